What follows belongs to an exercise in optimizing a design on an open flow for small area, a short achievable clock period and few clock cycles; a production flow would make more cautious choices. Only simulation tests tie the RTL to the original design; equivalence was not proved. The runs stand in the order in which they began. Some may have run side by side, so a run need not build on the results above it, and the first need not be the original design. The series may have gaps, and a smaller design here may also do less where the tests do not look.

### flow/run.sh
#!/bin/bash
# synth_recipe.tcl (not shown) runs the flow's synth.tcl, then flattens the netlist and writes it again
# the make line also repeats each setting of config.mk as NAME=value (left out here)
make -C /OpenROAD-flow-scripts/flow DESIGN_CONFIG=/design/flow/config.mk WORK_HOME=/design/flow/orfs CLKGATE_MAP_FILE= SYNTH_SCRIPT=/design/flow/synth_recipe.tcl finish
### flow/config.mk
export PLATFORM = sky130hd
export DESIGN_NAME = Top
export DESIGN_NICKNAME = Top
export VERILOG_FILES = /design/flow/design.v
export SDC_FILE = /design/flow/constraint.sdc
export NUM_CORES = 4
export LEC_CHECK = 0
export CAP_MARGIN = 20
export CORE_MARGIN = 2
export CORE_UTILIZATION = 40
export SLEW_MARGIN = 20
### flow/constraint.sdc
create_clock -name core_clock -period 8.0 [get_ports {clock}]
set_input_delay 1.6000 -clock core_clock [delete_from_list [all_inputs] [get_ports {clock}]]
set_output_delay 1.6000 -clock core_clock [all_outputs]
set_load 0.01 [all_outputs]
### flow/design.v
module DW01_add #(parameter width = 8) (
  input  wire [width-1:0] A,
  input  wire [width-1:0] B,
  input  wire             CI,
  output wire [width-1:0] SUM,
  output wire             CO
  );
  assign {CO, SUM} = A + B + CI;
endmodule
module divider_pipe_stage(
  input wire clock,
  input wire reset_n,
  input wire start,
  input wire [27:0] divided,
  input wire [19:0] divisor,
  input wire [7:0] q_in,
  output reg start_out,
  output reg [19:0] divisor_out,
  output reg [27:0] result,
  output reg [7:0] q_out
  );
  wire [20:0] stage_result;
  wire [27:0] stage_divided;
  wire q;
  wire [7:0] q_inner;
  assign stage_divided = {divided, 1'd0};
  DW01_add #(20)
    stage_add(.A(stage_divided[27:8]), .B(divisor), .CI(1'd1), .SUM(stage_result[19:0]), .CO(stage_result[20]));
  assign q = stage_result[20] ^ divided[27];
  assign q_inner = {q_in,q};
  always@(posedge clock or negedge reset_n)
    begin
      if(!reset_n)
        begin
          divisor_out <= 20'd0;
          result <= 28'd0;
          q_out <= 8'd0;
          start_out <= 1'd0;
        end
      else
        begin
          if(start)
            begin
              divisor_out <= divisor;
              result <= q ? {stage_result, stage_divided[7:0]} : stage_divided;
              q_out <= q_inner;
              start_out <= 1'd1;
            end
          else
            begin
              divisor_out <= 20'd0;
              result <= 28'd0;
              q_out <= 8'd0;
              start_out <= 1'd0;
            end
        end
    end
endmodule
module end_pipe_stage(
  input wire clock,
  input wire reset_n,
  input wire start,
  input wire [27:0] divided,
  input wire [19:0] divisor,
  input wire [7:0] q_in,
  output reg start_out,
  output reg [7:0] q_out
  );
  reg [27:0] result;
  wire [20:0] stage_result;
  wire [27:0] stage_divided;
  wire q;
  wire [7:0] q_inner;
  wire [19:0] divided_input;
  assign stage_divided = {divided, 1'd0};
  assign divided_input = stage_divided[27:8];
  DW01_add #(20)
    stage_add(.A(divided_input), .B(divisor), .CI(1'd1), .SUM(stage_result[19:0]), .CO(stage_result[20]));
  assign q = stage_result[20] ^ divided[27];
  assign q_inner = {q_in,q};
  always@(posedge clock or negedge reset_n)
    begin
      if(!reset_n)
        begin
          result <= 28'd0;
          q_out <= 8'd0;
          start_out <= 1'd0;
        end
      else
        begin
          if(start)
            begin
              result <= stage_result;
              q_out <= q_inner;
              start_out <= 1'd1;
            end
          else
            begin
              result <= 28'd0;
              q_out <= 8'd0;
              start_out <= 1'd0;
            end
        end
    end
endmodule
module pipeline_divider(
  input wire clock,
  input wire reset_n,
  input wire start,
  input wire [27:0] divided,
  input wire [19:0] divisor,
  output wire [7:0] q,
  output wire StartOut
  );
  wire start1, start2, start3, start4, start5, start6, start7;
  wire [19:0] divisor1, divisor2, divisor3, divisor4, divisor5, divisor6, divisor7, divisor_in;
  wire [27:0] result1, result2, result3, result4, result5, result6, result7;
  wire [7:0] q0, q1, q2, q3, q4, q5, q6;
  wire [9:0] input_init;
  assign divisor_in = ~divisor;
  divider_pipe_stage stage0(
  .clock(clock),
  .reset_n(reset_n),
  .start(start),
  .divided(divided),
  .divisor(divisor_in),
  .q_in(8'd0),
  .start_out(start1),
  .divisor_out(divisor1),
  .result(result1),
  .q_out(q0)
  );
  divider_pipe_stage stage1(
  .clock(clock),
  .reset_n(reset_n),
  .start(start1),
  .divided(result1),
  .divisor(divisor1),
  .q_in(q0),
  .start_out(start2),
  .divisor_out(divisor2),
  .result(result2),
  .q_out(q1)
  );
  divider_pipe_stage stage2(
  .clock(clock),
  .reset_n(reset_n),
  .start(start2),
  .divided(result2),
  .divisor(divisor2),
  .q_in(q1),
  .start_out(start3),
  .divisor_out(divisor3),
  .result(result3),
  .q_out(q2)
  );
  divider_pipe_stage stage3(
  .clock(clock),
  .reset_n(reset_n),
  .start(start3),
  .divided(result3),
  .divisor(divisor3),
  .q_in(q2),
  .start_out(start4),
  .divisor_out(divisor4),
  .result(result4),
  .q_out(q3)
  );
  divider_pipe_stage stage4(
  .clock(clock),
  .reset_n(reset_n),
  .start(start4),
  .divided(result4),
  .divisor(divisor4),
  .q_in(q3),
  .start_out(start5),
  .divisor_out(divisor5),
  .result(result5),
  .q_out(q4)
  );
  divider_pipe_stage stage5(
  .clock(clock),
  .reset_n(reset_n),
  .start(start5),
  .divided(result5),
  .divisor(divisor5),
  .q_in(q4),
  .start_out(start6),
  .divisor_out(divisor6),
  .result(result6),
  .q_out(q5)
  );
  divider_pipe_stage stage6(
  .clock(clock),
  .reset_n(reset_n),
  .start(start6),
  .divided(result6),
  .divisor(divisor6),
  .q_in(q5),
  .start_out(start7),
  .divisor_out(divisor7),
  .result(result7),
  .q_out(q6)
  );
  end_pipe_stage stage7(
  .clock(clock),
  .reset_n(reset_n),
  .start(start7),
  .divided(result7),
  .divisor(divisor7),
  .q_in(q6),
  .start_out(StartOut),
  .q_out(q)
  );
endmodule
module Output_Fetch_MEM(
  input wire          clock,
  input wire          reset_n,
  input wire          start,
  input wire [127:0]  ReadBus,
  output reg [15:0]   ReadAddress,
  output reg [15:0]   DataOut,
  output reg          StartOut,
  input wire output_base_offset,
  output reg done
  );
  reg [3:0]           short_count;
  reg [127:0]           data_in;
  reg done0, done1, done2, done3, done4, done5, done6, done7, done8, done9, done10, done11;
  reg base_offset;
  reg StartOut1,  StartOut0;
  always@(posedge clock or negedge reset_n)
    begin
      if(!reset_n)
        begin
          done1 <= 1'd0;
          done2 <= 1'd0;
          done3 <= 1'd0;
          done4 <= 1'd0;
          done5 <= 1'd0;
          done6 <= 1'd0;
          done7 <= 1'd0;
          done8 <= 1'd0;
          done9 <= 1'd0;
          done10 <= 1'd0;
          done11 <= 1'd0;
          done <= 1'd0;
        end
      else if(start)
        begin
          done1 <= done0;
          done2 <= done1;
          done3 <= done2;
          done4 <= done3;
          done5 <= done4;
          done6 <= done5;
          done7 <= done6;
          done8 <= done7;
          done9 <= done8;
          done10 <= done9;
          done11 <= done10;
          done <= done11;
        end
      else
         begin
          done1 <= 1'd0;
          done2 <= 1'd0;
          done3 <= 1'd0;
          done4 <= 1'd0;
          done5 <= 1'd0;
          done6 <= 1'd0;
          done7 <= 1'd0;
          done8 <= 1'd0;
          done9 <= 1'd0;
          done10 <= 1'd0;
          done11 <= 1'd0;
          done <= 1'd0;
        end
    end
  always@(posedge clock or negedge reset_n)
    begin
      if(!reset_n)
        begin
          ReadAddress <= 16'b0;
          StartOut <= 1'b0;
          data_in <= 8'd0;
          short_count <= 4'd0;
          done0 <= 1'b0;
        end
      else
        begin
          if(start & (ReadAddress[14:0]) == 15'd19200)
            begin
              StartOut <= 1'd0;
              ReadAddress <= ReadAddress;
              data_in <= 8'd0;
              short_count <= 4'd0;
              done0 <= 1'b1;
            end
          else if(start & (short_count != 4'hf))
            begin
              ReadAddress <= ReadAddress;
              StartOut <= 1'b1;
              data_in <= ReadBus;
              short_count <= short_count + 1'b1;
              done0 <= 1'b0;
            end
          else if(start & (short_count == 4'hf))
            begin
              StartOut <= 1'd1;
              ReadAddress <= ReadAddress + 1'd1;
              short_count <= 4'd0;
              done0 <= 1'b0;
              data_in <= ReadBus;
            end
          else
            begin
              ReadAddress <= {output_base_offset, 15'b0};
              StartOut <= 1'b0;
              data_in <= 8'd0;
              short_count <= 1'b0;
              done0 <= 1'd0;
            end
        end
    end
  always@(posedge clock)
    base_offset <= output_base_offset;
  always@(*)
    begin
      case(short_count)
        16'hf: DataOut <= {base_offset,7'd0, data_in[15:8]};
        16'he: DataOut <= {base_offset,7'd0, data_in[23:16]};
        16'hd: DataOut <= {base_offset,7'd0, data_in[31:24]};
        16'hc: DataOut <= {base_offset,7'd0, data_in[39:32]};
        16'hb: DataOut <= {base_offset,7'd0, data_in[47:40]};
        16'ha: DataOut <= {base_offset,7'd0, data_in[55:48]};
        16'h9: DataOut <= {base_offset,7'd0, data_in[63:56]};
        16'h8: DataOut <= {base_offset,7'd0, data_in[71:64]};
        16'h7: DataOut <= {base_offset,7'd0, data_in[79:72]};
        16'h6: DataOut <= {base_offset,7'd0, data_in[87:80]};
        16'h5: DataOut <= {base_offset,7'd0, data_in[95:88]};
        16'h4: DataOut <= {base_offset,7'd0, data_in[103:96]};
        16'h3: DataOut <= {base_offset,7'd0, data_in[111:104]};
        16'h2: DataOut <= {base_offset,7'd0, data_in[119:112]};
        16'h1: DataOut <= {base_offset,7'd0, data_in[127:120]};
        16'h0: DataOut <= {base_offset,7'd0, data_in[7:0]};
      endcase
    end
endmodule
module Output_Fetch_Cdf(
  input wire          clock,
  input wire          reset_n,
  input wire [19:0]  ReadBus,
  output reg [19:0]   DataOut,
  input wire          StartIn,
  output reg          StartOut
  );
  always@(posedge clock or negedge reset_n)
    begin
      if(!reset_n)
        begin
          StartOut <= 1'b0;
          DataOut <= 20'd0;
        end
      else
        begin
          if(StartIn)
            begin
              StartOut <= 1'b1;
              DataOut <= ReadBus[19:0];
            end
          else
            begin
              StartOut <= 1'b0;
              DataOut <= 20'd0;
            end
        end
    end
endmodule
module Output_TopExpression(
  input wire clock,
  input wire reset_n,
  input wire [19:0] DataIn,
  input wire [19:0] CdfMin,
  input wire StartIn,
  output reg StartOut,
  output reg [27:0] DataOut
  );
  reg [19:0] Data;
  wire [19:0] dataResult;
  reg [19:0] dataTop;
  reg dataCout;
  wire [13:0] result, data_Result;
  reg [13:0] dataBottom;
  wire cout, bottom_cout, data_cout;
  reg  Start0, Start1;
  wire [27:0] B;
  DW01_add #(20)
    first_add(.A(DataIn), .B(~CdfMin), .CI(1'd1), .SUM(dataResult), .CO(data_cout));
  always@(posedge clock or negedge reset_n)
    if(!reset_n)
      begin
        Data <= 20'd0;
        Start0 <= 1'd0;
      end
    else
      begin
        if(StartIn)
          begin
            Data <= dataResult;
            Start0 <= 1'd1;
          end
        else
          begin
            Data <= 20'b0;
            Start0 <= 1'd0;
          end
      end
  DW01_add #(14)
    bottom_add(.A({Data[5:0],8'd0}), .B(~Data[13:0]), .CI(1'd1), .SUM(data_Result), .CO(bottom_cout));
  always@(posedge clock or negedge reset_n)
    begin
      if(!reset_n)
        begin
          dataTop <= 20'd0;
          dataBottom <= 14'd0;
          dataCout <= 1'd0;
          Start1 <= 1'd0;
        end
      else
        begin
          if(Start0)
            begin
              dataTop <= Data;
              dataBottom <= data_Result;
              dataCout <= bottom_cout;
              Start1 <= 1'd1;
            end
          else
            begin
              dataTop <= 20'd0;
              dataBottom <= 14'd0;
              dataCout <= 1'd0;
              Start1 <= 1'd0;
            end
        end
    end
  DW01_add #(14)
    top_add(.A(dataTop[19:6]), .B(~{8'd0,dataTop[19:14]}), .CI(dataCout), .SUM(result), .CO(cout));
  always@(posedge clock or negedge reset_n)
    begin
      if(!reset_n)
        begin
          DataOut <= 28'b0;
          StartOut <= 1'd0;
        end
      else
        begin
          if(Start1)
            begin
                DataOut <= {result, dataBottom};
                StartOut <= 1'd1;
            end
          else
            begin
              DataOut <= 28'b0;
              StartOut <= 1'd0;
            end
        end
    end
endmodule
module Output_Result(
  input wire clock,
  input wire reset_n,
  input wire [27:0] DataIn,
  input wire StartIn,
  input wire [19:0] Divisor,
  output wire StartOut,
  output wire [7:0] DataOut
  );
  pipeline_divider divider(
    .clock(clock),
    .reset_n(reset_n),
    .start(StartIn),
    .divided(DataIn),
    .divisor(Divisor),
    .q(DataOut),
    .StartOut(StartOut)
  );
endmodule
module Output_Store(
  input wire clock,
  input wire reset_n,
  input wire StartIn,
  input wire [7:0] ResultIn,
  output reg [127:0] WriteBus,
  output reg [15:0] WriteAddress,
  output reg WriteEnable,
  input wire output_base_offset
  );
  reg [4:0] short_count;
  reg [15:0] next_WriteAddress;
  reg [127:0] data;
  reg [127:0] offset;
  always@(posedge clock)
    begin
      WriteAddress <= next_WriteAddress;
    end
  always@(posedge clock or negedge reset_n)
    begin
      if(!reset_n)
        begin
          WriteBus <= 127'b0;
          next_WriteAddress <= 16'b0;
          WriteEnable <= 1'b0;
          short_count <= 4'd15;
        end
      else
        begin
          if(StartIn)
            begin
              case(short_count)
                4'h0: WriteBus <= {WriteBus[127:8], ResultIn};
                4'h1: WriteBus <= {WriteBus[127:16], ResultIn, WriteBus[7:0]};
                4'h2: WriteBus <= {WriteBus[127:24], ResultIn, WriteBus[15:0]};
                4'h3: WriteBus <= {WriteBus[127:32], ResultIn, WriteBus[23:0]};
                4'h4: WriteBus <= {WriteBus[127:40], ResultIn, WriteBus[31:0]};
                4'h5: WriteBus <= {WriteBus[127:48], ResultIn, WriteBus[39:0]};
                4'h6: WriteBus <= {WriteBus[127:56], ResultIn, WriteBus[47:0]};
                4'h7: WriteBus <= {WriteBus[127:64], ResultIn, WriteBus[55:0]};
                4'h8: WriteBus <= {WriteBus[127:72], ResultIn, WriteBus[63:0]};
                4'h9: WriteBus <= {WriteBus[127:80], ResultIn, WriteBus[71:0]};
                4'ha: WriteBus <= {WriteBus[127:88], ResultIn, WriteBus[79:0]};
                4'hb: WriteBus <= {WriteBus[127:96], ResultIn, WriteBus[87:0]};
                4'hc: WriteBus <= {WriteBus[127:104], ResultIn, WriteBus[95:0]};
                4'hd: WriteBus <= {WriteBus[127:112], ResultIn, WriteBus[103:0]};
                4'he: WriteBus <= {WriteBus[127:120], ResultIn, WriteBus[111:0]};
                4'hf: WriteBus <= {ResultIn, WriteBus[119:0]};
              endcase
              if(short_count == 4'h0)
                begin
                  next_WriteAddress <= next_WriteAddress + 1'd1;
                  WriteEnable <= 1'b1;
                  short_count <= 4'd15;
                end
              else
                begin
                  next_WriteAddress <= next_WriteAddress;
                  WriteEnable <= 1'b0;
                  short_count <= short_count - 1'b1;
                end
            end
          else
            begin
              WriteBus <= 127'b0;
              next_WriteAddress <= 16'b0;
              WriteEnable <= 1'b0;
              short_count <= 4'd15;
            end
        end
    end
  endmodule
module Output_top(
  input wire          clock,
  input wire          reset_n,
  input wire          start,
  input wire [19:0]   CdfMin,
  input wire [19:0]   divisor,
  input wire [19:0]  M2SP_ReadBus,
  output wire [15:0]  M2SP_ReadAddress,
  input wire [127:0]  M3SP_ReadBus,
  output wire [15:0]  M3SP_ReadAddress,
  output wire         WriteEnable,
  output wire [127:0] Output_MEMBus,
  output wire [15:0]  Output_MEMAddress,
  output wire done,
  input wire output_base_offset
  );
  wire                start_to_stage_two;
  wire [19:0]         DataToStageThree;
  wire                start_to_stage_three;
  wire [27:0]         DataToStageFour;
  wire                start_to_stage_four;
  wire [7:0]          result;
  wire                start_to_stage_five;
  Output_Fetch_MEM stage1(
    .clock(clock),
    .reset_n(reset_n),
    .start(start),
    .ReadBus(M3SP_ReadBus),
    .ReadAddress(M3SP_ReadAddress),
    .DataOut(M2SP_ReadAddress),
    .StartOut(start_to_stage_two),
    .output_base_offset(output_base_offset),
    .done(done)
    );
  Output_Fetch_Cdf stage2(
    .clock(clock),
    .reset_n(reset_n),
    .ReadBus(M2SP_ReadBus),
    .DataOut(DataToStageThree),
    .StartIn(start_to_stage_two),
    .StartOut(start_to_stage_three)
    );
  Output_TopExpression stage3(
    .clock(clock),
    .reset_n(reset_n),
    .DataIn(DataToStageThree),
    .CdfMin(CdfMin),
    .StartIn(start_to_stage_three),
    .StartOut(start_to_stage_four),
    .DataOut(DataToStageFour)
  );
  Output_Result stage4(
    .clock(clock),
    .reset_n(reset_n),
    .DataIn(DataToStageFour),
    .StartIn(start_to_stage_four),
    .StartOut(start_to_stage_five),
    .Divisor(divisor),
    .DataOut(result)
  );
  Output_Store stage5(
    .clock(clock),
    .reset_n(reset_n),
    .StartIn(start_to_stage_five),
    .ResultIn(result),
    .WriteBus(Output_MEMBus),
    .WriteAddress(Output_MEMAddress),
    .WriteEnable(WriteEnable),
    .output_base_offset(output_base_offset)
  );
endmodule
module Cdf_Fetch(
  input wire          clock,
  input wire          reset_n,
  input wire         start,
  input wire [35:0]  ReadBus,
  output wire [15:0]   ReadAddr,
  output reg [19:0]   AccumlateOut,
  output reg          StartOut,
  output reg [15:0]   StoreAddress,
  input wire input_base_offset,
  output reg done
  );
  reg [8:0]           count;
  reg [19:0]         DataIn;
  reg [15:0]          ReadAddress;
  reg done0, done1;
  assign ReadAddr =  ReadAddress;
  always@(*)
    begin
      if(ReadBus[35:20] == 16'haaaa)
        DataIn <= ReadBus[19:0];
      else
        DataIn <= 20'd0;
    end
  always@(posedge clock or negedge reset_n)
    begin
      if(!reset_n)
        begin
          StoreAddress <= 16'b0;
          done1 <= 1'd0;
          done <= 1'd0;
        end
      else if(start)
        begin
          StoreAddress <= ReadAddress;
          done1 <= done0;
          done <= done1;
        end
      else
        begin
          StoreAddress <= 16'b0;
          done1 <= 1'd0;
          done <= 1'd0;
        end
    end
  always@(posedge clock or negedge reset_n)
    begin
      if(!reset_n)
        begin
          ReadAddress <= 16'b0;
          AccumlateOut <= 20'b0;
          StartOut <= 1'b0;
          count <= 0;
          done0 <= 1'd0;
        end
      else
        begin
          if(start & (count < 9'd256))
            begin
              ReadAddress <= ReadAddress + 1'b1;
              AccumlateOut <= DataIn;
              StartOut <= 1'b1;
              count <= count + 1'b1;
              done0 <= 1'd0;
            end
          else if(start & (count >9'd255))
            begin
              ReadAddress <= 16'd0;
              AccumlateOut <= DataIn;
              StartOut <= 1'b0;
              count <= count;
              done0 <= 1'd1;
            end
          else
            begin
              ReadAddress <= {input_base_offset,15'b0};
              AccumlateOut <= 20'b0;
              StartOut <= 1'b0;
              count <= 1'b0;
              done0 <= 1'd0;
            end
        end
    end
endmodule
module Cdf_Accumlate(
  input wire clock,
  input wire reset_n,
  input wire [19:0] AccumlateIn,
  input wire StartIn,
  input wire [15:0] StoreAddressIn,
  output reg [19:0] AccumlateResult,
  output reg [15:0] StoreAddressOut,
  output reg StartOut,
  output reg [19:0] CdfMin,
  output reg CdfValid
  );
  wire [19:0] AccumlateOut;
  wire Cout;
  always@(posedge clock or negedge reset_n)
    if(!reset_n)
      begin
        StartOut <= 1'b0;
      end
    else
      begin
        if(StartIn)
          begin
            StartOut <= 1'b1;
          end
        else
          begin
            StartOut <= 1'b0;
          end
      end
  always@(posedge clock)
    begin
      StoreAddressOut <= StoreAddressIn;
    end
  always@(posedge clock or negedge reset_n)
    begin
      if(!reset_n)
        begin
          AccumlateResult <= 1'b0;
          CdfMin <= 20'd0;
          CdfValid <= 1'd0;
        end
      else
        begin
          if(StartIn)
            begin
              AccumlateResult <= AccumlateOut;
              if(CdfMin == 20'd0)
                begin
                  if(AccumlateOut > 20'd0)
                    begin
                      CdfMin <= AccumlateOut;
                      CdfValid <= 1'd1;
                    end
                  else
                    begin
                      CdfMin <= CdfMin;
                      CdfValid <= 1'd0;
                    end
                end
              else
                begin
                  CdfMin <= CdfMin;
                  CdfValid <= 1'd0;
                end
            end
          else
            begin
              AccumlateResult <= 1'b0;
              CdfMin <= 20'd0;
              CdfValid <= 1'd0;
            end
        end
    end
  DW01_add #(20)
    add(.A(AccumlateResult), .B(AccumlateIn), .CI(1'd0), .SUM(AccumlateOut), .CO(Cout));
endmodule
module Cdf_Store(
  input wire clock,
  input wire reset_n,
  input wire StartIn,
  input wire [19:0] ResultIn,
  input wire [15:0] StoreAddressIn,
  output reg [127:0] WriteBus,
  output reg [15:0] WriteAddress,
  output reg WriteEnable
  );
  always@(posedge clock or negedge reset_n)
    begin
      if(!reset_n)
        begin
          WriteBus <= 16'b0;
          WriteAddress <= 16'b0;
          WriteEnable <= 1'b0;
        end
      else
        begin
          if(StartIn)
            begin    
              WriteBus <= ResultIn;
              WriteAddress <= StoreAddressIn;
              WriteEnable <= 1'b1;
            end
          else
            begin
              WriteBus <= 16'b0;
              WriteAddress <= 16'b0;
              WriteEnable <= 1'b0;
            end
        end
    end
  endmodule
module Cdf_top(
  input wire          clock,
  input wire          reset_n,
  input wire          start,
  input wire [35:0]  SP_ReadBus,
  output wire [15:0]  SP_ReadAddress,
  output wire         WriteEnable,
  output wire [127:0] Output_MEMBus,
  output wire [15:0]  Output_MEMAddress,
  output wire [19:0] Cdf_Min,
  output wire done,
  input wire input_base_offset,
  output wire cdf_valid
  );
  wire [19:0]         Accumlate;
  wire [19:0]         AccumlateResult;
  wire [15:0]         store_address;
  wire [15:0]         store_address_to_store;
  wire                start_to_accumlate;
  wire                start_to_store;
  Cdf_Fetch stage1 (
    .clock(clock),
    .reset_n(reset_n),
    .start(start),
    .ReadBus(SP_ReadBus),
    .ReadAddr(SP_ReadAddress),
    .AccumlateOut(Accumlate),
    .StartOut(start_to_accumlate),
    .StoreAddress(store_address),
    .input_base_offset(input_base_offset),
    .done(done)
    );
  Cdf_Accumlate stage2(
    .clock(clock),
    .reset_n(reset_n),
    .AccumlateIn(Accumlate),
    .StartIn(start_to_accumlate),
    .StoreAddressIn(store_address),
    .AccumlateResult(AccumlateResult),
    .StoreAddressOut(store_address_to_store),
    .StartOut(start_to_store),
    .CdfMin(Cdf_Min),
    .CdfValid(cdf_valid)
    );
  Cdf_Store stage3(
    .clock(clock),
    .reset_n(reset_n),
    .StartIn(start_to_store),
    .ResultIn(AccumlateResult),
    .StoreAddressIn(store_address_to_store),
    .WriteBus(Output_MEMBus),
    .WriteAddress(Output_MEMAddress),
    .WriteEnable(WriteEnable)
  );
endmodule
module input_pipeline(
  input start, clock, rst_n,
  input [127:0] m1ReadBus,
  input [35:0] m2ReadBus,
  input inputBaseOffset,
  output reg [15:0] m1ReadAddr, 
  output reg [15:0] m2ReadAddr, 
  output reg [15:0] m2WriteAddr, m3WriteAddr, 
  output reg [127:0] m2WriteBus, m3WriteBus,
  output reg m2WE, m3WE,
  output reg input_done
);
parameter ADDRESS_OF_LAST = 15'd19199;
parameter [2:0]
  RESET = 3'b000,
  GET_VALUES = 3'b001,
  LOAD_NEXT = 3'b010,
  GET_LAST_VAL = 3'b011,
  FINAL_LOAD1 = 3'b100,
  FINAL_LOAD2 = 3'b101, 
  DONE = 3'b110;
reg write_enable, m2WE_FI, m2WE_FS, m2WE_Accum;
reg [14:0] readInitial_FI, readInitial_FS, readInitial_Accum;
reg [35:0] scratchVal_FS, scratchVal_Accum;
reg done_FI, done_FS, done_Accum, done_enable;
reg [6:0] pipelineCounter;
reg [15:0] memoryCounter;
reg [15:0] m1ReadBus_Reg;
reg [35:0] m2ReadBus_Reg;
always@(*) begin
  m1ReadBus_Reg <= m1ReadBus[pipelineCounter+:8'd8];
  m1ReadAddr <= memoryCounter;
  m2ReadAddr <= {inputBaseOffset,readInitial_FI};
  if(!input_done && m2WE && (readInitial_FI == m2WriteAddr[14:0])) begin
    m2ReadBus_Reg <= m2WriteBus[35:0];
  end else begin 
    m2ReadBus_Reg <= m2ReadBus[35:0];
  end
end
always@(posedge clock) begin
  m2WE <= m2WE_Accum;
  m2WriteAddr <= {inputBaseOffset,readInitial_Accum};
  m2WriteBus <= scratchVal_Accum;
  m3WE <= m2WE_FI;
  m3WriteAddr <= {inputBaseOffset,m1ReadAddr[14:0]};
  m3WriteBus <= m1ReadBus;
  input_done <= done_Accum;
end
always@(posedge clock or negedge rst_n) begin
  if(!rst_n) begin
      readInitial_FI <= 0;
      readInitial_FS <= 0;
      readInitial_Accum <= 0;
      scratchVal_FS <= 36'hAAAA00000;
      scratchVal_Accum <= 36'hAAAA00000;
      m2WE_FI <= 1'b0;
      m2WE_FS <= 1'b0;
      m2WE_Accum <= 1'b0;
      done_FI <= 1'b0;
      done_FS <= 1'b0;
      done_Accum <= 1'b0;   
  end else begin 
    if(start) begin
      done_FI <= done_enable;
      m2WE_FI <= write_enable;
      readInitial_FI <= m1ReadBus_Reg;
      done_FS <= done_FI;
      m2WE_FS <= m2WE_FI;
      readInitial_FS <= readInitial_FI;
      if(m2WE_Accum && (readInitial_FI == readInitial_Accum)) begin
        scratchVal_FS <= scratchVal_Accum;
      end else begin
        if(m2ReadBus_Reg[35:20] == 16'hAAAA) begin
          scratchVal_FS <= m2ReadBus_Reg;
        end else begin
          scratchVal_FS <= 36'hAAAA00000;
        end
      end
      done_Accum <= done_FS;
      m2WE_Accum <= m2WE_FS;
      readInitial_Accum <= readInitial_FS;
      if(m2WE_Accum && (readInitial_FS == readInitial_Accum)) begin
        scratchVal_Accum <= scratchVal_Accum + 1'b1;
      end else begin
        scratchVal_Accum <= scratchVal_FS + 1'b1;
      end
    end else begin
      readInitial_FI <= 0;
      readInitial_FS <= 0;
      readInitial_Accum <= 0;
      scratchVal_FS <= 36'hAAAA00000;
      scratchVal_Accum <= 36'hAAAA00000;
      m2WE_FI <= 1'b0;
      m2WE_FS <= 1'b0;
      m2WE_Accum <= 1'b0;
      done_FI <= 1'b0;
      done_FS <= 1'b0;
      done_Accum <= 1'b0;   
    end
  end
end
always@(posedge clock or negedge rst_n) begin
  if(!rst_n) begin
    memoryCounter <= 0;
    pipelineCounter <= 0;
    write_enable <= 1'b0;
    done_enable <= 1'b0;
  end else begin
    if(start & (pipelineCounter != 127'd120)) begin
      memoryCounter <= memoryCounter;
      pipelineCounter <= pipelineCounter + 127'd8;
      write_enable <= 1'b1;
      done_enable <= 1'b0;
    end else begin
      if(start & (pipelineCounter == 127'd120)) begin
        if(memoryCounter[14:0] == ADDRESS_OF_LAST) begin
          memoryCounter <= memoryCounter;
          pipelineCounter <= pipelineCounter;
          write_enable <= 1'b0;
          done_enable <= 1'b1;
        end else begin
          memoryCounter <= memoryCounter + 1'b1;
          pipelineCounter <= 127'b0;
          write_enable <= 1'b1;
          done_enable <= 1'b0;
        end
      end else begin
        pipelineCounter <= 127'b0;
        memoryCounter <= 15'b0;
        write_enable <= 1'b1;
        done_enable <= 1'b0;
      end
    end
  end
end
endmodule
module input_top(
  input wire start, 
  input wire clock, 
  input wire rst_n,
  input wire [127:0] m1ReadBus, 
  input wire [35:0]m2ReadBus,
  input wire inputBaseOffset,
  output wire [15:0] m1ReadAddr, 
  output wire [15:0] m2ReadAddr, 
  output wire [15:0] m2WriteAddr, m3WriteAddr, 
  output wire [127:0] m2WriteBus, m3WriteBus,
  output wire m2WE, m3WE,
  output wire done,
  output wire cdf_valid,
  output wire [19:0] cdf_min
);
wire input_done;
wire [15:0] CDF_m2ReadAddr, CDF_m2WriteAddr, input_m2WriteAddr, input_m2ReadAddr;
wire [127:0] CDF_m2WriteBus, input_m2WriteBus;
wire CDF_m2WE, input_m2WE;
assign m2WriteAddr = input_done ? CDF_m2WriteAddr : input_m2WriteAddr;
assign m2WriteBus = input_done ? CDF_m2WriteBus : input_m2WriteBus;
assign m2ReadAddr = input_done ? CDF_m2ReadAddr : input_m2ReadAddr;
assign m2WE = input_done ? CDF_m2WE : input_m2WE;
input_pipeline input_dut(
  .start(start), .clock(clock), .rst_n(rst_n),
  .m1ReadBus(m1ReadBus),
  .m2ReadBus(m2ReadBus),
  .inputBaseOffset(inputBaseOffset),
  .m1ReadAddr(m1ReadAddr), 
  .m2ReadAddr(input_m2ReadAddr), 
  .m2WriteAddr(input_m2WriteAddr), .m3WriteAddr(m3WriteAddr), 
  .m2WriteBus(input_m2WriteBus), .m3WriteBus(m3WriteBus),
  .m2WE(input_m2WE), .m3WE(m3WE),
  .input_done(input_done)
);
Cdf_top CDF_dut(
    .clock(clock),
    .reset_n(rst_n),
    .start(input_done),
    .SP_ReadBus(m2ReadBus),
    .SP_ReadAddress(CDF_m2ReadAddr),
    .WriteEnable(CDF_m2WE),
    .Output_MEMBus(CDF_m2WriteBus),
    .Output_MEMAddress(CDF_m2WriteAddr),
    .Cdf_Min(cdf_min),
    .done(done),
    .input_base_offset(inputBaseOffset),
    .cdf_valid(cdf_valid)
  );
endmodule
module Controllor(
  input wire clock,
  input wire reset_n,
  input wire start,
  output reg output_start,
  output reg input_start,
  input wire input_done,
  input wire output_done,
  input wire [19:0] Cdf_Min,
  output reg [19:0] Cdf_Min_Out,
  output reg [19:0] Divisor,
  output reg output_base_offset,
  output reg input_base_offset,
  input wire cdf_valid
  );
  parameter INITIAL         = 2'd0;
  parameter BEGIN           = 2'd1;
  parameter BEGIN_CDF       = 2'd2;
  parameter REPEAT          = 2'd3;
  parameter WAIT_FOR_INPUT = 1'd1;
  parameter REPEAT_START    = 1'd0;
  parameter DIVIDEND        = 20'd307200;
  reg [19:0] cdf_min1;
  reg [19:0] cdf_min0;
  reg [1:0] State;
  reg RepeatState;
  always@(*)
    begin
      if(output_base_offset)
        begin
          Cdf_Min_Out <= cdf_min1;
          Divisor <= DIVIDEND - cdf_min1;
        end
      else
        begin
          Cdf_Min_Out <= cdf_min0;
          Divisor <= DIVIDEND - cdf_min0;
        end
    end
  always@(posedge clock)
    if(cdf_valid)
    begin
      if(input_base_offset)
        begin
          cdf_min1 <= Cdf_Min;
        end
      else
        begin
          cdf_min0 <= Cdf_Min;
        end
    end
  always@(posedge clock or negedge reset_n)
    begin
      if(!reset_n)
        begin
          input_start <= 1'd0;
          output_start <= 1'd0;
          State <= INITIAL;
          input_base_offset <= 1'd0;
          output_base_offset <= 1'd0;
        end
      else
        begin
          case(State)
            INITIAL:
              begin
                if(start)
                  begin
                    input_start <= 1'd1;
                    output_start <= 1'd0;
                    State <= BEGIN;
                  end
                else
                  begin
                    input_start <= 1'd0;
                    output_start <= 1'd0;
                    State <= INITIAL; 
                  end
                  RepeatState <= REPEAT_START;
                  input_base_offset <= 1'd0;
                  output_base_offset <= 1'd0;
              end
            BEGIN:
              begin
                if(input_done)
                  begin
                    input_start <= 1'd0;
                    output_start <= 1'd0;
                    State <= REPEAT; 
                    input_base_offset <= 1'd1;
                    output_base_offset <= 1'd0;
                  end
                else
                  begin
                    input_start <= 1'd1;
                    output_start <= 1'd0;
                    State <= BEGIN; 
                    input_base_offset <= 1'd0;
                    output_base_offset <= 1'd0;
                  end
                  RepeatState <= REPEAT_START;
              end
            REPEAT:
              begin
                case(RepeatState)
                  REPEAT_START:
                    begin
                      if(output_done)
                        begin
                          input_start <= 1'd1;  
                          output_start <= 1'd0;
                          RepeatState <= WAIT_FOR_INPUT;
                        end
                      else
                        begin
                          input_start <= 1'd1; 
                          output_start <= 1'd1;
                          RepeatState <= REPEAT_START;
                        end
                        input_base_offset <= input_base_offset;
                        output_base_offset <= output_base_offset;
                    end
                  WAIT_FOR_INPUT:
                    begin
                      if(input_done)
                        begin
                          input_start <= 1'd0; 
                          output_start <= 1'd0;
                          RepeatState <= REPEAT_START;
                          input_base_offset <= ~input_base_offset;
                          output_base_offset <= ~output_base_offset;
                        end
                      else
                        begin
                          input_start <= 1'd1; 
                          output_start <= 1'd0;
                          RepeatState <= WAIT_FOR_INPUT;
                          input_base_offset <= input_base_offset;
                          output_base_offset <= output_base_offset;
                        end
                    end
                endcase  
                State <= REPEAT;
              end
          endcase
        end
    end
endmodule
module Top(
  input wire clock,
  input wire reset_n,
  input wire start,
  input wire [127:0] M1_ReadBus1,
  output wire [15:0] M1_ReadAddress1,
  input wire [35:0] M2_ReadBus1,
  input wire [19:0] M2_ReadBus2,
  output wire [15:0] M2_ReadAddress1,
  output wire [15:0] M2_ReadAddress2,
  output wire [127:0] M2_WriteBus,
  output wire [15:0] M2_WriteAddress,
  output wire M2_WriteEnable,
  input wire [127:0] M3_ReadBus1,
  output wire [15:0] M3_ReadAddress1,
  output wire [127:0] M3_WriteBus,
  output wire [15:0] M3_WriteAddress,
  output wire M3_WriteEnable,
  output wire [127:0] M4_WriteBus,
  output wire [15:0] M4_WriteAddress,
  output wire M4_WriteEnable
  );
  wire input_base_offset, output_base_offset;
  wire output_start, input_start;
  wire output_done,input_done;
  wire [19:0] cdf_min, cdf_min_out, divisor;
  wire cdf_valid;
  Output_top dut_output_top(
    .clock(clock),
    .reset_n(reset_n),
    .start(output_start),
    .CdfMin(cdf_min_out),
    .divisor(divisor),
    .M2SP_ReadBus(M2_ReadBus2[19:0]),
    .M2SP_ReadAddress(M2_ReadAddress2),
    .M3SP_ReadBus(M3_ReadBus1),
    .M3SP_ReadAddress(M3_ReadAddress1),
    .WriteEnable(M4_WriteEnable),
    .Output_MEMBus(M4_WriteBus),
    .Output_MEMAddress(M4_WriteAddress),
    .done(output_done),
    .output_base_offset(output_base_offset)
    );
  Controllor dut_Controller(
    .clock(clock),
    .reset_n(reset_n),
    .start(start),
    .output_start(output_start),
    .input_start(input_start),
    .input_done(input_done),
    .output_done(output_done),
    .Cdf_Min(cdf_min),
    .Cdf_Min_Out(cdf_min_out),
    .Divisor(divisor),
    .input_base_offset(input_base_offset),
    .output_base_offset(output_base_offset),
    .cdf_valid(cdf_valid)
    );
input_top top_dut(.start(input_start), .clock(clock), .rst_n(reset_n), .m1ReadBus(M1_ReadBus1), .m2ReadBus(M2_ReadBus1[35:0]),
        .inputBaseOffset(input_base_offset), .m1ReadAddr(M1_ReadAddress1), .m2ReadAddr(M2_ReadAddress1), 
        .m2WriteAddr(M2_WriteAddress), .m3WriteAddr(M3_WriteAddress), .m2WriteBus(M2_WriteBus), .m3WriteBus(M3_WriteBus),
        .m2WE(M2_WriteEnable), .m3WE(M3_WriteEnable), .done(input_done), .cdf_valid(cdf_valid), .cdf_min(cdf_min));
endmodule
==> flow_results.org, run 1 <==
** Outcome
- The run finished with no timing, DRC or antenna violations.

** Global routing
- Via count of the first global-routing pass :: 40700
- First-pass GRT wire length :: 264.6 mm
- Number of antenna violations at the first check in global routing :: 25
- Overflow left after global routing :: 0
- All-layer global routing usage :: 23.94%
- Entering global routing, the biggest net connects 175 pins.

** Worst setup path
- Type of the worst setup path :: register to register
- Delay-heaviest family, CP :: compound AO/OA/AOI/OAI gates
- For the worst flop-to-flop path, the logic depth is 18.
- On the worst path, the slowest cell contributes a delay of 0.95 ns.
- Crit path from :: dut_Controller.output_base_offset$_DFFE_PN0P_
- STA puts the critical path data required time at 8.66 ns.
- In this run the worst setup path terminates at dut_output_top.stage4.divider.stage0.result[18]$_DFF_PN0_.
- Kind of start point of the critical path :: register
- Slack of the worst reg-to-reg path :: 2.17 ns
- CP Depth :: 18
- Worst path cell trace :: mux2i_1, ha_1, nand3_1, xor2_1, ha_1, o21ai_0, o21ai_0, a221o_1, a31oi_1, nor4b_2, o41a_1, o22ai_2, a21oi_1, o311ai_1, a311o_2, o211a_4, or3_1, a21oi_1
- Worst reg2reg path startpoint :: dut_Controller.output_base_offset$_DFFE_PN0P_
- CP Buf/Inv Count :: 0
- Arrival time of the worst setup path :: 6.49 ns
- Worst Path Max Fanout :: 42
- Worst r2r dst :: dut_output_top.stage4.divider.stage0.result[18]$_DFF_PN0_
- STA classifies the critical path endpoint as a register.
- The slowest stage of the critical path is the dfrtp_2 cell.

** Min path
- Class of the worst hold path :: register to register

** Yosys
- Counting flops with an async set or reset pin after synthesis yields a share of 79.68%.
- Post-synth top area share :: 44.44%
- Counting flops with a built-in enable in the synthesized netlist gives 41.
- Unique cell type count in the Yosys netlist :: 101
- Synth top cells by count :: dfrtp_1, and2_1, nand2_1
- Most numerous cell in the Yosys netlist :: dfrtp_1
- Of all cell types, the one taking the most synthesized area is dfrtp_1.
- Synthesized netlist cell count :: 5129
- Top cells by area in the synthesized netlist :: dfrtp_1, dfxtp_1, and2_1
- Synth Flop Type :: dfrtp_1
- Count of yosys warnings during synthesis :: 11
- A synthesized cell averages 11.19 um^2.
- Counting flops and latches in the post-synthesis netlist gives 1304.
- The synthesized netlist occupies a cell area of 57380 um^2.
- Sequential fraction of the synthesis area :: 55.31%

** Cells and area
- For this run, the number of standard cells in the final layout without fillers is 7858.
- Cells with a size suffix above 1 make up 7.709% of the layout.
- Relative area change from synthesis to final layout :: 24.27%
- The net count of the finished layout is 6377.

** Clock network
- The tree is rooted in a clkbuf_16.
- Buffers added to address setup during post-CTS repair amount to 0.
- The number of hold buffers added after CTS was 0.
- Maximum buffer depth of the clock tree :: 3
- The clock reaches the later pin of the worst-skew pair after 0.76 ns.
- The H-tree was split into 4 levels.
- Clock-pin slew was measured on the worst setup and hold paths at 0.06 ns.
- In this run, post-CTS repair resized a total of 0 instances.
- Buffers inserted during clock tree synthesis total 147.
- Total number of clock tree sinks :: 1304
- TritonCTS built the clock tree.

** STA
- Setup violators final :: 0
- In this run the tightest slew margin relative to its limit is 25.53%.
- Largest clock skew in the final design :: 0.01987 ns
- Post-route clock period utilization :: 72.92%
- Timing would allow up to 171.4 MHz.
- Final hold vios :: 0
- Unrepaired setup endpoints after global routing :: no
- At the pin with the least slew margin, the transition time is 1.103 ns.
- Setup total negative slack on the finished layout was measured at 0 ns.
- Fin. max-slew vios :: 0
- Final period demand of the worst path :: 5.833 ns

** Drt
- After detailed routing, the number of vias per cell comes to 5.152.
- The pre-antenna-repair detailed-routing pass consisted of 6 iterations.
- Count of unresolved DRC violations after routing :: 0
- For this block, the via count after detailed routing is 40480.
- The routed design has 176.0 mm of wire.
- In this run the remaining antenna-violating nets after routing total 0.
- Wire length per cell after detailed routing :: 22.40 um
- Iteration-0 DRC Markers :: 2785

** Die
- In this run the count of I/O pins placed on the die edge is 814.
- The die covers 146500 um^2.
- Initial Utilization :: 40.43%
- The die is 382.8 um tall.
- Row cnt :: 138
- The die is 382.8 um wide.
- The total area inside the core boundary comes to 141900 um^2.

** Placed design
- DP HPWL :: 136.1 mm
- In this run, placement finished with an instance count of 7573.
- The count of buffers added on input and output ports is 714.
- The congestion estimate from routability-driven global placement came to 0.9748.

** Flow run
- Number of max-cap violations :: 0
registers in the layout, summed over array words and instances, names as in the netlist, 21 cells and up:
| register | count |
|---|---|
| dut_output_top.stage4.divider.stage0.result | 27 |
| dut_output_top.stage1.data_in | 128 |
| dut_output_top.stage5.WriteBus | 128 |
| dut_output_top.stage4.divider.stage4.result | 23 |
| dut_output_top.stage4.divider.stage2.result | 25 |
| dut_output_top.stage4.divider.stage5.result | 22 |
| top_dut.input_dut.m2WriteBus | 36 |
| dut_output_top.stage3.DataOut | 28 |
| top_dut.input_dut.m3WriteBus | 128 |
| dut_output_top.stage4.divider.stage6.result | 21 |
| top_dut.input_dut.scratchVal_FS | 36 |
| dut_output_top.stage4.divider.stage1.result | 26 |
| top_dut.input_dut.scratchVal_Accum | 36 |
| dut_output_top.stage4.divider.stage3.result | 24 |
kinds of logic (layout without fill, tap and decap cells):
logic type	Yosys count	in the layout	synth area share, %
other	1	113	0.006535
DFF	1304	1304	55.31
xor gates and xnor gates	275	275	4.223
and+or+nand+nor	1765	1765	16.46
adders and majority gates	233	233	5.211
muxes	234	234	5.130
AOI/OAI and AO/OA	865	865	9.978
buffers and inverters	452	1179	3.674
layout make-up:
class / count / area (um^2)
flip-flops and latches: 1304 / 31750
clock buffers: 211 / 4348
inverters: 146 / 548.0
diodes: 14 / 35.03
repair buffers: 762 / 7591
multi-input cells: 3471 / 23940
fillers: 12780 / 70620
well taps: 1890 / 2365
clock inverters: 60 / 733.2
how the worst min path moves through the flow:
stage,start,depth (start not counted),endpoint,slack [ns]
3_3_place_gp,top_dut.CDF_dut.stage1.StoreAddress[4]$_DFF_PN0_,0,top_dut.CDF_dut.stage2.StoreAddressOut[4]$_DFF_P_,0.33
5_1_grt,top_dut.CDF_dut.stage1.StoreAddress[12]$_DFF_PN0_,0,top_dut.CDF_dut.stage2.StoreAddressOut[12]$_DFF_P_,0.35
3_5_place_dp,top_dut.CDF_dut.stage1.StoreAddress[11]$_DFF_PN0_,0,top_dut.CDF_dut.stage2.StoreAddressOut[11]$_DFF_P_,0.33
6_report,top_dut.CDF_dut.stage1.StoreAddress[1]$_DFF_PN0_,0,top_dut.CDF_dut.stage2.StoreAddressOut[1]$_DFF_P_,0.34
4_1_cts,top_dut.CDF_dut.stage1.StoreAddress[12]$_DFF_PN0_,0,top_dut.CDF_dut.stage2.StoreAddressOut[12]$_DFF_P_,0.34
2_1_floorplan,top_dut.CDF_dut.stage1.StoreAddress[0]$_DFF_PN0_,0,top_dut.CDF_dut.stage2.StoreAddressOut[0]$_DFF_P_,0.32
stage by stage:
stage                     util, %  hold WS [ns]  cell area, um^2  worst slack [ns]
after floorplan                 -        0.3242            57750             2.432
after detailed placement    46.63        0.3269            66190             2.194
final                       50.24        0.3380            71310             2.167
after global routing        50.23        0.3469            71290             1.585
after CTS                   50.21        0.3391            71270             2.174
after global placement      46.63        0.3252            66180             2.265
routing by layer:
metal | vias to the layer above | share of wire (%) | global-route usage, %
met2 | 1095 | 47 | 39.08
met3 | 205 | 6.8 | 6.342
met4 | 12 | 1.9 | 5.570
met1 | 20070 | 44 | 31.78
met5 | - | 0.035 | 0
li1 | 19100 | - | -
cell usage in the layout, fill, tap and decap left out, types with 31 or more instances in the layout:
cell type and count:
a21o_1 48, a21oi_1 172, a22o_1 90, and2_1 450, and3_1 182, buf_4 41
clkbuf_16 154, clkdlybuf4s50_1 713, conb_1 99, dfrtp_1 1015, dfxtp_1 223, edfxtp_1 41
ha_1 219, inv_1 142, mux2_2 56, mux2i_1 134, mux4_2 42, nand2_1 321
nand2b_1 33, nand3_1 170, nand4_1 32, nor2_1 267, nor2b_1 85, nor3_1 84
o21a_1 31, o21ai_0 262, or3_1 48, xnor2_1 174, xor2_1 98
Testbench counts, summed over its fixed seeds: cycles 7,377,160.
Power of run 1 is not shown: the default activity estimate is doubtful for this run.
==> inputs of run 2 (changes only) <==
==> flow/design.v (replaced) <==
module Top(
  input wire clock,
  input wire reset_n,
  input wire start,
  input wire [127:0] M1_ReadBus1,
  output wire [15:0] M1_ReadAddress1,
  input wire [35:0] M2_ReadBus1,
  input wire [19:0] M2_ReadBus2,
  output wire [15:0] M2_ReadAddress1,
  output wire [15:0] M2_ReadAddress2,
  output wire [127:0] M2_WriteBus,
  output wire [15:0] M2_WriteAddress,
  output wire M2_WriteEnable,
  input wire [127:0] M3_ReadBus1,
  output wire [15:0] M3_ReadAddress1,
  output wire [127:0] M3_WriteBus,
  output wire [15:0] M3_WriteAddress,
  output wire M3_WriteEnable,
  output wire [127:0] M4_WriteBus,
  output wire [15:0] M4_WriteAddress,
  output wire M4_WriteEnable
  );
  localparam REPLAY = 1'b1;
  localparam [14:0] LASTW = 15'd19199;
  localparam [27:0] NPIX = 28'd307200;
  localparam [2:0] S_IDLE  = 3'd0,
                   S_CLR   = 3'd1,
                   S_HIST  = 3'd2,
                   S_DRAIN = 3'd3,
                   S_LUT   = 3'd4,
                   S_OUT   = 3'd5,
                   S_WAIT  = 3'd6,
                   S_REP   = 3'd7;
  reg [2:0]  st;
  reg [14:0] w;         
  reg [2:0]  ph;        
  reg [7:0]  p;         
  reg [1:0]  ls;        
  reg [1:0]  dc;        
  reg [7:0]  ra1, ra2, rc;
  reg        pv;        
  reg        od;        
  reg [2:0]  phd;
  reg        we2;
  reg [7:0]  wa2;
  reg [18:0] wd2c;
  reg [7:0]  wd2l;
  reg        we3;
  reg [15:0] wa3;
  reg        w3o;       
  reg [18:0] wd3c;
  reg [7:0]  wd3l;
  reg        m4we;
  reg [14:0] m4a;
  reg [127:0] asm;
  reg [18:0] h;
  reg [27:0] E;
  reg [19:0] Dn;        
  reg [7:0]  v;
  reg        found;
  function [7:0] pix;
    input [127:0] bus;
    input [3:0] k;
    pix = bus[k*8 +: 8];
  endfunction
  reg [3:0] k1, k2, k3;
  always @(*) begin
    case (ph)
      3'd0: begin k1 = 4'd0;  k2 = 4'd1;  k3 = 4'd2;  end
      3'd1: begin k1 = 4'd3;  k2 = 4'd4;  k3 = 4'd5;  end
      3'd2: begin k1 = 4'd6;  k2 = 4'd7;  k3 = 4'd8;  end
      3'd3: begin k1 = 4'd9;  k2 = 4'd10; k3 = 4'd11; end
      3'd4: begin k1 = 4'd12; k2 = 4'd13; k3 = 4'd14; end
      3'd5: begin k1 = 4'd15; k2 = 4'd13; k3 = 4'd7;  end
      3'd6: begin k1 = 4'd1;  k2 = 4'd13; k3 = 4'd10; end
      default: begin k1 = 4'd4; k2 = 4'd13; k3 = 4'd13; end
    endcase
  end
  wire in_lut = (st == S_LUT);
  assign M1_ReadAddress1 = {1'b0, w};
  assign M2_ReadAddress1 = {8'd0, in_lut ? p : ra1};
  assign M2_ReadAddress2 = {8'd0, ra2};
  assign M3_ReadAddress1 = (st == S_REP) ? {1'b1, w} : {8'd0, in_lut ? p : rc};
  assign M2_WriteEnable  = we2;
  assign M2_WriteAddress = {8'd0, wa2};
  assign M2_WriteBus     = {92'd0, wd2c, 9'd0, wd2l};
  assign M3_WriteEnable  = we3;
  assign M3_WriteAddress = wa3;
  assign M3_WriteBus     = w3o ? asm : {101'd0, wd3c, wd3l};
  assign M4_WriteEnable  = m4we;
  assign M4_WriteAddress = {1'b0, m4a};
  assign M4_WriteBus     = asm;
  wire [18:0] c2 = (we2 && wa2 == ra1) ? wd2c : M2_ReadBus1[35:17];
  wire [18:0] c3 = (we3 && wa3[7:0] == rc) ? wd3c : M3_ReadBus1[26:8];
  reg  [27:0] ea, eb;
  reg         ec;
  wire [27:0] esum = ea + eb + {27'd0, ec};
  always @(*) begin
    ea = E; eb = {{8{Dn[19]}}, Dn}; ec = 1'b0;
    if (ls == 2'd1) begin
      if (!found) begin ea = 28'd0 - NPIX; eb = {9'd0, h}; end
      else        begin eb = {1'b0, h, 8'd0}; end
    end else if (ls == 2'd2) begin
      eb = ~{9'd0, h}; ec = 1'b1;
    end
  end
  wire loop_go = found && (v != 8'd255) && !E[27];
  wire wlast = (w == LASTW);
  always @(posedge clock or negedge reset_n) begin
    if (!reset_n) begin
      st <= S_IDLE; w <= 15'd0; ph <= 3'd0; p <= 8'd0; ls <= 2'd0; dc <= 2'd0;
      pv <= 1'b0; od <= 1'b0; we2 <= 1'b0; we3 <= 1'b0; m4we <= 1'b0; m4a <= 15'd0;
      found <= 1'b0; v <= 8'd0; w3o <= 1'b0;
    end else begin
      pv <= 1'b0; od <= 1'b0; m4we <= 1'b0;
      we2 <= 1'b0; we3 <= 1'b0;
      if (pv) begin
        we2 <= 1'b1; we3 <= 1'b1; w3o <= 1'b0;
      end
      if (od && phd == 3'd5) begin
        m4we <= 1'b1;
        we3 <= REPLAY; w3o <= 1'b1;
      end
      if (m4we) m4a <= (m4a == LASTW) ? 15'd0 : m4a + 15'd1;
      case (st)
        S_IDLE: if (start) begin st <= S_CLR; p <= 8'd0; end
        S_CLR: begin
          we3 <= 1'b1; w3o <= 1'b0;
          p <= p + 8'd1;
          if (p == 8'd255) begin st <= S_HIST; w <= 15'd0; ph <= 3'd0; end
        end
        S_HIST: begin
          pv <= 1'b1;
          ph <= ph + 3'd1;
          if (ph == 3'd7) begin
            w <= wlast ? 15'd0 : w + 15'd1;
            if (wlast) begin st <= S_DRAIN; dc <= 2'd0; end
          end
        end
        S_DRAIN: begin
          dc <= dc + 2'd1;
          if (dc == 2'd1) begin st <= S_LUT; p <= 8'd0; ls <= 2'd0; found <= 1'b0; v <= 8'd0; end
        end
        S_LUT: begin
          case (ls)
            2'd0: ls <= 2'd1;
            2'd1: begin
              if (h == 19'd0) ls <= 2'd3;
              else if (!found) begin found <= 1'b1; ls <= 2'd3; end
              else ls <= 2'd2;
            end
            2'd2: ls <= 2'd3;
            default: begin
              if (loop_go) v <= v + 8'd1;
              else begin
                we2 <= 1'b1; we3 <= 1'b1; w3o <= 1'b0;
                p <= p + 8'd1; ls <= 2'd0;
                if (p == 8'd255) begin st <= S_OUT; w <= 15'd0; ph <= 3'd0; end
              end
            end
          endcase
        end
        S_OUT: begin
          od <= 1'b1;
          ph <= (ph == 3'd5) ? 3'd0 : ph + 3'd1;
          if (ph == 3'd5) begin
            w <= wlast ? 15'd0 : w + 15'd1;
            if (wlast) begin st <= S_WAIT; dc <= 2'd0; end
          end
        end
        S_WAIT: begin
          dc <= dc + 2'd1;
          if (dc == 2'd1) begin
            if (REPLAY) st <= S_REP;
            else begin st <= S_HIST; ph <= 3'd0; end
          end
        end
        default: begin  
          m4we <= 1'b1;
          w <= wlast ? 15'd0 : w + 15'd1;
        end
      endcase
    end
  end
  always @(posedge clock) begin
    phd <= ph;
    ra1 <= pix(M1_ReadBus1, k1);
    ra2 <= pix(M1_ReadBus1, k2);
    rc  <= pix(M1_ReadBus1, k3);
    if (pv) begin
      wa2 <= ra1; wd2c <= c2 + 19'd1; wd2l <= 8'd0;
      wa3 <= {8'd0, rc}; wd3c <= c3 + 19'd1; wd3l <= 8'd0;
    end
    if (st == S_CLR) begin
      wa3 <= {8'd0, p}; wd3c <= 19'd0; wd3l <= 8'd0;
    end
    if (st == S_LUT && ls == 2'd3) begin
      wa2 <= p; wd2c <= 19'd0; wd2l <= v;
      wa3 <= {8'd0, p}; wd3c <= 19'd0; wd3l <= v;
    end
    if (od && phd == 3'd5) wa3 <= {1'b1, m4a};
    if (st == S_REP) asm <= M3_ReadBus1;
    else if (od) begin
      case (phd)
        3'd0: begin asm[7:0]     <= M2_ReadBus1[7:0]; asm[15:8]    <= M2_ReadBus2[7:0]; asm[23:16]   <= M3_ReadBus1[7:0]; end
        3'd1: begin asm[31:24]   <= M2_ReadBus1[7:0]; asm[39:32]   <= M2_ReadBus2[7:0]; asm[47:40]   <= M3_ReadBus1[7:0]; end
        3'd2: begin asm[55:48]   <= M2_ReadBus1[7:0]; asm[63:56]   <= M2_ReadBus2[7:0]; asm[71:64]   <= M3_ReadBus1[7:0]; end
        3'd3: begin asm[79:72]   <= M2_ReadBus1[7:0]; asm[87:80]   <= M2_ReadBus2[7:0]; asm[95:88]   <= M3_ReadBus1[7:0]; end
        3'd4: begin asm[103:96]  <= M2_ReadBus1[7:0]; asm[111:104] <= M2_ReadBus2[7:0]; asm[119:112] <= M3_ReadBus1[7:0]; end
        default: asm[127:120] <= M2_ReadBus1[7:0];
      endcase
    end
    if (st == S_LUT) begin
      if (ls == 2'd0) h <= M2_ReadBus1[35:17] + M3_ReadBus1[26:8];
      if (ls == 2'd1 && h != 19'd0) begin
        E <= esum;
        if (!found) Dn <= esum[19:0];
      end
      if (ls == 2'd2) E <= esum;
      if (ls == 2'd3 && loop_go) E <= esum;
    end
  end
endmodule
==> flow_results.org, run 2 <==
** Outcome
- The run finished with no timing, DRC or antenna violations.

** STA
- Max frequency :: 197.6 MHz (+15%)
- Setup TNS Final :: 0 ns (unchanged)
- The pin slew with the least headroom to its limit is 1.141 ns (+0.03837 ns).
- Fin. max-slew vios :: 0 (unchanged)
- The number of endpoints with negative hold slack in the final report was 0 (unchanged).
- Unrepaired setup endpoints after global routing :: no
- The worst-case clock skew was 0.02942 ns (+0.009553 ns).
- The final setup violation count is 0 (unchanged).
- Post-route clock period utilization :: 63.25% (-9.7 points)
- The clock period minus final worst setup slack was 5.060 ns (-0.7732 ns).
- The max-slew headroom at the worst pin was 23.94% (-1.6 points).

** Global routing
- First-pass GRT wire length :: 158.7 mm (-40%)
- Maximum number of pins on one net before global-route repair :: 102 (-42%)
- All-layer global routing usage :: 35.55% (+12 points)
- The number of global-route vias before repair came to 21280 (-48%).
- The number of antenna violations at the first check in global routing was 6 (-76%).
- Overflow left after global routing :: 0 (unchanged)

** Die
- Initial Utilization :: 40.38% (-0.048 points)
- The number of cell rows came to 90 (-35%).
- The die width is 250.4 um (-35%).
- Top Ports :: 814 (unchanged)
- Die H :: 250.4 um (-35%)
- Core area :: 60130 um^2 (-58%)
- The area of the die is 62700 um^2 (-57%).

** Clock network
- Number of gates resized after CTS :: 0 (unchanged)
- TritonCTS built the clock tree.
- The number of hold-repair buffers added at the cts stage came to 0 (unchanged).
- The clock latency at the later pin of the worst-skew pair came to 0.60 ns (-0.16 ns).
- Clock-pin slew reported for the worst setup and hold paths after clock tree synthesis :: 0.06 ns (about the same)
- Maximum buffer depth of the clock tree :: 3 (unchanged)
- Total number of clock tree sinks :: 363 (-72%)
- Cell at the root of the clock tree :: clkbuf_16
- Setup Buffers After CTS :: 0 (unchanged)
- The number of clock buffers inserted by TritonCTS is 43 (-71%).
- H-tree depth reported by CTS :: 2 (-2)

** Yosys
- Share of synthesized cell area in full adder, half adder and majority cells :: 3.545% (-1.7 points)
- The area fraction of the dominant cell type after synthesis came to 28.94% (-16 points).
- Flip-flop and latch count after synthesis :: 363 (-72%)
- Largest family of logic cells by synthesized area :: simple AND/OR/NAND/NOR gates
- Sequential fraction of the synthesis area :: 40.87% (-14 points)
- Cell area after synthesis :: 24280 um^2 (-58%)
- Counting instances in the post-synthesis netlist gives the leading cell types as nand2_1, edfxtp_1, and2_1.
- nand2_1 is the most common cell in the netlist.
- The fraction of the mapped netlist area in compound gates is 14.11% (+4.1 points).
- Post-synthesis simple-gate area fraction :: 17.09% (+0.63 points)
- Synthesized area per cell :: 10.06 um^2 (-10%)
- The proportion of register bits with asynchronous set or reset after synthesis came to 17.36% (-62 points).
- The proportion of synthesized area in mux cells was 14.31% (+9.2 points).
- The count of yosys warnings during synthesis was 1 (-10).
- Unique cell type count in the Yosys netlist :: 76 (-25%)
- The count of mapped cells out of synthesis was 2414 (-53%).
- EDFF count, synth :: 234 (+470%)
- Top cells by area in the synthesized netlist :: edfxtp_1, mux4_2, dfrtp_1
- Synth Flop Type :: edfxtp_1
- Cell taking the most area after synthesis :: edfxtp_1
- The xor/xnor share of the synthesized area is 3.210% (-1.0 points).

** Min path
- The tightest min-delay check is of the register to register type.

** Worst setup path
- Reg2reg path depth :: 15 (-3)
- The largest fanout on the critical path is 20 (-52%).
- Type of the worst setup path :: register to primary output
- The slowest stage of the critical path is the nand2b_1 cell.
- Worst reg2reg path startpoint :: ls[0]$_DFFE_PN0P_
- Tracing the worst setup path back leads to its startpoint at st[0]$_DFFE_PN0P_.
- The register-to-register setup slack is 3.22 ns (+1.05 ns).
- The most critical setup path has its endpoint at M3_ReadAddress1[7].
- Arrival time of the worst setup path :: 3.46 ns (-3.03 ns)
- Kind of start point of the critical path :: register
- Among the stages of the critical path, the cell type that occurs most often is nand2b_1.
- The worst register-to-register path ends at E[27]$_DFFE_PP_.
- The stage delay of the slowest cell on the critical path was 0.78 ns (-0.17 ns).
- Required @ worst endpoint :: 6.40 ns (-2.26 ns)
- The critical path goes through nand2b_1, nand2b_1, nand2_1, a31oi_1, clkdlybuf4s50_1.
- Type of destination of the critical path :: primary output

** Drt
- Count of unresolved DRC violations after routing :: 0 (unchanged)
- The post-detailed-route count of antenna-violating nets was 0 (unchanged).
- Iteration-0 DRC Markers :: 1736 (-38%)
- Via count :: 22040 (-46%)
- The post-detailed-route wirelength per cell is 29.93 um (+34%).
- DRT Wirelength :: 115.0 mm (-35%)
- Via-per-instance ratio :: 5.734 (+11%)
- Length of the first detailed-routing pass in iterations :: 5 (-1)

** Placed design
- The HPWL reported at the end of detailed placement is 92.72 mm (-32%).
- The routability-driven placement congestion ratio is 1.018 (+4.4%).
- Port bufs :: 665 (-6.9%)
- The total instance count after detailed placement came to 3758 (-50%).

** Cells and area
- The final net count is 3403 (-47%).
- The register with the most flip-flops in the layout has 128 of them.
- The fraction of final layout cells sized beyond drive strength 1 is 8.901% (+1.2 points).
- The top cell types in the final layout, fill and taps aside, are clkdlybuf4s50_1, nand2_1, edfxtp_1, and2_1, a21o_1.
- Largest Register :: asm
- Number of standard cells in the final layout excluding fillers :: 3843 (-51%)
- Leaving out fill and tap cells, the most frequent cell in the layout is clkdlybuf4s50_1.
- The count of filler cells inserted in the layout came to 5395 (-58%).
- Top flop regs :: asm: 128 flops, E: 28 flops, Dn: 20 flops
- Compared with the post-synthesis result, the final layout area differs by 34.63%.

** Flow run
- Number of max-cap violations :: 0 (unchanged)
[run 2: layout make-up]
class                      count  area, um^2  share of cell area, %
sequential                   363        9928                  30.37
multi-input combinational   1864       13290                  40.67
antenna                        5       12.51                0.03827
clock buffer                  58        1152                  3.525
timing repair buffer         697        6892                  21.08
tap                          782       978.4                  2.993
clock inverter                22       236.5                 0.7234
inverter                      52       197.7                 0.6047
[run 2: worst min path at each step]
stage / startpoint / end / slack [ns] / cells past startpoint
after floorplan: ph[2]$_DFFE_PN0P_ / phd[2]$_DFF_P_ / 0.37 / 0
after global placement: ph[0]$_DFFE_PN0P_ / phd[0]$_DFF_P_ / 0.47 / 0
after detailed placement: ph[0]$_DFFE_PN0P_ / phd[0]$_DFF_P_ / 0.48 / 0
after CTS: ph[0]$_DFFE_PN0P_ / phd[0]$_DFF_P_ / 0.49 / 0
after global routing: wd2c[12]$_SDFFE_PP0P_ / wd2c[12]$_SDFFE_PP0P_ / 0.51 / 2
final: ph[0]$_DFFE_PN0P_ / phd[0]$_DFF_P_ / 0.50 / 0
[run 2: cell families (layout without fill, tap and decap cells)]
| group | Yosys count | in the layout |
|---|---|---|
| and+or+nand+nor | 826 | 826 |
| AOI/OAI and AO/OA | 534 | 534 |
| DFF | 363 | 363 |
| buffers and inverters | 313 | 829 |
| muxes | 221 | 221 |
| xor gates and xnor gates | 89 | 89 |
| adders and majority gates | 67 | 67 |
| other | 1 | 132 |
[run 2: routing by layer]
metal / GRT usage [%] / wire (um)
met1: 37.33 / 38530
met2: 60.65 / 56190
met3: 8.209 / 8959
met4: 29.82 / 11310
met5: 0 / 24
[run 2: through the flow]
stage                     area (um^2)  utilization, %  setup slack, ns  hold WS (ns)
after floorplan                 24760               -            3.910        0.3716
after global placement          31280           52.02            3.228        0.4685
after detailed placement        31280           52.02            3.238        0.4757
after CTS                       32670           54.33            2.932        0.4891
after global routing            32690           54.36            2.832        0.5089
final                           32690           54.37            2.940        0.4959
[run 2: worst max-delay path, delay by kind of cell, from the launching register on]
family	cells	cell delay (ns)
AO/OA/AOI/OAI	1	0.31
flip-flops	1	0.75
AND/OR/NAND/NOR	3	1.15
buffers and inverters	1	0.63
Testbench counts for the RTL of run 2, summed over its fixed seeds: cycles 2,315,766.
Power of run 2 is not shown: the default activity estimate is doubtful for this run.
==> inputs of run 3 (changes only) <==
--- a/flow/design.v
+++ b/flow/design.v
@@ -20,7 +20,7 @@
   output wire [15:0] M4_WriteAddress,
   output wire M4_WriteEnable
   );
-  localparam REPLAY = 1'b1;
+  localparam REPLAY = 1'b0;
   localparam [14:0] LASTW = 15'd19199;
   localparam [27:0] NPIX = 28'd307200;
   localparam [2:0] S_IDLE  = 3'd0,
==> flow_results.org, run 3 <==
** Outcome
- Status :: finished clean

** Cells and area
- The final net count was 3419 (+0.47%).
- Share of post-route cells with drive strength above 1 :: 10.19% (+1.3 points)
- Top flop regs :: asm: 128 flops, E: 28 flops, Dn: 20 flops
- Max FFs per register :: 128 (unchanged)
- Leaving out fill and tap cells, the most frequent cell in the layout is clkdlybuf4s50_1.
- Compared with the post-synthesis result, the final layout area differs by 34.79%.
- Share of the core filled with cells in the final layout :: 54.18% (-0.18 points)
- The final instance area was 33250 um^2 (+1.7%).
- Number of standard cells in the final layout excluding fillers :: 3870 (+0.70%)
- The top cell types in the final layout, fill and taps aside, are clkdlybuf4s50_1, nand2_1, edfxtp_1, and2_1, a21o_1.
- Largest Register :: asm

** Clock network
- In this run the clock root is driven by a clkbuf_16.
- The maximum clock insertion buffer count came to 3 (unchanged).
- Hold_buf cts :: 0 (unchanged)
- Total number of clock tree sinks :: 363 (unchanged)
- Skew-Pair Late Insertion Delay :: 0.60 ns (about the same)
- The post-CTS repair timing setup buffer count came to 0 (unchanged).
- Number of buffers inserted during clock tree synthesis :: 44 (+2.3%)
- H-tree depth reported by CTS :: 2 (unchanged)
- TritonCTS built the clock tree.
- The number of gates resized after cts was 0 (unchanged).
- The clock input transition at the sequential cells of the worst setup and hold paths is 0.06 ns (about the same).

** Yosys
- Cell taking the most area after synthesis :: edfxtp_1
- The total standard cell area after synthesis is 24670 um^2 (+1.6%).
- The area fraction of the dominant cell type after synthesis is 28.48% (-0.45 points).
- The number of enable-type register cells in the synthesized netlist came to 234 (unchanged).
- The mean instance size in the synthesized netlist came to 10.15 um^2 (+0.88%).
- The register area share after synthesis was 40.23% (-0.64 points).
- Top cells by area in the synthesized netlist :: edfxtp_1, mux4_2, dfrtp_1
- The count of different cell masters after synthesis came to 99 (+30%).
- Flip-flop and latch count after synthesis :: 363 (unchanged)
- The count of yosys warnings during synthesis came to 1 (unchanged).
- The proportion of register bits with asynchronous set or reset after synthesis was 17.36% (unchanged).
- Synth Flop Type :: edfxtp_1
- Synth top cells by count :: nand2_1, edfxtp_1, and2_1
- Among all cell types in the netlist, the one instantiated most often is nand2_1.
- The count of mapped cells out of synthesis is 2431 (+0.70%).

** Drt
- Detailed-routed wire length on met2 :: 54.40 mm (-3.2%)
- The post-detailed-route wirelength per cell came to 29.32 um (-2.0%).
- Via-per-instance ratio :: 5.778 (+0.77%)
- The total length of routed met3 wires was 8.824 mm (-1.5%).
- Post-route ant nets :: 0 (unchanged)
- Iteration-0 DRC Markers :: 1886 (+8.6%)
- DRT Wirelength :: 113.5 mm (-1.4%)
- The detailed router used layers up to and including met4.
- Metal-1 WL :: 41.20 mm (+6.9%)
- Count of unresolved DRC violations after routing :: 0 (unchanged)
- The via count came to 22360 (+1.5%).
- The total iterations of the first detailed-routing run came to 6 (+1).

** Worst setup path
- Required @ worst endpoint :: 6.40 ns (about the same)
- On the critical path the largest part of the delay comes from buffers and inverters.
- Worst path cell trace :: clkinv_1, nand3_1, buf_4, nand2_1, a31oi_1, clkdlybuf4s50_1
- Kind of start point of the critical path :: register
- The stage delay of the slowest cell on the critical path came to 0.73 ns (-0.05 ns).
- Slowest-stage cell, CP :: dfrtp_1
- STA classifies the critical path endpoint as a primary output.
- Arrival time of the worst setup path :: 3.47 ns (about the same)
- The sum of buffers and inverters on the critical path is 3 (+2).
- The worst setup path is of the register to primary output kind.
- The largest fanout on the critical path came to 18 (-10%).

** STA
- Fin. max-slew vios :: 0 (unchanged)
- Unrepaired setup endpoints after global routing :: no
- Largest clock skew in the final design :: 0.02146 ns (-0.007955 ns)
- The highest clock frequency the design can meet came to 197.3 MHz (-0.17%).
- The pin slew with the least headroom to its limit was 1.037 ns (-0.1036 ns).
- Relative slew margins :: 30.58% (+6.6 points)
- The clock period minus final worst setup slack is 5.069 ns (+0.008420 ns).
- The period utilization was 63.36% (+0.11 points).
- Setup TNS Final :: 0 ns (unchanged)
- Setup violators final :: 0 (unchanged)
- The number of endpoints with negative hold slack in the final report was 0 (unchanged).

** Placed design
- The count of port buffers added during placement was 665 (unchanged).
- The total instance count after detailed placement is 3779 (+0.56%).
- Placer Congestion :: 0.9682 (-4.9%)
- DP HPWL :: 90.07 mm (-2.9%)
- Post-detailed-placement cell area :: 31640 um^2 (+1.1%)

** Die
- The area of the die is 63680 um^2 (+1.6%).
- Die H :: 252.3 um (+0.78%)
- Core area :: 61370 um^2 (+2.1%)
- The initial standard-cell utilization of the core came to 40.20% (-0.18 points).
- Chip Width :: 252.3 um (+0.78%)
- The count of pins on the block boundary came to 814 (unchanged).
- The number of cell rows came to 91 (+1.1%).

** Global routing
- The total global routing overflow came to 0 (unchanged).
- All-layer global routing usage :: 34.37% (-1.2 points)
- First-pass GRT wire length :: 156.7 mm (-1.3%)
- The number of global-route vias before repair was 21710 (+2.0%).
- The number of antenna violations at the first check in global routing is 6 (unchanged).
- The pin count of the biggest net entering global routing was 114 (+12%).

** Flow run
- The max-cap check violation count is 0 (unchanged).

** Min path
- Class of the worst hold path :: register to register
[run 3: cell types whose count changed after synthesis, sizes merged, moves of 6 or more]
cell / delta
nor4: +6
nand3: +14
clkbuf: -16
nand2b: -12
buf: +19
o21bai: +7
a31oi: +12
nor2b: -7
a22oi: -6
inv: +8
or2: -6
nand2: -20
[run 3: worst register-to-register path, delay by kind of cell, from the launching register on]
family | cells | cell delay (ns)
compound gates | 5 | 1.42
xor+xnor | 1 | 0.15
fa+ha+maj | 3 | 1.48
buf+inv | 1 | 0.14
flops | 1 | 0.45
simple gates | 2 | 0.83
[run 3: logic make-up after synthesis]
group                      Yosys count  share of synthesized area, %
AOI/OAI and AO/OA                  553                         14.77
xor gates and xnor gates            89                         3.373
adders and majority gates           68                         3.530
and+or+nand+nor                    817                         17.13
other                                1                       0.01520
muxes                              215                         13.84
DFF                                363                         40.23
buffers and inverters              325                         7.116
[run 3: path summary, 6_finish.rpt]
check                                startpoint                   end  slack, ns  depth (start not counted)
max                           st[1]$_DFFE_PN0P_    M3_ReadAddress1[1]       2.93                          6
min                        wa3[15]$_SDFFE_PP1P_  wa3[15]$_SDFFE_PP1P_       0.45                          2
max reg2reg                   ls[1]$_DFFE_PN0P_       E[16]$_DFFE_PP_       3.27                         12
min reg2reg                wa3[15]$_SDFFE_PP1P_  wa3[15]$_SDFFE_PP1P_       0.45                          2
max in group asynchronous               reset_n         w3o$_DFF_PN0_       6.10                          2
min in group asynchronous               reset_n         we2$_DFF_PN0_       1.22                          2
[run 3: layout make-up]
| class | instances | area (um^2) |
|---|---|---|
| multi-input cells | 1869 | 13620 |
| well taps | 790 | 988.4 |
| clock buffers | 62 | 1270 |
| fillers | 5528 | 28120 |
| repair buffers | 698 | 6939 |
| inverters | 61 | 231.5 |
| flip-flops and latches | 363 | 9928 |
| clock inverters | 20 | 260.3 |
| diodes | 7 | 17.52 |
[run 3: stage by stage]
step | hold WS (ns) | setup slack (ns)
2_1_floorplan | 0.3684 | 4.125
3_3_place_gp | 0.4338 | 3.073
3_5_place_dp | 0.4377 | 3.008
4_1_cts | 0.4501 | 2.937
5_1_grt | 0.5022 | 2.806
6_report | 0.4484 | 2.931
[run 3: per-layer routing]
layer	up-vias	global-route usage, %
li1	9881	-
met1	11100	39.67
met2	1167	57.35
met3	214	6.787
met4	0	24.38
met5	-	0
Testbench counts for the RTL of run 3, summed over its fixed seeds: cycles 4,322,260.
Power of run 3 is not shown: the default activity estimate is doubtful for this run.
==> inputs of run 4 (changes only) <==
==> flow/design.v (replaced) <==
module Top(
  input wire clock,
  input wire reset_n,
  input wire start,
  input wire [127:0] M1_ReadBus1,
  output wire [15:0] M1_ReadAddress1,
  input wire [35:0] M2_ReadBus1,
  input wire [19:0] M2_ReadBus2,
  output wire [15:0] M2_ReadAddress1,
  output wire [15:0] M2_ReadAddress2,
  output wire [127:0] M2_WriteBus,
  output wire [15:0] M2_WriteAddress,
  output wire M2_WriteEnable,
  input wire [127:0] M3_ReadBus1,
  output wire [15:0] M3_ReadAddress1,
  output wire [127:0] M3_WriteBus,
  output wire [15:0] M3_WriteAddress,
  output wire M3_WriteEnable,
  output wire [127:0] M4_WriteBus,
  output wire [15:0] M4_WriteAddress,
  output wire M4_WriteEnable
  );
  localparam REPLAY = 1'b1;
  localparam [14:0] LASTW = 15'd19199;
  localparam [27:0] NPIX = 28'd307200;
  localparam [2:0] S_IDLE  = 3'd0,
                   S_CLR   = 3'd1,
                   S_HIST  = 3'd2,
                   S_DRAIN = 3'd3,
                   S_LUT   = 3'd4,
                   S_OUT   = 3'd5,
                   S_WAIT  = 3'd6,
                   S_REP   = 3'd7;
  localparam [2:0] L_CAP  = 3'd0,    
                   L_A2   = 3'd1,    
                   L_B2   = 3'd2,    
                   L_A3   = 3'd3,    
                   L_B3   = 3'd4,    
                   L_LOOP = 3'd5;    
  reg [2:0]  st;
  reg [14:0] w;         
  reg [2:0]  ph;        
  reg [2:0]  ls;        
  reg        dc;        
  reg [7:0]  ra1, ra2, rc;
  reg        pv;        
  reg        od;        
  reg [2:0]  phd;
  reg        we2, we3, m4we;
  reg [7:0]  wa2;
  reg [15:0] wa3;
  reg [14:0] m4a;
  reg [127:0] asm;
  reg [7:0]  v;
  reg        found;
  wire [18:0] a_c3 = asm[26:8];
  wire [18:0] a_c2 = asm[67:49];
  wire [27:0] E    = asm[95:68];
  wire [19:0] Dn   = asm[115:96];
  function [7:0] pix;
    input [127:0] bus;
    input [3:0] k;
    pix = bus[k*8 +: 8];
  endfunction
  reg [3:0] k1, k2, k3;
  always @(*) begin
    case (ph)
      3'd0: begin k1 = 4'd0;  k2 = 4'd1;  k3 = 4'd2;  end
      3'd1: begin k1 = 4'd3;  k2 = 4'd4;  k3 = 4'd5;  end
      3'd2: begin k1 = 4'd6;  k2 = 4'd7;  k3 = 4'd8;  end
      3'd3: begin k1 = 4'd9;  k2 = 4'd10; k3 = 4'd11; end
      3'd4: begin k1 = 4'd12; k2 = 4'd13; k3 = 4'd14; end
      3'd5: begin k1 = 4'd15; k2 = 4'd13; k3 = 4'd7;  end
      3'd6: begin k1 = 4'd1;  k2 = 4'd13; k3 = 4'd10; end
      default: begin k1 = 4'd4; k2 = 4'd13; k3 = 4'd13; end
    endcase
  end
  assign M1_ReadAddress1 = {1'b0, w};
  assign M2_ReadAddress1 = {8'd0, ra1};
  assign M2_ReadAddress2 = {8'd0, ra2};
  assign M3_ReadAddress1 = (st == S_REP) ? {1'b1, w} : {8'd0, rc};
  assign M2_WriteEnable  = we2;
  assign M2_WriteAddress = {8'd0, wa2};
  assign M2_WriteBus     = {asm[31:0], asm[127:32]};
  assign M3_WriteEnable  = we3;
  assign M3_WriteAddress = wa3;
  assign M3_WriteBus     = asm;
  assign M4_WriteEnable  = m4we;
  assign M4_WriteAddress = {1'b0, m4a};
  assign M4_WriteBus     = asm;
  wire [18:0] c2 = (we2 && wa2 == ra1) ? a_c2 : M2_ReadBus1[35:17];
  wire [18:0] c3 = (we3 && wa3[7:0] == rc) ? a_c3 : M3_ReadBus1[26:8];
  wire [18:0] cx = (ls == L_A3 || ls == L_B3 || (ls == L_B2 && !found)) ? a_c3 : a_c2;
  reg  [27:0] ea, eb;
  reg         ec;
  always @(*) begin
    ea = E; eb = {{8{Dn[19]}}, Dn}; ec = 1'b0;
    case (ls)
      L_A2, L_A3: begin
        if (!found) begin ea = 28'd0 - NPIX; eb = {9'd0, cx}; end
        else eb = {1'b0, cx, 8'd0};
      end
      L_B2, L_B3: begin
        if (!found) eb = {9'd0, cx};
        else begin eb = ~{9'd0, cx}; ec = 1'b1; end
      end
      default: ;
    endcase
  end
  wire [27:0] esum = ea + eb + {27'd0, ec};
  wire loop_go = found && (v != 8'd255) && !E[27];
  wire emit = (st == S_LUT) && (ls == L_LOOP) && !loop_go;
  wire wlast = (w == LASTW);
  wire nz_next = (M2_ReadBus1[35:17] != 19'd0) || (M3_ReadBus1[26:8] != 19'd0);
  always @(posedge clock or negedge reset_n) begin
    if (!reset_n) begin
      st <= S_IDLE; w <= 15'd0; ph <= 3'd0; ls <= L_CAP; dc <= 1'b0;
      pv <= 1'b0; od <= 1'b0; we2 <= 1'b0; we3 <= 1'b0; m4we <= 1'b0; m4a <= 15'd0;
      found <= 1'b0; v <= 8'd0;
    end else begin
      pv <= 1'b0; od <= 1'b0; m4we <= 1'b0;
      we2 <= 1'b0; we3 <= 1'b0;
      if (pv) begin we2 <= 1'b1; we3 <= 1'b1; end
      if (od && phd == 3'd5) begin m4we <= 1'b1; we3 <= REPLAY; end
      if (m4we) m4a <= (m4a == LASTW) ? 15'd0 : m4a + 15'd1;
      case (st)
        S_IDLE: if (start) st <= S_CLR;
        S_CLR: begin
          we3 <= 1'b1;
          if (ra1 == 8'd255) begin st <= S_HIST; w <= 15'd0; ph <= 3'd0; end
        end
        S_HIST: begin
          pv <= 1'b1;
          ph <= ph + 3'd1;
          if (ph == 3'd7) begin
            w <= wlast ? 15'd0 : w + 15'd1;
            if (wlast) begin st <= S_DRAIN; dc <= 1'b0; end
          end
        end
        S_DRAIN: begin
          dc <= 1'b1;
          if (dc) begin st <= S_LUT; ls <= L_CAP; found <= 1'b0; v <= 8'd0; end
        end
        S_LUT: begin
          case (ls)
            L_CAP: ls <= nz_next ? L_A2 : L_LOOP;
            L_A2:  ls <= L_B2;
            L_B2:  begin ls <= found ? L_A3 : L_LOOP; found <= 1'b1; end
            L_A3:  ls <= L_B3;
            L_B3:  ls <= L_LOOP;
            default: begin
              if (loop_go) v <= v + 8'd1;
              else begin
                we2 <= 1'b1; we3 <= 1'b1;
                ls <= L_CAP;
                if (ra1 == 8'd255) begin st <= S_OUT; w <= 15'd0; ph <= 3'd0; end
              end
            end
          endcase
        end
        S_OUT: begin
          od <= 1'b1;
          ph <= (ph == 3'd5) ? 3'd0 : ph + 3'd1;
          if (ph == 3'd5) begin
            w <= wlast ? 15'd0 : w + 15'd1;
            if (wlast) begin st <= S_WAIT; dc <= 1'b0; end
          end
        end
        S_WAIT: begin
          dc <= 1'b1;
          if (dc) begin
            if (REPLAY) st <= S_REP;
            else begin st <= S_HIST; ph <= 3'd0; end
          end
        end
        default: begin  
          m4we <= 1'b1;
          w <= wlast ? 15'd0 : w + 15'd1;
        end
      endcase
    end
  end
  wire [7:0] ra1_inc = ra1 + 8'd1;
  always @(posedge clock) begin
    phd <= ph;
    if (st == S_CLR) begin
      ra1 <= ra1_inc;
      wa3 <= {8'd0, ra1};
      asm[26:8] <= 19'd0;
    end else if (st == S_LUT) begin
      if (emit) begin
        ra1 <= ra1_inc; rc <= ra1_inc;
        wa2 <= ra1; wa3 <= {8'd0, ra1};
        asm[7:0] <= v; asm[39:32] <= v;
        asm[26:8] <= 19'd0; asm[67:49] <= 19'd0;
      end
      if (ls == L_CAP) begin
        asm[67:49] <= M2_ReadBus1[35:17];
        asm[26:8]  <= M3_ReadBus1[26:8];
      end
      if (((ls == L_A2 || ls == L_B2 || ls == L_A3 || ls == L_B3)) ||
          (ls == L_LOOP && loop_go))
        asm[95:68] <= esum;
      if (ls == L_B2 && !found) asm[115:96] <= esum[19:0];
    end else if (st == S_DRAIN) begin
      ra1 <= 8'd0; rc <= 8'd0;
    end else if (st == S_IDLE) begin
      ra1 <= 8'd0;
    end else begin
      ra1 <= pix(M1_ReadBus1, k1);
      ra2 <= pix(M1_ReadBus1, k2);
      rc  <= pix(M1_ReadBus1, k3);
    end
    if (pv) begin
      wa2 <= ra1; asm[67:49] <= c2 + 19'd1;
      wa3 <= {8'd0, rc}; asm[26:8] <= c3 + 19'd1;
    end
    if (od && phd == 3'd5) wa3 <= {1'b1, m4a};
    if (st == S_REP) asm <= M3_ReadBus1;
    else if (od) begin
      case (phd)
        3'd0: begin asm[7:0]     <= M2_ReadBus1[7:0]; asm[15:8]    <= M2_ReadBus2[7:0]; asm[23:16]   <= M3_ReadBus1[7:0]; end
        3'd1: begin asm[31:24]   <= M2_ReadBus1[7:0]; asm[39:32]   <= M2_ReadBus2[7:0]; asm[47:40]   <= M3_ReadBus1[7:0]; end
        3'd2: begin asm[55:48]   <= M2_ReadBus1[7:0]; asm[63:56]   <= M2_ReadBus2[7:0]; asm[71:64]   <= M3_ReadBus1[7:0]; end
        3'd3: begin asm[79:72]   <= M2_ReadBus1[7:0]; asm[87:80]   <= M2_ReadBus2[7:0]; asm[95:88]   <= M3_ReadBus1[7:0]; end
        3'd4: begin asm[103:96]  <= M2_ReadBus1[7:0]; asm[111:104] <= M2_ReadBus2[7:0]; asm[119:112] <= M3_ReadBus1[7:0]; end
        default: asm[127:120] <= M2_ReadBus1[7:0];
      endcase
    end
  end
endmodule
==> flow_results.org, run 4 <==
** Die
- Top Ports :: 814 (unchanged)
- Total Die Area :: 56770 um^2 (-11%)
- The core box area is 54030 um^2 (-12%).
- The die width came to 238.3 um (-5.6%).
- The number of cell rows is 85 (-6.6%).
- Initial Utilization :: 40.63% (+0.43 points)
- Die H :: 238.3 um (-5.6%)

** Yosys
- Unique cell type count in the Yosys netlist :: 88 (-11%)
- Cell area after synthesis :: 21950 um^2 (-11%)
- Post-synth top area share :: 9.986% (-18 points)
- The mean instance size in the synthesized netlist was 8.172 um^2 (-19%).
- Sequential fraction of the synthesis area :: 25.81% (-14 points)
- XOR/XNOR share of the synthesized area :: 4.064% (+0.69 points)
- Synth Flop Type :: dfxtp_1
- Of all cell types, the one taking the most synthesized area is edfxtp_1.
- nand2_1 is the most common cell in the netlist.
- The simple logic cell fraction of the synthesized area came to 18.42% (+1.3 points).
- By area the synthesized netlist is led by edfxtp_1, buf_4, dfxtp_1.
- EDFF count, synth :: 73 (-69%)
- Fraction of the mapped netlist area in compound gates :: 20.47% (+5.7 points)
- After synthesis, the largest family of logic cells by area is compound AO/OA/AOI/OAI gates.
- Count of yosys warnings during synthesis :: 1 (unchanged)
- Flip-flop and latch count after synthesis :: 233 (-36%)
- Share of synthesized cell area in full adder, half adder and majority cells :: 3.260% (-0.27 points)
- The proportion of synthesized area in mux cells came to 14.49% (+0.65 points).
- The proportion of register bits with asynchronous set or reset after synthesis was 23.18% (+5.8 points).
- Synth top cells by count :: nand2_1, buf_4, a21oi_1
- The count of mapped cells out of synthesis was 2686 (+10%).

** Worst setup path
- The critical path data required time was 8.46 ns (+2.06 ns).
- The cell count along the critical path was 19 (+13).
- Arrival time of the worst setup path :: 6.49 ns (+3.02 ns)
- Worst Path Max Fanout :: 31 (+13)
- Worst path cell trace :: or2_2, mux2_2, mux2_2, ha_1, nand2_1, o21ai_0, o22ai_1, a21oi_1, fa_1, inv_1, fa_1, a211oi_1, o21bai_1, o211a_1, o21ai_1, o211ai_1, or3_1, a21oi_1, o31ai_1
- STA classifies the critical path endpoint as a register.
- The sum of buffers and inverters on the critical path is 1 (-2).
- The stage delay of the slowest cell on the critical path was 0.95 ns (+0.22 ns).
- Kind of start point of the critical path :: register
- Crit path from :: ls[0]$_DFFE_PN0P_
- Slowest-stage cell, CP :: dfrtp_1
- The cell count of the worst reg-to-reg path came to 19 (+7).
- In this run the critical register-to-register path is launched from ls[0]$_DFFE_PN0P_.
- The kind of cell with the highest combined delay along the critical path is compound AO/OA/AOI/OAI gates.
- Type of the worst setup path :: register to register

** Drt
- The DRC marker count from the first detailed-route iteration came to 2482 (+32%).
- Length of the first detailed-routing pass in iterations :: 6 (unchanged)
- Via-per-instance ratio :: 6.041 (+4.5%)
- Post-route ant nets :: 0 (unchanged)
- Count of unresolved DRC violations after routing :: 0 (unchanged)
- DRT Wirelength :: 106.8 mm (-5.9%)
- The via count was 23110 (+3.4%).
- The post-detailed-route wirelength per cell was 27.90 um (-4.8%).

** Cells and area
- Commonest non-fill, non-tap cell in the layout :: clkdlybuf4s50_1
- Share of the core filled with cells in the final layout :: 53.83% (-0.35 points)
- The final net count is 3463 (+1.3%).
- Total area of multi-input combinational cells :: 13500 um^2 (-0.86%)
- The count of filler cells inserted in the layout came to 4955 (-10%).
- The flip-flop count of the largest register, all copies and words added is 128 (unchanged).
- Largest Register :: asm
- Relative area change from synthesis to final layout :: 32.49%
- The largest registers in the layout are asm: 128 flops, wa3: 16 flops.
- Commonest cells after routing, fill and taps aside :: clkdlybuf4s50_1, nand2_1, a21oi_1, o21ai_0, nor2_1
- The final instance area is 29080 um^2 (-13%).
- The fraction of final layout cells sized beyond drive strength 1 is 7.478% (-2.7 points).
- FF/Latch Area :: 5667 um^2 (-43%)

** Clock network
- Number of gates resized after CTS :: 0 (unchanged)
- TritonCTS built the clock tree.
- The post-CTS repair timing setup buffer count was 0 (unchanged).
- Cell at the root of the clock tree :: clkbuf_16
- The number of sinks driven by the clock tree was 233 (-36%).
- Skew-Pair Late Insertion Delay :: 0.60 ns (about the same)
- The maximum clock insertion buffer count is 3 (unchanged).
- The number of clock buffers inserted by TritonCTS came to 30 (-32%).
- The number of H-tree levels is 1 (-1).
- Clock-pin slew reported for the worst setup and hold paths after clock tree synthesis :: 0.07 ns (about the same)
- The number of hold-repair buffers added at the cts stage is 0 (unchanged).

** Global routing
- Maximum number of pins on one net before global-route repair :: 77 (-32%)
- Number of antenna violations at the first check in global routing :: 20 (+14)
- Via count of the first global-routing pass :: 21730 (+0.12%)
- The total global routing overflow came to 0 (unchanged).
- First-pass GRT wire length :: 151.6 mm (-3.3%)
- The overall routing resource usage came to 35.92% (+1.5 points).

** STA
- Setup violators final :: 0 (unchanged)
- The number of endpoints with negative hold slack in the final report is 0 (unchanged).
- Unrepaired setup endpoints after global routing :: no
- Final period demand of the worst path :: 6.027 ns (+0.9589 ns)
- The final-report max-slew violation count is 0 (unchanged).
- Setup TNS Final :: 0 ns (unchanged)
- The pin slew with the least headroom to its limit is 1.072 ns (+0.03463 ns).
- Max frequency :: 165.9 MHz (-16%)
- The worst-case clock skew came to 0.03393 ns (+0.01247 ns).
- Relative slew margins :: 28.46% (-2.1 points)
- The period utilization came to 75.34% (+12 points).

** Min path
- The number of cells on the worst hold path is 2 (unchanged).
- The worst hold path begins at wa3[15]$_SDFFE_PP1P_.
- Class of the worst hold path :: register to register

** Placed design
- Placer Congestion :: 0.9642 (-0.41%)
- Port bufs :: 766 (+15%)
- Post-detailed-placement cell area :: 28070 um^2 (-11%)
- The HPWL reported at the end of detailed placement came to 81.18 mm (-9.9%).

** Outcome
- Status :: finished clean

** Flow run
- The max-cap check violation count is 0 (unchanged).
==> run 4: changes by cell type after synthesis, sizes merged, moves of 45 or more <==
cell | before | now
o22ai | 10 | 57
edfxtp | 234 | 73
a21o | 159 | 23
a211oi | 20 | 65
and2 | 173 | 41
o21ai | 154 | 201
mux2i | 74 | 131
a21oi | 84 | 191
buf | 173 | 337
nand2 | 252 | 364
==> run 4: stage by stage <==
stage / hold slack, ns / setup WS [ns] / std cells
6_report: 0.4762 / 1.973 / 3826
5_1_grt: 0.5150 / 1.547 / 3823
4_1_cts: 0.4765 / 2.085 / 3812
3_5_place_dp: 0.4623 / 2.131 / 3756
3_3_place_gp: 0.4485 / 2.132 / 3755
2_1_floorplan: 0.4369 / 3.404 / 2711
==> run 4: path summary, 6_finish.rpt <==
path / to / slack, ns
max: asm[90]$_DFF_P_ / 1.97
min: wa3[15]$_SDFFE_PP1P_ / 0.48
max reg2reg: asm[90]$_DFF_P_ / 1.97
min reg2reg: wa3[15]$_SDFFE_PP1P_ / 0.48
max in group asynchronous: pv$_DFF_PN0_ / 6.24
min in group asynchronous: m4a[13]$_DFFE_PN0P_ / 1.19
==> run 4: per-layer routing <==
metal | wire length [um] | GRT usage (%) | vias up
met5 | 111 | 0 | -
met4 | 4836 | 15.17 | 16
met3 | 9504 | 8.873 | 215
met2 | 50720 | 59.47 | 1243
met1 | 41590 | 44.54 | 11310
li1 | - | - | 10330
==> run 4: final cells by class <==
cell class,count,area share (%)
Multi-Input combinational cell,2001,46.42
Clock buffer,44,3.046
Sequential cell,233,19.48
Clock inverter,12,0.3184
Inverter,24,0.3184
Antenna cell,14,0.1205
Timing Repair Buffer,802,27.30
Tap cell,696,2.994
==> run 4: logic make-up (layout without fill, tap and decap cells) <==
logic type | count (synthesis) | count (layout)
AND/OR/NAND/NOR | 870 | 870
AO/OA/AOI/OAI | 715 | 715
buffers and inverters | 477 | 882
multiplexers | 233 | 233
flip-flops | 233 | 233
XOR/XNOR | 101 | 101
adder cells (fa/ha/maj) | 56 | 56
other | 1 | 40
==> run 4: worst register-to-register path, delay by kind of cell, from the launching register on <==
family / cells / cell delay (ns)
flip-flops: 1 / 0.95
multiplexers: 2 / 0.97
buffers and inverters: 1 / 0.08
adder cells (fa/ha/maj): 3 / 1.04
AND/OR/NAND/NOR: 3 / 0.81
AO/OA/AOI/OAI: 10 / 2.03
Testbench counts for the RTL of run 4, summed over its fixed seeds: cycles 2,318,192.
Power of run 4 is not shown: the default activity estimate is doubtful for this run.
==> inputs of run 5 (changes only) <==
==> flow/flow/run.sh (new file) <==
#!/bin/bash
set -euo pipefail
bash standard.sh 'BUFFER_PORTS_ARGS=-buffer_cell sky130_fd_sc_hd__buf_1' finish > make_finish.log 2>&1
==> flow/standard.sh (new file) <==
#!/bin/bash
# synth_recipe.tcl (not shown) runs the flow's synth.tcl, then flattens the netlist and writes it again
# the make line also repeats each setting of config.mk as NAME=value (left out here)
make -C /OpenROAD-flow-scripts/flow DESIGN_CONFIG=/design/flow/config.mk WORK_HOME=/design/flow/orfs CLKGATE_MAP_FILE= SYNTH_SCRIPT=/design/flow/synth_recipe.tcl "${@:-finish}"
removed: flow/run.sh
==> flow_results.org, run 5 <==
** Outcome
- The flow ran to the end and the layout has no timing, DRC or antenna violations.

** STA
- The number of endpoints with negative hold slack in the final report came to 0 (unchanged).
- Setup violators final :: 0 (unchanged)
- Setup repair after global routing left no endpoint under its margin.
- The max-slew headroom at the worst pin is 21.62% (-6.8 points).
- Final worst slack :: 2.024 ns (+0.05142 ns)
- Transition at the pin with the smallest max-transition slack :: 1.176 ns (+0.1038 ns)
- Max frequency :: 167.3 MHz (+0.86%)
- The clock period minus final worst setup slack is 5.976 ns (-0.05142 ns).
- Fin. max-slew vios :: 0 (unchanged)
- The worst-case clock skew is 0.02976 ns (-0.004171 ns).
- Setup TNS Final :: 0 ns (unchanged)
- Post-route clock period utilization :: 74.70% (-0.64 points)

** Cells and area
- In the layout the commonest cells are buf_1, nand2_1, a21oi_1, o21ai_0, nor2_1.
- The largest registers in the layout are asm: 128 flops, wa3: 16 flops.
- Largest Register :: asm
- Compared with the post-synthesis result, the final layout area differs by 10.72%.
- The final net count is 3463 (unchanged).
- Max FFs per register :: 128 (unchanged)
- The fraction of final layout cells sized beyond drive strength 1 is 7.510% (+0.032 points).
- Commonest non-fill, non-tap cell in the layout :: buf_1

** Die
- The height of the die is 238.3 um (unchanged).
- Initial Utilization :: 40.63% (unchanged)
- Total Die Area :: 56770 um^2 (unchanged)
- The die width was 238.3 um (unchanged).
- The number of cell rows was 85 (unchanged).
- Core area :: 54030 um^2 (unchanged)
- The count of pins on the block boundary came to 814 (unchanged).

** Worst setup path
- Worst Path Max Fanout :: 31 (unchanged)
- The critical path data required time was 8.47 ns (about the same).
- STA classifies the critical path endpoint as a register.
- The critical path is of the register to register type.
- Kind of start point of the critical path :: register
- The worst endpoint data arrival time was 6.45 ns (-0.04 ns).

** Global routing
- The number of antenna violations at the first check in global routing is 24 (+20%).
- Overflow left after global routing :: 0 (unchanged)
- The overall routing resource usage came to 34.59% (-1.3 points).
- First-pass GRT wire length :: 145.8 mm (-3.8%)
- Maximum number of pins on one net before global-route repair :: 76 (-1.3%)
- The number of global-route vias before repair was 21560 (-0.80%).

** Yosys
- Most numerous cell in the Yosys netlist :: nand2_1
- The area fraction of the dominant cell type after synthesis is 9.986% (unchanged).
- The count of different cell masters after synthesis was 88 (unchanged).
- In the post-synthesis netlist, the biggest area contributors are edfxtp_1, buf_4, dfxtp_1.
- Flip-flop and latch count after synthesis :: 233 (unchanged)
- Cell area after synthesis :: 21950 um^2 (unchanged)
- The count of mapped cells out of synthesis is 2686 (unchanged).
- The biggest area contributor in the post-synthesis netlist is edfxtp_1.
- The mean instance size in the synthesized netlist is 8.172 um^2 (unchanged).
- Synth Flop Type :: dfxtp_1
- Synth top cells by count :: nand2_1, buf_4, a21oi_1
- Post-synthesis simple-gate area fraction :: 18.42% (unchanged)
- EDFF count, synth :: 73 (unchanged)
- Mux contribution to synthesized area :: 14.49% (unchanged)
- Fraction of the mapped netlist area in compound gates :: 20.47% (unchanged)
- The proportion of register bits with asynchronous set or reset after synthesis came to 23.18% (unchanged).
- Largest family of logic cells by synthesized area :: compound AO/OA/AOI/OAI gates
- The post-synthesis adder-cell area fraction came to 3.260% (unchanged).
- The xor/xnor share of the synthesized area was 4.064% (unchanged).
- The count of yosys warnings during synthesis is 1 (unchanged).
- Sequential fraction of the synthesis area :: 25.81% (unchanged)

** Placed design
- The HPWL reported at the end of detailed placement was 78.48 mm (-3.3%).
- The setup slack at placement is 2.099 ns (-0.03135 ns).
- The count of port buffers added during placement was 766 (unchanged).
- The routability-driven placement congestion ratio was 0.9508 (-1.4%).

** Drt
- The DRC marker count from the first detailed-route iteration is 2386 (-3.9%).
- The DRC violation count after routing came to 0 (unchanged).
- The total iterations of the first detailed-routing run came to 6 (unchanged).
- Via-per-instance ratio :: 6.075 (+0.57%)
- DRT Wirelength :: 103.4 mm (-3.2%)
- Via count :: 23230 (+0.49%)
- Post-route ant nets :: 0 (unchanged)
- The post-detailed-route wirelength per cell came to 27.04 um (-3.1%).

** Clock network
- Total number of clock tree sinks :: 233 (unchanged)
- The number of H-tree levels was 1 (unchanged).
- Number of buffers inserted during clock tree synthesis :: 30 (unchanged)
- Hold_buf cts :: 0 (unchanged)
- The clock input transition at the sequential cells of the worst setup and hold paths is 0.06 ns (about the same).
- The clock latency at the later pin of the worst-skew pair was 0.61 ns (about the same).
- TritonCTS built the clock tree.
- Number of gates resized after CTS :: 0 (unchanged)
- The maximum clock insertion buffer count is 3 (unchanged).
- The post-CTS repair timing setup buffer count was 0 (unchanged).
- Cell at the root of the clock tree :: clkbuf_16

** Min path
- Class of the worst hold path :: register to register

** Flow run
- The max-cap check violation count was 0 (unchanged).
-- run 5: cell counts after synthesis --
Identical to the previous run, type by type.
-- run 5: critical path: stages, from the launching register on --
cell       delay (ns)
dfrtp_1          0.97
or2_2            0.42
mux2_2           0.52
mux2_2           0.41
ha_1             0.30
nand2_1          0.05
o21ai_0          0.09
o22ai_1          0.10
a21oi_1          0.23
fa_1             0.26
inv_1            0.07
fa_1             0.48
a211oi_1         0.24
o21bai_1         0.19
o2111ai_1        0.32
a21oi_1          0.19
a211oi_1         0.51
o21a_1           0.23
xor2_1           0.16
a21oi_1          0.08
-- run 5: area by class of cell --
| type | count | area [um^2] |
|---|---|---|
| timing repair buffer | 802 | 3154 |
| inverter | 24 | 92.59 |
| antenna | 11 | 27.53 |
| sequential | 233 | 5667 |
| clock inverter | 16 | 161.4 |
| multi-input combinational | 2001 | 13500 |
| tap | 696 | 870.8 |
| clock buffer | 40 | 829.5 |
| fill | 5434 | 29720 |
-- run 5: per-stage QoR --
stage | instances | instance area [um^2] | util (%) | hold slack [ns]
floorplan | 2711 | 22040 | - | 0.4369
global placement | 3754 | 23260 | 43.05 | 0.4445
detailed placement | 3756 | 23280 | 43.10 | 0.4477
CTS | 3812 | 24270 | 44.93 | 0.4668
global route | 3819 | 24290 | 44.97 | 0.5168
finish | 3823 | 24300 | 44.99 | 0.4746
-- run 5: metal layers --
layer	track usage (%)	up-vias	wire [um]
met5	0	-	166
met4	17.86	24	5629
met3	9.116	251	10060
met2	55.16	1319	47450
met1	43.02	11290	40060
li1	-	10340	-
-- run 5: kinds of logic after synthesis --
logic type               after synthesis
multiplexers                         233
flip-flops                           233
XOR/XNOR                             101
AO/OA/AOI/OAI                        715
buffers and inverters                477
adder cells (fa/ha/maj)               56
AND/OR/NAND/NOR                      870
other                                  1
-- run 5: path summary, 6_finish.rpt --
kind	end	slack, ns	cells past startpoint	from
max	asm[92]$_DFF_P_	2.02	19	ls[0]$_DFFE_PN0P_
min	wa3[15]$_SDFFE_PP1P_	0.47	2	wa3[15]$_SDFFE_PP1P_
max reg2reg	asm[92]$_DFF_P_	2.02	19	ls[0]$_DFFE_PN0P_
min reg2reg	wa3[15]$_SDFFE_PP1P_	0.47	2	wa3[15]$_SDFFE_PP1P_
max in group asynchronous	pv$_DFF_PN0_	6.24	2	reset_n
min in group asynchronous	v[5]$_DFFE_PN0P_	1.17	2	reset_n
Power of run 5 is not shown: the default activity estimate is doubtful for this run.
==> inputs of run 6 (changes only) <==
==> flow/design.v (replaced) <==
module Top(
  input wire clock,
  input wire reset_n,
  input wire start,
  input wire [127:0] M1_ReadBus1,
  output wire [15:0] M1_ReadAddress1,
  input wire [35:0] M2_ReadBus1,
  input wire [19:0] M2_ReadBus2,
  output wire [15:0] M2_ReadAddress1,
  output wire [15:0] M2_ReadAddress2,
  output wire [127:0] M2_WriteBus,
  output wire [15:0] M2_WriteAddress,
  output wire M2_WriteEnable,
  input wire [127:0] M3_ReadBus1,
  output wire [15:0] M3_ReadAddress1,
  output wire [127:0] M3_WriteBus,
  output wire [15:0] M3_WriteAddress,
  output wire M3_WriteEnable,
  output wire [127:0] M4_WriteBus,
  output wire [15:0] M4_WriteAddress,
  output wire M4_WriteEnable
  );
  localparam REPLAY = 1'b1;
  localparam [14:0] LASTW = 15'd19199;
  localparam [27:0] NPIX = 28'd307200;
  localparam [2:0] L_CAP  = 3'd0,    
                   L_A2   = 3'd1,    
                   L_B2   = 3'd2,    
                   L_A3   = 3'd3,    
                   L_B3   = 3'd4,    
                   L_LOOP = 3'd5;    
  reg s_clr, s_hist, s_drain, s_lut, s_out, s_wait, s_rep;
  reg [14:0] w;         
  reg [2:0]  ph;        
  reg [2:0]  ls;        
  reg        dc;        
  reg [7:0]  ra1, ra2;
  reg [15:0] ra3;       
  wire [7:0] rc = ra3[7:0];
  reg        pv;        
  reg        od;        
  reg [5:0]  phd;       
  reg        we2, we3, m4we;
  reg [7:0]  wa2;
  reg [15:0] wa3;
  reg [14:0] m4a;
  reg [127:0] asm;
  reg [7:0]  v;
  reg        found;
  wire [18:0] a_c3 = asm[26:8];
  wire [18:0] a_c2 = asm[67:49];
  wire [27:0] E    = asm[95:68];
  wire [19:0] Dn   = asm[115:96];
  function [7:0] pix;
    input [127:0] bus;
    input [3:0] k;
    pix = bus[k*8 +: 8];
  endfunction
  reg [3:0] k1, k2, k3;
  always @(*) begin
    case (ph)
      3'd0: begin k1 = 4'd0;  k2 = 4'd1;  k3 = 4'd2;  end
      3'd1: begin k1 = 4'd3;  k2 = 4'd4;  k3 = 4'd5;  end
      3'd2: begin k1 = 4'd6;  k2 = 4'd7;  k3 = 4'd8;  end
      3'd3: begin k1 = 4'd9;  k2 = 4'd10; k3 = 4'd11; end
      3'd4: begin k1 = 4'd12; k2 = 4'd13; k3 = 4'd14; end
      3'd5: begin k1 = 4'd15; k2 = 4'd13; k3 = 4'd7;  end
      3'd6: begin k1 = 4'd1;  k2 = 4'd13; k3 = 4'd10; end
      default: begin k1 = 4'd4; k2 = 4'd13; k3 = 4'd13; end
    endcase
  end
  assign M1_ReadAddress1 = {1'b0, w};
  assign M2_ReadAddress1 = {8'd0, ra1};
  assign M2_ReadAddress2 = {8'd0, ra2};
  assign M3_ReadAddress1 = ra3;
  assign M2_WriteEnable  = we2;
  assign M2_WriteAddress = {8'd0, wa2};
  assign M2_WriteBus     = {asm[31:0], asm[127:32]};
  assign M3_WriteEnable  = we3;
  assign M3_WriteAddress = wa3;
  assign M3_WriteBus     = asm;
  assign M4_WriteEnable  = m4we;
  assign M4_WriteAddress = {1'b0, m4a};
  assign M4_WriteBus     = asm;
  wire [18:0] c2 = (we2 && wa2 == ra1) ? a_c2 : M2_ReadBus1[35:17];
  wire [18:0] c3 = (we3 && wa3[7:0] == rc) ? a_c3 : M3_ReadBus1[26:8];
  wire [18:0] cx = (ls == L_A3 || ls == L_B3 || (ls == L_B2 && !found)) ? a_c3 : a_c2;
  reg  [27:0] ea, eb;
  reg         ec;
  always @(*) begin
    ea = E; eb = {{8{Dn[19]}}, Dn}; ec = 1'b0;
    case (ls)
      L_A2, L_A3: begin
        if (!found) begin ea = 28'd0 - NPIX; eb = {9'd0, cx}; end
        else eb = {1'b0, cx, 8'd0};
      end
      L_B2, L_B3: begin
        if (!found) eb = {9'd0, cx};
        else begin eb = ~{9'd0, cx}; ec = 1'b1; end
      end
      default: ;
    endcase
  end
  wire [27:0] esum = ea + eb + {27'd0, ec};
  wire loop_go = found && (v != 8'd255) && !E[27];
  wire emit = s_lut && (ls == L_LOOP) && !loop_go;
  wire lut_end = emit && (ra1 == 8'd255);
  wire wlast = (w == LASTW);
  wire [14:0] w_inc = wlast ? 15'd0 : w + 15'd1;
  wire nz_next = (M2_ReadBus1[35:17] != 19'd0) || (M3_ReadBus1[26:8] != 19'd0);
  wire hist_end = s_hist && ph == 3'd7 && wlast;
  wire out_end  = s_out && ph == 3'd5 && wlast;
  always @(posedge clock or negedge reset_n) begin
    if (!reset_n) begin
      s_clr <= 1'b0; s_hist <= 1'b0; s_drain <= 1'b0; s_lut <= 1'b0;
      s_out <= 1'b0; s_wait <= 1'b0; s_rep <= 1'b0;
      w <= 15'd0; ph <= 3'd0; ls <= L_CAP; dc <= 1'b0;
      pv <= 1'b0; od <= 1'b0; we2 <= 1'b0; we3 <= 1'b0; m4we <= 1'b0;
      found <= 1'b0; v <= 8'd0;
    end else begin
      pv <= s_hist;
      od <= s_out;
      m4we <= (od && phd[5]) || s_rep;
      we2 <= pv || emit;
      we3 <= pv || emit || s_clr || (REPLAY && od && phd[5]);
      if (start && !s_clr && !s_hist && !s_drain && !s_lut && !s_out && !s_wait && !s_rep)
        s_clr <= 1'b1;
      else if (s_clr && ra1 == 8'd255) begin s_clr <= 1'b0; s_hist <= 1'b1; end
      if (hist_end) begin s_hist <= 1'b0; s_drain <= 1'b1; end
      if (s_drain || s_wait) dc <= ~dc;
      if (s_drain && dc) begin s_drain <= 1'b0; s_lut <= 1'b1; found <= 1'b0; v <= 8'd0; end
      if (lut_end) begin s_lut <= 1'b0; s_out <= 1'b1; end
      if (out_end) begin s_out <= 1'b0; s_wait <= 1'b1; end
      if (s_wait && dc) begin
        s_wait <= 1'b0;
        if (REPLAY) s_rep <= 1'b1; else s_hist <= 1'b1;
      end
      if (s_hist) ph <= ph + 3'd1;
      else if (s_out) ph <= (ph == 3'd5) ? 3'd0 : ph + 3'd1;
      else ph <= 3'd0;
      if ((s_hist && ph == 3'd7) || (s_out && ph == 3'd5) || s_rep) w <= w_inc;
      if (s_lut) begin
        case (ls)
          L_CAP: ls <= nz_next ? L_A2 : L_LOOP;
          L_A2:  ls <= L_B2;
          L_B2:  begin ls <= found ? L_A3 : L_LOOP; found <= 1'b1; end
          L_A3:  ls <= L_B3;
          L_B3:  ls <= L_LOOP;
          default: begin
            if (loop_go) v <= v + 8'd1;
            else ls <= L_CAP;
          end
        endcase
      end
    end
  end
  wire [7:0] ra1_inc = ra1 + 8'd1;
  wire idle = !(s_clr || s_hist || s_drain || s_lut || s_out || s_wait || s_rep);
  always @(posedge clock) begin
    phd <= {s_out && ph == 3'd5, s_out && ph == 3'd4, s_out && ph == 3'd3,
            s_out && ph == 3'd2, s_out && ph == 3'd1, s_out && ph == 3'd0};
    if ((s_out && ph == 3'd5) || s_rep) m4a <= w;
    if (s_clr) begin
      ra1 <= ra1_inc;
    end else if (s_lut) begin
      if (emit) begin ra1 <= ra1_inc; ra3 <= {8'd0, ra1_inc}; end
    end else if (s_drain || idle) begin
      ra1 <= 8'd0; ra3 <= 16'd0;
    end else if (s_rep || (s_wait && dc && REPLAY)) begin
      ra3 <= {1'b1, s_rep ? w_inc : 15'd0};
    end else begin
      ra1 <= pix(M1_ReadBus1, k1);
      ra2 <= pix(M1_ReadBus1, k2);
      ra3 <= {8'd0, pix(M1_ReadBus1, k3)};
    end
    if (s_clr) wa3 <= {8'd0, ra1};
    if (emit) begin wa2 <= ra1; wa3 <= {8'd0, ra1}; end
    if (pv) begin wa2 <= ra1; wa3 <= {8'd0, rc}; end
    if (od && phd[5]) wa3 <= {1'b1, m4a};
    if (s_clr) asm[26:8] <= 19'd0;
    if (s_lut) begin
      if (ls == L_CAP) begin
        asm[67:49] <= M2_ReadBus1[35:17];
        asm[26:8]  <= M3_ReadBus1[26:8];
      end
      if (emit) begin
        asm[7:0] <= v; asm[39:32] <= v;
        asm[26:8] <= 19'd0; asm[67:49] <= 19'd0;
      end
      if (((ls == L_A2 || ls == L_B2 || ls == L_A3 || ls == L_B3)) ||
          (ls == L_LOOP && loop_go))
        asm[95:68] <= esum;
      if (ls == L_B2 && !found) asm[115:96] <= esum[19:0];
    end
    if (pv) begin
      asm[67:49] <= c2 + 19'd1;
      asm[26:8]  <= c3 + 19'd1;
    end
    if (s_rep) asm <= M3_ReadBus1;
    if (od) begin
      if (phd[0]) begin asm[7:0]     <= M2_ReadBus1[7:0]; asm[15:8]    <= M2_ReadBus2[7:0]; asm[23:16]   <= M3_ReadBus1[7:0]; end
      if (phd[1]) begin asm[31:24]   <= M2_ReadBus1[7:0]; asm[39:32]   <= M2_ReadBus2[7:0]; asm[47:40]   <= M3_ReadBus1[7:0]; end
      if (phd[2]) begin asm[55:48]   <= M2_ReadBus1[7:0]; asm[63:56]   <= M2_ReadBus2[7:0]; asm[71:64]   <= M3_ReadBus1[7:0]; end
      if (phd[3]) begin asm[79:72]   <= M2_ReadBus1[7:0]; asm[87:80]   <= M2_ReadBus2[7:0]; asm[95:88]   <= M3_ReadBus1[7:0]; end
      if (phd[4]) begin asm[103:96]  <= M2_ReadBus1[7:0]; asm[111:104] <= M2_ReadBus2[7:0]; asm[119:112] <= M3_ReadBus1[7:0]; end
      if (phd[5]) asm[127:120] <= M2_ReadBus1[7:0];
    end
  end
endmodule
--- a/flow/config.mk
+++ b/flow/config.mk
@@ -5,7 +5,9 @@
 export SDC_FILE = /design/flow/constraint.sdc
 export NUM_CORES = 4
 export LEC_CHECK = 0
+export ABC_CLOCK_PERIOD_IN_PS = 3000
 export CAP_MARGIN = 20
 export CORE_MARGIN = 2
 export CORE_UTILIZATION = 40
+export SETUP_SLACK_MARGIN = 5
 export SLEW_MARGIN = 20
==> flow_results.org, run 6 <==
** Yosys
- Synthesized area per cell :: 7.936 um^2 (-2.9%)
- Unique cell type count in the Yosys netlist :: 68 (-23%)
- Synthesized netlist cell count :: 2662 (-0.89%)
- Sequential fraction of the synthesis area :: 27.84% (+2.0 points)
- Summed over all instances, the cell type with the most area after synthesis is dfxtp_1.
- Cell area after synthesis :: 21130 um^2 (-3.8%)
- The register bit total from synthesis is 248 (+6.4%).
- Synth top cells by count :: nand2_1, buf_4, o21ai_0
- After synthesis, the cell types taking the most area are dfxtp_1, buf_4, edfxtp_1.
- Synth Flop Type :: dfxtp_1
- The number of enable-type register cells in the synthesized netlist is 70 (-4.1%).
- The count of yosys warnings during synthesis is 1 (unchanged).
- The proportion of register bits with asynchronous set or reset after synthesis came to 17.34% (-5.8 points).
- The area fraction of the dominant cell type after synthesis is 12.79% (+2.8 points).
- Yosys instantiated no cell more often than nand2_1.

** Drt
- The DRC marker count from the first detailed-route iteration is 2694 (+13%).
- Via-per-instance ratio :: 6.006 (-1.1%)
- Post-route ant nets :: 0 (unchanged)
- The post-detailed-route wirelength per cell is 28.23 um (+4.4%).
- DRT Wirelength :: 111.3 mm (+7.7%)
- The DRC violation count after routing is 0 (unchanged).
- Length of the first detailed-routing pass in iterations :: 6 (unchanged)
- The via count is 23690 (+2.0%).

** Cells and area
- In the final layout, the registers with the most flip-flops are asm: 128 flops, ra3: 16 flops, wa3: 16 flops.
- The flip-flop count of the largest register, all copies and words added came to 128 (unchanged).
- Ranked by flip-flop count, first place goes to asm.
- Number of nets in the finished design :: 3599 (+3.9%)
- From synthesis to final layout, the design area changed by 26.32%.
- The count of filler cells inserted in the layout was 5106 (-6.0%).
- In the layout the commonest cells are buf_1, nand2_1, o21ai_0, nor2_1, buf_4.
- Share of post-route cells with drive strength above 1 :: 20.14% (+13 points)
- Commonest non-fill, non-tap cell in the layout :: buf_1

** STA
- The pin slew with the least headroom to its limit came to 1.129 ns (-0.04662 ns).
- The highest clock frequency the design can meet was 243.4 MHz (+45%).
- Setup violators final :: 0 (unchanged)
- The period utilization is 51.36% (-23 points).
- The worst-case clock skew is 0.01501 ns (-0.01475 ns).
- Setup repair after global routing could not meet its margin everywhere.
- Final period demand of the worst path :: 4.109 ns (-1.867 ns)
- The number of endpoints with negative hold slack in the final report came to 0 (unchanged).
- Relative slew margins :: 24.45% (+2.8 points)
- The final-report max-slew violation count is 0 (unchanged).
- Setup TNS Final :: 0 ns (unchanged)

** Min path
- Class of the worst hold path :: register to register

** Die
- The core box area was 52340 um^2 (-3.1%).
- The count of pins on the block boundary is 814 (unchanged).
- The die width was 233.8 um (-1.9%).
- The number of cell rows came to 84 (-1.2%).
- Total Die Area :: 54670 um^2 (-3.7%)
- The initial standard-cell utilization of the core is 40.36% (-0.27 points).
- The height of the die came to 233.8 um (-1.9%).

** Worst setup path
- Required @ worst endpoint :: 8.54 ns (+0.07 ns)
- The worst endpoint data arrival time is 4.65 ns (-1.80 ns).
- The worst setup path is captured at a register.
- The largest fanout on the critical path came to 5 (-84%).
- The critical path is of the register to register type.
- Kind of start point of the critical path :: register

** Global routing
- The pin count of the biggest net entering global routing came to 91 (+20%).
- All-layer global routing usage :: 38.19% (+3.6 points)
- Overflow left after global routing :: 0 (unchanged)
- The global-route wire length before repair was 152.4 mm (+4.5%).
- The number of global-route vias before repair was 21750 (+0.90%).
- Number of antenna violations at the first check in global routing :: 10 (-58%)

** Clock network
- Maximum buffer depth of the clock tree :: 3 (unchanged)
- The clock input transition at the sequential cells of the worst setup and hold paths was 0.07 ns (about the same).
- TritonCTS built the clock tree.
- Number of buffers inserted during clock tree synthesis :: 31 (+3.3%)
- Skew-Pair Late Insertion Delay :: 0.61 ns (about the same)
- The number of sinks driven by the clock tree came to 248 (+6.4%).
- H-tree depth reported by CTS :: 1 (unchanged)
- Clock tree synthesis selected as its root buffer the cell clkbuf_16.
- Hold_buf cts :: 0 (unchanged)

** Flow run
- Number of max-cap violations :: 0 (unchanged)

** Outcome
- Status :: finished clean

** Placed design
- Port bufs :: 766 (unchanged)
- Placer Congestion :: 0.9438 (-0.74%)
- DP HPWL :: 79.83 mm (+1.7%)
run 6: cell count changes after synthesis, sizes merged, moves of 24 or more:
cell,before,now
nand3,96,133
a22oi,8,32
a21oi,191,162
o21ai,201,236
and2,41,12
nand2,364,401
mux4,64,33
o22ai,57,9
dfxtp,106,135
a211oi,65,35
run 6: timing repair:
action / in CTS / in global routing
endpoints found under the setup margin: 242 / 134
endpoints found under the hold margin: 0 / 0
resized for setup: 322 / 121
setup buffers: 121 / 25
cloned: 9 / 4
pin swaps: 124 / 68
run 6: final timing paths:
check | startpoint | to | slack (ns) | cells past startpoint
min reg2reg | wa3[15]$_SDFFE_PP1P_ | wa3[15]$_SDFFE_PP1P_ | 0.51 | 1
min in group asynchronous | reset_n | w[14]$_DFFE_PN0P_ | 1.10 | 2
max reg2reg | ls[0]$_DFFE_PN0P_ | asm[87]$_DFF_P_ | 3.89 | 19
max in group asynchronous | reset_n | ph[0]$_DFF_PN0_ | 6.40 | 2
min | wa3[15]$_SDFFE_PP1P_ | wa3[15]$_SDFFE_PP1P_ | 0.51 | 1
max | ls[0]$_DFFE_PN0P_ | asm[87]$_DFF_P_ | 3.89 | 19
run 6: logic make-up (layout without fill, tap and decap cells):
logic type	after synthesis	after routing	synth area share, %
AOI/OAI and AO/OA	657	658	19.40
xor gates and xnor gates	108	108	4.478
adders and majority gates	55	55	3.329
buffers and inverters	477	1040	13.78
DFF	248	248	27.84
muxes	190	190	11.24
other	1	30	0.01775
and+or+nand+nor	926	927	19.93
run 6: metal layers:
metal | share of wire, % | vias to the layer above | global-route usage [%]
li1 | - | 10430 | -
met2 | 45 | 1472 | 60.99
met5 | 0.17 | - | 1.696
met4 | 5.7 | 10 | 18.59
met1 | 37 | 11510 | 45.60
met3 | 12 | 269 | 13.35
run 6: cell type report:
type,count,area [um^2],area share (%)
multi-input combinational,1964,13860,51.95
inverter,24,93.84,0.3517
clock buffer,38,862.1,3.230
timing repair buffer,960,4897,18.35
sequential,248,5954,22.31
tap,688,860.8,3.226
antenna,4,10.01,0.03751
clock inverter,18,142.6,0.5345
run 6: stage by stage:
| stage | std cells | util (%) | setup slack [ns] | hold WS [ns] | instance area, um^2 |
|---|---|---|---|---|---|
| CTS | 3910 | 49.60 | 3.925 | 0.5118 | 25960 |
| global placement | 3724 | 43.26 | 3.328 | 0.4812 | 22640 |
| floorplan | 2687 | - | 4.005 | 0.3519 | 21490 |
| global route | 3940 | 50.97 | 3.720 | 0.5470 | 26680 |
| detailed placement | 3724 | 43.27 | 3.273 | 0.4965 | 22650 |
| finish | 3944 | 50.98 | 3.891 | 0.5051 | 26690 |
run 6: worst max-delay path, stage by stage (launching register included):
cell and delay [ns]:
dfrtp_2 0.44, nand2b_4 0.16, a22oi_2 0.16, buf_4 0.18
buf_8 0.13, mux2_4 0.31, ha_1 0.28, nor2_1 0.04
a221o_1 0.32, ha_4 0.31, o21ai_2 0.08, a211oi_2 0.29
o211ai_1 0.12, buf_4 0.17, a211oi_4 0.29, buf_4 0.18
nor3_2 0.05, nor4_1 0.30, a211oi_1 0.08, o21ai_1 0.15
Testbench counts for the RTL of run 6, summed over its fixed seeds: cycles 2,318,192.
Power of run 6 is not shown: the default activity estimate is doubtful for this run.
==> inputs of run 7 (changes only) <==
==> flow/config.mk (replaced) <==
export PLATFORM = sky130hd
export DESIGN_NAME = Top
export DESIGN_NICKNAME = Top
export VERILOG_FILES = /design/flow/design.v
export SDC_FILE = /design/flow/constraint.sdc
export NUM_CORES = 4
export LEC_CHECK = 0
export ABC_CLOCK_PERIOD_IN_PS = 4000
export CAP_MARGIN = 20
export CORE_MARGIN = 2
export CORE_UTILIZATION = 40
export SETUP_SLACK_MARGIN = 4
export SLEW_MARGIN = 20
==> flow_results.org, run 7 <==
** Clock network
- H-tree depth reported by CTS :: 1 (unchanged)
- Clock tree from TritonCTS :: built
- Skew-Pair Late Insertion Delay :: 0.61 ns (about the same)
- The clock input transition at the sequential cells of the worst setup and hold paths is 0.06 ns (about the same).
- In this run the clock root is driven by a clkbuf_16.
- The number of hold-repair buffers added at the cts stage came to 0 (unchanged).
- Number of buffers inserted during clock tree synthesis :: 31 (unchanged)
- Total number of clock tree sinks :: 248 (unchanged)
- Maximum buffer depth of the clock tree :: 3 (unchanged)

** Worst setup path
- The sum of buffers and inverters on the critical path came to 4 (unchanged).
- Worst path cell trace :: nand2b_4, a22oi_2, buf_4, buf_12, mux2_4, ha_4, nor2_2, a221oi_2, fa_2, inv_2, fa_2, a211oi_4, o21ai_2, a31oi_2, buf_4, nand4b_1, o211ai_1, xnor2_1, mux2i_1, o21ai_1
- CP Depth :: 20 (+1)
- Stage delay of the slowest cell on the critical path :: 0.44 ns (about the same)
- The worst setup path is launched from a register.
- The cell count of the worst reg-to-reg path came to 20 (+1).
- STA classifies the critical path endpoint as a register.
- The largest individual stage delay along the critical path comes from the cell dfrtp_2.
- The cell family contributing the most delay on the critical path is compound AO/OA/AOI/OAI gates.
- The critical path data required time came to 8.54 ns (about the same).
- The register-to-register setup slack was 3.77 ns (-0.12 ns).
- Arrival time of the worst setup path :: 4.77 ns (+0.12 ns)
- Type of the worst setup path :: register to register
- The startpoint identified for the worst register-to-register timing path is ls[0]$_DFFE_PN0P_.
- Worst r2r dst :: asm[110]$_DFF_P_
- Worst Path Max Fanout :: 5 (unchanged)

** STA
- The worst-case clock skew is 0.02006 ns (+0.005053 ns).
- The clock period minus final worst setup slack was 4.232 ns (+0.1234 ns).
- Unrepaired setup endpoints after global routing :: yes
- The number of endpoints with negative hold slack in the final report was 0 (unchanged).
- Setup TNS Final :: 0 ns (unchanged)
- Post-route clock period utilization :: 52.90% (+1.5 points)
- The pin slew with the least headroom to its limit was 1.220 ns (+0.09064 ns).
- The highest clock frequency the design can meet was 236.3 MHz (-2.9%).
- The max-slew headroom at the worst pin was 18.68% (-5.8 points).
- The final-report max-slew violation count came to 0 (unchanged).
- Setup violators final :: 0 (unchanged)

** Min path
- In this run the most critical hold path is launched from wa3[15]$_SDFFE_PP1P_.
- The number of cells on the worst hold path is 1 (unchanged).
- Class of the worst hold path :: register to register
- The worst hold path terminates at wa3[15]$_SDFFE_PP1P_.

** Global routing
- First-pass GRT wire length :: 147.8 mm (-3.0%)
- The total global routing overflow is 0 (unchanged).
- Maximum number of pins on one net before global-route repair :: 94 (+3.3%)
- The overall routing resource usage came to 37.07% (-1.1 points).
- The number of global-route vias before repair was 21000 (-3.5%).
- The number of antenna violations at the first check in global routing was 14 (+4).

** Die
- The die width came to 233.8 um (unchanged).
- Core area :: 52340 um^2 (unchanged)
- Row cnt :: 84 (unchanged)
- The area of the die was 54670 um^2 (unchanged).
- The height of the die was 233.8 um (unchanged).
- The initial standard-cell utilization of the core came to 40.36% (unchanged).
- The count of pins on the block boundary came to 814 (unchanged).

** Yosys
- Most numerous cell in the Yosys netlist :: nand2_1
- The register bit total from synthesis was 248 (unchanged).
- Cell area after synthesis :: 21130 um^2 (unchanged)
- Cell taking the most area after synthesis :: dfxtp_1
- Synth Flop Type :: dfxtp_1
- The proportion of register bits with asynchronous set or reset after synthesis came to 17.34% (unchanged).
- The area fraction of the dominant cell type after synthesis is 12.79% (unchanged).
- The register area share after synthesis was 27.84% (unchanged).
- Count of yosys warnings during synthesis :: 1 (unchanged)
- The commonest cells after synthesis are nand2_1, buf_4, o21ai_0.
- Sorting the synthesized cells by area gives the leading types as dfxtp_1, buf_4, edfxtp_1.
- The count of mapped cells out of synthesis came to 2662 (unchanged).
- Synthesized area per cell :: 7.936 um^2 (unchanged)
- Unique cell type count in the Yosys netlist :: 68 (unchanged)
- EDFF count, synth :: 70 (unchanged)

** Placed design
- DP HPWL :: 80.39 mm (+0.69%)
- Placed Instances :: 3726 (+0.054%)
- The cell area after placement is 22520 um^2 (-0.57%).
- Port bufs :: 766 (unchanged)
- The routability-driven placement congestion ratio came to 0.9744 (+3.2%).

** Drt
- Iteration-0 DRC Markers :: 2265 (-16%)
- The post-detailed-route count of antenna-violating nets was 0 (unchanged).
- The total iterations of the first detailed-routing run came to 9 (+3).
- The detailed-routing wirelength on met1 came to 40.08 mm (-2.9%).
- Via count :: 23080 (-2.6%)
- Count of unresolved DRC violations after routing :: 0 (unchanged)
- The average vias per placed instance came to 6.014 (+0.14%).
- The met2 wire length was 49.16 mm (-2.2%).
- The total length of routed met3 wires is 12.62 mm (-4.9%).
- The highest layer touched by signal routing is met5.
- Wire length per cell after detailed routing :: 28.00 um (-0.82%)
- DRT Wirelength :: 107.4 mm (-3.5%)

** Cells and area
- The final net count is 3494 (-2.9%).
- The largest registers in the layout are asm: 128 flops, ra3: 16 flops, wa3: 16 flops.
- The core occupancy in the finished layout was 47.00% (-4.0 points).
- The flip-flop count of the largest register, all copies and words added came to 128 (unchanged).
- Number of standard cells in the final layout excluding fillers :: 3837 (-2.7%)
- The antenna diode count is 0 (-4).
- Commonest non-fill, non-tap cell in the layout :: buf_1
- Largest Register :: asm
- The area growth from synthesis to layout is 16.45%.
- The library cells used most frequently in the layout, excluding fill and tap cells, are buf_1, nand2_1, o21ai_0, nor2_1, a21oi_1.
- The fraction of final layout cells sized beyond drive strength 1 is 11.18% (-9.0 points).
- Summed area of non-filler cells in the final layout :: 24600 um^2 (-7.8%)

** Flow run
- Number of max-cap violations :: 0 (unchanged)

** Outcome
- The flow ran to the end and the layout has no timing, DRC or antenna violations.
-- run 7: cell types whose count changed in the layout (fill, tap and decap cells not counted), sizes merged --
cell / change
bufinv: -1
buf: -81
clkinvlp: -1
inv: -2
clkinv: -6
diode: -4
or2: -1
bufbuf: -3
o21ai: -1
clkbuf: -7
-- run 7: layout make-up --
class	instances	area (um^2)
Tap cell	688	860.8
Inverter	24	91.34
Timing Repair Buffer	857	3669
Clock buffer	50	979.7
Sequential cell	248	5894
Fill cell	5331	27740
Multi-Input combinational cell	1962	13040
Clock inverter	8	66.31
-- run 7: routing by layer --
layer	vias to the layer above	track usage, %
li1	10200	-
met1	11260	44.59
met2	1359	59.16
met3	247	13.16
met4	18	17.27
met5	-	0
-- run 7: what timing repair did --
item | 4_1_cts | 5_1_grt
gates resized for setup | 71 | 75
gates cloned | 2 | 0
endpoints found under the setup margin | 63 | 45
setup buffers | 37 | 14
pin swaps | 36 | 45
-- run 7: metrics by stage --
step                      worst slack [ns]  hold slack [ns]
after CTS                            3.815           0.5026
final                                3.768           0.5010
after floorplan                      4.003           0.3519
after detailed placement             3.239           0.4872
after global placement               3.318           0.4792
after global routing                 3.610           0.5119
-- run 7: how the worst max path moves through the flow --
| stage | start | end | slack [ns] |
|---|---|---|---|
| after global placement | found$_DFF_PN0_ | asm[108]$_DFF_P_ | 3.32 |
| after global routing | ls[1]$_DFFE_PN0P_ | asm[93]$_DFF_P_ | 3.61 |
| after floorplan | ls[0]$_DFFE_PN0P_ | asm[80]$_DFF_P_ | 4.00 |
| after detailed placement | found$_DFF_PN0_ | asm[108]$_DFF_P_ | 3.24 |
| final | ls[0]$_DFFE_PN0P_ | asm[110]$_DFF_P_ | 3.77 |
| after CTS | ls[0]$_DFFE_PN0P_ | asm[108]$_DFF_P_ | 3.82 |
-- run 7: cells by family (layout without fill, tap and decap cells) --
family                   Yosys count  after routing  share of synthesized area [%]
adder cells (fa/ha/maj)           55             55                          3.329
buffers and inverters            477            939                          13.78
XOR/XNOR                         108            108                          4.478
multiplexers                     190            190                          11.24
flip-flops                       248            248                          27.84
AO/OA/AOI/OAI                    657            657                          19.40
AND/OR/NAND/NOR                  926            926                          19.93
other                              1             26                        0.01775
-- run 7: worst reg2reg max path: cells and delay by family, from the launching register on --
family | cells | cell delay [ns]
fa+ha+maj | 3 | 0.94
buf+inv | 4 | 0.44
compound gates | 7 | 1.26
mux | 2 | 0.46
xor+xnor | 1 | 0.32
simple gates | 3 | 0.31
flops | 1 | 0.44
Power of run 7 is not shown: the default activity estimate is doubtful for this run.
==> inputs of run 8 (changes only) <==
--- a/flow/design.v
+++ b/flow/design.v
@@ -20,7 +20,7 @@
   output wire [15:0] M4_WriteAddress,
   output wire M4_WriteEnable
   );
-  localparam REPLAY = 1'b1;
+  localparam REPLAY = 1'b0;
   localparam [14:0] LASTW = 15'd19199;
   localparam [27:0] NPIX = 28'd307200;
   localparam [2:0] L_CAP  = 3'd0,    
==> flow_results.org, run 8 <==
** Outcome
- Status :: aborted with a tool error
- The flow stopped in I/O pin placement (3_2_place_iop).
- The first error in the log reads "[ERROR PPL-0024] Number of IO pins (814) exceeds maximum number of available positions (796). Increase the die perimeter from 886.10um to 1107.04um".

** Yosys
- The proportion of register bits with asynchronous set or reset after synthesis is 17.57% (+0.23 points).
- In the synthesized netlist the dominant register cell turns out to be dfxtp_1.
- The number of enable-type register cells in the synthesized netlist came to 88 (+26%).
- Cell area after synthesis :: 18930 um^2 (-10%)
- Ranked by total cell area, the synthesized netlist is headed by edfxtp_1, buf_4, dfxtp_1.
- Flip-flop and latch count after synthesis :: 239 (-3.6%)
- Synthesized area per cell :: 9.017 um^2 (+14%)
- Unique cell type count in the Yosys netlist :: 82 (+21%)
- The largest total area in the synthesized netlist belongs to edfxtp_1.
- The count of mapped cells out of synthesis was 2099 (-21%).
- The count of yosys warnings during synthesis came to 1 (unchanged).
- Synth top cells by count :: buf_4, nand2_1, nor2_1
- Post-synth top area share :: 13.96% (+1.2 points)
- Sequential fraction of the synthesis area :: 31.04% (+3.2 points)
- Most numerous cell in the Yosys netlist :: buf_4

** Die
- The initial standard-cell utilization of the core was 40.57% (+0.21 points).
- The die width came to 221.5 um (-5.3%).
- Die H :: 221.5 um (-5.3%)
- Row cnt :: 79 (-6.0%)
[run 8: cell types whose count changed after synthesis, moves of 25 or more]
cell      previous run  this run
nand3_1            133        50
dfxtp_1            135       109
o21ai_0            231        97
nor2_1             167       192
mux4_2              33        65
clkbuf_1           125        73
mux2i_1            112        78
nand2_1            401       195
[run 8: cell families after synthesis]
logic type | count (synthesis) | share of synthesized area [%]
AO/OA/AOI/OAI | 474 | 16.20
XOR/XNOR | 98 | 4.535
adder cells (fa/ha/maj) | 55 | 3.715
buffers and inverters | 417 | 14.30
flip-flops | 239 | 31.04
multiplexers | 194 | 14.89
other | 1 | 0.01981
AND/OR/NAND/NOR | 621 | 15.30
Testbench counts for the RTL of run 8, summed over its fixed seeds: cycles 4,327,112.
==> inputs of run 9 (changes only) <==
==> flow/design.v (replaced) <==
module Top(
  input wire clock,
  input wire reset_n,
  input wire start,
  input wire [127:0] M1_ReadBus1,
  output wire [15:0] M1_ReadAddress1,
  input wire [35:0] M2_ReadBus1,
  input wire [19:0] M2_ReadBus2,
  output wire [15:0] M2_ReadAddress1,
  output wire [15:0] M2_ReadAddress2,
  output wire [127:0] M2_WriteBus,
  output wire [15:0] M2_WriteAddress,
  output wire M2_WriteEnable,
  input wire [127:0] M3_ReadBus1,
  output wire [15:0] M3_ReadAddress1,
  output wire [127:0] M3_WriteBus,
  output wire [15:0] M3_WriteAddress,
  output wire M3_WriteEnable,
  output wire [127:0] M4_WriteBus,
  output wire [15:0] M4_WriteAddress,
  output wire M4_WriteEnable
  );
  localparam REPLAY = 1'b1;
  localparam [14:0] LASTW = 15'd19199;
  localparam [27:0] NPIX = 28'd307200;
  reg s_clr, s_hist, s_drain, s_lut, s_out, s_wait, s_rep;
  wire idle = !(s_clr || s_hist || s_drain || s_lut || s_out || s_wait || s_rep);
  reg [14:0] w;         
  reg [2:0]  ph;        
  reg        dc;        
  reg o_cap, o_a2, o_b2, o_a3, o_b3, o_loop;
  reg hf;               
  reg cf;               
  reg [7:0] v;
  reg found;
  reg [7:0]  ra1, ra2;
  reg [15:0] ra3;       
  reg        pv;        
  reg        od;        
  reg [5:0]  phd;       
  reg        fwd2, fwd3;
  reg        we2, we3, m4we;
  reg [7:0]  wa2;
  reg [15:0] wa3;
  reg [14:0] m4a;
  reg [127:0] asm;
  wire [18:0] a_c3 = asm[26:8];
  wire [18:0] a_c2 = asm[67:49];
  wire [13:0] El   = asm[81:68];
  wire [13:0] Eh   = asm[95:82];
  wire [19:0] Dn   = asm[115:96];
  reg [7:0] p1, p2, p3;
  always @(*) begin
    case (ph)
      3'd0: begin p1 = M1_ReadBus1[7:0];     p2 = M1_ReadBus1[15:8];    p3 = M1_ReadBus1[23:16];   end
      3'd1: begin p1 = M1_ReadBus1[31:24];   p2 = M1_ReadBus1[39:32];   p3 = M1_ReadBus1[47:40];   end
      3'd2: begin p1 = M1_ReadBus1[55:48];   p2 = M1_ReadBus1[63:56];   p3 = M1_ReadBus1[71:64];   end
      3'd3: begin p1 = M1_ReadBus1[79:72];   p2 = M1_ReadBus1[87:80];   p3 = M1_ReadBus1[95:88];   end
      3'd4: begin p1 = M1_ReadBus1[103:96];  p2 = M1_ReadBus1[111:104]; p3 = M1_ReadBus1[119:112]; end
      3'd5: begin p1 = M1_ReadBus1[127:120]; p2 = M1_ReadBus1[111:104]; p3 = M1_ReadBus1[63:56];   end
      3'd6: begin p1 = M1_ReadBus1[15:8];    p2 = M1_ReadBus1[111:104]; p3 = M1_ReadBus1[87:80];   end
      default: begin p1 = M1_ReadBus1[39:32]; p2 = M1_ReadBus1[111:104]; p3 = M1_ReadBus1[111:104]; end
    endcase
  end
  assign M1_ReadAddress1 = {1'b0, w};
  assign M2_ReadAddress1 = {8'd0, ra1};
  assign M2_ReadAddress2 = {8'd0, ra2};
  assign M3_ReadAddress1 = ra3;
  assign M2_WriteEnable  = we2;
  assign M2_WriteAddress = {8'd0, wa2};
  assign M2_WriteBus     = {asm[31:0], asm[127:32]};
  assign M3_WriteEnable  = we3;
  assign M3_WriteAddress = wa3;
  assign M3_WriteBus     = asm;
  assign M4_WriteEnable  = m4we;
  assign M4_WriteAddress = {1'b0, m4a};
  assign M4_WriteBus     = asm;
  wire [18:0] c2 = fwd2 ? a_c2 : M2_ReadBus1[35:17];
  wire [18:0] c3 = fwd3 ? a_c3 : M3_ReadBus1[26:8];
  wire [18:0] c2n = c2 + {18'd0, pv};
  wire [18:0] c3n = c3 + {18'd0, pv};
  wire        ld   = !found && o_a2;             
  wire [18:0] cx   = (o_a3 || o_b3 || (o_b2 && !found)) ? a_c3 : a_c2;
  reg  [27:0] xop;
  reg         cin0;
  always @(*) begin
    xop = {{8{Dn[19]}}, Dn}; cin0 = 1'b0;
    if (o_a2 || o_a3) xop = found ? {1'b0, cx, 8'd0} : {9'd0, cx};
    else if (o_b2 || o_b3) begin
      if (found) begin xop = ~{9'd0, cx}; cin0 = 1'b1; end
      else xop = {9'd0, cx};
    end
  end
  wire [27:0] abase = ld ? (28'd0 - NPIX) : {Eh, El};
  wire [14:0] s14 = (hf ? abase[27:14] : abase[13:0]) + (hf ? xop[27:14] : xop[13:0]) +
                    {14'd0, hf ? cf : cin0};
  wire loop_go = found && (v != 8'd255) && !Eh[13];
  wire e_op = o_a2 || o_b2 || o_a3 || o_b3 || (o_loop && (hf || loop_go));
  wire emit = o_loop && !hf && !loop_go;
  wire lut_end = emit && (ra1 == 8'd255);
  wire wlast = (w == LASTW);
  wire [14:0] w_inc = wlast ? 15'd0 : w + 15'd1;
  wire nz_next = (M2_ReadBus1[35:17] != 19'd0) || (M3_ReadBus1[26:8] != 19'd0);
  wire hist_end = s_hist && ph == 3'd7 && wlast;
  wire out_end  = s_out && ph == 3'd5 && wlast;
  always @(posedge clock or negedge reset_n) begin
    if (!reset_n) begin
      s_clr <= 1'b0; s_hist <= 1'b0; s_drain <= 1'b0; s_lut <= 1'b0;
      s_out <= 1'b0; s_wait <= 1'b0; s_rep <= 1'b0;
      w <= 15'd0; ph <= 3'd0; dc <= 1'b0;
      o_cap <= 1'b0; o_a2 <= 1'b0; o_b2 <= 1'b0; o_a3 <= 1'b0; o_b3 <= 1'b0; o_loop <= 1'b0;
      hf <= 1'b0; found <= 1'b0; v <= 8'd0;
      pv <= 1'b0; od <= 1'b0; we2 <= 1'b0; we3 <= 1'b0; m4we <= 1'b0;
    end else begin
      pv <= s_hist;
      od <= s_out;
      m4we <= (od && phd[5]) || s_rep;
      we2 <= pv || emit;
      we3 <= pv || emit || s_clr || (REPLAY && od && phd[5]);
      if (start && idle) s_clr <= 1'b1;
      else if (s_clr && ra1 == 8'd255) begin s_clr <= 1'b0; s_hist <= 1'b1; end
      if (hist_end) begin s_hist <= 1'b0; s_drain <= 1'b1; end
      if (s_drain || s_wait) dc <= ~dc;
      if (s_drain && dc) begin
        s_drain <= 1'b0; s_lut <= 1'b1; o_cap <= 1'b1; hf <= 1'b0; found <= 1'b0; v <= 8'd0;
      end
      if (lut_end) begin s_lut <= 1'b0; s_out <= 1'b1; end
      if (out_end) begin s_out <= 1'b0; s_wait <= 1'b1; end
      if (s_wait && dc) begin
        s_wait <= 1'b0;
        if (REPLAY) s_rep <= 1'b1; else s_hist <= 1'b1;
      end
      if (s_hist) ph <= ph + 3'd1;
      else if (s_out) ph <= (ph == 3'd5) ? 3'd0 : ph + 3'd1;
      else ph <= 3'd0;
      if ((s_hist && ph == 3'd7) || (s_out && ph == 3'd5) || s_rep) w <= w_inc;
      if (o_cap) begin
        o_cap <= 1'b0;
        if (nz_next) o_a2 <= 1'b1; else o_loop <= 1'b1;
      end
      if (o_a2 || o_b2 || o_a3 || o_b3) hf <= ~hf;
      if (o_a2 && hf) begin o_a2 <= 1'b0; o_b2 <= 1'b1; end
      if (o_b2 && hf) begin
        o_b2 <= 1'b0; found <= 1'b1;
        if (found) o_a3 <= 1'b1; else o_loop <= 1'b1;
      end
      if (o_a3 && hf) begin o_a3 <= 1'b0; o_b3 <= 1'b1; end
      if (o_b3 && hf) begin o_b3 <= 1'b0; o_loop <= 1'b1; end
      if (o_loop) begin
        if (hf) begin hf <= 1'b0; v <= v + 8'd1; end
        else if (loop_go) hf <= 1'b1;
        else begin o_loop <= 1'b0; if (!lut_end) o_cap <= 1'b1; end
      end
    end
  end
  wire [7:0] ra1_inc = ra1 + 8'd1;
  always @(posedge clock) begin
    phd <= {s_out && ph == 3'd5, s_out && ph == 3'd4, s_out && ph == 3'd3,
            s_out && ph == 3'd2, s_out && ph == 3'd1, s_out && ph == 3'd0};
    if ((s_out && ph == 3'd5) || s_rep) m4a <= w;
    fwd2 <= pv && (ra1 == p1);
    fwd3 <= pv && (ra3[7:0] == p3);
    if (s_clr || emit) begin
      ra1 <= ra1_inc; ra3 <= {8'd0, ra1_inc};
    end else if (s_lut) begin
    end else if (s_drain || idle) begin
      ra1 <= 8'd0; ra3 <= 16'd0;
    end else if (s_rep || (s_wait && dc && REPLAY)) begin
      ra3 <= {1'b1, s_rep ? w_inc : 15'd0};
    end else begin
      ra1 <= p1;
      ra2 <= p2;
      ra3 <= {8'd0, p3};
    end
    wa2 <= ra1;
    wa3 <= (od && phd[5]) ? {1'b1, m4a} : {8'd0, ra3[7:0]};
    if (pv || o_cap) begin
      asm[67:49] <= c2n;
      asm[26:8]  <= c3n;
    end
    if (s_clr || emit) begin
      asm[26:8] <= 19'd0; asm[67:49] <= 19'd0;
      asm[7:0] <= v; asm[39:32] <= v;
    end
    if (e_op) begin
      if (hf) asm[95:82] <= s14[13:0];
      else begin asm[81:68] <= s14[13:0]; cf <= s14[14]; end
    end
    if (o_b2 && hf && !found) asm[115:96] <= {s14[5:0], El};
    if (s_rep) asm <= M3_ReadBus1;
    if (od) begin
      if (phd[0]) begin asm[7:0]     <= M2_ReadBus1[7:0]; asm[15:8]    <= M2_ReadBus2[7:0]; asm[23:16]   <= M3_ReadBus1[7:0]; end
      if (phd[1]) begin asm[31:24]   <= M2_ReadBus1[7:0]; asm[39:32]   <= M2_ReadBus2[7:0]; asm[47:40]   <= M3_ReadBus1[7:0]; end
      if (phd[2]) begin asm[55:48]   <= M2_ReadBus1[7:0]; asm[63:56]   <= M2_ReadBus2[7:0]; asm[71:64]   <= M3_ReadBus1[7:0]; end
      if (phd[3]) begin asm[79:72]   <= M2_ReadBus1[7:0]; asm[87:80]   <= M2_ReadBus2[7:0]; asm[95:88]   <= M3_ReadBus1[7:0]; end
      if (phd[4]) begin asm[103:96]  <= M2_ReadBus1[7:0]; asm[111:104] <= M2_ReadBus2[7:0]; asm[119:112] <= M3_ReadBus1[7:0]; end
      if (phd[5]) asm[127:120] <= M2_ReadBus1[7:0];
    end
  end
endmodule
==> flow/config.mk (replaced) <==
export PLATFORM = sky130hd
export DESIGN_NAME = Top
export DESIGN_NICKNAME = Top
export VERILOG_FILES = /design/flow/design.v
export SDC_FILE = /design/flow/constraint.sdc
export NUM_CORES = 4
export LEC_CHECK = 0
export ABC_CLOCK_PERIOD_IN_PS = 3000
export CAP_MARGIN = 20
export CORE_MARGIN = 2
export CORE_UTILIZATION = 40
export SETUP_SLACK_MARGIN = 5
export SLEW_MARGIN = 20
==> flow_results.org, run 9 <==
** Outcome
- Status :: aborted with a tool error
- Last stage :: I/O pin placement (3_2_place_iop)
- Error message :: [ERROR PPL-0024] Number of IO pins (814) exceeds maximum number of available positions (790). Increase the die perimeter from 879.86um to 1107.04um.

** Yosys
- Sequential fraction of the synthesis area :: 30.77% (-0.27 points)
- The total standard cell area after synthesis came to 18660 um^2 (-1.4%).
- Flip-flop and latch count after synthesis :: 255 (+6.7%)
- The count of different cell masters after synthesis was 96 (+17%).
- Ranked by instance count, the synthesized netlist is headed by buf_4, nand2_1, dfxtp_1.
- Count of yosys warnings during synthesis :: 1 (unchanged)
- Synth Flop Type :: dfxtp_1
- dfxtp_1 takes more of the synthesized area than any other cell.
- Synthesized area per cell :: 8.244 um^2 (-8.6%)
- The number of enable-type register cells in the synthesized netlist came to 40 (-55%).
- Top cells by area in the synthesized netlist :: dfxtp_1, buf_4, edfxtp_1
- buf_4 is the most common cell in the netlist.
- The area fraction of the dominant cell type after synthesis is 18.03% (+4.1 points).
- The count of mapped cells out of synthesis came to 2263 (+7.8%).
- Fraction of registers with async set/reset :: 18.43% (+0.86 points)

** Die
- Chip Width :: 220.0 um (-0.70%)
- The height of the die was 220.0 um (-0.70%).
- Initial Utilization :: 40.33% (-0.24 points)
- Row cnt :: 79 (unchanged)
==> run 9: logic make-up after synthesis <==
| family | after synthesis | share of synthesized area (%) |
|---|---|---|
| adder cells (fa/ha/maj) | 44 | 3.031 |
| other | 1 | 0.02010 |
| AO/OA/AOI/OAI | 644 | 22.47 |
| XOR/XNOR | 49 | 2.300 |
| buffers and inverters | 452 | 15.16 |
| multiplexers | 147 | 8.618 |
| AND/OR/NAND/NOR | 671 | 17.62 |
| flip-flops | 255 | 30.77 |
Testbench counts for the RTL of run 9, summed over its fixed seeds: cycles 2,326,192.
==> inputs of run 10 (changes only) <==
==> flow/config.mk (replaced) <==
export PLATFORM = sky130hd
export DESIGN_NAME = Top
export DESIGN_NICKNAME = Top
export VERILOG_FILES = /design/flow/design.v
export SDC_FILE = /design/flow/constraint.sdc
export NUM_CORES = 4
export LEC_CHECK = 0
export ABC_CLOCK_PERIOD_IN_PS = 3500
export CAP_MARGIN = 20
export CORE_AREA = 3 3 237 237
export DIE_AREA = 0 0 240 240
export SETUP_SLACK_MARGIN = 4.5
export SLEW_MARGIN = 20
==> flow_results.org, run 10 <==
** Yosys
- The post-synthesis adder-cell area fraction is 3.031% (unchanged).
- The proportion of register bits with asynchronous set or reset after synthesis was 18.43% (unchanged).
- By area, the combinational part of the netlist is dominated by compound AO/OA/AOI/OAI gates.
- Mux contribution to synthesized area :: 8.618% (unchanged)
- The mean instance size in the synthesized netlist is 8.244 um^2 (unchanged).
- The total standard cell area after synthesis was 18660 um^2 (unchanged).
- The fraction of the mapped netlist area in compound gates came to 22.47% (unchanged).
- The most used flip-flop cell after synthesis is dfxtp_1.
- XOR/XNOR share of the synthesized area :: 2.300% (unchanged)
- Cell taking the most area after synthesis :: dfxtp_1
- Yosys instantiated no cell more often than buf_4.
- Flip-flop and latch count after synthesis :: 255 (unchanged)
- Yosys attributes the largest share of cell area to dfxtp_1, buf_4, edfxtp_1.
- The number of enable-type register cells in the synthesized netlist was 40 (unchanged).
- Unique cell type count in the Yosys netlist :: 96 (unchanged)
- Count of yosys warnings during synthesis :: 1 (unchanged)
- Sequential fraction of the synthesis area :: 30.77% (unchanged)
- Post-synth top area share :: 18.03% (unchanged)
- The simple logic cell fraction of the synthesized area came to 17.62% (unchanged).
- Synth top cells by count :: buf_4, nand2_1, dfxtp_1
- The count of mapped cells out of synthesis came to 2263 (unchanged).

** Global routing
- First-pass GRT wire length :: 134.1 mm
- Via count of the first global-routing pass :: 18650
- Global routing consumed, over all layers together, 31.95% of the routing resources.
- Number of antenna violations at the first check in global routing :: 7
- Entering global routing, the biggest net connects 81 pins.
- Overflow left after global routing :: 0

** Placed design
- Placer Congestion :: 0.9534
- Port buffering added 766 buffers.
- DP HPWL :: 72.00 mm

** STA
- Summed over all failing endpoints, the final setup total negative slack is 0 ns.
- Setup violations remaining at the end of the flow were counted as 0.
- Counting I/O delays and the setup requirement, the final critical path takes 4.345 ns.
- On the final layout, the worst clock skew is 0.02106 ns.
- The final-report max-slew violation count came to 0.
- At the pin with the least slew margin, the transition time is 1.135 ns.
- Based on the critical path, the design can be clocked at up to 230.2 MHz.
- Measured against its own limit, the worst slew margin works out to 24.35%.
- Setup repair after global routing could not meet its margin everywhere.
- Of the available clock period, the critical path in the final layout requires 54.31%.
- Final hold vios :: 0

** Drt
- Wire length per cell after detailed routing :: 27.98 um
- After detailed routing, the number of remaining DRC violations is 0.
- Post-route ant nets :: 0
- Dividing the detail-routed via count by the number of cells gives 5.810.
- Across all layers, the routed design uses 20100 vias.
- Summed over all layers, the routed wires come to 96.77 mm.
- Iteration-0 DRC Markers :: 1847
- Before antenna repair, the detailed router went through 8 iterations.

** Worst setup path
- Worst path cell trace :: o21ai_4, buf_6, mux2_4, ha_4, inv_2, mux4_2, o21ai_4, fa_2, inv_2, fa_2, a211o_1, a2111oi_4, o211ai_1, a31oi_2, mux2i_1, nand3_1
- Type of destination of the critical path :: register
- Slowest-stage cell, CP :: dfrtp_4
- Of all nets on the critical path, the largest fanout is 3.
- Type of the worst setup path :: register to register
- Delay-heaviest family, CP :: compound AO/OA/AOI/OAI gates
- Data on the critical path is required at its endpoint by 8.44 ns.
- Arrival time of the worst setup path :: 4.79 ns
- Kind of start point of the critical path :: register
- For this run, the slowest stage of the critical path takes 0.49 ns.
- CP Buf/Inv Count :: 3

** Die
- The number of cell rows came to 85 (+7.6%).
- Total Die Area :: 57600 um^2
- For this design the top-level I/O count stands at 814.
- Core area :: 54030 um^2
- Chip Width :: 240 um (+9.1%)
- The height of the die was 240 um (+9.1%).
- The initial standard-cell utilization of the core is 34.53% (-5.8 points).

** Clock network
- In this run, CTS created clock tree buffers numbering 34.
- Skew-Pair Late Insertion Delay :: 0.56 ns
- In this run the number of H-tree levels came out at 2.
- Clock tree from TritonCTS :: built
- No sink is reached through more buffers than the 3 on the longest clock path.
- Clock tree synthesis selected as its root buffer the cell clkbuf_16.
- Total number of clock tree sinks :: 255
- Clock-pin slew reported for the worst setup and hold paths after clock tree synthesis :: 0.07 ns
- After clock tree synthesis, the flow added hold-fix buffers numbering 0.

** Cells and area
- Relative to the synthesized area, the layout overhead comes to 17.21%.
- At the end of the flow, the number of nets in the layout was 3095.
- Commonest non-fill, non-tap cell in the layout :: buf_1
- Leaving out fill and tap cells, the most frequent cells in the layout are buf_1, nand2_1, dfxtp_1, a21oi_1, o21ai_0.
- The register with the most flip-flops in the layout has 128 of them.
- Largest Register :: asm
- The largest registers in the layout are asm: 128 flops, ra3: 16 flops, wa3: 16 flops.
- Fillcell total :: 5688
- Share of post-route cells with drive strength above 1 :: 9.710%

** Flow run
- The tool flagged a number of max-cap violations equal to 0.

** Outcome
- Status :: finished clean

** Min path
- In this run the worst hold path is classified as register to register.
-- run 10: path summary, 6_finish.rpt --
check	startpoint	endpoint	slack, ns	cells after the start
worst max register to register	found$_DFFE_PN0P_	asm[80]$_DFF_P_	3.66	16
max in group asynchronous	reset_n	found$_DFFE_PN0P_	6.30	2
min in group asynchronous	reset_n	w[14]$_DFFE_PN0P_	1.17	2
worst min register to register	ra3[8]$_SDFFE_PN0N_	ra3[8]$_SDFFE_PN0N_	0.46	1
worst min-delay path	ra3[8]$_SDFFE_PN0N_	ra3[8]$_SDFFE_PN0N_	0.46	1
worst max-delay path	found$_DFFE_PN0P_	asm[80]$_DFF_P_	3.66	16
-- run 10: cell families after synthesis --
| group | Yosys count |
|---|---|
| xor+xnor | 49 |
| compound gates | 644 |
| other cells | 1 |
| simple gates | 671 |
| buf+inv | 452 |
| fa+ha+maj | 44 |
| flops | 255 |
| mux | 147 |
-- run 10: per-stage QoR --
step / utilization (%) / setup WS (ns) / hold WS [ns] / cells / area [um^2]
final: 40.47 / 3.655 / 0.4644 / 3459 / 21870
after global routing: 40.47 / 3.459 / 0.4917 / 3458 / 21860
after CTS: 40.14 / 3.687 / 0.4652 / 3445 / 21690
after detailed placement: 37.37 / 2.794 / 0.4497 / 3363 / 20190
after global placement: 37.37 / 2.862 / 0.4518 / 3363 / 20190
after floorplan: - / 3.883 / 0.3519 / 2288 / 18870
-- run 10: layer usage --
metal	track usage [%]	up-vias	wire, um	share of wire (%)
met4	13.90	4	4261	4.4
met3	6.836	170	8729	9.0
met2	49.66	1165	43330	45
met5	0	-	29	0.030
met1	42.83	9872	40420	42
li1	-	8887	-	-
-- run 10: worst register-to-register path: cells and delay by family (launching register included) --
kind	cells	cell delay, ns
simple gates	1	0.08
fa+ha+maj	3	0.86
buf+inv	3	0.21
mux	3	1.04
compound gates	6	1.54
flops	1	0.49
-- run 10: area by class of cell --
class	instances	area, um^2	share of cell area [%]
Clock inverter	15	156.4	0.7152
Tap cell	696	870.8	3.982
Timing Repair Buffer	835	3430	15.68
Multi-Input combinational cell	1581	10570	48.34
Antenna cell	3	7.507	0.03433
Sequential cell	255	5753	26.31
Clock buffer	45	964.7	4.412
Inverter	29	113.9	0.5207
-- run 10: repair_timing --
item / CTS / global route
endpoints found under the hold margin: 0 / 0
setup endpoints to repair: 39 / 39
gates resized for setup: 46 / 22
pin swaps: 26 / 9
setup buffers: 22 / 11
Power of run 10 is not shown: the default activity estimate is doubtful for this run.
==> inputs of run 11 (changes only) <==
==> flow/config.mk (replaced) <==
export PLATFORM = sky130hd
export DESIGN_NAME = Top
export DESIGN_NICKNAME = Top
export VERILOG_FILES = /design/flow/design.v
export SDC_FILE = /design/flow/constraint.sdc
export NUM_CORES = 4
export LEC_CHECK = 0
export ABC_CLOCK_PERIOD_IN_PS = 3000
export CAP_MARGIN = 20
export CORE_AREA = 3 3 237 237
export DIE_AREA = 0 0 240 240
export SETUP_SLACK_MARGIN = 5
export SLEW_MARGIN = 20
==> flow_results.org, run 11 <==
** Outcome
- Status :: finished clean

** Drt
- Iteration-0 DRC Markers :: 1896 (+2.7%)
- The DRC violation count after routing came to 0 (unchanged).
- Via-per-instance ratio :: 5.762 (-0.84%)
- Detailed-routed wire length on met2 :: 43.14 mm (-0.45%)
- The post-detailed-route count of antenna-violating nets came to 0 (unchanged).
- The detailed router used layers up to and including met5.
- The total length of routed met3 wires came to 8.185 mm (-6.2%).
- The total iterations of the first detailed-routing run was 8 (unchanged).
- The post-detailed-route wirelength per cell came to 26.82 um (-4.1%).
- Metal-1 WL :: 36.53 mm (-9.6%)
- DRT Wirelength :: 93.46 mm (-3.4%)
- Via count :: 20080 (-0.095%)

** STA
- The highest clock frequency the design can meet was 228.8 MHz (-0.61%).
- Post-route clock period utilization :: 54.64% (+0.33 points)
- Relative slew margins :: 24.81% (+0.46 points)
- Setup TNS Final :: 0 ns (unchanged)
- Largest clock skew in the final design :: 0.02474 ns (+0.003680 ns)
- Setup repair after global routing could not meet its margin everywhere.
- Final hold vios :: 0 (unchanged)
- Fin. max-slew vios :: 0 (unchanged)
- Final worst slack :: 3.629 ns (-0.02662 ns)
- The pin slew with the least headroom to its limit is 1.128 ns (-0.006881 ns).
- Setup violators final :: 0 (unchanged)
- Final period demand of the worst path :: 4.371 ns (+0.02662 ns)

** Yosys
- Sorting the synthesized cells by how often they occur yields buf_4, nand2_1, dfxtp_1.
- Synthesized area per cell :: 8.244 um^2 (unchanged)
- Fraction of registers with async set/reset :: 18.43% (unchanged)
- Unique cell type count in the Yosys netlist :: 96 (unchanged)
- Cell area after synthesis :: 18660 um^2 (unchanged)
- Summed over all instances, the cell type with the most area after synthesis is dfxtp_1.
- Post-synth top area share :: 18.03% (unchanged)
- Ranked by total cell area, the synthesized netlist is headed by dfxtp_1, buf_4, edfxtp_1.
- The register bit total from synthesis was 255 (unchanged).
- The number of enable-type register cells in the synthesized netlist was 40 (unchanged).
- The register area share after synthesis was 30.77% (unchanged).
- buf_4 is the most common cell in the netlist.
- Synthesized netlist cell count :: 2263 (unchanged)
- Count of yosys warnings during synthesis :: 1 (unchanged)
- Among all flip-flop cells after synthesis, the most frequent one is dfxtp_1.

** Die
- Top Ports :: 814 (unchanged)
- The height of the die came to 240 um (unchanged).
- The die width is 240 um (unchanged).
- The number of cell rows was 85 (unchanged).
- Core area :: 54030 um^2 (unchanged)
- The initial standard-cell utilization of the core is 34.53% (unchanged).
- The area of the die was 57600 um^2 (unchanged).

** Clock network
- The number of sinks driven by the clock tree is 255 (unchanged).
- Skew-Pair Late Insertion Delay :: 0.60 ns (+0.04 ns)
- TritonCTS built the clock tree.
- Maximum buffer depth of the clock tree :: 3 (unchanged)
- Cell at the root of the clock tree :: clkbuf_16
- Clock-pin slew reported for the worst setup and hold paths after clock tree synthesis :: 0.06 ns (about the same)
- Number of buffers inserted during clock tree synthesis :: 31 (-8.8%)
- H-tree depth reported by CTS :: 1 (-1)
- The number of hold-repair buffers added at the cts stage was 0 (unchanged).

** Placed design
- Port bufs :: 766 (unchanged)
- The setup slack at placement is 3.134 ns (+0.3407 ns).
- DP HPWL :: 68.26 mm (-5.2%)
- Placed Instances :: 3358 (-0.15%)
- Post-detailed-placement cell area :: 20260 um^2 (+0.35%)
- The routability-driven placement congestion ratio was 0.9403 (-1.4%).

** Cells and area
- Relative area change from synthesis to final layout :: 19.70%
- The flip-flop count of the largest register, all copies and words added was 128 (unchanged).
- Leaving out fill and tap cells, the most frequent cell in the layout is buf_1.
- Share of post-route cells with drive strength above 1 :: 14.03% (+4.3 points)
- Counting flops per register, the top entry is asm.
- The library cells used most frequently in the layout, excluding fill and tap cells, are buf_1, nand2_1, a21oi_1, nor2_1, o21ai_0.
- The count of non-filler cells in the finished layout was 3485 (+0.75%).
- Fillcell total :: 5625 (-1.1%)
- The final net count is 3120 (+0.81%).
- The final instance area is 22330 um^2 (+2.1%).
- In the final layout, the registers with the most flip-flops are asm: 128 flops, ra3: 16 flops, wa3: 16 flops.

** Worst setup path
- The worst endpoint data arrival time came to 4.85 ns (+0.06 ns).
- The largest fanout on the critical path was 4 (+1).
- Required @ worst endpoint :: 8.48 ns (+0.04 ns)
- Kind of start point of the critical path :: register
- Type of destination of the critical path :: register
- Type of the worst setup path :: register to register

** Global routing
- The number of global-route vias before repair is 18270 (-2.1%).
- The pin count of the biggest net entering global routing is 68 (-16%).
- The total global routing overflow was 0 (unchanged).
- The global-route wire length before repair was 128.4 mm (-4.3%).
- The overall routing resource usage was 30.19% (-1.8 points).
- Number of antenna violations at the first check in global routing :: 6 (-1)

** Min path
- In this run the worst hold path is classified as register to register.

** Flow run
- Number of max-cap violations :: 0 (unchanged)
[run 11: cell types whose count changed in the layout (fill, tap and decap cells not counted), moves of 5 or more]
cell	before	now
buf_1	765	744
buf_2	0	13
buf_4	62	76
buf_6	6	14
clkbuf_16	36	31
clkbuf_2	1	8
dfxtp_1	166	128
dfxtp_2	2	40
nand2_1	233	228
nand3_1	60	55
o21ai_0	144	133
o21ai_1	33	44
[run 11: layout make-up]
type	instances	area, um^2	area share (%)
multi-input combinational	1582	10800	48.34
sequential	255	5804	25.99
timing repair buffer	861	3754	16.81
tap	696	870.8	3.899
clock buffer	43	860.8	3.855
inverter	29	121.4	0.5434
clock inverter	15	112.6	0.5042
antenna	3	7.507	0.03362
timing repair inverter	1	5.005	0.02241
[run 11: stage by stage]
stage / hold WS, ns / utilization [%]
final: 0.4801 / 41.34
after global routing: 0.4998 / 41.33
after CTS: 0.4769 / 40.64
after detailed placement: 0.4580 / 37.50
after global placement: 0.4491 / 37.49
after floorplan: 0.3519 / -
[run 11: metal layers]
metal  GRT usage (%)  vias up
li1                -     8946
met1           38.29     9801
met2           49.02     1121
met3           5.884      207
met4           15.25        4
met5               0        -
[run 11: cell families (layout without fill, tap and decap cells)]
| logic type | Yosys count | after routing | synth area share [%] |
|---|---|---|---|
| other | 1 | 29 | 0.02010 |
| AOI/OAI and AO/OA | 644 | 645 | 22.47 |
| muxes | 147 | 147 | 8.618 |
| adders and majority gates | 44 | 44 | 3.031 |
| DFF | 255 | 255 | 30.77 |
| buffers and inverters | 452 | 949 | 15.16 |
| and+or+nand+nor | 671 | 671 | 17.62 |
| xor gates and xnor gates | 49 | 49 | 2.300 |
[run 11: path summary, 6_finish.rpt]
check                                startpoint                    to  slack (ns)  cells after the start
setup / recovery              found$_DFFE_PN0P_       asm[80]$_DFF_P_        3.63                     16
hold / removal             ra3[11]$_SDFFE_PN0N_  ra3[11]$_SDFFE_PN0N_        0.48                      1
setup reg to reg              found$_DFFE_PN0P_       asm[80]$_DFF_P_        3.63                     16
hold reg to reg            ra3[11]$_SDFFE_PN0N_  ra3[11]$_SDFFE_PN0N_        0.48                      1
max in group asynchronous               reset_n     found$_DFFE_PN0P_        6.31                      2
min in group asynchronous               reset_n     w[10]$_DFFE_PN0P_        1.14                      2
[run 11: worst max-delay path, stage by stage, from the launching register on]
cell	delay, ns
dfrtp_4	0.49
o21ai_4	0.20
buf_12	0.14
mux2_4	0.33
ha_4	0.27
inv_2	0.02
mux4_2	0.46
o21ai_4	0.18
fa_2	0.26
inv_2	0.05
fa_2	0.39
a211o_1	0.31
a2111oi_4	0.36
o211ai_1	0.18
a31oi_2	0.31
mux2i_1	0.24
nand3_1	0.08
[run 11: what timing repair did]
item | 4_1_cts | 5_1_grt
hold endpoints to repair | 0 | 0
gates cloned | 2 | 1
pin swaps | 38 | 33
buffers inserted | 42 | 21
gates resized for setup | 113 | 55
endpoints found under the setup margin | 144 | 97
Power of run 11 is not shown: the default activity estimate is doubtful for this run.
==> inputs of run 12 (changes only) <==
--- a/flow/design.v
+++ b/flow/design.v
@@ -31,6 +31,8 @@
   reg o_cap, o_a2, o_b2, o_a3, o_b3, o_loop;
   reg hf;               
   reg cf;               
+  reg [13:0] xr;        
+  reg cinr;             
   reg [7:0] v;
   reg found;
   reg [7:0]  ra1, ra2;
@@ -79,28 +81,30 @@
   wire [18:0] c3 = fwd3 ? a_c3 : M3_ReadBus1[26:8];
   wire [18:0] c2n = c2 + {18'd0, pv};
   wire [18:0] c3n = c3 + {18'd0, pv};
-  wire        ld   = !found && o_a2;             
-  wire [18:0] cx   = (o_a3 || o_b3 || (o_b2 && !found)) ? a_c3 : a_c2;
-  reg  [27:0] xop;
-  reg         cin0;
-  always @(*) begin
-    xop = {{8{Dn[19]}}, Dn}; cin0 = 1'b0;
-    if (o_a2 || o_a3) xop = found ? {1'b0, cx, 8'd0} : {9'd0, cx};
-    else if (o_b2 || o_b3) begin
-      if (found) begin xop = ~{9'd0, cx}; cin0 = 1'b1; end
-      else xop = {9'd0, cx};
-    end
-  end
-  wire [27:0] abase = ld ? (28'd0 - NPIX) : {Eh, El};
-  wire [14:0] s14 = (hf ? abase[27:14] : abase[13:0]) + (hf ? xop[27:14] : xop[13:0]) +
-                    {14'd0, hf ? cf : cin0};
+  wire [14:0] s14 = (hf ? Eh : El) + xr + {14'd0, hf ? cf : cinr};
   wire loop_go = found && (v != 8'd255) && !Eh[13];
   wire e_op = o_a2 || o_b2 || o_a3 || o_b3 || (o_loop && (hf || loop_go));
   wire emit = o_loop && !hf && !loop_go;
   wire lut_end = emit && (ra1 == 8'd255);
+  wire [18:0] bus_c2 = M2_ReadBus1[35:17];
+  wire [18:0] bus_c3 = M3_ReadBus1[26:8];
+  reg  [13:0] xn;
+  reg         cn;
+  always @(*) begin
+    xn = Dn[13:0]; cn = 1'b0;
+    if (o_cap) xn = found ? {bus_c2[5:0], 8'd0} : bus_c2[13:0];
+    else if (o_a2 && !hf) xn = found ? {1'b0, a_c2[18:6]} : {9'd0, a_c2[18:14]};
+    else if (o_a2 && hf) begin xn = found ? ~a_c2[13:0] : a_c3[13:0]; cn = found; end
+    else if (o_b2 && !hf) begin xn = found ? {9'h1ff, ~a_c2[18:14]} : {9'd0, a_c3[18:14]}; cn = found; end
+    else if (o_b2 && hf) xn = found ? {a_c3[5:0], 8'd0} : El;
+    else if (o_a3 && !hf) xn = {1'b0, a_c3[18:6]};
+    else if (o_a3 && hf) begin xn = ~a_c3[13:0]; cn = 1'b1; end
+    else if (o_b3 && !hf) begin xn = {9'h1ff, ~a_c3[18:14]}; cn = 1'b1; end
+    else if (o_loop && !hf) xn = {{8{Dn[19]}}, Dn[19:14]};
+  end
   wire wlast = (w == LASTW);
   wire [14:0] w_inc = wlast ? 15'd0 : w + 15'd1;
-  wire nz_next = (M2_ReadBus1[35:17] != 19'd0) || (M3_ReadBus1[26:8] != 19'd0);
+  wire nz_next = (bus_c2 != 19'd0) || (bus_c3 != 19'd0);
   wire hist_end = s_hist && ph == 3'd7 && wlast;
   wire out_end  = s_out && ph == 3'd5 && wlast;
   always @(posedge clock or negedge reset_n) begin
@@ -187,6 +191,8 @@
       else begin asm[81:68] <= s14[13:0]; cf <= s14[14]; end
     end
     if (o_b2 && hf && !found) asm[115:96] <= {s14[5:0], El};
+    xr <= xn; cinr <= cn;
+    if (s_drain) asm[95:68] <= 28'd0 - NPIX;
     if (s_rep) asm <= M3_ReadBus1;
     if (od) begin
       if (phd[0]) begin asm[7:0]     <= M2_ReadBus1[7:0]; asm[15:8]    <= M2_ReadBus2[7:0]; asm[23:16]   <= M3_ReadBus1[7:0]; end
==> flow_results.org, run 12 <==
** Worst setup path
- The cell count of the worst reg-to-reg path was 12 (-4).
- The worst register-to-register path ends at asm[63]$_DFF_P_.
- Type of the worst setup path :: input pin to register
- Required @ worst endpoint :: 8.44 ns (-0.04 ns)
- Cell with the most instances on the worst path :: ha_4
- The register-to-register setup slack came to 4.91 ns (+1.28 ns).
- Worst Path Max Fanout :: 4 (unchanged)
- The worst setup path is launched from an input pin.
- Worst setup endpoint :: asm[63]$_DFF_P_
- The signal on the critical path passes through buf_8, mux2_4, ha_4, ha_4, nand4_1, a221oi_4, buf_6, nand3_2, xnor2_2, o21ai_1, a221oi_2, nor2_1.
- Stage delay of the slowest cell on the critical path :: 0.45 ns (-0.04 ns)
- Worst reg2reg path startpoint :: fwd2$_DFF_P_
- The worst setup path is captured at a register.
- In this run the worst setup path begins at M2_ReadBus1[17].
- The worst endpoint data arrival time came to 3.65 ns (-1.20 ns).
- Slowest-stage cell, CP :: a221oi_4

** Cells and area
- Max FFs per register :: 128 (unchanged)
- The count of non-filler cells in the finished layout came to 3561 (+2.2%).
- The library cells used most frequently in the layout, excluding fill and tap cells, are buf_1, nand2_1, o21ai_0, a21oi_1, nor2_1.
- Top flop regs :: asm: 128 flops, ra3: 16 flops, wa3: 16 flops
- FF/Latch Area :: 6097 um^2 (+5.0%)
- Fillcell total :: 5719 (+1.7%)
- The core occupancy in the finished layout was 41.48% (+0.14 points).
- Share of post-route cells with drive strength above 1 :: 11.05% (-3.0 points)
- The final net count was 3177 (+1.8%).
- The register with the most flip-flops in the final layout is asm.
- The library cell used most frequently in the layout, excluding fill and tap cells, is buf_1.
- The total area of multi-input combinational cells was 10600 um^2 (-1.8%).
- Compared with the post-synthesis result, the final layout area differs by 18.40%.

** Clock network
- The clock input transition at the sequential cells of the worst setup and hold paths came to 0.06 ns (about the same).
- Hold_buf cts :: 0 (unchanged)
- Clock tree from TritonCTS :: built
- Total number of clock tree sinks :: 270 (+5.9%)
- The maximum clock insertion buffer count came to 3 (unchanged).
- Skew-Pair Late Insertion Delay :: 0.55 ns (-0.05 ns)
- The number of H-tree levels was 2 (+1).
- The tree is rooted in a clkbuf_16.
- Number of buffers inserted during clock tree synthesis :: 36 (+16%)

** Die
- The area of the die is 57600 um^2 (unchanged).
- The initial standard-cell utilization of the core was 35.03% (+0.50 points).
- Core area :: 54030 um^2 (unchanged)
- Top Ports :: 814 (unchanged)
- Die H :: 240 um (unchanged)
- The die width came to 240 um (unchanged).
- The number of cell rows came to 85 (unchanged).

** Placed design
- The HPWL reported at the end of detailed placement is 69.64 mm (+2.0%).
- The total instance count after detailed placement came to 3457 (+2.9%).
- Placer Congestion :: 0.9518 (+1.2%)
- The count of port buffers added during placement was 766 (unchanged).
- The setup slack at placement was 3.723 ns (+0.5887 ns).

** Yosys
- Synthesized area per cell :: 7.963 um^2 (-3.4%)
- Fraction of registers with async set/reset :: 17.41% (-1.0 points)
- Top cells by area in the synthesized netlist :: dfxtp_1, buf_4, edfxtp_1
- The count of mapped cells out of synthesis came to 2377 (+5.0%).
- Flip-flop and latch count after synthesis :: 270 (+5.9%)
- The register area share after synthesis is 31.91% (+1.1 points).
- nand2_1 is the most common cell in the netlist.
- The count of different cell masters after synthesis came to 84 (-13%).
- EDFF count, synth :: 40 (unchanged)
- The area fraction of the dominant cell type after synthesis is 19.35% (+1.3 points).
- Cell area after synthesis :: 18930 um^2 (+1.5%)
- dfxtp_1 takes more of the synthesized area than any other cell.
- After synthesis, the most frequently instantiated cells are nand2_1, buf_4, o21ai_0.
- For this run, the leading register cell type out of synthesis is dfxtp_1.
- Count of yosys warnings during synthesis :: 1 (unchanged)

** Drt
- Length of the first detailed-routing pass in iterations :: 8 (unchanged)
- Wire length per cell after detailed routing :: 26.53 um (-1.1%)
- Post-route ant nets :: 0 (unchanged)
- Via-per-instance ratio :: 5.733 (-0.49%)
- DRT Wirelength :: 94.47 mm (+1.1%)
- Count of unresolved DRC violations after routing :: 0 (unchanged)
- The via count was 20420 (+1.7%).
- The DRC marker count from the first detailed-route iteration came to 1768 (-6.8%).

** Global routing
- The total global routing overflow was 0 (unchanged).
- The number of antenna violations at the first check in global routing is 7 (+1).
- The overall routing resource usage came to 30.68% (+0.49 points).
- First-pass GRT wire length :: 129.2 mm (+0.63%)
- The pin count of the biggest net entering global routing came to 73 (+7.4%).
- The number of global-route vias before repair was 18290 (+0.15%).

** STA
- Unrepaired setup endpoints after global routing :: yes
- The worst-case clock skew was 0.01725 ns (-0.007492 ns).
- The clock period minus final worst setup slack was 3.210 ns (-1.161 ns).
- Setup violators final :: 0 (unchanged)
- Final hold vios :: 0 (unchanged)
- The total negative slack for setup checks was 0 ns (unchanged).
- The highest clock frequency the design can meet was 311.5 MHz (+36%).
- The period utilization was 40.12% (-15 points).
- Final worst slack :: 4.790 ns (+1.161 ns)
- Fin. max-slew vios :: 0 (unchanged)
- The pin slew with the least headroom to its limit came to 1.144 ns (+0.01582 ns).
- The max-slew headroom at the worst pin came to 23.75% (-1.1 points).

** Outcome
- Status :: finished clean

** Min path
- The number of cells on the worst hold path is 2 (+1).
- The min-delay analysis places its worst path in the category register to register.

** Flow run
- Number of max-cap violations :: 0 (unchanged)
==> run 12: what timing repair did <==
| item | in CTS | in global routing |
|---|---|---|
| endpoints found under the setup margin | 180 | 44 |
| setup buffers | 13 | 22 |
| endpoints found under the hold margin | 0 | 0 |
| gates resized for setup | 82 | 45 |
| pin swaps | 10 | 30 |
| cloned | 0 | 0 |
==> run 12: final cells by class <==
type | instances | share of cell area (%)
sequential | 270 | 27.21
clock inverter | 15 | 0.7202
tap | 696 | 3.886
antenna | 4 | 0.04467
timing repair buffer | 836 | 15.60
inverter | 30 | 0.5248
multi-input combinational | 1660 | 47.31
clock buffer | 50 | 4.707
==> run 12: per-stage QoR <==
stage,hold slack (ns),area [um^2]
2_1_floorplan,0.4337,19250
3_3_place_gp,0.4502,20510
3_5_place_dp,0.4538,20510
4_1_cts,0.4614,22040
5_1_grt,0.5040,22410
6_report,0.4595,22410
==> run 12: how the worst min path moves through the flow <==
stage	from	slack [ns]	end
2_1_floorplan	ra1[2]$_DFFE_PP_	0.43	wa2[2]$_DFF_P_
3_5_place_dp	ra3[13]$_SDFFE_PN0N_	0.45	ra3[13]$_SDFFE_PN0N_
4_1_cts	ra3[13]$_SDFFE_PN0N_	0.46	ra3[13]$_SDFFE_PN0N_
3_3_place_gp	ra3[13]$_SDFFE_PN0N_	0.45	ra3[13]$_SDFFE_PN0N_
5_1_grt	ra3[13]$_SDFFE_PN0N_	0.50	ra3[13]$_SDFFE_PN0N_
6_report	ra3[13]$_SDFFE_PN0N_	0.46	ra3[13]$_SDFFE_PN0N_
==> run 12: logic make-up (layout without fill, tap and decap cells) <==
| family | count (synthesis) | after routing | share of synthesized area (%) |
|---|---|---|---|
| compound gates | 719 | 719 | 24.16 |
| mux | 126 | 126 | 6.901 |
| other cells | 1 | 30 | 0.01981 |
| buf+inv | 472 | 931 | 15.04 |
| fa+ha+maj | 28 | 28 | 1.930 |
| xor+xnor | 50 | 50 | 2.314 |
| flops | 270 | 270 | 31.91 |
| simple gates | 711 | 711 | 17.72 |
==> run 12: critical path, delay by kind of cell <==
family | cells | cell delay [ns]
muxes | 1 | 0.15
AOI/OAI and AO/OA | 3 | 0.79
xor gates and xnor gates | 1 | 0.18
and+or+nand+nor | 3 | 0.37
buffers and inverters | 2 | 0.26
adders and majority gates | 2 | 0.29
==> run 12: metal layers <==
layer	global-route usage, %	up-vias	part of all wire, %
li1	-	9230	-
met1	36.38	9725	37
met2	52.44	1207	48
met3	5.712	248	8.6
met4	16.85	6	6.5
met5	0	-	0.048
Testbench counts for the RTL of run 12, summed over its fixed seeds: cycles 2,326,192.
Power of run 12 is not shown: the default activity estimate is doubtful for this run.
==> inputs of run 13 (changes only) <==
--- a/flow/design.v
+++ b/flow/design.v
@@ -20,7 +20,7 @@
   output wire [15:0] M4_WriteAddress,
   output wire M4_WriteEnable
   );
-  localparam REPLAY = 1'b1;
+  localparam REPLAY = 1'b0;
   localparam [14:0] LASTW = 15'd19199;
   localparam [27:0] NPIX = 28'd307200;
   reg s_clr, s_hist, s_drain, s_lut, s_out, s_wait, s_rep;
==> flow_results.org, run 13 <==
** Yosys
- EDFF count, synth :: 66 (+65%)
- The register area share after synthesis is 35.41% (+3.5 points).
- In the synthesized netlist the dominant register cell turns out to be dfxtp_1.
- Synthesized area per cell :: 8.563 um^2 (+7.5%)
- The count of different cell masters after synthesis came to 79 (-6.0%).
- Synth top cells by count :: buf_4, nand2_1, o21ai_0
- Most numerous cell in the Yosys netlist :: buf_4
- Yosys attributes the largest share of cell area to dfxtp_1, buf_4, edfxtp_1.
- The biggest area contributor in the post-synthesis netlist is dfxtp_1.
- Count of yosys warnings during synthesis :: 1 (unchanged)
- Synthesized netlist cell count :: 2017 (-15%)
- Cell area after synthesis :: 17270 um^2 (-8.8%)
- Fraction of registers with async set/reset :: 17.62% (+0.22 points)
- The area fraction of the dominant cell type after synthesis was 17.27% (-2.1 points).
- Flip-flop and latch count after synthesis :: 261 (-3.3%)

** Clock network
- Total number of clock tree sinks :: 261 (-3.3%)
- Maximum buffer depth of the clock tree :: 3 (unchanged)
- The clock input transition at the sequential cells of the worst setup and hold paths was 0.06 ns (about the same).
- Hold_buf cts :: 0 (unchanged)
- Clock tree synthesis selected as its root buffer the cell clkbuf_16.
- The number of clock buffers inserted by TritonCTS is 34 (-5.6%).
- TritonCTS built the clock tree.
- The number of H-tree levels came to 2 (unchanged).
- The clock latency at the later pin of the worst-skew pair was 0.56 ns (about the same).

** Cells and area
- Share of post-route cells with drive strength above 1 :: 14.40% (+3.4 points)
- The flip-flop count of the largest register, all copies and words added is 128 (unchanged).
- asm holds more flip-flops than any other register.
- Leaving out fill and tap cells, the most frequent cells in the layout are buf_1, nand2_1, o21ai_0, nor2_1, a21oi_1.
- Fillcell total :: 5584 (-2.4%)
- The count of non-filler cells in the finished layout is 3136 (-12%).
- Leaving out fill and tap cells, the most frequent cell in the layout is buf_1.
- The final net count came to 2755 (-13%).
- The largest registers in the layout are asm: 128 flops, wa3: 16 flops.
- The area growth from synthesis to layout is 18.34% (about the same).

** Global routing
- The global-route wire length before repair was 126.7 mm (-1.9%).
- Number of antenna violations at the first check in global routing :: 3 (-4)
- The pin count of the biggest net entering global routing was 61 (-16%).
- The total global routing overflow is 0 (unchanged).
- The number of global-route vias before repair was 16280 (-11%).
- The overall routing resource usage came to 31.06% (+0.38 points).

** STA
- Largest clock skew in the final design :: 0.02201 ns (+0.004762 ns)
- The total negative slack for setup checks came to 0 ns (unchanged).
- The max-slew headroom at the worst pin is 27.99% (+4.2 points).
- Setup repair after global routing could not meet its margin everywhere.
- The number of endpoints with negative hold slack in the final report is 0 (unchanged).
- The period utilization came to 41.10% (+0.98 points).
- The clock period minus final worst setup slack was 3.288 ns (+0.07833 ns).
- The highest clock frequency the design can meet was 304.1 MHz (-2.4%).
- The final worst setup slack came to 4.712 ns (-0.07833 ns).
- The final-report max-slew violation count was 0 (unchanged).
- The pin slew with the least headroom to its limit came to 1.080 ns (-0.06357 ns).
- Setup violators final :: 0 (unchanged)

** Worst setup path
- Slowest-stage cell, CP :: buf_4
- The signal on the critical path passes through buf_8, mux2_4, ha_4, ha_4, nand4_1, buf_4, buf_4, buf_4, buf_4, buf_4, buf_4, buf_4, buf_6, nand2_2, o211ai_1, o221a_2, o21ai_2.
- Reg2reg path depth :: 17 (+5)
- Stage delay of the slowest cell on the critical path :: 0.21 ns (-0.24 ns)
- Worst Path Max Fanout :: 4 (unchanged)
- STA classifies the critical path endpoint as a register.
- Required @ worst endpoint :: 8.49 ns (+0.05 ns)
- Cell with the most instances on the worst path :: buf_4
- The worst endpoint data arrival time is 3.78 ns (+0.13 ns).
- Kind of start point of the critical path :: input pin
- Type of the worst setup path :: input pin to register

** Die
- Top Ports :: 814 (unchanged)
- The area of the die is 57600 um^2 (unchanged).
- Row cnt :: 85 (unchanged)
- Die H :: 240 um (unchanged)
- The die width came to 240 um (unchanged).
- The core box area came to 54030 um^2 (unchanged).
- Initial Utilization :: 31.97% (-3.1 points)

** Drt
- DRT Wirelength :: 94.42 mm (about the same)
- The post-detailed-route count of antenna-violating nets is 0 (unchanged).
- The via count was 17910 (-12%).
- Iteration-0 DRC Markers :: 2132 (+21%)
- Count of unresolved DRC violations after routing :: 0 (unchanged)
- Via-per-instance ratio :: 5.710 (-0.40%)
- The total iterations of the first detailed-routing run is 8 (unchanged).
- The post-detailed-route wirelength per cell was 30.11 um (+13%).

** Placed design
- Placed Instances :: 3011 (-13%)
- Setup slack after placement :: 3.546 ns (-0.1777 ns)
- DP HPWL :: 70.97 mm (+1.9%)
- The routability-driven placement congestion ratio came to 0.9866 (+3.7%).
- The count of port buffers added during placement is 657 (-14%).

** Flow run
- The max-cap check violation count was 0 (unchanged).

** Outcome
- The run finished with no timing, DRC or antenna violations.

** Min path
- Class of the worst hold path :: register to register
- The number of cells on the worst hold path was 1 (-1).
-- run 13: cell families (layout without fill, tap and decap cells) --
kind of cell / after synthesis / after routing / synth area share, %
simple gates: 559 / 559 / 15.27
fa+ha+maj: 28 / 28 / 2.115
other cells: 1 / 36 / 0.02171
compound gates: 539 / 539 / 20.10
mux: 132 / 132 / 8.266
flops: 261 / 261 / 35.41
buf+inv: 448 / 836 / 16.33
xor+xnor: 49 / 49 / 2.485
-- run 13: through the flow --
stage,instance area [um^2],util [%],hold WS [ns]
finish,20440,37.83,0.5041
CTS,19970,36.95,0.4975
floorplan,17560,-,0.3519
global placement,18360,33.97,0.4767
global route,20430,37.82,0.5155
detailed placement,18360,33.97,0.4837
-- run 13: critical path: cells and delay by family --
kind / cells / cell delay, ns
AO/OA/AOI/OAI: 3 / 0.36
adder cells (fa/ha/maj): 2 / 0.30
buffers and inverters: 9 / 1.13
multiplexers: 1 / 0.14
AND/OR/NAND/NOR: 2 / 0.23
-- run 13: path summary, 6_finish.rpt --
path | startpoint | slack (ns) | to
worst min register to register | ph[0]$_DFF_PN0_ | 0.50 | ph[0]$_DFF_PN0_
max in group asynchronous | reset_n | 6.35 | hf$_DFF_PN0_
min in group asynchronous | reset_n | 1.14 | w[10]$_DFFE_PN0P_
worst max register to register | fwd2$_DFF_P_ | 4.88 | asm[53]$_DFF_P_
worst max-delay path | M2_ReadBus1[17] | 4.71 | asm[53]$_DFF_P_
worst min-delay path | ph[0]$_DFF_PN0_ | 0.50 | ph[0]$_DFF_PN0_
-- run 13: timing repair --
action                     4_1_cts  5_1_grt
gates cloned                     1        1
pin swaps                       11       20
setup endpoints to repair      273      100
resized for setup              116       58
buffers inserted                27       32
-- run 13: area by class of cell --
| cell class | instances | area [um^2] | share of cell area (%) |
|---|---|---|---|
| Antenna cell | 2 | 5.005 | 0.02449 |
| Clock buffer | 45 | 953.4 | 4.665 |
| Clock inverter | 17 | 181.4 | 0.8876 |
| Inverter | 33 | 127.6 | 0.6244 |
| Multi-Input combinational cell | 1341 | 8778 | 42.95 |
| Sequential cell | 261 | 6218 | 30.42 |
| Tap cell | 696 | 870.8 | 4.261 |
| Timing Repair Buffer | 741 | 3304 | 16.17 |
-- run 13: per-layer routing --
layer  GRT usage, %  vias to the layer above  share of wire (%)
met3          12.94                      216                 13
met4          14.83                        2                5.2
met5              0                        -              0.014
met2          45.66                     1194                 43
met1          39.35                     8726                 39
li1               -                     7769                  -
Testbench counts for the RTL of run 13, summed over its fixed seeds: cycles 4,343,112.
Power of run 13 is not shown: the default activity estimate is doubtful for this run.
==> inputs of run 14 (changes only) <==
--- a/flow/design.v
+++ b/flow/design.v
@@ -20,7 +20,7 @@
   output wire [15:0] M4_WriteAddress,
   output wire M4_WriteEnable
   );
-  localparam REPLAY = 1'b0;
+  localparam REPLAY = 1'b1;
   localparam [14:0] LASTW = 15'd19199;
   localparam [27:0] NPIX = 28'd307200;
   reg s_clr, s_hist, s_drain, s_lut, s_out, s_wait, s_rep;
--- a/flow/config.mk
+++ b/flow/config.mk
@@ -8,6 +8,7 @@
 export ABC_CLOCK_PERIOD_IN_PS = 3000
 export CAP_MARGIN = 20
 export CORE_AREA = 3 3 237 237
+export CTS_BUF_LIST = sky130_fd_sc_hd__clkbuf_4 sky130_fd_sc_hd__clkbuf_8
 export DIE_AREA = 0 0 240 240
 export SETUP_SLACK_MARGIN = 5
 export SLEW_MARGIN = 20
==> flow_results.org, run 14 <==
** Die
- Top Ports :: 814 (unchanged)
- Chip Width :: 240 um (unchanged)
- Total Die Area :: 57600 um^2 (unchanged)
- Core area :: 54030 um^2 (unchanged)
- The number of cell rows is 85 (unchanged).
- The initial standard-cell utilization of the core came to 35.03% (+3.1 points).
- The height of the die came to 240 um (unchanged).

** Global routing
- All-layer global routing usage :: 30.84% (-0.22 points)
- Number of antenna violations at the first check in global routing :: 9 (+6)
- The total global routing overflow is 0 (unchanged).
- First-pass GRT wire length :: 129.6 mm (+2.3%)
- The pin count of the biggest net entering global routing came to 73 (+20%).
- Via count of the first global-routing pass :: 18420 (+13%)

** Drt
- Count of unresolved DRC violations after routing :: 0 (unchanged)
- Length of the first detailed-routing pass in iterations :: 9 (+1)
- The via count came to 20540 (+15%).
- The average vias per placed instance was 5.727 (+0.30%).
- DRT Wirelength :: 94.87 mm (+0.47%)
- Post-route ant nets :: 0 (unchanged)
- The post-detailed-route wirelength per cell came to 26.45 um (-12%).
- The DRC marker count from the first detailed-route iteration was 1695 (-20%).

** STA
- Final period demand of the worst path :: 3.128 ns (-0.1599 ns)
- The highest clock frequency the design can meet is 319.7 MHz (+5.1%).
- Unrepaired setup endpoints after global routing :: yes
- Transition at the pin with the smallest max-transition slack :: 1.173 ns (+0.09301 ns)
- Setup violators final :: 0 (unchanged)
- Fin. max-slew vios :: 0 (unchanged)
- The period utilization was 39.10% (-2.0 points).
- The max-slew headroom at the worst pin was 21.79% (-6.2 points).
- The total negative slack for setup checks came to 0 ns (unchanged).
- Final hold vios :: 0 (unchanged)
- Largest clock skew in the final design :: 0.02844 ns (+0.006430 ns)

** Worst setup path
- Arrival time of the worst setup path :: 3.65 ns (-0.13 ns)
- The most numerous cell type found on the critical path is ha_4.
- The largest fanout on the critical path was 3 (-1).
- Kind of start point of the critical path :: input pin
- Worst path cell trace :: buf_8, mux2_4, ha_4, ha_4, nand4b_1, a221oi_4, buf_6, nor3b_2, xor2_1, o21ai_1, a221oi_2, nor2_1
- Stage delay of the slowest cell on the critical path :: 0.41 ns (+0.20 ns)
- The sum of buffers and inverters on the critical path is 2 (-7).
- Type of the worst setup path :: input pin to register
- The worst setup path is captured at a register.
- Slowest-stage cell, CP :: a221oi_4
- Delay-heaviest family, CP :: compound AO/OA/AOI/OAI gates
- Required @ worst endpoint :: 8.52 ns (+0.03 ns)

** Clock network
- Skew-Pair Late Insertion Delay :: 0.65 ns (+0.09 ns)
- The number of clock buffers inserted by TritonCTS came to 53 (+56%).
- H-tree depth reported by CTS :: 2 (unchanged)
- The clock input transition at the sequential cells of the worst setup and hold paths was 0.06 ns (about the same).
- The cell sitting at the root of the clock tree is a clkbuf_8.
- Maximum buffer depth of the clock tree :: 3 (unchanged)
- The number of sinks driven by the clock tree is 270 (+3.4%).
- TritonCTS built the clock tree.

** Yosys
- The area fraction of the dominant cell type after synthesis was 19.35% (+2.1 points).
- The count of yosys warnings during synthesis was 1 (unchanged).
- The register bit total from synthesis came to 270 (+3.4%).
- Top cells by area in the synthesized netlist :: dfxtp_1, buf_4, edfxtp_1
- Synthesized netlist cell count :: 2377 (+18%)
- Summed over all instances, the cell type with the most area after synthesis is dfxtp_1.
- Synthesized area per cell :: 7.963 um^2 (-7.0%)
- Synth Flop Type :: dfxtp_1
- Fraction of registers with async set/reset :: 17.41% (-0.22 points)
- Cell area after synthesis :: 18930 um^2 (+9.6%)
- The count of different cell masters after synthesis was 84 (+6.3%).
- Synth top cells by count :: nand2_1, buf_4, o21ai_0
- In the post-synthesis netlist, the cell with the most instances is nand2_1.
- EDFF count, synth :: 40 (-39%)
- Sequential fraction of the synthesis area :: 31.91% (-3.5 points)

** Placed design
- Port bufs :: 766 (+17%)
- Placer Congestion :: 0.9518 (-3.5%)
- The HPWL reported at the end of detailed placement came to 69.64 mm (-1.9%).

** Min path
- The tightest min-delay check is of the register to register type.

** Cells and area
- Top flop regs :: asm: 128 flops, ra3: 16 flops, wa3: 16 flops
- Max FFs per register :: 128 (unchanged)
- Leaving out fill and tap cells, the most frequent cell in the layout is buf_1.
- The area growth from synthesis to layout is 18.20%.
- The final net count came to 3190 (+16%).
- Commonest cells after routing, fill and taps aside :: buf_1, nand2_1, o21ai_0, a21oi_1, nor2_1
- Largest Register :: asm
- Share of post-route cells with drive strength above 1 :: 13.23% (-1.2 points)

** Flow run
- Number of max-cap violations :: 0 (unchanged)

** Outcome
- Status :: finished clean
## run 14: cell types whose count changed after synthesis, moves of 32 or more
| cell | change |
|---|---|
| nor2_1 | +44 |
| clkbuf_1 | +50 |
| o21ai_0 | +32 |
| nand2_1 | +69 |
| a21oi_1 | +91 |
| dfxtp_1 | +34 |
## run 14: per-layer routing
metal / part of all wire, % / routed length (um) / track usage [%]
met4: 7.3 / 6881 / 19.02
met1: 37 / 34940 / 36.27
met5: 0.042 / 40 / 0
met2: 47 / 44440 / 51.62
met3: 9.0 / 8562 / 6.355
## run 14: repair_timing
| item | CTS | global route |
|---|---|---|
| endpoints found under the hold margin | 0 | 0 |
| pin swaps | 6 | 15 |
| resized for setup | 137 | 40 |
| hold buffers | 0 | 0 |
| buffers inserted | 19 | 12 |
| endpoints found under the setup margin | 301 | 42 |
## run 14: final cells by class
class	instances	area (um^2)
antenna	3	7.507
fill	5777	31650
clock inverter	20	191.4
tap	696	870.8
sequential	270	6171
inverter	30	117.6
timing repair buffer	832	3493
multi-input combinational	1660	10540
clock buffer	76	983.4
## run 14: logic make-up (layout without fill, tap and decap cells)
family	count (synthesis)	in the layout	share of synthesized area, %
AO/OA/AOI/OAI	719	719	24.16
XOR/XNOR	50	50	2.314
adder cells (fa/ha/maj)	28	28	1.930
buffers and inverters	472	958	15.04
flip-flops	270	270	31.91
multiplexers	126	126	6.901
other	1	29	0.01981
AND/OR/NAND/NOR	711	711	17.72
## run 14: final timing paths
| path | start | end | slack [ns] | cells past startpoint |
|---|---|---|---|---|
| max reg2reg | fwd2$_DFF_P_ | asm[59]$_DFF_P_ | 5.08 | 12 |
| min | ra3[13]$_SDFFE_PN0N_ | ra3[13]$_SDFFE_PN0N_ | 0.46 | 2 |
| min reg2reg | ra3[13]$_SDFFE_PN0N_ | ra3[13]$_SDFFE_PN0N_ | 0.46 | 2 |
| min in group asynchronous | reset_n | o_b2$_DFFE_PN0P_ | 1.10 | 2 |
| max | M2_ReadBus1[17] | asm[59]$_DFF_P_ | 4.87 | 12 |
| max in group asynchronous | reset_n | ph[2]$_DFF_PN0_ | 6.26 | 2 |
## run 14: through the flow
stage               setup slack, ns  utilization (%)  hold WS, ns  instance area, um^2  std cells
detailed placement            3.723            37.97       0.4538                20510       3457
global placement              3.814            37.97       0.4502                20510       3457
floorplan                     4.530                -       0.4337                19250       2402
CTS                           4.924            40.91       0.4615                22110       3572
finish                        4.872            41.41       0.4598                22370       3587
global route                  4.738            41.41       0.5041                22370       3586
## run 14: tightest hold or removal path, cell delays in order (launching register included)
cell,delay (ns)
dfxtp_1,0.31
nand2_1,0.06
a21oi_1,0.05
Testbench counts for the RTL of run 14, summed over its fixed seeds: cycles 2,326,192.
Power of run 14 is not shown: the default activity estimate is doubtful for this run.
==> inputs of run 15 (changes only) <==
--- a/flow/design.v
+++ b/flow/design.v
@@ -51,6 +51,36 @@
   wire [13:0] El   = asm[81:68];
   wire [13:0] Eh   = asm[95:82];
   wire [19:0] Dn   = asm[115:96];
+  function [18:0] inc19;
+    input [18:0] c;
+    input ci;
+    integer i;
+    begin
+      for (i = 0; i < 19; i = i + 1)
+        inc19[i] = c[i] ^ (ci & ((c & ((19'd1 << i) - 19'd1)) == ((19'd1 << i) - 19'd1)));
+    end
+  endfunction
+  function [14:0] add14;
+    input [13:0] a, b;
+    input ci;
+    integer i, l;
+    reg [14:0] g, p, g2, p2;
+    begin
+      g = {(a & b), ci};
+      p = {(a ^ b), 1'b0};
+      for (l = 1; l < 16; l = l * 2) begin
+        g2 = g; p2 = p;
+        for (i = 0; i < 15; i = i + 1)
+          if ((i & l) != 0) begin
+            g2[i] = g[i] | (p[i] & g[(i & ~(l - 1)) - 1]);
+            p2[i] = p[i] & p[(i & ~(l - 1)) - 1];
+          end
+        g = g2; p = p2;
+      end
+      add14[13:0] = a ^ b ^ g[13:0];
+      add14[14] = g[14];
+    end
+  endfunction
   reg [7:0] p1, p2, p3;
   always @(*) begin
     case (ph)
@@ -79,9 +109,9 @@
   assign M4_WriteBus     = asm;
   wire [18:0] c2 = fwd2 ? a_c2 : M2_ReadBus1[35:17];
   wire [18:0] c3 = fwd3 ? a_c3 : M3_ReadBus1[26:8];
-  wire [18:0] c2n = c2 + {18'd0, pv};
-  wire [18:0] c3n = c3 + {18'd0, pv};
-  wire [14:0] s14 = (hf ? Eh : El) + xr + {14'd0, hf ? cf : cinr};
+  wire [18:0] c2n = inc19(c2, pv);
+  wire [18:0] c3n = inc19(c3, pv);
+  wire [14:0] s14 = add14(hf ? Eh : El, xr, hf ? cf : cinr);
   wire loop_go = found && (v != 8'd255) && !Eh[13];
   wire e_op = o_a2 || o_b2 || o_a3 || o_b3 || (o_loop && (hf || loop_go));
   wire emit = o_loop && !hf && !loop_go;
--- a/flow/config.mk
+++ b/flow/config.mk
@@ -8,7 +8,6 @@
 export ABC_CLOCK_PERIOD_IN_PS = 3000
 export CAP_MARGIN = 20
 export CORE_AREA = 3 3 237 237
-export CTS_BUF_LIST = sky130_fd_sc_hd__clkbuf_4 sky130_fd_sc_hd__clkbuf_8
 export DIE_AREA = 0 0 240 240
 export SETUP_SLACK_MARGIN = 5
 export SLEW_MARGIN = 20
==> flow_results.org, run 15 <==
** STA
- The max-slew headroom at the worst pin is 21.33% (-0.46 points).
- The final-report max-slew violation count was 0 (unchanged).
- Max frequency :: 321.2 MHz (+0.48%)
- Unrepaired setup endpoints after global routing :: yes
- The total negative slack for setup checks was 0 ns (unchanged).
- Post-route clock period utilization :: 38.92% (-0.19 points)
- Final period demand of the worst path :: 3.113 ns (-0.01503 ns)
- The final setup violation count was 0 (unchanged).
- Transition at the pin with the smallest max-transition slack :: 1.180 ns (+0.006861 ns)
- Final hold vios :: 0 (unchanged)
- Largest clock skew in the final design :: 0.02900 ns (+0.0005623 ns)

** Worst setup path
- CP Depth :: 1 (-11)
- Crit path from :: asm[76]$_DFF_P_
- The worst endpoint data arrival time is 1.51 ns (-2.14 ns).
- Reg2reg path depth :: 13 (+1)
- Worst r2r dst :: asm[76]$_DFF_P_
- Slowest-stage cell, CP :: dfxtp_1
- The largest fanout on the critical path came to 7 (+4).
- Required @ worst endpoint :: 6.40 ns (-2.12 ns)
- In this run the critical register-to-register path is launched from hf$_DFF_PN0_.
- Slack of the worst reg-to-reg path :: 4.94 ns (-0.14 ns)
- Type of destination of the critical path :: primary output
- The sum of buffers and inverters on the critical path came to 1 (-1).
- Worst path cell trace :: buf_1
- Type of the worst setup path :: register to primary output
- The kind of cell with the highest combined delay along the critical path is flip-flops.
- The worst setup path is launched from a register.
- Worst setup endpoint :: M3_WriteBus[76]
- The stage delay of the slowest cell on the critical path is 0.73 ns (+0.32 ns).

** Die
- The die width came to 240 um (unchanged).
- Row cnt :: 85 (unchanged)
- The area of the die came to 57600 um^2 (unchanged).
- The height of the die was 240 um (unchanged).
- Initial Utilization :: 35.14% (+0.10 points)
- Core area :: 54030 um^2 (unchanged)
- The count of pins on the block boundary came to 814 (unchanged).

** Global routing
- First-pass GRT wire length :: 135.8 mm (+4.8%)
- All-layer global routing usage :: 32.61% (+1.8 points)
- Via count of the first global-routing pass :: 18600 (+0.98%)
- Overflow left after global routing :: 0 (unchanged)
- Maximum number of pins on one net before global-route repair :: 73 (unchanged)
- The number of antenna violations at the first check in global routing came to 13 (+4).

** Cells and area
- Max FFs per register :: 128 (unchanged)
- Number of nets in the finished design :: 3168 (-0.69%)
- The largest registers in the layout are asm: 128 flops, ra3: 16 flops, wa3: 16 flops.
- Leaving out fill and tap cells, the most frequent cells in the layout are buf_1, nand2_1, o21ai_0, a21oi_1, nor2_1.
- The area growth from synthesis to layout was 18.11% (about the same).
- The library cell used most frequently in the layout, excluding fill and tap cells, is buf_1.
- The count of non-filler cells in the finished layout is 3556 (-0.86%).
- The fraction of final layout cells sized beyond drive strength 1 is 11.72% (-1.5 points).
- The final instance area was 22420 um^2 (+0.22%).
- Largest Register :: asm

** Drt
- Via count :: 20400 (-0.71%)
- The DRC violation count after routing came to 0 (unchanged).
- DRT Wirelength :: 100.3 mm (+5.7%)
- The total iterations of the first detailed-routing run came to 7 (-2).
- Post-route ant nets :: 0 (unchanged)
- Via-per-instance ratio :: 5.736 (+0.15%)
- Iteration-0 DRC Markers :: 2366 (+40%)
- The post-detailed-route wirelength per cell is 28.20 um (+6.6%).

** Yosys
- Yosys attributes the largest share of cell area to dfxtp_1, buf_4, edfxtp_1.
- Synth top cells by count :: buf_4, nand2_1, o21ai_0
- The register area share after synthesis came to 31.82% (-0.095 points).
- The number of enable-type register cells in the synthesized netlist was 40 (unchanged).
- Unique cell type count in the Yosys netlist :: 82 (-2.4%)
- Synth Flop Type :: dfxtp_1
- Flip-flop and latch count after synthesis :: 270 (unchanged)
- Post-synth top area share :: 19.30% (-0.057 points)
- Cell taking the most area after synthesis :: dfxtp_1
- Fraction of registers with async set/reset :: 17.41% (unchanged)
- Cell area after synthesis :: 18980 um^2 (+0.30%)
- Synthesized netlist cell count :: 2362 (-0.63%)
- Count of yosys warnings during synthesis :: 1 (unchanged)
- In the post-synthesis netlist, the cell with the most instances is buf_4.
- Synthesized area per cell :: 8.037 um^2 (+0.93%)

** Clock network
- Cell at the root of the clock tree :: clkbuf_16
- Clock-pin slew reported for the worst setup and hold paths after clock tree synthesis :: 0.06 ns (about the same)
- Clock tree from TritonCTS :: built
- Number of buffers inserted during clock tree synthesis :: 35 (-34%)
- H-tree depth reported by CTS :: 2 (unchanged)
- Skew-Pair Late Insertion Delay :: 0.57 ns (-0.08 ns)
- The number of sinks driven by the clock tree is 270 (unchanged).
- The number of hold-repair buffers added at the cts stage came to 0 (unchanged).
- Maximum buffer depth of the clock tree :: 3 (unchanged)

** Placed design
- DP HPWL :: 74.09 mm (+6.4%)
- The cell area after placement came to 20460 um^2 (-0.24%).
- The total instance count after detailed placement was 3445 (-0.35%).
- The count of port buffers added during placement came to 766 (unchanged).
- The routability-driven placement congestion ratio is 0.9571 (+0.56%).

** Min path
- Class of the worst hold path :: register to register

** Flow run
- Number of max-cap violations :: 0 (unchanged)

** Outcome
- The run finished with no timing, DRC or antenna violations.
## run 15: cell types whose count changed in the layout (fill, tap and decap cells not counted), sizes merged, moves of 8 or more
cell,change
nand2,-31
mux2i,+29
inv,+27
o211ai,-22
nor2b,-19
clkbuf,-17
xor2,+16
nor2,+12
a22oi,-11
a31oi,-10
a21oi,-9
a222oi,+8
## run 15: layout make-up
type | count | area [um^2]
diodes | 9 | 22.52
multi-input cells | 1619 | 10470
repair buffers | 839 | 3597
clock buffers | 46 | 989.7
fillers | 5635 | 31600
inverters | 60 | 225.2
clock inverters | 17 | 135.1
well taps | 696 | 870.8
flip-flops and latches | 270 | 6117
## run 15: logic make-up after synthesis
logic type / share of synthesized area [%]
AO/OA/AOI/OAI: 21.80
XOR/XNOR: 3.276
adder cells (fa/ha/maj): 2.004
buffers and inverters: 15.71
flip-flops: 31.82
multiplexers: 9.082
other: 0.01975
AND/OR/NAND/NOR: 16.29
## run 15: worst min path at each step
stage / start / endpoint / slack (ns) / cells after the start
finish: ra3[13]$_SDFFE_PN0N_ / ra3[13]$_SDFFE_PN0N_ / 0.46 / 2
global route: ra3[15]$_SDFFE_PN0N_ / ra3[15]$_SDFFE_PN0N_ / 0.48 / 2
CTS: ra3[13]$_SDFFE_PN0N_ / ra3[13]$_SDFFE_PN0N_ / 0.46 / 2
detailed placement: ra3[11]$_SDFFE_PN0N_ / ra3[11]$_SDFFE_PN0N_ / 0.45 / 2
global placement: ra3[10]$_SDFFE_PN0N_ / ra3[10]$_SDFFE_PN0N_ / 0.44 / 2
floorplan: s_hist$_DFFE_PN0P_ / pv$_DFF_PN0_ / 0.35 / 0
## run 15: stage by stage
stage	setup slack [ns]	hold slack, ns	util, %
2_1_floorplan	4.708	0.3519	-
3_3_place_gp	3.900	0.4421	37.88
3_5_place_dp	3.880	0.4462	37.88
4_1_cts	4.789	0.4611	40.69
5_1_grt	4.850	0.4763	41.49
6_report	4.887	0.4588	41.50
## run 15: per-layer routing
layer	part of all wire, %	track usage [%]	vias to the layer above	routed length [um]
met5	0.024	0	-	24
met4	7.3	22.11	4	7344
met3	9.5	7.720	252	9574
met2	45	50.54	1305	45020
met1	38	40.24	9744	38320
li1	-	-	9093	-
## run 15: repair_timing
action	4_1_cts	5_1_grt
pin swaps	15	30
gates resized for setup	87	89
endpoints found under the setup margin	204	118
gates cloned	1	0
setup buffers	17	20
Testbench counts for the RTL of run 15, summed over its fixed seeds: cycles 2,326,192.
Power of run 15 is not shown: the default activity estimate is doubtful for this run.
==> inputs of run 16 (changes only) <==
--- a/flow/config.mk
+++ b/flow/config.mk
@@ -5,9 +5,10 @@
 export SDC_FILE = /design/flow/constraint.sdc
 export NUM_CORES = 4
 export LEC_CHECK = 0
-export ABC_CLOCK_PERIOD_IN_PS = 3000
+export ABC_AREA = 1
 export CAP_MARGIN = 20
 export CORE_AREA = 3 3 237 237
+export CTS_BUF_LIST = sky130_fd_sc_hd__clkbuf_4 sky130_fd_sc_hd__clkbuf_8
 export DIE_AREA = 0 0 240 240
 export SETUP_SLACK_MARGIN = 5
 export SLEW_MARGIN = 20
==> flow_results.org, run 16 <==
** Drt
- The total iterations of the first detailed-routing run was 6 (-1).
- The via count is 21350 (+4.7%).
- Iteration-0 DRC Markers :: 1932 (-18%)
- The average vias per placed instance came to 5.260 (-8.3%).
- Wire length per cell after detailed routing :: 24.72 um (-12%)
- Count of unresolved DRC violations after routing :: 0 (unchanged)
- The post-detailed-route count of antenna-violating nets came to 0 (unchanged).
- DRT Wirelength :: 100.4 mm (about the same)

** Cells and area
- Max FFs per register :: 128 (unchanged)
- The final net count is 3660 (+16%).
- Largest Register :: asm
- The count of filler cells inserted in the layout was 5924 (+5.1%).
- Number of standard cells in the final layout excluding fillers :: 4059 (+14%)
- The fraction of final layout cells sized beyond drive strength 1 was 9.291% (-2.4 points).
- The total area of multi-input combinational cells was 9094 um^2 (-13%).
- In the final layout, the registers with the most flip-flops are asm: 128 flops, ra3: 16 flops, wa3: 16 flops.
- Summed area of non-filler cells in the final layout :: 21640 um^2 (-3.5%)
- In the layout the commonest cells are nand2_1, buf_1, nor2_1, inv_1, o21ai_0.
- The sequential cell area was 6176 um^2 (+0.96%).
- The library cell used most frequently in the layout, excluding fill and tap cells, is nand2_1.
- Relative to the synthesized area, the layout overhead comes to 15.93%.

** Worst setup path
- By startpoint and endpoint, the worst setup path is classified as register to primary output.
- Delay-heaviest family, CP :: flip-flops
- The sum of buffers and inverters on the critical path came to 1 (unchanged).
- Kind of start point of the critical path :: register
- Walking the worst path, the cells encountered are buf_2.
- On the critical path, the stage with the largest delay is an instance of dfxtp_2.
- Stage delay of the slowest cell on the critical path :: 0.46 ns (-0.27 ns)
- The largest fanout on the critical path is 5 (-2).
- Required @ worst endpoint :: 6.40 ns (about the same)
- Slack of the worst reg-to-reg path :: 5.16 ns (+0.22 ns)
- The worst setup path is captured at a primary output.
- The worst endpoint data arrival time was 1.36 ns (-0.15 ns).

** Yosys
- The register area share after synthesis came to 32.36% (+0.54 points).
- Synth Flop Type :: dfxtp_1
- The count of mapped cells out of synthesis was 2839 (+20%).
- The count of different cell masters after synthesis is 54 (-34%).
- The biggest area contributor in the post-synthesis netlist is dfxtp_1.
- Post-synth top area share :: 19.63% (+0.33 points)
- Synth top cells by count :: nand2_1, nor2_1, buf_4
- The total standard cell area after synthesis is 18670 um^2 (-1.7%).
- Flip-flop and latch count after synthesis :: 270 (unchanged)
- Synthesized area per cell :: 6.575 um^2 (-18%)
- Count of yosys warnings during synthesis :: 1 (unchanged)
- The proportion of register bits with asynchronous set or reset after synthesis came to 17.41% (unchanged).
- Most numerous cell in the Yosys netlist :: nand2_1
- Top cells by area in the synthesized netlist :: dfxtp_1, nand2_1, buf_4
- The number of enable-type register cells in the synthesized netlist came to 40 (unchanged).

** Clock network
- The number of clock buffers inserted by TritonCTS is 51 (+46%).
- The tree is rooted in a clkbuf_8.
- Clock tree from TritonCTS :: built
- Total number of clock tree sinks :: 270 (unchanged)
- The maximum clock insertion buffer count came to 3 (unchanged).
- The number of H-tree levels is 2 (unchanged).
- The clock input transition at the sequential cells of the worst setup and hold paths came to 0.07 ns (about the same).
- The clock latency at the later pin of the worst-skew pair was 0.67 ns (+0.10 ns).

** Die
- The core box area is 54030 um^2 (unchanged).
- Initial Utilization :: 34.55% (-0.59 points)
- The height of the die is 240 um (unchanged).
- The number of cell rows is 85 (unchanged).
- Total Die Area :: 57600 um^2 (unchanged)
- Chip Width :: 240 um (unchanged)
- Top Ports :: 814 (unchanged)

** STA
- Max frequency :: 337.7 MHz (+5.1%)
- The period utilization is 37.02% (-1.9 points).
- Final period demand of the worst path :: 2.962 ns (-0.1517 ns)
- The final-report max-slew violation count is 0 (unchanged).
- Setup TNS Final :: 0 ns (unchanged)
- The worst-case clock skew is 0.06033 ns (+0.03133 ns).
- The pin slew with the least headroom to its limit was 1.106 ns (-0.07427 ns).
- Unrepaired setup endpoints after global routing :: yes
- The number of endpoints with negative hold slack in the final report was 0 (unchanged).
- The final setup violation count is 0 (unchanged).
- The max-slew headroom at the worst pin is 26.28% (+5.0 points).

** Global routing
- The number of antenna violations at the first check in global routing came to 9 (-4).
- The number of global-route vias before repair came to 19650 (+5.6%).
- The pin count of the biggest net entering global routing is 77 (+5.5%).
- First-pass GRT wire length :: 137.4 mm (+1.1%)
- All-layer global routing usage :: 33.08% (+0.47 points)
- The total global routing overflow came to 0 (unchanged).

** Placed design
- Placed Instances :: 3947 (+15%)
- DP HPWL :: 78.14 mm (+5.5%)
- Post-detailed-placement cell area :: 20040 um^2 (-2.1%)
- The count of port buffers added during placement was 766 (unchanged).
- The routability-driven placement congestion ratio is 1.012 (+5.7%).

** Outcome
- The flow ran to the end and the layout has no timing, DRC or antenna violations.

** Min path
- Class of the worst hold path :: register to register

** Flow run
- Number of max-cap violations :: 0 (unchanged)
[run 16: cell families after synthesis]
family          share of synthesized area (%)
compound gates                          16.80
xor+xnor                               0.6569
fa+ha+maj                               2.038
buf+inv                                 19.77
flops                                   32.36
mux                                   0.05363
other cells                           0.02009
simple gates                            28.30
[run 16: per-layer routing]
metal  wire [um]  GRT usage (%)  up-vias
li1            -              -     9932
met1       36830          38.34     9900
met2       46260          54.45     1238
met3        9032          7.008      275
met4        8201          23.48        4
met5          26              0        -
[run 16: area by class of cell]
class                           instances  area share [%]
Multi-Input combinational cell       1913           42.02
Sequential cell                       270           28.54
Timing Repair Buffer                  800           14.98
Inverter                              280           4.932
Clock buffer                           78           4.556
Tap cell                              696           4.024
Clock inverter                         16          0.8615
Antenna cell                            5         0.05782
Timing Repair inverter                  1         0.02313
[run 16: worst reg2reg max path, delay by kind of cell (launching register included)]
kind,cells,cell delay [ns]
buffers and inverters,3,0.92
AND/OR/NAND/NOR,4,0.91
flip-flops,1,0.45
AO/OA/AOI/OAI,2,0.43
[run 16: path summary, 6_finish.rpt]
check | to | start | cells past startpoint
max | M4_WriteBus[97] | asm[97]$_DFF_P_ | 1
min | ra3[8]$_SDFFE_PN0N_ | ra3[8]$_SDFFE_PN0N_ | 2
max reg2reg | asm[75]$_DFF_P_ | hf$_DFF_PN0_ | 9
min reg2reg | ra3[8]$_SDFFE_PN0N_ | ra3[8]$_SDFFE_PN0N_ | 2
max in group asynchronous | w[1]$_DFFE_PN0P_ | reset_n | 2
min in group asynchronous | ph[1]$_DFF_PN0_ | reset_n | 2
[run 16: stage by stage]
| step | setup slack, ns | utilization, % | hold WS [ns] |
|---|---|---|---|
| final | 5.038 | 40.05 | 0.4683 |
| after global routing | 4.974 | 40.04 | 0.4940 |
| after CTS | 5.001 | 39.92 | 0.4691 |
| after detailed placement | 4.344 | 37.10 | 0.4442 |
| after global placement | 4.305 | 37.10 | 0.4458 |
| after floorplan | 5.158 | - | 0.4131 |
[run 16: timing repair]
| action | 4_1_cts | 5_1_grt |
|---|---|---|
| setup endpoints to repair | 272 | 87 |
| gates cloned | 2 | 0 |
| resized for setup | 146 | 22 |
| setup buffers | 9 | 2 |
| hold buffers | 0 | 0 |
Power of run 16 is not shown: the default activity estimate is doubtful for this run.
==> inputs of run 17 (changes only) <==
==> flow/flow/run.sh (replaced) <==
#!/bin/bash
set -euo pipefail
bash standard.sh 'BUFFER_PORTS_ARGS=-buffer_cell sky130_fd_sc_hd__buf_1' SETUP_SLACK_MARGIN=5.5 finish > make_finish.log 2>&1
--- a/flow/config.mk
+++ b/flow/config.mk
@@ -5,7 +5,7 @@
 export SDC_FILE = /design/flow/constraint.sdc
 export NUM_CORES = 4
 export LEC_CHECK = 0
-export ABC_AREA = 1
+export ABC_CLOCK_PERIOD_IN_PS = 3000
 export CAP_MARGIN = 20
 export CORE_AREA = 3 3 237 237
 export CTS_BUF_LIST = sky130_fd_sc_hd__clkbuf_4 sky130_fd_sc_hd__clkbuf_8
==> flow_results.org, run 17 <==
** Drt
- The post-detailed-route wirelength per cell was 30.41 um (+23%).
- The DRC violation count after routing came to 0 (unchanged).
- The final wirelength was 115.1 mm (+15%).
- The DRC marker count from the first detailed-route iteration came to 2435 (+26%).
- Via-per-instance ratio :: 5.850 (+11%)
- Length of the first detailed-routing pass in iterations :: 6 (unchanged)
- The post-detailed-route count of antenna-violating nets was 0 (unchanged).
- Via count :: 22140 (+3.7%)

** Yosys
- The number of enable-type register cells in the synthesized netlist was 40 (unchanged).
- The register area share after synthesis is 31.82% (-0.54 points).
- Unique cell type count in the Yosys netlist :: 82 (+52%)
- Cell area after synthesis :: 18980 um^2 (+1.7%)
- The register bit total from synthesis was 270 (unchanged).
- Cell taking the most area after synthesis :: dfxtp_1
- By count the netlist is led by buf_4, nand2_1, o21ai_0.
- Synth Flop Type :: dfxtp_1
- In the post-synthesis netlist, the cell with the most instances is buf_4.
- The area fraction of the dominant cell type after synthesis was 19.30% (-0.33 points).
- The proportion of register bits with asynchronous set or reset after synthesis came to 17.41% (unchanged).
- Top cells by area in the synthesized netlist :: dfxtp_1, buf_4, edfxtp_1
- Count of yosys warnings during synthesis :: 1 (unchanged)
- Synthesized area per cell :: 8.037 um^2 (+22%)
- The count of mapped cells out of synthesis is 2362 (-17%).

** Worst setup path
- The stage delay of the slowest cell on the critical path came to 0.52 ns (+0.06 ns).
- Kind of start point of the critical path :: register
- The sum of buffers and inverters on the critical path came to 3 (+2).
- Broken down by cell family, the worst path's largest delay share belongs to compound AO/OA/AOI/OAI gates.
- The worst endpoint data arrival time was 3.69 ns (+2.33 ns).
- Required @ worst endpoint :: 8.53 ns (+2.13 ns)
- Worst Path Max Fanout :: 5 (unchanged)
- The setup path with the least slack is of type register to register.
- STA classifies the critical path endpoint as a register.
- The signal on the critical path passes through buf_12, buf_4, mux2i_4, inv_2, ha_1, o21a_1, o31a_1, o31a_1, o21a_1, nor2_2, fa_2, xor2_2, o21ai_0, o22ai_1, o21ai_0.
- Slowest-stage cell, CP :: dfrtp_4

** Cells and area
- Share of the core filled with cells in the final layout :: 53.10% (+13 points)
- The largest registers in the layout are asm: 128 flops, ra3: 16 flops, wa3: 16 flops.
- Leaving out fill and tap cells, the most frequent cell in the layout is buf_6.
- Largest Register :: asm
- Max FFs per register :: 128 (unchanged)
- Relative area change from synthesis to final layout :: 51.12%
- The count of filler cells inserted in the layout was 4979 (-16%).
- Summed area of non-filler cells in the final layout :: 28690 um^2 (+33%)
- In the layout the commonest cells are buf_6, buf_1, nand2_1, buf_4, a21oi_1.
- Number of nets in the finished design :: 3383 (-7.6%)
- The fraction of final layout cells sized beyond drive strength 1 came to 39.92% (+31 points).

** Die
- Initial Utilization :: 35.14% (+0.59 points)
- Chip Width :: 240 um (unchanged)
- Row cnt :: 85 (unchanged)
- Total Die Area :: 57600 um^2 (unchanged)
- Top Ports :: 814 (unchanged)
- The height of the die came to 240 um (unchanged).
- Core area :: 54030 um^2 (unchanged)

** Global routing
- The global-route wire length before repair is 154.0 mm (+12%).
- The number of global-route vias before repair was 20800 (+5.8%).
- Number of antenna violations at the first check in global routing :: 11 (+2)
- Maximum number of pins on one net before global-route repair :: 81 (+5.2%)
- All-layer global routing usage :: 37.31% (+4.2 points)
- The total global routing overflow was 0 (unchanged).

** Clock network
- The number of clock buffers inserted by TritonCTS was 52 (+2.0%).
- Clock tree from TritonCTS :: built
- The clock latency at the later pin of the worst-skew pair is 0.69 ns (+0.02 ns).
- Cell at the root of the clock tree :: clkbuf_8
- The clock input transition at the sequential cells of the worst setup and hold paths is 0.06 ns (about the same).
- Hold_buf cts :: 0 (unchanged)
- H-tree depth reported by CTS :: 2 (unchanged)
- The number of sinks driven by the clock tree came to 270 (unchanged).
- The maximum clock insertion buffer count was 3 (unchanged).

** STA
- Unrepaired setup endpoints after global routing :: yes
- The total negative slack for setup checks came to 0 ns (unchanged).
- The clock period minus final worst setup slack came to 3.168 ns (+0.2063 ns).
- Final hold vios :: 0 (unchanged)
- The pin slew with the least headroom to its limit was 1.235 ns (+0.1288 ns).
- Largest clock skew in the final design :: 0.06196 ns (+0.001633 ns)
- The max-slew headroom at the worst pin came to 17.70% (-8.6 points).
- The final setup violation count came to 0 (unchanged).
- Max frequency :: 315.7 MHz (-6.5%)
- The final-report max-slew violation count came to 0 (unchanged).
- The period utilization was 39.60% (+2.6 points).

** Placed design
- The count of port buffers added during placement is 766 (unchanged).
- Post-detailed-placement cell area :: 20520 um^2 (+2.4%)
- The routability-driven placement congestion ratio was 0.9886 (-2.3%).
- The HPWL reported at the end of detailed placement is 76.72 mm (-1.8%).

** Flow run
- Number of max-cap violations :: 0 (unchanged)

** Outcome
- The run finished with no timing, DRC or antenna violations.

** Min path
- The tightest min-delay check is of the register to register type.
## run 17: timing repair
item,CTS,global route
setup endpoints to repair,649,610
cloned,2,2
pin swaps,75,82
gates resized for setup,1403,179
endpoints found under the hold margin,0,0
setup buffers,193,46
## run 17: logic make-up after synthesis
kind of cell             synth area share [%]
other                                 0.01975
adder cells (fa/ha/maj)                 2.004
AND/OR/NAND/NOR                         16.29
buffers and inverters                   15.71
multiplexers                            9.082
AO/OA/AOI/OAI                           21.80
flip-flops                              31.82
XOR/XNOR                                3.276
## run 17: area by class of cell
| type | instances | area (um^2) | share of cell area, % |
|---|---|---|---|
| Timing Repair Buffer | 1036 | 8698 | 30.32 |
| Clock inverter | 10 | 150.1 | 0.5233 |
| Inverter | 60 | 236.5 | 0.8242 |
| Antenna cell | 9 | 22.52 | 0.07850 |
| Sequential cell | 270 | 6569 | 22.90 |
| Timing Repair inverter | 1 | 5.005 | 0.01744 |
| Multi-Input combinational cell | 1619 | 11110 | 38.74 |
| Clock buffer | 83 | 1023 | 3.567 |
| Tap cell | 696 | 870.8 | 3.035 |
## run 17: metal layers
| metal | track usage [%] | up-vias | share of wire [%] | routed length (um) |
|---|---|---|---|---|
| met1 | 42.16 | 10520 | 35 | 39720 |
| li1 | - | 9554 | - | - |
| met2 | 59.91 | 1653 | 46 | 52620 |
| met5 | 1.178 | - | 0.093 | 107 |
| met4 | 27.12 | 4 | 8.5 | 9836 |
| met3 | 11.08 | 411 | 11 | 12780 |
## run 17: final timing paths
path	slack, ns	end	from	cells after the start
worst max-delay path	4.83	asm[90]$_DFF_P_	hf$_DFF_PN0_	15
worst min-delay path	0.46	ra3[12]$_SDFFE_PN0N_	ra3[12]$_SDFFE_PN0N_	2
worst max register to register	4.83	asm[90]$_DFF_P_	hf$_DFF_PN0_	15
worst min register to register	0.46	ra3[12]$_SDFFE_PN0N_	ra3[12]$_SDFFE_PN0N_	2
max in group asynchronous	6.37	s_rep$_DFFE_PN0P_	reset_n	2
min in group asynchronous	1.08	o_loop$_DFF_PN0_	reset_n	2
## run 17: through the flow
stage          instances  setup slack, ns  hold WS, ns
2_1_floorplan       2387            4.708       0.3519
3_3_place_gp        3439            3.897       0.4391
3_5_place_dp        3439            3.884       0.4448
4_1_cts             3727            4.834       0.4571
5_1_grt             3782            4.716       0.4888
6_report            3784            4.832       0.4644
## run 17: worst reg2reg max path, stage by stage, from the launching register on
cell	delay, ns
dfrtp_4	0.52
buf_12	0.16
buf_4	0.16
mux2i_4	0.18
inv_2	0.05
ha_1	0.27
o21a_1	0.10
o31a_1	0.13
o31a_1	0.34
o21a_1	0.21
nor2_2	0.14
fa_2	0.23
xor2_2	0.20
o21ai_0	0.11
o22ai_1	0.12
o21ai_0	0.09
Power of run 17 is not shown: the default activity estimate is doubtful for this run.
==> inputs of run 18 (changes only) <==
--- a/flow/config.mk
+++ b/flow/config.mk
@@ -5,7 +5,7 @@
 export SDC_FILE = /design/flow/constraint.sdc
 export NUM_CORES = 4
 export LEC_CHECK = 0
-export ABC_CLOCK_PERIOD_IN_PS = 3000
+export ABC_AREA = 1
 export CAP_MARGIN = 20
 export CORE_AREA = 3 3 237 237
 export CTS_BUF_LIST = sky130_fd_sc_hd__clkbuf_4 sky130_fd_sc_hd__clkbuf_8
==> flow_results.org, run 18 <==
** Outcome
- Status :: finished clean

** Cells and area
- The flip-flop count of the largest register, all copies and words added came to 128 (unchanged).
- Leaving out fill and tap cells, the most frequent cells in the layout are nand2_1, buf_6, buf_1, nor2_1, inv_1.
- Top flop regs :: asm: 128 flops, ra3: 16 flops, wa3: 16 flops
- Number of nets in the finished design :: 3835 (+13%)
- Commonest non-fill, non-tap cell in the layout :: nand2_1
- The fraction of final layout cells sized beyond drive strength 1 is 32.27% (-7.6 points).
- The final instance area came to 27280 um^2 (-4.9%).
- Fillcell total :: 5359 (+7.6%)
- More flip-flops sit in one register than any other, and that register is asm.
- Number of standard cells in the final layout excluding fillers :: 4237 (+12%)
- Relative area change from synthesis to final layout :: 46.18%

** STA
- The highest clock frequency the design can meet came to 339.3 MHz (+7.5%).
- The final setup violation count came to 0 (unchanged).
- The pin slew with the least headroom to its limit is 1.170 ns (-0.06480 ns).
- Final hold vios :: 0 (unchanged)
- The worst-case clock skew was 0.04770 ns (-0.01426 ns).
- Setup TNS Final :: 0 ns (unchanged)
- Relative slew margins :: 22.02% (+4.3 points)
- The period utilization is 36.84% (-2.8 points).
- Unrepaired setup endpoints after global routing :: yes
- The final-report max-slew violation count came to 0 (unchanged).
- The clock period minus final worst setup slack is 2.947 ns (-0.2210 ns).
- The worst hold slack is 0.4667 ns (+0.002341 ns).

** Drt
- The DRC marker count from the first detailed-route iteration came to 2189 (-10%).
- The post-detailed-route wirelength per cell is 25.31 um (-17%).
- DRT Wirelength :: 107.3 mm (-6.8%)
- Post-route ant nets :: 0 (unchanged)
- Via count :: 22710 (+2.6%)
- Count of unresolved DRC violations after routing :: 0 (unchanged)
- Via-per-instance ratio :: 5.360 (-8.4%)
- Length of the first detailed-routing pass in iterations :: 6 (unchanged)

** Die
- The initial standard-cell utilization of the core came to 34.55% (-0.59 points).
- The height of the die was 240 um (unchanged).
- Core area :: 54030 um^2 (unchanged)
- Row cnt :: 85 (unchanged)
- The area of the die was 57600 um^2 (unchanged).
- Top Ports :: 814 (unchanged)
- Chip Width :: 240 um (unchanged)

** Clock network
- The clock latency at the later pin of the worst-skew pair came to 0.68 ns (about the same).
- The maximum clock insertion buffer count is 3 (unchanged).
- Total number of clock tree sinks :: 270 (unchanged)
- The clock input transition at the sequential cells of the worst setup and hold paths came to 0.06 ns (about the same).
- The root buffer cell chosen for the clock tree is clkbuf_8.
- Clock tree from TritonCTS :: built
- H-tree depth reported by CTS :: 2 (unchanged)
- The number of hold-repair buffers added at the cts stage came to 0 (unchanged).
- Number of buffers inserted during clock tree synthesis :: 51 (-1.9%)

** Worst setup path
- The worst endpoint data arrival time came to 1.35 ns (-2.34 ns).
- The worst setup path is captured at a primary output.
- Worst Path Max Fanout :: 2 (-3)
- Delay-heaviest family, CP :: flip-flops
- Slowest-stage cell, CP :: edfxtp_1
- Stage delay of the slowest cell on the critical path :: 0.53 ns (about the same)
- The cell count of the worst reg-to-reg path was 14 (-1).
- Worst reg2reg path startpoint :: hf$_DFF_PN0_
- Crit path from :: ra1[7]$_DFFE_PP_
- The critical path data required time was 6.40 ns (-2.13 ns).
- The register-to-register setup slack is 5.25 ns (+0.42 ns).
- Kind of start point of the critical path :: register
- Worst setup endpoint :: M2_ReadAddress1[7]
- Worst path cell trace :: buf_1
- The sum of buffers and inverters on the critical path is 1 (-2).
- Type of the worst setup path :: register to primary output
- The cell count along the critical path was 1 (-14).
- Worst r2r dst :: asm[114]$_DFF_P_

** Global routing
- All-layer global routing usage :: 35.00% (-2.3 points)
- Overflow left after global routing :: 0 (unchanged)
- The number of antenna violations at the first check in global routing was 9 (-2).
- Via count of the first global-routing pass :: 21330 (+2.5%)
- Maximum number of pins on one net before global-route repair :: 79 (-2.5%)
- The global-route wire length before repair came to 146.7 mm (-4.7%).

** Yosys
- Unique cell type count in the Yosys netlist :: 54 (-34%)
- For this run, the leading register cell type out of synthesis is dfxtp_1.
- Cell area after synthesis :: 18670 um^2 (-1.7%)
- Most numerous cell in the Yosys netlist :: nand2_1
- Flip-flop and latch count after synthesis :: 270 (unchanged)
- The number of enable-type register cells in the synthesized netlist is 40 (unchanged).
- Synthesized area per cell :: 6.575 um^2 (-18%)
- Synth top cells by count :: nand2_1, nor2_1, buf_4
- Fraction of registers with async set/reset :: 17.41% (unchanged)
- The register area share after synthesis came to 32.36% (+0.54 points).
- Count of yosys warnings during synthesis :: 1 (unchanged)
- Cell taking the most area after synthesis :: dfxtp_1
- The count of mapped cells out of synthesis is 2839 (+20%).
- The area fraction of the dominant cell type after synthesis was 19.63% (+0.33 points).
- Top cells by area in the synthesized netlist :: dfxtp_1, nand2_1, buf_4

** Min path
- The worst hold path belongs to the class register to register.
- The worst hold path begins at s_out$_DFFE_PN0P_.

** Placed design
- Port bufs :: 766 (unchanged)
- Placed Instances :: 3949 (+15%)
- The cell area after placement came to 20160 um^2 (-1.8%).
- The routability-driven placement congestion ratio was 1.037 (+4.9%).
- DP HPWL :: 77.17 mm (+0.58%)

** Flow run
- The max-cap check violation count came to 0 (unchanged).
-- run 18: changes by cell type in the layout (fill, tap and decap cells not counted), moves of 41 or more --
cell,change
nand2_1,+474
inv_1,+186
mux2i_1,-112
nor2_1,+96
nand3_1,+68
buf_4,-47
a222oi_1,-41
-- run 18: routing by layer --
metal / up-vias / global-route usage [%] / share of wire (%)
li1: 10310 / - / -
met1: 10680 / 39.25 / 35
met2: 1390 / 57.69 / 47
met3: 334 / 9.108 / 9.6
met4: 2 / 25.34 / 8.1
met5: - / 0 / 0.012
-- run 18: final cells by class --
cell class	count	area, um^2	share of cell area (%)
Antenna cell	8	20.02	0.07337
Multi-Input combinational cell	1914	9814	35.97
Timing Repair inverter	1	5.005	0.01834
Timing Repair Buffer	974	7830	28.70
Tap cell	696	870.8	3.192
Clock inverter	20	143.9	0.5274
Clock buffer	74	924.6	3.389
Inverter	280	1102	4.040
Sequential cell	270	6574	24.09
-- run 18: logic make-up after synthesis --
| kind of cell | share of synthesized area [%] |
|---|---|
| simple gates | 28.30 |
| buf+inv | 19.77 |
| compound gates | 16.80 |
| flops | 32.36 |
| fa+ha+maj | 2.038 |
| xor+xnor | 0.6569 |
| other cells | 0.02009 |
| mux | 0.05363 |
-- run 18: how the worst min path moves through the flow --
| stage | endpoint | cells after the start | slack, ns |
|---|---|---|---|
| after detailed placement | od$_DFF_PN0_ | 0 | 0.45 |
| after CTS | od$_DFF_PN0_ | 0 | 0.47 |
| after global routing | od$_DFF_PN0_ | 0 | 0.49 |
| after floorplan | od$_DFF_PN0_ | 0 | 0.41 |
| final | od$_DFF_PN0_ | 0 | 0.47 |
| after global placement | ra3[11]$_SDFFE_PN0N_ | 2 | 0.45 |
-- run 18: timing repair --
action | 4_1_cts | 5_1_grt
setup buffers | 144 | 38
setup endpoints to repair | 652 | 604
gates resized for setup | 1305 | 166
pin swaps | 35 | 60
endpoints found under the hold margin | 0 | 0
cloned | 2 | 2
-- run 18: stage by stage --
stage               utilization [%]  setup WS [ns]
global placement              37.31          4.369
CTS                           48.91          4.997
global route                  50.48          5.003
detailed placement            37.31          4.324
finish                        50.50          5.053
floorplan                         -          5.318
Power of run 18 is not shown: the default activity estimate is doubtful for this run.
==> inputs of run 19 (changes only) <==
==> flow/flow/run.sh (replaced) <==
#!/bin/bash
set -euo pipefail
bash standard.sh 'BUFFER_PORTS_ARGS=-buffer_cell sky130_fd_sc_hd__buf_1' finish > make_finish.log 2>&1
--- a/flow/config.mk
+++ b/flow/config.mk
@@ -10,5 +10,6 @@
 export CORE_AREA = 3 3 237 237
 export CTS_BUF_LIST = sky130_fd_sc_hd__clkbuf_4 sky130_fd_sc_hd__clkbuf_8
 export DIE_AREA = 0 0 240 240
+export PLACE_DENSITY = 0.75
 export SETUP_SLACK_MARGIN = 5
 export SLEW_MARGIN = 20
==> flow_results.org, run 19 <==
** STA
- Post-route clock period utilization :: 37.28% (+0.44 points)
- Unrepaired setup endpoints after global routing :: yes
- The final-report max-slew violation count is 0 (unchanged).
- Final period demand of the worst path :: 2.982 ns (+0.03541 ns)
- The number of endpoints with negative hold slack in the final report was 0 (unchanged).
- The max-slew headroom at the worst pin came to 24.79% (+2.8 points).
- Max frequency :: 335.3 MHz (-1.2%)
- The worst-case clock skew was 0.03202 ns (-0.01568 ns).
- The total negative slack for setup checks was 0 ns (unchanged).
- The pin slew with the least headroom to its limit came to 1.128 ns (-0.04155 ns).
- The final setup violation count is 0 (unchanged).

** Yosys
- Yosys instantiated no cell more often than nand2_1.
- Sequential fraction of the synthesis area :: 32.36% (unchanged)
- Count of yosys warnings during synthesis :: 1 (unchanged)
- Synth Flop Type :: dfxtp_1
- Sorting the synthesized cells by how often they occur yields nand2_1, nor2_1, buf_4.
- Summed over all instances, the cell type with the most area after synthesis is dfxtp_1.
- Flip-flop and latch count after synthesis :: 270 (unchanged)
- The proportion of register bits with asynchronous set or reset after synthesis was 17.41% (unchanged).
- Unique cell type count in the Yosys netlist :: 54 (unchanged)
- The area fraction of the dominant cell type after synthesis is 19.63% (unchanged).
- EDFF count, synth :: 40 (unchanged)
- The total standard cell area after synthesis is 18670 um^2 (unchanged).
- Ranked by total cell area, the synthesized netlist is headed by dfxtp_1, nand2_1, buf_4.
- Synthesized area per cell :: 6.575 um^2 (unchanged)
- Synthesized netlist cell count :: 2839 (unchanged)

** Placed design
- The routability-driven placement congestion ratio was 1.006 (-3.0%).
- Port bufs :: 766 (unchanged)
- The HPWL reported at the end of detailed placement came to 76.93 mm (-0.31%).

** Global routing
- Maximum number of pins on one net before global-route repair :: 67 (-15%)
- The global-route wire length before repair is 135.7 mm (-7.5%).
- The number of antenna violations at the first check in global routing is 9 (unchanged).
- The total global routing overflow was 0 (unchanged).
- The number of global-route vias before repair was 19440 (-8.9%).
- All-layer global routing usage :: 32.54% (-2.5 points)

** Worst setup path
- The largest individual stage delay along the critical path comes from the cell dfxtp_1.
- Kind of start point of the critical path :: register
- Worst Path Max Fanout :: 5 (+3)
- Delay-heaviest family, CP :: flip-flops
- The critical path is of the register to primary output type.
- Worst path cell trace :: buf_2
- CP Depth :: 1 (unchanged)
- The stage delay of the slowest cell on the critical path came to 0.47 ns (-0.06 ns).
- Arrival time of the worst setup path :: 1.38 ns (+0.03 ns)
- Type of destination of the critical path :: primary output
- The critical path data required time is 6.40 ns (about the same).
- The sum of buffers and inverters on the critical path is 1 (unchanged).
- Reg2reg path depth :: 11 (-3)

** Drt
- Via-per-instance ratio :: 5.345 (-0.28%)
- Length of the first detailed-routing pass in iterations :: 6 (unchanged)
- Iteration-0 DRC Markers :: 2227 (+1.7%)
- Wire length per cell after detailed routing :: 24.44 um (-3.4%)
- The via count came to 21740 (-4.3%).
- The DRC violation count after routing came to 0 (unchanged).
- The final wirelength is 99.41 mm (-7.3%).
- Post-route ant nets :: 0 (unchanged)

** Die
- The initial standard-cell utilization of the core is 34.55% (unchanged).
- Die H :: 240 um (unchanged)
- The number of cell rows came to 85 (unchanged).
- The area of the die came to 57600 um^2 (unchanged).
- The core box area came to 54030 um^2 (unchanged).
- The die width was 240 um (unchanged).
- Top Ports :: 814 (unchanged)

** Clock network
- The clock latency at the later pin of the worst-skew pair was 0.66 ns (-0.02 ns).
- The clock input transition at the sequential cells of the worst setup and hold paths came to 0.07 ns (about the same).
- Clock tree synthesis selected as its root buffer the cell clkbuf_8.
- The number of H-tree levels came to 2 (unchanged).
- The number of sinks driven by the clock tree came to 270 (unchanged).
- Number of buffers inserted during clock tree synthesis :: 52 (+2.0%)
- TritonCTS built the clock tree.
- The maximum clock insertion buffer count came to 3 (unchanged).

** Cells and area
- The flip-flop count of the largest register, all copies and words added came to 128 (unchanged).
- Ranked by flip-flop count, first place goes to asm.
- The largest registers in the layout are asm: 128 flops, ra3: 16 flops, wa3: 16 flops.
- The fraction of final layout cells sized beyond drive strength 1 is 8.321% (-24 points).
- Fillcell total :: 5980 (+12%)
- The final net count was 3666 (-4.4%).
- Commonest non-fill, non-tap cell in the layout :: nand2_1
- Relative area change from synthesis to final layout :: 15.95%
- Commonest cells after routing, fill and taps aside :: nand2_1, buf_1, nor2_1, inv_1, o21ai_0

** Flow run
- The max-cap check violation count was 0 (unchanged).

** Min path
- The worst hold path belongs to the class register to register.
- The number of cells on the worst hold path was 0 (unchanged).

** Outcome
- Status :: finished clean
-- run 19: cell counts after synthesis --
No cell type changed its count.
-- run 19: cells by family (layout without fill, tap and decap cells) --
group	Yosys count	after routing	share of synthesized area (%)
AO/OA/AOI/OAI	551	551	16.80
XOR/XNOR	14	14	0.6569
adder cells (fa/ha/maj)	28	28	2.038
buffers and inverters	681	1182	19.77
flip-flops	270	270	32.36
multiplexers	1	1	0.05363
other	1	32	0.02009
AND/OR/NAND/NOR	1293	1293	28.30
-- run 19: cell type report --
| cell class | instances | area [um^2] | share of cell area [%] |
|---|---|---|---|
| Multi-Input combinational cell | 1913 | 9111 | 42.10 |
| Timing Repair inverter | 1 | 5.005 | 0.02313 |
| Clock buffer | 81 | 1002 | 4.631 |
| Inverter | 280 | 1067 | 4.931 |
| Clock inverter | 15 | 168.9 | 0.7805 |
| Sequential cell | 270 | 6137 | 28.36 |
| Tap cell | 696 | 870.8 | 4.024 |
| Timing Repair Buffer | 805 | 3264 | 15.08 |
| Antenna cell | 6 | 15.01 | 0.06938 |
-- run 19: final timing paths --
check	startpoint	to	slack, ns
max	asm[86]$_DFF_P_	M4_WriteBus[86]	5.02
min	s_out$_DFFE_PN0P_	od$_DFF_PN0_	0.48
max reg2reg	found$_DFFE_PN0P_	ra3[10]$_SDFFE_PN0N_	5.14
min reg2reg	s_out$_DFFE_PN0P_	od$_DFF_PN0_	0.48
max in group asynchronous	reset_n	s_rep$_DFFE_PN0P_	6.36
min in group asynchronous	reset_n	m4we$_DFF_PN0_	1.09
-- run 19: repair_timing --
action,4_1_cts,5_1_grt
endpoints found under the hold margin,0,0
hold buffers,0,0
gates cloned,2,0
pin swaps,1,1
endpoints found under the setup margin,241,60
setup buffers,10,6
gates resized for setup,109,22
-- run 19: metrics by stage --
stage                     util (%)  worst slack (ns)  hold slack [ns]  area [um^2]  std cells
after floorplan                  -             5.158           0.4131        18760       2864
final                        40.06             5.018           0.4765        21640       4067
after global placement       37.10             4.270           0.4456        20040       3947
after CTS                    39.84             5.000           0.4743        21520       4055
after detailed placement     37.10             4.308           0.4509        20040       3947
after global routing         40.04             4.922           0.4900        21630       4063
-- run 19: per-layer routing --
layer	vias up	global-route usage, %	wire (um)
met5	-	0	26
met4	4	24.21	8357
met3	334	7.823	10020
met2	1441	52.43	45550
met1	10000	37.65	35450
li1	9957	-	-
Power of run 19 is not shown: the default activity estimate is doubtful for this run.
==> inputs of run 20 (changes only) <==
--- a/flow/config.mk
+++ b/flow/config.mk
@@ -10,6 +10,5 @@
 export CORE_AREA = 3 3 237 237
 export CTS_BUF_LIST = sky130_fd_sc_hd__clkbuf_4 sky130_fd_sc_hd__clkbuf_8
 export DIE_AREA = 0 0 240 240
-export PLACE_DENSITY = 0.75
-export SETUP_SLACK_MARGIN = 5
+export SETUP_SLACK_MARGIN = 4.8
 export SLEW_MARGIN = 20
==> flow_results.org, run 20 <==
** Worst setup path
- Slowest-stage cell, CP :: dfxtp_1
- The most critical setup path has its startpoint at asm[97]$_DFF_P_.
- The worst endpoint data arrival time was 1.57 ns (+0.19 ns).
- The critical path data required time is 6.40 ns (about the same).
- The register-to-register setup slack is 4.96 ns (-0.18 ns).
- Type of destination of the critical path :: primary output
- In this run the critical register-to-register path is captured at asm[90]$_DFF_P_.
- The cell count of the worst reg-to-reg path came to 14 (+3).
- Type of the worst setup path :: register to primary output
- Worst path cell trace :: buf_1
- The largest fanout on the critical path was 5 (unchanged).
- CP Buf/Inv Count :: 1 (unchanged)
- The startpoint identified for the worst register-to-register timing path is hf$_DFF_PN0_.
- The stage delay of the slowest cell on the critical path was 0.56 ns (+0.09 ns).
- Kind of start point of the critical path :: register
- Delay-heaviest family, CP :: flip-flops

** Yosys
- By area the synthesized netlist is led by dfxtp_1, nand2_1, buf_4.
- Count of yosys warnings during synthesis :: 1 (unchanged)
- Fraction of registers with async set/reset :: 17.41% (unchanged)
- The number of enable-type register cells in the synthesized netlist was 40 (unchanged).
- Among all cell types in the netlist, the one instantiated most often is nand2_1.
- The register bit total from synthesis was 270 (unchanged).
- Synth top cells by count :: nand2_1, nor2_1, buf_4
- Synthesized area per cell :: 6.575 um^2 (unchanged)
- The total standard cell area after synthesis is 18670 um^2 (unchanged).
- The register area share after synthesis is 32.36% (unchanged).
- Synth Flop Type :: dfxtp_1
- The count of different cell masters after synthesis came to 54 (unchanged).
- Post-synth top area share :: 19.63% (unchanged)
- Synthesized netlist cell count :: 2839 (unchanged)
- The synthesized design spends more area on one cell type than any other, namely dfxtp_1.

** STA
- The worst-case clock skew came to 0.07368 ns (+0.04166 ns).
- The max-slew headroom at the worst pin came to 20.02% (-4.8 points).
- The number of endpoints with negative hold slack in the final report was 0 (unchanged).
- Setup repair after global routing left no endpoint under its margin.
- The pin slew with the least headroom to its limit is 1.200 ns (+0.07156 ns).
- The highest clock frequency the design can meet came to 315.1 MHz (-6.0%).
- The final setup violation count was 0 (unchanged).
- The worst hold slack is 0.4661 ns (-0.01042 ns).
- The period utilization came to 39.67% (+2.4 points).
- Fin. max-slew vios :: 0 (unchanged)
- The clock period minus final worst setup slack was 3.173 ns (+0.1911 ns).
- Setup TNS Final :: 0 ns (unchanged)

** Clock network
- The number of clock buffers inserted by TritonCTS was 51 (-1.9%).
- Total number of clock tree sinks :: 270 (unchanged)
- The maximum clock insertion buffer count is 3 (unchanged).
- The clock latency at the later pin of the worst-skew pair came to 0.68 ns (+0.02 ns).
- Cell at the root of the clock tree :: clkbuf_8
- TritonCTS built the clock tree.
- The clock input transition at the sequential cells of the worst setup and hold paths came to 0.07 ns (about the same).
- H-tree depth reported by CTS :: 2 (unchanged)

** Cells and area
- Relative area change from synthesis to final layout :: 14.26%
- The count of filler cells inserted in the layout is 5966 (-0.23%).
- The fraction of final layout cells sized beyond drive strength 1 was 5.736% (-2.6 points).
- Top flop regs :: asm: 128 flops, ra3: 16 flops, wa3: 16 flops
- Ranked by flip-flop count, first place goes to asm.
- The final net count came to 3649 (-0.46%).
- In the layout the commonest cells are nand2_1, buf_1, nor2_1, inv_1, o21ai_0.
- The flip-flop count of the largest register, all copies and words added was 128 (unchanged).
- The library cell used most frequently in the layout, excluding fill and tap cells, is nand2_1.

** Die
- The core box area came to 54030 um^2 (unchanged).
- Total Die Area :: 57600 um^2 (unchanged)
- Top Ports :: 814 (unchanged)
- The number of cell rows came to 85 (unchanged).
- The height of the die came to 240 um (unchanged).
- The die width was 240 um (unchanged).
- The initial standard-cell utilization of the core came to 34.55% (unchanged).

** Flow run
- Number of max-cap violations :: 0 (unchanged)

** Placed design
- DP HPWL :: 78.14 mm (+1.6%)
- Placer Congestion :: 1.012 (+0.61%)
- The count of port buffers added during placement is 766 (unchanged).

** Drt
- Via count :: 21290 (-2.1%)
- The post-detailed-route wirelength per cell came to 24.59 um (+0.59%).
- The average vias per placed instance came to 5.259 (-1.6%).
- The total iterations of the first detailed-routing run came to 6 (unchanged).
- Count of unresolved DRC violations after routing :: 0 (unchanged)
- The final wirelength came to 99.53 mm (+0.12%).
- The DRC marker count from the first detailed-route iteration is 1832 (-18%).
- Post-route ant nets :: 0 (unchanged)

** Global routing
- The overall routing resource usage came to 32.90% (+0.36 points).
- The number of antenna violations at the first check in global routing came to 10 (+1).
- Maximum number of pins on one net before global-route repair :: 77 (+15%)
- Overflow left after global routing :: 0 (unchanged)
- The global-route wire length before repair is 136.7 mm (+0.74%).
- Via count of the first global-routing pass :: 19610 (+0.90%)

** Outcome
- The run finished with no timing, DRC or antenna violations.

** Min path
- The path class of the tightest hold or removal check is register to register.
- Endpoint, Worst Hold :: ra3[8]$_SDFFE_PN0N_
- Depth of the worst hold-timing path :: 2 (+2)
- Min-Delay Startpoint :: ra3[8]$_SDFFE_PN0N_
run 20: cell counts after synthesis:
No cell type changed its count.
run 20: worst max-delay path by stage:
stage | end | slack (ns) | cells after the start
after floorplan | asm[24]$_DFF_P_ | 5.16 | 11
after global placement | ra2[6]$_DFFE_PP_ | 4.30 | 9
after detailed placement | ra2[4]$_DFFE_PP_ | 4.34 | 9
after CTS | M4_WriteBus[85] | 4.80 | 1
after global routing | ra3[8]$_SDFFE_PN0N_ | 4.80 | 11
final | M4_WriteBus[97] | 4.83 | 1
run 20: area by class of cell:
type	instances	area [um^2]	share of cell area [%]
multi-input combinational	1913	9080	42.58
sequential	270	6058	28.41
timing repair buffer	789	3067	14.38
inverter	280	1061	4.975
clock buffer	78	985.9	4.623
tap	696	870.8	4.083
clock inverter	16	186.4	0.8742
antenna	5	12.51	0.05867
timing repair inverter	1	5.005	0.02347
run 20: per-stage QoR:
stage                     instances  utilization, %  instance area, um^2  worst slack, ns
after floorplan                2864               -                18760            5.158
after global placement         3947           37.10                20040            4.305
after global routing           4046           39.47                21320            4.796
after detailed placement       3947           37.10                20040            4.344
final                          4048           39.47                21330            4.827
after CTS                      4042           39.38                21280            4.801
run 20: per-layer routing:
| layer | global-route usage [%] | up-vias | share of wire, % |
|---|---|---|---|
| li1 | - | 9894 | - |
| met1 | 38.04 | 9877 | 37 |
| met2 | 53.88 | 1234 | 46 |
| met3 | 7.226 | 278 | 8.9 |
| met4 | 23.79 | 6 | 8.2 |
| met5 | 0 | - | 0.040 |
run 20: timing repair:
action	in CTS	in global routing
pin swaps	0	0
hold buffers	0	0
hold endpoints to repair	0	0
gates resized for setup	26	9
gates cloned	1	0
setup endpoints to repair	66	64
buffers inserted	0	1
run 20: cells by family (layout without fill, tap and decap cells):
logic type | count (synthesis) | after routing | synth area share, %
AO/OA/AOI/OAI | 551 | 551 | 16.80
XOR/XNOR | 14 | 14 | 0.6569
buffers and inverters | 681 | 1164 | 19.77
other | 1 | 31 | 0.02009
multiplexers | 1 | 1 | 0.05363
AND/OR/NAND/NOR | 1293 | 1293 | 28.30
adder cells (fa/ha/maj) | 28 | 28 | 2.038
flip-flops | 270 | 270 | 32.36
Power of run 20 is not shown: the default activity estimate is doubtful for this run.
==> inputs of run 21 (changes only) <==
--- a/flow/design.v
+++ b/flow/design.v
@@ -100,7 +100,7 @@
   assign M3_ReadAddress1 = ra3;
   assign M2_WriteEnable  = we2;
   assign M2_WriteAddress = {8'd0, wa2};
-  assign M2_WriteBus     = {asm[31:0], asm[127:32]};
+  assign M2_WriteBus     = {92'd0, asm[67:32]};
   assign M3_WriteEnable  = we3;
   assign M3_WriteAddress = wa3;
   assign M3_WriteBus     = asm;
--- a/flow/config.mk
+++ b/flow/config.mk
@@ -10,5 +10,5 @@
 export CORE_AREA = 3 3 237 237
 export CTS_BUF_LIST = sky130_fd_sc_hd__clkbuf_4 sky130_fd_sc_hd__clkbuf_8
 export DIE_AREA = 0 0 240 240
-export SETUP_SLACK_MARGIN = 4.8
+export SETUP_SLACK_MARGIN = 5
 export SLEW_MARGIN = 20
==> flow_results.org, run 21 <==
** Yosys
- EDFF count, synth :: 40 (unchanged)
- By area the synthesized netlist is led by dfxtp_1, nand2_1, buf_4.
- Summed over all instances, the cell type with the most area after synthesis is dfxtp_1.
- The most used flip-flop cell after synthesis is dfxtp_1.
- The register area share after synthesis came to 32.36% (unchanged).
- In the post-synthesis netlist, the cell with the most instances is nand2_1.
- Flip-flop and latch count after synthesis :: 270 (unchanged)
- Synth top cells by count :: nand2_1, nor2_1, buf_4
- Synthesized area per cell :: 6.575 um^2 (unchanged)
- The count of mapped cells out of synthesis was 2839 (unchanged).
- The fraction of the mapped netlist area in compound gates came to 16.80% (unchanged).
- Count of yosys warnings during synthesis :: 1 (unchanged)
- The count of different cell masters after synthesis came to 54 (unchanged).
- Largest family of logic cells by synthesized area :: simple AND/OR/NAND/NOR gates
- The total standard cell area after synthesis was 18670 um^2 (unchanged).
- Mux contribution to synthesized area :: 0.05363% (unchanged)
- The proportion of register bits with asynchronous set or reset after synthesis came to 17.41% (unchanged).
- Share of synthesized cell area in full adder, half adder and majority cells :: 2.038% (unchanged)
- Post-synthesis simple-gate area fraction :: 28.30% (unchanged)
- Post-synth top area share :: 19.63% (unchanged)
- The xor/xnor share of the synthesized area is 0.6569% (unchanged).

** Cells and area
- Fillcell total :: 6062 (+1.6%)
- The core occupancy in the finished layout was 39.84% (+0.37 points).
- Commonest cells after routing, fill and taps aside :: nand2_1, buf_1, nor2_1, inv_1, o21ai_0
- The flip-flop count of the largest register, all copies and words added came to 128 (unchanged).
- Compared with the post-synthesis result, the final layout area differs by 15.33%.
- Top flop regs :: asm: 128 flops, ra3: 16 flops, wa3: 16 flops
- The final net count is 3663 (+0.38%).
- Commonest non-fill, non-tap cell in the layout :: nand2_1
- Share of post-route cells with drive strength above 1 :: 7.708% (+2.0 points)
- Largest Register :: asm

** Worst setup path
- Type of the worst setup path :: register to primary output
- Slack of the worst reg-to-reg path :: 5.06 ns (+0.10 ns)
- Stage delay of the slowest cell on the critical path :: 0.53 ns (-0.03 ns)
- The worst setup path is launched from a register.
- The cell count along the critical path is 1 (unchanged).
- Type of destination of the critical path :: primary output
- Arrival time of the worst setup path :: 1.38 ns (-0.19 ns)
- Slowest-stage cell, CP :: edfxtp_1
- CP Buf/Inv Count :: 1 (unchanged)
- The largest fanout on the critical path was 3 (-2).
- The most critical setup path has its endpoint at M3_ReadAddress1[6].
- Delay-heaviest family, CP :: flip-flops
- Worst path cell trace :: buf_1
- In this run the critical register-to-register path is captured at xr[4]$_DFF_P_.
- Tracing the worst setup path back leads to its startpoint at ra3[6]$_DFFE_PP_.
- The cell count of the worst reg-to-reg path was 11 (-3).
- In this run the critical register-to-register path is launched from hf$_DFF_PN0_.
- Required @ worst endpoint :: 6.40 ns (about the same)

** STA
- The period utilization is 37.27% (-2.4 points).
- The total negative slack for setup checks came to 0 ns (unchanged).
- Unrepaired setup endpoints after global routing :: yes
- The highest clock frequency the design can meet came to 335.4 MHz (+6.4%).
- The final-report max-slew violation count is 0 (unchanged).
- The worst-case clock skew was 0.02783 ns (-0.04585 ns).
- Final hold vios :: 0 (unchanged)
- Relative slew margins :: 26.96% (+6.9 points)
- The pin slew with the least headroom to its limit came to 1.096 ns (-0.1041 ns).
- Final period demand of the worst path :: 2.982 ns (-0.1919 ns)
- The final setup violation count is 0 (unchanged).
- The final worst setup slack was 5.018 ns (+0.1919 ns).

** Die
- The initial standard-cell utilization of the core came to 34.55% (unchanged).
- The number of cell rows came to 85 (unchanged).
- The core box area was 54030 um^2 (unchanged).
- The area of the die was 57600 um^2 (unchanged).
- The height of the die was 240 um (unchanged).
- The count of pins on the block boundary came to 814 (unchanged).
- Chip Width :: 240 um (unchanged)

** Min path
- The min-delay analysis places its worst path in the category register to register.
- Depth of the worst hold-timing path :: 2 (unchanged)

** Placed design
- Setup slack after placement :: 4.355 ns (+0.01053 ns)
- The count of port buffers added during placement was 674 (-12%).
- Placer Congestion :: 0.9668 (-4.4%)
- The HPWL reported at the end of detailed placement was 73.94 mm (-5.4%).

** Clock network
- Maximum buffer depth of the clock tree :: 3 (unchanged)
- Clock tree from TritonCTS :: built
- Cell at the root of the clock tree :: clkbuf_8
- Skew-Pair Late Insertion Delay :: 0.66 ns (-0.02 ns)
- Number of buffers inserted during clock tree synthesis :: 51 (unchanged)
- The number of hold-repair buffers added at the cts stage was 0 (unchanged).
- H-tree depth reported by CTS :: 2 (unchanged)
- Clock-pin slew reported for the worst setup and hold paths after clock tree synthesis :: 0.07 ns (about the same)
- Total number of clock tree sinks :: 270 (unchanged)

** Drt
- The DRC marker count from the first detailed-route iteration is 1924 (+5.0%).
- Length of the first detailed-routing pass in iterations :: 6 (unchanged)
- Via-per-instance ratio :: 5.185 (-1.4%)
- The post-detailed-route count of antenna-violating nets came to 0 (unchanged).
- Via count :: 21050 (-1.1%)
- The DRC violation count after routing is 0 (unchanged).
- The final wirelength was 95.75 mm (-3.8%).
- Wire length per cell after detailed routing :: 23.59 um (-4.1%)

** Global routing
- Via count of the first global-routing pass :: 19070 (-2.8%)
- Number of antenna violations at the first check in global routing :: 5 (-5)
- First-pass GRT wire length :: 131.2 mm (-4.1%)
- The overall routing resource usage came to 31.33% (-1.6 points).
- The total global routing overflow is 0 (unchanged).
- The pin count of the biggest net entering global routing is 79 (+2.6%).

** Outcome
- Status :: finished clean

** Flow run
- Number of max-cap violations :: 0 (unchanged)
run 21: kinds of logic (layout without fill, tap and decap cells):
group | after synthesis | count (layout)
flip-flops | 270 | 270
AO/OA/AOI/OAI | 551 | 551
XOR/XNOR | 14 | 14
AND/OR/NAND/NOR | 1293 | 1293
buffers and inverters | 681 | 1085
adder cells (fa/ha/maj) | 28 | 28
other | 1 | 121
multiplexers | 1 | 1
run 21: area by class of cell:
type | count | area (um^2) | area share [%]
Timing Repair Buffer | 711 | 2849 | 13.23
Clock buffer | 77 | 959.7 | 4.458
Multi-Input combinational cell | 2005 | 9443 | 43.87
Tap cell | 696 | 870.8 | 4.045
Inverter | 280 | 1071 | 4.975
Sequential cell | 270 | 6127 | 28.46
Timing Repair inverter | 1 | 5.005 | 0.02325
Clock inverter | 16 | 193.9 | 0.9009
Antenna cell | 3 | 7.507 | 0.03487
run 21: what timing repair did:
| action | CTS | global route |
|---|---|---|
| resized for setup | 81 | 25 |
| cloned | 1 | 0 |
| setup endpoints to repair | 192 | 82 |
| pin swaps | 0 | 1 |
| setup buffers | 10 | 5 |
run 21: worst min path at each step:
| stage | startpoint | end |
|---|---|---|
| 2_1_floorplan | s_out$_DFFE_PN0P_ | od$_DFF_PN0_ |
| 3_3_place_gp | ra3[14]$_SDFFE_PN0N_ | ra3[14]$_SDFFE_PN0N_ |
| 3_5_place_dp | ra3[14]$_SDFFE_PN0N_ | ra3[14]$_SDFFE_PN0N_ |
| 4_1_cts | ra3[14]$_SDFFE_PN0N_ | ra3[14]$_SDFFE_PN0N_ |
| 5_1_grt | ra3[11]$_SDFFE_PN0N_ | ra3[11]$_SDFFE_PN0N_ |
| 6_report | ra3[12]$_SDFFE_PN0N_ | ra3[12]$_SDFFE_PN0N_ |
run 21: routing by layer:
metal | GRT usage [%] | part of all wire, % | wire length [um]
met5 | 0 | 0.024 | 23
met4 | 15.34 | 5.4 | 5216
met3 | 6.412 | 8.1 | 7765
met2 | 54.00 | 48 | 46070
met1 | 37.17 | 38 | 36680
run 21: through the flow:
step,hold WS (ns),area (um^2),cells
after global placement,0.4433,20040,3947
after global routing,0.4986,21520,4057
final,0.4650,21530,4059
after detailed placement,0.4498,20040,3947
after CTS,0.4662,21430,4051
after floorplan,0.4131,19100,2956
Testbench counts for the RTL of run 21, summed over its fixed seeds: cycles 2,326,192.
Power of run 21 is not shown: the default activity estimate is doubtful for this run.
==> inputs of run 22 (changes only) <==
--- a/flow/design.v
+++ b/flow/design.v
@@ -20,7 +20,7 @@
   output wire [15:0] M4_WriteAddress,
   output wire M4_WriteEnable
   );
-  localparam REPLAY = 1'b1;
+  localparam REPLAY = 1'b0;
   localparam [14:0] LASTW = 15'd19199;
   localparam [27:0] NPIX = 28'd307200;
   reg s_clr, s_hist, s_drain, s_lut, s_out, s_wait, s_rep;
@@ -100,7 +100,7 @@
   assign M3_ReadAddress1 = ra3;
   assign M2_WriteEnable  = we2;
   assign M2_WriteAddress = {8'd0, wa2};
-  assign M2_WriteBus     = {92'd0, asm[67:32]};
+  assign M2_WriteBus     = {asm[31:0], asm[127:32]};
   assign M3_WriteEnable  = we3;
   assign M3_WriteAddress = wa3;
   assign M3_WriteBus     = asm;
==> flow_results.org, run 22 <==
** Global routing
- GR Layer Usage met2 :: 47.78% (-6.2 points)
- The number of global-route vias before repair was 16700 (-12%).
- Number of antenna violations at the first check in global routing :: 9 (+4)
- The global-route met3 utilization is 5.517% (-0.89 points).
- Overflow left after global routing :: 0 (unchanged)
- After global routing, the most crowded layer is met2.
- The met1 demand-to-capacity share in global routing is 31.25% (-5.9 points).
- The global-route wire length before repair is 113.4 mm (-14%).
- The overall routing resource usage came to 27.06% (-4.3 points).
- The pin count of the biggest net entering global routing was 58 (-27%).

** Cells and area
- The sequential cell area was 6192 um^2 (+1.1%).
- Top flop regs :: asm: 128 flops, wa3: 16 flops
- Fillcell total :: 6020 (-0.69%)
- Commonest non-fill, non-tap cell in the layout :: nand2_1
- Relative area change from synthesis to final layout :: 13.68%
- The flip-flop count of the largest register, all copies and words added came to 128 (unchanged).
- The total area of multi-input combinational cells was 7915 um^2 (-16%).
- The final instance area was 19870 um^2 (-7.7%).
- The library cells used most frequently in the layout, excluding fill and tap cells, are nand2_1, buf_1, inv_1, nor2_1, o21ai_0.
- The core occupancy in the finished layout was 36.78% (-3.1 points).
- The fraction of final layout cells sized beyond drive strength 1 came to 8.629% (+0.92 points).
- Number of nets in the finished design :: 3316 (-9.5%)
- Counting flops per register, the top entry is asm.

** Yosys
- Post-synth top area share :: 17.09% (-2.5 points)
- The fraction of the mapped netlist area in compound gates was 12.05% (-4.8 points).
- The count of different cell masters after synthesis is 52 (-3.7%).
- Share of synthesized cell area in full adder, half adder and majority cells :: 2.176% (+0.14 points)
- Cell area after synthesis :: 17480 um^2 (-6.3%)
- The mean instance size in the synthesized netlist is 6.776 um^2 (+3.1%).
- Count of yosys warnings during synthesis :: 1 (unchanged)
- The register bit total from synthesis was 261 (-3.3%).
- The xor/xnor share of the synthesized area is 0.8517% (+0.19 points).
- Synthesized netlist cell count :: 2580 (-9.1%)
- The proportion of register bits with asynchronous set or reset after synthesis was 17.62% (+0.22 points).
- The commonest cells after synthesis are nand2_1, buf_4, inv_1.
- In the post-synthesis netlist, the cell with the most instances is nand2_1.
- EDFF count, synth :: 66 (+65%)
- Top cells by area in the synthesized netlist :: nand2_1, dfxtp_1, buf_4
- The register area share after synthesis was 34.98% (+2.6 points).
- The simple logic cell fraction of the synthesized area was 28.74% (+0.44 points).
- The synthesized design spends more area on one cell type than any other, namely nand2_1.
- By area, the combinational part of the netlist is dominated by simple AND/OR/NAND/NOR gates.
- The proportion of synthesized area in mux cells came to 0.1718% (+0.12 points).
- Among all flip-flop cells after synthesis, the most frequent one is dfxtp_1.

** Drt
- Via-per-instance ratio :: 4.961 (-4.3%)
- The total iterations of the first detailed-routing run is 5 (-1).
- The final wirelength came to 82.13 mm (-14%).
- The DRC marker count from the first detailed-route iteration came to 1615 (-16%).
- The post-detailed-route count of antenna-violating nets is 0 (unchanged).
- The post-detailed-route wirelength per cell was 22.11 um (-6.3%).
- The DRC violation count after routing was 0 (unchanged).
- The via count came to 18430 (-12%).

** Placed design
- Placer Congestion :: 0.9989 (+3.3%)
- Port bufs :: 657 (-2.5%)
- The HPWL reported at the end of detailed placement was 64.01 mm (-13%).
- Post-detailed-placement cell area :: 18420 um^2 (-8.1%)
- Setup slack after placement :: 4.431 ns (+0.07611 ns)

** Clock network
- The number of H-tree levels was 2 (unchanged).
- Number of buffers inserted during clock tree synthesis :: 49 (-3.9%)
- The tree is rooted in a clkbuf_8.
- The clock latency at the later pin of the worst-skew pair is 0.64 ns (-0.02 ns).
- The maximum clock insertion buffer count came to 3 (unchanged).
- The number of hold-repair buffers added at the cts stage is 0 (unchanged).
- Clock tree from TritonCTS :: built
- The number of sinks driven by the clock tree is 261 (-3.3%).
- Clock-pin slew reported for the worst setup and hold paths after clock tree synthesis :: 0.07 ns (about the same)

** Worst setup path
- Arrival time of the worst setup path :: 1.37 ns (about the same)
- The critical path data required time was 6.40 ns (about the same).
- Worst setup endpoint :: M4_WriteBus[48]
- Slowest-stage cell, CP :: edfxtp_1
- The cell count of the worst reg-to-reg path came to 13 (+2).
- Worst r2r dst :: asm[114]$_DFF_P_
- Worst reg2reg path startpoint :: hf$_DFF_PN0_
- Type of destination of the critical path :: primary output
- The stage delay of the slowest cell on the critical path was 0.45 ns (-0.08 ns).
- The largest fanout on the critical path came to 2 (-1).
- STA classifies the critical path startpoint as a register.
- Slack of the worst reg-to-reg path :: 5.15 ns (+0.09 ns)
- The critical path is of the register to primary output type.
- Crit path from :: asm[48]$_DFFE_PP_
- Worst path cell trace :: buf_12, buf_6

** STA
- Largest clock skew in the final design :: 0.05610 ns (+0.02827 ns)
- The clock period minus final worst setup slack is 2.969 ns (-0.01216 ns).
- The total negative slack for setup checks is 0 ns (unchanged).
- The max-slew headroom at the worst pin was 30.73% (+3.8 points).
- Unrepaired setup endpoints after global routing :: yes
- The final setup violation count is 0 (unchanged).
- Transition at the pin with the smallest max-transition slack :: 1.039 ns (-0.05659 ns)
- The number of endpoints with negative hold slack in the final report is 0 (unchanged).
- The period utilization came to 37.12% (-0.15 points).
- The final worst setup slack is 5.031 ns (+0.01216 ns).
- Fin. max-slew vios :: 0 (unchanged)
- Max frequency :: 336.8 MHz (+0.41%)

** Outcome
- The run finished with no timing, DRC or antenna violations.

** Min path
- The startpoint identified for the worst hold timing path is s_out$_DFFE_PN0P_.
- The number of cells on the worst hold path was 0 (-2).
- Class of the worst hold path :: register to register

** Die
- Row cnt :: 85 (unchanged)
- Die H :: 240 um (unchanged)
- The core box area is 54030 um^2 (unchanged).
- Top Ports :: 814 (unchanged)
- Chip Width :: 240 um (unchanged)
- Total Die Area :: 57600 um^2 (unchanged)
- The initial standard-cell utilization of the core was 32.36% (-2.2 points).

** Flow run
- Number of max-cap violations :: 0 (unchanged)
[run 22: cell count changes after synthesis, sizes merged, moves of 9 or more]
| cell | before | now |
|---|---|---|
| a21oi | 165 | 111 |
| nor2 | 293 | 239 |
| o21ai | 212 | 165 |
| dfxtp | 183 | 149 |
| clkbuf | 73 | 41 |
| edfxtp | 40 | 66 |
| o22ai | 56 | 30 |
| nand2 | 782 | 804 |
| o211ai | 30 | 17 |
| a31oi | 25 | 15 |
| nand3b | 17 | 7 |
| buf | 328 | 337 |
[run 22: what timing repair did]
| action | 4_1_cts | 5_1_grt |
|---|---|---|
| buffers inserted | 6 | 10 |
| pin swaps | 1 | 9 |
| setup endpoints to repair | 229 | 37 |
| resized for setup | 100 | 26 |
| gates cloned | 1 | 0 |
[run 22: per-layer routing]
| metal | part of all wire, % | routed length, um |
|---|---|---|
| met3 | 8.5 | 6977 |
| met5 | 0.016 | 13 |
| met2 | 49 | 40190 |
| met4 | 5.1 | 4203 |
| met1 | 37 | 30750 |
[run 22: worst min-delay path by stage]
stage | end
finish | od$_DFF_PN0_
global route | od$_DFF_PN0_
CTS | od$_DFF_PN0_
detailed placement | od$_DFF_PN0_
global placement | wa3[2]$_DFF_P_
floorplan | pv$_DFF_PN0_
[run 22: final cells by class]
| cell class | count | share of cell area (%) |
|---|---|---|
| Multi-Input combinational cell | 1693 | 39.83 |
| Sequential cell | 261 | 31.16 |
| Timing Repair Buffer | 686 | 13.90 |
| Inverter | 281 | 5.421 |
| Clock buffer | 75 | 4.754 |
| Tap cell | 696 | 4.382 |
| Clock inverter | 16 | 0.4596 |
| Antenna cell | 6 | 0.07555 |
| Timing Repair inverter | 1 | 0.02518 |
[run 22: cell families (layout without fill, tap and decap cells)]
family | Yosys count | after routing
AND/OR/NAND/NOR | 1234 | 1234
buffers and inverters | 659 | 1059
AO/OA/AOI/OAI | 377 | 377
flip-flops | 261 | 261
adder cells (fa/ha/maj) | 28 | 28
XOR/XNOR | 17 | 17
multiplexers | 3 | 3
other | 1 | 40
[run 22: metrics by stage]
| step | cells | hold slack (ns) |
|---|---|---|
| 6_report | 3715 | 0.4852 |
| 5_1_grt | 3713 | 0.5122 |
| 4_1_cts | 3699 | 0.4832 |
| 3_5_place_dp | 3601 | 0.4651 |
| 3_3_place_gp | 3601 | 0.4616 |
| 2_1_floorplan | 2613 | 0.4130 |
[run 22: worst max-delay path, delay by kind of cell, from the launching register on]
kind	cells	cell delay [ns]
flops	1	0.45
buf+inv	2	0.29
Testbench counts for the RTL of run 22, summed over its fixed seeds: cycles 4,343,112.
Power of run 22 is not shown: the default activity estimate is doubtful for this run.
==> inputs of run 23 (changes only) <==
--- a/flow/design.v
+++ b/flow/design.v
@@ -20,7 +20,7 @@
   output wire [15:0] M4_WriteAddress,
   output wire M4_WriteEnable
   );
-  localparam REPLAY = 1'b0;
+  localparam REPLAY = 1'b1;
   localparam [14:0] LASTW = 15'd19199;
   localparam [27:0] NPIX = 28'd307200;
   reg s_clr, s_hist, s_drain, s_lut, s_out, s_wait, s_rep;
==> flow/config.mk (replaced) <==
export PLATFORM = sky130hd
export DESIGN_NAME = Top
export DESIGN_NICKNAME = Top
export VERILOG_FILES = /design/flow/design.v
export SDC_FILE = /design/flow/constraint.sdc
export NUM_CORES = 4
export LEC_CHECK = 0
export ABC_AREA = 1
export CAP_MARGIN = 20
export CORE_AREA = 3 3 233 233
export DIE_AREA = 0 0 236 236
export SETUP_SLACK_MARGIN = 5
export SLEW_MARGIN = 20
==> flow_results.org, run 23 <==
** Worst setup path
- Reg2reg path depth :: 14 (+1)
- Worst r2r dst :: asm[90]$_DFF_P_
- The sum of buffers and inverters on the critical path came to 1 (-1).
- Required @ worst endpoint :: 6.40 ns (about the same)
- Delay-heaviest family, CP :: flip-flops
- STA classifies the critical path endpoint as a primary output.
- Kind of start point of the critical path :: register
- Worst Path Max Fanout :: 4 (+2)
- CP Depth :: 1 (-1)
- The register-to-register setup slack was 5.08 ns (-0.07 ns).
- The stage delay of the slowest cell on the critical path came to 0.47 ns (+0.02 ns).
- Arrival time of the worst setup path :: 1.42 ns (+0.05 ns)
- The critical path goes through buf_1.
- The slowest stage of the critical path is the dfxtp_2 cell.
- The startpoint identified for the worst register-to-register timing path is hf$_DFF_PN0_.
- Type of the worst setup path :: register to primary output

** Placed design
- The count of port buffers added during placement is 766 (+17%).
- The HPWL reported at the end of detailed placement was 76.45 mm (+19%).
- Placer Congestion :: 0.9966 (-0.23%)

** Cells and area
- Commonest cells after routing, fill and taps aside :: nand2_1, buf_1, nor2_1, inv_1, o21ai_0
- The library cell used most frequently in the layout, excluding fill and tap cells, is nand2_1.
- The count of filler cells inserted in the layout is 5861 (-2.6%).
- The largest registers in the layout are asm: 128 flops, ra3: 16 flops, wa3: 16 flops.
- The total area of multi-input combinational cells was 9115 um^2 (+15%).
- The final net count is 3635 (+9.6%).
- Max FFs per register :: 128 (unchanged)
- Relative area change from synthesis to final layout :: 14.81%
- FF/Latch Area :: 6073 um^2 (-1.9%)
- The register with the most flip-flops in the final layout is asm.
- The fraction of final layout cells sized beyond drive strength 1 came to 5.638% (-3.0 points).

** Yosys
- The register bit total from synthesis came to 270 (+3.4%).
- Share of synthesized cell area in full adder, half adder and majority cells :: 2.038% (-0.14 points)
- Mux contribution to synthesized area :: 0.05363% (-0.12 points)
- Cell taking the most area after synthesis :: dfxtp_1
- The count of different cell masters after synthesis came to 54 (+3.8%).
- Synthesized area per cell :: 6.575 um^2 (-3.0%)
- The count of yosys warnings during synthesis came to 1 (unchanged).
- Sequential fraction of the synthesis area :: 32.36% (-2.6 points)
- Synth top cells by count :: nand2_1, nor2_1, buf_4
- Synth Flop Type :: dfxtp_1
- Top cells by area in the synthesized netlist :: dfxtp_1, nand2_1, buf_4
- The simple logic cell fraction of the synthesized area was 28.30% (-0.44 points).
- XOR/XNOR share of the synthesized area :: 0.6569% (-0.19 points)
- Fraction of the mapped netlist area in compound gates :: 16.80% (+4.8 points)
- EDFF count, synth :: 40 (-39%)
- Largest family of logic cells by synthesized area :: simple AND/OR/NAND/NOR gates
- The area fraction of the dominant cell type after synthesis is 19.63% (+2.5 points).
- Most numerous cell in the Yosys netlist :: nand2_1
- The total standard cell area after synthesis came to 18670 um^2 (+6.8%).
- Synthesized netlist cell count :: 2839 (+10%)
- Fraction of registers with async set/reset :: 17.41% (-0.22 points)

** Clock network
- The clock input transition at the sequential cells of the worst setup and hold paths was 0.06 ns (about the same).
- Maximum buffer depth of the clock tree :: 3 (unchanged)
- Cell at the root of the clock tree :: clkbuf_16
- The number of H-tree levels is 2 (unchanged).
- The number of clock buffers inserted by TritonCTS came to 36 (-27%).
- The clock latency at the later pin of the worst-skew pair is 0.57 ns (-0.07 ns).
- Clock tree from TritonCTS :: built
- Total number of clock tree sinks :: 270 (+3.4%)

** Global routing
- Number of antenna violations at the first check in global routing :: 7 (-2)
- Overflow left after global routing :: 0 (unchanged)
- The overall routing resource usage is 33.09% (+6.0 points).
- The pin count of the biggest net entering global routing was 80 (+38%).
- The global-route wire length before repair came to 136.1 mm (+20%).
- Via count of the first global-routing pass :: 19500 (+17%)

** Flow run
- The max-cap check violation count was 0 (unchanged).

** Drt
- The post-detailed-route count of antenna-violating nets was 0 (unchanged).
- Length of the first detailed-routing pass in iterations :: 6 (+1)
- DRT Wirelength :: 97.26 mm (+18%)
- The average vias per placed instance came to 5.279 (+6.4%).
- The DRC violation count after routing came to 0 (unchanged).
- The DRC marker count from the first detailed-route iteration was 1929 (+19%).
- Wire length per cell after detailed routing :: 24.31 um (+10%)
- Via count :: 21120 (+15%)

** STA
- The highest clock frequency the design can meet is 331.5 MHz (-1.6%).
- Post-route clock period utilization :: 37.71% (+0.59 points)
- Largest clock skew in the final design :: 0.02588 ns (-0.03022 ns)
- The max-slew headroom at the worst pin is 25.64% (-5.1 points).
- The clock period minus final worst setup slack is 3.016 ns (+0.04697 ns).
- Setup repair after global routing could not meet its margin everywhere.
- Final hold vios :: 0 (unchanged)
- The total negative slack for setup checks was 0 ns (unchanged).
- The final-report max-slew violation count is 0 (unchanged).
- The final setup violation count was 0 (unchanged).
- The pin slew with the least headroom to its limit came to 1.115 ns (+0.07643 ns).

** Die
- The area of the die was 55700 um^2 (-3.3%).
- The die width is 236 um (-1.7%).
- Row cnt :: 83 (-2.4%)
- Top Ports :: 814 (unchanged)
- Die H :: 236 um (-1.7%)
- Initial Utilization :: 36.02% (+3.7 points)
- The core box area is 51820 um^2 (-4.1%).

** Min path
- Min-Delay Startpoint :: s_out$_DFFE_PN0P_
- The worst hold path terminates at od$_DFF_PN0_.
- Depth of the worst hold-timing path :: 0 (unchanged)
- Class of the worst hold path :: register to register

** Outcome
- Status :: finished clean
## run 23: cell types whose count changed after synthesis, sizes merged, moves of 32 or more
cell,delta
a21oi,+54
clkbuf,+32
dfxtp,+34
nor2,+54
o21ai,+47
## run 23: per-stage QoR
stage	instance area [um^2]	utilization, %	cells	setup slack (ns)	hold WS, ns
final	21430	41.35	4001	4.984	0.4568
after global routing	21420	41.34	3998	4.857	0.4786
after CTS	21340	41.19	3995	5.001	0.4562
after detailed placement	20030	38.65	3931	4.599	0.4422
after global placement	20030	38.65	3931	4.575	0.4404
after floorplan	18760	-	2864	5.158	0.4131
## run 23: worst max-delay path by stage
stage                            to  slack [ns]               from
2_1_floorplan       asm[24]$_DFF_P_        5.16    M3_ReadBus1[13]
3_3_place_gp       ra2[4]$_DFFE_PP_        4.58  found$_DFFE_PN0P_
3_5_place_dp        asm[65]$_DFF_P_        4.60    M2_ReadBus1[17]
4_1_cts             M4_WriteBus[80]        5.00    asm[80]$_DFF_P_
5_1_grt        ra3[11]$_SDFFE_PN0N_        4.86  found$_DFFE_PN0P_
6_report             M2_WriteBus[0]        4.98    asm[32]$_DFF_P_
## run 23: kinds of logic (layout without fill, tap and decap cells)
family | after synthesis | count (layout)
AOI/OAI and AO/OA | 551 | 551
xor gates and xnor gates | 14 | 14
adders and majority gates | 28 | 28
buffers and inverters | 681 | 1133
DFF | 270 | 270
muxes | 1 | 1
other | 1 | 30
and+or+nand+nor | 1293 | 1294
## run 23: metal layers
metal	vias to the layer above	part of all wire [%]	GRT usage, %
met5	-	0.025	0
met4	4	6.4	18.10
met3	224	7.9	6.664
met2	1126	48	56.33
met1	9882	38	39.04
li1	9885	-	-
## run 23: final cells by class
type,instances,area share [%]
inverter,280,4.980
clock inverter,13,0.7474
sequential,270,28.34
antenna,4,0.04671
multi-input combinational,1914,42.54
clock buffer,50,4.928
timing repair buffer,790,14.45
tap,680,3.970
## run 23: repair_timing
action / in CTS / in global routing
gates cloned: 0 / 1
buffers inserted: 1 / 1
hold buffers: 0 / 0
endpoints found under the hold margin: 0 / 0
pin swaps: 0 / 1
endpoints found under the setup margin: 129 / 76
resized for setup: 53 / 19
Testbench counts for the RTL of run 23, summed over its fixed seeds: cycles 2,326,192.
Power of run 23 is not shown: the default activity estimate is doubtful for this run.
==> inputs of run 24 (changes only) <==
--- a/flow/design.v
+++ b/flow/design.v
@@ -30,10 +30,6 @@
   reg        dc;        
   reg o_cap, o_a2, o_b2, o_a3, o_b3, o_loop;
   reg hf;               
-  reg cf;               
-  reg [13:0] xr;        
-  reg cinr;             
-  reg [7:0] v;
   reg found;
   reg [7:0]  ra1, ra2;
   reg [15:0] ra3;       
@@ -51,6 +47,10 @@
   wire [13:0] El   = asm[81:68];
   wire [13:0] Eh   = asm[95:82];
   wire [19:0] Dn   = asm[115:96];
+  wire [13:0] xr   = {asm[41:40], asm[127:116]};   
+  wire [7:0]  v    = {asm[48:42], asm[31]};         
+  wire        cf   = asm[30];                       
+  wire        cinr = asm[29];                       
   function [18:0] inc19;
     input [18:0] c;
     input ci;
@@ -100,7 +100,7 @@
   assign M3_ReadAddress1 = ra3;
   assign M2_WriteEnable  = we2;
   assign M2_WriteAddress = {8'd0, wa2};
-  assign M2_WriteBus     = {asm[31:0], asm[127:32]};
+  assign M2_WriteBus     = {92'd0, asm[67:32]};
   assign M3_WriteEnable  = we3;
   assign M3_WriteAddress = wa3;
   assign M3_WriteBus     = asm;
@@ -143,7 +143,7 @@
       s_out <= 1'b0; s_wait <= 1'b0; s_rep <= 1'b0;
       w <= 15'd0; ph <= 3'd0; dc <= 1'b0;
       o_cap <= 1'b0; o_a2 <= 1'b0; o_b2 <= 1'b0; o_a3 <= 1'b0; o_b3 <= 1'b0; o_loop <= 1'b0;
-      hf <= 1'b0; found <= 1'b0; v <= 8'd0;
+      hf <= 1'b0; found <= 1'b0;
       pv <= 1'b0; od <= 1'b0; we2 <= 1'b0; we3 <= 1'b0; m4we <= 1'b0;
     end else begin
       pv <= s_hist;
@@ -156,7 +156,7 @@
       if (hist_end) begin s_hist <= 1'b0; s_drain <= 1'b1; end
       if (s_drain || s_wait) dc <= ~dc;
       if (s_drain && dc) begin
-        s_drain <= 1'b0; s_lut <= 1'b1; o_cap <= 1'b1; hf <= 1'b0; found <= 1'b0; v <= 8'd0;
+        s_drain <= 1'b0; s_lut <= 1'b1; o_cap <= 1'b1; hf <= 1'b0; found <= 1'b0;
       end
       if (lut_end) begin s_lut <= 1'b0; s_out <= 1'b1; end
       if (out_end) begin s_out <= 1'b0; s_wait <= 1'b1; end
@@ -181,7 +181,7 @@
       if (o_a3 && hf) begin o_a3 <= 1'b0; o_b3 <= 1'b1; end
       if (o_b3 && hf) begin o_b3 <= 1'b0; o_loop <= 1'b1; end
       if (o_loop) begin
-        if (hf) begin hf <= 1'b0; v <= v + 8'd1; end
+        if (hf) hf <= 1'b0;
         else if (loop_go) hf <= 1'b1;
         else begin o_loop <= 1'b0; if (!lut_end) o_cap <= 1'b1; end
       end
@@ -218,10 +218,12 @@
     end
     if (e_op) begin
       if (hf) asm[95:82] <= s14[13:0];
-      else begin asm[81:68] <= s14[13:0]; cf <= s14[14]; end
+      else begin asm[81:68] <= s14[13:0]; asm[30] <= s14[14]; end
     end
     if (o_b2 && hf && !found) asm[115:96] <= {s14[5:0], El};
-    xr <= xn; cinr <= cn;
+    if (s_lut) begin {asm[41:40], asm[127:116]} <= xn; asm[29] <= cn; end
+    if (s_drain) {asm[48:42], asm[31]} <= 8'd0;
+    if (o_loop && hf) {asm[48:42], asm[31]} <= v + 8'd1;
     if (s_drain) asm[95:68] <= 28'd0 - NPIX;
     if (s_rep) asm <= M3_ReadBus1;
     if (od) begin
--- a/flow/config.mk
+++ b/flow/config.mk
@@ -7,7 +7,8 @@
 export LEC_CHECK = 0
 export ABC_AREA = 1
 export CAP_MARGIN = 20
-export CORE_AREA = 3 3 233 233
-export DIE_AREA = 0 0 236 236
+export CORE_AREA = 3 3 237 237
+export CTS_BUF_LIST = sky130_fd_sc_hd__clkbuf_4 sky130_fd_sc_hd__clkbuf_8
+export DIE_AREA = 0 0 240 240
 export SETUP_SLACK_MARGIN = 5
 export SLEW_MARGIN = 20
==> flow_results.org, run 24 <==
** Yosys
- The area fraction of the dominant cell type after synthesis is 17.94% (-1.7 points).
- Fraction of registers with async set/reset :: 15.85% (-1.6 points)
- In the synthesized netlist, the cells that appear most often are nand2_1, nor2_1, inv_1.
- Cell taking the most area after synthesis :: nand2_1
- Most numerous cell in the Yosys netlist :: nand2_1
- The count of mapped cells out of synthesis came to 2984 (+5.1%).
- Unique cell type count in the Yosys netlist :: 58 (+7.4%)
- The count of yosys warnings during synthesis is 1 (unchanged).
- Top cells by area in the synthesized netlist :: nand2_1, dfxtp_1, buf_4
- Cell area after synthesis :: 18790 um^2 (+0.68%)
- The number of enable-type register cells in the synthesized netlist was 39 (-2.5%).
- Flip-flop and latch count after synthesis :: 246 (-8.9%)
- The register area share after synthesis is 29.32% (-3.0 points).
- Synthesized area per cell :: 6.298 um^2 (-4.2%)
- In the synthesized netlist the dominant register cell turns out to be dfxtp_1.

** STA
- Fin. max-slew vios :: 0 (unchanged)
- Post-route clock period utilization :: 37.03% (-0.68 points)
- Setup violators final :: 0 (unchanged)
- The highest clock frequency the design can meet was 337.6 MHz (+1.8%).
- Largest clock skew in the final design :: 0.03570 ns (+0.009819 ns)
- The max-slew headroom at the worst pin is 20.34% (-5.3 points).
- Transition at the pin with the smallest max-transition slack :: 1.195 ns (+0.07950 ns)
- The total negative slack for setup checks came to 0 ns (unchanged).
- Final period demand of the worst path :: 2.962 ns (-0.05411 ns)
- Setup repair after global routing left no endpoint under its margin.
- The number of endpoints with negative hold slack in the final report came to 0 (unchanged).

** Worst setup path
- Type of destination of the critical path :: primary output
- The cell count along the critical path was 1 (unchanged).
- Worst path cell trace :: clkbuf_2
- The largest individual stage delay along the critical path comes from the cell dfxtp_1.
- The worst setup path is of the register to primary output kind.
- CP Buf/Inv Count :: 1 (unchanged)
- The largest fanout on the critical path came to 4 (unchanged).
- Kind of start point of the critical path :: register
- The stage delay of the slowest cell on the critical path is 0.46 ns (about the same).
- The critical path data required time was 6.40 ns (about the same).
- Delay-heaviest family, CP :: flip-flops
- Arrival time of the worst setup path :: 1.36 ns (-0.06 ns)
- Reg2reg path depth :: 4 (-10)

** Clock network
- The number of hold-repair buffers added at the cts stage is 0 (unchanged).
- The number of H-tree levels came to 2 (unchanged).
- Skew-Pair Late Insertion Delay :: 0.66 ns (+0.09 ns)
- The number of sinks driven by the clock tree is 246 (-8.9%).
- TritonCTS built the clock tree.
- Cell at the root of the clock tree :: clkbuf_8
- Number of buffers inserted during clock tree synthesis :: 50 (+39%)
- Maximum buffer depth of the clock tree :: 3 (unchanged)
- Clock-pin slew reported for the worst setup and hold paths after clock tree synthesis :: 0.06 ns (about the same)

** Placed design
- The routability-driven placement congestion ratio came to 0.9557 (-4.1%).
- The total instance count after detailed placement came to 4087 (+4.0%).
- The HPWL reported at the end of detailed placement is 75.75 mm (-0.92%).
- The count of port buffers added during placement is 674 (-12%).

** Global routing
- GR Layer Usage met2 :: 53.01% (-3.3 points)
- In this run the most used layer during global routing was met2.
- First-pass GRT wire length :: 134.2 mm (-1.4%)
- The overall routing resource usage came to 32.22% (-0.87 points).
- M3 GR Usage :: 7.536% (+0.87 points)
- The pin count of the biggest net entering global routing came to 65 (-19%).
- Via count of the first global-routing pass :: 19550 (+0.26%)
- The number of antenna violations at the first check in global routing was 13 (+6).
- Overflow left after global routing :: 0 (unchanged)
- The met1 demand-to-capacity share in global routing came to 39.10% (+0.067 points).

** Die
- The height of the die came to 240 um (+1.7%).
- The die width is 240 um (+1.7%).
- The area of the die came to 57600 um^2 (+3.4%).
- Initial Utilization :: 34.78% (-1.2 points)
- The count of pins on the block boundary is 814 (unchanged).
- The core box area came to 54030 um^2 (+4.3%).
- Row cnt :: 85 (+2.4%)

** Outcome
- Status :: finished clean

** Cells and area
- The library cells used most frequently in the layout, excluding fill and tap cells, are nand2_1, buf_1, nor2_1, inv_1, o21ai_0.
- From synthesis to final layout, the design area changed by 14.95%.
- Number of nets in the finished design :: 3804 (+4.6%)
- Share of post-route cells with drive strength above 1 :: 7.826% (+2.2 points)
- The largest registers in the layout are asm: 128 flops, ra3: 16 flops, wa3: 16 flops.
- The count of non-filler cells in the finished layout was 4208 (+5.2%).
- Leaving out fill and tap cells, the most frequent cell in the layout is nand2_1.
- The register with the most flip-flops in the final layout is asm.
- The flip-flop count of the largest register, all copies and words added was 128 (unchanged).
- The count of filler cells inserted in the layout was 6070 (+3.6%).

** Drt
- The DRC marker count from the first detailed-route iteration is 2040 (+5.8%).
- The final wirelength is 98.49 mm (+1.3%).
- Count of unresolved DRC violations after routing :: 0 (unchanged)
- Via-per-instance ratio :: 5.116 (-3.1%)
- Via count :: 21530 (+1.9%)
- Post-route ant nets :: 0 (unchanged)
- Wire length per cell after detailed routing :: 23.41 um (-3.7%)
- Length of the first detailed-routing pass in iterations :: 6 (unchanged)

** Min path
- Class of the worst hold path :: register to register
- The number of cells on the worst hold path was 0 (unchanged).

** Flow run
- Number of max-cap violations :: 0 (unchanged)
-- run 24: cell types whose count changed in the layout (fill, tap and decap cells not counted), moves of 17 or more --
cell / change
buf_1: -91
conb_1: +92
buf_4: +17
o22ai_1: -22
dfxtp_1: -44
clkbuf_16: -38
nand2_1: +118
inv_1: +37
dfxtp_2: +21
nor2_1: +42
clkbuf_8: +52
-- run 24: cell type report --
type                            instances  area (um^2)  area share [%]
Inverter                              314         1199           5.549
Tap cell                              696        870.8           4.031
Sequential cell                       246         5610           25.97
Clock buffer                           69        880.8           4.078
Timing Repair Buffer                  713         2880           13.33
Multi-Input combinational cell       2136         9941           46.02
Clock inverter                         23        192.7          0.8920
Antenna cell                           11        27.53          0.1274
-- run 24: path summary, 6_finish.rpt --
kind / from / end / slack (ns)
setup / recovery: asm[26]$_DFF_P_ / M3_WriteBus[26] / 5.04
hold / removal: s_out$_DFFE_PN0P_ / od$_DFF_PN0_ / 0.39
setup reg to reg: s_lut$_DFFE_PN0P_ / ra2[5]$_DFFE_PP_ / 5.12
hold reg to reg: s_out$_DFFE_PN0P_ / od$_DFF_PN0_ / 0.39
max in group asynchronous: reset_n / ph[2]$_DFF_PN0_ / 6.38
min in group asynchronous: reset_n / o_b3$_DFFE_PN0P_ / 1.05
-- run 24: routing by layer --
metal	vias up	wire [um]	part of all wire, %
met5	-	47	0.048
met4	6	5792	5.9
met3	239	9674	9.8
met2	1185	45460	46
met1	9891	37510	38
li1	10210	-	-
-- run 24: timing repair --
item,in CTS,in global routing
setup endpoints to repair,197,77
pin swaps,0,2
hold endpoints to repair,0,0
gates resized for setup,83,38
gates cloned,0,0
setup buffers,6,12
-- run 24: through the flow --
step	worst slack (ns)	util [%]	hold WS (ns)	cell area [um^2]
after detailed placement	4.452	37.25	0.3837	20120
after global routing	4.989	39.95	0.4189	21580
after CTS	4.948	39.59	0.3990	21390
after global placement	4.441	37.25	0.3826	20120
final	5.038	39.98	0.3946	21600
after floorplan	5.106	-	0.3737	19230
-- run 24: cell families after synthesis --
group                      share of synthesized area, %
xor gates and xnor gates                         0.6059
other                                           0.01996
AOI/OAI and AO/OA                                 15.74
and+or+nand+nor                                   31.74
adders and majority gates                         2.024
DFF                                               29.32
buffers and inverters                             20.55
Testbench counts for the RTL of run 24, summed over its fixed seeds: cycles 2,326,192.
Power of run 24 is not shown: the default activity estimate is doubtful for this run.
==> inputs of run 25 (changes only) <==
--- a/flow/config.mk
+++ b/flow/config.mk
@@ -8,7 +8,7 @@
 export ABC_AREA = 1
 export CAP_MARGIN = 20
 export CORE_AREA = 3 3 237 237
-export CTS_BUF_LIST = sky130_fd_sc_hd__clkbuf_4 sky130_fd_sc_hd__clkbuf_8
+export CTS_BUF_LIST = sky130_fd_sc_hd__clkbuf_8 sky130_fd_sc_hd__clkbuf_16
 export DIE_AREA = 0 0 240 240
 export SETUP_SLACK_MARGIN = 5
 export SLEW_MARGIN = 20
==> flow_results.org, run 25 <==
** Global routing
- Global route hottest layer :: met2
- GR met1 Demand/Resource :: 39.14% (+0.041 points)
- All-layer global routing usage :: 31.89% (-0.33 points)
- The global-route track usage on met2 came to 52.88% (-0.13 points).
- The global-route wire length before repair came to 133.5 mm (-0.57%).
- The total global routing overflow came to 0 (unchanged).
- The pin count of the biggest net entering global routing came to 65 (unchanged).
- M3 GR Usage :: 6.630% (-0.91 points)
- Number of antenna violations at the first check in global routing :: 13 (unchanged)
- Via count of the first global-routing pass :: 19360 (-0.95%)

** Yosys
- Cell area after synthesis :: 18790 um^2 (unchanged)
- Post-synth top area share :: 17.94% (unchanged)
- Synthesized netlist cell count :: 2984 (unchanged)
- The proportion of register bits with asynchronous set or reset after synthesis is 15.85% (unchanged).
- The count of different cell masters after synthesis came to 58 (unchanged).
- The largest total area in the synthesized netlist belongs to nand2_1.
- The most common cell in the synthesized netlist is nand2_1.
- Synth top cells by count :: nand2_1, nor2_1, inv_1
- Sequential fraction of the synthesis area :: 29.32% (unchanged)
- Flip-flop and latch count after synthesis :: 246 (unchanged)
- The mean instance size in the synthesized netlist was 6.298 um^2 (unchanged).
- The most used flip-flop cell after synthesis is dfxtp_1.
- Top cells by area in the synthesized netlist :: nand2_1, dfxtp_1, buf_4
- Count of yosys warnings during synthesis :: 1 (unchanged)
- EDFF count, synth :: 39 (unchanged)

** Cells and area
- Top flop regs :: asm: 128 flops, ra3: 16 flops, wa3: 16 flops
- The total area of multi-input combinational cells came to 9946 um^2 (about the same).
- Relative area change from synthesis to final layout :: 14.11%
- The count of non-filler cells in the finished layout was 4163 (-1.1%).
- The flip-flop count of the largest register, all copies and words added is 128 (unchanged).
- Commonest cells after routing, fill and taps aside :: nand2_1, buf_1, nor2_1, inv_1, o21ai_0
- Number of nets in the finished design :: 3776 (-0.74%)
- The library cell used most frequently in the layout, excluding fill and tap cells, is nand2_1.
- The fraction of final layout cells sized beyond drive strength 1 is 5.495% (-2.3 points).
- Largest Register :: asm
- The sequential cell area was 5565 um^2 (-0.80%).
- Summed area of non-filler cells in the final layout :: 21440 um^2 (-0.74%)
- Fillcell total :: 6053 (-0.28%)
- The core occupancy in the finished layout came to 39.69% (-0.29 points).

** Die
- Top Ports :: 814 (unchanged)
- Die H :: 240 um (unchanged)
- Total Die Area :: 57600 um^2 (unchanged)
- Row cnt :: 85 (unchanged)
- Chip Width :: 240 um (unchanged)
- Initial Utilization :: 34.78% (unchanged)
- Core area :: 54030 um^2 (unchanged)

** STA
- Fin. max-slew vios :: 0 (unchanged)
- Relative slew margins :: 23.37% (+3.0 points)
- Post-route clock period utilization :: 37.21% (+0.18 points)
- The worst-case clock skew was 0.02927 ns (-0.006428 ns).
- Unrepaired setup endpoints after global routing :: yes
- Setup TNS Final :: 0 ns (unchanged)
- Final hold vios :: 0 (unchanged)
- Max frequency :: 335.9 MHz (-0.49%)
- Transition at the pin with the smallest max-transition slack :: 1.149 ns (-0.04549 ns)
- Final period demand of the worst path :: 2.977 ns (+0.01469 ns)
- The final setup violation count was 0 (unchanged).

** Clock network
- CTS placed an instance of clkbuf_16 at the clock tree root.
- Skew-Pair Late Insertion Delay :: 0.61 ns (-0.05 ns)
- Total number of clock tree sinks :: 246 (unchanged)
- The number of H-tree levels is 1 (-1).
- Number of buffers inserted during clock tree synthesis :: 31 (-38%)
- TritonCTS built the clock tree.
- The clock input transition at the sequential cells of the worst setup and hold paths is 0.06 ns (about the same).
- Maximum buffer depth of the clock tree :: 3 (unchanged)

** Worst setup path
- Delay-heaviest family, CP :: flip-flops
- The sum of buffers and inverters on the critical path was 1 (unchanged).
- Slowest-stage cell, CP :: edfxtp_1
- Type of the worst setup path :: register to primary output
- Kind of start point of the critical path :: register
- The largest fanout on the critical path is 6 (+2).
- CP Depth :: 1 (unchanged)
- Required @ worst endpoint :: 6.40 ns (about the same)
- STA classifies the critical path endpoint as a primary output.
- The signal on the critical path passes through buf_1.
- Reg2reg path depth :: 12 (+8)
- Stage delay of the slowest cell on the critical path :: 0.58 ns (+0.12 ns)
- The worst endpoint data arrival time was 1.38 ns (+0.02 ns).

** Min path
- The worst hold path belongs to the class register to register.
- Depth of the worst hold-timing path :: 0 (unchanged)

** Drt
- The post-detailed-route wirelength per cell was 23.42 um (about the same).
- The via count came to 21380 (-0.70%).
- The final wirelength is 97.50 mm (-1.0%).
- Via-per-instance ratio :: 5.135 (+0.37%)
- The DRC violation count after routing is 0 (unchanged).
- Iteration-0 DRC Markers :: 1993 (-2.3%)
- Length of the first detailed-routing pass in iterations :: 6 (unchanged)
- The post-detailed-route count of antenna-violating nets came to 0 (unchanged).

** Placed design
- DP HPWL :: 75.75 mm (unchanged)
- The cell area after placement came to 20120 um^2 (unchanged).
- The total instance count after detailed placement is 4087 (unchanged).
- The routability-driven placement congestion ratio is 0.9557 (unchanged).
- The count of port buffers added during placement came to 674 (unchanged).

** Outcome
- Status :: finished clean

** Flow run
- Number of max-cap violations :: 0 (unchanged)
## run 25: path summary, 6_finish.rpt
check	from	endpoint	slack (ns)
min	s_out$_DFFE_PN0P_	od$_DFF_PN0_	0.41
max in group asynchronous	reset_n	s_rep$_DFFE_PN0P_	6.38
min in group asynchronous	reset_n	o_a3$_DFFE_PN0P_	1.09
max reg2reg	ph[0]$_DFF_PN0_	fwd2$_DFF_P_	5.14
max	ra1[7]$_DFFE_PP_	M2_ReadAddress1[7]	5.02
min reg2reg	s_out$_DFFE_PN0P_	od$_DFF_PN0_	0.41
## run 25: worst register-to-register path, delay by kind of cell (launching register included)
family,cells,cell delay [ns]
adders and majority gates,2,0.42
DFF,1,0.42
buffers and inverters,2,0.44
and+or+nand+nor,7,1.29
xor gates and xnor gates,1,0.15
## run 25: cell type report
type / instances / share of cell area [%]
clock inverter: 19 / 0.7527
multi-input combinational: 2136 / 46.38
timing repair buffer: 704 / 12.98
tap: 696 / 4.061
inverter: 314 / 5.584
antenna: 9 / 0.1050
clock buffer: 39 / 4.184
sequential: 246 / 25.95
## run 25: logic make-up (layout without fill, tap and decap cells)
kind of cell,after synthesis,in the layout,synth area share (%)
fa+ha+maj,28,28,2.024
compound gates,518,518,15.74
buf+inv,719,1076,20.55
other cells,1,127,0.01996
simple gates,1459,1459,31.74
xor+xnor,13,13,0.6059
flops,246,246,29.32
## run 25: what timing repair did
| item | in CTS | in global routing |
|---|---|---|
| hold buffers | 0 | 0 |
| hold endpoints to repair | 0 | 0 |
| cloned | 0 | 0 |
| setup endpoints to repair | 136 | 57 |
| resized for setup | 50 | 22 |
| buffers inserted | 1 | 8 |
| pin swaps | 0 | 2 |
## run 25: per-stage QoR
step	setup WS, ns	hold WS, ns
after floorplan	5.106	0.3737
after CTS	4.909	0.4034
after global routing	4.946	0.4217
final	5.023	0.4082
after global placement	4.441	0.3826
after detailed placement	4.452	0.3837
## run 25: per-layer routing
layer | up-vias | part of all wire (%)
li1 | 10140 | -
met1 | 9900 | 39
met2 | 1112 | 47
met3 | 219 | 9.0
met4 | 8 | 5.6
met5 | - | 0.055
Power of run 25 is not shown: the default activity estimate is doubtful for this run.
==> inputs of run 26 (changes only) <==
--- a/flow/config.mk
+++ b/flow/config.mk
@@ -12,3 +12,4 @@
 export DIE_AREA = 0 0 240 240
 export SETUP_SLACK_MARGIN = 5
 export SLEW_MARGIN = 20
+export TNS_END_PERCENT = 10
==> flow_results.org, run 26 <==
** Global routing
- First-pass GRT wire length :: 133.4 mm (about the same)
- All-layer global routing usage :: 31.84% (-0.050 points)
- The pin count of the biggest net entering global routing was 65 (unchanged).
- Overflow left after global routing :: 0 (unchanged)
- The number of antenna violations at the first check in global routing came to 11 (-2).
- Via count of the first global-routing pass :: 19340 (-0.083%)

** Clock network
- Skew-Pair Late Insertion Delay :: 0.61 ns (about the same)
- The root buffer cell chosen for the clock tree is clkbuf_16.
- Maximum buffer depth of the clock tree :: 3 (unchanged)
- Total number of clock tree sinks :: 246 (unchanged)
- The clock input transition at the sequential cells of the worst setup and hold paths was 0.06 ns (about the same).
- The number of H-tree levels came to 1 (unchanged).
- Clock tree from TritonCTS :: built
- Number of buffers inserted during clock tree synthesis :: 31 (unchanged)

** Yosys
- In the post-synthesis netlist, the biggest area contributors are nand2_1, dfxtp_1, buf_4.
- The mean instance size in the synthesized netlist came to 6.298 um^2 (unchanged).
- The total standard cell area after synthesis came to 18790 um^2 (unchanged).
- The count of different cell masters after synthesis was 58 (unchanged).
- Among all flip-flop cells after synthesis, the most frequent one is dfxtp_1.
- The count of yosys warnings during synthesis came to 1 (unchanged).
- The number of enable-type register cells in the synthesized netlist was 39 (unchanged).
- Cell taking the most area after synthesis :: nand2_1
- By instance count, the leading cell after synthesis is nand2_1.
- Synthesized netlist cell count :: 2984 (unchanged)
- Flip-flop and latch count after synthesis :: 246 (unchanged)
- The area fraction of the dominant cell type after synthesis is 17.94% (unchanged).
- Synth top cells by count :: nand2_1, nor2_1, inv_1
- The proportion of register bits with asynchronous set or reset after synthesis is 15.85% (unchanged).
- Sequential fraction of the synthesis area :: 29.32% (unchanged)

** STA
- Final period demand of the worst path :: 3.217 ns (+0.2399 ns)
- The worst-case clock skew was 0.02542 ns (-0.003853 ns).
- Fin. max-slew vios :: 0 (unchanged)
- Unrepaired setup endpoints after global routing :: yes
- Final worst slack :: 4.783 ns (-0.2399 ns)
- The total negative slack for setup checks is 0 ns (unchanged).
- The period utilization came to 40.21% (+3.0 points).
- The final setup violation count was 0 (unchanged).
- The highest clock frequency the design can meet was 310.9 MHz (-7.5%).
- Transition at the pin with the smallest max-transition slack :: 1.179 ns (+0.02952 ns)
- The number of endpoints with negative hold slack in the final report is 0 (unchanged).
- Relative slew margins :: 21.40% (-2.0 points)

** Worst setup path
- Required @ worst endpoint :: 6.40 ns (about the same)
- Stage delay of the slowest cell on the critical path :: 0.61 ns (+0.03 ns)
- Type of the worst setup path :: register to primary output
- CP Buf/Inv Count :: 1 (unchanged)
- Arrival time of the worst setup path :: 1.62 ns (+0.24 ns)
- Kind of start point of the critical path :: register
- Traced cell by cell, the critical path runs through buf_1.
- Among cell families on the critical path, the largest total delay comes from flip-flops.
- Slowest-stage cell, CP :: dfxtp_1
- The worst setup path is captured at a primary output.
- The largest fanout on the critical path was 7 (+1).

** Die
- The number of cell rows was 85 (unchanged).
- Initial Utilization :: 34.78% (unchanged)
- Chip Width :: 240 um (unchanged)
- Total Die Area :: 57600 um^2 (unchanged)
- Top Ports :: 814 (unchanged)
- Die H :: 240 um (unchanged)
- Core area :: 54030 um^2 (unchanged)

** Cells and area
- Commonest non-fill, non-tap cell in the layout :: nand2_1
- Share of post-route cells with drive strength above 1 :: 4.257% (-1.2 points)
- Relative area change from synthesis to final layout :: 13.48%
- The largest registers in the layout are asm: 128 flops, ra3: 16 flops, wa3: 16 flops.
- Number of nets in the finished design :: 3771 (-0.13%)
- In the layout the commonest cells are nand2_1, buf_1, nor2_1, inv_1, o21ai_0.
- Largest Register :: asm
- Max FFs per register :: 128 (unchanged)

** Drt
- Via count :: 21340 (-0.19%)
- The post-detailed-route wirelength per cell came to 23.49 um (+0.28%).
- Post-route ant nets :: 0 (unchanged)
- Length of the first detailed-routing pass in iterations :: 5 (-1)
- The DRC marker count from the first detailed-route iteration came to 2000 (+0.35%).
- Via-per-instance ratio :: 5.133 (about the same)
- DRT Wirelength :: 97.63 mm (+0.14%)
- The DRC violation count after routing came to 0 (unchanged).

** Placed design
- The count of port buffers added during placement is 674 (unchanged).
- Setup slack after placement :: 4.452 ns (unchanged)
- DP HPWL :: 75.75 mm (unchanged)
- The routability-driven placement congestion ratio came to 0.9557 (unchanged).

** Flow run
- Number of max-cap violations :: 0 (unchanged)

** Outcome
- The flow ran to the end and the layout has no timing, DRC or antenna violations.

** Min path
- Class of the worst hold path :: register to register
[run 26: changes by cell type in the layout (fill, tap and decap cells not counted), sizes merged]
cell    delta
buf        -5
clkinv     -1
diode      -1
inv        +1
[run 26: cell type report]
type                       count  area, um^2
inverter                     314        1196
multi-input combinational   2136        9928
tap                          696       870.8
fill                        6067       32700
sequential                   246        5522
clock inverter                19       161.4
timing repair buffer         699        2730
antenna                        8       20.02
clock buffer                  39       897.1
[run 26: routing by layer]
metal	global-route usage (%)	vias up	routed length, um	part of all wire (%)
met5	0	-	47	0.048
met4	16.87	6	5584	5.7
met3	6.458	222	8719	8.9
met2	52.45	1102	45320	46
met1	39.28	9891	37950	39
li1	-	10120	-	-
[run 26: worst paths after layout]
check                                        from          endpoint  slack, ns  cells past startpoint
worst max register to register       hf$_DFF_PN0_  ra3[7]$_DFFE_PP_       4.96                      7
min in group asynchronous                 reset_n  o_a3$_DFFE_PN0P_       1.10                      2
worst max-delay path              asm[31]$_DFF_P_   M3_WriteBus[31]       4.78                      1
worst min-delay path            s_out$_DFFE_PN0P_      od$_DFF_PN0_       0.40                      0
worst min register to register  s_out$_DFFE_PN0P_      od$_DFF_PN0_       0.40                      0
max in group asynchronous                 reset_n   ph[2]$_DFF_PN0_       6.38                      2
[run 26: repair_timing]
item,CTS,global route
endpoints found under the setup margin,136,147
hold buffers,0,0
pin swaps,0,2
resized for setup,12,14
buffers inserted,0,4
[run 26: stage by stage]
stage                     cell area [um^2]  util [%]  std cells  hold slack, ns
after floorplan                      19230         -       3101          0.3737
after global placement               20120     37.25       4087          0.3826
after detailed placement             20120     37.25       4087          0.3837
after CTS                            21220     39.27       4145          0.4034
after global routing                 21310     39.45       4152          0.4217
final                                21330     39.47       4157          0.4025
[run 26: kinds of logic (layout without fill, tap and decap cells)]
family | Yosys count | in the layout | synth area share [%]
AO/OA/AOI/OAI | 518 | 518 | 15.74
AND/OR/NAND/NOR | 1459 | 1459 | 31.74
adder cells (fa/ha/maj) | 28 | 28 | 2.024
other | 1 | 126 | 0.01996
buffers and inverters | 719 | 1071 | 20.55
flip-flops | 246 | 246 | 29.32
XOR/XNOR | 13 | 13 | 0.6059
Power of run 26 is not shown: the default activity estimate is doubtful for this run.
==> inputs of run 27 (changes only) <==
--- a/flow/config.mk
+++ b/flow/config.mk
@@ -12,4 +12,4 @@
 export DIE_AREA = 0 0 240 240
 export SETUP_SLACK_MARGIN = 5
 export SLEW_MARGIN = 20
-export TNS_END_PERCENT = 10
+export TNS_END_PERCENT = 40
==> flow_results.org, run 27 <==
** Yosys
- Ranked by instance count, the synthesized netlist is headed by nand2_1, nor2_1, inv_1.
- Sequential fraction of the synthesis area :: 29.32% (unchanged)
- The count of yosys warnings during synthesis came to 1 (unchanged).
- Flip-flop and latch count after synthesis :: 246 (unchanged)
- The count of different cell masters after synthesis is 58 (unchanged).
- EDFF count, synth :: 39 (unchanged)
- Largest family of logic cells by synthesized area :: simple AND/OR/NAND/NOR gates
- Post-synthesis simple-gate area fraction :: 31.74% (unchanged)
- In the post-synthesis netlist, the cell with the most instances is nand2_1.
- In the synthesized netlist the dominant register cell turns out to be dfxtp_1.
- The total standard cell area after synthesis was 18790 um^2 (unchanged).
- Fraction of the mapped netlist area in compound gates :: 15.74% (unchanged)
- Synthesized area per cell :: 6.298 um^2 (unchanged)
- The proportion of register bits with asynchronous set or reset after synthesis came to 15.85% (unchanged).
- Mux contribution to synthesized area :: 0% (unchanged)
- The post-synthesis adder-cell area fraction is 2.024% (unchanged).
- Sorting the synthesized cells by area gives the leading types as nand2_1, dfxtp_1, buf_4.
- XOR/XNOR share of the synthesized area :: 0.6059% (unchanged)
- Cell taking the most area after synthesis :: nand2_1
- Post-synth top area share :: 17.94% (unchanged)
- The count of mapped cells out of synthesis was 2984 (unchanged).

** Placed design
- DP HPWL :: 75.75 mm (unchanged)
- Setup slack after placement :: 4.452 ns (unchanged)
- Placer Congestion :: 0.9557 (unchanged)
- The total instance count after detailed placement came to 4087 (unchanged).
- Port bufs :: 674 (unchanged)

** Clock network
- Cell at the root of the clock tree :: clkbuf_16
- The number of H-tree levels was 1 (unchanged).
- Maximum buffer depth of the clock tree :: 3 (unchanged)
- Clock tree from TritonCTS :: built
- The clock input transition at the sequential cells of the worst setup and hold paths was 0.06 ns (about the same).
- The number of sinks driven by the clock tree came to 246 (unchanged).
- Skew-Pair Late Insertion Delay :: 0.61 ns (about the same)
- The number of clock buffers inserted by TritonCTS was 31 (unchanged).

** Die
- The initial standard-cell utilization of the core was 34.78% (unchanged).
- The area of the die came to 57600 um^2 (unchanged).
- Row cnt :: 85 (unchanged)
- The die width was 240 um (unchanged).
- The height of the die was 240 um (unchanged).
- Core area :: 54030 um^2 (unchanged)
- Top Ports :: 814 (unchanged)

** Drt
- The via count came to 21430 (+0.43%).
- Wire length per cell after detailed routing :: 23.50 um (about the same)
- DRT Wirelength :: 97.70 mm (about the same)
- The total iterations of the first detailed-routing run was 5 (unchanged).
- The average vias per placed instance is 5.154 (+0.41%).
- Iteration-0 DRC Markers :: 1900 (-5.0%)
- Post-route ant nets :: 0 (unchanged)
- The DRC violation count after routing is 0 (unchanged).

** Cells and area
- Number of nets in the finished design :: 3773 (+0.053%)
- Largest Register :: asm
- Number of standard cells in the final layout excluding fillers :: 4158 (+0.024%)
- The fraction of final layout cells sized beyond drive strength 1 came to 4.805% (+0.55 points).
- The flip-flop count of the largest register, all copies and words added is 128 (unchanged).
- Relative area change from synthesis to final layout :: 13.73%
- The largest registers in the layout are asm: 128 flops, ra3: 16 flops, wa3: 16 flops.
- Commonest non-fill, non-tap cell in the layout :: nand2_1
- Commonest cells after routing, fill and taps aside :: nand2_1, buf_1, nor2_1, inv_1, o21ai_0

** Worst setup path
- The sum of buffers and inverters on the critical path is 1 (unchanged).
- Arrival time of the worst setup path :: 1.44 ns (-0.18 ns)
- Required @ worst endpoint :: 6.40 ns (about the same)
- The stage delay of the slowest cell on the critical path is 0.63 ns (+0.02 ns).
- Type of destination of the critical path :: primary output
- The largest individual stage delay along the critical path comes from the cell dfxtp_1.
- Kind of start point of the critical path :: register
- Broken down by cell family, the worst path's largest delay share belongs to flip-flops.
- Worst Path Max Fanout :: 7 (unchanged)
- Worst path cell trace :: buf_1
- The setup path with the least slack is of type register to primary output.

** STA
- Transition at the pin with the smallest max-transition slack :: 1.180 ns (+0.001131 ns)
- The max-slew headroom at the worst pin came to 21.33% (-0.075 points).
- The final setup violation count was 0 (unchanged).
- The final-report max-slew violation count came to 0 (unchanged).
- The total negative slack for setup checks came to 0 ns (unchanged).
- The clock period minus final worst setup slack came to 3.037 ns (-0.1803 ns).
- Setup repair after global routing could not meet its margin everywhere.
- The final worst setup slack came to 4.963 ns (+0.1803 ns).
- The worst-case clock skew is 0.02683 ns (+0.001417 ns).
- Max frequency :: 329.3 MHz (+5.9%)
- Post-route clock period utilization :: 37.96% (-2.3 points)
- The number of endpoints with negative hold slack in the final report came to 0 (unchanged).

** Global routing
- Via count of the first global-routing pass :: 19340 (-0.026%)
- First-pass GRT wire length :: 133.4 mm (unchanged)
- Number of antenna violations at the first check in global routing :: 11 (unchanged)
- The total global routing overflow was 0 (unchanged).
- The overall routing resource usage came to 31.84% (unchanged).
- The pin count of the biggest net entering global routing was 65 (unchanged).

** Flow run
- Number of max-cap violations :: 0 (unchanged)

** Min path
- Class of the worst hold path :: register to register

** Outcome
- The run finished with no timing, DRC or antenna violations.
-- run 27: area by class of cell --
type / count / area [um^2]
diodes: 7 / 17.52
clock buffers: 39 / 897.1
clock inverters: 19 / 161.4
fillers: 6060 / 32660
inverters: 314 / 1197
multi-input cells: 2136 / 9931
flip-flops and latches: 246 / 5540
well taps: 696 / 870.8
repair buffers: 701 / 2756
-- run 27: metrics by stage --
step / utilization [%] / cell area (um^2) / hold slack [ns]
floorplan: - / 19230 / 0.3737
global placement: 37.25 / 20120 / 0.3826
detailed placement: 37.25 / 20120 / 0.3837
CTS: 39.29 / 21230 / 0.4034
finish: 39.56 / 21370 / 0.4020
global route: 39.54 / 21360 / 0.4217
-- run 27: final timing paths --
check / startpoint / endpoint / slack (ns) / cells after the start
setup / recovery: asm[15]$_DFF_P_ / M4_WriteBus[15] / 4.96 / 1
hold / removal: s_out$_DFFE_PN0P_ / od$_DFF_PN0_ / 0.40 / 0
max in group asynchronous: reset_n / ph[2]$_DFF_PN0_ / 6.37 / 2
hold reg to reg: s_out$_DFFE_PN0P_ / od$_DFF_PN0_ / 0.40 / 0
min in group asynchronous: reset_n / o_a3$_DFFE_PN0P_ / 1.09 / 2
setup reg to reg: s_lut$_DFFE_PN0P_ / ra2[1]$_DFFE_PP_ / 5.09 / 4
-- run 27: layer usage --
layer / wire length (um) / vias to the layer above / GRT usage, %
li1: - / 10120 / -
met1: 38560 / 9993 / 39.31
met2: 45160 / 1086 / 52.49
met3: 8245 / 222 / 6.401
met4: 5685 / 6 / 16.81
met5: 47 / - / 0
-- run 27: logic make-up after synthesis --
family                   Yosys count
flip-flops                       246
XOR/XNOR                          13
AND/OR/NAND/NOR                 1459
buffers and inverters            719
other                              1
AO/OA/AOI/OAI                    518
adder cells (fa/ha/maj)           28
-- run 27: repair_timing --
| item | 4_1_cts | 5_1_grt |
|---|---|---|
| setup endpoints to repair | 136 | 126 |
| hold buffers | 0 | 0 |
| buffers inserted | 0 | 6 |
| resized for setup | 16 | 32 |
| pin swaps | 0 | 2 |
-- run 27: worst register-to-register path, stage by stage (launching register included) --
cell and delay [ns]:
dfrtp_1 0.53, clkinv_1 0.56, nand3_1 0.35, nand3_1 0.18, nor3_2 0.89
Power of run 27 is not shown: the default activity estimate is doubtful for this run.
==> inputs of run 28 (changes only) <==
==> flow/flow/run.sh (replaced) <==
#!/bin/bash
set -euo pipefail
bash standard.sh 'BUFFER_PORTS_ARGS=-buffer_cell sky130_fd_sc_hd__buf_1' SETUP_SLACK_MARGIN=5.1 finish > make_finish.log 2>&1
--- a/flow/config.mk
+++ b/flow/config.mk
@@ -12,4 +12,3 @@
 export DIE_AREA = 0 0 240 240
 export SETUP_SLACK_MARGIN = 5
 export SLEW_MARGIN = 20
-export TNS_END_PERCENT = 40
==> flow_results.org, run 28 <==
** Yosys
- Unique cell type count in the Yosys netlist :: 58 (unchanged)
- The count of mapped cells out of synthesis is 2984 (unchanged).
- The total standard cell area after synthesis was 18790 um^2 (unchanged).
- Top cells by area in the synthesized netlist :: nand2_1, dfxtp_1, buf_4
- Fraction of registers with async set/reset :: 15.85% (unchanged)
- The area fraction of the dominant cell type after synthesis came to 17.94% (unchanged).
- Sequential fraction of the synthesis area :: 29.32% (unchanged)
- The number of enable-type register cells in the synthesized netlist was 39 (unchanged).
- The register bit total from synthesis is 246 (unchanged).
- Synthesized area per cell :: 6.298 um^2 (unchanged)
- Cell taking the most area after synthesis :: nand2_1
- Synth top cells by count :: nand2_1, nor2_1, inv_1
- Count of yosys warnings during synthesis :: 1 (unchanged)
- Synth Flop Type :: dfxtp_1
- Among all cell types in the netlist, the one instantiated most often is nand2_1.

** Die
- Die H :: 240 um (unchanged)
- Chip Width :: 240 um (unchanged)
- Row cnt :: 85 (unchanged)
- Initial Utilization :: 34.78% (unchanged)
- Top Ports :: 814 (unchanged)
- Core area :: 54030 um^2 (unchanged)
- The area of the die was 57600 um^2 (unchanged).

** Global routing
- The met1 demand-to-capacity share in global routing came to 39.30% (about the same).
- Via count of the first global-routing pass :: 19480 (+0.71%)
- The pin count of the biggest net entering global routing came to 65 (unchanged).
- Overflow left after global routing :: 0 (unchanged)
- The overall routing resource usage came to 32.15% (+0.31 points).
- GR Layer Usage met2 :: 53.28% (+0.79 points)
- The global-route met3 utilization is 6.917% (+0.52 points).
- Number of antenna violations at the first check in global routing :: 12 (+1)
- The global-route wire length before repair came to 134.5 mm (+0.87%).
- After global routing, the most crowded layer is met2.

** Drt
- The final wirelength was 98.57 mm (+0.89%).
- The via count is 21690 (+1.2%).
- Wire length per cell after detailed routing :: 23.60 um (+0.45%)
- The average vias per placed instance was 5.194 (+0.78%).
- Post-route ant nets :: 0 (unchanged)
- Count of unresolved DRC violations after routing :: 0 (unchanged)
- The DRC marker count from the first detailed-route iteration came to 2090 (+10%).
- The total iterations of the first detailed-routing run was 6 (+1).

** Placed design
- Port bufs :: 674 (unchanged)
- Placer Congestion :: 0.9557 (unchanged)
- The setup slack at placement was 4.452 ns (unchanged).
- The HPWL reported at the end of detailed placement came to 75.75 mm (unchanged).
- The total instance count after detailed placement came to 4087 (unchanged).

** Worst setup path
- Worst Path Max Fanout :: 2 (-5)
- CP Buf/Inv Count :: 1 (unchanged)
- The largest individual stage delay along the critical path comes from the cell edfxtp_1.
- Type of destination of the critical path :: primary output
- Type of the worst setup path :: register to primary output
- Slack of the worst reg-to-reg path :: 5.20 ns (+0.11 ns)
- Worst path cell trace :: buf_1
- Required @ worst endpoint :: 6.40 ns (about the same)
- The worst endpoint data arrival time came to 1.30 ns (-0.14 ns).
- Stage delay of the slowest cell on the critical path :: 0.52 ns (-0.11 ns)
- Broken down by cell family, the worst path's largest delay share belongs to flip-flops.
- The worst setup path is launched from a register.

** Cells and area
- Number of standard cells in the final layout excluding fillers :: 4176 (+0.43%)
- Commonest cells after routing, fill and taps aside :: nand2_1, buf_1, nor2_1, inv_1, o21ai_0
- The total area of multi-input combinational cells was 9985 um^2 (+0.54%).
- Top flop regs :: asm: 128 flops, ra3: 16 flops, wa3: 16 flops
- FF/Latch Area :: 5643 um^2 (+1.9%)
- Relative to the synthesized area, the layout overhead comes to 15.59%.
- Commonest non-fill, non-tap cell in the layout :: nand2_1
- The fraction of final layout cells sized beyond drive strength 1 was 7.839% (+3.0 points).
- The register with the most flip-flops in the final layout is asm.
- Fillcell total :: 6039 (-0.35%)
- Number of nets in the finished design :: 3788 (+0.40%)
- Max FFs per register :: 128 (unchanged)

** STA
- Final worst slack :: 5.103 ns (+0.1392 ns)
- The highest clock frequency the design can meet was 345.1 MHz (+4.8%).
- The period utilization came to 36.22% (-1.7 points).
- Setup repair after global routing could not meet its margin everywhere.
- Fin. max-slew vios :: 0 (unchanged)
- Setup violators final :: 0 (unchanged)
- The worst-case clock skew is 0.02664 ns (-0.0001953 ns).
- The pin slew with the least headroom to its limit was 1.182 ns (+0.001422 ns).
- The max-slew headroom at the worst pin is 21.23% (-0.095 points).
- Final period demand of the worst path :: 2.897 ns (-0.1392 ns)
- Setup TNS Final :: 0 ns (unchanged)
- The number of endpoints with negative hold slack in the final report is 0 (unchanged).

** Clock network
- Number of buffers inserted during clock tree synthesis :: 31 (unchanged)
- The clock input transition at the sequential cells of the worst setup and hold paths is 0.06 ns (about the same).
- The number of sinks driven by the clock tree was 246 (unchanged).
- Clock tree from TritonCTS :: built
- The number of hold-repair buffers added at the cts stage is 0 (unchanged).
- H-tree depth reported by CTS :: 1 (unchanged)
- Skew-Pair Late Insertion Delay :: 0.61 ns (about the same)
- Cell at the root of the clock tree :: clkbuf_16
- Maximum buffer depth of the clock tree :: 3 (unchanged)

** Flow run
- Number of max-cap violations :: 0 (unchanged)

** Outcome
- Status :: finished clean

** Min path
- Class of the worst hold path :: register to register
-- run 28: cell count changes in the layout (fill, tap and decap cells not counted), moves of 6 or more --
cell,previous run,this run
dfrtp_2,0,11
dfxtp_1,156,107
dfxtp_4,3,14
buf_1,668,640
dfxtp_2,9,47
buf_4,25,40
buf_2,1,18
dfrtp_1,37,26
clkbuf_2,5,11
-- run 28: worst paths after layout --
check	startpoint	end	cells after the start
worst max-delay path	ra1[7]$_DFFE_PP_	M2_ReadAddress1[7]	1
worst min-delay path	s_out$_DFFE_PN0P_	od$_DFF_PN0_	0
worst max register to register	ph[0]$_DFF_PN0_	fwd2$_DFF_P_	12
worst min register to register	s_out$_DFFE_PN0P_	od$_DFF_PN0_	0
max in group asynchronous	reset_n	s_rep$_DFFE_PN0P_	2
min in group asynchronous	reset_n	o_a3$_DFFE_PN0P_	2
-- run 28: final cells by class --
cell class / count / area share (%)
Multi-Input combinational cell: 2137 / 45.97
Timing Repair Buffer: 715 / 13.52
Antenna cell: 10 / 0.1152
Clock inverter: 19 / 0.7430
Tap cell: 696 / 4.009
Sequential cell: 246 / 25.98
Inverter: 314 / 5.541
Clock buffer: 39 / 4.130
-- run 28: through the flow --
stage               util (%)  cell area [um^2]  hold slack [ns]
floorplan                  -             19230           0.3737
global placement       37.25             20120           0.3826
detailed placement     37.25             20120           0.3837
CTS                    39.80             21500           0.4034
global route           40.17             21700           0.4218
finish                 40.21             21720           0.4071
-- run 28: repair_timing --
action                     in CTS  in global routing
pin swaps                       1                  4
setup buffers                  11                  9
hold endpoints to repair        0                  0
setup endpoints to repair     252                 86
cloned                          0                  1
gates resized for setup       124                 44
-- run 28: logic make-up (layout without fill, tap and decap cells) --
kind of cell             after synthesis  after routing  synth area share (%)
adder cells (fa/ha/maj)               28             28                 2.024
XOR/XNOR                              13             13                0.6059
flip-flops                           246            246                 29.32
AO/OA/AOI/OAI                        518            518                 15.74
buffers and inverters                719           1087                 20.55
AND/OR/NAND/NOR                     1459           1460                 31.74
other                                  1            128               0.01996
-- run 28: layer usage --
layer  wire length (um)  share of wire (%)  vias to the layer above
li1                   -                  -                    10170
met1              37750                 38                    10110
met2              45980                 47                     1182
met3               9186                9.3                      226
met4               5586                5.7                        8
met5                 60              0.061                        -
Power of run 28 is not shown: the default activity estimate is doubtful for this run.
==> inputs of run 29 (changes only) <==
==> flow/flow/run.sh (replaced) <==
#!/bin/bash
set -euo pipefail
bash standard.sh 'BUFFER_PORTS_ARGS=-buffer_cell sky130_fd_sc_hd__buf_1' SETUP_SLACK_MARGIN=5.25 finish > make_finish.log 2>&1
==> flow_results.org, run 29 <==
** Clock network
- Cell at the root of the clock tree :: clkbuf_16
- Hold_buf cts :: 0 (unchanged)
- Maximum buffer depth of the clock tree :: 3 (unchanged)
- Total number of clock tree sinks :: 246 (unchanged)
- Clock-pin slew reported for the worst setup and hold paths after clock tree synthesis :: 0.06 ns (about the same)
- The number of H-tree levels came to 2 (+1).
- Skew-Pair Late Insertion Delay :: 0.56 ns (-0.05 ns)
- Number of buffers inserted during clock tree synthesis :: 35 (+13%)
- TritonCTS built the clock tree.

** Min path
- Min-Delay Startpoint :: s_out$_DFFE_PN0P_
- Endpoint, Worst Hold :: od$_DFF_PN0_
- Depth of the worst hold-timing path :: 0 (unchanged)
- The path class of the tightest hold or removal check is register to register.

** Yosys
- Synthesized area per cell :: 6.298 um^2 (unchanged)
- For this run, the leading register cell type out of synthesis is dfxtp_1.
- In the post-synthesis netlist, the biggest area contributors are nand2_1, dfxtp_1, buf_4.
- Count of yosys warnings during synthesis :: 1 (unchanged)
- The register area share after synthesis is 29.32% (unchanged).
- The number of enable-type register cells in the synthesized netlist was 39 (unchanged).
- The area fraction of the dominant cell type after synthesis was 17.94% (unchanged).
- Synth top cells by count :: nand2_1, nor2_1, inv_1
- The synthesized design spends more area on one cell type than any other, namely nand2_1.
- Most numerous cell in the Yosys netlist :: nand2_1
- Synthesized netlist cell count :: 2984 (unchanged)
- Fraction of registers with async set/reset :: 15.85% (unchanged)
- The register bit total from synthesis is 246 (unchanged).
- Unique cell type count in the Yosys netlist :: 58 (unchanged)
- Cell area after synthesis :: 18790 um^2 (unchanged)

** Worst setup path
- Delay-heaviest family, CP :: flip-flops
- Arrival time of the worst setup path :: 1.24 ns (-0.06 ns)
- In this run the critical register-to-register path is captured at fwd2$_DFF_P_.
- The critical path data required time is 6.40 ns (about the same).
- Worst reg2reg path startpoint :: ph[0]$_DFF_PN0_
- The register-to-register setup slack is 5.34 ns (+0.14 ns).
- By startpoint and endpoint, the worst setup path is classified as register to primary output.
- The stage delay of the slowest cell on the critical path was 0.51 ns (about the same).
- Kind of start point of the critical path :: register
- STA classifies the critical path endpoint as a primary output.
- CP Buf/Inv Count :: 1 (unchanged)
- Reg2reg path depth :: 14 (+2)
- The slowest stage of the critical path belongs to the cell edfxtp_1.
- The largest fanout on the critical path is 2 (unchanged).
- Traced cell by cell, the critical path runs through buf_1.

** STA
- Setup repair after global routing could not meet its margin everywhere.
- The final-report max-slew violation count was 0 (unchanged).
- Max frequency :: 352.7 MHz (+2.2%)
- Final period demand of the worst path :: 2.835 ns (-0.06244 ns)
- Largest clock skew in the final design :: 0.01727 ns (-0.009372 ns)
- Setup violators final :: 0 (unchanged)
- The final worst setup slack came to 5.165 ns (+0.06244 ns).
- Setup TNS Final :: 0 ns (unchanged)
- The number of endpoints with negative hold slack in the final report came to 0 (unchanged).
- The max-slew headroom at the worst pin was 27.87% (+6.6 points).
- Post-route clock period utilization :: 35.44% (-0.78 points)
- Transition at the pin with the smallest max-transition slack :: 1.082 ns (-0.09966 ns)

** Drt
- Count of unresolved DRC violations after routing :: 0 (unchanged)
- Iteration-0 DRC Markers :: 2241 (+7.2%)
- DRT Wirelength :: 99.92 mm (+1.4%)
- Via-per-instance ratio :: 5.212 (+0.34%)
- The total iterations of the first detailed-routing run came to 6 (unchanged).
- Via count :: 22120 (+2.0%)
- The post-detailed-route wirelength per cell was 23.55 um (-0.22%).
- The post-detailed-route count of antenna-violating nets is 0 (unchanged).

** Die
- The die width came to 240 um (unchanged).
- Top Ports :: 814 (unchanged)
- The number of cell rows came to 85 (unchanged).
- Total Die Area :: 57600 um^2 (unchanged)
- The height of the die came to 240 um (unchanged).
- The core box area is 54030 um^2 (unchanged).
- The initial standard-cell utilization of the core came to 34.78% (unchanged).

** Cells and area
- Commonest non-fill, non-tap cell in the layout :: nand2_1
- Relative area change from synthesis to final layout :: 23.13%
- Commonest cells after routing, fill and taps aside :: nand2_1, buf_1, nor2_1, inv_1, o21ai_0
- Share of post-route cells with drive strength above 1 :: 14.83% (+7.0 points)
- Max FFs per register :: 128 (unchanged)
- The core occupancy in the finished layout is 42.83% (+2.6 points).
- Number of nets in the finished design :: 3858 (+1.8%)
- Largest Register :: asm
- Fillcell total :: 5974 (-1.1%)
- The largest registers in the layout are asm: 128 flops, ra3: 16 flops, wa3: 16 flops.
- Number of standard cells in the final layout excluding fillers :: 4243 (+1.6%)

** Global routing
- Overflow left after global routing :: 0 (unchanged)
- Maximum number of pins on one net before global-route repair :: 66 (+1.5%)
- All-layer global routing usage :: 32.41% (+0.26 points)
- First-pass GRT wire length :: 135.8 mm (+0.96%)
- Number of antenna violations at the first check in global routing :: 11 (-1)
- Via count of the first global-routing pass :: 19680 (+1.1%)

** Placed design
- The total instance count after detailed placement came to 4087 (unchanged).
- Placer Congestion :: 0.9824 (+2.8%)
- The HPWL reported at the end of detailed placement came to 74.73 mm (-1.3%).
- Setup slack after placement :: 4.437 ns (-0.01536 ns)
- Port bufs :: 674 (unchanged)

** Flow run
- The max-cap check violation count is 0 (unchanged).

** Outcome
- Status :: finished clean
==> run 29: cell type report <==
cell class / count / area, um^2 / area share [%]
Inverter: 314 / 1220 / 5.272
Antenna cell: 6 / 15.01 / 0.06489
Tap cell: 696 / 870.8 / 3.764
Sequential cell: 246 / 5788 / 25.01
Clock buffer: 47 / 1064 / 4.596
Timing Repair inverter: 1 / 7.507 / 0.03244
Timing Repair Buffer: 780 / 3880 / 16.77
Multi-Input combinational cell: 2137 / 10130 / 43.77
Clock inverter: 16 / 165.2 / 0.7138
==> run 29: stage by stage <==
stage / hold slack (ns) / cell area [um^2]
2_1_floorplan: 0.3737 / 19240
3_3_place_gp: 0.3823 / 20130
3_5_place_dp: 0.3840 / 20130
4_1_cts: 0.3975 / 22430
5_1_grt: 0.4174 / 23130
6_report: 0.3976 / 23140
==> run 29: cells by family (layout without fill, tap and decap cells) <==
kind of cell | Yosys count | count (layout) | synth area share, %
and+or+nand+nor | 1459 | 1460 | 31.74
buffers and inverters | 719 | 1158 | 20.55
xor gates and xnor gates | 13 | 13 | 0.6059
DFF | 246 | 246 | 29.32
adders and majority gates | 28 | 28 | 2.024
AOI/OAI and AO/OA | 518 | 518 | 15.74
other | 1 | 124 | 0.01996
==> run 29: timing repair <==
action | in CTS | in global routing
cloned | 0 | 4
buffers inserted | 48 | 35
pin swaps | 5 | 13
setup endpoints to repair | 388 | 249
resized for setup | 328 | 143
==> run 29: worst max-delay path by stage <==
| stage | startpoint | to | slack (ns) | cells after the start |
|---|---|---|---|---|
| after floorplan | hf$_DFF_PN0_ | asm[76]$_DFF_P_ | 5.25 | 16 |
| after global placement | hf$_DFF_PN0_ | asm[126]$_DFF_P_ | 4.41 | 15 |
| after detailed placement | hf$_DFF_PN0_ | asm[126]$_DFF_P_ | 4.44 | 15 |
| after CTS | ra1[0]$_DFFE_PP_ | M2_ReadAddress1[0] | 5.14 | 1 |
| after global routing | ra1[0]$_DFFE_PP_ | M2_ReadAddress1[0] | 5.15 | 1 |
| final | ra1[0]$_DFFE_PP_ | M2_ReadAddress1[0] | 5.16 | 1 |
==> run 29: metal layers <==
metal  wire length (um)  track usage, %  share of wire, %  up-vias
li1                   -               -                 -    10310
met1              38190           39.85                38    10360
met2              47790           55.26                48     1239
met3               8812           6.194               8.8      203
met4               5078           14.24               5.1        8
met5                 56               0             0.056        -
Power of run 29 is not shown: the default activity estimate is doubtful for this run.
==> inputs of run 30 (changes only) <==
--- a/flow/design.v
+++ b/flow/design.v
@@ -20,7 +20,7 @@
   output wire [15:0] M4_WriteAddress,
   output wire M4_WriteEnable
   );
-  localparam REPLAY = 1'b1;
+  localparam REPLAY = 1'b0;
   localparam [14:0] LASTW = 15'd19199;
   localparam [27:0] NPIX = 28'd307200;
   reg s_clr, s_hist, s_drain, s_lut, s_out, s_wait, s_rep;
==> flow/flow/run.sh (replaced) <==
#!/bin/bash
set -euo pipefail
bash standard.sh 'BUFFER_PORTS_ARGS=-buffer_cell sky130_fd_sc_hd__buf_1' SETUP_SLACK_MARGIN=5.1 finish > make_finish.log 2>&1
==> flow_results.org, run 30 <==
** Outcome
- Status :: finished clean

** Global routing
- All-layer global routing usage :: 27.90% (-4.5 points)
- The global-route met3 utilization is 5.965% (-0.23 points).
- Global route hottest layer :: met2
- The global-route wire length before repair is 117.0 mm (-14%).
- The met1 demand-to-capacity share in global routing was 35.68% (-4.2 points).
- Maximum number of pins on one net before global-route repair :: 55 (-17%)
- The total global routing overflow is 0 (unchanged).
- Number of antenna violations at the first check in global routing :: 8 (-3)
- Via count of the first global-routing pass :: 16650 (-15%)
- GR Layer Usage met2 :: 46.43% (-8.8 points)

** Yosys
- The register bit total from synthesis was 237 (-3.7%).
- By area the synthesized netlist is led by dfxtp_1, nand2_1, buf_4.
- The area fraction of the dominant cell type after synthesis was 18.48% (+0.54 points).
- The mean instance size in the synthesized netlist is 6.592 um^2 (+4.7%).
- Count of yosys warnings during synthesis :: 1 (unchanged)
- The proportion of register bits with asynchronous set or reset after synthesis came to 16.03% (+0.18 points).
- The count of different cell masters after synthesis was 51 (-12%).
- Sequential fraction of the synthesis area :: 31.22% (+1.9 points)
- Most numerous cell in the Yosys netlist :: nand2_1
- The number of enable-type register cells in the synthesized netlist was 41 (+5.1%).
- Synth Flop Type :: dfxtp_1
- The total standard cell area after synthesis is 17120 um^2 (-8.9%).
- After synthesis, the most frequently instantiated cells are nand2_1, buf_4, inv_1.
- The count of mapped cells out of synthesis came to 2597 (-13%).
- The synthesized design spends more area on one cell type than any other, namely dfxtp_1.

** STA
- The pin slew with the least headroom to its limit is 1.006 ns (-0.07573 ns).
- Relative slew margins :: 32.85% (+5.0 points)
- The worst-case clock skew came to 0.05166 ns (+0.03440 ns).
- Final period demand of the worst path :: 2.879 ns (+0.04361 ns)
- Fin. max-slew vios :: 0 (unchanged)
- Max frequency :: 347.4 MHz (-1.5%)
- The period utilization came to 35.98% (+0.55 points).
- Unrepaired setup endpoints after global routing :: yes
- The final setup violation count is 0 (unchanged).
- Final hold vios :: 0 (unchanged)
- Post-route worst hold slack :: 0.4471 ns (+0.04955 ns)
- Setup TNS Final :: 0 ns (unchanged)

** Worst setup path
- The critical path is of the register to primary output type.
- The sum of buffers and inverters on the critical path is 1 (unchanged).
- The worst endpoint data arrival time is 1.28 ns (+0.04 ns).
- STA classifies the critical path startpoint as a register.
- The cell family contributing the most delay on the critical path is flip-flops.
- The largest fanout on the critical path came to 5 (+3).
- On the critical path, the stage with the largest delay is an instance of dfxtp_4.
- Walking the worst path, the cells encountered are buf_6.
- Required @ worst endpoint :: 6.40 ns (about the same)
- Stage delay of the slowest cell on the critical path :: 0.50 ns (about the same)
- Type of destination of the critical path :: primary output

** Clock network
- Maximum buffer depth of the clock tree :: 3 (unchanged)
- The number of hold-repair buffers added at the cts stage is 0 (unchanged).
- The number of H-tree levels was 1 (-1).
- Cell at the root of the clock tree :: clkbuf_16
- Number of buffers inserted during clock tree synthesis :: 31 (-11%)
- Total number of clock tree sinks :: 237 (-3.7%)
- Skew-Pair Late Insertion Delay :: 0.61 ns (+0.05 ns)
- The clock input transition at the sequential cells of the worst setup and hold paths is 0.06 ns (about the same).
- Clock tree from TritonCTS :: built

** Cells and area
- Relative area change from synthesis to final layout :: 14.05%
- The fraction of final layout cells sized beyond drive strength 1 was 8.833% (-6.0 points).
- Ranked by flip-flop count, first place goes to asm.
- Max FFs per register :: 128 (unchanged)
- Commonest non-fill, non-tap cell in the layout :: nand2_1
- Commonest cells after routing, fill and taps aside :: nand2_1, buf_1, inv_1, nor2_1, o21ai_0
- Top flop regs :: asm: 128 flops, wa3: 16 flops
- Number of nets in the finished design :: 3319 (-14%)

** Drt
- The post-detailed-route wirelength per cell was 22.98 um (-2.4%).
- Count of unresolved DRC violations after routing :: 0 (unchanged)
- The post-detailed-route count of antenna-violating nets came to 0 (unchanged).
- Via count :: 18770 (-15%)
- The final wirelength came to 85.02 mm (-15%).
- The average vias per placed instance is 5.075 (-2.6%).
- Iteration-0 DRC Markers :: 1882 (-16%)
- The total iterations of the first detailed-routing run was 6 (unchanged).

** Die
- The count of pins on the block boundary is 814 (unchanged).
- The number of cell rows is 85 (unchanged).
- The core box area was 54030 um^2 (unchanged).
- Total Die Area :: 57600 um^2 (unchanged)
- The initial standard-cell utilization of the core is 31.69% (-3.1 points).
- The height of the die is 240 um (unchanged).
- Chip Width :: 240 um (unchanged)

** Flow run
- The max-cap check violation count came to 0 (unchanged).

** Min path
- Class of the worst hold path :: register to register

** Placed design
- Port bufs :: 565 (-16%)
- Placer Congestion :: 0.9994 (+1.7%)
- DP HPWL :: 66.61 mm (-11%)
run 30: cell types whose count changed after synthesis, sizes merged, moves of 10 or more:
cell,before,now
a21oi,165,139
a31oi,41,30
a41oi,16,0
clkbuf,70,39
dfxtp,168,158
inv,307,250
nand2,905,766
nand3,132,150
nor2,335,247
o21ai,193,179
run 30: repair_timing:
action / in CTS / in global routing
cloned: 1 / 0
endpoints found under the setup margin: 261 / 95
buffers inserted: 7 / 11
resized for setup: 121 / 36
pin swaps: 2 / 2
run 30: worst paths after layout:
check,slack (ns),startpoint,cells after the start,to
max in group asynchronous,6.34,reset_n,2,ph[2]$_DFF_PN0_
worst max-delay path,5.12,asm[55]$_DFF_P_,1,M3_WriteBus[55]
worst min-delay path,0.45,ra1[3]$_DFFE_PP_,0,wa2[3]$_DFF_P_
worst min register to register,0.45,ra1[3]$_DFFE_PP_,0,wa2[3]$_DFF_P_
min in group asynchronous,1.08,reset_n,2,o_a3$_DFFE_PN0P_
worst max register to register,5.28,ph[0]$_DFF_PN0_,14,fwd2$_DFF_P_
run 30: final cells by class:
cell class              count  area (um^2)
flip-flops and latches    237         5483
fillers                  6046        34500
clock inverters            25        211.5
well taps                 696        870.8
clock buffers              32        789.5
inverters                 258        977.2
repair buffers            597         2456
multi-input cells        1851         8728
diodes                      3        7.507
run 30: cells by family after synthesis:
| kind of cell | Yosys count | share of synthesized area, % |
|---|---|---|
| AND/OR/NAND/NOR | 1250 | 30.76 |
| multiplexers | 3 | 0.1754 |
| AO/OA/AOI/OAI | 429 | 13.92 |
| adder cells (fa/ha/maj) | 28 | 2.222 |
| other | 1 | 0.02191 |
| buffers and inverters | 635 | 20.97 |
| flip-flops | 237 | 31.22 |
| XOR/XNOR | 14 | 0.7163 |
run 30: stage by stage:
stage,std cells,utilization [%],area [um^2],setup WS [ns]
3_3_place_gp,3620,33.45,18070,4.478
3_5_place_dp,3620,33.45,18070,4.442
4_1_cts,3685,35.82,19350,5.091
5_1_grt,3698,36.13,19520,5.097
2_1_floorplan,2722,-,17590,5.147
6_report,3699,36.14,19520,5.121
run 30: routing by layer:
metal	part of all wire (%)	up-vias	wire, um
met5	0.021	-	18
li1	-	8763	-
met1	40	8795	33750
met4	3.9	4	3327
met2	46	1039	39460
met3	10	170	8466
Testbench counts for the RTL of run 30, summed over its fixed seeds: cycles 4,343,112.
Power of run 30 is not shown: the default activity estimate is doubtful for this run.

## static timing again, ports no longer ideal
How much do the figures lean on ideal ports? The routed layouts below were timed once more, with nothing changed but the port constraints. Step 1 assumes that a clkbuf_16 drives the clock port and a buf_2 every other input. Step 2 times the ports against the registers' clock, not the clock port: input delays grow and output delays shrink by t, the midpoint of the rising clock arrivals with the driver on. a / b / c = ideal / step 1 / step 2; a / b = the first two.
run	t, ns	setup WS [ns]	clock arrival spread, ns
run 1	0.826	2.167 / 2.167 / 2.167	0.030 / 0.030
run 2	0.643	2.940 / 2.885 / 3.138	0.033 / 0.033
run 3	0.639	2.931 / 2.884 / 3.064	0.023 / 0.023
run 4	0.648	1.973 / 1.973 / 1.973	0.034 / 0.034
run 5	0.656	2.024 / 2.024 / 2.024	0.031 / 0.030
run 6	0.654	3.891 / 3.891 / 3.891	0.016 / 0.016
run 7	0.652	3.768 / 3.768 / 3.768	0.022 / 0.022
run 10	0.611	3.655 / 3.655 / 3.655	0.024 / 0.024
run 11	0.639	3.629 / 3.629 / 3.629	0.024 / 0.025
run 12	0.605	4.790 / 4.792 / 4.187	0.018 / 0.019
run 13	0.607	4.712 / 4.713 / 4.106	0.023 / 0.023
run 14	0.697	4.872 / 4.871 / 4.174	0.034 / 0.033
run 15	0.597	4.887 / 4.842 / 4.409	0.029 / 0.029
run 16	0.695	5.038 / 4.988 / 4.496	0.060 / 0.060
run 17	0.716	4.832 / 4.832 / 4.502	0.064 / 0.064
run 18	0.707	5.053 / 4.999 / 4.882	0.048 / 0.047
run 19	0.686	5.018 / 4.969 / 4.500	0.037 / 0.037
run 20	0.696	4.827 / 4.778 / 4.530	0.073 / 0.074
run 21	0.697	5.018 / 4.962 / 4.402	0.031 / 0.031
run 22	0.663	5.031 / 4.979 / 4.602	0.057 / 0.057
run 23	0.605	4.984 / 4.931 / 4.595	0.032 / 0.032
run 24	0.698	5.038 / 4.981 / 4.517	0.038 / 0.038
run 25	0.660	5.023 / 4.962 / 4.528	0.029 / 0.030
run 26	0.657	4.783 / 4.723 / 4.512	0.025 / 0.025
run 27	0.659	4.963 / 4.903 / 4.494	0.027 / 0.027
run 28	0.660	5.103 / 5.041 / 4.614	0.027 / 0.026
run 29	0.611	5.165 / 5.104 / 4.728	0.021 / 0.022
run 30	0.653	5.121 / 5.058 / 4.630	0.053 / 0.053
After both steps every run listed still meets setup and hold. For run 14, which loses most, drivers alone change the setup slack by -0.001 ns; drivers and shift together by -0.698 ns.
